This design comes from an exercise in tuning for small area, a short achievable clock period and few clock cycles per item on the open sky130 flow, not from production work.
At most, simulation tests tie the RTL to the original design; equivalence was not proved.
Order is by start time. A run may have started before the one above it ended, and the first run may already hold edits.
Some runs may be left out. An edit can pass the tests and still lose a function that they never use.
Only the layout flow was run in runs 2 to 4, 7 to 13, 19 and 21 to 23; the RTL was not checked for function there.
Power and IR drop assume default switching activity.

`flow/config.mk`:
```
export PLATFORM = sky130hd
export DESIGN_NAME = Datapath
export DESIGN_NICKNAME = Datapath
export VERILOG_FILES = /design/flow/design.v
export SDC_FILE = /design/flow/constraint.sdc
export NUM_CORES = 4
export LEC_CHECK = 0
export CAP_MARGIN = 20
export CORE_MARGIN = 2
export CORE_UTILIZATION = 40
export SLEW_MARGIN = 20
```
`flow/design.v`:
```
module adder(a, b,enable, out);
	parameter N = 16;
	input signed [N-1:0] a;
	input signed [N-1:0] b;
	output reg signed [N-1:0] out;  
  input enable;
	always @(*) begin
			   out = a + b;
	end    
endmodule
module subtractor(a, b,enable, out);
	parameter N = 16;
	input signed [N-1:0] a, b;
	output reg signed [N-1:0] out;  
    input enable;
	always @(*) begin
			   out = a - b;
	    end
endmodule
module mux2to1( a, b, sel, out);
  parameter N=8;
  input [N-1:0]a;
  input [N-1:0] b;
  input sel;        
  output reg [N-1:0] out;         
  always @(*) begin
    if (sel) 
      out = b;       
    else 
      out = a;       
  end
endmodule
module mux4to1 #(parameter N=8) (
    input [N-1:0] a,    
    input [N-1:0] b,    
    input [N-1:0] c,    
    input [N-1:0] d,    
    input [1:0] sel,    
    output reg [N-1:0] out   
);
    always @(*) begin
        case (sel)
            2'b00: out = a;    
            2'b01: out = b;    
            2'b10: out = c;    
            2'b11: out = d;    
            default: out = d;  
        endcase
    end
endmodule
module comparator( inp1, inp2, inp_positive, inp_negative,inp_equal);
	parameter N = 16;
	input signed [N-1:0]inp1, inp2;
	output  inp_positive, inp_negative,inp_equal;
	assign inp_positive = (inp1 > inp2); 
	assign inp_negative = (inp1 < inp2); 
	assign inp_equal = (inp1 == inp2);
endmodule
module inp_reg (inp_in, inp_out, inp_ld, clk, reset);
	parameter N = 8;
	input signed [N-1:0] inp_in;
	input inp_ld, clk, reset;
	output reg signed [N-1:0] inp_out;
	always @(posedge clk or posedge reset) begin
		if (reset)
			inp_out <= 0;   
		else if (inp_ld)
			inp_out <= inp_in;   
	end
endmodule
module out_reg (out_in, out_ld, clk, out_out);
	parameter N = 8;
	input signed [N-1:0] out_in;   
	input out_ld, clk;
	output reg signed [N-1:0] out_out;   
	always @(posedge clk) begin
		if (out_ld)
			out_out <= out_in;   
	end
endmodule
module Counter_reg (Counter_in, Counter_ld, clk, reset, Counter_dec, Counter_out);
	input [3:0]Counter_in;
	input Counter_ld, Counter_dec, clk, reset;
	output reg [3:0]Counter_out;
	always @(posedge clk or posedge reset) begin
		if (reset)
			Counter_out <= 4'b0;
		else if (Counter_ld)
			Counter_out <= Counter_in;
		else if (Counter_dec && Counter_out > 0)
			Counter_out <= Counter_out - 1;
	end
endmodule
module shifter(shift_dir, shift_in, clk, reset,enable, shift_out);
	parameter N = 8;
	input [N-1:0] shift_in;	
	input shift_dir, clk, reset,enable;
	output reg [N-1:0] shift_out;
	always @(negedge clk or posedge reset) begin
        if (reset)
            shift_out <= {N{1'b0}};               
        else if (enable) begin
            if (shift_dir)
                shift_out <= shift_in >> 1;         
            else
                shift_out <= shift_in << 1;         
        end
    end
endmodule
module control_unit (
    input clk,             
    input reset,           
    input start,           
    output done,
    input eq1, eq2,        
    input pos1, pos2, neg1, neg2, 
    output reg a_ld,      
    output reg sel1,      
    output reg sel2,
    output reg [1:0] sel3,     
    output reg b_ld,      
    output reg Counter_ld,  
    output reg sub_en,     
    output reg add_en,     
    output reg O_ld,      
    output reg Counter_dec,   
    output reg Right_enable, Left_enable, 
    output reg [1:0] sel_mux_A_sig, sel_mux_B_sig, sel_mux_O_sig 
);
    parameter IDLE = 3'b000;
    parameter LOAD = 3'b001;
    parameter SUBTRACT_1 = 3'b010;
    parameter SUBTRACT_2 = 3'b011;
    parameter ADD = 3'b100;
    parameter SHIFT = 3'b101;    
    parameter OUTCHECK = 3'b110;
    parameter DONE = 3'b111;
    reg [2:0] current_state, next_state; 
    reg check1, check2;
    always @(posedge clk or posedge reset) begin
        if (reset)
            current_state <= IDLE;
        else
            current_state <= next_state; 
    end
    assign done = (current_state == DONE);
    always @(posedge clk or posedge reset) begin
        if (reset) begin
            check1 <= 1'b0;
            check2 <= 1'b0;
        end else if (current_state == SUBTRACT_1)
            check1 <= neg1;
        else if (current_state == SUBTRACT_2)
            check2 <= neg2;
    end
    always @(*) begin
        a_ld = 0;
        b_ld = 0;
        Counter_ld = 0;
        O_ld = 0;
        Counter_dec = 0;
        Right_enable = 0;
        Left_enable = 0;
        sel_mux_A_sig = 2'b00;
        sel_mux_B_sig = 2'b00;
        sel_mux_O_sig = 2'b00;
        sel1 = 0;
        sel2 = 0;
        sel3 = 0;
        sub_en = 0;
        add_en = 0;
        next_state = current_state;
  if (current_state == IDLE) begin
            if (start) 
                next_state = LOAD; 
            end
  else if (current_state == LOAD) begin
            a_ld = 1;
            sel_mux_A_sig = 2'b00; 
            b_ld = 1;
            sel_mux_B_sig = 2'b00;
            O_ld=1;
            sel_mux_O_sig=2'b00; 
            Counter_ld = 1; 
            next_state = SUBTRACT_1; 
            end
  else if (current_state == SUBTRACT_1) begin
            sel1 = 1'b0;
            if (neg1) begin
                sel3 = 2'b00;
                sub_en = 1'b1;
                sel_mux_A_sig = 2'b10;  
                a_ld = 1;
            end
            else if (pos1) begin
                sub_en = 0;
                sel_mux_A_sig = 2'b00;
                a_ld = 0;
            end
			 next_state = SUBTRACT_2; 
end
 else if (current_state == SUBTRACT_2) begin
            sel2 =1'b0;
            if (neg2) begin
                sel3 = 2'b01;
                sub_en = 1'b1;
                sel_mux_B_sig = 2'b10;  
                b_ld = 1;
            end else if (pos2) begin
                sub_en = 0;
                sel_mux_B_sig = 2'b00;
                b_ld = 0;
            end
              next_state = ADD; 
            end
else if (current_state == ADD) begin
    sel1 = 1'b1;   
    case (eq1)
        1: begin
            next_state = SHIFT;
        end
        0: begin
            add_en = 1;               
            sel_mux_O_sig = 2'b01;    
            O_ld = 1;                 
            next_state = SHIFT;      
        end
    endcase
end
  else if (current_state == SHIFT) begin
            Left_enable = 1;
            Right_enable = 1;
            a_ld = 1;
            sel_mux_A_sig = 2'b01;
            b_ld = 1;
            sel_mux_B_sig = 2'b01;
            Counter_dec = 1;
            sel2 = 1;
            if (eq2) begin 
                next_state = OUTCHECK; 
            end else begin
                next_state = ADD; 
            end
            end
  else if (current_state == OUTCHECK) begin
            if (check1 != check2) begin
                sub_en = 1;
                sel3 = 2'b10;
                O_ld = 1;
                sel_mux_O_sig = 2'b10;
                next_state = DONE;
            end else 
                next_state = DONE;
            end
  else if (current_state == DONE) begin
            if (start)
                next_state = LOAD;
            end
            end
endmodule
module Datapath #(parameter N = 8) (
    input [N-1:0] a_in,         
    input [N-1:0] b_in,         
	output [2*N-1:0] result,  
    input clk,                  
    input reset,                
    input start,                
    output done                 
);
    wire [3:0]Counter = 4'd8;      
    wire a_ld, b_ld, O_ld;
    wire Counter_ld, Counter_dec;
    wire sel1, sel2;
    wire [1:0] sel3;
    wire Right_enable, Left_enable; 
    wire [1:0] sel_mux_A_sig, sel_mux_B_sig, sel_mux_O_sig;
    wire sub_en, add_en;
    wire pos1, neg1, eq1;
    wire pos2, neg2, eq2;
    wire [2*N-1:0] Left_out, Right_out, Sub_out;  
    wire [3:0] out_Counter;
    wire [2*N-1:0] out_a, out_b;  
    wire [2*N-1:0] out_out, add_out;  
    wire [2*N-1:0] mux1_out, mux2_out, mux3_out;  
    reg  [2*N-1:0] a, b;  
    reg  [2*N-1:0] O;     
	wire [2*N-1:0] O_in = 0;
	assign result = out_out;
    control_unit control (
        .clk(clk),
        .reset(reset),
        .start(start),  
        .done(done),
        .eq1(eq1),
        .eq2(eq2),
        .pos1(pos1), 
        .pos2(pos2),
        .neg1(neg1),
        .neg2(neg2),
        .a_ld(a_ld),
        .b_ld(b_ld),
        .Counter_ld(Counter_ld),
        .sub_en(sub_en),
        .add_en(add_en),
        .O_ld(O_ld),
        .Counter_dec(Counter_dec),
        .Right_enable(Right_enable),
        .Left_enable(Left_enable),
        .sel_mux_A_sig(sel_mux_A_sig),
        .sel_mux_B_sig(sel_mux_B_sig),
        .sel_mux_O_sig(sel_mux_O_sig),
        .sel1(sel1),
        .sel2(sel2),
        .sel3(sel3)
    );
    always @(*) begin
        case (sel_mux_A_sig)
            2'b00: a = {{8{a_in[7]}}, a_in};  
            2'b01: a = Left_out;              
            2'b10: a = Sub_out;
			2'b11: a = out_a;					 
        endcase
    end
    always @(*) begin
        case (sel_mux_B_sig)
            2'b00: b = {{8{b_in[7]}}, b_in};  
            2'b01: b = Right_out;             
            2'b10: b = Sub_out;
			2'b11: b = out_b;				 
        endcase
    end
    always @(*) begin
        case (sel_mux_O_sig)
            2'b00: O = O_in;                  
            2'b01: O = add_out;               
            2'b10: O = Sub_out;  
			2'b11: O = out_out;				 
        endcase
    end
    inp_reg #(.N(2*N)) reg_a (
        .inp_in(a),
        .inp_ld(a_ld),
        .clk(clk),
        .reset(reset),
        .inp_out(out_a)
    );
    inp_reg #(.N(2*N)) reg_b (
        .inp_in(b),
        .inp_ld(b_ld),
        .clk(clk),
        .reset(reset),
        .inp_out(out_b)
    );
    Counter_reg Counter1 (
        .Counter_in(Counter),
        .Counter_ld(Counter_ld),
        .clk(clk),
        .reset(reset),
        .Counter_out(out_Counter),
        .Counter_dec(Counter_dec)
    );
    mux2to1 #(.N(2*N)) mux1 (
        .a(out_a),
        .b({{(2*N-1){1'b0}}, out_b[0]}),
        .sel(sel1),
        .out(mux1_out)
    );
    mux2to1 #(.N(2*N)) mux2 (
        .a(out_b),
        .b({{(2*N-4){1'b0}}, out_Counter}),
        .sel(sel2),
        .out(mux2_out)
    );
    mux4to1 #(.N(2*N)) mux3 (
        .a(out_a),
        .b(out_b),
        .c(out_out),
        .d(16'b0),
        .sel(sel3),
        .out(mux3_out)
    );
    comparator #(.N(N)) comp1 (
        .inp1(mux1_out[N-1:0]),
        .inp2(8'b0),
        .inp_positive(pos1),
        .inp_negative(neg1),
        .inp_equal(eq1)
    );
    comparator #(.N(N)) comp2 (
        .inp1(mux2_out[N-1:0]),
        .inp2(8'b0),
        .inp_positive(pos2),
        .inp_negative(neg2),
        .inp_equal(eq2)
    );
    subtractor #(.N(2*N)) sub1 (
        .a(16'b0),
        .b(mux3_out),
        .out(Sub_out),
        .enable(sub_en)
    );
    adder #(.N(2*N)) add1 (
        .a(out_out),
        .b(out_a),
        .out(add_out),
        .enable(add_en)
    );
    shifter #(.N(2*N)) Right (
        .shift_dir(1'b1),
        .shift_in(out_b),
        .clk(clk),
        .reset(reset),
        .enable(Right_enable), 
        .shift_out(Right_out)
    );
    shifter #(.N(2*N)) LEFT (
        .shift_dir(1'b0),
        .shift_in(out_a), 
        .clk(clk),
        .reset(reset),
        .enable(Left_enable),
        .shift_out(Left_out)
    );
    out_reg #(.N(2*N)) OUTPUT (
        .out_in(O),
        .out_ld(O_ld),
        .clk(clk), 
        .out_out(out_out)
    );
endmodule
```
`flow/run.sh`:
```
#!/bin/bash
# synth_recipe.tcl (not shown) runs the flow's synth.tcl, then flattens the netlist and writes it again
# the make line also repeats each setting of config.mk as NAME=value (left out here)
make -C /OpenROAD-flow-scripts/flow DESIGN_CONFIG=/design/flow/config.mk WORK_HOME=/design/flow/orfs CLKGATE_MAP_FILE= SYNTH_SCRIPT=/design/flow/synth_recipe.tcl finish
```
`flow/constraint.sdc`:
```
create_clock -name core_clock -period 5.0 [get_ports {clk}]
set_input_delay 1.0000 -clock core_clock [delete_from_list [all_inputs] [get_ports {clk}]]
set_output_delay 1.0000 -clock core_clock [all_outputs]
set_load 0.01 [all_outputs]
```
==> summary.md, run 1 <==
| Metric | Value |
|---|---|
| Die X | 122 µm |
| Reg2Reg Setup Slack | 0.81 ns |
| Congestion Overflow GR | 0 |
| Worst Hold Class | reg -> reg |
| FF+latch area | 2260 µm² |
| Max stage delay on crit path | 0.53 ns |
| Clock-pin slew on the worst setup and hold paths | 0.06 ns |
| Antenna violations before repair | 0 |
| Die area | 14900 µm² |
| GPL Wtd Cong | 0.855 |
| Top_reg_cell synth | dfrtp_1 |
| Fin Setup TNS | 0 ns |
| Via Count | 4718 |
| Num ports | 36 |
| Worst slew pin tran | 0.984 ns |
| IO Port Bufs | 35 |
| RSZ-0062 raised after global routing | no |
| Post-CTS Setup Bufs | 0 |
| Clk latency of the worst-skew pair | 0.35 ns |
| Clock Skews | 0.00919 ns |
| Highest routed layer | met4 |
| Post-Synth Adder-Cell Area | 6.19% |
| Cell count after synthesis | 583 |
| CTS HTree Levels | 3 |
| Dominant cell type by area after synthesis | dfrtp_1 |
| HP Start | LEFT.shift_out[8] |
| Most common cell in the netlist | a21oi_1 |
| Synthesized netlist net count | 629 |
| Number of vias per cell | 5.95 |
| Synth area leaders | dfrtp_1, dfrtn_1, edfxtp_1, mux2_2, ha_1 |
| CP bufs+invs | 1 |
| Top-area cell type share of the netlist area | 18.4% |
| Initial Utilization | 40.5% |
| Critical Path AT | 1.88 ns |
| Ant diodes | 0 |
| Met3 routed WL | 698 µm |
| Multiplexer share of the synthesized area | 6.84% |
| Worst Path Required | 2.69 ns |
| Slowest-stage cell, CP | dfrtp_1 |
| CP Class | reg -> reg |
| Row count | 43 |
| Num CTS Buffers | 9 |
| Avg Inst Size Synth | 9.57 µm² |
| Synth cell types | 65 |
| Worst Reg-to-Reg Cells | 4 |
| Clk sinks | 87 |
| Largest family of logic cells by synthesized area | compound AO/OA/AOI/OAI gates |
| Critical Path Source Type | register |
| Async SR Flop Fraction | 81.6% |
| Crit. End Element | register |
| Worst slack at placement | 0.782 ns |
| Worst Path Max Fanout | 26 |
| Post-synth EDFFs | 16 |
| First-pass GRT wire length | 24500 µm |
| Slew HR | 34.2% |
| Layout fillers | 1319 |
| Cell family with most CP delay | flip-flops |
| Final setup vio count | 0 |
| Area growth syn-to-layout | 14.5% |
| CTS tree | built |
| Die Ht | 122 µm |
| Simple-gate area share of the yosys netlist | 18.7% |
| Max Root-Sink Buffers | 2 |
| Hold Path Depth | 2 |
| Post-DP HPWL | 11100 µm |
| Max Slew Vio Count | 0 |
| Synth Area in Compound Gates | 20.1% |
| RR Startpoint | control.current_state[1] |
| Syn. warnings | 10 |
| Synth top cells by count | a21oi_1, dfrtp_1, nand2_1, o21ai_0, mux2_2 |
| DRT antenna net count | 0 |
| Final Worst Setup Slack | 0.813 ns |
| WHS Endpoint | LEFT.shift_out[8] |
| TritonRoute pass-1 iters | 5 |
| Area occupied by multi-input gates | 3110 µm² |
| Nets | 654 |
| Share of cells above drive strength 1 | 11.3% |
| Hold-fix buffers, CTS | 0 |
| Iter 0 DRT Violations | 332 |
| Root buf cell | clkbuf_16 |
| Post-cts resize count | 0 |
| DRC | 0 |
| Worst R2R End | LEFT.shift_out[5] |
| Outcome | complete, no violations |
| Cells along the critical path | nor2b_1 > nand2_1 > buf_4 > mux2_2 |
| Fin area | 6390 µm² |
| Largest net degree at the start of global routing | 72 |
| Core ar. | 13800 µm² |
| Vias in the first global route | 4643 |
| GRT Total Usage | 21.6% |
| Post-synthesis instance area | 5580 µm² |
| Routed wl met2 | 6720 µm |
| Seq cells post-synth | 87 |
| Dpl cell area | 6100 µm² |
| Final count of hold timing violations | 0 |
| M1 wire length | 7330 µm |
| Synth Area in XOR/XNOR | 3.77% |
| MaxCap Viol Count | 0 |
| DR WL/cell | 19.1 µm |
| Sequential element share of the synthesized area | 40.5% |
| Routed WL | 15100 µm |
[worst max-delay path by stage]
stage | cells past startpoint | start | end | slack (ns)
after floorplan | 5 | control.current_state[1] | LEFT.shift_out[10] | 0.70
after global placement | 3 | reset | LEFT.shift_out[14] | 0.78
after detailed placement | 3 | reset | LEFT.shift_out[14] | 0.78
after CTS | 4 | control.current_state[0] | Right.shift_out[14] | 0.82
after global routing | 4 | control.current_state[1] | Right.shift_out[14] | 0.71
final | 4 | control.current_state[1] | LEFT.shift_out[5] | 0.81
[logic make-up after synthesis]
logic type,count (synthesis)
compound gates,174
fa+ha+maj,27
flops,87
xor+xnor,24
buf+inv,54
mux,34
simple gates,183
[layer usage]
layer  track usage, %  vias to the layer above
met3             3.51                       29
li1                 -                     2226
met5                0                        -
met4             8.41                        0
met1             31.2                     2323
met2             32.3                      140
[worst register-to-register path: stages, from the launching register on]
cell     delay (ns)
dfrtp_1        0.53
nor2b_1        0.15
nand2_1        0.11
buf_4          0.34
mux2_2         0.40
[stage by stage]
stage | cells | hold WS (ns) | util (%)
2_1_floorplan | 583 | 0.410 | -
3_3_place_gp | 777 | 0.425 | 44.3
3_5_place_dp | 777 | 0.434 | 44.3
4_1_cts | 793 | 0.434 | 46.4
5_1_grt | 793 | 0.443 | 46.4
6_report | 793 | 0.433 | 46.4
[layout by cell type, fill, tap and decap left out, types with 25 or more instances in the layout]
cell type / instances
a21oi_1: 47
clkdlybuf4s50_1: 35
dfrtn_1: 30
dfrtp_1: 41
ha_1: 26
inv_1: 26
mux2_2: 33
nand2_1: 39
nor2_1: 28
nor3_1: 25
o21ai_0: 39
[sequential cells by signal, summed over array words and instances (netlist names)]
register,cells
LEFT.shift_out,15
Counter1.Counter_out,4
control.check2,1
reg_a.inp_out,16
reg_b.inp_out,16
Right.shift_out,15
OUTPUT.out_out,16
control.current_state,3
control.check1,1
[cell type report]
class / count / share of cell area [%]
inverter: 27 / 1.65
clock buffer: 11 / 3.64
timing repair buffer: 41 / 6.39
tap: 180 / 3.53
clock inverter: 5 / 0.784
sequential: 87 / 35.3
multi-input combinational: 442 / 48.7
Testbench counts, summed over its fixed seeds: cycles 73,600, items 3,200.
Power of run 1 is not shown: the default activity estimate is doubtful for this run.
==> run 2, diff against run 1 <==
==> flow/design.v (replaced) <==
module Datapath #(parameter N = 8) (
    input  [N-1:0]   a_in,
    input  [N-1:0]   b_in,
    output [2*N-1:0] result,
    input            clk,
    input            reset,
    input            start,
    output           done
);
    reg [N-1:0] ra, rb;
    reg         done_r;
    always @(posedge clk) begin
        if (start) begin
            ra <= a_in;
            rb <= b_in;
        end
    end
    always @(posedge clk or posedge reset) begin
        if (reset)
            done_r <= 1'b0;
        else if (start)
            done_r <= 1'b1;
    end
    assign done   = done_r;
    assign result = $signed(ra) * $signed(rb);
endmodule
==> run 2 against run 1 <==
Compared with the run above: now fails the layout checks on negative setup slack; cell count is 35% lower; highest routed layer is now met3; critical path depth is 13 higher; critical path type is now reg -> out; clock skew is 0.0092 ns lower.
==> summary.md, run 2 <==
| Metric | Value |
|---|---|
| Outcome | complete, but fails checks |
| SO Faults | negative setup slack |
| Cell count after synthesis | 311 |
| RR Startpoint | done_r |
| Synth cell types | 29 |
| Number of vias per cell | 4.50 |
| Clk latency of the worst-skew pair | 0.25 ns |
| Reg2Reg Setup Slack | 4.22 ns |
| Clock-pin slew on the worst setup and hold paths | 0.07 ns |
| Clock Skews | 0 ns |
| Critical Path AT | 4.47 ns |
| Top_reg_cell synth | edfxtp_1 |
| Worst Path Required | 4.00 ns |
| Final setup vio count | 8 |
| DR WL/cell | 11.6 µm |
| HP Start | done_r |
| Synthesized netlist net count | 414 |
| DRC | 0 |
| Placed Cells | 489 |
| Fin crit share | 109% |
| Num ports | 36 |
| Post-DP HPWL | 4920 µm |
| RSZ-0062 raised after global routing | yes |
| Max Slew Vio Count | 0 |
| Area growth syn-to-layout | 41.2% |
| Most common cell after layout, fill and taps aside | inv_1 |
| Die Ht | 91.4 µm |
| Worst hold margin | 0.476 ns |
| Die X | 91.4 µm |
| Worst Reg-to-Reg Cells | 1 |
| Async SR Flop Fraction | 5.88% |
| Die area | 8360 µm² |
| Final count of hold timing violations | 0 |
| Largest net degree at the start of global routing | 18 |
| Worst Hold Class | reg -> reg |
| First-pass GRT wire length | 11200 µm |
| Fin Setup TNS | -2.77 ns |
| Initial Utilization | 41.7% |
| CTS HTree Levels | 1 |
| Worst Path Max Fanout | 6 |
| Max stage delay on crit path | 0.53 ns |
| Dominant cell type by area after synthesis | fa_1 |
| GRT Total Usage | 16.1% |
| Critical Path Source Type | register |
| DRT antenna net count | 0 |
| Post-synth EDFFs | 16 |
| Non-Filler Instances | 514 |
| Slowest-stage cell, CP | fa_1 |
| Congestion Overflow GR | 0 |
| Cells along the critical path | buf_4 > nand2b_1 > fa_1 > fa_1 > inv_2 > fa_1 > inv_1 > fa_1 > inv_2 > ha_4 > o21a_1 > o31a_1 > nor4b_4 > buf_4 > o21ai_2 > xor2_1 > buf_2 |
| GPL Wtd Cong | 0.783 |
| Area occupied by multi-input gates | 2490 µm² |
| Crit. End Element | output port |
| Most common cell in the netlist | inv_1 |
| Worst slew pin tran | 0.720 ns |
| Commonest non-fill, non-tap cells in the layout | inv_1, buf_4, fa_1 |
| Synth area leaders | fa_1, edfxtp_1, ha_1, inv_1, and2_1 |
| WHS Endpoint | done_r |
| Share of cells above drive strength 1 | 32.3% |
| CP Class | reg -> out |
| Max Root-Sink Buffers | 2 |
| Vias in the first global route | 2615 |
| CP most frequent cell | fa_1 |
| Layout fillers | 643 |
| Core ar. | 7330 µm² |
| FF+latch area | 505 µm² |
| Slew HR | 51.8% |
| Syn. warnings | 1 |
| Ant diodes | 0 |
| Hold Path Depth | 1 |
| Row count | 31 |
| Worst R2R End | done_r |
| CP bufs+invs | 6 |
| Top-area cell type share of the netlist area | 36.0% |
| IO Port Bufs | 35 |
| Clk sinks | 17 |
| Seq cells post-synth | 17 |
| Synth top cells by count | inv_1, fa_1, and2_1, ha_1, edfxtp_1 |
| Cell family with most CP delay | adder cells |
| Post-synthesis instance area | 3060 µm² |
| Post-layout min period | 5.47 ns |
| MaxCap Viol Count | 0 |
| Hold-fix buffers, CTS | 0 |
| Biggest regs | ra x8, rb x8, done_r x1 |
| Worst slack at placement | -0.729 ns |
| Sequential element share of the synthesized area | 16.5% |
| CTS tree | built |
| Iter 0 DRT Violations | 49 |
| Avg Inst Size Synth | 9.83 µm² |
| TritonRoute pass-1 iters | 4 |
| Antenna violations before repair | 0 |
| Max Freq | 183 MHz |
| Routed WL | 5990 µm |
| Final Worst Setup Slack | -0.469 ns |
| Nets | 519 |
| Num CTS Buffers | 3 |
| Root buf cell | clkbuf_8 |
| Via Count | 2313 |
==> run 2: changes by cell type after synthesis, sizes merged, moves of 32 or more <==
cell / delta
a21oi: -40
inv: +62
fa: +54
o21ai: -35
dfrtp: -40
mux2: -32
==> run 2: final cells by class <==
type | count | area share (%)
Multi-Input combinational cell | 205 | 57.6
Sequential cell | 17 | 11.7
Inverter | 89 | 7.74
Clock inverter | 1 | 0.116
Timing Repair Buffer | 100 | 19.0
Clock buffer | 3 | 0.957
Tap cell | 99 | 2.87
==> run 2: cells by family after synthesis <==
family          Yosys count  share of synthesized area [%]
simple gates             85                           15.6
flops                    17                           16.5
xor+xnor                 14                           4.01
fa+ha+maj                84                           47.9
compound gates           21                           4.67
buf+inv                  89                           10.9
mux                       1                          0.368
==> run 2: how the worst max path moves through the flow <==
stage / from / endpoint / slack, ns / cells after the start
after floorplan: ra[3] / result[11] / -0.03 / 15
after global placement: ra[0] / result[15] / -0.68 / 15
after detailed placement: ra[0] / result[15] / -0.73 / 15
after CTS: ra[5] / result[15] / -0.58 / 17
after global routing: rb[7] / result[15] / -0.62 / 18
final: rb[7] / result[14] / -0.47 / 17
==> run 2: through the flow <==
stage / utilization, % / cell area [µm²]
floorplan: - / 3080
global placement: 53.0 / 3880
detailed placement: 53.0 / 3880
CTS: 57.1 / 4190
global route: 58.9 / 4320
finish: 58.9 / 4320
==> run 2: timing repair <==
item | in CTS | in global routing
gates resized for setup | 77 | 27
gates cloned | 0 | 0
pin swaps | 35 | 36
setup endpoints to repair | 10 | 11
buffers inserted | 18 | 3
==> run 2: layer usage <==
layer / vias to the layer above / GRT usage (%) / share of wire, %
met5: - / 0 / 0
met1: 1141 / 20.6 / 44
li1: 1143 / - / -
met3: 0 / 1.58 / 1.7
met4: 0 / 1.52 / 0
met2: 29 / 30.3 / 54
Power of run 2 is not shown: the default activity estimate is doubtful for this run.
==> run 3, diff against run 2 <==
==> flow/design.v (replaced) <==
module fa3 (input a, input b, input ci, output s, output co);
    assign s  = a ^ b ^ ci;
    assign co = (a & b) | (a & ci) | (b & ci);
endmodule
module ha2 (input a, input b, output s, output co);
    assign s  = a ^ b;
    assign co = a & b;
endmodule
module Datapath #(parameter N = 8) (
    input  [N-1:0]   a_in,
    input  [N-1:0]   b_in,
    output [2*N-1:0] result,
    input            clk,
    input            reset,
    input            start,
    output           done
);
    reg done_r;
    always @(posedge clk or posedge reset) begin
        if (reset)
            done_r <= 1'b0;
        else if (start)
            done_r <= 1'b1;
    end
    assign done = done_r;
    wire p1, p2, p3, p4, p5, p6, p7, p8, p9, p10, p11, p12, p13, p14, p15, p16, p17, p18, p19, p20, p21, p22, p23, p24, p25, p26, p27, p28, p29, p30, p31, p32, p33, p34, p35, p36, p37, p38, p39, p40, p41, p42, p43, p44, p45, p46, p47, p48, p49, p50, p51, p52, p53, p54, p55, p56, p57, p58, p59, p60, p61, p62, p63, p64, s65, c66, s67, c68, s69, c70, s71, c72, s73, c74, s75, c76, s77, c78, s79, c80, s81, c82, s83, c84, s85, c86, s87, c88, s89, c90, s91, c92, s93, c94, s95, c96, s97, c98, s99, c100, s101, c102, s103, c104, s105, c106, s107, c108, s109, c110, s111, c112, s113, c114, s115, c116, s117, c118, s119, c120, s121, c122, s123, c124, s125, c126, s127, c128, s129, c130, s131, c132, s133, c134, s135, c136, s137, c138, s139, c140, s141, c142, s143, c144, s145, c146, s147, c148;
    assign p1 = ~(a_in[0] & b_in[0]);
    assign p2 = ~(a_in[0] & b_in[1]);
    assign p3 = ~(a_in[0] & b_in[2]);
    assign p4 = ~(a_in[0] & b_in[3]);
    assign p5 = ~(a_in[0] & b_in[4]);
    assign p6 = ~(a_in[0] & b_in[5]);
    assign p7 = ~(a_in[0] & b_in[6]);
    assign p8 = a_in[0] & b_in[7];
    assign p9 = ~(a_in[1] & b_in[0]);
    assign p10 = ~(a_in[1] & b_in[1]);
    assign p11 = ~(a_in[1] & b_in[2]);
    assign p12 = ~(a_in[1] & b_in[3]);
    assign p13 = ~(a_in[1] & b_in[4]);
    assign p14 = ~(a_in[1] & b_in[5]);
    assign p15 = ~(a_in[1] & b_in[6]);
    assign p16 = a_in[1] & b_in[7];
    assign p17 = ~(a_in[2] & b_in[0]);
    assign p18 = ~(a_in[2] & b_in[1]);
    assign p19 = ~(a_in[2] & b_in[2]);
    assign p20 = ~(a_in[2] & b_in[3]);
    assign p21 = ~(a_in[2] & b_in[4]);
    assign p22 = ~(a_in[2] & b_in[5]);
    assign p23 = ~(a_in[2] & b_in[6]);
    assign p24 = a_in[2] & b_in[7];
    assign p25 = ~(a_in[3] & b_in[0]);
    assign p26 = ~(a_in[3] & b_in[1]);
    assign p27 = ~(a_in[3] & b_in[2]);
    assign p28 = ~(a_in[3] & b_in[3]);
    assign p29 = ~(a_in[3] & b_in[4]);
    assign p30 = ~(a_in[3] & b_in[5]);
    assign p31 = ~(a_in[3] & b_in[6]);
    assign p32 = a_in[3] & b_in[7];
    assign p33 = ~(a_in[4] & b_in[0]);
    assign p34 = ~(a_in[4] & b_in[1]);
    assign p35 = ~(a_in[4] & b_in[2]);
    assign p36 = ~(a_in[4] & b_in[3]);
    assign p37 = ~(a_in[4] & b_in[4]);
    assign p38 = ~(a_in[4] & b_in[5]);
    assign p39 = ~(a_in[4] & b_in[6]);
    assign p40 = a_in[4] & b_in[7];
    assign p41 = ~(a_in[5] & b_in[0]);
    assign p42 = ~(a_in[5] & b_in[1]);
    assign p43 = ~(a_in[5] & b_in[2]);
    assign p44 = ~(a_in[5] & b_in[3]);
    assign p45 = ~(a_in[5] & b_in[4]);
    assign p46 = ~(a_in[5] & b_in[5]);
    assign p47 = ~(a_in[5] & b_in[6]);
    assign p48 = a_in[5] & b_in[7];
    assign p49 = ~(a_in[6] & b_in[0]);
    assign p50 = ~(a_in[6] & b_in[1]);
    assign p51 = ~(a_in[6] & b_in[2]);
    assign p52 = ~(a_in[6] & b_in[3]);
    assign p53 = ~(a_in[6] & b_in[4]);
    assign p54 = ~(a_in[6] & b_in[5]);
    assign p55 = ~(a_in[6] & b_in[6]);
    assign p56 = a_in[6] & b_in[7];
    assign p57 = a_in[7] & b_in[0];
    assign p58 = a_in[7] & b_in[1];
    assign p59 = a_in[7] & b_in[2];
    assign p60 = a_in[7] & b_in[3];
    assign p61 = a_in[7] & b_in[4];
    assign p62 = a_in[7] & b_in[5];
    assign p63 = a_in[7] & b_in[6];
    assign p64 = ~(a_in[7] & b_in[7]);
    fa3 us65 (.a(p3), .b(p10), .ci(p17), .s(s65), .co(c66));
    fa3 us67 (.a(p4), .b(p11), .ci(p18), .s(s67), .co(c68));
    fa3 us69 (.a(p25), .b(c66), .ci(s67), .s(s69), .co(c70));
    fa3 us71 (.a(p5), .b(p12), .ci(p19), .s(s71), .co(c72));
    fa3 us73 (.a(p26), .b(p33), .ci(c68), .s(s73), .co(c74));
    fa3 us75 (.a(s71), .b(c70), .ci(s73), .s(s75), .co(c76));
    fa3 us77 (.a(p6), .b(p13), .ci(p20), .s(s77), .co(c78));
    fa3 us79 (.a(p27), .b(p34), .ci(p41), .s(s79), .co(c80));
    fa3 us81 (.a(c72), .b(s77), .ci(s79), .s(s81), .co(c82));
    fa3 us83 (.a(c74), .b(s81), .ci(c76), .s(s83), .co(c84));
    fa3 us85 (.a(p7), .b(p14), .ci(p21), .s(s85), .co(c86));
    fa3 us87 (.a(p28), .b(p35), .ci(p42), .s(s87), .co(c88));
    fa3 us89 (.a(p49), .b(c78), .ci(c80), .s(s89), .co(c90));
    fa3 us91 (.a(s85), .b(s87), .ci(c82), .s(s91), .co(c92));
    assign s93 = s89 ^ s91;
    assign c94 = ~s89 & ~s91;
    fa3 us95 (.a(p8), .b(p15), .ci(p22), .s(s95), .co(c96));
    fa3 us97 (.a(p29), .b(p36), .ci(p43), .s(s97), .co(c98));
    fa3 us99 (.a(p50), .b(p57), .ci(c86), .s(s99), .co(c100));
    fa3 us101 (.a(c88), .b(s95), .ci(s97), .s(s101), .co(c102));
    fa3 us103 (.a(c90), .b(s99), .ci(s101), .s(s103), .co(c104));
    assign s105 = c92 ^ s103;
    assign c106 = ~c92 & ~s103;
    fa3 us107 (.a(1'b0), .b(p16), .ci(p23), .s(s107), .co(c108));
    fa3 us109 (.a(p30), .b(p37), .ci(p44), .s(s109), .co(c110));
    fa3 us111 (.a(p51), .b(p58), .ci(c96), .s(s111), .co(c112));
    fa3 us113 (.a(c98), .b(s107), .ci(s109), .s(s113), .co(c114));
    fa3 us115 (.a(c100), .b(c102), .ci(s111), .s(s115), .co(c116));
    fa3 us117 (.a(s113), .b(s115), .ci(c104), .s(s117), .co(c118));
    fa3 us119 (.a(p24), .b(p31), .ci(p38), .s(s119), .co(c120));
    fa3 us121 (.a(p45), .b(p52), .ci(p59), .s(s121), .co(c122));
    fa3 us123 (.a(c108), .b(c110), .ci(s119), .s(s123), .co(c124));
    fa3 us125 (.a(s121), .b(c112), .ci(c114), .s(s125), .co(c126));
    fa3 us127 (.a(s123), .b(c116), .ci(s125), .s(s127), .co(c128));
    fa3 us129 (.a(p32), .b(p39), .ci(p46), .s(s129), .co(c130));
    fa3 us131 (.a(p53), .b(p60), .ci(c120), .s(s131), .co(c132));
    fa3 us133 (.a(c122), .b(s129), .ci(c124), .s(s133), .co(c134));
    fa3 us135 (.a(s131), .b(c126), .ci(s133), .s(s135), .co(c136));
    fa3 us137 (.a(p40), .b(p47), .ci(p54), .s(s137), .co(c138));
    fa3 us139 (.a(p61), .b(c130), .ci(s137), .s(s139), .co(c140));
    fa3 us141 (.a(c132), .b(s139), .ci(c134), .s(s141), .co(c142));
    fa3 us143 (.a(p48), .b(p55), .ci(p62), .s(s143), .co(c144));
    fa3 us145 (.a(c138), .b(s143), .ci(c140), .s(s145), .co(c146));
    fa3 us147 (.a(p56), .b(p63), .ci(c144), .s(s147), .co(c148));
    reg r_p1, r_p2, r_p9, r_s65, r_s69, r_s75, r_s83, r_s93, r_c84, r_c94, r_s105, r_c106, r_s117, r_c118, r_s127, r_c128, r_s135, r_s141, r_c136, r_s145, r_c142, r_s147, r_c146, r_p64, r_c148;
    always @(posedge clk) begin
        if (start) begin
            r_p1 <= p1;
            r_p2 <= p2;
            r_p9 <= p9;
            r_s65 <= s65;
            r_s69 <= s69;
            r_s75 <= s75;
            r_s83 <= s83;
            r_s93 <= s93;
            r_c84 <= c84;
            r_c94 <= c94;
            r_s105 <= s105;
            r_c106 <= c106;
            r_s117 <= s117;
            r_c118 <= c118;
            r_s127 <= s127;
            r_c128 <= c128;
            r_s135 <= s135;
            r_s141 <= s141;
            r_c136 <= c136;
            r_s145 <= s145;
            r_c142 <= c142;
            r_s147 <= s147;
            r_c146 <= c146;
            r_p64 <= p64;
            r_c148 <= c148;
        end
    end
    assign result = {1'b1, ~r_p64, ~r_s147, ~r_s145, ~r_s141, ~r_c128, ~r_c118, r_c106, r_c94, r_s93, ~r_s83, ~r_s75, ~r_s69, ~r_s65, ~r_p2, ~r_p1}
                  + {1'b0, ~r_c148, ~r_c146, ~r_c142, ~r_c136, ~r_s135, ~r_s127, ~r_s117, r_s105, ~r_c84, 1'b0, 1'b0, 1'b0, 1'b0, ~r_p9, 1'b0};
endmodule
--- a/flow/config.mk
+++ b/flow/config.mk
@@ -9,3 +9,5 @@
 export CORE_MARGIN = 2
 export CORE_UTILIZATION = 40
 export SLEW_MARGIN = 20
+export SYNTH_HIERARCHICAL = 1
+export SYNTH_MINIMUM_KEEP_SIZE = 0
==> run 3 against run 2 <==
Compared with the run above: the run now finishes clean; wire length decreased by 27%; cell area decreased by 29%; core utilization decreased by 10 points; first-iteration DRC count increased by 20%; critical path type unchanged.
==> summary.md, run 3 <==
| Metric | Value |
|---|---|
| Clock Skews | 0 ns |
| IO Port Bufs | 35 |
| PwrDens | 418 nW/µm² |
| Final setup vio count | 0 |
| Commonest non-fill, non-tap cells in the layout | nand2_1, fa_1, clkdlybuf4s50_1 |
| Async SR Flop Fraction | 3.85% |
| CP Class | reg -> out |
| Row count | 29 |
| Cell count after synthesis | 233 |
| Crit. End Element | output port |
| Most common cell after layout, fill and taps aside | nand2_1 |
| Slew HR | 63.9% |
| Hold-fix buffers, CTS | 0 |
| DRC | 0 |
| First-pass GRT wire length | 7730 µm |
| Die area | 7080 µm² |
| Num ports | 36 |
| GPL Wtd Cong | 0.883 |
| Nets | 337 |
| Placed Cells | 337 |
| GRT Total Usage | 13.2% |
| Share of cells above drive strength 1 | 4.92% |
| Die X | 84.1 µm |
| Via Count | 1626 |
| Clk latency of the worst-skew pair | 0.26 ns |
| Root buf cell | clkbuf_8 |
| Worst Path Required | 4.00 ns |
| Dominant cell type by area after synthesis | fa_1 |
| Clock-pin slew on the worst setup and hold paths | 0.08 ns |
| Max Root-Sink Buffers | 2 |
| Top_reg_cell synth | edfxtp_1 |
| Post-synthesis instance area | 2570 µm² |
| Synth area leaders | fa_1, edfxtp_1, nand2_1, ha_1, inv_1 |
| MaxCap Viol Count | 0 |
| Reg2Reg Setup Slack | 4.23 ns |
| Post-synth EDFFs | 25 |
| Critical Path AT | 2.99 ns |
| Synthesized netlist net count | 305 |
| Seq cells post-synth | 26 |
| Post-cts resize count | 0 |
| Dpl cell area | 2980 µm² |
| Leak Pwr | 1.20 nW |
| DR WL/cell | 12.8 µm |
| Iter 0 DRT Violations | 59 |
| Fin crit share | 79.8% |
| Worst Reg-to-Reg Cells | 1 |
| Initial Utilization | 40.9% |
| Worst slew pin tran | 0.534 ns |
| Die Ht | 84.1 µm |
| CTS tree | built |
| Avg Inst Size Synth | 11.0 µm² |
| Post-layout min period | 3.99 ns |
| Routed WL | 4360 µm |
| Fin Setup TNS | 0 ns |
| Ant diodes | 0 |
| Most common cell in the netlist | nand2_1 |
| Top-area cell type share of the netlist area | 31.2% |
| Critical Path Source Type | register |
| Fin area | 3040 µm² |
| Worst Path Max Fanout | 3 |
| Sequential element share of the synthesized area | 30.2% |
| Max Slew Vio Count | 0 |
| Final count of hold timing violations | 0 |
| Clk sinks | 26 |
| Antenna violations before repair | 0 |
| Post-CTS Setup Bufs | 0 |
| Congestion Overflow GR | 0 |
| Peak VDD IR | 0.222 mV |
| Synth cell types | 37 |
| RSZ-0062 raised after global routing | no |
| Area growth syn-to-layout | 18.6% |
| Non-Filler Instances | 341 |
| Outcome | complete, no violations |
| Vias in the first global route | 1711 |
| Post-DP HPWL | 3660 µm |
| Worst Hold Class | reg -> reg |
| Synth top cells by count | nand2_1, fa_1, inv_1, edfxtp_1, and2_1 |
| Final core occ | 48.5% |
| Hold Path Depth | 1 |
| DRT antenna net count | 0 |
| Max Freq | 251 MHz |
| Largest net degree at the start of global routing | 27 |
| Core ar. | 6280 µm² |
| TritonRoute pass-1 iters | 4 |
| Syn. warnings | 7 |
| Number of vias per cell | 4.77 |
| CTS HTree Levels | 1 |
| Num CTS Buffers | 3 |
run 3: changes by cell type after synthesis, moves of 4 or more:
cell,before,now
nor2b_1,8,2
nor2_1,9,3
nand2_1,15,55
clkbuf_1,0,7
xnor2_1,11,7
fa_1,55,40
inv_1,89,26
ha_1,29,13
and2_1,43,14
edfxtp_1,16,25
run 3: logic make-up after synthesis:
| kind of cell | Yosys count | synth area share, % |
|---|---|---|
| compound gates | 21 | 6.63 |
| xor+xnor | 10 | 3.41 |
| fa+ha+maj | 53 | 37.5 |
| buf+inv | 34 | 5.21 |
| flops | 26 | 30.2 |
| mux | 2 | 0.780 |
| other cells | 1 | 0.146 |
| simple gates | 86 | 16.1 |
run 3: path summary, 6_finish.rpt:
path,from,endpoint
setup / recovery,r_p2,result[15]
hold / removal,done_r,done_r
setup reg to reg,done_r,done_r
hold reg to reg,done_r,done_r
max in group asynchronous,reset,done_r
min in group asynchronous,reset,done_r
run 3: metal layers:
metal | GRT usage, % | up-vias | routed length, µm
li1 | - | 817 | -
met1 | 18.7 | 773 | 2160
met2 | 22.0 | 34 | 2020
met3 | 1.19 | 2 | 149
met4 | 3.52 | 0 | 36
met5 | 0 | - | 0
run 3: area by class of cell:
type / count / area, µm²
Fill cell: 613 / 3230
Multi-Input combinational cell: 173 / 1660
Sequential cell: 26 / 776
Timing Repair Buffer: 35 / 345
Inverter: 26 / 97.6
Tap cell: 77 / 96.3
Clock buffer: 3 / 41.3
Clock inverter: 1 / 30.0
run 3: power by group:
part           internal (mW)  switching [mW]  leakage [nW]  total (mW)
Sequential             0.315          0.0195         0.254       0.335
Clock                  0.107          0.0586        0.0357       0.166
Combinational          0.404           0.369         0.914       0.773
run 3: Yosys stat by module (local to each module, per instance):
module / cells inside / copies in the design / flip-flops and latches
Datapath: 193 / 1 / 26
fa3: 1 / 40 / 0
run 3: critical path, stage by stage (launching register included):
cell and delay, ns:
edfxtp_1 0.32, inv_1 0.04, ha_1 0.22, ha_1 0.21, nor3b_1 0.18, and4bb_2 0.24
o311ai_0 0.51, nand2_1 0.18, a221oi_1 0.26, clkdlybuf4s50_1 0.58
run 3: through the flow:
| step | setup slack, ns | hold slack, ns | power (mW) |
|---|---|---|---|
| 2_1_floorplan | 1.59 | 0.512 | 0.832 |
| 3_3_place_gp | 1.06 | 0.454 | 1.11 |
| 3_5_place_dp | 0.999 | 0.459 | 1.13 |
| 4_1_cts | 0.970 | 0.479 | 1.29 |
| 5_1_grt | 0.838 | 0.510 | 1.39 |
| 6_report | 1.01 | 0.474 | 1.27 |
==> run 4, diff against run 3 <==
--- a/flow/config.mk
+++ b/flow/config.mk
@@ -9,5 +9,3 @@
 export CORE_MARGIN = 2
 export CORE_UTILIZATION = 40
 export SLEW_MARGIN = 20
-export SYNTH_HIERARCHICAL = 1
-export SYNTH_MINIMUM_KEEP_SIZE = 0
==> run 4 against run 3 <==
Compared with the run above: largest power group unchanged; highest routed layer unchanged; count of clock-buffer cells in the layout did not move; die area rose by 1.2%; still clean on timing, DRC and antenna; worst setup slack improved by 0.26 ns; critical endpoint is now r_s127; largest cell class unchanged; wire length rose by 2.9%; critical path depth fell by 1.
==> summary.md, run 4 <==
| Metric | Value |
|---|---|
| Post-layout min period | 3.74 ns |
| Worst slew pin tran | 0.523 ns |
| Root buf cell | clkbuf_8 |
| IO Port Bufs | 35 |
| Seq cells post-synth | 26 |
| Hold-fix buffers, CTS | 0 |
| Max Root-Sink Buffers | 2 |
| Clk latency of the worst-skew pair | 0.26 ns |
| Most common cell after layout, fill and taps aside | inv_1 |
| Peak VDD IR | 0.347 mV |
| Non-Filler Instances | 359 |
| Congestion Overflow GR | 0 |
| Synth cell types | 29 |
| Via Count | 1674 |
| Worst Path Required | 5.01 ns |
| Row count | 29 |
| Dominant cell type by area after synthesis | fa_1 |
| Worst Hold Class | reg -> reg |
| CP most frequent cell | fa_1 |
| Post-synthesis instance area | 2600 µm² |
| Critical Path Source | a_in[3] |
| First-pass GRT wire length | 8180 µm |
| GRT Total Usage | 14.1% |
| Clock-pin slew on the worst setup and hold paths | 0.08 ns |
| Num CTS Buffers | 3 |
| Die Ht | 84.6 µm |
| Crit. End Element | register |
| Routed WL | 4490 µm |
| CTS HTree Levels | 1 |
| Syn. warnings | 1 |
| Cells along the critical path | clkdlybuf4s50_1 > nand2_1 > fa_1 > inv_1 > fa_1 > fa_1 > inv_1 > fa_1 |
| PwrDens | 397 nW/µm² |
| Worst hold margin | 0.473 ns |
| CTS tree | built |
| Post-synth EDFFs | 25 |
| Cell family with most CP delay | adder cells |
| Slew HR | 65.2% |
| Placed Cells | 355 |
| Num ports | 36 |
| Most common cell in the netlist | inv_1 |
| Nets | 355 |
| Vias in the first global route | 1757 |
| Slowest-stage cell, CP | clkdlybuf4s50_1 |
| DR WL/cell | 12.5 µm |
| Final setup vio count | 0 |
| Max Slew Vio Count | 0 |
| Outcome | complete, no violations |
| HP Start | done_r |
| Post-CTS Setup Bufs | 0 |
| Final Worst Setup Slack | 1.26 ns |
| Worst slack at placement | 0.958 ns |
| Die area | 7160 µm² |
| Fin Setup TNS | 0 ns |
| Antenna violations before repair | 0 |
| Ant diodes | 0 |
| Leak Pwr | 1.38 nW |
| Avg Inst Size Synth | 10.7 µm² |
| Post-cts resize count | 0 |
| Synth top cells by count | inv_1, fa_1, nand2_1, and2_1, edfxtp_1 |
| DRC | 0 |
| Number of vias per cell | 4.66 |
| TritonRoute pass-1 iters | 4 |
| Critical Path Source Type | primary input |
| MaxCap Viol Count | 0 |
| Top_reg_cell synth | edfxtp_1 |
| Max Freq | 268 MHz |
| Commonest non-fill, non-tap cells in the layout | inv_1, nand2_1, fa_1 |
| GPL Wtd Cong | 0.847 |
| CP Class | in -> reg |
| Async SR Flop Fraction | 3.85% |
| Largest net degree at the start of global routing | 27 |
| Top-area cell type share of the netlist area | 30.0% |
| RSZ-0062 raised after global routing | no |
| Core ar. | 6310 µm² |
| Die X | 84.6 µm |
| Area growth syn-to-layout | 19.7% |
| Clock Skews | 0 ns |
| Synth area leaders | fa_1, edfxtp_1, and2_1, inv_1, ha_1 |
| Worst Path Max Fanout | 8 |
| Share of cells above drive strength 1 | 3.90% |
| Sequential element share of the synthesized area | 29.8% |
| Iter 0 DRT Violations | 34 |
| Final core occ | 49.3% |
| Final count of hold timing violations | 0 |
| Clk sinks | 26 |
| Fin crit share | 74.7% |
| Cell count after synthesis | 243 |
| Max stage delay on crit path | 0.66 ns |
| Post-DP HPWL | 3890 µm |
| DRT antenna net count | 0 |
| CP bufs+invs | 3 |
| Initial Utilization | 41.2% |
| RR Startpoint | done_r |
| Critical Path AT | 3.75 ns |
| Synthesized netlist net count | 315 |
==> run 4: final timing paths <==
kind	to	slack [ns]	depth (start not counted)
setup / recovery	r_s127	1.26	8
hold / removal	done_r	0.47	1
setup reg to reg	done_r	4.23	1
hold reg to reg	done_r	0.47	1
max in group asynchronous	done_r	4.05	2
min in group asynchronous	done_r	0.86	2
==> run 4: logic make-up after synthesis <==
kind of cell	synth area share, %
AOI/OAI and AO/OA	5.53
adders and majority gates	36.8
DFF	29.8
and+or+nand+nor	17.1
buffers and inverters	7.07
xor gates and xnor gates	3.71
==> run 4: area by class of cell <==
type | instances | area (µm²)
timing repair buffer | 35 | 345
inverter | 49 | 184
sequential | 26 | 776
clock inverter | 1 | 30.0
clock buffer | 3 | 41.3
tap | 77 | 96.3
multi-input combinational | 168 | 1640
fill | 598 | 3200
==> run 4: where the power goes <==
part	internal [mW]	total [mW]	switching [mW]
clock network	0.107	0.166	0.0592
registers	0.315	0.336	0.0215
logic	0.384	0.733	0.349
==> run 4: metrics by stage <==
stage | area [µm²] | power [mW]
floorplan | 2600 | 0.780
global placement | 3050 | 1.07
detailed placement | 3050 | 1.09
CTS | 3120 | 1.25
global route | 3110 | 1.35
finish | 3110 | 1.24
==> run 4: per-layer routing <==
layer / vias up / GRT usage, % / part of all wire, %
met3: 4 / 0.885 / 3.0
met4: 0 / 4.33 / 1.0
met1: 805 / 20.1 / 48
met5: - / 0 / 0
li1: 831 / - / -
met2: 34 / 23.3 / 48
==> run 5, diff against run 4 <==
--- a/flow/design.v
+++ b/flow/design.v
@@ -102,15 +102,15 @@
     fa3 us87 (.a(p28), .b(p35), .ci(p42), .s(s87), .co(c88));
     fa3 us89 (.a(p49), .b(c78), .ci(c80), .s(s89), .co(c90));
     fa3 us91 (.a(s85), .b(s87), .ci(c82), .s(s91), .co(c92));
-    assign s93 = s89 ^ s91;
-    assign c94 = ~s89 & ~s91;
+    assign s93 = ~(s89 ^ s91);
+    assign c94 = s89 | s91;
     fa3 us95 (.a(p8), .b(p15), .ci(p22), .s(s95), .co(c96));
     fa3 us97 (.a(p29), .b(p36), .ci(p43), .s(s97), .co(c98));
     fa3 us99 (.a(p50), .b(p57), .ci(c86), .s(s99), .co(c100));
     fa3 us101 (.a(c88), .b(s95), .ci(s97), .s(s101), .co(c102));
     fa3 us103 (.a(c90), .b(s99), .ci(s101), .s(s103), .co(c104));
-    assign s105 = c92 ^ s103;
-    assign c106 = ~c92 & ~s103;
+    assign s105 = ~(c92 ^ s103);
+    assign c106 = c92 | s103;
     fa3 us107 (.a(1'b0), .b(p16), .ci(p23), .s(s107), .co(c108));
     fa3 us109 (.a(p30), .b(p37), .ci(p44), .s(s109), .co(c110));
     fa3 us111 (.a(p51), .b(p58), .ci(c96), .s(s111), .co(c112));
@@ -162,6 +162,8 @@
             r_c148 <= c148;
         end
     end
-    assign result = {1'b1, ~r_p64, ~r_s147, ~r_s145, ~r_s141, ~r_c128, ~r_c118, r_c106, r_c94, r_s93, ~r_s83, ~r_s75, ~r_s69, ~r_s65, ~r_p2, ~r_p1}
-                  + {1'b0, ~r_c148, ~r_c146, ~r_c142, ~r_c136, ~r_s135, ~r_s127, ~r_s117, r_s105, ~r_c84, 1'b0, 1'b0, 1'b0, 1'b0, ~r_p9, 1'b0};
+    wire [15:0] sx = {1'b0, r_p64, r_s147, r_s145, r_s141, r_c128, r_c118, r_c106, r_c94, r_s93, r_s83, r_s75, r_s69, r_s65, r_p2, r_p1};
+    wire [15:0] sy = {1'b1, r_c148, r_c146, r_c142, r_c136, r_s135, r_s127, r_s117, r_s105, r_c84, 1'b1, 1'b1, 1'b1, 1'b1, r_p9, 1'b1};
+    wire [15:0] nsum = sx + sy + 16'd1;
+    assign result = ~nsum;
 endmodule
--- a/flow/config.mk
+++ b/flow/config.mk
@@ -9,3 +9,5 @@
 export CORE_MARGIN = 2
 export CORE_UTILIZATION = 40
 export SLEW_MARGIN = 20
+export SYNTH_HIERARCHICAL = 1
+export SYNTH_MINIMUM_KEEP_SIZE = 0
==> run 5 against run 4 <==
Compared with the run above: global-route usage down 0.27 points; sequential share of layout area up 1.1 points; first-iteration DRC count down 18%; critical endpoint unchanged; worst hold slack about the same; cell area down 4.1%; largest cell class unchanged.
==> summary.md, run 5 <==
| Metric | Value |
|---|---|
| Outcome | complete, no violations |
| P_int | 0.850 mW |
| Critical Path AT | 3.69 ns |
| Top_reg_cell synth | edfxtp_1 |
| Seq cells post-synth | 26 |
| Clk sinks | 26 |
| Die Ht | 83.1 µm |
| Share of cells above drive strength 1 | 5.58% |
| Commonest non-fill, non-tap cells in the layout | nand2_1, fa_1, clkdlybuf4s50_1 |
| Largest net degree at the start of global routing | 27 |
| Synth area leaders | fa_1, edfxtp_1, nand2_1, ha_1, and2_1 |
| Number of vias per cell | 4.88 |
| Clock-pin slew on the worst setup and hold paths | 0.08 ns |
| CTS HTree Levels | 1 |
| CP Class | in -> reg |
| Slew HR | 64.5% |
| Synthesized netlist net count | 291 |
| Post-synth EDFFs | 25 |
| Clock Skews | 0 ns |
| Leak Pwr | 1.14 nW |
| Layout fillers | 571 |
| Syn. warnings | 7 |
| RSZ-0062 raised after global routing | no |
| Critical Path Source | a_in[1] |
| Worst R2R End | done_r |
| DR WL/cell | 13.6 µm |
| Row count | 28 |
| Fin Setup TNS | 0 ns |
| Iter 0 DRT Violations | 28 |
| Vias in the first global route | 1671 |
| Antenna violations before repair | 0 |
| Dominant cell type by area after synthesis | fa_1 |
| GRT Total Usage | 13.8% |
| Peak VDD IR | 0.341 mV |
| Avg Inst Size Synth | 11.4 µm² |
| IO Port Bufs | 35 |
| Reg2Reg Setup Slack | 4.23 ns |
| Hold-fix buffers, CTS | 0 |
| Critical Path Source Type | primary input |
| Sw Ratio | 35.6% |
| Worst Hold Class | reg -> reg |
| Core ar. | 5990 µm² |
| Worst Path Max Fanout | 8 |
| Synth top cells by count | nand2_1, fa_1, edfxtp_1, inv_1, and2_1 |
| Initial Utilization | 41.7% |
| Most common cell in the netlist | nand2_1 |
| Sequential element share of the synthesized area | 31.0% |
| First-pass GRT wire length | 7890 µm |
| Clk pwr share | 12.5% |
| Cell count after synthesis | 219 |
| CP endpoint | r_s127 |
| Area occupied by multi-input gates | 1640 µm² |
| Post-cts resize count | 0 |
| Crit. End Element | register |
| DRT antenna net count | 0 |
| Root buf cell | clkbuf_8 |
| FF+latch area | 776 µm² |
| Post-CTS Setup Bufs | 0 |
| RR Startpoint | done_r |
| Ant diodes | 0 |
| Final setup vio count | 0 |
| Max Root-Sink Buffers | 2 |
| Worst slew pin tran | 0.533 ns |
| Num CTS Buffers | 3 |
| Flop pwr share | 25.9% |
| CTS tree | built |
| Final count of hold timing violations | 0 |
| Post-layout min period | 3.68 ns |
| Synth cell types | 29 |
| Num ports | 36 |
| Nets | 324 |
| Fin crit share | 73.6% |
| Max Slew Vio Count | 0 |
| Post-DP HPWL | 3700 µm |
| Max Freq | 272 MHz |
| P_sw | 0.471 mW |
| TritonRoute pass-1 iters | 4 |
| Post-synthesis instance area | 2500 µm² |
| Die area | 6900 µm² |
| Via Count | 1592 |
| Async SR Flop Fraction | 3.85% |
| Combinational power share | 61.6% |
| MaxCap Viol Count | 0 |
| Area growth syn-to-layout | 19.4% |
| Worst Path Required | 5.01 ns |
| Top-area cell type share of the netlist area | 32.0% |
| Most common cell after layout, fill and taps aside | nand2_1 |
| DRC | 0 |
| Routed WL | 4420 µm |
| PwrDens | 442 nW/µm² |
| Congestion Overflow GR | 0 |
| GPL Wtd Cong | 0.851 |
| Clk latency of the worst-skew pair | 0.26 ns |
| Worst Reg-to-Reg Cells | 1 |
| Die X | 83.1 µm |
| Hold Path Depth | 1 |
| Final core occ | 49.8% |
## run 5: cell count changes after synthesis, moves of 2 or more
| cell | before | now |
|---|---|---|
| and2_1 | 31 | 14 |
| nand2_1 | 39 | 53 |
| o21ai_0 | 3 | 1 |
| inv_1 | 49 | 15 |
| clkbuf_1 | 0 | 7 |
| and3_1 | 1 | 3 |
| o21ai_1 | 0 | 3 |
| nor3_2 | 0 | 2 |
## run 5: kinds of logic after synthesis
kind of cell	count (synthesis)	synth area share, %
DFF	26	31.0
AOI/OAI and AO/OA	24	6.81
buffers and inverters	22	3.30
xor gates and xnor gates	11	3.85
and+or+nand+nor	82	16.3
other	1	0.150
adders and majority gates	53	38.5
## run 5: per-module statistics from Yosys, one instance, submodules excluded
module,cell area [µm²],cells
Datapath,1700,179
fa3,20.0,1
## run 5: power groups by stage
| stage | sequential [mW] | clock (mW) | combinational, mW |
|---|---|---|---|
| CTS | 0.343 | 0.169 | 0.823 |
| global route | 0.349 | 0.180 | 0.909 |
| floorplan | 0.341 | 0 | 0.502 |
| finish | 0.341 | 0.165 | 0.813 |
| global placement | 0.347 | 0 | 0.808 |
| detailed placement | 0.348 | 0 | 0.822 |
## run 5: how the worst min path moves through the flow
stage,start,end,slack (ns)
after floorplan,done_r,done_r,0.51
after global placement,done_r,done_r,0.45
after detailed placement,done_r,done_r,0.46
after CTS,done_r,done_r,0.48
after global routing,done_r,done_r,0.51
final,done_r,done_r,0.47
## run 5: per-layer routing
metal / vias to the layer above / global-route usage (%) / part of all wire (%)
li1: 777 / - / -
met1: 778 / 19.5 / 48
met2: 32 / 22.8 / 48
met3: 5 / 1.09 / 2.9
met4: 0 / 4.47 / 1.3
met5: - / 0 / 0
## run 5: worst max-delay path, stage by stage
cell and delay (ns):
clkdlybuf4s50_1 0.57, and2_1 0.26, fa_1 0.48, fa_1 0.45, fa_1 0.52, fa_1 0.41
## run 5: metrics by stage
stage / hold slack (ns) / instances / worst slack [ns] / power (mW) / instance area (µm²)
after detailed placement: 0.456 / 322 / 1.02 / 1.17 / 2920
after floorplan: 0.512 / 219 / 1.59 / 0.843 / 2500
after CTS: 0.477 / 326 / 1.32 / 1.34 / 2990
final: 0.472 / 326 / 1.32 / 1.32 / 2980
after global routing: 0.509 / 326 / 1.15 / 1.44 / 2980
after global placement: 0.453 / 322 / 1.07 / 1.15 / 2920
## run 5: cell type report
type | instances | share of cell area (%)
clock buffer | 3 | 1.38
clock inverter | 1 | 1.01
inverter | 15 | 1.89
multi-input combinational | 171 | 55.0
sequential | 26 | 26.0
tap | 75 | 3.14
timing repair buffer | 35 | 11.6
Testbench counts for the RTL of run 5, summed over its fixed seeds: cycles 3,200, items 3,200.
==> run 6, diff against run 5 <==
==> flow/design.v (replaced) <==
module fa3 (input a, input b, input ci, output s, output co);
    assign s  = a ^ b ^ ci;
    assign co = (a & b) | (a & ci) | (b & ci);
endmodule
module pgi (input a, input b, output p, output g);
    assign p = a ^ b;
    assign g = ~(a | b);
endmodule
module xo2 (input a, input b, output y);
    assign y = a ^ b;
endmodule
module xn2 (input a, input b, output y);
    assign y = ~(a ^ b);
endmodule
module or2 (input a, input b, output y);
    assign y = a | b;
endmodule
module an2 (input a, input b, output y);
    assign y = a & b;
endmodule
module nd2 (input a, input b, output y);
    assign y = ~(a & b);
endmodule
module nr3 (input a, input b, input c, output y);
    assign y = ~(a | b | c);
endmodule
module inv1 (input a, output y);
    assign y = ~a;
endmodule
module mj3 (input a, input b, input c, output y);
    assign y = (a & b) | (a & c) | (b & c);
endmodule
module an2x (input a, input b, output y);
    assign y = a & b;
endmodule
module ao21 (input a, input b, input c, output y);
    assign y = (a & b) | c;
endmodule
module ha2 (input a, input b, output s, output co);
    assign s  = a ^ b;
    assign co = a & b;
endmodule
module Datapath #(parameter N = 8) (
    input  [N-1:0]   a_in,
    input  [N-1:0]   b_in,
    output [2*N-1:0] result,
    input            clk,
    input            reset,
    input            start,
    output           done
);
    reg done_r;
    always @(posedge clk or posedge reset) begin
        if (reset)
            done_r <= 1'b0;
        else if (start)
            done_r <= 1'b1;
    end
    assign done = done_r;
    wire p1, p2, p3, p4, p5, p6, p7, p8, p9, p10, p11, p12, p13, p14, p15, p16, p17, p18, p19, p20, p21, p22, p23, p24, p25, p26, p27, p28, p29, p30, p31, p32, p33, p34, p35, p36, p37, p38, p39, p40, p41, p42, p43, p44, p45, p46, p47, p48, p49, p50, p51, p52, p53, p54, p55, p56, p57, p58, p59, p60, p61, p62, p63, p64, s65, c66, s67, c68, s69, c70, s71, c72, s73, c74, s75, c76, s77, c78, s79, c80, s81, c82, s83, c84, s85, c86, s87, c88, s89, c90, s91, c92, s93, c94, s95, c96, s97, c98, s99, c100, s101, c102, s103, c104, s105, c106, s107, c108, s109, c110, s111, c112, s113, c114, s115, c116, s117, c118, s119, c120, s121, c122, s123, c124, s125, c126, s127, c128, s129, c130, s131, c132, s133, c134, s135, c136, s137, c138, s139, c140, s141, c142, s143, c144, s145, c146, s147, c148, s149, c150, s151, c152, s153, c154, s155, c156, s157, c158, s71x, s73x, s79x, s81x, s91x, s101x, s103x, s113x, s125x, s127x, s137x, s145x;
    assign p1 = a_in[0] & b_in[0];
    assign p2 = ~(a_in[0] & b_in[1]);
    assign p3 = ~(a_in[0] & b_in[2]);
    assign p4 = ~(a_in[0] & b_in[3]);
    assign p5 = ~(a_in[0] & b_in[4]);
    assign p6 = ~(a_in[0] & b_in[5]);
    assign p7 = ~(a_in[0] & b_in[6]);
    assign p8 = a_in[0] & b_in[7];
    assign p9 = ~(a_in[1] & b_in[0]);
    assign p10 = ~(a_in[1] & b_in[1]);
    assign p11 = ~(a_in[1] & b_in[2]);
    assign p12 = ~(a_in[1] & b_in[3]);
    assign p13 = ~(a_in[1] & b_in[4]);
    assign p14 = ~(a_in[1] & b_in[5]);
    assign p15 = ~(a_in[1] & b_in[6]);
    assign p16 = a_in[1] & b_in[7];
    assign p17 = ~(a_in[2] & b_in[0]);
    assign p18 = ~(a_in[2] & b_in[1]);
    assign p19 = ~(a_in[2] & b_in[2]);
    assign p20 = ~(a_in[2] & b_in[3]);
    assign p21 = ~(a_in[2] & b_in[4]);
    assign p22 = ~(a_in[2] & b_in[5]);
    assign p23 = ~(a_in[2] & b_in[6]);
    assign p24 = a_in[2] & b_in[7];
    assign p25 = ~(a_in[3] & b_in[0]);
    assign p26 = ~(a_in[3] & b_in[1]);
    assign p27 = ~(a_in[3] & b_in[2]);
    assign p28 = ~(a_in[3] & b_in[3]);
    assign p29 = ~(a_in[3] & b_in[4]);
    assign p30 = ~(a_in[3] & b_in[5]);
    assign p31 = ~(a_in[3] & b_in[6]);
    assign p32 = a_in[3] & b_in[7];
    assign p33 = ~(a_in[4] & b_in[0]);
    assign p34 = ~(a_in[4] & b_in[1]);
    assign p35 = ~(a_in[4] & b_in[2]);
    assign p36 = ~(a_in[4] & b_in[3]);
    assign p37 = ~(a_in[4] & b_in[4]);
    assign p38 = ~(a_in[4] & b_in[5]);
    assign p39 = ~(a_in[4] & b_in[6]);
    assign p40 = a_in[4] & b_in[7];
    assign p41 = ~(a_in[5] & b_in[0]);
    assign p42 = ~(a_in[5] & b_in[1]);
    assign p43 = ~(a_in[5] & b_in[2]);
    assign p44 = ~(a_in[5] & b_in[3]);
    assign p45 = ~(a_in[5] & b_in[4]);
    assign p46 = ~(a_in[5] & b_in[5]);
    assign p47 = ~(a_in[5] & b_in[6]);
    assign p48 = a_in[5] & b_in[7];
    assign p49 = ~(a_in[6] & b_in[0]);
    assign p50 = ~(a_in[6] & b_in[1]);
    assign p51 = ~(a_in[6] & b_in[2]);
    assign p52 = ~(a_in[6] & b_in[3]);
    assign p53 = ~(a_in[6] & b_in[4]);
    assign p54 = ~(a_in[6] & b_in[5]);
    assign p55 = ~(a_in[6] & b_in[6]);
    assign p56 = a_in[6] & b_in[7];
    assign p57 = a_in[7] & b_in[0];
    assign p58 = a_in[7] & b_in[1];
    assign p59 = a_in[7] & b_in[2];
    assign p60 = a_in[7] & b_in[3];
    assign p61 = a_in[7] & b_in[4];
    assign p62 = a_in[7] & b_in[5];
    assign p63 = a_in[7] & b_in[6];
    assign p64 = ~(a_in[7] & b_in[7]);
    xo2 us65 (.a(p2), .b(p9), .y(s65));
    or2 uc66 (.a(p2), .b(p9), .y(c66));
    fa3 us67 (.a(p3), .b(p10), .ci(p17), .s(s67), .co(c68));
    xo2 us69 (.a(c66), .b(s67), .y(s69));
    or2 uc70 (.a(c66), .b(s67), .y(c70));
    xo2 us71x (.a(p4), .b(p11), .y(s71x));
    xo2 us71 (.a(s71x), .b(p18), .y(s71));
    mj3 uc72 (.a(p4), .b(p11), .c(p18), .y(c72));
    xo2 us73x (.a(p25), .b(c68), .y(s73x));
    xo2 us73 (.a(s73x), .b(s71), .y(s73));
    mj3 uc74 (.a(p25), .b(c68), .c(s71), .y(c74));
    xo2 us75 (.a(c70), .b(s73), .y(s75));
    or2 uc76 (.a(c70), .b(s73), .y(c76));
    fa3 us77 (.a(p5), .b(p12), .ci(p19), .s(s77), .co(c78));
    xo2 us79x (.a(p26), .b(p33), .y(s79x));
    xo2 us79 (.a(s79x), .b(c72), .y(s79));
    mj3 uc80 (.a(p26), .b(p33), .c(c72), .y(c80));
    xo2 us81x (.a(s77), .b(s79), .y(s81x));
    xo2 us81 (.a(s81x), .b(c74), .y(s81));
    mj3 uc82 (.a(s77), .b(s79), .c(c74), .y(c82));
    xo2 us83 (.a(c76), .b(s81), .y(s83));
    or2 uc84 (.a(c76), .b(s81), .y(c84));
    fa3 us85 (.a(p6), .b(p13), .ci(p20), .s(s85), .co(c86));
    fa3 us87 (.a(p27), .b(p34), .ci(p41), .s(s87), .co(c88));
    fa3 us89 (.a(c78), .b(s85), .ci(s87), .s(s89), .co(c90));
    xo2 us91x (.a(c80), .b(s89), .y(s91x));
    xo2 us91 (.a(s91x), .b(c82), .y(s91));
    mj3 uc92 (.a(c80), .b(s89), .c(c82), .y(c92));
    xo2 us93 (.a(c84), .b(s91), .y(s93));
    or2 uc94 (.a(c84), .b(s91), .y(c94));
    fa3 us95 (.a(p7), .b(p14), .ci(p21), .s(s95), .co(c96));
    fa3 us97 (.a(p28), .b(p35), .ci(p42), .s(s97), .co(c98));
    fa3 us99 (.a(p49), .b(c86), .ci(c88), .s(s99), .co(c100));
    xo2 us101x (.a(s95), .b(s97), .y(s101x));
    xo2 us101 (.a(s101x), .b(c90), .y(s101));
    mj3 uc102 (.a(s95), .b(s97), .c(c90), .y(c102));
    xo2 us103x (.a(s99), .b(s101), .y(s103x));
    xo2 us103 (.a(s103x), .b(c92), .y(s103));
    mj3 uc104 (.a(s99), .b(s101), .c(c92), .y(c104));
    fa3 us105 (.a(p8), .b(p15), .ci(p22), .s(s105), .co(c106));
    fa3 us107 (.a(p29), .b(p36), .ci(p43), .s(s107), .co(c108));
    fa3 us109 (.a(p50), .b(p57), .ci(c96), .s(s109), .co(c110));
    fa3 us111 (.a(c98), .b(s105), .ci(s107), .s(s111), .co(c112));
    xo2 us113x (.a(s109), .b(c100), .y(s113x));
    xo2 us113 (.a(s113x), .b(s111), .y(s113));
    mj3 uc114 (.a(s109), .b(c100), .c(s111), .y(c114));
    xn2 us115 (.a(c102), .b(s113), .y(s115));
    or2 uc116 (.a(c102), .b(s113), .y(c116));
    ha2 us117 (.a(p16), .b(p23), .s(s117), .co(c118));
    fa3 us119 (.a(p30), .b(p37), .ci(p44), .s(s119), .co(c120));
    fa3 us121 (.a(p51), .b(p58), .ci(c106), .s(s121), .co(c122));
    fa3 us123 (.a(c108), .b(s117), .ci(s119), .s(s123), .co(c124));
    xo2 us125x (.a(c110), .b(s121), .y(s125x));
    xo2 us125 (.a(s125x), .b(c112), .y(s125));
    mj3 uc126 (.a(c110), .b(s121), .c(c112), .y(c126));
    xo2 us127x (.a(s123), .b(s125), .y(s127x));
    xo2 us127 (.a(s127x), .b(c114), .y(s127));
    mj3 uc128 (.a(s123), .b(s125), .c(c114), .y(c128));
    fa3 us129 (.a(p24), .b(p31), .ci(p38), .s(s129), .co(c130));
    fa3 us131 (.a(p45), .b(p52), .ci(p59), .s(s131), .co(c132));
    fa3 us133 (.a(c118), .b(c120), .ci(s129), .s(s133), .co(c134));
    fa3 us135 (.a(s131), .b(c122), .ci(c124), .s(s135), .co(c136));
    xo2 us137x (.a(s133), .b(c126), .y(s137x));
    xo2 us137 (.a(s137x), .b(s135), .y(s137));
    mj3 uc138 (.a(s133), .b(c126), .c(s135), .y(c138));
    fa3 us139 (.a(p32), .b(p39), .ci(p46), .s(s139), .co(c140));
    fa3 us141 (.a(p53), .b(p60), .ci(c130), .s(s141), .co(c142));
    fa3 us143 (.a(c132), .b(s139), .ci(s141), .s(s143), .co(c144));
    xo2 us145x (.a(c134), .b(s143), .y(s145x));
    xo2 us145 (.a(s145x), .b(c136), .y(s145));
    mj3 uc146 (.a(c134), .b(s143), .c(c136), .y(c146));
    fa3 us147 (.a(p40), .b(p47), .ci(p54), .s(s147), .co(c148));
    fa3 us149 (.a(p61), .b(c140), .ci(s147), .s(s149), .co(c150));
    fa3 us151 (.a(c142), .b(s149), .ci(c144), .s(s151), .co(c152));
    fa3 us153 (.a(p48), .b(p55), .ci(p62), .s(s153), .co(c154));
    fa3 us155 (.a(c148), .b(s153), .ci(c150), .s(s155), .co(c156));
    fa3 us157 (.a(p56), .b(p63), .ci(c154), .s(s157), .co(c158));
    reg r_p1, r_s65, r_s69, r_s75, r_s83, r_s93, r_c94, r_s103, r_s115, r_c104, r_c116, r_s127, r_c128, r_s137, r_c138, r_s145, r_s151, r_c146, r_s155, r_c152, r_s157, r_c156, r_p64, r_c158;
    always @(posedge clk) begin
        if (start) begin
            r_p1 <= p1;
            r_s65 <= s65;
            r_s69 <= s69;
            r_s75 <= s75;
            r_s83 <= s83;
            r_s93 <= s93;
            r_c94 <= c94;
            r_s103 <= s103;
            r_s115 <= s115;
            r_c104 <= c104;
            r_c116 <= c116;
            r_s127 <= s127;
            r_c128 <= c128;
            r_s137 <= s137;
            r_c138 <= c138;
            r_s145 <= s145;
            r_s151 <= s151;
            r_c146 <= c146;
            r_s155 <= s155;
            r_c152 <= c152;
            r_s157 <= s157;
            r_c156 <= c156;
            r_p64 <= p64;
            r_c158 <= c158;
        end
    end
    wire hp6, hk6;
    xo2 uhp6 (.a(r_c94), .b(r_s103), .y(hp6));
    an2 uhk6 (.a(r_c94), .b(r_s103), .y(hk6));
    wire hp7, hk7;
    xo2 uhp7 (.a(r_s115), .b(r_c104), .y(hp7));
    an2 uhk7 (.a(r_s115), .b(r_c104), .y(hk7));
    wire hp8, hk8;
    xo2 uhp8 (.a(r_c116), .b(r_s127), .y(hp8));
    an2 uhk8 (.a(r_c116), .b(r_s127), .y(hk8));
    wire hp9, hk9;
    xo2 uhp9 (.a(r_c128), .b(r_s137), .y(hp9));
    an2 uhk9 (.a(r_c128), .b(r_s137), .y(hk9));
    wire hp10, hk10;
    xo2 uhp10 (.a(r_c138), .b(r_s145), .y(hp10));
    an2 uhk10 (.a(r_c138), .b(r_s145), .y(hk10));
    wire hp11, hk11;
    xo2 uhp11 (.a(r_s151), .b(r_c146), .y(hp11));
    an2 uhk11 (.a(r_s151), .b(r_c146), .y(hk11));
    wire hp12, hk12;
    xo2 uhp12 (.a(r_s155), .b(r_c152), .y(hp12));
    an2 uhk12 (.a(r_s155), .b(r_c152), .y(hk12));
    wire hp13, hk13;
    xo2 uhp13 (.a(r_s157), .b(r_c156), .y(hp13));
    an2 uhk13 (.a(r_s157), .b(r_c156), .y(hk13));
    wire hp14, hk14;
    xo2 uhp14 (.a(r_p64), .b(r_c158), .y(hp14));
    an2 uhk14 (.a(r_p64), .b(r_c158), .y(hk14));
    wire q159 = (hk7 | hp7) & (hk7 | hk6);
    wire q160 = hp7 & hp6;
    wire q161 = (hk9 | hp9) & (hk9 | hk8);
    wire q162 = hp9 & hp8;
    wire q163 = (hk11 | hp11) & (hk11 | hk10);
    wire q164 = hp11 & hp10;
    wire q165 = (hk13 | hp13) & (hk13 | hk12);
    wire q166 = hp13 & hp12;
    wire q167 = (hk8 | hp8) & (hk8 | q159);
    wire q168 = hp8 & q160;
    wire q169 = (q161 | q162) & (q161 | q159);
    wire q170 = q162 & q160;
    wire q171 = (hk12 | hp12) & (hk12 | q163);
    wire q172 = hp12 & q164;
    wire q173 = (q165 | q166) & (q165 | q163);
    wire q174 = q166 & q164;
    wire q175 = (hk10 | hp10) & (hk10 | q169);
    wire q176 = hp10 & q170;
    wire q177 = (q163 | q164) & (q163 | q169);
    wire q178 = q164 & q170;
    wire q179 = (q171 | q172) & (q171 | q169);
    wire q180 = q172 & q170;
    wire q181 = (q173 | q174) & (q173 | q169);
    wire q182 = q174 & q170;
    wire q183 = (hk14 | hp14) & (hk14 | q181);
    wire q184 = hp14 & q182;
    wire q185 = hk6 | hp6;
    wire q186 = q159 | q160;
    wire q187 = q167 | q168;
    wire q188 = q169 | q170;
    wire q189 = q175 | q176;
    wire q190 = q177 | q178;
    wire q191 = q179 | q180;
    wire q192 = q181 | q182;
    wire q193 = q183 | q184;
    wire m1;
    xn2 ug1 (.a(hp7), .b(q185), .y(m1));
    wire m2;
    xn2 ug2 (.a(hp8), .b(q186), .y(m2));
    wire m3;
    xn2 ug3 (.a(hp9), .b(q187), .y(m3));
    wire m4;
    xn2 ug4 (.a(hp10), .b(q188), .y(m4));
    wire m5;
    xn2 ug5 (.a(hp11), .b(q189), .y(m5));
    wire m6;
    xn2 ug6 (.a(hp12), .b(q190), .y(m6));
    wire m7;
    xn2 ug7 (.a(hp13), .b(q191), .y(m7));
    wire m8;
    xn2 ug8 (.a(hp14), .b(q192), .y(m8));
    assign result = {q193, m8, m7, m6, m5, m4, m3, m2, m1, hp6, r_s93, r_s83, r_s75, r_s69, r_s65, r_p1};
endmodule
==> flow/flow/run.sh (new file) <==
#!/bin/bash
# Own flow: the standard layout with buf_2 port buffers; after placement the
# output-port buffers (which drive only the port) are swapped to buf_1.
set -e
cp standard.sh standard_sh.log
cp config.mk config_mk.log
export BUFFER_PORTS_ARGS="-buffer_cell sky130_fd_sc_hd__buf_2"
bash standard.sh place > standard_place.log 2>&1
ODB=$PWD/orfs/results/$FLOW_PLATFORM/Datapath/base/3_place.odb openroad -no_init -exit flow/outbuf.tcl > outbuf.log 2>&1
bash standard.sh finish > standard.log 2>&1
==> flow/flow/outbuf.tcl (new file) <==
read_db $::env(ODB)
set block [ord::get_db_block]
set m [[ord::get_db] findMaster sky130_fd_sc_hd__buf_1]
set n 0
foreach inst [$block getInsts] {
  if {[string match "output*" [$inst getName]] && [[$inst getMaster] getName] eq "sky130_fd_sc_hd__buf_2"} {
    $inst swapMaster $m
    incr n
  }
}
puts "swapped $n output buffers"
write_db $::env(ODB)
==> flow/standard.sh (new file) <==
#!/bin/bash
# synth_recipe.tcl (not shown) runs the flow's synth.tcl, then flattens the netlist and writes it again
# the make line also repeats each setting of config.mk as NAME=value (left out here)
make -C /OpenROAD-flow-scripts/flow DESIGN_CONFIG=/design/flow/config.mk WORK_HOME=/design/flow/orfs CLKGATE_MAP_FILE= SYNTH_SCRIPT=/design/flow/synth_recipe.tcl "${@:-finish}"
removed: flow/run.sh
==> run 6 against run 5 <==
Compared with the run above: worst hold slack lost 0.0011 ns; area after synthesis grew 0.75%; cell area shrank 10%; count of clock-buffer cells in the layout is the same; core utilization shrank 5.2 points; wire length shrank 7.8%; clock skew is the same; power shrank 19%; critical endpoint is now r_s151; synthesized cell count grew 5.9%; still clean on timing, DRC and antenna.
==> summary.md, run 6 <==
| Metric | Value |
|---|---|
| GR Util met1 | 18.2% |
| PwrDens | 400 nW/µm² |
| Worst Path Max Fanout | 8 |
| CP Class | in -> reg |
| Worst hold margin | 0.471 ns |
| Most common cell in the netlist | nand2_1 |
| Worst slew pin tran | 0.502 ns |
| Area growth syn-to-layout | 6.16% |
| Avg Inst Size Synth | 10.9 µm² |
| Top_reg_cell synth | edfxtp_1 |
| Critical Path Source Type | primary input |
| Leak Pwr | 0.985 nW |
| Slowest-stage cell, CP | fa_1 |
| Syn. warnings | 7 |
| Worst Hold Class | reg -> reg |
| GRT busiest layer | met2 |
| Combinational power share | 58.3% |
| Async SR Flop Fraction | 4.00% |
| Flop pwr share | 31.2% |
| Slew HR | 66.6% |
| Outcome | complete, no violations |
| Ant diodes | 0 |
| Nets | 299 |
| Max stage delay on crit path | 0.47 ns |
| Post-synth EDFFs | 24 |
| Clk pwr share | 10.5% |
| Synth area leaders | edfxtp_1, fa_1, xor2_1, nand2_1, and2_1 |
| Fin Setup TNS | 0 ns |
| P_int | 0.646 mW |
| M2 GR Usage | 20.1% |
| Synth cell types | 24 |
| Top-area cell type share of the netlist area | 28.6% |
| Root buf cell | clkbuf_8 |
| Post-synthesis instance area | 2520 µm² |
| Layout fillers | 601 |
| GPL Wtd Cong | 0.850 |
| Post-layout min period | 3.06 ns |
| Dominant cell type by area after synthesis | edfxtp_1 |
| Fin crit share | 61.2% |
| Die area | 6950 µm² |
| Hold-fix buffers, CTS | 0 |
| Max Freq | 327 MHz |
| Clock Skews | 0 ns |
| P_sw | 0.422 mW |
| Core ar. | 5990 µm² |
| Clk sinks | 25 |
| Row count | 28 |
| Synth top cells by count | nand2_1, xor2_1, fa_1, and2_1, edfxtp_1 |
| GR Util met3 | 1.29% |
| Max Slew Vio Count | 0 |
| Post-DP HPWL | 3530 µm |
| Number of vias per cell | 4.76 |
| Post-CTS Setup Bufs | 0 |
| Sequential element share of the synthesized area | 29.6% |
| Crit. End Element | register |
| Cells along the critical path | buf_2 > and2_1 > fa_1 > fa_1 > fa_1 > fa_1 |
| RSZ-0062 raised after global routing | no |
| Num ports | 36 |
| Most common cell after layout, fill and taps aside | nand2_1 |
| Die Ht | 83.4 µm |
| Routed WL | 4080 µm |
| Clk latency of the worst-skew pair | 0.26 ns |
| GRT Total Usage | 12.6% |
| Final count of hold timing violations | 0 |
| Final setup vio count | 0 |
| Cell family with most CP delay | adder cells |
| DRC | 0 |
| CP bufs+invs | 1 |
| Worst slack at placement | 1.66 ns |
| Reg2Reg Setup Slack | 4.23 ns |
| CTS HTree Levels | 1 |
| IO Port Bufs | 35 |
| Initial Utilization | 42.0% |
| TritonRoute pass-1 iters | 4 |
| Congestion Overflow GR | 0 |
| Num CTS Buffers | 3 |
| Synthesized netlist net count | 280 |
| CP most frequent cell | fa_1 |
| Vias in the first global route | 1542 |
| Antenna violations before repair | 0 |
| DRT antenna net count | 0 |
| Sw Ratio | 39.5% |
| DR WL/cell | 12.5 µm |
| Non-Filler Instances | 325 |
| CTS tree | built |
| Commonest non-fill, non-tap cells in the layout | nand2_1, xor2_1, fa_1 |
| Critical Path AT | 3.06 ns |
| Largest net degree at the start of global routing | 26 |
| Placed Cells | 321 |
| MaxCap Viol Count | 0 |
| Via Count | 1546 |
| Post-cts resize count | 0 |
| Worst Path Required | 5.00 ns |
| Share of cells above drive strength 1 | 16.4% |
| First-pass GRT wire length | 7320 µm |
| Seq cells post-synth | 25 |
| Clock-pin slew on the worst setup and hold paths | 0.08 ns |
| Max Root-Sink Buffers | 2 |
| Final Worst Setup Slack | 1.94 ns |
| Cell count after synthesis | 232 |
| Peak VDD IR | 0.191 mV |
| Iter 0 DRT Violations | 34 |
| Die X | 83.4 µm |
==> run 6: cell types whose count changed after synthesis, sizes merged, moves of 4 or more <==
| cell | delta |
|---|---|
| a21oi | -6 |
| and2 | +10 |
| buf | +16 |
| fa | -12 |
| ha | -12 |
| inv | -14 |
| maj3 | +12 |
| nor2 | -5 |
| o21ai | -4 |
| or2 | +7 |
| xor2 | +35 |
==> run 6: power by group through the flow <==
stage / registers [mW] / clock network (mW) / logic (mW)
3_5_place_dp: 0.339 / 0 / 0.661
3_3_place_gp: 0.337 / 0 / 0.649
5_1_grt: 0.342 / 0.127 / 0.703
4_1_cts: 0.334 / 0.116 / 0.637
6_report: 0.334 / 0.112 / 0.623
2_1_floorplan: 0.333 / 0 / 0.615
==> run 6: worst paths after layout <==
check / startpoint / to / depth (start not counted)
setup / recovery: a_in[2] / r_s151 / 6
hold / removal: done_r / done_r / 1
setup reg to reg: done_r / done_r / 1
hold reg to reg: done_r / done_r / 1
max in group asynchronous: reset / done_r / 2
min in group asynchronous: reset / done_r / 2
==> run 6: Yosys stat by module (local to each module, per instance), excerpt <==
module / area (µm²) / flip-flops and latches / times used
or2: 6.26 / 0 / 6
Datapath: 1310 / 25 / 1
xo2: 8.76 / 0 / 38
an2: 6.26 / 0 / 9
fa3: 20.0 / 0 / 28
mj3: 11.3 / 0 / 12
==> run 6: kinds of logic (layout without fill, tap and decap cells) <==
kind of cell	count (synthesis)	in the layout	share of synthesized area (%)
simple gates	85	85	16.3
xor+xnor	47	47	16.3
fa+ha+maj	41	41	28.1
flops	25	25	29.6
buf+inv	22	40	5.66
compound gates	12	12	3.92
==> run 6: area by class of cell <==
| class | instances | area [µm²] | share of cell area (%) |
|---|---|---|---|
| inverters | 1 | 3.75 | 0.140 |
| flip-flops and latches | 25 | 746 | 27.9 |
| clock buffers | 3 | 41.3 | 1.54 |
| multi-input cells | 185 | 1630 | 61.0 |
| clock inverters | 1 | 5.00 | 0.187 |
| well taps | 75 | 93.8 | 3.51 |
| repair buffers | 35 | 154 | 5.76 |
==> run 6: per-stage QoR <==
| stage | total power, mW | instance area, µm² | utilization [%] |
|---|---|---|---|
| 2_1_floorplan | 0.948 | 2520 | - |
| 3_3_place_gp | 0.985 | 2650 | 44.2 |
| 3_5_place_dp | 1.00 | 2650 | 44.2 |
| 4_1_cts | 1.09 | 2670 | 44.6 |
| 5_1_grt | 1.17 | 2670 | 44.6 |
| 6_report | 1.07 | 2670 | 44.6 |
==> run 6: layer usage <==
metal | wire length [µm] | vias up | part of all wire (%)
met5 | 0 | - | 0
met4 | 36 | 0 | 0.88
met3 | 140 | 2 | 3.4
met2 | 1920 | 31 | 47
met1 | 1980 | 739 | 49
li1 | - | 774 | -
Testbench counts for the RTL of run 6, summed over its fixed seeds: cycles 3,200, items 3,200.
==> run 7, diff against run 6 <==
--- a/flow/design.v
+++ b/flow/design.v
@@ -57,7 +57,7 @@
             done_r <= 1'b1;
     end
     assign done = done_r;
-    wire p1, p2, p3, p4, p5, p6, p7, p8, p9, p10, p11, p12, p13, p14, p15, p16, p17, p18, p19, p20, p21, p22, p23, p24, p25, p26, p27, p28, p29, p30, p31, p32, p33, p34, p35, p36, p37, p38, p39, p40, p41, p42, p43, p44, p45, p46, p47, p48, p49, p50, p51, p52, p53, p54, p55, p56, p57, p58, p59, p60, p61, p62, p63, p64, s65, c66, s67, c68, s69, c70, s71, c72, s73, c74, s75, c76, s77, c78, s79, c80, s81, c82, s83, c84, s85, c86, s87, c88, s89, c90, s91, c92, s93, c94, s95, c96, s97, c98, s99, c100, s101, c102, s103, c104, s105, c106, s107, c108, s109, c110, s111, c112, s113, c114, s115, c116, s117, c118, s119, c120, s121, c122, s123, c124, s125, c126, s127, c128, s129, c130, s131, c132, s133, c134, s135, c136, s137, c138, s139, c140, s141, c142, s143, c144, s145, c146, s147, c148, s149, c150, s151, c152, s153, c154, s155, c156, s157, c158, s71x, s73x, s79x, s81x, s91x, s101x, s103x, s113x, s125x, s127x, s137x, s145x;
+    wire p1, p2, p3, p4, p5, p6, p7, p8, p9, p10, p11, p12, p13, p14, p15, p16, p17, p18, p19, p20, p21, p22, p23, p24, p25, p26, p27, p28, p29, p30, p31, p32, p33, p34, p35, p36, p37, p38, p39, p40, p41, p42, p43, p44, p45, p46, p47, p48, p49, p50, p51, p52, p53, p54, p55, p56, p57, p58, p59, p60, p61, p62, p63, p64, s65, c66, s67, c68, s69, c70, s71, c72, s73, c74, s75, c76, s77, c78, s79, c80, s81, c82, s83, c84, s85, c86, s87, c88, s89, c90, s91, c92, s93, c94, s95, c96, s97, c98, s99, c100, s101, c102, s103, c104, s105, c106, s107, c108, s109, c110, s111, c112, s113, c114, s115, c116, s117, c118, s119, c120, s121, c122, s123, c124, s125, c126, s127, c128, s129, c130, s131, c132, s133, c134, s135, c136, s137, c138, s139, c140, s141, c142, s143, c144, s145, c146, s147, c148, s149, c150, s151, c152, s153, c154, s155, c156, s157, c158, s71x, s73x, s79x, s81x, s91x, s101x, s103x, s127x, s137x, s145x;
     assign p1 = a_in[0] & b_in[0];
     assign p2 = ~(a_in[0] & b_in[1]);
     assign p3 = ~(a_in[0] & b_in[2]);
@@ -165,18 +165,14 @@
     fa3 us107 (.a(p29), .b(p36), .ci(p43), .s(s107), .co(c108));
     fa3 us109 (.a(p50), .b(p57), .ci(c96), .s(s109), .co(c110));
     fa3 us111 (.a(c98), .b(s105), .ci(s107), .s(s111), .co(c112));
-    xo2 us113x (.a(s109), .b(c100), .y(s113x));
-    xo2 us113 (.a(s113x), .b(s111), .y(s113));
-    mj3 uc114 (.a(s109), .b(c100), .c(s111), .y(c114));
+    fa3 us113 (.a(s109), .b(c100), .ci(s111), .s(s113), .co(c114));
     xn2 us115 (.a(c102), .b(s113), .y(s115));
     or2 uc116 (.a(c102), .b(s113), .y(c116));
     ha2 us117 (.a(p16), .b(p23), .s(s117), .co(c118));
     fa3 us119 (.a(p30), .b(p37), .ci(p44), .s(s119), .co(c120));
     fa3 us121 (.a(p51), .b(p58), .ci(c106), .s(s121), .co(c122));
     fa3 us123 (.a(c108), .b(s117), .ci(s119), .s(s123), .co(c124));
-    xo2 us125x (.a(c110), .b(s121), .y(s125x));
-    xo2 us125 (.a(s125x), .b(c112), .y(s125));
-    mj3 uc126 (.a(c110), .b(s121), .c(c112), .y(c126));
+    fa3 us125 (.a(c110), .b(s121), .ci(c112), .s(s125), .co(c126));
     xo2 us127x (.a(s123), .b(s125), .y(s127x));
     xo2 us127 (.a(s127x), .b(c114), .y(s127));
     mj3 uc128 (.a(s123), .b(s125), .c(c114), .y(c128));
==> run 7 against run 6 <==
Compared with the run above: still clean on timing, DRC and antenna; sequential power barely moved; area after synthesis fell by 0.70%; clock skew did not move; global-route usage fell by 0.065 points; count of clock-buffer cells in the layout rose by 1; combinational power fell by 2%; worst hold slack improved by 0.0066 ns; first-iteration DRC count rose by 26%; flip-flop and latch count did not move.
==> summary.md, run 7 <==
| Metric | Value |
|---|---|
| Critical Path Source Type | primary input |
| CP Class | in -> reg |
| Via Count | 1534 |
| Row count | 28 |
| Post-layout min period | 3.08 ns |
| Final setup vio count | 0 |
| WHS Endpoint | done_r |
| Clk sinks | 25 |
| Congestion Overflow GR | 0 |
| Final count of hold timing violations | 0 |
| First-pass GRT wire length | 7150 µm |
| Clock-pin slew on the worst setup and hold paths | 0.07 ns |
| Combinational power share | 57.8% |
| DRC | 0 |
| Layout fillers | 576 |
| Worst Path Max Fanout | 8 |
| P_int | 0.646 mW |
| Cells along the critical path | buf_2 > and2_1 > fa_1 > fa_1 > fa_1 > fa_1 |
| Iter 0 DRT Violations | 43 |
| Leak Pwr | 0.976 nW |
| Clock Skews | 0 ns |
| Max Freq | 325 MHz |
| Synthesized netlist net count | 278 |
| Most common cell after layout, fill and taps aside | nand2_1 |
| Critical Path AT | 3.08 ns |
| Hold-fix buffers, CTS | 0 |
| Peak VDD IR | 0.256 mV |
| RR Startpoint | done_r |
| Synth area leaders | edfxtp_1, fa_1, xor2_1, nand2_1, and2_1 |
| Post-synthesis instance area | 2500 µm² |
| PwrDens | 399 nW/µm² |
| Routed WL | 4130 µm |
| GRT Total Usage | 12.6% |
| Ant diodes | 0 |
| Reg2Reg Setup Slack | 4.22 ns |
| Flop pwr share | 31.6% |
| Worst Hold Class | reg -> reg |
| GPL Wtd Cong | 0.779 |
| Seq cells post-synth | 25 |
| Nets | 297 |
| Clk pwr share | 10.6% |
| Num ports | 36 |
| Share of cells above drive strength 1 | 15.4% |
| Fin crit share | 61.5% |
| Number of vias per cell | 4.78 |
| Hold Path Depth | 1 |
| RSZ-0062 raised after global routing | no |
| Cell count after synthesis | 228 |
| Die X | 83.1 µm |
| Antenna violations before repair | 0 |
| Syn. warnings | 7 |
| P_sw | 0.413 mW |
| Top-area cell type share of the netlist area | 28.8% |
| Avg Inst Size Synth | 11.0 µm² |
| Power after layout | 1.06 mW |
| Root buf cell | clkbuf_8 |
| Dominant cell type by area after synthesis | edfxtp_1 |
| Vias in the first global route | 1539 |
| Worst slew pin tran | 0.511 ns |
| TritonRoute pass-1 iters | 4 |
| Worst hold margin | 0.478 ns |
| Area growth syn-to-layout | 6.15% |
| Max Slew Vio Count | 0 |
| Outcome | complete, no violations |
| Core ar. | 5990 µm² |
| Worst R2R End | done_r |
| Clk latency of the worst-skew pair | 0.26 ns |
| Num CTS Buffers | 3 |
| Die Ht | 83.1 µm |
| Die area | 6900 µm² |
| Area occupied by multi-input gates | 1610 µm² |
| Sequential element share of the synthesized area | 29.8% |
| Sw Ratio | 39.0% |
| Synth cell types | 24 |
| Initial Utilization | 41.8% |
| CTS tree | built |
| Slowest-stage cell, CP | fa_1 |
| Post-DP HPWL | 3440 µm |
| Post-CTS Setup Bufs | 0 |
| Post-cts resize count | 0 |
| HP Start | done_r |
| FF+latch area | 746 µm² |
| CP most frequent cell | fa_1 |
| Synth top cells by count | nand2_1, xor2_1, fa_1, and2_1, edfxtp_1 |
| CTS HTree Levels | 1 |
| IO Port Bufs | 35 |
| Async SR Flop Fraction | 4.00% |
| Fin Setup TNS | 0 ns |
| Max Root-Sink Buffers | 2 |
| Top_reg_cell synth | edfxtp_1 |
| Crit. End Element | register |
| Post-synth EDFFs | 24 |
| Worst Path Required | 5.01 ns |
| Slew HR | 65.9% |
| Most common cell in the netlist | nand2_1 |
| Max stage delay on crit path | 0.46 ns |
| DR WL/cell | 12.9 µm |
| Largest net degree at the start of global routing | 26 |
| Final core occ | 44.3% |
| Commonest non-fill, non-tap cells in the layout | nand2_1, xor2_1, fa_1 |
| Worst Reg-to-Reg Cells | 1 |
| DRT antenna net count | 0 |
| MaxCap Viol Count | 0 |
run 7: cell families after synthesis:
group / share of synthesized area (%)
compound gates: 3.95
xor+xnor: 15.1
fa+ha+maj: 29.0
buf+inv: 5.70
flops: 29.8
simple gates: 16.5
run 7: layout make-up:
cell class	count	area share, %
tap	75	3.53
sequential	25	28.1
clock buffer	4	1.70
inverter	1	0.141
multi-input combinational	181	60.7
timing repair buffer	35	5.80
run 7: how the worst max path moves through the flow:
stage             from  slack (ns)  cells after the start      to
6_report       a_in[2]        1.92                      6  r_s151
5_1_grt        a_in[0]        1.86                      7  r_s127
4_1_cts        a_in[2]        1.94                      6  r_s151
3_5_place_dp   a_in[2]        1.65                      6  r_s151
3_3_place_gp   a_in[0]        1.65                      6  r_c128
2_1_floorplan  a_in[1]        1.72                      7  r_c104
run 7: stage by stage:
stage          worst slack [ns]  area, µm²  cells
2_1_floorplan              1.72       2500    228
3_3_place_gp               1.65       2630    317
3_5_place_dp               1.65       2630    317
4_1_cts                    1.94       2660    321
5_1_grt                    1.86       2660    321
6_report                   1.92       2660    321
run 7: power groups by stage:
| stage | logic [mW] | registers (mW) | clock network (mW) |
|---|---|---|---|
| after floorplan | 0.609 | 0.333 | 0 |
| after global routing | 0.692 | 0.342 | 0.123 |
| after detailed placement | 0.647 | 0.340 | 0 |
| after global placement | 0.637 | 0.337 | 0 |
| after CTS | 0.624 | 0.335 | 0.116 |
| final | 0.612 | 0.334 | 0.112 |
run 7: modules after synthesis (local to each module, per instance):
module | times used | area (µm²) | flip-flops and latches | cells inside
Datapath | 1 | 1310 | 25 | 129
an2 | 9 | 6.26 | 0 | 1
fa3 | 30 | 20.0 | 0 | 1
ha2 | 1 | 12.5 | 0 | 1
mj3 | 10 | 11.3 | 0 | 1
or2 | 6 | 6.26 | 0 | 1
xn2 | 9 | 8.76 | 0 | 1
xo2 | 34 | 8.76 | 0 | 1
run 7: critical path, delay by kind of cell:
| kind | cells | cell delay (ns) |
|---|---|---|
| buf+inv | 1 | 0.15 |
| fa+ha+maj | 4 | 1.75 |
| simple gates | 1 | 0.19 |
run 7: per-layer routing:
layer | wire length, µm | GRT usage, % | vias up
met5 | 0 | 0 | -
li1 | - | - | 758
met2 | 1910 | 20.5 | 29
met3 | 152 | 0.895 | 5
met1 | 1990 | 17.7 | 742
met4 | 65 | 4.47 | 0
==> run 8, diff against run 7 <==
--- a/flow/design.v
+++ b/flow/design.v
@@ -57,7 +57,7 @@
             done_r <= 1'b1;
     end
     assign done = done_r;
-    wire p1, p2, p3, p4, p5, p6, p7, p8, p9, p10, p11, p12, p13, p14, p15, p16, p17, p18, p19, p20, p21, p22, p23, p24, p25, p26, p27, p28, p29, p30, p31, p32, p33, p34, p35, p36, p37, p38, p39, p40, p41, p42, p43, p44, p45, p46, p47, p48, p49, p50, p51, p52, p53, p54, p55, p56, p57, p58, p59, p60, p61, p62, p63, p64, s65, c66, s67, c68, s69, c70, s71, c72, s73, c74, s75, c76, s77, c78, s79, c80, s81, c82, s83, c84, s85, c86, s87, c88, s89, c90, s91, c92, s93, c94, s95, c96, s97, c98, s99, c100, s101, c102, s103, c104, s105, c106, s107, c108, s109, c110, s111, c112, s113, c114, s115, c116, s117, c118, s119, c120, s121, c122, s123, c124, s125, c126, s127, c128, s129, c130, s131, c132, s133, c134, s135, c136, s137, c138, s139, c140, s141, c142, s143, c144, s145, c146, s147, c148, s149, c150, s151, c152, s153, c154, s155, c156, s157, c158, s71x, s73x, s79x, s81x, s91x, s101x, s103x, s127x, s137x, s145x;
+    wire p1, p2, p3, p4, p5, p6, p7, p8, p9, p10, p11, p12, p13, p14, p15, p16, p17, p18, p19, p20, p21, p22, p23, p24, p25, p26, p27, p28, p29, p30, p31, p32, p33, p34, p35, p36, p37, p38, p39, p40, p41, p42, p43, p44, p45, p46, p47, p48, p49, p50, p51, p52, p53, p54, p55, p56, p57, p58, p59, p60, p61, p62, p63, p64, s65, c66, s67, c68, s69, c70, s71, c72, s73, c74, s75, c76, s77, c78, s79, c80, s81, c82, s83, c84, s85, c86, s87, c88, s89, c90, s91, c92, s93, c94, s95, c96, s97, c98, s99, c100, s101, c102, s103, c104, s105, c106, s107, c108, s109, c110, s111, c112, s113, c114, s115, c116, s117, c118, s119, c120, s121, c122, s123, c124, s125, c126, s127, c128, s129, c130, s131, c132, s133, c134, s135, c136, s137, c138, s139, c140, s141, c142, s143, c144, s145, c146, s147, c148, s149, c150, s151, c152, s153, c154, s155, c156, s157, c158, s73x, s81x, s91x, s103x, s127x, s137x;
     assign p1 = a_in[0] & b_in[0];
     assign p2 = ~(a_in[0] & b_in[1]);
     assign p3 = ~(a_in[0] & b_in[2]);
@@ -127,18 +127,14 @@
     fa3 us67 (.a(p3), .b(p10), .ci(p17), .s(s67), .co(c68));
     xo2 us69 (.a(c66), .b(s67), .y(s69));
     or2 uc70 (.a(c66), .b(s67), .y(c70));
-    xo2 us71x (.a(p4), .b(p11), .y(s71x));
-    xo2 us71 (.a(s71x), .b(p18), .y(s71));
-    mj3 uc72 (.a(p4), .b(p11), .c(p18), .y(c72));
+    fa3 us71 (.a(p4), .b(p11), .ci(p18), .s(s71), .co(c72));
     xo2 us73x (.a(p25), .b(c68), .y(s73x));
     xo2 us73 (.a(s73x), .b(s71), .y(s73));
     mj3 uc74 (.a(p25), .b(c68), .c(s71), .y(c74));
     xo2 us75 (.a(c70), .b(s73), .y(s75));
     or2 uc76 (.a(c70), .b(s73), .y(c76));
     fa3 us77 (.a(p5), .b(p12), .ci(p19), .s(s77), .co(c78));
-    xo2 us79x (.a(p26), .b(p33), .y(s79x));
-    xo2 us79 (.a(s79x), .b(c72), .y(s79));
-    mj3 uc80 (.a(p26), .b(p33), .c(c72), .y(c80));
+    fa3 us79 (.a(p26), .b(p33), .ci(c72), .s(s79), .co(c80));
     xo2 us81x (.a(s77), .b(s79), .y(s81x));
     xo2 us81 (.a(s81x), .b(c74), .y(s81));
     mj3 uc82 (.a(s77), .b(s79), .c(c74), .y(c82));
@@ -155,9 +151,7 @@
     fa3 us95 (.a(p7), .b(p14), .ci(p21), .s(s95), .co(c96));
     fa3 us97 (.a(p28), .b(p35), .ci(p42), .s(s97), .co(c98));
     fa3 us99 (.a(p49), .b(c86), .ci(c88), .s(s99), .co(c100));
-    xo2 us101x (.a(s95), .b(s97), .y(s101x));
-    xo2 us101 (.a(s101x), .b(c90), .y(s101));
-    mj3 uc102 (.a(s95), .b(s97), .c(c90), .y(c102));
+    fa3 us101 (.a(s95), .b(s97), .ci(c90), .s(s101), .co(c102));
     xo2 us103x (.a(s99), .b(s101), .y(s103x));
     xo2 us103 (.a(s103x), .b(c92), .y(s103));
     mj3 uc104 (.a(s99), .b(s101), .c(c92), .y(c104));
@@ -186,9 +180,7 @@
     fa3 us139 (.a(p32), .b(p39), .ci(p46), .s(s139), .co(c140));
     fa3 us141 (.a(p53), .b(p60), .ci(c130), .s(s141), .co(c142));
     fa3 us143 (.a(c132), .b(s139), .ci(s141), .s(s143), .co(c144));
-    xo2 us145x (.a(c134), .b(s143), .y(s145x));
-    xo2 us145 (.a(s145x), .b(c136), .y(s145));
-    mj3 uc146 (.a(c134), .b(s143), .c(c136), .y(c146));
+    fa3 us145 (.a(c134), .b(s143), .ci(c136), .s(s145), .co(c146));
     fa3 us147 (.a(p40), .b(p47), .ci(p54), .s(s147), .co(c148));
     fa3 us149 (.a(p61), .b(c140), .ci(s147), .s(s149), .co(c150));
     fa3 us151 (.a(c142), .b(s149), .ci(c144), .s(s151), .co(c152));
==> run 8 against run 7 <==
Compared with the run above: maximum frequency decreased by 2.9%; sequential share of layout area increased by 0.38 points; worst setup slack got worse by 0.091 ns; register-to-register slack about the same; clock skew unchanged; via count decreased by 5.1%; cell area decreased by 1.3%; core utilization decreased by 0.33 points; still clean; worst hold slack improved by 0.0045 ns; die area decreased by 1.3%; critical path type unchanged; sequential power about the same; power decreased by 1.2%.
==> summary.md, run 8 <==
| Metric | Value |
|---|---|
| CTS HTree Levels | 1 |
| PwrDens | 399 nW/µm² |
| Synth area leaders | edfxtp_1, fa_1, xor2_1, nand2_1, and2_1 |
| Congestion Overflow GR | 0 |
| GR Util met1 | 19.8% |
| Routed WL | 3970 µm |
| Worst Hold Class | reg -> reg |
| Cells along the critical path | buf_2 > nand2_1 > fa_1 > fa_1 > maj3_2 > maj3_2 > maj3_2 |
| Via Count | 1456 |
| DR WL/cell | 12.7 µm |
| Post-Synth Adder-Cell Area | 30.8% |
| Antenna violations before repair | 0 |
| Post-CTS Setup Bufs | 0 |
| Die Ht | 82.5 µm |
| Slew HR | 66.7% |
| Top-area cell type share of the netlist area | 29.2% |
| Row count | 28 |
| Avg Inst Size Synth | 11.2 µm² |
| Worst Path Max Fanout | 8 |
| Worst slack at placement | 1.53 ns |
| Outcome | complete, no violations |
| Final Worst Setup Slack | 1.83 ns |
| Post-DP HPWL | 3380 µm |
| IO Port Bufs | 35 |
| Leak Pwr | 0.963 nW |
| Synth cell types | 24 |
| Placed Cells | 309 |
| Root buf cell | clkbuf_8 |
| Clock Skews | 0 ns |
| GRT Total Usage | 13.4% |
| Synth top cells by count | nand2_1, fa_1, xor2_1, and2_1, edfxtp_1 |
| Cell count after synthesis | 220 |
| GRT busiest layer | met2 |
| Core ar. | 5960 µm² |
| Largest family of logic cells by synthesized area | adder cells |
| Seq cells post-synth | 25 |
| TritonRoute pass-1 iters | 4 |
| Fin crit share | 63.3% |
| Post-synthesis instance area | 2470 µm² |
| Post-layout min period | 3.17 ns |
| Post-synth EDFFs | 24 |
| Sequential element share of the synthesized area | 30.2% |
| Clk sinks | 25 |
| Simple-gate area share of the yosys netlist | 16.7% |
| Worst slew pin tran | 0.499 ns |
| Number of vias per cell | 4.65 |
| Clk latency of the worst-skew pair | 0.25 ns |
| GR Util met3 | 0.543% |
| Iter 0 DRT Violations | 17 |
| Synthesized netlist net count | 274 |
| Post-cts resize count | 0 |
| Critical Path Source Type | primary input |
| Max stage delay on crit path | 0.48 ns |
| Final core occ | 44.0% |
| Num ports | 36 |
| Num CTS Buffers | 3 |
| Syn. warnings | 7 |
| Non-Filler Instances | 313 |
| CTS tree | built |
| Max Slew Vio Count | 0 |
| DRT antenna net count | 0 |
| GPL Wtd Cong | 0.857 |
| Synth Area in XOR/XNOR | 12.4% |
| Final setup vio count | 0 |
| Peak VDD IR | 0.200 mV |
| Fin Setup TNS | 0 ns |
| Nets | 293 |
| CP most frequent cell | maj3_2 |
| Ant diodes | 0 |
| Largest net degree at the start of global routing | 26 |
| Initial Utilization | 41.4% |
| M2 GR Usage | 21.5% |
| Hold-fix buffers, CTS | 0 |
| DRC | 0 |
| Final count of hold timing violations | 0 |
| Multiplexer share of the synthesized area | 0% |
| Max Freq | 316 MHz |
| Share of cells above drive strength 1 | 14.3% |
| Most common cell in the netlist | nand2_1 |
| Top_reg_cell synth | edfxtp_1 |
| Die area | 6810 µm² |
| RSZ-0062 raised after global routing | no |
| CP Class | in -> reg |
| Crit. End Element | register |
| Clock-pin slew on the worst setup and hold paths | 0.07 ns |
| Commonest non-fill, non-tap cells in the layout | nand2_1, fa_1, xor2_1 |
| Slowest-stage cell, CP | fa_1 |
| Die X | 82.5 µm |
| Area growth syn-to-layout | 6.24% |
| MaxCap Viol Count | 0 |
| Vias in the first global route | 1491 |
| Max Root-Sink Buffers | 2 |
| Most common cell after layout, fill and taps aside | nand2_1 |
| First-pass GRT wire length | 6940 µm |
| Dominant cell type by area after synthesis | edfxtp_1 |
| Worst Path Required | 5.01 ns |
| Synth Area in Compound Gates | 4.01% |
| Async SR Flop Fraction | 4.00% |
| Power after layout | 1.05 mW |
| Critical Path AT | 3.18 ns |
[run 8: per-stage QoR]
step	hold slack [ns]	area, µm²
6_report	0.482	2620
3_3_place_gp	0.448	2600
3_5_place_dp	0.462	2600
2_1_floorplan	0.512	2470
4_1_cts	0.484	2620
5_1_grt	0.521	2620
[run 8: area by class of cell]
cell class,count,area [µm²]
inverter,1,3.75
tap,75,93.8
clock buffer,4,45.0
multi-input combinational,173,1580
fill,597,3340
timing repair buffer,35,154
sequential,25,746
[run 8: modules after synthesis (local to each module, per instance), a selection]
module	flip-flops and latches	area, µm²	copies in the design	cells inside
Datapath	25	1310	1	129
an2	0	6.26	9	1
fa3	0	20.0	34	1
mj3	0	11.3	6	1
or2	0	6.26	6	1
xn2	0	8.76	9	1
xo2	0	8.76	26	1
[run 8: path summary, 6_finish.rpt]
path | endpoint | from | slack, ns | cells after the start
worst max-delay path | r_c104 | b_in[3] | 1.83 | 7
worst min-delay path | done_r | done_r | 0.48 | 1
worst max register to register | done_r | done_r | 4.22 | 1
worst min register to register | done_r | done_r | 0.48 | 1
max in group asynchronous | done_r | reset | 4.35 | 2
min in group asynchronous | done_r | reset | 0.56 | 2
[run 8: logic make-up after synthesis]
group                      after synthesis
adders and majority gates               41
buffers and inverters                   22
and+or+nand+nor                         85
AOI/OAI and AO/OA                       12
DFF                                     25
xor gates and xnor gates                35
[run 8: power breakdown]
group | internal (mW) | switching (mW) | leakage (nW)
sequential | 0.308 | 0.0249 | 0.244
combinational | 0.275 | 0.330 | 0.696
clock | 0.0566 | 0.0523 | 0.0228
total | 0.639 | 0.407 | 0.963
[run 8: worst max-delay path: cells and delay by family]
| family | cells | cell delay (ns) |
|---|---|---|
| buffers and inverters | 1 | 0.17 |
| adders and majority gates | 5 | 1.91 |
| and+or+nand+nor | 1 | 0.10 |
[run 8: routing by layer]
layer  up-vias  part of all wire [%]
li1        728                     -
met2        21                    44
met1       705                    52
met5         -                     0
met4         0                  0.86
met3         2                   2.6
==> run 9, diff against run 8 <==
--- a/flow/design.v
+++ b/flow/design.v
@@ -57,7 +57,7 @@
             done_r <= 1'b1;
     end
     assign done = done_r;
-    wire p1, p2, p3, p4, p5, p6, p7, p8, p9, p10, p11, p12, p13, p14, p15, p16, p17, p18, p19, p20, p21, p22, p23, p24, p25, p26, p27, p28, p29, p30, p31, p32, p33, p34, p35, p36, p37, p38, p39, p40, p41, p42, p43, p44, p45, p46, p47, p48, p49, p50, p51, p52, p53, p54, p55, p56, p57, p58, p59, p60, p61, p62, p63, p64, s65, c66, s67, c68, s69, c70, s71, c72, s73, c74, s75, c76, s77, c78, s79, c80, s81, c82, s83, c84, s85, c86, s87, c88, s89, c90, s91, c92, s93, c94, s95, c96, s97, c98, s99, c100, s101, c102, s103, c104, s105, c106, s107, c108, s109, c110, s111, c112, s113, c114, s115, c116, s117, c118, s119, c120, s121, c122, s123, c124, s125, c126, s127, c128, s129, c130, s131, c132, s133, c134, s135, c136, s137, c138, s139, c140, s141, c142, s143, c144, s145, c146, s147, c148, s149, c150, s151, c152, s153, c154, s155, c156, s157, c158, s73x, s81x, s91x, s103x, s127x, s137x;
+    wire p1, p2, p3, p4, p5, p6, p7, p8, p9, p10, p11, p12, p13, p14, p15, p16, p17, p18, p19, p20, p21, p22, p23, p24, p25, p26, p27, p28, p29, p30, p31, p32, p33, p34, p35, p36, p37, p38, p39, p40, p41, p42, p43, p44, p45, p46, p47, p48, p49, p50, p51, p52, p53, p54, p55, p56, p57, p58, p59, p60, p61, p62, p63, p64, s65, c66, s67, c68, s69, c70, s71, c72, s73, c74, s75, c76, s77, c78, s79, c80, s81, c82, s83, c84, s85, c86, s87, c88, s89, c90, s91, c92, s93, c94, s95, c96, s97, c98, s99, c100, s101, c102, s103, c104, s105, c106, s107, c108, s109, c110, s111, c112, s113, c114, s115, c116, s117, c118, s119, c120, s121, c122, s123, c124, s125, c126, s127, c128, s129, c130, s131, c132, s133, c134, s135, c136, s137, c138, s139, c140, s141, c142, s143, c144, s145, c146, s147, c148, s149, c150, s151, c152, s153, c154, s155, c156, s157, c158, s67x, s71x, s73x, s79x, s81x, s91x, s101x, s103x, s113x, s125x, s127x, s137x, s145x, s151x;
     assign p1 = a_in[0] & b_in[0];
     assign p2 = ~(a_in[0] & b_in[1]);
     assign p3 = ~(a_in[0] & b_in[2]);
@@ -124,17 +124,23 @@
     assign p64 = ~(a_in[7] & b_in[7]);
     xo2 us65 (.a(p2), .b(p9), .y(s65));
     or2 uc66 (.a(p2), .b(p9), .y(c66));
-    fa3 us67 (.a(p3), .b(p10), .ci(p17), .s(s67), .co(c68));
+    xo2 us67x (.a(p3), .b(p10), .y(s67x));
+    xo2 us67 (.a(s67x), .b(p17), .y(s67));
+    mj3 uc68 (.a(p3), .b(p10), .c(p17), .y(c68));
     xo2 us69 (.a(c66), .b(s67), .y(s69));
     or2 uc70 (.a(c66), .b(s67), .y(c70));
-    fa3 us71 (.a(p4), .b(p11), .ci(p18), .s(s71), .co(c72));
+    xo2 us71x (.a(p4), .b(p11), .y(s71x));
+    xo2 us71 (.a(s71x), .b(p18), .y(s71));
+    mj3 uc72 (.a(p4), .b(p11), .c(p18), .y(c72));
     xo2 us73x (.a(p25), .b(c68), .y(s73x));
     xo2 us73 (.a(s73x), .b(s71), .y(s73));
     mj3 uc74 (.a(p25), .b(c68), .c(s71), .y(c74));
     xo2 us75 (.a(c70), .b(s73), .y(s75));
     or2 uc76 (.a(c70), .b(s73), .y(c76));
     fa3 us77 (.a(p5), .b(p12), .ci(p19), .s(s77), .co(c78));
-    fa3 us79 (.a(p26), .b(p33), .ci(c72), .s(s79), .co(c80));
+    xo2 us79x (.a(p26), .b(p33), .y(s79x));
+    xo2 us79 (.a(s79x), .b(c72), .y(s79));
+    mj3 uc80 (.a(p26), .b(p33), .c(c72), .y(c80));
     xo2 us81x (.a(s77), .b(s79), .y(s81x));
     xo2 us81 (.a(s81x), .b(c74), .y(s81));
     mj3 uc82 (.a(s77), .b(s79), .c(c74), .y(c82));
@@ -151,7 +157,9 @@
     fa3 us95 (.a(p7), .b(p14), .ci(p21), .s(s95), .co(c96));
     fa3 us97 (.a(p28), .b(p35), .ci(p42), .s(s97), .co(c98));
     fa3 us99 (.a(p49), .b(c86), .ci(c88), .s(s99), .co(c100));
-    fa3 us101 (.a(s95), .b(s97), .ci(c90), .s(s101), .co(c102));
+    xo2 us101x (.a(s95), .b(s97), .y(s101x));
+    xo2 us101 (.a(s101x), .b(c90), .y(s101));
+    mj3 uc102 (.a(s95), .b(s97), .c(c90), .y(c102));
     xo2 us103x (.a(s99), .b(s101), .y(s103x));
     xo2 us103 (.a(s103x), .b(c92), .y(s103));
     mj3 uc104 (.a(s99), .b(s101), .c(c92), .y(c104));
@@ -159,14 +167,18 @@
     fa3 us107 (.a(p29), .b(p36), .ci(p43), .s(s107), .co(c108));
     fa3 us109 (.a(p50), .b(p57), .ci(c96), .s(s109), .co(c110));
     fa3 us111 (.a(c98), .b(s105), .ci(s107), .s(s111), .co(c112));
-    fa3 us113 (.a(s109), .b(c100), .ci(s111), .s(s113), .co(c114));
+    xo2 us113x (.a(s109), .b(c100), .y(s113x));
+    xo2 us113 (.a(s113x), .b(s111), .y(s113));
+    mj3 uc114 (.a(s109), .b(c100), .c(s111), .y(c114));
     xn2 us115 (.a(c102), .b(s113), .y(s115));
     or2 uc116 (.a(c102), .b(s113), .y(c116));
     ha2 us117 (.a(p16), .b(p23), .s(s117), .co(c118));
     fa3 us119 (.a(p30), .b(p37), .ci(p44), .s(s119), .co(c120));
     fa3 us121 (.a(p51), .b(p58), .ci(c106), .s(s121), .co(c122));
     fa3 us123 (.a(c108), .b(s117), .ci(s119), .s(s123), .co(c124));
-    fa3 us125 (.a(c110), .b(s121), .ci(c112), .s(s125), .co(c126));
+    xo2 us125x (.a(c110), .b(s121), .y(s125x));
+    xo2 us125 (.a(s125x), .b(c112), .y(s125));
+    mj3 uc126 (.a(c110), .b(s121), .c(c112), .y(c126));
     xo2 us127x (.a(s123), .b(s125), .y(s127x));
     xo2 us127 (.a(s127x), .b(c114), .y(s127));
     mj3 uc128 (.a(s123), .b(s125), .c(c114), .y(c128));
@@ -180,10 +192,14 @@
     fa3 us139 (.a(p32), .b(p39), .ci(p46), .s(s139), .co(c140));
     fa3 us141 (.a(p53), .b(p60), .ci(c130), .s(s141), .co(c142));
     fa3 us143 (.a(c132), .b(s139), .ci(s141), .s(s143), .co(c144));
-    fa3 us145 (.a(c134), .b(s143), .ci(c136), .s(s145), .co(c146));
+    xo2 us145x (.a(c134), .b(s143), .y(s145x));
+    xo2 us145 (.a(s145x), .b(c136), .y(s145));
+    mj3 uc146 (.a(c134), .b(s143), .c(c136), .y(c146));
     fa3 us147 (.a(p40), .b(p47), .ci(p54), .s(s147), .co(c148));
     fa3 us149 (.a(p61), .b(c140), .ci(s147), .s(s149), .co(c150));
-    fa3 us151 (.a(c142), .b(s149), .ci(c144), .s(s151), .co(c152));
+    xo2 us151x (.a(c142), .b(s149), .y(s151x));
+    xo2 us151 (.a(s151x), .b(c144), .y(s151));
+    mj3 uc152 (.a(c142), .b(s149), .c(c144), .y(c152));
     fa3 us153 (.a(p48), .b(p55), .ci(p62), .s(s153), .co(c154));
     fa3 us155 (.a(c148), .b(s153), .ci(c150), .s(s155), .co(c156));
     fa3 us157 (.a(p56), .b(p63), .ci(c154), .s(s157), .co(c158));
==> run 9 against run 8 <==
Compared with the run above: still clean; non-clock buffer count did not move; first-iteration DRC count rose to 3.2 times the previous value; maximum frequency rose by 4.5%; worst setup slack improved by 0.14 ns; sequential power barely moved; clock skew did not move; synthesized cell count rose by 7.3%; global-route usage fell by 0.53 points; combinational power rose by 3%; register-to-register slack barely moved; core utilization fell by 0.85 points; power rose by 2.2%; critical path type unchanged; largest power group unchanged.
==> summary.md, run 9 <==
| Metric | Value |
|---|---|
| Worst Path Max Fanout | 8 |
| Vias in the first global route | 1592 |
| Worst R2R End | done_r |
| CP most frequent cell | fa_1 |
| Clk sinks | 25 |
| Layout fillers | 637 |
| Sequential element share of the synthesized area | 29.4% |
| Final setup vio count | 0 |
| Core ar. | 6240 µm² |
| Non-Filler Instances | 331 |
| Post-layout min period | 3.03 ns |
| Via Count | 1567 |
| GPL Wtd Cong | 0.878 |
| CTS tree | built |
| CTS HTree Levels | 1 |
| PwrDens | 397 nW/µm² |
| Worst slew pin tran | 0.501 ns |
| Area occupied by multi-input gates | 1650 µm² |
| IO Port Bufs | 35 |
| Num ports | 36 |
| Fin area | 2690 µm² |
| Reg2Reg Setup Slack | 4.23 ns |
| CP bufs+invs | 1 |
| Cell count after synthesis | 236 |
| Critical Path AT | 3.04 ns |
| Cells along the critical path | buf_2 > and2_1 > fa_1 > fa_1 > fa_1 > xor2_1 > xor2_1 |
| MaxCap Viol Count | 0 |
| Crit. End Element | register |
| Cell family with most CP delay | adder cells |
| Worst Path Required | 5.01 ns |
| Max Root-Sink Buffers | 2 |
| Hold-fix buffers, CTS | 0 |
| Critical Path Source Type | primary input |
| Iter 0 DRT Violations | 55 |
| Largest net degree at the start of global routing | 26 |
| Leak Pwr | 0.990 nW |
| Dominant cell type by area after synthesis | edfxtp_1 |
| Slowest-stage cell, CP | fa_1 |
| Placed Cells | 327 |
| GRT Total Usage | 12.8% |
| Synth top cells by count | nand2_1, xor2_1, fa_1, and2_1, edfxtp_1 |
| Post-cts resize count | 0 |
| Row count | 29 |
| Peak VDD IR | 0.157 mV |
| Avg Inst Size Synth | 10.7 µm² |
| Max Slew Vio Count | 0 |
| Clock Skews | 0 ns |
| Worst Hold Class | reg -> reg |
| Initial Utilization | 40.6% |
| Num CTS Buffers | 3 |
| DRC | 0 |
| Fin Setup TNS | 0 ns |
| Clock-pin slew on the worst setup and hold paths | 0.08 ns |
| Final count of hold timing violations | 0 |
| Outcome | complete, no violations |
| Worst Reg-to-Reg Cells | 1 |
| Synth cell types | 24 |
| Commonest non-fill, non-tap cells in the layout | nand2_1, xor2_1, fa_1 |
| WHS Endpoint | done_r |
| TritonRoute pass-1 iters | 4 |
| Dpl cell area | 2670 µm² |
| Post-CTS Setup Bufs | 0 |
| Most common cell after layout, fill and taps aside | nand2_1 |
| FF+latch area | 746 µm² |
| Die area | 6990 µm² |
| Synth area leaders | edfxtp_1, fa_1, xor2_1, nand2_1, maj3_2 |
| First-pass GRT wire length | 7330 µm |
| Max Freq | 330 MHz |
| Slew HR | 66.6% |
| Post-synthesis instance area | 2540 µm² |
| Most common cell in the netlist | nand2_1 |
| Share of cells above drive strength 1 | 16.5% |
| CP Class | in -> reg |
| Number of vias per cell | 4.73 |
| Congestion Overflow GR | 0 |
| Post-synth EDFFs | 24 |
| Routed WL | 4060 µm |
| Die Ht | 83.6 µm |
| Nets | 301 |
| DR WL/cell | 12.3 µm |
| Antenna violations before repair | 0 |
| Ant diodes | 0 |
| Async SR Flop Fraction | 4.00% |
| HP Start | done_r |
| Top-area cell type share of the netlist area | 28.4% |
| Die X | 83.6 µm |
| Hold Path Depth | 1 |
| Top_reg_cell synth | edfxtp_1 |
| Synthesized netlist net count | 282 |
| Area growth syn-to-layout | 6.17% |
| RSZ-0062 raised after global routing | no |
| Root buf cell | clkbuf_8 |
| Seq cells post-synth | 25 |
| Clk latency of the worst-skew pair | 0.26 ns |
| Syn. warnings | 7 |
| DRT antenna net count | 0 |
| Fin crit share | 60.6% |
| RR Startpoint | done_r |
| Post-DP HPWL | 3380 µm |
| Max stage delay on crit path | 0.51 ns |
==> run 9: changes by cell type after synthesis, sizes merged <==
cell / change
fa: -8
xor2: +16
maj3: +8
==> run 9: layout make-up <==
type	instances	share of cell area [%]
Timing Repair Buffer	35	5.72
Sequential cell	25	27.7
Clock buffer	4	1.67
Tap cell	77	3.58
Inverter	1	0.139
Multi-Input combinational cell	189	61.2
==> run 9: worst max-delay path by stage <==
stage                 start          to  slack [ns]  cells after the start
detailed placement  a_in[2]      r_s145        1.67                      7
CTS                 a_in[2]      r_s145        1.98                      7
global placement    a_in[2]      r_s145        1.70                      7
finish              a_in[2]      r_s145        1.97                      7
global route         r_s127  result[12]        1.86                      7
floorplan           a_in[2]      r_s145        1.73                      7
==> run 9: power by group <==
group          switching (mW)  total [mW]  internal, mW  leakage (nW)
combinational           0.340       0.624         0.285         0.723
clock                  0.0552       0.112        0.0568        0.0228
sequential             0.0251       0.333         0.308         0.244
==> run 9: logic make-up after synthesis <==
logic type               synth area share, %
AO/OA/AOI/OAI                           3.90
flip-flops                              29.4
XOR/XNOR                                17.6
buffers and inverters                   5.62
AND/OR/NAND/NOR                         16.2
adder cells (fa/ha/maj)                 27.2
==> run 9: metrics by stage <==
stage               utilization (%)  hold slack [ns]  setup slack [ns]  power, mW
finish                         43.1            0.470              1.97       1.07
global route                   43.1            0.500              1.86       1.17
CTS                            43.1            0.475              1.98       1.09
detailed placement             42.8            0.453              1.67      0.998
global placement               42.8            0.448              1.70      0.989
floorplan                         -            0.512              1.73      0.955
==> run 9: Yosys stat by module, one instance, submodules excluded <==
module,flip-flops and latches,times used,area (µm²)
or2,0,6,6.26
ha2,0,1,12.5
xo2,0,42,8.76
fa3,0,26,20.0
an2,0,9,6.26
xn2,0,9,8.76
mj3,0,14,11.3
Datapath,25,1,1310
==> run 9: routing by layer <==
layer / track usage (%) / up-vias / wire (µm)
met5: 0 / - / 0
met4: 5.28 / 0 / 36
met3: 0.989 / 2 / 114
met2: 20.1 / 22 / 1890
li1: - / 791 / -
met1: 18.4 / 752 / 2020
==> run 10, diff against run 9 <==
--- a/flow/design.v
+++ b/flow/design.v
@@ -57,7 +57,7 @@
             done_r <= 1'b1;
     end
     assign done = done_r;
-    wire p1, p2, p3, p4, p5, p6, p7, p8, p9, p10, p11, p12, p13, p14, p15, p16, p17, p18, p19, p20, p21, p22, p23, p24, p25, p26, p27, p28, p29, p30, p31, p32, p33, p34, p35, p36, p37, p38, p39, p40, p41, p42, p43, p44, p45, p46, p47, p48, p49, p50, p51, p52, p53, p54, p55, p56, p57, p58, p59, p60, p61, p62, p63, p64, s65, c66, s67, c68, s69, c70, s71, c72, s73, c74, s75, c76, s77, c78, s79, c80, s81, c82, s83, c84, s85, c86, s87, c88, s89, c90, s91, c92, s93, c94, s95, c96, s97, c98, s99, c100, s101, c102, s103, c104, s105, c106, s107, c108, s109, c110, s111, c112, s113, c114, s115, c116, s117, c118, s119, c120, s121, c122, s123, c124, s125, c126, s127, c128, s129, c130, s131, c132, s133, c134, s135, c136, s137, c138, s139, c140, s141, c142, s143, c144, s145, c146, s147, c148, s149, c150, s151, c152, s153, c154, s155, c156, s157, c158, s67x, s71x, s73x, s79x, s81x, s91x, s101x, s103x, s113x, s125x, s127x, s137x, s145x, s151x;
+    wire p1, p2, p3, p4, p5, p6, p7, p8, p9, p10, p11, p12, p13, p14, p15, p16, p17, p18, p19, p20, p21, p22, p23, p24, p25, p26, p27, p28, p29, p30, p31, p32, p33, p34, p35, p36, p37, p38, p39, p40, p41, p42, p43, p44, p45, p46, p47, p48, p49, p50, p51, p52, p53, p54, p55, p56, p57, p58, p59, p60, p61, p62, p63, p64, s65, c66, s67, c68, s69, c70, s71, c72, s73, c74, s75, c76, s77, c78, s79, c80, s81, c82, s83, c84, s85, c86, s87, c88, s89, c90, s91, c92, s93, c94, s95, c96, s97, c98, s99, c100, s101, c102, s103, c104, s105, c106, s107, c108, s109, c110, s111, c112, s113, c114, s115, c116, s117, c118, s119, c120, s121, c122, s123, c124, s125, c126, s127, c128, s129, c130, s131, c132, s133, c134, s135, c136, s137, c138, s139, c140, s141, c142, s143, c144, s145, c146, s147, c148, s149, c150, s151, c152, s153, c154, s155, c156, s157, c158, s67x, s71x, s73x, s79x, s81x, s89x, s91x, s101x, s103x, s111x, s113x, s121x, s125x, s127x, s135x, s137x, s143x, s145x, s151x;
     assign p1 = a_in[0] & b_in[0];
     assign p2 = ~(a_in[0] & b_in[1]);
     assign p3 = ~(a_in[0] & b_in[2]);
@@ -148,7 +148,9 @@
     or2 uc84 (.a(c76), .b(s81), .y(c84));
     fa3 us85 (.a(p6), .b(p13), .ci(p20), .s(s85), .co(c86));
     fa3 us87 (.a(p27), .b(p34), .ci(p41), .s(s87), .co(c88));
-    fa3 us89 (.a(c78), .b(s85), .ci(s87), .s(s89), .co(c90));
+    xo2 us89x (.a(c78), .b(s85), .y(s89x));
+    xo2 us89 (.a(s89x), .b(s87), .y(s89));
+    mj3 uc90 (.a(c78), .b(s85), .c(s87), .y(c90));
     xo2 us91x (.a(c80), .b(s89), .y(s91x));
     xo2 us91 (.a(s91x), .b(c82), .y(s91));
     mj3 uc92 (.a(c80), .b(s89), .c(c82), .y(c92));
@@ -166,7 +168,9 @@
     fa3 us105 (.a(p8), .b(p15), .ci(p22), .s(s105), .co(c106));
     fa3 us107 (.a(p29), .b(p36), .ci(p43), .s(s107), .co(c108));
     fa3 us109 (.a(p50), .b(p57), .ci(c96), .s(s109), .co(c110));
-    fa3 us111 (.a(c98), .b(s105), .ci(s107), .s(s111), .co(c112));
+    xo2 us111x (.a(c98), .b(s105), .y(s111x));
+    xo2 us111 (.a(s111x), .b(s107), .y(s111));
+    mj3 uc112 (.a(c98), .b(s105), .c(s107), .y(c112));
     xo2 us113x (.a(s109), .b(c100), .y(s113x));
     xo2 us113 (.a(s113x), .b(s111), .y(s113));
     mj3 uc114 (.a(s109), .b(c100), .c(s111), .y(c114));
@@ -174,7 +178,9 @@
     or2 uc116 (.a(c102), .b(s113), .y(c116));
     ha2 us117 (.a(p16), .b(p23), .s(s117), .co(c118));
     fa3 us119 (.a(p30), .b(p37), .ci(p44), .s(s119), .co(c120));
-    fa3 us121 (.a(p51), .b(p58), .ci(c106), .s(s121), .co(c122));
+    xo2 us121x (.a(p51), .b(p58), .y(s121x));
+    xo2 us121 (.a(s121x), .b(c106), .y(s121));
+    mj3 uc122 (.a(p51), .b(p58), .c(c106), .y(c122));
     fa3 us123 (.a(c108), .b(s117), .ci(s119), .s(s123), .co(c124));
     xo2 us125x (.a(c110), .b(s121), .y(s125x));
     xo2 us125 (.a(s125x), .b(c112), .y(s125));
@@ -185,13 +191,17 @@
     fa3 us129 (.a(p24), .b(p31), .ci(p38), .s(s129), .co(c130));
     fa3 us131 (.a(p45), .b(p52), .ci(p59), .s(s131), .co(c132));
     fa3 us133 (.a(c118), .b(c120), .ci(s129), .s(s133), .co(c134));
-    fa3 us135 (.a(s131), .b(c122), .ci(c124), .s(s135), .co(c136));
+    xo2 us135x (.a(s131), .b(c122), .y(s135x));
+    xo2 us135 (.a(s135x), .b(c124), .y(s135));
+    mj3 uc136 (.a(s131), .b(c122), .c(c124), .y(c136));
     xo2 us137x (.a(s133), .b(c126), .y(s137x));
     xo2 us137 (.a(s137x), .b(s135), .y(s137));
     mj3 uc138 (.a(s133), .b(c126), .c(s135), .y(c138));
     fa3 us139 (.a(p32), .b(p39), .ci(p46), .s(s139), .co(c140));
     fa3 us141 (.a(p53), .b(p60), .ci(c130), .s(s141), .co(c142));
-    fa3 us143 (.a(c132), .b(s139), .ci(s141), .s(s143), .co(c144));
+    xo2 us143x (.a(c132), .b(s139), .y(s143x));
+    xo2 us143 (.a(s143x), .b(s141), .y(s143));
+    mj3 uc144 (.a(c132), .b(s139), .c(s141), .y(c144));
     xo2 us145x (.a(c134), .b(s143), .y(s145x));
     xo2 us145 (.a(s145x), .b(c136), .y(s145));
     mj3 uc146 (.a(c134), .b(s143), .c(c136), .y(c146));
==> run 10 against run 9 <==
Compared with the run above: still clean on timing, DRC and antenna; maximum frequency increased by 1.7%; global-route usage decreased by 0.095 points; clock power about the same; worst hold slack about the same; clock skew unchanged; worst setup slack improved by 0.050 ns; cell area increased by 1.6%; synthesized cell count increased by 4.2%; critical endpoint is now result[12]; largest cell class unchanged; largest power group unchanged.
==> summary.md, run 10 <==
| Metric | Value |
|---|---|
| Outcome | complete, no violations |
| Area growth syn-to-layout | 6.06% |
| Leak Pwr | 1.01 nW |
| Number of vias per cell | 4.78 |
| Worst Path Max Fanout | 3 |
| Iter 0 DRT Violations | 37 |
| Critical Path AT | 1.98 ns |
| DRC | 0 |
| Commonest non-fill, non-tap cells in the layout | xor2_1, nand2_1, and2_1, edfxtp_1, fa_1 |
| Max Root-Sink Buffers | 2 |
| Final setup vio count | 0 |
| Worst R2R End | done_r |
| Largest net degree at the start of global routing | 26 |
| Clock-pin slew on the worst setup and hold paths | 0.08 ns |
| Ant diodes | 0 |
| Critical Path Source Type | register |
| Post-DP HPWL | 3470 µm |
| PwrDens | 393 nW/µm² |
| First-pass GRT wire length | 7460 µm |
| Final core occ | 43.6% |
| Die Ht | 84.3 µm |
| Reg2Reg Setup Slack | 4.23 ns |
| HP Start | done_r |
| Synth top cells by count | xor2_1, nand2_1, and2_1, edfxtp_1, fa_1 |
| Hold-fix buffers, CTS | 0 |
| Synth area leaders | edfxtp_1, xor2_1, fa_1, maj3_2, nand2_1 |
| WHS Endpoint | done_r |
| Num ports | 36 |
| Area occupied by multi-input gates | 1690 µm² |
| Clock Skews | 0 ns |
| Worst Reg-to-Reg Cells | 1 |
| DRT antenna net count | 0 |
| Synthesized netlist net count | 287 |
| Worst slack at placement | 1.78 ns |
| Post-synth EDFFs | 24 |
| Syn. warnings | 7 |
| Worst Hold Class | reg -> reg |
| Share of cells above drive strength 1 | 17.8% |
| Max Freq | 335 MHz |
| RSZ-0062 raised after global routing | no |
| DR WL/cell | 12.1 µm |
| Most common cell in the netlist | xor2_1 |
| Final Worst Setup Slack | 2.02 ns |
| Routed WL | 4140 µm |
| Top-area cell type share of the netlist area | 27.9% |
| Via Count | 1630 |
| Nets | 306 |
| Fin area | 2740 µm² |
| CP Class | reg -> out |
| Max Slew Vio Count | 0 |
| FF+latch area | 746 µm² |
| Antenna violations before repair | 0 |
| Worst slew pin tran | 0.516 ns |
| Crit. End Element | output port |
| Worst hold margin | 0.469 ns |
| GRT Total Usage | 12.7% |
| Avg Inst Size Synth | 10.5 µm² |
| Dominant cell type by area after synthesis | edfxtp_1 |
| Peak VDD IR | 0.195 mV |
| Clk latency of the worst-skew pair | 0.26 ns |
| Cell count after synthesis | 246 |
| MaxCap Viol Count | 0 |
| RR Startpoint | done_r |
| IO Port Bufs | 35 |
| Seq cells post-synth | 25 |
| Clk sinks | 25 |
| TritonRoute pass-1 iters | 4 |
| Core ar. | 6280 µm² |
| CTS HTree Levels | 1 |
| Async SR Flop Fraction | 4.00% |
| Dpl cell area | 2710 µm² |
| Root buf cell | clkbuf_8 |
| Num CTS Buffers | 3 |
| Die X | 84.3 µm |
| Final count of hold timing violations | 0 |
| Sequential element share of the synthesized area | 28.9% |
| Hold Path Depth | 1 |
| Slew HR | 65.6% |
| Post-cts resize count | 0 |
| GPL Wtd Cong | 0.851 |
| Layout fillers | 607 |
| Worst Path Required | 4.00 ns |
| Row count | 29 |
| Fin crit share | 59.6% |
| CTS tree | built |
| Synth cell types | 24 |
| Top_reg_cell synth | edfxtp_1 |
| Post-CTS Setup Bufs | 0 |
| Vias in the first global route | 1648 |
| Initial Utilization | 41.1% |
| Congestion Overflow GR | 0 |
| Fin Setup TNS | 0 ns |
| Post-synthesis instance area | 2580 µm² |
| Most common cell after layout, fill and taps aside | xor2_1 |
| Die area | 7110 µm² |
| Post-layout min period | 2.98 ns |
## run 10: logic make-up after synthesis
logic type      count (synthesis)  synth area share, %
compound gates                 12                 3.83
buf+inv                        22                 5.53
xor+xnor                       61                 20.7
fa+ha+maj                      41                 25.1
simple gates                   85                 16.0
flops                          25                 28.9
## run 10: layout make-up
cell class | count | share of cell area (%)
inverters | 1 | 0.137
flip-flops and latches | 25 | 27.3
well taps | 77 | 3.52
repair buffers | 35 | 5.62
clock buffers | 4 | 1.65
multi-input cells | 199 | 61.8
## run 10: report_power, final
group | switching, mW | internal (mW)
registers | 0.0249 | 0.308
logic | 0.342 | 0.288
clock network | 0.0563 | 0.0567
total | 0.423 | 0.653
## run 10: worst max-delay path, stage by stage (launching register included)
cell and delay, ns:
edfxtp_1 0.40, xor2_1 0.21, a21oi_1 0.22, nand2_1 0.11, a21o_1 0.22, a31o_2 0.26
xnor2_1 0.15, buf_1 0.17
## run 10: modules after synthesis, one instance, submodules excluded
| module | area (µm²) | flops+latches | cells | copies in the design |
|---|---|---|---|---|
| Datapath | 1310 | 25 | 129 | 1 |
| an2 | 6.26 | 0 | 1 | 9 |
| fa3 | 20.0 | 0 | 1 | 21 |
| ha2 | 12.5 | 0 | 1 | 1 |
| mj3 | 11.3 | 0 | 1 | 19 |
| or2 | 6.26 | 0 | 1 | 6 |
| xn2 | 8.76 | 0 | 1 | 9 |
| xo2 | 8.76 | 0 | 1 | 52 |
## run 10: through the flow
stage,power [mW],cells
finish,1.08,341
global route,1.18,341
CTS,1.10,341
detailed placement,1.01,337
global placement,0.996,337
floorplan,0.965,246
## run 10: worst max path at each step
stage / startpoint / to / slack (ns) / cells after the start
2_1_floorplan: a_in[1] / r_c104 / 1.81 / 8
3_3_place_gp: b_in[1] / r_c104 / 1.83 / 7
3_5_place_dp: b_in[2] / r_c104 / 1.78 / 8
4_1_cts: r_s127 / result[12] / 1.97 / 7
5_1_grt: r_c152 / result[14] / 1.83 / 7
6_report: r_s127 / result[12] / 2.02 / 7
## run 10: metal layers
metal | up-vias | global-route usage, % | routed length [µm]
met1 | 768 | 18.0 | 2060
li1 | 823 | - | -
met4 | 0 | 4.11 | 47
met2 | 35 | 20.8 | 1880
met5 | - | 0 | 0
met3 | 4 | 1.08 | 155
==> run 11, diff against run 10 <==
--- a/flow/design.v
+++ b/flow/design.v
@@ -57,7 +57,7 @@
             done_r <= 1'b1;
     end
     assign done = done_r;
-    wire p1, p2, p3, p4, p5, p6, p7, p8, p9, p10, p11, p12, p13, p14, p15, p16, p17, p18, p19, p20, p21, p22, p23, p24, p25, p26, p27, p28, p29, p30, p31, p32, p33, p34, p35, p36, p37, p38, p39, p40, p41, p42, p43, p44, p45, p46, p47, p48, p49, p50, p51, p52, p53, p54, p55, p56, p57, p58, p59, p60, p61, p62, p63, p64, s65, c66, s67, c68, s69, c70, s71, c72, s73, c74, s75, c76, s77, c78, s79, c80, s81, c82, s83, c84, s85, c86, s87, c88, s89, c90, s91, c92, s93, c94, s95, c96, s97, c98, s99, c100, s101, c102, s103, c104, s105, c106, s107, c108, s109, c110, s111, c112, s113, c114, s115, c116, s117, c118, s119, c120, s121, c122, s123, c124, s125, c126, s127, c128, s129, c130, s131, c132, s133, c134, s135, c136, s137, c138, s139, c140, s141, c142, s143, c144, s145, c146, s147, c148, s149, c150, s151, c152, s153, c154, s155, c156, s157, c158, s67x, s71x, s73x, s79x, s81x, s89x, s91x, s101x, s103x, s111x, s113x, s121x, s125x, s127x, s135x, s137x, s143x, s145x, s151x;
+    wire p1, p2, p3, p4, p5, p6, p7, p8, p9, p10, p11, p12, p13, p14, p15, p16, p17, p18, p19, p20, p21, p22, p23, p24, p25, p26, p27, p28, p29, p30, p31, p32, p33, p34, p35, p36, p37, p38, p39, p40, p41, p42, p43, p44, p45, p46, p47, p48, p49, p50, p51, p52, p53, p54, p55, p56, p57, p58, p59, p60, p61, p62, p63, p64, s65, c66, s67, c68, s69, c70, s71, c72, s73, c74, s75, c76, s77, c78, s79, c80, s81, c82, s83, c84, s85, c86, s87, c88, s89, c90, s91, c92, s93, c94, s95, c96, s97, c98, s99, c100, s101, c102, s103, c104, s105, c106, s107, c108, s109, c110, s111, c112, s113, c114, s115, c116, s117, c118, s119, c120, s121, c122, s123, c124, s125, c126, s127, c128, s129, c130, s131, c132, s133, c134, s135, c136, s137, c138, s139, c140, s141, c142, s143, c144, s145, c146, s147, c148, s149, c150, s151, c152, s153, c154, s155, c156, s157, c158, s67x, s71x, s73x, s79x, s81x, s89x, s91x, s101x, s103x, s111x, s113x, s125x, s127x, s135x, s137x, s143x, s145x, s151x;
     assign p1 = a_in[0] & b_in[0];
     assign p2 = ~(a_in[0] & b_in[1]);
     assign p3 = ~(a_in[0] & b_in[2]);
@@ -178,9 +178,7 @@
     or2 uc116 (.a(c102), .b(s113), .y(c116));
     ha2 us117 (.a(p16), .b(p23), .s(s117), .co(c118));
     fa3 us119 (.a(p30), .b(p37), .ci(p44), .s(s119), .co(c120));
-    xo2 us121x (.a(p51), .b(p58), .y(s121x));
-    xo2 us121 (.a(s121x), .b(c106), .y(s121));
-    mj3 uc122 (.a(p51), .b(p58), .c(c106), .y(c122));
+    fa3 us121 (.a(p51), .b(p58), .ci(c106), .s(s121), .co(c122));
     fa3 us123 (.a(c108), .b(s117), .ci(s119), .s(s123), .co(c124));
     xo2 us125x (.a(c110), .b(s121), .y(s125x));
     xo2 us125 (.a(s125x), .b(c112), .y(s125));
==> run 11 against run 10 <==
Compared with the run above: still clean; clock skew is the same; register-to-register slack is essentially flat; die area shrank 0.32%; cell count shrank 0.59%; core utilization shrank 0.14 points; critical path type is now in -> reg; critical endpoint is now r_s127; largest cell class unchanged; largest power group unchanged.
==> summary.md, run 11 <==
| Metric | Value |
|---|---|
| Core ar. | 6280 µm² |
| Sw Ratio | 39.2% |
| Initial Utilization | 41.0% |
| Clk sinks | 25 |
| Max Freq | 334 MHz |
| Synth cell types | 24 |
| Root buf cell | clkbuf_8 |
| Max Slew Vio Count | 0 |
| Congestion Overflow GR | 0 |
| CTS HTree Levels | 1 |
| Critical Path Source | a_in[0] |
| Clk latency of the worst-skew pair | 0.26 ns |
| Share of cells above drive strength 1 | 17.6% |
| Num ports | 36 |
| Worst Path Max Fanout | 8 |
| P_sw | 0.421 mW |
| Ant diodes | 0 |
| TritonRoute pass-1 iters | 4 |
| P_int | 0.653 mW |
| Max stage delay on crit path | 0.54 ns |
| CTS tree | built |
| Async SR Flop Fraction | 4.00% |
| Flop pwr share | 31.0% |
| Final core occ | 43.5% |
| Crit. End Element | register |
| Nets | 305 |
| Largest net degree at the start of global routing | 26 |
| Die X | 84.2 µm |
| Worst slew pin tran | 0.516 ns |
| Clk pwr share | 10.6% |
| Hold-fix buffers, CTS | 0 |
| Area growth syn-to-layout | 6.08% |
| Seq cells post-synth | 25 |
| Fin crit share | 59.9% |
| RR Startpoint | done_r |
| DRC | 0 |
| Vias in the first global route | 1599 |
| Num CTS Buffers | 3 |
| Clock-pin slew on the worst setup and hold paths | 0.08 ns |
| Cell family with most CP delay | adder cells |
| Slew HR | 65.6% |
| CP Class | in -> reg |
| GPL Wtd Cong | 0.858 |
| Critical Path AT | 3.01 ns |
| Number of vias per cell | 4.71 |
| Cell count after synthesis | 244 |
| Max Root-Sink Buffers | 2 |
| CP most frequent cell | xor2_1 |
| Power after layout | 1.07 mW |
| Post-synthesis instance area | 2570 µm² |
| Top-area cell type share of the netlist area | 28.0% |
| Top_reg_cell synth | edfxtp_1 |
| Critical Path Source Type | primary input |
| Synthesized netlist net count | 286 |
| CP bufs+invs | 1 |
| HP Start | done_r |
| Worst Hold Class | reg -> reg |
| Worst Path Required | 5.02 ns |
| Die Ht | 84.2 µm |
| Outcome | complete, no violations |
| Row count | 29 |
| First-pass GRT wire length | 7120 µm |
| Worst hold margin | 0.466 ns |
| Avg Inst Size Synth | 10.5 µm² |
| Via Count | 1597 |
| Iter 0 DRT Violations | 45 |
| Leak Pwr | 1.00 nW |
| Die area | 7090 µm² |
| Peak VDD IR | 0.239 mV |
| Slowest-stage cell, CP | fa_1 |
| Layout fillers | 657 |
| Post-CTS Setup Bufs | 0 |
| Syn. warnings | 7 |
| Final count of hold timing violations | 0 |
| Post-layout min period | 3.00 ns |
| Combinational power share | 58.5% |
| Commonest non-fill, non-tap cells in the layout | nand2_1, xor2_1, and2_1, edfxtp_1, fa_1 |
| Antenna violations before repair | 0 |
| Post-synth EDFFs | 24 |
| Final setup vio count | 0 |
| DRT antenna net count | 0 |
| RSZ-0062 raised after global routing | no |
| Post-cts resize count | 0 |
| PwrDens | 394 nW/µm² |
| GRT Total Usage | 12.3% |
| Routed WL | 4040 µm |
| Cells along the critical path | buf_2 > and2_1 > fa_1 > fa_1 > xor2_1 > xor2_1 > xor2_1 > xor2_1 |
| Sequential element share of the synthesized area | 29.0% |
| IO Port Bufs | 35 |
| MaxCap Viol Count | 0 |
| Dominant cell type by area after synthesis | edfxtp_1 |
| Fin Setup TNS | 0 ns |
| Clock Skews | 0 ns |
| Post-DP HPWL | 3400 µm |
| Synth top cells by count | nand2_1, xor2_1, and2_1, edfxtp_1, fa_1 |
| DR WL/cell | 11.9 µm |
| Synth area leaders | edfxtp_1, fa_1, xor2_1, maj3_2, nand2_1 |
[run 11: cell types whose count changed after synthesis, sizes merged]
| cell | before | now |
|---|---|---|
| xor2 | 52 | 50 |
| maj3 | 19 | 18 |
| fa | 21 | 22 |
[run 11: cell type report]
type	count	area [µm²]	share of cell area, %
inverter	1	3.75	0.138
multi-input combinational	197	1680	61.7
sequential	25	746	27.3
timing repair buffer	35	154	5.64
tap	77	96.3	3.53
clock buffer	4	45.0	1.65
[run 11: Yosys stat by module, one instance, submodules excluded]
module / area, µm² / cells / flip-flops and latches
or2: 6.26 / 1 / 0
xo2: 8.76 / 1 / 0
ha2: 12.5 / 1 / 0
Datapath: 1310 / 129 / 25
xn2: 8.76 / 1 / 0
fa3: 20.0 / 1 / 0
mj3: 11.3 / 1 / 0
an2: 6.26 / 1 / 0
[run 11: power by group through the flow]
stage,sequential [mW],clock (mW),combinational [mW]
after floorplan,0.333,0,0.631
final,0.332,0.113,0.628
after CTS,0.333,0.115,0.642
after global placement,0.337,0,0.659
after global routing,0.341,0.125,0.705
after detailed placement,0.338,0,0.664
[run 11: worst paths after layout]
path	end	slack [ns]	depth (start not counted)
min reg2reg	done_r	0.47	1
min in group asynchronous	done_r	0.55	2
max in group asynchronous	done_r	4.36	2
max reg2reg	done_r	4.23	1
min	done_r	0.47	1
max	r_s127	2.00	8
[run 11: layer usage]
layer,up-vias,global-route usage [%],share of wire (%)
li1,815,-,-
met2,22,19.9,46
met1,755,17.2,49
met3,5,0.983,2.7
met5,-,0,0
met4,0,5.28,1.6
[run 11: cell families (layout without fill, tap and decap cells)]
logic type | count (synthesis) | count (layout) | synth area share, %
AO/OA/AOI/OAI | 12 | 12 | 3.84
buffers and inverters | 22 | 40 | 5.55
XOR/XNOR | 59 | 59 | 20.1
AND/OR/NAND/NOR | 85 | 85 | 16.0
flip-flops | 25 | 25 | 29.0
adder cells (fa/ha/maj) | 41 | 41 | 25.5
[run 11: metrics by stage]
| step | cells | cell area, µm² | setup WS (ns) |
|---|---|---|---|
| floorplan | 244 | 2570 | 1.81 |
| global placement | 335 | 2700 | 1.78 |
| detailed placement | 335 | 2700 | 1.73 |
| CTS | 339 | 2730 | 1.98 |
| global route | 339 | 2730 | 1.85 |
| finish | 339 | 2730 | 2.00 |
==> run 12, diff against run 11 <==
--- a/flow/design.v
+++ b/flow/design.v
@@ -57,7 +57,7 @@
             done_r <= 1'b1;
     end
     assign done = done_r;
-    wire p1, p2, p3, p4, p5, p6, p7, p8, p9, p10, p11, p12, p13, p14, p15, p16, p17, p18, p19, p20, p21, p22, p23, p24, p25, p26, p27, p28, p29, p30, p31, p32, p33, p34, p35, p36, p37, p38, p39, p40, p41, p42, p43, p44, p45, p46, p47, p48, p49, p50, p51, p52, p53, p54, p55, p56, p57, p58, p59, p60, p61, p62, p63, p64, s65, c66, s67, c68, s69, c70, s71, c72, s73, c74, s75, c76, s77, c78, s79, c80, s81, c82, s83, c84, s85, c86, s87, c88, s89, c90, s91, c92, s93, c94, s95, c96, s97, c98, s99, c100, s101, c102, s103, c104, s105, c106, s107, c108, s109, c110, s111, c112, s113, c114, s115, c116, s117, c118, s119, c120, s121, c122, s123, c124, s125, c126, s127, c128, s129, c130, s131, c132, s133, c134, s135, c136, s137, c138, s139, c140, s141, c142, s143, c144, s145, c146, s147, c148, s149, c150, s151, c152, s153, c154, s155, c156, s157, c158, s67x, s71x, s73x, s79x, s81x, s89x, s91x, s101x, s103x, s111x, s113x, s125x, s127x, s135x, s137x, s143x, s145x, s151x;
+    wire p1, p2, p3, p4, p5, p6, p7, p8, p9, p10, p11, p12, p13, p14, p15, p16, p17, p18, p19, p20, p21, p22, p23, p24, p25, p26, p27, p28, p29, p30, p31, p32, p33, p34, p35, p36, p37, p38, p39, p40, p41, p42, p43, p44, p45, p46, p47, p48, p49, p50, p51, p52, p53, p54, p55, p56, p57, p58, p59, p60, p61, p62, p63, p64, s65, c66, s67, c68, s69, c70, s71, c72, s73, c74, s75, c76, s77, c78, s79, c80, s81, c82, s83, c84, s85, c86, s87, c88, s89, c90, s91, c92, s93, c94, s95, c96, s97, c98, s99, c100, s101, c102, s103, c104, s105, c106, s107, c108, s109, c110, s111, c112, s113, c114, s115, c116, s117, c118, s119, c120, s121, c122, s123, c124, s125, c126, s127, c128, s129, c130, s131, c132, s133, c134, s135, c136, s137, c138, s139, c140, s141, c142, s143, c144, s145, c146, s147, c148, s149, c150, s151, c152, s153, c154, s155, c156, s157, c158, s67x, s71x, s73x, s79x, s81x, s91x, s101x, s103x, s113x, s125x, s127x, s135x, s137x, s143x, s145x, s151x, pre_p11, pre_k11, pre_p12, pre_k12, pre_p13, pre_k13, pre_p14, pre_k14;
     assign p1 = a_in[0] & b_in[0];
     assign p2 = ~(a_in[0] & b_in[1]);
     assign p3 = ~(a_in[0] & b_in[2]);
@@ -148,9 +148,7 @@
     or2 uc84 (.a(c76), .b(s81), .y(c84));
     fa3 us85 (.a(p6), .b(p13), .ci(p20), .s(s85), .co(c86));
     fa3 us87 (.a(p27), .b(p34), .ci(p41), .s(s87), .co(c88));
-    xo2 us89x (.a(c78), .b(s85), .y(s89x));
-    xo2 us89 (.a(s89x), .b(s87), .y(s89));
-    mj3 uc90 (.a(c78), .b(s85), .c(s87), .y(c90));
+    fa3 us89 (.a(c78), .b(s85), .ci(s87), .s(s89), .co(c90));
     xo2 us91x (.a(c80), .b(s89), .y(s91x));
     xo2 us91 (.a(s91x), .b(c82), .y(s91));
     mj3 uc92 (.a(c80), .b(s89), .c(c82), .y(c92));
@@ -168,9 +166,7 @@
     fa3 us105 (.a(p8), .b(p15), .ci(p22), .s(s105), .co(c106));
     fa3 us107 (.a(p29), .b(p36), .ci(p43), .s(s107), .co(c108));
     fa3 us109 (.a(p50), .b(p57), .ci(c96), .s(s109), .co(c110));
-    xo2 us111x (.a(c98), .b(s105), .y(s111x));
-    xo2 us111 (.a(s111x), .b(s107), .y(s111));
-    mj3 uc112 (.a(c98), .b(s105), .c(s107), .y(c112));
+    fa3 us111 (.a(c98), .b(s105), .ci(s107), .s(s111), .co(c112));
     xo2 us113x (.a(s109), .b(c100), .y(s113x));
     xo2 us113 (.a(s113x), .b(s111), .y(s113));
     mj3 uc114 (.a(s109), .b(c100), .c(s111), .y(c114));
@@ -211,7 +207,15 @@
     fa3 us153 (.a(p48), .b(p55), .ci(p62), .s(s153), .co(c154));
     fa3 us155 (.a(c148), .b(s153), .ci(c150), .s(s155), .co(c156));
     fa3 us157 (.a(p56), .b(p63), .ci(c154), .s(s157), .co(c158));
-    reg r_p1, r_s65, r_s69, r_s75, r_s83, r_s93, r_c94, r_s103, r_s115, r_c104, r_c116, r_s127, r_c128, r_s137, r_c138, r_s145, r_s151, r_c146, r_s155, r_c152, r_s157, r_c156, r_p64, r_c158;
+    xo2 upre_p11 (.a(c146), .b(s151), .y(pre_p11));
+    an2 upre_k11 (.a(c146), .b(s151), .y(pre_k11));
+    xo2 upre_p12 (.a(c152), .b(s155), .y(pre_p12));
+    an2 upre_k12 (.a(c152), .b(s155), .y(pre_k12));
+    xo2 upre_p13 (.a(c156), .b(s157), .y(pre_p13));
+    an2 upre_k13 (.a(c156), .b(s157), .y(pre_k13));
+    xo2 upre_p14 (.a(p64), .b(c158), .y(pre_p14));
+    an2 upre_k14 (.a(p64), .b(c158), .y(pre_k14));
+    reg r_p1, r_s65, r_s69, r_s75, r_s83, r_s93, r_c94, r_s103, r_s115, r_c104, r_c116, r_s127, r_c128, r_s137, r_c138, r_s145, r_pre_p11, r_pre_k11, r_pre_p12, r_pre_k12, r_pre_p13, r_pre_k13, r_pre_p14, r_pre_k14;
     always @(posedge clk) begin
         if (start) begin
             r_p1 <= p1;
@@ -230,14 +234,14 @@
             r_s137 <= s137;
             r_c138 <= c138;
             r_s145 <= s145;
-            r_s151 <= s151;
-            r_c146 <= c146;
-            r_s155 <= s155;
-            r_c152 <= c152;
-            r_s157 <= s157;
-            r_c156 <= c156;
-            r_p64 <= p64;
-            r_c158 <= c158;
+            r_pre_p11 <= pre_p11;
+            r_pre_k11 <= pre_k11;
+            r_pre_p12 <= pre_p12;
+            r_pre_k12 <= pre_k12;
+            r_pre_p13 <= pre_p13;
+            r_pre_k13 <= pre_k13;
+            r_pre_p14 <= pre_p14;
+            r_pre_k14 <= pre_k14;
         end
     end
     wire hp6, hk6;
@@ -255,32 +259,20 @@
     wire hp10, hk10;
     xo2 uhp10 (.a(r_c138), .b(r_s145), .y(hp10));
     an2 uhk10 (.a(r_c138), .b(r_s145), .y(hk10));
-    wire hp11, hk11;
-    xo2 uhp11 (.a(r_s151), .b(r_c146), .y(hp11));
-    an2 uhk11 (.a(r_s151), .b(r_c146), .y(hk11));
-    wire hp12, hk12;
-    xo2 uhp12 (.a(r_s155), .b(r_c152), .y(hp12));
-    an2 uhk12 (.a(r_s155), .b(r_c152), .y(hk12));
-    wire hp13, hk13;
-    xo2 uhp13 (.a(r_s157), .b(r_c156), .y(hp13));
-    an2 uhk13 (.a(r_s157), .b(r_c156), .y(hk13));
-    wire hp14, hk14;
-    xo2 uhp14 (.a(r_p64), .b(r_c158), .y(hp14));
-    an2 uhk14 (.a(r_p64), .b(r_c158), .y(hk14));
     wire q159 = (hk7 | hp7) & (hk7 | hk6);
     wire q160 = hp7 & hp6;
     wire q161 = (hk9 | hp9) & (hk9 | hk8);
     wire q162 = hp9 & hp8;
-    wire q163 = (hk11 | hp11) & (hk11 | hk10);
-    wire q164 = hp11 & hp10;
-    wire q165 = (hk13 | hp13) & (hk13 | hk12);
-    wire q166 = hp13 & hp12;
+    wire q163 = (r_pre_k11 | r_pre_p11) & (r_pre_k11 | hk10);
+    wire q164 = r_pre_p11 & hp10;
+    wire q165 = (r_pre_k13 | r_pre_p13) & (r_pre_k13 | r_pre_k12);
+    wire q166 = r_pre_p13 & r_pre_p12;
     wire q167 = (hk8 | hp8) & (hk8 | q159);
     wire q168 = hp8 & q160;
     wire q169 = (q161 | q162) & (q161 | q159);
     wire q170 = q162 & q160;
-    wire q171 = (hk12 | hp12) & (hk12 | q163);
-    wire q172 = hp12 & q164;
+    wire q171 = (r_pre_k12 | r_pre_p12) & (r_pre_k12 | q163);
+    wire q172 = r_pre_p12 & q164;
     wire q173 = (q165 | q166) & (q165 | q163);
     wire q174 = q166 & q164;
     wire q175 = (hk10 | hp10) & (hk10 | q169);
@@ -291,8 +283,8 @@
     wire q180 = q172 & q170;
     wire q181 = (q173 | q174) & (q173 | q169);
     wire q182 = q174 & q170;
-    wire q183 = (hk14 | hp14) & (hk14 | q181);
-    wire q184 = hp14 & q182;
+    wire q183 = (r_pre_k14 | r_pre_p14) & (r_pre_k14 | q181);
+    wire q184 = r_pre_p14 & q182;
     wire q185 = hk6 | hp6;
     wire q186 = q159 | q160;
     wire q187 = q167 | q168;
@@ -311,12 +303,12 @@
     wire m4;
     xn2 ug4 (.a(hp10), .b(q188), .y(m4));
     wire m5;
-    xn2 ug5 (.a(hp11), .b(q189), .y(m5));
+    xn2 ug5 (.a(r_pre_p11), .b(q189), .y(m5));
     wire m6;
-    xn2 ug6 (.a(hp12), .b(q190), .y(m6));
+    xn2 ug6 (.a(r_pre_p12), .b(q190), .y(m6));
     wire m7;
-    xn2 ug7 (.a(hp13), .b(q191), .y(m7));
+    xn2 ug7 (.a(r_pre_p13), .b(q191), .y(m7));
     wire m8;
-    xn2 ug8 (.a(hp14), .b(q192), .y(m8));
+    xn2 ug8 (.a(r_pre_p14), .b(q192), .y(m8));
     assign result = {q193, m8, m7, m6, m5, m4, m3, m2, m1, hp6, r_s93, r_s83, r_s75, r_s69, r_s65, r_p1};
 endmodule
==> run 12 against run 11 <==
Compared with the run above: non-clock buffer count stayed put; still clean on timing, DRC and antenna; clock skew is the same; cell area decreased by 0.64%; sequential power grew 5%; synthesized cell count decreased by 1.6%; count of clock-buffer cells in the layout unchanged; via count is 0.75% higher; worst setup slack got worse by 0.077 ns; largest cell class unchanged.
==> summary.md, run 12 <==
| Metric | Value |
|---|---|
| Via Count | 1609 |
| Power after layout | 1.06 mW |
| Routed WL | 4050 µm |
| Slew HR | 66.2% |
| Seq cells post-synth | 25 |
| Die Ht | 83.9 µm |
| Final Worst Setup Slack | 1.93 ns |
| Num ports | 36 |
| Fin area | 2710 µm² |
| GPL Wtd Cong | 0.883 |
| Async SR Flop Fraction | 4.00% |
| Ant diodes | 0 |
| Final core occ | 43.2% |
| Clock Skews | 0 ns |
| Max Freq | 325 MHz |
| Clk latency of the worst-skew pair | 0.25 ns |
| Antenna violations before repair | 0 |
| Die X | 83.9 µm |
| CP Class | in -> reg |
| Post-cts resize count | 0 |
| Largest net degree at the start of global routing | 26 |
| Placed Cells | 331 |
| Dominant cell type by area after synthesis | edfxtp_1 |
| Post-CTS Setup Bufs | 0 |
| Worst slew pin tran | 0.507 ns |
| Hold-fix buffers, CTS | 0 |
| Non-Filler Instances | 335 |
| Clock-pin slew on the worst setup and hold paths | 0.08 ns |
| Share of cells above drive strength 1 | 17.1% |
| Cell count after synthesis | 240 |
| Avg Inst Size Synth | 10.6 µm² |
| Commonest non-fill, non-tap cells in the layout | nand2_1, xor2_1, and2_1, fa_1, edfxtp_1 |
| Post-layout min period | 3.07 ns |
| Combinational power share | 57.0% |
| Fin Setup TNS | 0 ns |
| Congestion Overflow GR | 0 |
| Number of vias per cell | 4.80 |
| Synth area leaders | edfxtp_1, fa_1, xor2_1, nand2_1, maj3_2 |
| RSZ-0062 raised after global routing | no |
| Root buf cell | clkbuf_8 |
| CTS tree | built |
| P_int | 0.653 mW |
| M2 GR Usage | 20.2% |
| TritonRoute pass-1 iters | 4 |
| GR Util met1 | 17.8% |
| Worst slack at placement | 1.64 ns |
| Outcome | complete, no violations |
| Fin crit share | 61.4% |
| Flop pwr share | 32.7% |
| Num CTS Buffers | 3 |
| Most common cell in the netlist | nand2_1 |
| Peak VDD IR | 0.191 mV |
| Max Root-Sink Buffers | 2 |
| Nets | 303 |
| Syn. warnings | 7 |
| Vias in the first global route | 1542 |
| Post-DP HPWL | 3370 µm |
| Post-synthesis instance area | 2550 µm² |
| Initial Utilization | 40.7% |
| Clk sinks | 25 |
| Clk pwr share | 10.3% |
| Top_reg_cell synth | edfxtp_1 |
| Synth top cells by count | nand2_1, xor2_1, and2_1, edfxtp_1, fa_1 |
| Sequential element share of the synthesized area | 29.2% |
| Most common cell after layout, fill and taps aside | nand2_1 |
| Final count of hold timing violations | 0 |
| Worst Hold Class | reg -> reg |
| PwrDens | 393 nW/µm² |
| CTS HTree Levels | 1 |
| Sw Ratio | 38.7% |
| Area growth syn-to-layout | 6.12% |
| Layout fillers | 626 |
| Die area | 7040 µm² |
| Iter 0 DRT Violations | 62 |
| Row count | 29 |
| Core ar. | 6280 µm² |
| Final setup vio count | 0 |
| P_sw | 0.412 mW |
| Max Slew Vio Count | 0 |
| DR WL/cell | 12.1 µm |
| Top-area cell type share of the netlist area | 28.2% |
| Dpl cell area | 2690 µm² |
| Synthesized netlist net count | 284 |
| DRT antenna net count | 0 |
| IO Port Bufs | 35 |
| Post-synth EDFFs | 24 |
| GRT busiest layer | met2 |
| Worst hold margin | 0.469 ns |
| GR Util met3 | 0.692% |
| Crit. End Element | register |
| MaxCap Viol Count | 0 |
| Critical Path Source Type | primary input |
| Critical Path AT | 3.09 ns |
| GRT Total Usage | 12.3% |
| Synth cell types | 24 |
| Worst Path Required | 5.01 ns |
| DRC | 0 |
| First-pass GRT wire length | 7120 µm |
| Leak Pwr | 0.990 nW |
| Worst Path Max Fanout | 8 |
run 12: cell types whose count changed after synthesis:
cell and change:
maj3_2 -2, fa_1 +2, xor2_1 -4
run 12: worst paths after layout:
| path | slack (ns) | to | cells past startpoint | startpoint |
|---|---|---|---|---|
| max | 1.93 | r_pre_k12 | 7 | a_in[2] |
| max in group asynchronous | 4.35 | done_r | 2 | reset |
| min | 0.47 | done_r | 1 | done_r |
| max reg2reg | 4.23 | done_r | 1 | done_r |
| min in group asynchronous | 0.56 | done_r | 2 | reset |
| min reg2reg | 0.47 | done_r | 1 | done_r |
run 12: critical path: stages:
cell	delay, ns
buf_2	0.15
and2_1	0.18
fa_1	0.44
fa_1	0.49
maj3_2	0.35
maj3_2	0.33
and2_1	0.16
run 12: final cells by class:
class / count / area (µm²) / area share (%)
repair buffers: 35 / 154 / 5.68
flip-flops and latches: 25 / 746 / 27.5
inverters: 1 / 3.75 / 0.139
multi-input cells: 193 / 1670 / 61.4
well taps: 77 / 96.3 / 3.55
clock buffers: 4 / 45.0 / 1.66
run 12: power by group through the flow:
stage	Sequential (mW)	Clock, mW	Combinational, mW
global route	0.359	0.123	0.683
floorplan	0.348	0	0.600
finish	0.348	0.110	0.606
CTS	0.350	0.113	0.617
detailed placement	0.354	0	0.639
global placement	0.354	0	0.630
run 12: Yosys stat by module (local to each module, per instance):
module / area, µm² / cells inside / times used / flops+latches
xo2: 8.76 / 1 / 46 / 0
mj3: 11.3 / 1 / 16 / 0
xn2: 8.76 / 1 / 9 / 0
fa3: 20.0 / 1 / 24 / 0
ha2: 12.5 / 1 / 1 / 0
an2: 6.26 / 1 / 9 / 0
Datapath: 1310 / 129 / 1 / 25
or2: 6.26 / 1 / 6 / 0
run 12: kinds of logic (layout without fill, tap and decap cells):
kind of cell	count (synthesis)	after routing	synth area share (%)
DFF	25	25	29.2
and+or+nand+nor	85	85	16.1
buffers and inverters	22	40	5.59
adders and majority gates	41	41	26.4
xor gates and xnor gates	55	55	18.9
AOI/OAI and AO/OA	12	12	3.87
run 12: metal layers:
layer  up-vias  wire length (µm)
met2        39              1830
met1       763              2020
met3         4               159
met4         0                42
met5         -                 0
li1        803                 -
==> run 13, diff against run 12 <==
--- a/flow/design.v
+++ b/flow/design.v
@@ -57,7 +57,7 @@
             done_r <= 1'b1;
     end
     assign done = done_r;
-    wire p1, p2, p3, p4, p5, p6, p7, p8, p9, p10, p11, p12, p13, p14, p15, p16, p17, p18, p19, p20, p21, p22, p23, p24, p25, p26, p27, p28, p29, p30, p31, p32, p33, p34, p35, p36, p37, p38, p39, p40, p41, p42, p43, p44, p45, p46, p47, p48, p49, p50, p51, p52, p53, p54, p55, p56, p57, p58, p59, p60, p61, p62, p63, p64, s65, c66, s67, c68, s69, c70, s71, c72, s73, c74, s75, c76, s77, c78, s79, c80, s81, c82, s83, c84, s85, c86, s87, c88, s89, c90, s91, c92, s93, c94, s95, c96, s97, c98, s99, c100, s101, c102, s103, c104, s105, c106, s107, c108, s109, c110, s111, c112, s113, c114, s115, c116, s117, c118, s119, c120, s121, c122, s123, c124, s125, c126, s127, c128, s129, c130, s131, c132, s133, c134, s135, c136, s137, c138, s139, c140, s141, c142, s143, c144, s145, c146, s147, c148, s149, c150, s151, c152, s153, c154, s155, c156, s157, c158, s67x, s71x, s73x, s79x, s81x, s91x, s101x, s103x, s113x, s125x, s127x, s135x, s137x, s143x, s145x, s151x, pre_p11, pre_k11, pre_p12, pre_k12, pre_p13, pre_k13, pre_p14, pre_k14;
+    wire p1, p2, p3, p4, p5, p6, p7, p8, p9, p10, p11, p12, p13, p14, p15, p16, p17, p18, p19, p20, p21, p22, p23, p24, p25, p26, p27, p28, p29, p30, p31, p32, p33, p34, p35, p36, p37, p38, p39, p40, p41, p42, p43, p44, p45, p46, p47, p48, p49, p50, p51, p52, p53, p54, p55, p56, p57, p58, p59, p60, p61, p62, p63, p64, s65, c66, s67, c68, s69, c70, s71, c72, s73, c74, s75, c76, s77, c78, s79, c80, s81, c82, s83, c84, s85, c86, s87, c88, s89, c90, s91, c92, s93, c94, s95, c96, s97, c98, s99, c100, s101, c102, s103, c104, s105, c106, s107, c108, s109, c110, s111, c112, s113, c114, s115, c116, s117, c118, s119, c120, s121, c122, s123, c124, s125, c126, s127, c128, s129, c130, s131, c132, s133, c134, s135, c136, s137, c138, s139, c140, s141, c142, s143, c144, s145, c146, s147, c148, s149, c150, s151, c152, s153, c154, s155, c156, s157, c158, s67x, s71x, s73x, s79x, s81x, s91x, s101x, s103x, s113x, s125x, s127x, s135x, s137x, s143x, s145x, s151x, pre_p12, pre_k12, pre_p13, pre_k13, pre_p14, pre_k14;
     assign p1 = a_in[0] & b_in[0];
     assign p2 = ~(a_in[0] & b_in[1]);
     assign p3 = ~(a_in[0] & b_in[2]);
@@ -207,15 +207,13 @@
     fa3 us153 (.a(p48), .b(p55), .ci(p62), .s(s153), .co(c154));
     fa3 us155 (.a(c148), .b(s153), .ci(c150), .s(s155), .co(c156));
     fa3 us157 (.a(p56), .b(p63), .ci(c154), .s(s157), .co(c158));
-    xo2 upre_p11 (.a(c146), .b(s151), .y(pre_p11));
-    an2 upre_k11 (.a(c146), .b(s151), .y(pre_k11));
     xo2 upre_p12 (.a(c152), .b(s155), .y(pre_p12));
     an2 upre_k12 (.a(c152), .b(s155), .y(pre_k12));
     xo2 upre_p13 (.a(c156), .b(s157), .y(pre_p13));
     an2 upre_k13 (.a(c156), .b(s157), .y(pre_k13));
     xo2 upre_p14 (.a(p64), .b(c158), .y(pre_p14));
     an2 upre_k14 (.a(p64), .b(c158), .y(pre_k14));
-    reg r_p1, r_s65, r_s69, r_s75, r_s83, r_s93, r_c94, r_s103, r_s115, r_c104, r_c116, r_s127, r_c128, r_s137, r_c138, r_s145, r_pre_p11, r_pre_k11, r_pre_p12, r_pre_k12, r_pre_p13, r_pre_k13, r_pre_p14, r_pre_k14;
+    reg r_p1, r_s65, r_s69, r_s75, r_s83, r_s93, r_c94, r_s103, r_s115, r_c104, r_c116, r_s127, r_c128, r_s137, r_c138, r_s145, r_s151, r_c146, r_pre_p12, r_pre_k12, r_pre_p13, r_pre_k13, r_pre_p14, r_pre_k14;
     always @(posedge clk) begin
         if (start) begin
             r_p1 <= p1;
@@ -234,8 +232,8 @@
             r_s137 <= s137;
             r_c138 <= c138;
             r_s145 <= s145;
-            r_pre_p11 <= pre_p11;
-            r_pre_k11 <= pre_k11;
+            r_s151 <= s151;
+            r_c146 <= c146;
             r_pre_p12 <= pre_p12;
             r_pre_k12 <= pre_k12;
             r_pre_p13 <= pre_p13;
@@ -259,12 +257,15 @@
     wire hp10, hk10;
     xo2 uhp10 (.a(r_c138), .b(r_s145), .y(hp10));
     an2 uhk10 (.a(r_c138), .b(r_s145), .y(hk10));
+    wire hp11, hk11;
+    xo2 uhp11 (.a(r_s151), .b(r_c146), .y(hp11));
+    an2 uhk11 (.a(r_s151), .b(r_c146), .y(hk11));
     wire q159 = (hk7 | hp7) & (hk7 | hk6);
     wire q160 = hp7 & hp6;
     wire q161 = (hk9 | hp9) & (hk9 | hk8);
     wire q162 = hp9 & hp8;
-    wire q163 = (r_pre_k11 | r_pre_p11) & (r_pre_k11 | hk10);
-    wire q164 = r_pre_p11 & hp10;
+    wire q163 = (hk11 | hp11) & (hk11 | hk10);
+    wire q164 = hp11 & hp10;
     wire q165 = (r_pre_k13 | r_pre_p13) & (r_pre_k13 | r_pre_k12);
     wire q166 = r_pre_p13 & r_pre_p12;
     wire q167 = (hk8 | hp8) & (hk8 | q159);
@@ -303,7 +304,7 @@
     wire m4;
     xn2 ug4 (.a(hp10), .b(q188), .y(m4));
     wire m5;
-    xn2 ug5 (.a(r_pre_p11), .b(q189), .y(m5));
+    xn2 ug5 (.a(hp11), .b(q189), .y(m5));
     wire m6;
     xn2 ug6 (.a(r_pre_p12), .b(q190), .y(m6));
     wire m7;
==> run 13 against run 12 <==
Compared with the run above: cell area did not move; maximum frequency is 0.76% higher; cell count did not move; sequential share of layout area unchanged; combinational power up 1%; largest power group unchanged; power up 0.31%; die area unchanged; wire length fell by 1.3%; area after synthesis unchanged.
==> summary.md, run 13 <==
| Metric | Value |
|---|---|
| Outcome | complete, no violations |
| Max Root-Sink Buffers | 2 |
| Num CTS Buffers | 3 |
| CTS HTree Levels | 1 |
| RSZ-0062 raised after global routing | no |
| Seq cells post-synth | 25 |
| Congestion Overflow GR | 0 |
| Vias in the first global route | 1658 |
| Fin Setup TNS | 0 ns |
| Routed WL | 4000 µm |
| Worst Hold Class | reg -> reg |
| Commonest non-fill, non-tap cells in the layout | nand2_1, xor2_1, and2_1, fa_1, edfxtp_1 |
| P_int | 0.651 mW |
| Post-DP HPWL | 3380 µm |
| Syn. warnings | 7 |
| Async SR Flop Fraction | 4.00% |
| Ant diodes | 0 |
| Final core occ | 43.2% |
| Die Ht | 83.9 µm |
| P_sw | 0.416 mW |
| Flop pwr share | 32.0% |
| Sw Ratio | 39.0% |
| Combinational power share | 57.5% |
| Synth area leaders | edfxtp_1, fa_1, xor2_1, nand2_1, maj3_2 |
| Most common cell in the netlist | nand2_1 |
| PwrDens | 394 nW/µm² |
| Synth Area in Compound Gates | 3.87% |
| Number of vias per cell | 4.73 |
| Row count | 29 |
| Avg Inst Size Synth | 10.6 µm² |
| Post-synthesis instance area | 2550 µm² |
| Dominant cell type by area after synthesis | edfxtp_1 |
| Critical Path Source Type | primary input |
| Top_reg_cell synth | edfxtp_1 |
| Via Count | 1585 |
| Crit. End Element | register |
| Worst slew pin tran | 0.495 ns |
| Slew HR | 67.0% |
| TritonRoute pass-1 iters | 2 |
| Leak Pwr | 0.993 nW |
| Synth Area in XOR/XNOR | 18.9% |
| DRC | 0 |
| Die X | 83.9 µm |
| Max Slew Vio Count | 0 |
| Sequential element share of the synthesized area | 29.2% |
| Critical Path AT | 3.06 ns |
| DR WL/cell | 11.9 µm |
| Synth cell types | 24 |
| Post-cts resize count | 0 |
| Initial Utilization | 40.7% |
| Hold-fix buffers, CTS | 0 |
| Nets | 303 |
| Post-synth EDFFs | 24 |
| Worst Path Required | 5.01 ns |
| GRT Total Usage | 12.5% |
| IO Port Bufs | 35 |
| Antenna violations before repair | 0 |
| Num ports | 36 |
| Fin crit share | 61.0% |
| Simple-gate area share of the yosys netlist | 16.1% |
| Post-layout min period | 3.05 ns |
| Worst slack at placement | 1.66 ns |
| Max Freq | 328 MHz |
| Iter 0 DRT Violations | 24 |
| Final count of hold timing violations | 0 |
| Most common cell after layout, fill and taps aside | nand2_1 |
| Dpl cell area | 2690 µm² |
| Peak VDD IR | 0.163 mV |
| Post-CTS Setup Bufs | 0 |
| Top-area cell type share of the netlist area | 28.2% |
| First-pass GRT wire length | 7360 µm |
| CTS tree | built |
| Post-Synth Adder-Cell Area | 26.4% |
| Clock-pin slew on the worst setup and hold paths | 0.07 ns |
| Largest family of logic cells by synthesized area | adder cells |
| Final Worst Setup Slack | 1.95 ns |
| Fin area | 2710 µm² |
| Clk latency of the worst-skew pair | 0.26 ns |
| Largest net degree at the start of global routing | 26 |
| DRT antenna net count | 0 |
| MaxCap Viol Count | 0 |
| CP Class | in -> reg |
| Clk sinks | 25 |
| Multiplexer share of the synthesized area | 0% |
| Clock Skews | 0 ns |
| Final setup vio count | 0 |
| Layout fillers | 638 |
| Clk pwr share | 10.5% |
| Worst Path Max Fanout | 8 |
| GPL Wtd Cong | 0.897 |
| Synth top cells by count | nand2_1, xor2_1, and2_1, edfxtp_1, fa_1 |
| Share of cells above drive strength 1 | 17.1% |
| Cell count after synthesis | 240 |
| Die area | 7040 µm² |
| Worst hold margin | 0.476 ns |
| Root buf cell | clkbuf_8 |
| Core ar. | 6280 µm² |
| Synthesized netlist net count | 284 |
| Area growth syn-to-layout | 6.12% |
## run 13: cell counts after synthesis
No cell type changed its count.
## run 13: area by class of cell
class | count | area [µm²] | share of cell area, %
Tap cell | 77 | 96.3 | 3.55
Inverter | 1 | 3.75 | 0.139
Sequential cell | 25 | 746 | 27.5
Multi-Input combinational cell | 193 | 1670 | 61.4
Timing Repair Buffer | 35 | 154 | 5.68
Clock buffer | 4 | 45.0 | 1.66
## run 13: path summary, 6_finish.rpt
kind	slack (ns)	endpoint	cells after the start	startpoint
max	1.95	r_pre_p12	7	a_in[2]
min	0.48	done_r	1	done_r
max reg2reg	4.22	done_r	1	done_r
min reg2reg	0.48	done_r	1	done_r
max in group asynchronous	4.36	done_r	2	reset
min in group asynchronous	0.55	done_r	2	reset
## run 13: power by group through the flow
stage	Sequential, mW	Clock (mW)	Combinational, mW
after global placement	0.346	0	0.640
after CTS	0.343	0.115	0.627
after floorplan	0.341	0	0.609
after global routing	0.352	0.125	0.691
after detailed placement	0.347	0	0.649
final	0.341	0.112	0.614
## run 13: stage by stage
stage,std cells,power (mW)
after global placement,331,0.986
after floorplan,240,0.951
final,335,1.07
after detailed placement,331,0.996
after CTS,335,1.08
after global routing,335,1.17
## run 13: cells by family (layout without fill, tap and decap cells)
family,after synthesis,count (layout)
flip-flops,25,25
AO/OA/AOI/OAI,12,12
AND/OR/NAND/NOR,85,85
adder cells (fa/ha/maj),41,41
buffers and inverters,22,40
XOR/XNOR,55,55
## run 13: modules after synthesis, one instance, submodules excluded
module / cells / area, µm² / copies in the design
Datapath: 129 / 1310 / 1
fa3: 1 / 20.0 / 24
ha2: 1 / 12.5 / 1
mj3: 1 / 11.3 / 16
xn2: 1 / 8.76 / 9
xo2: 1 / 8.76 / 46
an2: 1 / 6.26 / 9
or2: 1 / 6.26 / 6
## run 13: worst max-delay path, cell delays in order
cell and delay (ns):
buf_2 0.15, and2_1 0.18, fa_1 0.44, fa_1 0.48, maj3_2 0.34, maj3_2 0.32, xor2_1 0.15
## run 13: per-layer routing
layer	up-vias	global-route usage, %	wire length, µm	share of wire (%)
li1	800	-	-	-
met1	754	16.7	2000	50
met2	26	20.9	1800	45
met3	5	1.19	123	3.1
met4	0	4.84	70	1.8
met5	-	0	0	0
==> run 14, diff against run 13 <==
--- a/flow/design.v
+++ b/flow/design.v
@@ -57,7 +57,7 @@
             done_r <= 1'b1;
     end
     assign done = done_r;
-    wire p1, p2, p3, p4, p5, p6, p7, p8, p9, p10, p11, p12, p13, p14, p15, p16, p17, p18, p19, p20, p21, p22, p23, p24, p25, p26, p27, p28, p29, p30, p31, p32, p33, p34, p35, p36, p37, p38, p39, p40, p41, p42, p43, p44, p45, p46, p47, p48, p49, p50, p51, p52, p53, p54, p55, p56, p57, p58, p59, p60, p61, p62, p63, p64, s65, c66, s67, c68, s69, c70, s71, c72, s73, c74, s75, c76, s77, c78, s79, c80, s81, c82, s83, c84, s85, c86, s87, c88, s89, c90, s91, c92, s93, c94, s95, c96, s97, c98, s99, c100, s101, c102, s103, c104, s105, c106, s107, c108, s109, c110, s111, c112, s113, c114, s115, c116, s117, c118, s119, c120, s121, c122, s123, c124, s125, c126, s127, c128, s129, c130, s131, c132, s133, c134, s135, c136, s137, c138, s139, c140, s141, c142, s143, c144, s145, c146, s147, c148, s149, c150, s151, c152, s153, c154, s155, c156, s157, c158, s67x, s71x, s73x, s79x, s81x, s91x, s101x, s103x, s113x, s125x, s127x, s135x, s137x, s143x, s145x, s151x, pre_p12, pre_k12, pre_p13, pre_k13, pre_p14, pre_k14;
+    wire p1, p2, p3, p4, p5, p6, p7, p8, p9, p10, p11, p12, p13, p14, p15, p16, p17, p18, p19, p20, p21, p22, p23, p24, p25, p26, p27, p28, p29, p30, p31, p32, p33, p34, p35, p36, p37, p38, p39, p40, p41, p42, p43, p44, p45, p46, p47, p48, p49, p50, p51, p52, p53, p54, p55, p56, p57, p58, p59, p60, p61, p62, p63, p64, s65, c66, s67, c68, s69, c70, s71, c72, s73, c74, s75, c76, s77, c78, s79, c80, s81, c82, s83, c84, s85, c86, s87, c88, s89, c90, s91, c92, s93, c94, s95, c96, s97, c98, s99, c100, s101, c102, s103, c104, s105, c106, s107, c108, s109, c110, s111, c112, s113, c114, s115, c116, s117, c118, s119, c120, s121, c122, s123, c124, s125, c126, s127, c128, s129, c130, s131, c132, s133, c134, s135, c136, s137, c138, s139, c140, s141, c142, s143, c144, s145, c146, s147, c148, s149, c150, s151, c152, s153, c154, s155, c156, s157, c158, s67x, s71x, s73x, s79x, s81x, s91x, s101x, s103x, s113x, s125x, s127x, s135x, s137x, s143x, s145x, s151x;
     assign p1 = a_in[0] & b_in[0];
     assign p2 = ~(a_in[0] & b_in[1]);
     assign p3 = ~(a_in[0] & b_in[2]);
@@ -207,13 +207,7 @@
     fa3 us153 (.a(p48), .b(p55), .ci(p62), .s(s153), .co(c154));
     fa3 us155 (.a(c148), .b(s153), .ci(c150), .s(s155), .co(c156));
     fa3 us157 (.a(p56), .b(p63), .ci(c154), .s(s157), .co(c158));
-    xo2 upre_p12 (.a(c152), .b(s155), .y(pre_p12));
-    an2 upre_k12 (.a(c152), .b(s155), .y(pre_k12));
-    xo2 upre_p13 (.a(c156), .b(s157), .y(pre_p13));
-    an2 upre_k13 (.a(c156), .b(s157), .y(pre_k13));
-    xo2 upre_p14 (.a(p64), .b(c158), .y(pre_p14));
-    an2 upre_k14 (.a(p64), .b(c158), .y(pre_k14));
-    reg r_p1, r_s65, r_s69, r_s75, r_s83, r_s93, r_c94, r_s103, r_s115, r_c104, r_c116, r_s127, r_c128, r_s137, r_c138, r_s145, r_s151, r_c146, r_pre_p12, r_pre_k12, r_pre_p13, r_pre_k13, r_pre_p14, r_pre_k14;
+    reg r_p1, r_s65, r_s69, r_s75, r_s83, r_s93, r_c94, r_s103, r_s115, r_c104, r_c116, r_s127, r_c128, r_s137, r_c138, r_s145, r_s151, r_c146, r_s155, r_c152, r_s157, r_c156, r_p64, r_c158;
     always @(posedge clk) begin
         if (start) begin
             r_p1 <= p1;
@@ -234,12 +228,12 @@
             r_s145 <= s145;
             r_s151 <= s151;
             r_c146 <= c146;
-            r_pre_p12 <= pre_p12;
-            r_pre_k12 <= pre_k12;
-            r_pre_p13 <= pre_p13;
-            r_pre_k13 <= pre_k13;
-            r_pre_p14 <= pre_p14;
-            r_pre_k14 <= pre_k14;
+            r_s155 <= s155;
+            r_c152 <= c152;
+            r_s157 <= s157;
+            r_c156 <= c156;
+            r_p64 <= p64;
+            r_c158 <= c158;
         end
     end
     wire hp6, hk6;
@@ -260,20 +254,29 @@
     wire hp11, hk11;
     xo2 uhp11 (.a(r_s151), .b(r_c146), .y(hp11));
     an2 uhk11 (.a(r_s151), .b(r_c146), .y(hk11));
+    wire hp12, hk12;
+    xo2 uhp12 (.a(r_s155), .b(r_c152), .y(hp12));
+    an2 uhk12 (.a(r_s155), .b(r_c152), .y(hk12));
+    wire hp13, hk13;
+    xo2 uhp13 (.a(r_s157), .b(r_c156), .y(hp13));
+    an2 uhk13 (.a(r_s157), .b(r_c156), .y(hk13));
+    wire hp14, hk14;
+    xo2 uhp14 (.a(r_p64), .b(r_c158), .y(hp14));
+    an2 uhk14 (.a(r_p64), .b(r_c158), .y(hk14));
     wire q159 = (hk7 | hp7) & (hk7 | hk6);
     wire q160 = hp7 & hp6;
     wire q161 = (hk9 | hp9) & (hk9 | hk8);
     wire q162 = hp9 & hp8;
     wire q163 = (hk11 | hp11) & (hk11 | hk10);
     wire q164 = hp11 & hp10;
-    wire q165 = (r_pre_k13 | r_pre_p13) & (r_pre_k13 | r_pre_k12);
-    wire q166 = r_pre_p13 & r_pre_p12;
+    wire q165 = (hk13 | hp13) & (hk13 | hk12);
+    wire q166 = hp13 & hp12;
     wire q167 = (hk8 | hp8) & (hk8 | q159);
     wire q168 = hp8 & q160;
     wire q169 = (q161 | q162) & (q161 | q159);
     wire q170 = q162 & q160;
-    wire q171 = (r_pre_k12 | r_pre_p12) & (r_pre_k12 | q163);
-    wire q172 = r_pre_p12 & q164;
+    wire q171 = (hk12 | hp12) & (hk12 | q163);
+    wire q172 = hp12 & q164;
     wire q173 = (q165 | q166) & (q165 | q163);
     wire q174 = q166 & q164;
     wire q175 = (hk10 | hp10) & (hk10 | q169);
@@ -284,8 +287,8 @@
     wire q180 = q172 & q170;
     wire q181 = (q173 | q174) & (q173 | q169);
     wire q182 = q174 & q170;
-    wire q183 = (r_pre_k14 | r_pre_p14) & (r_pre_k14 | q181);
-    wire q184 = r_pre_p14 & q182;
+    wire q183 = (hk14 | hp14) & (hk14 | q181);
+    wire q184 = hp14 & q182;
     wire q185 = hk6 | hp6;
     wire q186 = q159 | q160;
     wire q187 = q167 | q168;
@@ -306,10 +309,10 @@
     wire m5;
     xn2 ug5 (.a(hp11), .b(q189), .y(m5));
     wire m6;
-    xn2 ug6 (.a(r_pre_p12), .b(q190), .y(m6));
+    xn2 ug6 (.a(hp12), .b(q190), .y(m6));
     wire m7;
-    xn2 ug7 (.a(r_pre_p13), .b(q191), .y(m7));
+    xn2 ug7 (.a(hp13), .b(q191), .y(m7));
     wire m8;
-    xn2 ug8 (.a(r_pre_p14), .b(q192), .y(m8));
+    xn2 ug8 (.a(hp14), .b(q192), .y(m8));
     assign result = {q193, m8, m7, m6, m5, m4, m3, m2, m1, hp6, r_s93, r_s83, r_s75, r_s69, r_s65, r_p1};
 endmodule
--- a/flow/config.mk
+++ b/flow/config.mk
@@ -7,7 +7,7 @@
 export LEC_CHECK = 0
 export CAP_MARGIN = 20
 export CORE_MARGIN = 2
-export CORE_UTILIZATION = 40
+export CORE_UTILIZATION = 30
 export SLEW_MARGIN = 20
 export SYNTH_HIERARCHICAL = 1
 export SYNTH_MINIMUM_KEEP_SIZE = 0
==> run 14 against run 13 <==
Compared with the run above: still clean; cell area rose by 1.3%; first-iteration DRC count fell by 17%; sequential share of layout area fell by 0.35 points; register-to-register slack barely moved; sequential power fell by 3%; flip-flop and latch count did not move; count of clock-buffer cells in the layout did not move; power rose by 0.94%; synthesized cell count did not move; global-route usage fell by 2.0 points; cell count rose by 8.4%.
==> summary.md, run 14 <==
| Metric | Value |
|---|---|
| Outcome | complete, no violations |
| Worst Reg-to-Reg Cells | 1 |
| Max Freq | 334 MHz |
| DR WL/cell | 11.7 µm |
| Avg Inst Size Synth | 10.6 µm² |
| Post-layout min period | 3.00 ns |
| Clock Skews | 0 ns |
| Met3 routed WL | 161 µm |
| Via Count | 1596 |
| Layout fillers | 856 |
| Post-synthesis instance area | 2550 µm² |
| Most common cell after layout, fill and taps aside | nand2_1 |
| Peak VDD IR | 0.113 mV |
| Final core occ | 33.4% |
| Max Slew Vio Count | 0 |
| MaxCap Viol Count | 0 |
| Die X | 96.3 µm |
| Root buf cell | clkbuf_8 |
| Die Ht | 96.3 µm |
| Crit. End Element | output port |
| Number of vias per cell | 4.40 |
| Post-cts resize count | 0 |
| Nets | 303 |
| Worst slew pin tran | 0.483 ns |
| First-pass GRT wire length | 7710 µm |
| Fin Setup TNS | 0 ns |
| Iter 0 DRT Violations | 20 |
| Clk sinks | 25 |
| Sequential element share of the synthesized area | 29.2% |
| PwrDens | 393 nW/µm² |
| Synth top cells by count | nand2_1, xor2_1, and2_1, edfxtp_1, fa_1 |
| Most common cell in the netlist | nand2_1 |
| TritonRoute pass-1 iters | 4 |
| CP Class | reg -> out |
| Cell count after synthesis | 240 |
| Slew HR | 67.8% |
| M1 wire length | 1850 µm |
| Vias in the first global route | 1683 |
| Routed wl met2 | 2180 µm |
| GRT Total Usage | 10.5% |
| Num ports | 36 |
| Ant diodes | 0 |
| Worst Path Required | 4.00 ns |
| Post-DP HPWL | 3760 µm |
| WHS Endpoint | done_r |
| Largest net degree at the start of global routing | 26 |
| Async SR Flop Fraction | 4.00% |
| IO Port Bufs | 35 |
| Fin crit share | 60.0% |
| Hold-fix buffers, CTS | 0 |
| Num CTS Buffers | 3 |
| Clk latency of the worst-skew pair | 0.25 ns |
| Die area | 9270 µm² |
| Post-synth EDFFs | 24 |
| Synthesized netlist net count | 284 |
| RR Startpoint | done_r |
| Hold Path Depth | 1 |
| Worst Hold Class | reg -> reg |
| DRT antenna net count | 0 |
| Leak Pwr | 0.998 nW |
| Routed WL | 4250 µm |
| CTS tree | built |
| Clock-pin slew on the worst setup and hold paths | 0.07 ns |
| Post-CTS Setup Bufs | 0 |
| Seq cells post-synth | 25 |
| Core ar. | 8220 µm² |
| Initial Utilization | 31.1% |
| Area growth syn-to-layout | 7.50% |
| Critical Path Source Type | register |
| DRC | 0 |
| Row count | 33 |
| Placed Cells | 359 |
| Synth cell types | 24 |
| Worst R2R End | done_r |
| Final setup vio count | 0 |
| Final count of hold timing violations | 0 |
| Top_reg_cell synth | edfxtp_1 |
| Top-area cell type share of the netlist area | 28.2% |
| Worst Path Max Fanout | 3 |
| Share of cells above drive strength 1 | 17.1% |
| GPL Wtd Cong | 0.760 |
| Syn. warnings | 7 |
| Max Root-Sink Buffers | 2 |
| CTS HTree Levels | 1 |
| Synth area leaders | edfxtp_1, fa_1, xor2_1, nand2_1, maj3_2 |
| Antenna violations before repair | 0 |
| HP Start | done_r |
| Commonest non-fill, non-tap cells in the layout | nand2_1, xor2_1, and2_1, fa_1, edfxtp_1 |
| Power after layout | 1.08 mW |
| Critical Path AT | 2.00 ns |
| Highest routed layer | met4 |
| RSZ-0062 raised after global routing | no |
| Dominant cell type by area after synthesis | edfxtp_1 |
| Reg2Reg Setup Slack | 4.22 ns |
| Non-Filler Instances | 363 |
| Congestion Overflow GR | 0 |
==> run 14: how the worst max path moves through the flow <==
stage	from	endpoint	slack, ns	cells after the start
after detailed placement	a_in[0]	r_c128	1.74	6
final	r_s127	result[12]	2.00	7
after global placement	a_in[0]	r_c128	1.76	6
after floorplan	a_in[1]	r_c104	1.81	8
after CTS	r_s127	result[12]	1.95	7
after global routing	r_s127	result[12]	1.80	7
==> run 14: routing by layer <==
metal	vias up	GRT usage (%)
met5	-	0
met1	758	13.3
li1	801	-
met3	4	1.02
met4	0	4.40
met2	33	18.2
==> run 14: final cells by class <==
class | instances | area [µm²] | area share [%]
clock buffer | 4 | 45.0 | 1.64
inverter | 1 | 3.75 | 0.137
multi-input combinational | 193 | 1670 | 60.7
sequential | 25 | 746 | 27.2
tap | 105 | 131 | 4.79
timing repair buffer | 35 | 154 | 5.61
==> run 14: Yosys stat by module, one instance, submodules excluded <==
module    flip-flops and latches  cells inside
or2                            0             1
ha2                            0             1
Datapath                      25           129
mj3                            0             1
an2                            0             1
xo2                            0             1
fa3                            0             1
xn2                            0             1
==> run 14: where the power goes <==
group,internal (mW),switching [mW],leakage (nW),total (mW)
sequential,0.308,0.0244,0.244,0.332
clock,0.0567,0.0516,0.0228,0.108
combinational,0.286,0.351,0.731,0.637
==> run 14: kinds of logic after synthesis <==
family / synth area share (%)
simple gates: 16.1
xor+xnor: 18.9
buf+inv: 5.59
fa+ha+maj: 26.4
flops: 29.2
compound gates: 3.87
==> run 14: metrics by stage <==
stage / area [µm²] / hold slack (ns) / setup WS (ns)
2_1_floorplan: 2550 / 0.512 / 1.81
3_3_place_gp: 2720 / 0.447 / 1.76
3_5_place_dp: 2720 / 0.471 / 1.74
4_1_cts: 2750 / 0.491 / 1.95
5_1_grt: 2750 / 0.514 / 1.80
6_report: 2750 / 0.478 / 2.00
==> run 14: critical path, stage by stage, from the launching register on <==
cell and delay, ns:
edfxtp_1 0.39, xor2_1 0.21, a21oi_1 0.22, nand2_1 0.11, a21o_1 0.22, a31o_2 0.26, xnor2_1 0.15, buf_1 0.18
Testbench counts for the RTL of run 14, summed over its fixed seeds: cycles 3,200, items 3,200.
==> run 15, diff against run 14 <==
--- a/flow/config.mk
+++ b/flow/config.mk
@@ -7,7 +7,7 @@
 export LEC_CHECK = 0
 export CAP_MARGIN = 20
 export CORE_MARGIN = 2
-export CORE_UTILIZATION = 30
+export CORE_UTILIZATION = 55
 export SLEW_MARGIN = 20
 export SYNTH_HIERARCHICAL = 1
 export SYNTH_MINIMUM_KEEP_SIZE = 0
==> run 15 against run 14 <==
Compared with the run above: still clean on timing, DRC and antenna; sequential power about the same; global-route usage increased by 6.8 points; first-iteration DRC count increased by 110%; wire length decreased by 6.2%; core utilization increased by 27 points; worst hold slack got worse by 0.0038 ns; count of clock-buffer cells in the layout decreased by 1; cell count decreased by 15%; via count decreased by 3.3%; cell area decreased by 2.4%; combinational power decreased by 2%; critical endpoint is now r_c128; highest routed layer unchanged.
==> summary.md, run 15 <==
| Metric | Value |
|---|---|
| HP Start | done_r |
| Avg Inst Size Synth | 10.6 µm² |
| Synth area leaders | edfxtp_1, fa_1, xor2_1, nand2_1, maj3_2 |
| Cell family with most CP delay | adder cells |
| Max stage delay on crit path | 0.56 ns |
| Post-cts resize count | 0 |
| Slowest-stage cell, CP | fa_1 |
| GPL Wtd Cong | 0.853 |
| Root buf cell | clkbuf_8 |
| Share of cells above drive strength 1 | 17.4% |
| Slew HR | 66.4% |
| Clk pwr share | 10.4% |
| Worst Path Required | 5.01 ns |
| Final core occ | 60.7% |
| Clk sinks | 25 |
| RSZ-0062 raised after global routing | no |
| Fin area | 2680 µm² |
| IO Port Bufs | 35 |
| Syn. warnings | 7 |
| Sequential element share of the synthesized area | 29.2% |
| Crit. End Element | register |
| Clock-pin slew on the worst setup and hold paths | 0.08 ns |
| Worst Path Max Fanout | 8 |
| RR Startpoint | done_r |
| Post-synth EDFFs | 24 |
| Row count | 24 |
| Seq cells post-synth | 25 |
| Vias in the first global route | 1488 |
| Post-synthesis instance area | 2550 µm² |
| Cells along the critical path | buf_2 > and2_1 > fa_1 > fa_1 > maj3_2 > maj3_2 |
| Sw Ratio | 39.1% |
| Final count of hold timing violations | 0 |
| Dominant cell type by area after synthesis | edfxtp_1 |
| GRT Total Usage | 17.3% |
| Async SR Flop Fraction | 4.00% |
| Clock Skews | 0 ns |
| Die area | 5200 µm² |
| Final Worst Setup Slack | 2.01 ns |
| Nets | 303 |
| Num ports | 36 |
| PwrDens | 399 nW/µm² |
| Non-Filler Instances | 310 |
| Synthesized netlist net count | 284 |
| Number of vias per cell | 4.98 |
| Layout fillers | 392 |
| Num CTS Buffers | 3 |
| P_int | 0.650 mW |
| CP bufs+invs | 1 |
| Worst slack at placement | 1.72 ns |
| Via Count | 1544 |
| First-pass GRT wire length | 7040 µm |
| Top-area cell type share of the netlist area | 28.2% |
| Most common cell in the netlist | nand2_1 |
| Die Ht | 72.1 µm |
| Cell count after synthesis | 240 |
| Outcome | complete, no violations |
| Leak Pwr | 1.00 nW |
| DR WL/cell | 12.9 µm |
| CTS tree | built |
| Synth cell types | 24 |
| MaxCap Viol Count | 0 |
| Largest net degree at the start of global routing | 26 |
| Final setup vio count | 0 |
| Antenna violations before repair | 0 |
| Peak VDD IR | 0.165 mV |
| Area growth syn-to-layout | 4.95% |
| Critical Path Source Type | primary input |
| Post-DP HPWL | 3340 µm |
| Critical path depth in cells | 6 |
| Die X | 72.1 µm |
| Hold-fix buffers, CTS | 0 |
| Iter 0 DRT Violations | 43 |
| Top_reg_cell synth | edfxtp_1 |
| Synth top cells by count | nand2_1, xor2_1, and2_1, edfxtp_1, fa_1 |
| P_sw | 0.418 mW |
| CTS HTree Levels | 1 |
| Routed WL | 3990 µm |
| Critical Path Source | a_in[0] |
| Dpl cell area | 2660 µm² |
| Critical Path AT | 3.01 ns |
| Congestion Overflow GR | 0 |
| Fin Setup TNS | 0 ns |
| Max Slew Vio Count | 0 |
| Commonest non-fill, non-tap cells in the layout | nand2_1, xor2_1, and2_1, fa_1, edfxtp_1 |
| Clk latency of the worst-skew pair | 0.26 ns |
| Worst slew pin tran | 0.504 ns |
| Ant diodes | 0 |
| Max Root-Sink Buffers | 2 |
| Worst Hold Class | reg -> reg |
| Placed Cells | 306 |
| Core ar. | 4410 µm² |
| DRC | 0 |
| Worst Reg-to-Reg Cells | 1 |
| Fin crit share | 59.9% |
| Post-layout min period | 2.99 ns |
| Hold Path Depth | 1 |
| TritonRoute pass-1 iters | 4 |
| Flop pwr share | 31.3% |
| Initial Utilization | 57.9% |
| DRT antenna net count | 0 |
| Most common cell after layout, fill and taps aside | nand2_1 |
| Post-CTS Setup Bufs | 0 |
| Combinational power share | 58.3% |
| CP Class | in -> reg |
| Max Freq | 334 MHz |
-- run 15: cell counts after synthesis --
Identical to the previous run, type by type.
-- run 15: final timing paths --
check                         end  slack (ns)
max                        r_c128        2.01
min                        done_r        0.47
max reg2reg                done_r        4.23
min reg2reg                done_r        0.47
max in group asynchronous  done_r        4.36
min in group asynchronous  done_r        0.55
-- run 15: cell families after synthesis --
kind of cell | after synthesis | share of synthesized area [%]
simple gates | 85 | 16.1
xor+xnor | 55 | 18.9
fa+ha+maj | 41 | 26.4
flops | 25 | 29.2
buf+inv | 22 | 5.59
compound gates | 12 | 3.87
-- run 15: area by class of cell --
class                      count  area, µm²  share of cell area [%]
inverter                       1       3.75                   0.140
clock inverter                 1       5.00                   0.187
timing repair buffer          35        154                    5.74
sequential                    25        746                    27.8
clock buffer                   3       41.3                    1.54
multi-input combinational    193       1670                    62.1
tap                           52       65.1                    2.43
-- run 15: per-stage QoR --
stage | hold WS, ns | power [mW]
5_1_grt | 0.504 | 1.16
3_3_place_gp | 0.450 | 0.984
4_1_cts | 0.486 | 1.08
6_report | 0.474 | 1.07
2_1_floorplan | 0.512 | 0.960
3_5_place_dp | 0.463 | 0.993
-- run 15: power by group through the flow --
stage | Sequential [mW] | Combinational, mW | Clock, mW
global placement | 0.337 | 0.647 | 0
global route | 0.342 | 0.696 | 0.124
CTS | 0.334 | 0.631 | 0.117
finish | 0.334 | 0.623 | 0.111
detailed placement | 0.339 | 0.654 | 0
floorplan | 0.333 | 0.626 | 0
-- run 15: Yosys stat by module, one instance, submodules excluded, excerpt --
module    cells  flip-flops and latches  copies in the design  area [µm²]
Datapath    129                      25                     1        1310
fa3           1                       0                    24        20.0
ha2           1                       0                     1        12.5
mj3           1                       0                    16        11.3
xn2           1                       0                     9        8.76
an2           1                       0                     9        6.26
or2           1                       0                     6        6.26
-- run 15: routing by layer --
| metal | share of wire, % | global-route usage, % | vias to the layer above | wire length (µm) |
|---|---|---|---|---|
| li1 | - | - | 802 | - |
| met1 | 51 | 26.7 | 701 | 2030 |
| met2 | 45 | 26.5 | 39 | 1780 |
| met3 | 3.7 | 1.25 | 2 | 149 |
| met4 | 0.75 | 5.03 | 0 | 30 |
| met5 | 0 | 0 | - | 0 |
==> run 16, diff against run 15 <==
--- a/flow/config.mk
+++ b/flow/config.mk
@@ -7,7 +7,8 @@
 export LEC_CHECK = 0
 export CAP_MARGIN = 20
 export CORE_MARGIN = 2
-export CORE_UTILIZATION = 55
+export CORE_UTILIZATION = 40
+export PLACE_DENSITY = 0.8
 export SLEW_MARGIN = 20
 export SYNTH_HIERARCHICAL = 1
 export SYNTH_MINIMUM_KEEP_SIZE = 0
==> run 16 against run 15 <==
Compared with the run above: area after synthesis is the same; critical path type unchanged; wire length grew 1.2%; non-clock buffer count stayed put; clock power is essentially flat; via count grew 3.8%; power increased by 1.3%; sequential share of layout area shrank 0.31 points; sequential power is essentially flat; global-route usage down 5.4 points; core utilization shrank 18 points; die area is 35% higher; synthesized cell count unchanged.
==> summary.md, run 16 <==
| Metric | Value |
|---|---|
| P_sw | 0.431 mW |
| Worst hold margin | 0.469 ns |
| Antenna violations before repair | 0 |
| Post-synthesis instance area | 2550 µm² |
| MaxCap Viol Count | 0 |
| Seq cells post-synth | 25 |
| Clock Skews | 0 ns |
| Core ar. | 6280 µm² |
| CTS HTree Levels | 1 |
| Critical Path Source Type | primary input |
| Die Ht | 83.9 µm |
| Fin Setup TNS | 0 ns |
| CP bufs+invs | 1 |
| Commonest non-fill, non-tap cells in the layout | nand2_1, xor2_1, and2_1, fa_1, edfxtp_1 |
| Number of vias per cell | 4.78 |
| Share of cells above drive strength 1 | 17.1% |
| Cells along the critical path | buf_2 > and2_1 > fa_1 > fa_1 > maj3_2 > maj3_2 |
| Clk latency of the worst-skew pair | 0.25 ns |
| Async SR Flop Fraction | 4.00% |
| P_int | 0.651 mW |
| Fin area | 2710 µm² |
| RR Startpoint | done_r |
| Synth area leaders | edfxtp_1, fa_1, xor2_1, nand2_1, maj3_2 |
| Clock-pin slew on the worst setup and hold paths | 0.08 ns |
| DR WL/cell | 12.0 µm |
| Worst slack at placement | 1.69 ns |
| Sw Ratio | 39.9% |
| Dominant cell type by area after synthesis | edfxtp_1 |
| Die X | 83.9 µm |
| Cell family with most CP delay | adder cells |
| Avg Inst Size Synth | 10.6 µm² |
| Initial Utilization | 40.7% |
| Num CTS Buffers | 3 |
| Combinational power share | 59.0% |
| Max Root-Sink Buffers | 2 |
| IO Port Bufs | 35 |
| Reg2Reg Setup Slack | 4.23 ns |
| Layout fillers | 613 |
| Most common cell after layout, fill and taps aside | nand2_1 |
| Post-layout min period | 3.02 ns |
| Routed WL | 4040 µm |
| Worst slew pin tran | 0.496 ns |
| Worst Path Max Fanout | 8 |
| Post-synth EDFFs | 24 |
| CP Class | in -> reg |
| GRT Total Usage | 12.0% |
| Post-cts resize count | 0 |
| Max Freq | 331 MHz |
| RSZ-0062 raised after global routing | no |
| TritonRoute pass-1 iters | 4 |
| Cell count after synthesis | 240 |
| Top_reg_cell synth | edfxtp_1 |
| Final count of hold timing violations | 0 |
| Leak Pwr | 0.998 nW |
| Via Count | 1602 |
| Synth cell types | 24 |
| Dpl cell area | 2690 µm² |
| Synthesized netlist net count | 284 |
| Worst Path Required | 5.01 ns |
| Final Worst Setup Slack | 1.98 ns |
| Syn. warnings | 7 |
| Hold-fix buffers, CTS | 0 |
| Die area | 7040 µm² |
| Largest net degree at the start of global routing | 26 |
| Placed Cells | 331 |
| Outcome | complete, no violations |
| Clk sinks | 25 |
| Root buf cell | clkbuf_8 |
| Fin crit share | 60.5% |
| Flop pwr share | 30.8% |
| Top-area cell type share of the netlist area | 28.2% |
| Sequential element share of the synthesized area | 29.2% |
| HP Start | done_r |
| Nets | 303 |
| Worst Hold Class | reg -> reg |
| Worst R2R End | done_r |
| Clk pwr share | 10.2% |
| Final setup vio count | 0 |
| Vias in the first global route | 1652 |
| Congestion Overflow GR | 0 |
| PwrDens | 399 nW/µm² |
| Post-CTS Setup Bufs | 0 |
| Peak VDD IR | 0.168 mV |
| GPL Wtd Cong | 0.863 |
| Post-DP HPWL | 3420 µm |
| Iter 0 DRT Violations | 31 |
| Row count | 29 |
| Slowest-stage cell, CP | fa_1 |
| Max Slew Vio Count | 0 |
| WHS Endpoint | done_r |
| Non-Filler Instances | 335 |
| Critical Path AT | 3.03 ns |
| Hold Path Depth | 1 |
| Ant diodes | 0 |
| Num ports | 36 |
| Worst Reg-to-Reg Cells | 1 |
| Slew HR | 66.9% |
| First-pass GRT wire length | 6990 µm |
| Most common cell in the netlist | nand2_1 |
| Max stage delay on crit path | 0.57 ns |
| Crit. End Element | register |
| Area growth syn-to-layout | 6.12% |
| CTS tree | built |
| DRC | 0 |
| Synth top cells by count | nand2_1, xor2_1, and2_1, edfxtp_1, fa_1 |
| DRT antenna net count | 0 |
-- run 16: per-module statistics from Yosys, one instance, submodules excluded --
module / flip-flops and latches / cells inside / copies in the design / area (µm²)
Datapath: 25 / 129 / 1 / 1310
xn2: 0 / 1 / 9 / 8.76
xo2: 0 / 1 / 46 / 8.76
or2: 0 / 1 / 6 / 6.26
ha2: 0 / 1 / 1 / 12.5
fa3: 0 / 1 / 24 / 20.0
an2: 0 / 1 / 9 / 6.26
mj3: 0 / 1 / 16 / 11.3
-- run 16: cell type report --
type                       count  area (µm²)  area share (%)
timing repair buffer          35         154            5.68
tap                           77        96.3            3.55
sequential                    25         746            27.5
multi-input combinational    193        1670            61.4
clock buffer                   4        45.0            1.66
inverter                       1        3.75           0.139
-- run 16: worst max path at each step --
stage	from	end	slack [ns]	depth (start not counted)
floorplan	a_in[1]	r_c104	1.81	8
global placement	a_in[0]	r_c128	1.77	6
detailed placement	a_in[0]	r_c128	1.69	6
CTS	a_in[0]	r_c128	1.97	6
global route	r_s127	result[12]	1.87	7
finish	a_in[0]	r_c128	1.98	6
-- run 16: kinds of logic after synthesis --
kind of cell	synth area share, %
DFF	29.2
adders and majority gates	26.4
xor gates and xnor gates	18.9
AOI/OAI and AO/OA	3.87
buffers and inverters	5.59
and+or+nand+nor	16.1
-- run 16: power groups by stage --
stage	Clock [mW]	Sequential [mW]	Combinational (mW)
final	0.110	0.334	0.638
after global routing	0.120	0.340	0.714
after CTS	0.113	0.334	0.646
after detailed placement	0	0.339	0.669
after global placement	0	0.336	0.654
after floorplan	0	0.333	0.626
-- run 16: metrics by stage --
| stage | util [%] | power [mW] |
|---|---|---|
| finish | 43.2 | 1.08 |
| global route | 43.2 | 1.17 |
| CTS | 43.2 | 1.09 |
| detailed placement | 42.8 | 1.01 |
| global placement | 42.8 | 0.990 |
| floorplan | - | 0.960 |
-- run 16: routing by layer --
metal | global-route usage (%) | wire length [µm]
met4 | 4.25 | 50
met1 | 13.9 | 1800
met2 | 23.1 | 2090
met5 | 0 | 0
met3 | 0.692 | 95
==> run 17, diff against run 16 <==
--- a/flow/config.mk
+++ b/flow/config.mk
@@ -8,7 +8,7 @@
 export CAP_MARGIN = 20
 export CORE_MARGIN = 2
 export CORE_UTILIZATION = 40
-export PLACE_DENSITY = 0.8
+export PLACE_DENSITY = 0.4
 export SLEW_MARGIN = 20
 export SYNTH_HIERARCHICAL = 1
 export SYNTH_MINIMUM_KEEP_SIZE = 0
==> run 17 against run 16 <==
Compared with the run above: worst setup slack improved by 0.034 ns; combinational power decreased by 1%; count of clock-buffer cells in the layout decreased by 1; synthesized cell count unchanged; register-to-register slack about the same; wire length increased by 12%; non-clock buffer count unchanged; largest cell class unchanged; die area unchanged; clock power increased by 5%; sequential power about the same; worst hold slack improved by 0.014 ns; via count decreased by 2.7%.
==> summary.md, run 17 <==
| Metric | Value |
|---|---|
| Combinational power share | 58.4% |
| Avg Inst Size Synth | 10.6 µm² |
| Worst R2R End | done_r |
| Max Slew Vio Count | 0 |
| Flop pwr share | 30.9% |
| CP Class | in -> reg |
| Layout fillers | 639 |
| Outcome | complete, no violations |
| Final setup vio count | 0 |
| DRC | 0 |
| CTS HTree Levels | 1 |
| Area occupied by multi-input gates | 1670 µm² |
| GRT Total Usage | 13.6% |
| RSZ-0062 raised after global routing | no |
| Max Freq | 334 MHz |
| GPL Wtd Cong | 0.802 |
| Worst Path Max Fanout | 8 |
| Worst slew pin tran | 0.545 ns |
| Sequential element share of the synthesized area | 29.2% |
| Synth top cells by count | nand2_1, xor2_1, and2_1, edfxtp_1, fa_1 |
| Via Count | 1558 |
| Root buf cell | clkbuf_8 |
| Fin area | 2710 µm² |
| Worst Hold Class | reg -> reg |
| Reg2Reg Setup Slack | 4.22 ns |
| Routed WL | 4500 µm |
| Seq cells post-synth | 25 |
| Iter 0 DRT Violations | 37 |
| DR WL/cell | 13.4 µm |
| Worst slack at placement | 1.71 ns |
| Final Worst Setup Slack | 2.01 ns |
| First-pass GRT wire length | 7720 µm |
| Critical Path AT | 3.01 ns |
| Leak Pwr | 1.00 nW |
| Clock Skews | 0 ns |
| Nets | 303 |
| Post-synth EDFFs | 24 |
| P_sw | 0.429 mW |
| Syn. warnings | 7 |
| Most common cell in the netlist | nand2_1 |
| Top_reg_cell synth | edfxtp_1 |
| Async SR Flop Fraction | 4.00% |
| Clock-pin slew on the worst setup and hold paths | 0.09 ns |
| Final count of hold timing violations | 0 |
| DRT antenna net count | 0 |
| Post-CTS Setup Bufs | 0 |
| Fin crit share | 59.8% |
| Post-layout min period | 2.99 ns |
| Synth area leaders | edfxtp_1, fa_1, xor2_1, nand2_1, maj3_2 |
| Commonest non-fill, non-tap cells in the layout | nand2_1, xor2_1, and2_1, fa_1, edfxtp_1 |
| Peak VDD IR | 0.284 mV |
| Num ports | 36 |
| Number of vias per cell | 4.65 |
| WHS Endpoint | done_r |
| Most common cell after layout, fill and taps aside | nand2_1 |
| Area growth syn-to-layout | 6.17% |
| Post-synthesis instance area | 2550 µm² |
| Dpl cell area | 2690 µm² |
| Critical Path Source Type | primary input |
| Initial Utilization | 40.7% |
| Top-area cell type share of the netlist area | 28.2% |
| Vias in the first global route | 1607 |
| Hold-fix buffers, CTS | 0 |
| Num CTS Buffers | 3 |
| Die X | 83.9 µm |
| Synth cell types | 24 |
| Row count | 29 |
| HP Start | done_r |
| FF+latch area | 746 µm² |
| Clk sinks | 25 |
| Ant diodes | 0 |
| Congestion Overflow GR | 0 |
| Sw Ratio | 39.7% |
| Dominant cell type by area after synthesis | edfxtp_1 |
| PwrDens | 399 nW/µm² |
| Power after layout | 1.08 mW |
| Fin Setup TNS | 0 ns |
| Largest net degree at the start of global routing | 26 |
| Antenna violations before repair | 0 |
| P_int | 0.651 mW |
| Worst Reg-to-Reg Cells | 1 |
| Worst Path Required | 5.02 ns |
| Clk pwr share | 10.7% |
| RR Startpoint | done_r |
| Crit. End Element | register |
| Max Root-Sink Buffers | 2 |
| CTS tree | built |
| Share of cells above drive strength 1 | 17.4% |
| Post-cts resize count | 0 |
| Clk latency of the worst-skew pair | 0.27 ns |
| TritonRoute pass-1 iters | 4 |
| Die area | 7040 µm² |
| MaxCap Viol Count | 0 |
| Post-DP HPWL | 3830 µm |
| Synthesized netlist net count | 284 |
| Hold Path Depth | 1 |
| IO Port Bufs | 35 |
| Slew HR | 63.7% |
| Core ar. | 6280 µm² |
| Cell count after synthesis | 240 |
| Die Ht | 83.9 µm |
-- run 17: per-layer routing --
| metal | up-vias | share of wire (%) | global-route usage (%) |
|---|---|---|---|
| met2 | 37 | 42 | 20.5 |
| met3 | 4 | 2.8 | 0.890 |
| met1 | 716 | 54 | 21.0 |
| met5 | - | 0 | 0 |
| li1 | 801 | - | - |
| met4 | 0 | 0.91 | 3.96 |
-- run 17: power groups by stage --
stage	registers [mW]	clock network, mW	logic, mW
final	0.334	0.115	0.631
after global routing	0.341	0.130	0.703
after CTS	0.335	0.121	0.643
after detailed placement	0.340	0	0.666
after global placement	0.338	0	0.662
after floorplan	0.333	0	0.626
-- run 17: worst max-delay path, stage by stage --
cell and delay, ns:
buf_2 0.15, and2_1 0.18, fa_1 0.46, fa_1 0.54, xor2_1 0.17, xor2_1 0.24
xor2_1 0.19, xor2_1 0.08
-- run 17: Yosys stat by module (local to each module, per instance) --
module | area, µm² | times used
mj3 | 11.3 | 16
or2 | 6.26 | 6
Datapath | 1310 | 1
xo2 | 8.76 | 46
fa3 | 20.0 | 24
an2 | 6.26 | 9
xn2 | 8.76 | 9
ha2 | 12.5 | 1
-- run 17: worst max path at each step --
stage | startpoint | end | slack, ns | cells after the start
4_1_cts | r_c146 | result[14] | 1.98 | 7
3_3_place_gp | a_in[0] | r_s127 | 1.72 | 8
5_1_grt | r_c146 | result[14] | 1.87 | 7
6_report | a_in[0] | r_s127 | 2.01 | 8
2_1_floorplan | a_in[1] | r_c104 | 1.81 | 8
3_5_place_dp | a_in[0] | r_s127 | 1.71 | 8
-- run 17: cells by family (layout without fill, tap and decap cells) --
family	count (synthesis)	after routing	synth area share (%)
simple gates	85	85	16.1
xor+xnor	55	55	18.9
fa+ha+maj	41	41	26.4
flops	25	25	29.2
buf+inv	22	40	5.59
compound gates	12	12	3.87
-- run 17: layout make-up --
cell class	count	area share [%]
Clock buffer	3	1.52
Tap cell	77	3.55
Clock inverter	1	0.185
Sequential cell	25	27.5
Multi-Input combinational cell	193	61.4
Timing Repair Buffer	35	5.68
Inverter	1	0.138
-- run 17: per-stage QoR --
stage / std cells / utilization, % / hold WS, ns
6_report: 335 / 43.2 / 0.483
3_5_place_dp: 331 / 42.8 / 0.475
2_1_floorplan: 240 / - / 0.512
3_3_place_gp: 331 / 42.8 / 0.450
4_1_cts: 335 / 43.2 / 0.500
5_1_grt: 335 / 43.2 / 0.509
==> run 18, diff against run 17 <==
--- a/flow/config.mk
+++ b/flow/config.mk
@@ -8,7 +8,6 @@
 export CAP_MARGIN = 20
 export CORE_MARGIN = 2
 export CORE_UTILIZATION = 40
-export PLACE_DENSITY = 0.4
 export SLEW_MARGIN = 20
 export SYNTH_HIERARCHICAL = 1
 export SYNTH_MINIMUM_KEEP_SIZE = 0
==> run 18 against run 17 <==
Compared with the run above: wire length is 11% lower; first-iteration DRC count is 22% higher; clock power is 3% lower; combinational power is 0.8% lower; critical path type is now reg -> out; largest cell class unchanged.
==> summary.md, run 18 <==
| Metric | Value |
|---|---|
| Synth cell types | 24 |
| Final count of hold timing violations | 0 |
| Top_reg_cell synth | edfxtp_1 |
| Worst hold margin | 0.479 ns |
| Fin Setup TNS | 0 ns |
| DRT antenna net count | 0 |
| Max Root-Sink Buffers | 2 |
| Post-layout min period | 2.99 ns |
| Critical Path AT | 1.99 ns |
| Dominant cell type by area after synthesis | edfxtp_1 |
| Die area | 7040 µm² |
| Ant diodes | 0 |
| Num CTS Buffers | 3 |
| Flop pwr share | 31.1% |
| Most common cell in the netlist | nand2_1 |
| GRT Total Usage | 12.4% |
| Power after layout | 1.07 mW |
| Worst Path Required | 4.00 ns |
| Final setup vio count | 0 |
| Share of cells above drive strength 1 | 17.1% |
| Clk pwr share | 10.3% |
| Dpl cell area | 2690 µm² |
| Via Count | 1594 |
| Slew HR | 67.5% |
| DRC | 0 |
| Max stage delay on crit path | 0.39 ns |
| Max Freq | 335 MHz |
| Crit. End Element | output port |
| Async SR Flop Fraction | 4.00% |
| Congestion Overflow GR | 0 |
| Clk latency of the worst-skew pair | 0.26 ns |
| Num ports | 36 |
| CP Class | reg -> out |
| Syn. warnings | 7 |
| Most common cell after layout, fill and taps aside | nand2_1 |
| Worst Path Max Fanout | 5 |
| Top-area cell type share of the netlist area | 28.2% |
| Antenna violations before repair | 0 |
| Sw Ratio | 39.1% |
| Clock Skews | 0 ns |
| Layout fillers | 627 |
| Die X | 83.9 µm |
| Root buf cell | clkbuf_8 |
| Sequential element share of the synthesized area | 29.2% |
| Iter 0 DRT Violations | 45 |
| Vias in the first global route | 1595 |
| Synthesized netlist net count | 284 |
| Number of vias per cell | 4.76 |
| Cell count after synthesis | 240 |
| CTS tree | built |
| TritonRoute pass-1 iters | 4 |
| Clk sinks | 25 |
| Combinational power share | 58.5% |
| Leak Pwr | 0.998 nW |
| Synth area leaders | edfxtp_1, fa_1, xor2_1, nand2_1, maj3_2 |
| Die Ht | 83.9 µm |
| Slowest-stage cell, CP | edfxtp_1 |
| Worst Hold Class | reg -> reg |
| Post-DP HPWL | 3420 µm |
| P_sw | 0.418 mW |
| CTS HTree Levels | 1 |
| Post-CTS Setup Bufs | 0 |
| Largest net degree at the start of global routing | 26 |
| MaxCap Viol Count | 0 |
| CP bufs+invs | 1 |
| Fin crit share | 59.7% |
| Synth top cells by count | nand2_1, xor2_1, and2_1, edfxtp_1, fa_1 |
| Clock-pin slew on the worst setup and hold paths | 0.07 ns |
| GPL Wtd Cong | 0.890 |
| Nets | 303 |
| PwrDens | 394 nW/µm² |
| Area growth syn-to-layout | 6.12% |
| Post-cts resize count | 0 |
| Commonest non-fill, non-tap cells in the layout | nand2_1, xor2_1, and2_1, fa_1, edfxtp_1 |
| First-pass GRT wire length | 7220 µm |
| Routed WL | 4000 µm |
| Cells along the critical path | xor2_1 > a21o_1 > a211oi_2 > nand2b_2 > a21o_2 > xnor2_1 > buf_1 |
| Worst slew pin tran | 0.488 ns |
| Seq cells post-synth | 25 |
| Cell family with most CP delay | compound AO/OA/AOI/OAI gates |
| Critical Path Source Type | register |
| P_int | 0.651 mW |
| Row count | 29 |
| Core ar. | 6280 µm² |
| Outcome | complete, no violations |
| Post-synthesis instance area | 2550 µm² |
| Post-synth EDFFs | 24 |
| IO Port Bufs | 35 |
| Initial Utilization | 40.7% |
| Fin area | 2710 µm² |
| RSZ-0062 raised after global routing | no |
| Peak VDD IR | 0.161 mV |
| DR WL/cell | 12.0 µm |
| Hold-fix buffers, CTS | 0 |
| Max Slew Vio Count | 0 |
| Avg Inst Size Synth | 10.6 µm² |
## run 18: power by group through the flow
stage	Clock, mW	Combinational [mW]	Sequential (mW)
global route	0.119	0.714	0.341
floorplan	0	0.626	0.333
global placement	0	0.656	0.337
CTS	0.113	0.639	0.334
detailed placement	0	0.663	0.338
finish	0.111	0.626	0.333
## run 18: through the flow
stage               cells  worst slack [ns]  util, %
CTS                   335              2.00     43.2
detailed placement    331              1.74     42.8
global route          335              1.82     43.2
finish                335              2.01     43.2
floorplan             240              1.81        -
global placement      331              1.77     42.8
## run 18: path summary, 6_finish.rpt
| check | slack, ns | end | cells past startpoint | startpoint |
|---|---|---|---|---|
| setup / recovery | 2.01 | result[14] | 7 | r_c146 |
| hold / removal | 0.48 | done_r | 1 | done_r |
| setup reg to reg | 4.22 | done_r | 1 | done_r |
| hold reg to reg | 0.48 | done_r | 1 | done_r |
| max in group asynchronous | 4.35 | done_r | 2 | reset |
| min in group asynchronous | 0.56 | done_r | 2 | reset |
## run 18: metal layers
| metal | global-route usage (%) | share of wire (%) |
|---|---|---|
| met1 | 16.9 | 49 |
| met2 | 20.9 | 47 |
| met3 | 0.890 | 3.1 |
| met4 | 4.40 | 1.5 |
| met5 | 0 | 0 |
## run 18: cell type report
type	count	area [µm²]	area share [%]
well taps	77	96.3	3.55
clock buffers	4	45.0	1.66
flip-flops and latches	25	746	27.5
inverters	1	3.75	0.139
repair buffers	35	154	5.68
multi-input cells	193	1670	61.4
## run 18: modules after synthesis (local to each module, per instance)
module / flip-flops and latches / cell area (µm²) / copies in the design
Datapath: 25 / 1310 / 1
an2: 0 / 6.26 / 9
fa3: 0 / 20.0 / 24
ha2: 0 / 12.5 / 1
mj3: 0 / 11.3 / 16
or2: 0 / 6.26 / 6
xn2: 0 / 8.76 / 9
xo2: 0 / 8.76 / 46
## run 18: cells by family (layout without fill, tap and decap cells)
group	Yosys count	in the layout	synth area share, %
fa+ha+maj	41	41	26.4
simple gates	85	85	16.1
flops	25	25	29.2
buf+inv	22	40	5.59
xor+xnor	55	55	18.9
compound gates	12	12	3.87
==> run 19, diff against run 18 <==
==> flow/design.v: back to that of run 10 <==
--- a/flow/config.mk
+++ b/flow/config.mk
@@ -5,6 +5,7 @@
 export SDC_FILE = /design/flow/constraint.sdc
 export NUM_CORES = 4
 export LEC_CHECK = 0
+export ABC_AREA = 1
 export CAP_MARGIN = 20
 export CORE_MARGIN = 2
 export CORE_UTILIZATION = 40
==> run 19 against run 18 <==
Compared with the run above: still clean; area after synthesis is 39% higher; count of clock-buffer cells in the layout stayed put; register-to-register slack hardly changed; critical path type is now in -> reg; largest power group unchanged; highest routed layer unchanged.
==> summary.md, run 19 <==
| Metric | Value |
|---|---|
| CTS HTree Levels | 1 |
| DR WL/cell | 9.08 µm |
| Commonest non-fill, non-tap cells in the layout | nand2_1, inv_1, edfxtp_1 |
| Clock Skews | 0 ns |
| Most common cell after layout, fill and taps aside | nand2_1 |
| Fin area | 3700 µm² |
| CP bufs+invs | 5 |
| Post-DP HPWL | 5510 µm |
| Clock-pin slew on the worst setup and hold paths | 0.08 ns |
| Die Ht | 98.2 µm |
| Max Freq | 357 MHz |
| Antenna violations before repair | 0 |
| Worst Reg-to-Reg Cells | 1 |
| Syn. warnings | 7 |
| Worst R2R End | done_r |
| Share of cells above drive strength 1 | 8.17% |
| Iter 0 DRT Violations | 129 |
| Largest net degree at the start of global routing | 26 |
| Critical Path Source Type | primary input |
| Synth top cells by count | nand2_1, inv_1, edfxtp_1, fa_1, nand3_2 |
| Sequential element share of the synthesized area | 21.0% |
| Clk sinks | 25 |
| Number of vias per cell | 4.25 |
| Worst slew pin tran | 0.538 ns |
| Top_reg_cell synth | edfxtp_1 |
| Peak VDD IR | 0.0824 mV |
| Async SR Flop Fraction | 4.00% |
| Num ports | 36 |
| Max Slew Vio Count | 0 |
| Die X | 98.2 µm |
| Post-CTS Setup Bufs | 0 |
| CTS tree | built |
| Reg2Reg Setup Slack | 4.21 ns |
| Final count of hold timing violations | 0 |
| PwrDens | 283 nW/µm² |
| Non-Filler Instances | 732 |
| Post-synth EDFFs | 24 |
| DRT antenna net count | 0 |
| Synth area leaders | nand2_1, edfxtp_1, inv_1, fa_1, nand3_2 |
| Core ar. | 8680 µm² |
| Dpl cell area | 3680 µm² |
| Routed WL | 6640 µm |
| GPL Wtd Cong | 0.823 |
| Cell count after synthesis | 617 |
| Die area | 9640 µm² |
| DRC | 0 |
| Via Count | 3111 |
| Root buf cell | clkbuf_8 |
| Critical Path AT | 2.83 ns |
| TritonRoute pass-1 iters | 4 |
| Worst Hold Class | reg -> reg |
| Clk latency of the worst-skew pair | 0.26 ns |
| CP endpoint | r_s127 |
| GRT Total Usage | 14.5% |
| Max stage delay on crit path | 0.46 ns |
| Final core occ | 42.7% |
| MaxCap Viol Count | 0 |
| Seq cells post-synth | 25 |
| Worst Path Max Fanout | 8 |
| Num CTS Buffers | 3 |
| Slowest-stage cell, CP | fa_1 |
| Fin Setup TNS | 0 ns |
| Placed Cells | 728 |
| Outcome | complete, no violations |
| Congestion Overflow GR | 0 |
| First-pass GRT wire length | 11800 µm |
| Most common cell in the netlist | nand2_1 |
| RR Startpoint | done_r |
| Post-layout min period | 2.80 ns |
| Fin crit share | 56.1% |
| Final setup vio count | 0 |
| Initial Utilization | 40.9% |
| Critical path depth in cells | 16 |
| Critical Path Source | a_in[0] |
| Post-cts resize count | 0 |
| Post-synthesis instance area | 3550 µm² |
| Nets | 666 |
| Crit. End Element | register |
| Area growth syn-to-layout | 4.34% |
| Slew HR | 64.1% |
| CP Class | in -> reg |
| Worst Path Required | 5.03 ns |
| Hold-fix buffers, CTS | 0 |
| Layout fillers | 945 |
| Top-area cell type share of the netlist area | 35.4% |
| Row count | 34 |
| Vias in the first global route | 2732 |
| Cell family with most CP delay | adder cells |
| Ant diodes | 0 |
| Worst hold margin | 0.492 ns |
| IO Port Bufs | 35 |
| Leak Pwr | 2.59 nW |
| Hold Path Depth | 1 |
| Max Root-Sink Buffers | 2 |
| Dominant cell type by area after synthesis | nand2_1 |
| Synth cell types | 19 |
| Cells along the critical path | buf_2 > nand2_1 > fa_1 > fa_1 > inv_1 > nand2_1 > nand2_1 > inv_1 > nand2_1 > nand2_1 > inv_1 > nand2_1 > nand2_1 > inv_1 > nand2_1 > nand2_1 |
| Avg Inst Size Synth | 5.75 µm² |
| Synthesized netlist net count | 658 |
| RSZ-0062 raised after global routing | no |
| CP most frequent cell | nand2_1 |
-- run 19: changes by cell type in the layout (fill, tap and decap cells not counted), sizes merged, moves of 2 or more --
cell   delta
nand2   +289
inv     +165
xor2     -46
and2     -24
nand3    +22
maj3     -16
xnor2     -9
or2       -6
a21o      -5
fa        -3
nor2      +3
a21oi     +2
a31o      -2
-- run 19: worst min path at each step --
stage,startpoint,endpoint
after global routing,done_r,done_r
after detailed placement,done_r,done_r
after CTS,done_r,done_r
after floorplan,done_r,done_r
final,done_r,done_r
after global placement,done_r,done_r
-- run 19: Yosys stat by module, one instance, submodules excluded, a selection --
| module | flip-flops and latches | copies in the design | cells | cell area, µm² |
|---|---|---|---|---|
| xn2 | 0 | 9 | 5 | 18.8 |
| fa3 | 0 | 21 | 1 | 20.0 |
| or2 | 0 | 6 | 3 | 11.3 |
| ha2 | 0 | 1 | 1 | 12.5 |
| Datapath | 25 | 1 | 178 | 1430 |
| an2 | 0 | 9 | 2 | 7.51 |
| xo2 | 0 | 52 | 5 | 18.8 |
-- run 19: kinds of logic after synthesis --
group                    synth area share (%)
AND/OR/NAND/NOR                          42.9
buffers and inverters                    22.6
flip-flops                               21.0
adder cells (fa/ha/maj)                  12.2
AO/OA/AOI/OAI                            1.20
-- run 19: layout make-up --
type                            count  area, µm²  area share (%)
Multi-Input combinational cell    394       2000            54.0
Sequential cell                    25        746            20.1
Inverter                          166        623            16.8
Timing Repair Buffer               35        154            4.16
Tap cell                          108        135            3.65
Clock buffer                        4       45.0            1.22
-- run 19: metrics by stage --
step | power [mW] | worst slack (ns)
CTS | 1.06 | 2.20
floorplan | 0.875 | 1.97
global route | 1.18 | 2.00
detailed placement | 0.957 | 1.92
global placement | 0.933 | 1.96
finish | 1.05 | 2.20
-- run 19: power by group --
| part | leakage [nW] | total (mW) | internal (mW) | switching, mW |
|---|---|---|---|---|
| registers | 0.244 | 0.308 | 0.285 | 0.0230 |
| clock network | 0.0228 | 0.115 | 0.0568 | 0.0578 |
| logic | 2.33 | 0.626 | 0.219 | 0.407 |
| total | 2.59 | 1.05 | 0.562 | 0.488 |
-- run 19: routing by layer --
metal	track usage [%]	wire, µm
met5	0	0
met4	4.11	71
met3	0.644	187
met2	23.5	2990
met1	21.1	3390
==> run 20, diff against run 19 <==
==> flow/design.v: back to that of run 14 <==
==> run 20 against run 19 <==
Compared with the run above: critical path depth unchanged; worst hold slack worse by 0.012 ns; cell area fell by 3.2%; global-route usage down 0.80 points; flip-flop and latch count unchanged; area after synthesis fell by 3.3%; sequential share of layout area up 0.67 points; maximum frequency shrank 3.6%; critical path type unchanged; highest routed layer unchanged.
==> summary.md, run 20 <==
| Metric | Value |
|---|---|
| Flop pwr share | 29.4% |
| Number of vias per cell | 4.27 |
| GPL Wtd Cong | 0.811 |
| Sequential element share of the synthesized area | 21.7% |
| Worst Reg-to-Reg Cells | 1 |
| Die Ht | 96.6 µm |
| Synth Area in XOR/XNOR | 0% |
| CTS HTree Levels | 1 |
| Fin Setup TNS | 0 ns |
| Simple-gate area share of the yosys netlist | 40.6% |
| IO Port Bufs | 35 |
| DRT antenna net count | 0 |
| Commonest non-fill, non-tap cells in the layout | nand2_1, inv_1, fa_1, edfxtp_1, buf_2 |
| FF+latch area | 746 µm² |
| Sw Ratio | 46.2% |
| Num ports | 36 |
| Crit. End Element | register |
| Cell count after synthesis | 578 |
| Synth Area in Compound Gates | 1.24% |
| Ant diodes | 0 |
| Iter 0 DRT Violations | 83 |
| Worst Path Required | 5.03 ns |
| DRC | 0 |
| MaxCap Viol Count | 0 |
| Non-Filler Instances | 690 |
| Root buf cell | clkbuf_8 |
| Vias in the first global route | 2635 |
| Row count | 33 |
| Post-synth EDFFs | 24 |
| Antenna violations before repair | 0 |
| Synthesized netlist net count | 622 |
| DR WL/cell | 8.78 µm |
| Area occupied by multi-input gates | 1930 µm² |
| Core ar. | 8260 µm² |
| P_sw | 0.489 mW |
| RSZ-0062 raised after global routing | no |
| Area growth syn-to-layout | 4.41% |
| CP Class | in -> reg |
| Most common cell in the netlist | nand2_1 |
| Combinational power share | 59.6% |
| Num CTS Buffers | 3 |
| Post-Synth Adder-Cell Area | 14.4% |
| Leak Pwr | 2.45 nW |
| Die X | 96.6 µm |
| Final count of hold timing violations | 0 |
| WHS Endpoint | done_r |
| Critical Path Source Type | primary input |
| Dominant cell type by area after synthesis | nand2_1 |
| Max Freq | 344 MHz |
| GRT Total Usage | 13.7% |
| Most common cell after layout, fill and taps aside | nand2_1 |
| Max Slew Vio Count | 0 |
| Final setup vio count | 0 |
| Die area | 9340 µm² |
| Hold-fix buffers, CTS | 0 |
| Worst R2R End | done_r |
| Slew HR | 65.9% |
| Top_reg_cell synth | edfxtp_1 |
| Top-area cell type share of the netlist area | 33.7% |
| Clock-pin slew on the worst setup and hold paths | 0.08 ns |
| Avg Inst Size Synth | 5.94 µm² |
| P_int | 0.569 mW |
| Clk sinks | 25 |
| Post-layout min period | 2.91 ns |
| Async SR Flop Fraction | 4.00% |
| Post-CTS Setup Bufs | 0 |
| Fin crit share | 58.2% |
| Placed Cells | 686 |
| Power after layout | 1.06 mW |
| Multiplexer share of the synthesized area | 0% |
| Critical Path AT | 2.93 ns |
| Initial Utilization | 41.6% |
| Share of cells above drive strength 1 | 8.38% |
| CTS tree | built |
| Synth area leaders | nand2_1, edfxtp_1, inv_1, fa_1, nand3_2 |
| Hold Path Depth | 1 |
| Peak VDD IR | 0.0834 mV |
| Worst Path Max Fanout | 8 |
| Synth cell types | 19 |
| Clock Skews | 0 ns |
| Reg2Reg Setup Slack | 4.22 ns |
| Via Count | 2943 |
| Largest net degree at the start of global routing | 26 |
| Nets | 630 |
| Post-synthesis instance area | 3430 µm² |
| Post-DP HPWL | 5220 µm |
| Synth top cells by count | nand2_1, inv_1, edfxtp_1, fa_1 |
| PwrDens | 295 nW/µm² |
| Congestion Overflow GR | 0 |
| Outcome | complete, no violations |
| Worst Hold Class | reg -> reg |
| Final core occ | 43.4% |
| Post-cts resize count | 0 |
| Routed WL | 6060 µm |
| First-pass GRT wire length | 11000 µm |
| Clk latency of the worst-skew pair | 0.26 ns |
| Worst slew pin tran | 0.512 ns |
| Largest family of logic cells by synthesized area | simple AND/OR/NAND/NOR gates |
| Max Root-Sink Buffers | 2 |
| HP Start | done_r |
| Clk pwr share | 11.0% |
| Syn. warnings | 7 |
| Layout fillers | 896 |
| Seq cells post-synth | 25 |
| RR Startpoint | done_r |
| TritonRoute pass-1 iters | 4 |
==> run 20: cell types whose count changed in the layout (fill, tap and decap cells not counted), sizes merged <==
cell    previous run  this run
fa                21        24
inv              166       154
nand2            339       312
clkbuf             4         3
clkinv             0         1
nand3             22        19
==> run 20: cell type report <==
cell class | count | area share [%]
Sequential cell | 25 | 20.8
Clock inverter | 1 | 0.140
Tap cell | 105 | 3.67
Timing Repair Buffer | 35 | 4.29
Inverter | 154 | 16.1
Multi-Input combinational cell | 367 | 53.8
Clock buffer | 3 | 1.15
==> run 20: power by group through the flow <==
stage	clock network (mW)	registers (mW)	logic (mW)
6_report	0.116	0.311	0.630
2_1_floorplan	0	0.311	0.575
4_1_cts	0.120	0.312	0.639
3_5_place_dp	0	0.316	0.649
3_3_place_gp	0	0.315	0.629
5_1_grt	0.128	0.319	0.741
==> run 20: critical path, cell delays in order <==
cell and delay, ns:
buf_2 0.15, nand2_1 0.07, inv_1 0.05, fa_1 0.44
fa_1 0.55, nand2_1 0.07, nand2_1 0.08, inv_1 0.04
nand2_1 0.04, nand2_1 0.09, inv_1 0.06, nand2_1 0.04
nand2_1 0.09, inv_1 0.04, nand2_1 0.05, nand2_1 0.05
==> run 20: stage by stage <==
| stage | hold WS (ns) | setup WS, ns | area (µm²) |
|---|---|---|---|
| final | 0.480 | 2.09 | 3580 |
| after global routing | 0.499 | 1.96 | 3580 |
| after CTS | 0.486 | 2.10 | 3580 |
| after detailed placement | 0.462 | 1.82 | 3560 |
| after global placement | 0.447 | 1.89 | 3560 |
| after floorplan | 0.512 | 1.93 | 3430 |
==> run 20: layer usage <==
layer | part of all wire, % | up-vias | routed length (µm) | GRT usage, %
li1 | - | 1616 | - | -
met1 | 51 | 1293 | 3120 | 18.9
met2 | 46 | 32 | 2770 | 23.6
met3 | 2.1 | 2 | 130 | 0.650
met4 | 0.66 | 0 | 40 | 3.25
met5 | 0 | - | 0 | 0
==> run 20: worst max-delay path by stage <==
| stage | startpoint | to | slack [ns] |
|---|---|---|---|
| 3_3_place_gp | a_in[0] | r_s127 | 1.89 |
| 2_1_floorplan | a_in[1] | r_s127 | 1.93 |
| 3_5_place_dp | a_in[0] | r_s127 | 1.82 |
| 4_1_cts | a_in[0] | r_s127 | 2.10 |
| 6_report | a_in[0] | r_s127 | 2.09 |
| 5_1_grt | a_in[0] | r_s127 | 1.96 |
==> run 20: kinds of logic (layout without fill, tap and decap cells) <==
| group | after synthesis | in the layout |
|---|---|---|
| buffers and inverters | 186 | 193 |
| DFF | 25 | 25 |
| AOI/OAI and AO/OA | 6 | 6 |
| adders and majority gates | 25 | 25 |
| and+or+nand+nor | 336 | 336 |
==> run 20: per-module statistics from Yosys (local to each module, per instance) <==
module / times used / flops+latches / cells inside
xn2: 9 / 0 / 5
ha2: 1 / 0 / 1
fa3: 24 / 0 / 1
xo2: 46 / 0 / 5
an2: 9 / 0 / 2
mj3: 16 / 0 / 4
or2: 6 / 0 / 3
Datapath: 1 / 25 / 178
Testbench counts for the RTL of run 20, summed over its fixed seeds: cycles 3,200, items 3,200.
==> run 21, diff against run 20 <==
--- a/flow/design.v
+++ b/flow/design.v
@@ -57,7 +57,7 @@
             done_r <= 1'b1;
     end
     assign done = done_r;
-    wire p1, p2, p3, p4, p5, p6, p7, p8, p9, p10, p11, p12, p13, p14, p15, p16, p17, p18, p19, p20, p21, p22, p23, p24, p25, p26, p27, p28, p29, p30, p31, p32, p33, p34, p35, p36, p37, p38, p39, p40, p41, p42, p43, p44, p45, p46, p47, p48, p49, p50, p51, p52, p53, p54, p55, p56, p57, p58, p59, p60, p61, p62, p63, p64, s65, c66, s67, c68, s69, c70, s71, c72, s73, c74, s75, c76, s77, c78, s79, c80, s81, c82, s83, c84, s85, c86, s87, c88, s89, c90, s91, c92, s93, c94, s95, c96, s97, c98, s99, c100, s101, c102, s103, c104, s105, c106, s107, c108, s109, c110, s111, c112, s113, c114, s115, c116, s117, c118, s119, c120, s121, c122, s123, c124, s125, c126, s127, c128, s129, c130, s131, c132, s133, c134, s135, c136, s137, c138, s139, c140, s141, c142, s143, c144, s145, c146, s147, c148, s149, c150, s151, c152, s153, c154, s155, c156, s157, c158, s67x, s71x, s73x, s79x, s81x, s91x, s101x, s103x, s113x, s125x, s127x, s135x, s137x, s143x, s145x, s151x;
+    wire p1, p2, p3, p4, p5, p6, p7, p8, p9, p10, p11, p12, p13, p14, p15, p16, p17, p18, p19, p20, p21, p22, p23, p24, p25, p26, p27, p28, p29, p30, p31, p32, p33, p34, p35, p36, p37, p38, p39, p40, p41, p42, p43, p44, p45, p46, p47, p48, p49, p50, p51, p52, p53, p54, p55, p56, p57, p58, p59, p60, p61, p62, p63, p64, s65, c66, s67, c68, s69, c70, s71, c72, s73, c74, s75, c76, s77, c78, s79, c80, s81, c82, s83, c84, s85, c86, s87, c88, s89, c90, s91, c92, s93, c94, s95, c96, s97, c98, s99, c100, s101, c102, s103, c104, s105, c106, s107, c108, s109, c110, s111, c112, s113, c114, s115, c116, s117, c118, s119, c120, s121, c122, s123, c124, s125, c126, s127, c128, s129, c130, s131, c132, s133, c134, s135, c136, s137, c138, s139, c140, s141, c142, s143, c144, s145, c146, s147, c148, s149, c150, s151, c152, s153, c154, s155, c156, s157, c158, s67x, s71x, s73x, s79x, s81x, s91x, s101x, s103x, s111x, s113x, s125x, s127x, s137x, s143x, s145x, s151x;
     assign p1 = a_in[0] & b_in[0];
     assign p2 = ~(a_in[0] & b_in[1]);
     assign p3 = ~(a_in[0] & b_in[2]);
@@ -141,9 +141,9 @@
     xo2 us79x (.a(p26), .b(p33), .y(s79x));
     xo2 us79 (.a(s79x), .b(c72), .y(s79));
     mj3 uc80 (.a(p26), .b(p33), .c(c72), .y(c80));
-    xo2 us81x (.a(s77), .b(s79), .y(s81x));
-    xo2 us81 (.a(s81x), .b(c74), .y(s81));
-    mj3 uc82 (.a(s77), .b(s79), .c(c74), .y(c82));
+    xo2 us81x (.a(s77), .b(c74), .y(s81x));
+    xo2 us81 (.a(s81x), .b(s79), .y(s81));
+    mj3 uc82 (.a(s77), .b(c74), .c(s79), .y(c82));
     xo2 us83 (.a(c76), .b(s81), .y(s83));
     or2 uc84 (.a(c76), .b(s81), .y(c84));
     fa3 us85 (.a(p6), .b(p13), .ci(p20), .s(s85), .co(c86));
@@ -166,39 +166,39 @@
     fa3 us105 (.a(p8), .b(p15), .ci(p22), .s(s105), .co(c106));
     fa3 us107 (.a(p29), .b(p36), .ci(p43), .s(s107), .co(c108));
     fa3 us109 (.a(p50), .b(p57), .ci(c96), .s(s109), .co(c110));
-    fa3 us111 (.a(c98), .b(s105), .ci(s107), .s(s111), .co(c112));
-    xo2 us113x (.a(s109), .b(c100), .y(s113x));
+    xo2 us111x (.a(c98), .b(s105), .y(s111x));
+    xo2 us111 (.a(s111x), .b(s107), .y(s111));
+    mj3 uc112 (.a(c98), .b(s105), .c(s107), .y(c112));
+    xo2 us113x (.a(c100), .b(s109), .y(s113x));
     xo2 us113 (.a(s113x), .b(s111), .y(s113));
-    mj3 uc114 (.a(s109), .b(c100), .c(s111), .y(c114));
+    mj3 uc114 (.a(c100), .b(s109), .c(s111), .y(c114));
     xn2 us115 (.a(c102), .b(s113), .y(s115));
     or2 uc116 (.a(c102), .b(s113), .y(c116));
     ha2 us117 (.a(p16), .b(p23), .s(s117), .co(c118));
     fa3 us119 (.a(p30), .b(p37), .ci(p44), .s(s119), .co(c120));
     fa3 us121 (.a(p51), .b(p58), .ci(c106), .s(s121), .co(c122));
     fa3 us123 (.a(c108), .b(s117), .ci(s119), .s(s123), .co(c124));
-    xo2 us125x (.a(c110), .b(s121), .y(s125x));
-    xo2 us125 (.a(s125x), .b(c112), .y(s125));
-    mj3 uc126 (.a(c110), .b(s121), .c(c112), .y(c126));
+    xo2 us125x (.a(c110), .b(c112), .y(s125x));
+    xo2 us125 (.a(s125x), .b(s121), .y(s125));
+    mj3 uc126 (.a(c110), .b(c112), .c(s121), .y(c126));
     xo2 us127x (.a(s123), .b(s125), .y(s127x));
     xo2 us127 (.a(s127x), .b(c114), .y(s127));
     mj3 uc128 (.a(s123), .b(s125), .c(c114), .y(c128));
     fa3 us129 (.a(p24), .b(p31), .ci(p38), .s(s129), .co(c130));
     fa3 us131 (.a(p45), .b(p52), .ci(p59), .s(s131), .co(c132));
     fa3 us133 (.a(c118), .b(c120), .ci(s129), .s(s133), .co(c134));
-    xo2 us135x (.a(s131), .b(c122), .y(s135x));
-    xo2 us135 (.a(s135x), .b(c124), .y(s135));
-    mj3 uc136 (.a(s131), .b(c122), .c(c124), .y(c136));
+    fa3 us135 (.a(s131), .b(c122), .ci(c124), .s(s135), .co(c136));
     xo2 us137x (.a(s133), .b(c126), .y(s137x));
     xo2 us137 (.a(s137x), .b(s135), .y(s137));
     mj3 uc138 (.a(s133), .b(c126), .c(s135), .y(c138));
     fa3 us139 (.a(p32), .b(p39), .ci(p46), .s(s139), .co(c140));
     fa3 us141 (.a(p53), .b(p60), .ci(c130), .s(s141), .co(c142));
     xo2 us143x (.a(c132), .b(s139), .y(s143x));
-    xo2 us143 (.a(s143x), .b(s141), .y(s143));
-    mj3 uc144 (.a(c132), .b(s139), .c(s141), .y(c144));
-    xo2 us145x (.a(c134), .b(s143), .y(s145x));
-    xo2 us145 (.a(s145x), .b(c136), .y(s145));
-    mj3 uc146 (.a(c134), .b(s143), .c(c136), .y(c146));
+    xo2 us143 (.a(s143x), .b(c134), .y(s143));
+    mj3 uc144 (.a(c132), .b(s139), .c(c134), .y(c144));
+    xo2 us145x (.a(s141), .b(c136), .y(s145x));
+    xo2 us145 (.a(s145x), .b(s143), .y(s145));
+    mj3 uc146 (.a(s141), .b(c136), .c(s143), .y(c146));
     fa3 us147 (.a(p40), .b(p47), .ci(p54), .s(s147), .co(c148));
     fa3 us149 (.a(p61), .b(c140), .ci(s147), .s(s149), .co(c150));
     xo2 us151x (.a(c142), .b(s149), .y(s151x));
--- a/flow/config.mk
+++ b/flow/config.mk
@@ -5,7 +5,6 @@
 export SDC_FILE = /design/flow/constraint.sdc
 export NUM_CORES = 4
 export LEC_CHECK = 0
-export ABC_AREA = 1
 export CAP_MARGIN = 20
 export CORE_MARGIN = 2
 export CORE_UTILIZATION = 40
==> run 21 against run 20 <==
Compared with the run above: power up 1.2%; core utilization fell by 0.22 points; cell count fell by 51%; clock skew stayed put; area after synthesis is 26% lower; via count fell by 46%; sequential power increased by 6.8%; register-to-register slack barely moved; worst setup slack got worse by 0.079 ns; critical path depth shrank 10; largest cell class unchanged; highest routed layer unchanged.
==> summary.md, run 21 <==
| Metric | Value |
|---|---|
| Congestion Overflow GR | 0 |
| Largest net degree at the start of global routing | 26 |
| Core ar. | 6280 µm² |
| DR WL/cell | 12.2 µm |
| CP Class | in -> reg |
| Clock Skews | 0 ns |
| Worst Hold Class | reg -> reg |
| DRC | 0 |
| Cells along the critical path | buf_2 > nand2_1 > fa_1 > fa_1 > fa_1 > maj3_2 |
| Synth cell types | 24 |
| Cell count after synthesis | 240 |
| Post-Synth Adder-Cell Area | 26.4% |
| Final setup vio count | 0 |
| CTS tree | built |
| Post-synth EDFFs | 24 |
| IO Port Bufs | 35 |
| Most common cell in the netlist | nand2_1 |
| RSZ-0062 raised after global routing | no |
| Worst Path Max Fanout | 8 |
| Post-layout min period | 2.99 ns |
| Nets | 303 |
| Clk sinks | 25 |
| Fin Setup TNS | 0 ns |
| Synth area leaders | edfxtp_1, fa_1, xor2_1, nand2_1, maj3_2 |
| Iter 0 DRT Violations | 31 |
| PwrDens | 395 nW/µm² |
| Number of vias per cell | 4.71 |
| Synthesized netlist net count | 284 |
| Routed WL | 4080 µm |
| Max Freq | 335 MHz |
| Avg Inst Size Synth | 10.6 µm² |
| Initial Utilization | 40.7% |
| Vias in the first global route | 1571 |
| Max stage delay on crit path | 0.49 ns |
| Sw Ratio | 39.3% |
| CP bufs+invs | 1 |
| Final core occ | 43.2% |
| Post-synthesis instance area | 2550 µm² |
| Seq cells post-synth | 25 |
| GPL Wtd Cong | 0.842 |
| Largest family of logic cells by synthesized area | adder cells |
| Max Root-Sink Buffers | 2 |
| Post-CTS Setup Bufs | 0 |
| Outcome | complete, no violations |
| Top-area cell type share of the netlist area | 28.2% |
| GRT Total Usage | 12.5% |
| Synth top cells by count | nand2_1, xor2_1, and2_1, edfxtp_1, fa_1 |
| Hold Path Depth | 1 |
| Synth Area in XOR/XNOR | 18.9% |
| Post-DP HPWL | 3480 µm |
| P_sw | 0.420 mW |
| Slowest-stage cell, CP | fa_1 |
| Final count of hold timing violations | 0 |
| Multiplexer share of the synthesized area | 0% |
| Worst slew pin tran | 0.504 ns |
| Root buf cell | clkbuf_8 |
| Share of cells above drive strength 1 | 17.1% |
| Max Slew Vio Count | 0 |
| Top_reg_cell synth | edfxtp_1 |
| Non-Filler Instances | 335 |
| Num CTS Buffers | 3 |
| Cell family with most CP delay | adder cells |
| Critical Path Source Type | primary input |
| Clock-pin slew on the worst setup and hold paths | 0.07 ns |
| Simple-gate area share of the yosys netlist | 16.1% |
| Slew HR | 66.4% |
| Layout fillers | 609 |
| Syn. warnings | 7 |
| Worst Path Required | 5.01 ns |
| Clk latency of the worst-skew pair | 0.26 ns |
| Ant diodes | 0 |
| Via Count | 1577 |
| Worst hold margin | 0.477 ns |
| Area growth syn-to-layout | 6.12% |
| Commonest non-fill, non-tap cells in the layout | nand2_1, xor2_1, and2_1, fa_1, edfxtp_1 |
| Critical path depth in cells | 6 |
| Critical Path AT | 3.00 ns |
| TritonRoute pass-1 iters | 4 |
| CTS HTree Levels | 1 |
| Hold-fix buffers, CTS | 0 |
| P_int | 0.650 mW |
| Peak VDD IR | 0.151 mV |
| Flop pwr share | 31.0% |
| Antenna violations before repair | 0 |
| Die X | 83.9 µm |
| Row count | 29 |
| MaxCap Viol Count | 0 |
| Most common cell after layout, fill and taps aside | nand2_1 |
| Placed Cells | 331 |
| Die Ht | 83.9 µm |
| Dominant cell type by area after synthesis | edfxtp_1 |
| Die area | 7040 µm² |
| Clk pwr share | 10.3% |
| CP most frequent cell | fa_1 |
| Worst Reg-to-Reg Cells | 1 |
| Synth Area in Compound Gates | 3.87% |
| Leak Pwr | 0.999 nW |
| DRT antenna net count | 0 |
| Combinational power share | 58.6% |
| First-pass GRT wire length | 7180 µm |
| Async SR Flop Fraction | 4.00% |
| Post-cts resize count | 0 |
| Fin crit share | 59.7% |
| Num ports | 36 |
| Sequential element share of the synthesized area | 29.2% |
| Crit. End Element | register |
## run 21: layout make-up
| cell class | instances | area, µm² | share of cell area (%) |
|---|---|---|---|
| well taps | 77 | 96.3 | 3.55 |
| inverters | 1 | 3.75 | 0.139 |
| repair buffers | 35 | 154 | 5.68 |
| clock buffers | 4 | 45.0 | 1.66 |
| flip-flops and latches | 25 | 746 | 27.5 |
| multi-input cells | 193 | 1670 | 61.4 |
## run 21: worst paths after layout
check,from,end,slack (ns)
setup / recovery,a_in[3],r_c138,2.01
hold / removal,done_r,done_r,0.48
setup reg to reg,done_r,done_r,4.22
hold reg to reg,done_r,done_r,0.48
max in group asynchronous,reset,done_r,4.35
min in group asynchronous,reset,done_r,0.56
## run 21: metal layers
| metal | routed length, µm | up-vias | share of wire, % | global-route usage [%] |
|---|---|---|---|---|
| li1 | - | 804 | - | - |
| met1 | 1980 | 746 | 49 | 17.4 |
| met2 | 1940 | 23 | 48 | 20.5 |
| met3 | 96 | 4 | 2.4 | 0.989 |
| met4 | 59 | 0 | 1.4 | 4.40 |
| met5 | 0 | - | 0 | 0 |
## run 21: per-module statistics from Yosys, one instance, submodules excluded, excerpt
module | cells inside | area [µm²] | flip-flops and latches | copies in the design
or2 | 1 | 6.26 | 0 | 6
Datapath | 129 | 1310 | 25 | 1
mj3 | 1 | 11.3 | 0 | 16
fa3 | 1 | 20.0 | 0 | 24
ha2 | 1 | 12.5 | 0 | 1
an2 | 1 | 6.26 | 0 | 9
## run 21: stage by stage
step	power [mW]	worst slack, ns	area (µm²)
2_1_floorplan	0.957	1.77	2550
3_3_place_gp	0.992	1.77	2690
3_5_place_dp	1.00	1.73	2690
4_1_cts	1.09	1.99	2710
5_1_grt	1.18	1.82	2710
6_report	1.07	2.01	2710
## run 21: cell families (layout without fill, tap and decap cells)
family,count (synthesis),count (layout)
AND/OR/NAND/NOR,85,85
buffers and inverters,22,40
adder cells (fa/ha/maj),41,41
flip-flops,25,25
AO/OA/AOI/OAI,12,12
XOR/XNOR,55,55
## run 21: power by group through the flow
stage / clock network (mW) / logic, mW / registers (mW)
finish: 0.110 / 0.627 / 0.332
global route: 0.126 / 0.712 / 0.340
CTS: 0.115 / 0.639 / 0.333
detailed placement: 0 / 0.664 / 0.338
global placement: 0 / 0.656 / 0.336
floorplan: 0 / 0.624 / 0.333
==> run 22, diff against run 21 <==
--- a/flow/design.v
+++ b/flow/design.v
@@ -57,7 +57,7 @@
             done_r <= 1'b1;
     end
     assign done = done_r;
-    wire p1, p2, p3, p4, p5, p6, p7, p8, p9, p10, p11, p12, p13, p14, p15, p16, p17, p18, p19, p20, p21, p22, p23, p24, p25, p26, p27, p28, p29, p30, p31, p32, p33, p34, p35, p36, p37, p38, p39, p40, p41, p42, p43, p44, p45, p46, p47, p48, p49, p50, p51, p52, p53, p54, p55, p56, p57, p58, p59, p60, p61, p62, p63, p64, s65, c66, s67, c68, s69, c70, s71, c72, s73, c74, s75, c76, s77, c78, s79, c80, s81, c82, s83, c84, s85, c86, s87, c88, s89, c90, s91, c92, s93, c94, s95, c96, s97, c98, s99, c100, s101, c102, s103, c104, s105, c106, s107, c108, s109, c110, s111, c112, s113, c114, s115, c116, s117, c118, s119, c120, s121, c122, s123, c124, s125, c126, s127, c128, s129, c130, s131, c132, s133, c134, s135, c136, s137, c138, s139, c140, s141, c142, s143, c144, s145, c146, s147, c148, s149, c150, s151, c152, s153, c154, s155, c156, s157, c158, s67x, s71x, s73x, s79x, s81x, s91x, s101x, s103x, s111x, s113x, s125x, s127x, s137x, s143x, s145x, s151x;
+    wire p1, p2, p3, p4, p5, p6, p7, p8, p9, p10, p11, p12, p13, p14, p15, p16, p17, p18, p19, p20, p21, p22, p23, p24, p25, p26, p27, p28, p29, p30, p31, p32, p33, p34, p35, p36, p37, p38, p39, p40, p41, p42, p43, p44, p45, p46, p47, p48, p49, p50, p51, p52, p53, p54, p55, p56, p57, p58, p59, p60, p61, p62, p63, p64, s65, c66, s67, c68, s69, c70, s71, c72, s73, c74, s75, c76, s77, c78, s79, c80, s81, c82, s83, c84, s85, c86, s87, c88, s89, c90, s91, c92, s93, c94, s95, c96, s97, c98, s99, c100, s101, c102, s103, c104, s105, c106, s107, c108, s109, c110, s111, c112, s113, c114, s115, c116, s117, c118, s119, c120, s121, c122, s123, c124, s125, c126, s127, c128, s129, c130, s131, c132, s133, c134, s135, c136, s137, c138, s139, c140, s141, c142, s143, c144, s145, c146, s147, c148, s149, c150, s151, c152, s153, c154, s155, c156, s157, c158, s67x, s71x, s73x, s79x, s81x, s85x, s91x, s95x, s97x, s99x, s105x, s107x, s129x, s133x;
     assign p1 = a_in[0] & b_in[0];
     assign p2 = ~(a_in[0] & b_in[1]);
     assign p3 = ~(a_in[0] & b_in[2]);
@@ -141,12 +141,14 @@
     xo2 us79x (.a(p26), .b(p33), .y(s79x));
     xo2 us79 (.a(s79x), .b(c72), .y(s79));
     mj3 uc80 (.a(p26), .b(p33), .c(c72), .y(c80));
-    xo2 us81x (.a(s77), .b(c74), .y(s81x));
-    xo2 us81 (.a(s81x), .b(s79), .y(s81));
-    mj3 uc82 (.a(s77), .b(c74), .c(s79), .y(c82));
-    xo2 us83 (.a(c76), .b(s81), .y(s83));
-    or2 uc84 (.a(c76), .b(s81), .y(c84));
-    fa3 us85 (.a(p6), .b(p13), .ci(p20), .s(s85), .co(c86));
+    xo2 us81x (.a(s77), .b(s79), .y(s81x));
+    xo2 us81 (.a(s81x), .b(c74), .y(s81));
+    mj3 uc82 (.a(s77), .b(s79), .c(c74), .y(c82));
+    xo2 us83 (.a(s81), .b(c76), .y(s83));
+    or2 uc84 (.a(s81), .b(c76), .y(c84));
+    xo2 us85x (.a(p6), .b(p13), .y(s85x));
+    xo2 us85 (.a(s85x), .b(p20), .y(s85));
+    mj3 uc86 (.a(p6), .b(p13), .c(p20), .y(c86));
     fa3 us87 (.a(p27), .b(p34), .ci(p41), .s(s87), .co(c88));
     fa3 us89 (.a(c78), .b(s85), .ci(s87), .s(s89), .co(c90));
     xo2 us91x (.a(c80), .b(s89), .y(s91x));
@@ -154,60 +156,54 @@
     mj3 uc92 (.a(c80), .b(s89), .c(c82), .y(c92));
     xo2 us93 (.a(c84), .b(s91), .y(s93));
     or2 uc94 (.a(c84), .b(s91), .y(c94));
-    fa3 us95 (.a(p7), .b(p14), .ci(p21), .s(s95), .co(c96));
-    fa3 us97 (.a(p28), .b(p35), .ci(p42), .s(s97), .co(c98));
-    fa3 us99 (.a(p49), .b(c86), .ci(c88), .s(s99), .co(c100));
-    xo2 us101x (.a(s95), .b(s97), .y(s101x));
-    xo2 us101 (.a(s101x), .b(c90), .y(s101));
-    mj3 uc102 (.a(s95), .b(s97), .c(c90), .y(c102));
-    xo2 us103x (.a(s99), .b(s101), .y(s103x));
-    xo2 us103 (.a(s103x), .b(c92), .y(s103));
-    mj3 uc104 (.a(s99), .b(s101), .c(c92), .y(c104));
-    fa3 us105 (.a(p8), .b(p15), .ci(p22), .s(s105), .co(c106));
-    fa3 us107 (.a(p29), .b(p36), .ci(p43), .s(s107), .co(c108));
+    xo2 us95x (.a(p7), .b(p14), .y(s95x));
+    xo2 us95 (.a(s95x), .b(p21), .y(s95));
+    mj3 uc96 (.a(p7), .b(p14), .c(p21), .y(c96));
+    xo2 us97x (.a(p28), .b(p35), .y(s97x));
+    xo2 us97 (.a(s97x), .b(p42), .y(s97));
+    mj3 uc98 (.a(p28), .b(p35), .c(p42), .y(c98));
+    xo2 us99x (.a(p49), .b(c86), .y(s99x));
+    xo2 us99 (.a(s99x), .b(c88), .y(s99));
+    mj3 uc100 (.a(p49), .b(c86), .c(c88), .y(c100));
+    fa3 us101 (.a(s95), .b(s97), .ci(s99), .s(s101), .co(c102));
+    fa3 us103 (.a(c90), .b(s101), .ci(c92), .s(s103), .co(c104));
+    xo2 us105x (.a(p8), .b(p15), .y(s105x));
+    xo2 us105 (.a(s105x), .b(p22), .y(s105));
+    mj3 uc106 (.a(p8), .b(p15), .c(p22), .y(c106));
+    xo2 us107x (.a(p29), .b(p36), .y(s107x));
+    xo2 us107 (.a(s107x), .b(p43), .y(s107));
+    mj3 uc108 (.a(p29), .b(p36), .c(p43), .y(c108));
     fa3 us109 (.a(p50), .b(p57), .ci(c96), .s(s109), .co(c110));
-    xo2 us111x (.a(c98), .b(s105), .y(s111x));
-    xo2 us111 (.a(s111x), .b(s107), .y(s111));
-    mj3 uc112 (.a(c98), .b(s105), .c(s107), .y(c112));
-    xo2 us113x (.a(c100), .b(s109), .y(s113x));
-    xo2 us113 (.a(s113x), .b(s111), .y(s113));
-    mj3 uc114 (.a(c100), .b(s109), .c(s111), .y(c114));
+    fa3 us111 (.a(c98), .b(s105), .ci(s107), .s(s111), .co(c112));
+    fa3 us113 (.a(s109), .b(c100), .ci(s111), .s(s113), .co(c114));
     xn2 us115 (.a(c102), .b(s113), .y(s115));
     or2 uc116 (.a(c102), .b(s113), .y(c116));
     ha2 us117 (.a(p16), .b(p23), .s(s117), .co(c118));
     fa3 us119 (.a(p30), .b(p37), .ci(p44), .s(s119), .co(c120));
     fa3 us121 (.a(p51), .b(p58), .ci(c106), .s(s121), .co(c122));
-    fa3 us123 (.a(c108), .b(s117), .ci(s119), .s(s123), .co(c124));
-    xo2 us125x (.a(c110), .b(c112), .y(s125x));
-    xo2 us125 (.a(s125x), .b(s121), .y(s125));
-    mj3 uc126 (.a(c110), .b(c112), .c(s121), .y(c126));
-    xo2 us127x (.a(s123), .b(s125), .y(s127x));
-    xo2 us127 (.a(s127x), .b(c114), .y(s127));
-    mj3 uc128 (.a(s123), .b(s125), .c(c114), .y(c128));
-    fa3 us129 (.a(p24), .b(p31), .ci(p38), .s(s129), .co(c130));
+    fa3 us123 (.a(c108), .b(s119), .ci(s121), .s(s123), .co(c124));
+    fa3 us125 (.a(s117), .b(c110), .ci(c112), .s(s125), .co(c126));
+    fa3 us127 (.a(s123), .b(s125), .ci(c114), .s(s127), .co(c128));
+    xo2 us129x (.a(p24), .b(p31), .y(s129x));
+    xo2 us129 (.a(s129x), .b(p38), .y(s129));
+    mj3 uc130 (.a(p24), .b(p31), .c(p38), .y(c130));
     fa3 us131 (.a(p45), .b(p52), .ci(p59), .s(s131), .co(c132));
-    fa3 us133 (.a(c118), .b(c120), .ci(s129), .s(s133), .co(c134));
-    fa3 us135 (.a(s131), .b(c122), .ci(c124), .s(s135), .co(c136));
-    xo2 us137x (.a(s133), .b(c126), .y(s137x));
-    xo2 us137 (.a(s137x), .b(s135), .y(s137));
-    mj3 uc138 (.a(s133), .b(c126), .c(s135), .y(c138));
+    xo2 us133x (.a(c120), .b(s129), .y(s133x));
+    xo2 us133 (.a(s133x), .b(s131), .y(s133));
+    mj3 uc134 (.a(c120), .b(s129), .c(s131), .y(c134));
+    fa3 us135 (.a(c118), .b(c122), .ci(s133), .s(s135), .co(c136));
+    fa3 us137 (.a(c124), .b(s135), .ci(c126), .s(s137), .co(c138));
     fa3 us139 (.a(p32), .b(p39), .ci(p46), .s(s139), .co(c140));
     fa3 us141 (.a(p53), .b(p60), .ci(c130), .s(s141), .co(c142));
-    xo2 us143x (.a(c132), .b(s139), .y(s143x));
-    xo2 us143 (.a(s143x), .b(c134), .y(s143));
-    mj3 uc144 (.a(c132), .b(s139), .c(c134), .y(c144));
-    xo2 us145x (.a(s141), .b(c136), .y(s145x));
-    xo2 us145 (.a(s145x), .b(s143), .y(s145));
-    mj3 uc146 (.a(s141), .b(c136), .c(s143), .y(c146));
+    fa3 us143 (.a(c132), .b(s139), .ci(s141), .s(s143), .co(c144));
+    fa3 us145 (.a(c134), .b(s143), .ci(c136), .s(s145), .co(c146));
     fa3 us147 (.a(p40), .b(p47), .ci(p54), .s(s147), .co(c148));
     fa3 us149 (.a(p61), .b(c140), .ci(s147), .s(s149), .co(c150));
-    xo2 us151x (.a(c142), .b(s149), .y(s151x));
-    xo2 us151 (.a(s151x), .b(c144), .y(s151));
-    mj3 uc152 (.a(c142), .b(s149), .c(c144), .y(c152));
+    fa3 us151 (.a(c142), .b(s149), .ci(c144), .s(s151), .co(c152));
     fa3 us153 (.a(p48), .b(p55), .ci(p62), .s(s153), .co(c154));
     fa3 us155 (.a(c148), .b(s153), .ci(c150), .s(s155), .co(c156));
     fa3 us157 (.a(p56), .b(p63), .ci(c154), .s(s157), .co(c158));
-    reg r_p1, r_s65, r_s69, r_s75, r_s83, r_s93, r_c94, r_s103, r_s115, r_c104, r_c116, r_s127, r_c128, r_s137, r_c138, r_s145, r_s151, r_c146, r_s155, r_c152, r_s157, r_c156, r_p64, r_c158;
+    reg r_p1, r_s65, r_s69, r_s75, r_s83, r_s93, r_c94, r_s103, r_s115, r_c104, r_c116, r_s127, r_s137, r_c128, r_s145, r_c138, r_s151, r_c146, r_s155, r_c152, r_s157, r_c156, r_p64, r_c158;
     always @(posedge clk) begin
         if (start) begin
             r_p1 <= p1;
@@ -222,10 +218,10 @@
             r_c104 <= c104;
             r_c116 <= c116;
             r_s127 <= s127;
-            r_c128 <= c128;
             r_s137 <= s137;
-            r_c138 <= c138;
+            r_c128 <= c128;
             r_s145 <= s145;
+            r_c138 <= c138;
             r_s151 <= s151;
             r_c146 <= c146;
             r_s155 <= s155;
@@ -246,11 +242,11 @@
     xo2 uhp8 (.a(r_c116), .b(r_s127), .y(hp8));
     an2 uhk8 (.a(r_c116), .b(r_s127), .y(hk8));
     wire hp9, hk9;
-    xo2 uhp9 (.a(r_c128), .b(r_s137), .y(hp9));
-    an2 uhk9 (.a(r_c128), .b(r_s137), .y(hk9));
+    xo2 uhp9 (.a(r_s137), .b(r_c128), .y(hp9));
+    an2 uhk9 (.a(r_s137), .b(r_c128), .y(hk9));
     wire hp10, hk10;
-    xo2 uhp10 (.a(r_c138), .b(r_s145), .y(hp10));
-    an2 uhk10 (.a(r_c138), .b(r_s145), .y(hk10));
+    xo2 uhp10 (.a(r_s145), .b(r_c138), .y(hp10));
+    an2 uhk10 (.a(r_s145), .b(r_c138), .y(hk10));
     wire hp11, hk11;
     xo2 uhp11 (.a(r_s151), .b(r_c146), .y(hp11));
     an2 uhk11 (.a(r_s151), .b(r_c146), .y(hk11));
==> run 22 against run 21 <==
Compared with the run above: cell count down 1.2%; sequential power about the same; flip-flop and latch count unchanged; synthesized cell count down 1.7%; wire length down 1.0%; count of clock-buffer cells in the layout unchanged; critical path type unchanged; still clean on timing, DRC and antenna; largest cell class unchanged; non-clock buffer count unchanged; first-iteration DRC count up 23%; critical endpoint is now r_s145; die area down 0.65%; register-to-register slack about the same; highest routed layer unchanged; via count down 1.6%; worst setup slack worse by 0.11 ns.
==> summary.md, run 22 <==
| Metric | Value |
|---|---|
| DR WL/cell | 12.2 µm |
| Worst slew pin tran | 0.512 ns |
| Post-layout min period | 3.09 ns |
| Crit. End Element | register |
| Largest net degree at the start of global routing | 26 |
| Final setup vio count | 0 |
| Most common cell in the netlist | nand2_1 |
| Hold-fix buffers, CTS | 0 |
| Area growth syn-to-layout | 6.17% |
| DRT antenna net count | 0 |
| CTS tree | built |
| CTS HTree Levels | 1 |
| Final count of hold timing violations | 0 |
| RSZ-0062 raised after global routing | no |
| Fin crit share | 61.8% |
| Avg Inst Size Synth | 10.7 µm² |
| GPL Wtd Cong | 0.756 |
| Die Ht | 83.6 µm |
| Congestion Overflow GR | 0 |
| CP Class | in -> reg |
| Max stage delay on crit path | 0.52 ns |
| Max Freq | 323 MHz |
| Max Slew Vio Count | 0 |
| Slowest-stage cell, CP | fa_1 |
| First-pass GRT wire length | 7240 µm |
| Routed WL | 4040 µm |
| Die X | 83.6 µm |
| Synthesized netlist net count | 282 |
| Die area | 6990 µm² |
| Leak Pwr | 0.984 nW |
| Synth top cells by count | nand2_1, xor2_1, fa_1, and2_1, edfxtp_1 |
| MaxCap Viol Count | 0 |
| Max Root-Sink Buffers | 2 |
| Initial Utilization | 40.6% |
| Cells along the critical path | buf_2 > and2_1 > maj3_2 > fa_1 > fa_1 > fa_1 |
| Via Count | 1551 |
| Number of vias per cell | 4.69 |
| Row count | 29 |
| Fin Setup TNS | 0 ns |
| Layout fillers | 633 |
| Post-synth EDFFs | 24 |
| Cell family with most CP delay | adder cells |
| Sequential element share of the synthesized area | 29.4% |
| PwrDens | 384 nW/µm² |
| Cell count after synthesis | 236 |
| CP bufs+invs | 1 |
| Root buf cell | clkbuf_8 |
| Ant diodes | 0 |
| Num CTS Buffers | 3 |
| Async SR Flop Fraction | 4.00% |
| Top-area cell type share of the netlist area | 28.4% |
| Top_reg_cell synth | edfxtp_1 |
| Outcome | complete, no violations |
| Clock Skews | 0 ns |
| Post-DP HPWL | 3420 µm |
| Synth area leaders | edfxtp_1, fa_1, xor2_1, nand2_1, maj3_2 |
| Nets | 301 |
| Most common cell after layout, fill and taps aside | nand2_1 |
| TritonRoute pass-1 iters | 4 |
| Final Worst Setup Slack | 1.91 ns |
| CP most frequent cell | fa_1 |
| Post-CTS Setup Bufs | 0 |
| Clk sinks | 25 |
| Worst slack at placement | 1.64 ns |
| Seq cells post-synth | 25 |
| Core ar. | 6240 µm² |
| IO Port Bufs | 35 |
| Clk latency of the worst-skew pair | 0.25 ns |
| Dominant cell type by area after synthesis | edfxtp_1 |
| Critical Path AT | 3.09 ns |
| Worst hold margin | 0.476 ns |
| Worst Hold Class | reg -> reg |
| Worst Path Required | 5.00 ns |
| Critical Path Source Type | primary input |
| Clock-pin slew on the worst setup and hold paths | 0.07 ns |
| Syn. warnings | 7 |
| Iter 0 DRT Violations | 38 |
| Synth cell types | 24 |
| Slew HR | 65.8% |
| Worst Path Max Fanout | 8 |
| DRC | 0 |
| Post-synthesis instance area | 2540 µm² |
| Power after layout | 1.03 mW |
| Post-cts resize count | 0 |
| Antenna violations before repair | 0 |
| GRT Total Usage | 12.5% |
| Commonest non-fill, non-tap cells in the layout | nand2_1, xor2_1, fa_1 |
| Num ports | 36 |
| Vias in the first global route | 1577 |
| Peak VDD IR | 0.233 mV |
| Share of cells above drive strength 1 | 16.5% |
-- run 22: per-layer routing --
| layer | global-route usage (%) | vias up | wire [µm] |
|---|---|---|---|
| li1 | - | 787 | - |
| met1 | 18.0 | 738 | 2050 |
| met3 | 1.09 | 2 | 119 |
| met4 | 4.40 | 0 | 40 |
| met5 | 0 | - | 0 |
| met2 | 19.9 | 24 | 1820 |
-- run 22: metrics by stage --
step                      cell area, µm²  std cells  utilization (%)
after floorplan                     2540        236                -
after global placement              2670        327             42.8
after detailed placement            2670        327             42.8
after CTS                           2690        331             43.1
after global routing                2690        331             43.1
final                               2690        331             43.1
-- run 22: path summary, 6_finish.rpt --
check | startpoint | to | slack [ns] | cells after the start
setup / recovery | a_in[2] | r_s145 | 1.91 | 6
hold / removal | done_r | done_r | 0.48 | 1
setup reg to reg | done_r | done_r | 4.22 | 1
hold reg to reg | done_r | done_r | 0.48 | 1
max in group asynchronous | reset | done_r | 4.35 | 2
min in group asynchronous | reset | done_r | 0.56 | 2
-- run 22: logic make-up after synthesis --
logic type	count (synthesis)	synth area share [%]
compound gates	12	3.90
xor+xnor	51	17.6
fa+ha+maj	41	27.2
buf+inv	22	5.62
flops	25	29.4
simple gates	85	16.2
-- run 22: power breakdown --
| group | switching (mW) | internal (mW) | total [mW] | leakage, nW |
|---|---|---|---|---|
| logic | 0.325 | 0.265 | 0.590 | 0.717 |
| clock network | 0.0533 | 0.0567 | 0.110 | 0.0228 |
| registers | 0.0250 | 0.309 | 0.334 | 0.244 |
-- run 22: area by class of cell --
| type | count | area (µm²) | share of cell area [%] |
|---|---|---|---|
| repair buffers | 35 | 154 | 5.72 |
| inverters | 1 | 3.75 | 0.139 |
| flip-flops and latches | 25 | 746 | 27.7 |
| well taps | 77 | 96.3 | 3.58 |
| multi-input cells | 189 | 1650 | 61.2 |
| clock buffers | 4 | 45.0 | 1.67 |
-- run 22: modules after synthesis (local to each module, per instance) --
module | area, µm² | cells inside | flip-flops and latches | times used
ha2 | 12.5 | 1 | 0 | 1
mj3 | 11.3 | 1 | 0 | 14
xo2 | 8.76 | 1 | 0 | 42
an2 | 6.26 | 1 | 0 | 9
Datapath | 1310 | 129 | 25 | 1
fa3 | 20.0 | 1 | 0 | 26
xn2 | 8.76 | 1 | 0 | 9
or2 | 6.26 | 1 | 0 | 6
==> run 23, diff against run 22 <==
--- a/flow/design.v
+++ b/flow/design.v
@@ -57,7 +57,7 @@
             done_r <= 1'b1;
     end
     assign done = done_r;
-    wire p1, p2, p3, p4, p5, p6, p7, p8, p9, p10, p11, p12, p13, p14, p15, p16, p17, p18, p19, p20, p21, p22, p23, p24, p25, p26, p27, p28, p29, p30, p31, p32, p33, p34, p35, p36, p37, p38, p39, p40, p41, p42, p43, p44, p45, p46, p47, p48, p49, p50, p51, p52, p53, p54, p55, p56, p57, p58, p59, p60, p61, p62, p63, p64, s65, c66, s67, c68, s69, c70, s71, c72, s73, c74, s75, c76, s77, c78, s79, c80, s81, c82, s83, c84, s85, c86, s87, c88, s89, c90, s91, c92, s93, c94, s95, c96, s97, c98, s99, c100, s101, c102, s103, c104, s105, c106, s107, c108, s109, c110, s111, c112, s113, c114, s115, c116, s117, c118, s119, c120, s121, c122, s123, c124, s125, c126, s127, c128, s129, c130, s131, c132, s133, c134, s135, c136, s137, c138, s139, c140, s141, c142, s143, c144, s145, c146, s147, c148, s149, c150, s151, c152, s153, c154, s155, c156, s157, c158, s67x, s71x, s73x, s79x, s81x, s85x, s91x, s95x, s97x, s99x, s105x, s107x, s129x, s133x;
+    wire p1, p2, p3, p4, p5, p6, p7, p8, p9, p10, p11, p12, p13, p14, p15, p16, p17, p18, p19, p20, p21, p22, p23, p24, p25, p26, p27, p28, p29, p30, p31, p32, p33, p34, p35, p36, p37, p38, p39, p40, p41, p42, p43, p44, p45, p46, p47, p48, p49, p50, p51, p52, p53, p54, p55, p56, p57, p58, p59, p60, p61, p62, p63, p64, s65, c66, s67, c68, s69, c70, s71, c72, s73, c74, s75, c76, s77, c78, s79, c80, s81, c82, s83, c84, s85, c86, s87, c88, s89, c90, s91, c92, s93, c94, s95, c96, s97, c98, s99, c100, s101, c102, s103, c104, s105, c106, s107, c108, s109, c110, s111, c112, s113, c114, s115, c116, s117, c118, s119, c120, s121, c122, s123, c124, s125, c126, s127, c128, s129, c130, s131, c132, s133, c134, s135, c136, s137, c138, s139, c140, s141, c142, s143, c144, s145, c146, s147, c148, s149, c150, s151, c152, s153, c154, s155, c156, s157, c158, s67x, s71x, s73x, s77x, s79x, s81x, s85x, s87x, s95x, s97x, s105x, s107x, s129x;
     assign p1 = a_in[0] & b_in[0];
     assign p2 = ~(a_in[0] & b_in[1]);
     assign p3 = ~(a_in[0] & b_in[2]);
@@ -137,23 +137,25 @@
     mj3 uc74 (.a(p25), .b(c68), .c(s71), .y(c74));
     xo2 us75 (.a(c70), .b(s73), .y(s75));
     or2 uc76 (.a(c70), .b(s73), .y(c76));
-    fa3 us77 (.a(p5), .b(p12), .ci(p19), .s(s77), .co(c78));
+    xo2 us77x (.a(p5), .b(p12), .y(s77x));
+    xo2 us77 (.a(s77x), .b(p19), .y(s77));
+    mj3 uc78 (.a(p5), .b(p12), .c(p19), .y(c78));
     xo2 us79x (.a(p26), .b(p33), .y(s79x));
     xo2 us79 (.a(s79x), .b(c72), .y(s79));
     mj3 uc80 (.a(p26), .b(p33), .c(c72), .y(c80));
     xo2 us81x (.a(s77), .b(s79), .y(s81x));
     xo2 us81 (.a(s81x), .b(c74), .y(s81));
     mj3 uc82 (.a(s77), .b(s79), .c(c74), .y(c82));
-    xo2 us83 (.a(s81), .b(c76), .y(s83));
-    or2 uc84 (.a(s81), .b(c76), .y(c84));
+    xo2 us83 (.a(c76), .b(s81), .y(s83));
+    or2 uc84 (.a(c76), .b(s81), .y(c84));
     xo2 us85x (.a(p6), .b(p13), .y(s85x));
     xo2 us85 (.a(s85x), .b(p20), .y(s85));
     mj3 uc86 (.a(p6), .b(p13), .c(p20), .y(c86));
-    fa3 us87 (.a(p27), .b(p34), .ci(p41), .s(s87), .co(c88));
+    xo2 us87x (.a(p27), .b(p34), .y(s87x));
+    xo2 us87 (.a(s87x), .b(p41), .y(s87));
+    mj3 uc88 (.a(p27), .b(p34), .c(p41), .y(c88));
     fa3 us89 (.a(c78), .b(s85), .ci(s87), .s(s89), .co(c90));
-    xo2 us91x (.a(c80), .b(s89), .y(s91x));
-    xo2 us91 (.a(s91x), .b(c82), .y(s91));
-    mj3 uc92 (.a(c80), .b(s89), .c(c82), .y(c92));
+    fa3 us91 (.a(c80), .b(s89), .ci(c82), .s(s91), .co(c92));
     xo2 us93 (.a(c84), .b(s91), .y(s93));
     or2 uc94 (.a(c84), .b(s91), .y(c94));
     xo2 us95x (.a(p7), .b(p14), .y(s95x));
@@ -162,11 +164,9 @@
     xo2 us97x (.a(p28), .b(p35), .y(s97x));
     xo2 us97 (.a(s97x), .b(p42), .y(s97));
     mj3 uc98 (.a(p28), .b(p35), .c(p42), .y(c98));
-    xo2 us99x (.a(p49), .b(c86), .y(s99x));
-    xo2 us99 (.a(s99x), .b(c88), .y(s99));
-    mj3 uc100 (.a(p49), .b(c86), .c(c88), .y(c100));
-    fa3 us101 (.a(s95), .b(s97), .ci(s99), .s(s101), .co(c102));
-    fa3 us103 (.a(c90), .b(s101), .ci(c92), .s(s103), .co(c104));
+    fa3 us99 (.a(p49), .b(c86), .ci(c88), .s(s99), .co(c100));
+    fa3 us101 (.a(s95), .b(s97), .ci(c90), .s(s101), .co(c102));
+    fa3 us103 (.a(s99), .b(s101), .ci(c92), .s(s103), .co(c104));
     xo2 us105x (.a(p8), .b(p15), .y(s105x));
     xo2 us105 (.a(s105x), .b(p22), .y(s105));
     mj3 uc106 (.a(p8), .b(p15), .c(p22), .y(c106));
@@ -181,18 +181,16 @@
     ha2 us117 (.a(p16), .b(p23), .s(s117), .co(c118));
     fa3 us119 (.a(p30), .b(p37), .ci(p44), .s(s119), .co(c120));
     fa3 us121 (.a(p51), .b(p58), .ci(c106), .s(s121), .co(c122));
-    fa3 us123 (.a(c108), .b(s119), .ci(s121), .s(s123), .co(c124));
-    fa3 us125 (.a(s117), .b(c110), .ci(c112), .s(s125), .co(c126));
+    fa3 us123 (.a(c108), .b(s117), .ci(s119), .s(s123), .co(c124));
+    fa3 us125 (.a(c110), .b(s121), .ci(c112), .s(s125), .co(c126));
     fa3 us127 (.a(s123), .b(s125), .ci(c114), .s(s127), .co(c128));
     xo2 us129x (.a(p24), .b(p31), .y(s129x));
     xo2 us129 (.a(s129x), .b(p38), .y(s129));
     mj3 uc130 (.a(p24), .b(p31), .c(p38), .y(c130));
     fa3 us131 (.a(p45), .b(p52), .ci(p59), .s(s131), .co(c132));
-    xo2 us133x (.a(c120), .b(s129), .y(s133x));
-    xo2 us133 (.a(s133x), .b(s131), .y(s133));
-    mj3 uc134 (.a(c120), .b(s129), .c(s131), .y(c134));
-    fa3 us135 (.a(c118), .b(c122), .ci(s133), .s(s135), .co(c136));
-    fa3 us137 (.a(c124), .b(s135), .ci(c126), .s(s137), .co(c138));
+    fa3 us133 (.a(c118), .b(c120), .ci(s129), .s(s133), .co(c134));
+    fa3 us135 (.a(s131), .b(c122), .ci(c124), .s(s135), .co(c136));
+    fa3 us137 (.a(s133), .b(c126), .ci(s135), .s(s137), .co(c138));
     fa3 us139 (.a(p32), .b(p39), .ci(p46), .s(s139), .co(c140));
     fa3 us141 (.a(p53), .b(p60), .ci(c130), .s(s141), .co(c142));
     fa3 us143 (.a(c132), .b(s139), .ci(s141), .s(s143), .co(c144));
@@ -203,7 +201,7 @@
     fa3 us153 (.a(p48), .b(p55), .ci(p62), .s(s153), .co(c154));
     fa3 us155 (.a(c148), .b(s153), .ci(c150), .s(s155), .co(c156));
     fa3 us157 (.a(p56), .b(p63), .ci(c154), .s(s157), .co(c158));
-    reg r_p1, r_s65, r_s69, r_s75, r_s83, r_s93, r_c94, r_s103, r_s115, r_c104, r_c116, r_s127, r_s137, r_c128, r_s145, r_c138, r_s151, r_c146, r_s155, r_c152, r_s157, r_c156, r_p64, r_c158;
+    reg r_p1, r_s65, r_s69, r_s75, r_s83, r_s93, r_c94, r_s103, r_s115, r_c104, r_c116, r_s127, r_c128, r_s137, r_c138, r_s145, r_s151, r_c146, r_s155, r_c152, r_s157, r_c156, r_p64, r_c158;
     always @(posedge clk) begin
         if (start) begin
             r_p1 <= p1;
@@ -218,10 +216,10 @@
             r_c104 <= c104;
             r_c116 <= c116;
             r_s127 <= s127;
-            r_s137 <= s137;
             r_c128 <= c128;
-            r_s145 <= s145;
+            r_s137 <= s137;
             r_c138 <= c138;
+            r_s145 <= s145;
             r_s151 <= s151;
             r_c146 <= c146;
             r_s155 <= s155;
@@ -242,11 +240,11 @@
     xo2 uhp8 (.a(r_c116), .b(r_s127), .y(hp8));
     an2 uhk8 (.a(r_c116), .b(r_s127), .y(hk8));
     wire hp9, hk9;
-    xo2 uhp9 (.a(r_s137), .b(r_c128), .y(hp9));
-    an2 uhk9 (.a(r_s137), .b(r_c128), .y(hk9));
+    xo2 uhp9 (.a(r_c128), .b(r_s137), .y(hp9));
+    an2 uhk9 (.a(r_c128), .b(r_s137), .y(hk9));
     wire hp10, hk10;
-    xo2 uhp10 (.a(r_s145), .b(r_c138), .y(hp10));
-    an2 uhk10 (.a(r_s145), .b(r_c138), .y(hk10));
+    xo2 uhp10 (.a(r_c138), .b(r_s145), .y(hp10));
+    an2 uhk10 (.a(r_c138), .b(r_s145), .y(hk10));
     wire hp11, hk11;
     xo2 uhp11 (.a(r_s151), .b(r_c146), .y(hp11));
     an2 uhk11 (.a(r_s151), .b(r_c146), .y(hk11));
==> run 23 against run 22 <==
Compared with the run above: still clean on timing, DRC and antenna; area after synthesis shrank 0.35%; cell area shrank 0.42%; first-iteration DRC count grew 110%; register-to-register slack is essentially flat; core utilization grew 1.4 points; die area shrank 0.32%; highest routed layer unchanged.
==> summary.md, run 23 <==
| Metric | Value |
|---|---|
| Outcome | complete, no violations |
| Sequential element share of the synthesized area | 29.5% |
| Max Root-Sink Buffers | 2 |
| DR WL/cell | 12.7 µm |
| Synth cell types | 24 |
| Post-cts resize count | 0 |
| Post-CTS Setup Bufs | 0 |
| Die Ht | 83.5 µm |
| Max Slew Vio Count | 0 |
| Hold-fix buffers, CTS | 0 |
| Fin crit share | 62.8% |
| TritonRoute pass-1 iters | 4 |
| Clk sinks | 25 |
| Share of cells above drive strength 1 | 16.3% |
| Largest net degree at the start of global routing | 26 |
| Clock Skews | 0 ns |
| Worst slew pin tran | 0.539 ns |
| Num CTS Buffers | 3 |
| DRC | 0 |
| PwrDens | 383 nW/µm² |
| Crit. End Element | register |
| Avg Inst Size Synth | 10.8 µm² |
| Post-synthesis instance area | 2530 µm² |
| Max Freq | 319 MHz |
| Synth top cells by count | nand2_1, xor2_1, fa_1, and2_1, edfxtp_1 |
| WHS Endpoint | done_r |
| Worst Hold Class | reg -> reg |
| Routed WL | 4160 µm |
| Area growth syn-to-layout | 6.09% |
| Fin area | 2680 µm² |
| RR Startpoint | done_r |
| Die area | 6970 µm² |
| CTS tree | built |
| Synth area leaders | edfxtp_1, fa_1, xor2_1, nand2_1, and2_1 |
| Hold Path Depth | 1 |
| Clk latency of the worst-skew pair | 0.26 ns |
| Worst Path Required | 5.01 ns |
| GPL Wtd Cong | 0.809 |
| Most common cell after layout, fill and taps aside | nand2_1 |
| IO Port Bufs | 35 |
| Clock-pin slew on the worst setup and hold paths | 0.08 ns |
| First-pass GRT wire length | 7360 µm |
| Congestion Overflow GR | 0 |
| Die X | 83.5 µm |
| Commonest non-fill, non-tap cells in the layout | nand2_1, xor2_1, fa_1 |
| DRT antenna net count | 0 |
| Initial Utilization | 41.9% |
| Reg2Reg Setup Slack | 4.23 ns |
| Critical Path AT | 3.15 ns |
| MaxCap Viol Count | 0 |
| Most common cell in the netlist | nand2_1 |
| CP Class | in -> reg |
| Root buf cell | clkbuf_8 |
| RSZ-0062 raised after global routing | no |
| Critical Path Source | b_in[2] |
| Iter 0 DRT Violations | 79 |
| Top_reg_cell synth | edfxtp_1 |
| Leak Pwr | 0.981 nW |
| Async SR Flop Fraction | 4.00% |
| Worst Path Max Fanout | 8 |
| Post-DP HPWL | 3430 µm |
| Post-synth EDFFs | 24 |
| Synthesized netlist net count | 281 |
| Nets | 300 |
| Ant diodes | 0 |
| Worst R2R End | done_r |
| Antenna violations before repair | 0 |
| Critical Path Source Type | primary input |
| Power after layout | 1.03 mW |
| Final count of hold timing violations | 0 |
| Dominant cell type by area after synthesis | edfxtp_1 |
| Final setup vio count | 0 |
| HP Start | done_r |
| Via Count | 1539 |
| Worst Reg-to-Reg Cells | 1 |
| Layout fillers | 602 |
| Slew HR | 64.1% |
| Fin Setup TNS | 0 ns |
| GRT Total Usage | 13.1% |
| Post-layout min period | 3.14 ns |
| Top-area cell type share of the netlist area | 28.5% |
| Syn. warnings | 7 |
| Core ar. | 6030 µm² |
| Seq cells post-synth | 25 |
| CTS HTree Levels | 1 |
| Dpl cell area | 2660 µm² |
| Row count | 28 |
| Vias in the first global route | 1584 |
| Num ports | 36 |
| Cell count after synthesis | 234 |
| Peak VDD IR | 0.214 mV |
| Number of vias per cell | 4.71 |
==> run 23: cell types whose count changed in the layout (fill, tap and decap cells not counted) <==
cell	delta
maj3_2	-1
fa_1	+1
xor2_1	-2
==> run 23: cell families (layout without fill, tap and decap cells) <==
logic type	after synthesis	after routing	synth area share, %
buffers and inverters	22	40	5.64
adders and majority gates	41	41	27.7
and+or+nand+nor	85	85	16.3
AOI/OAI and AO/OA	12	12	3.91
DFF	25	25	29.5
xor gates and xnor gates	49	49	17.0
==> run 23: metal layers <==
layer / part of all wire (%) / up-vias / global-route usage (%)
met1: 50 / 726 / 18.6
met4: 1.9 / 0 / 5.57
met5: 0 / - / 0
met3: 3.3 / 5 / 1.38
met2: 45 / 30 / 20.4
li1: - / 778 / -
==> run 23: cell type report <==
cell class | count | area, µm² | area share [%]
multi-input combinational | 187 | 1640 | 61.1
sequential | 25 | 746 | 27.8
timing repair buffer | 35 | 154 | 5.74
tap | 75 | 93.8 | 3.50
clock buffer | 4 | 45.0 | 1.68
inverter | 1 | 3.75 | 0.140
==> run 23: worst max path at each step <==
stage             end  slack [ns]  cells after the start
2_1_floorplan  r_s103        1.65                      8
3_3_place_gp   r_s103        1.62                      8
3_5_place_dp   r_s103        1.59                      8
4_1_cts        r_s103        1.88                      8
5_1_grt        r_s103        1.76                      8
6_report       r_s103        1.86                      8
==> run 23: worst max-delay path: stages <==
cell     delay, ns
buf_2         0.18
nand2_1       0.11
xor2_1        0.18
xor2_1        0.17
maj3_2        0.35
maj3_2        0.33
fa_1          0.39
fa_1          0.43
==> run 23: power by group <==
| part | leakage [nW] | switching, mW | total, mW | internal (mW) |
|---|---|---|---|---|
| logic | 0.714 | 0.319 | 0.578 | 0.259 |
| clock network | 0.0228 | 0.0579 | 0.115 | 0.0569 |
| registers | 0.244 | 0.0253 | 0.333 | 0.308 |
| total | 0.981 | 0.402 | 1.03 | 0.624 |
==> run 23: stage by stage <==
stage | worst slack, ns | cells | utilization, % | hold WS, ns
final | 1.86 | 327 | 44.5 | 0.472
after global routing | 1.76 | 327 | 44.5 | 0.506
after CTS | 1.88 | 327 | 44.5 | 0.476
after detailed placement | 1.59 | 323 | 44.1 | 0.454
after global placement | 1.62 | 323 | 44.1 | 0.449
after floorplan | 1.65 | 234 | - | 0.512
==> run 23: Yosys stat by module, one instance, submodules excluded <==
module    times used  flip-flops and latches
fa3               27                       0
Datapath           1                      25
or2                6                       0
ha2                1                       0
an2                9                       0
mj3               13                       0
xo2               40                       0
xn2                9                       0

port drivers added, routing unchanged:
How much do the figures lean on ideal ports? The routed layouts below were timed once more, with nothing changed but the port constraints. Step 1 (the two cells are an assumption about what drives the block):
set clk [get_ports {clk}]
set_driving_cell -lib_cell sky130_fd_sc_hd__clkbuf_16 $clk
set_driving_cell -lib_cell sky130_fd_sc_hd__buf_2 [delete_from_list [all_inputs] $clk]
Step 2 also shifts input and output timing later by t, the mid clock arrival at the registers, as if the neighbouring blocks saw the same clock. Slacks: ideal ports / drivers / drivers and shift; pairs: ideal ports / drivers.
run	t, ns	slack for setup (ns)	worst setup path after step 2
run 2	0.264	-0.469 / -0.490 / -0.226	register to output
run 3	0.280	1.008 / 0.985 / 1.010	input to register
run 4	0.285	1.263 / 1.266 / 0.980	input to register
run 5	0.284	1.319 / 1.323 / 1.038	input to register
run 6	0.281	1.941 / 1.948 / 1.666	input to register
run 7	0.284	1.924 / 1.930 / 1.645	input to register
run 8	0.275	1.833 / 1.836 / 1.561	input to register
run 9	0.283	1.970 / 1.974 / 1.691	input to register
run 10	0.280	2.019 / 1.996 / 1.785	input to register
run 11	0.285	2.005 / 1.992 / 1.724	input to register
run 12	0.277	1.928 / 1.934 / 1.657	input to register
run 13	0.285	1.951 / 1.957 / 1.672	input to register
run 14	0.280	2.002 / 1.976 / 1.736	input to register
run 15	0.279	2.007 / 2.012 / 1.733	input to register
run 16	0.278	1.975 / 1.980 / 1.702	input to register
run 17	0.286	2.009 / 1.994 / 1.730	input to register
run 18	0.282	2.013 / 1.989 / 1.756	input to register
run 19	0.289	2.196 / 2.204 / 1.915	input to register
run 20	0.287	2.092 / 2.098 / 1.810	input to register
run 21	0.280	2.013 / 1.996 / 1.736	input to register
run 22	0.278	1.908 / 1.910 / 1.632	input to register
run 23	0.288	1.862 / 1.867 / 1.579	input to register
